What follows belongs to an exercise in optimizing a design on an open flow for small area; a production flow would make more cautious choices.
Function was checked by simulation only, so behaviour that the tests miss may differ from the original.
Order is by start time. A run may have started before the one above it ended, and the first run may already hold edits.
Some runs may be left out. An edit can pass the tests and still lose a function that they never use.
Power figures rest on the tool's default switching activity, not on a simulated workload.

$ cat design/flow/run.sh
#!/bin/bash
# synth_recipe.tcl (not shown) runs the flow's synth.tcl, then flattens the netlist and writes it again
# the make line also repeats each setting of config.mk as NAME=value (left out here)
make -C /OpenROAD-flow-scripts/flow DESIGN_CONFIG=/design/flow/config.mk WORK_HOME=/design/flow/orfs CLKGATE_MAP_FILE= SYNTH_SCRIPT=/design/flow/synth_recipe.tcl finish
$ cat design/flow/config.mk
export PLATFORM = sky130hd
export DESIGN_NAME = top
export DESIGN_NICKNAME = top
export VERILOG_FILES = /design/flow/design.v
export SDC_FILE = /design/flow/constraint.sdc
export NUM_CORES = 4
export LEC_CHECK = 0
export CAP_MARGIN = 20
export CORE_MARGIN = 2
export CORE_UTILIZATION = 40
export SLEW_MARGIN = 20
$ cat design/flow/constraint.sdc
create_clock -name core_clock -period 40.0 [get_ports {clk}]
set_input_delay 8.0000 -clock core_clock [delete_from_list [all_inputs] [get_ports {clk}]]
set_output_delay 8.0000 -clock core_clock [all_outputs]
set_load 0.01 [all_outputs]
$ cat design/flow/design.v
`timescale 1ns / 1ps
module sync(
    input  wire clk,        
    input  wire rst,
    output reg hsync,
    output reg vsync,
    output wire video_on,
    output wire [9:0] x,
    output wire [9:0] y
);
    parameter H_TOTAL       = 800;
    parameter H_SYNC_START  = 656;
    parameter H_SYNC_END    = 752;
    parameter H_VISIBLE     = 640;
    parameter V_TOTAL       = 525;
    parameter V_SYNC_START  = 490;
    parameter V_SYNC_END    = 492;
    parameter V_VISIBLE     = 480;
    reg [9:0] h_count;
    reg [9:0] v_count;
    always @(posedge clk or posedge rst) begin
        if (rst) begin
            h_count <= 0;
            v_count <= 0;
        end else begin
            if (h_count == H_TOTAL - 1) begin
                h_count <= 0;
                if (v_count == V_TOTAL - 1)
                    v_count <= 0;
                else
                    v_count <= v_count + 1;
            end else begin
                h_count <= h_count + 1;
            end
        end
    end
    always @(posedge clk or posedge rst) begin
        if (rst) begin
            hsync <= 1;
            vsync <= 1;
        end else begin
            hsync <= ~((h_count >= H_SYNC_START) && (h_count < H_SYNC_END));
            vsync <= ~((v_count >= V_SYNC_START) && (v_count < V_SYNC_END));
        end
    end
    assign video_on = (h_count < H_VISIBLE) && (v_count < V_VISIBLE);
    assign x = h_count;
    assign y = v_count;
endmodule
`timescale 1ns / 1ps
module top(
    input wire clk,          
    input wire rst,
    input wire anim_step,    
    output wire Hsync,
    output wire Vsync,
    output wire [3:0] vgaRed,
    output wire [3:0] vgaGreen,
    output wire [3:0] vgaBlue
);
    wire video_on;
    wire [9:0] x, y;
    wire vsync_int;
    sync sync_inst(
        .clk(clk),
        .rst(rst),
        .hsync(Hsync),
        .vsync(vsync_int),
        .video_on(video_on),
        .x(x),
        .y(y)
    );
    assign Vsync = vsync_int;
    reg [9:0] sun_pos;
    reg [9:0] moon_pos;
    reg moon_active;       
    reg vsync_q;
    always @(posedge clk or posedge rst) begin
        if (rst)
            vsync_q <= 1;
        else
            vsync_q <= vsync_int;
    end
    wire frame_tick = vsync_int & ~vsync_q;
    wire anim_tick = frame_tick | anim_step;
    always @(posedge clk or posedge rst) begin
        if (rst) begin
            sun_pos <= 0;
            moon_pos <= 639;
            moon_active <= 0;
        end else if (anim_tick) begin
            if (!moon_active) begin
                if (sun_pos < 639) 
                    sun_pos <= sun_pos + 1;
               else begin
                    sun_pos <= 0;
                    moon_active <= 1;            
                    moon_pos <= 639;             
                end
                moon_pos <= 639;                  
            end else begin
                if (moon_pos > 0) 
                    moon_pos <= moon_pos - 1;
            else begin
                    moon_pos <= 0;
                    moon_active <= 0;                
                    sun_pos <= 0;
                end
                sun_pos <= 0;                         
            end
        end
    end
    localparam SUN_Y = 200;
    localparam MOON_Y = 200;
    wire ground = y > 400;
    wire sun_area = ((x - sun_pos)*(x - sun_pos) + (y - SUN_Y)*(y - SUN_Y)) < 900;  
    wire moon_outer = ((x - moon_pos)*(x - moon_pos) + (y - MOON_Y)*(y - MOON_Y)) < 625;  
    wire moon_cutout = ((x - (moon_pos + 10))*(x - (moon_pos + 10)) + (y - MOON_Y)*(y - MOON_Y)) < 400;  
    wire moon_area = moon_outer & ~moon_cutout;
    wire is_day = (moon_active == 0);
    wire is_night = (moon_active == 1);
wire cloud1 = ( ((x-100)*(x-100) + (y-150)*(y-150)) < 900 ) ||  
              ( ((x-130)*(x-130) + (y-140)*(y-140)) < 625 ) ||  
              ( ((x-160)*(x-160) + (y-150)*(y-150)) < 900 );   
wire star1 = ((x-50)*(x-50) + (y-50)*(y-50)) < 9;     
wire star2 = ((x-200)*(x-200) + (y-100)*(y-100)) < 9;
wire star3 = ((x-300)*(x-300) + (y-80)*(y-80)) < 9;
wire star4 = ((x-400)*(x-400) + (y-60)*(y-60)) < 9;
wire star5 = ((x-500)*(x-500) + (y-90)*(y-90)) < 9;
wire star6 = ((x-600)*(x-600) + (y-70)*(y-70)) < 9;
wire stars = star1 || star2 || star3 || star4 || star5 || star6;
wire tree_trunk1 = ((x >= 80) && (x <= 90) && (y >= 350) && (y <= 410));
wire tree_crown1 = ((x-85)*(x-85)+(y-340)*(y-340) < 400);
    reg [3:0] red, green, blue;
always @* begin
    if (!video_on) begin
        red = 0; green = 0; blue = 0;  
    end 
    else if (is_day && sun_area) begin
        red = 4'hF; green = 4'hF; blue = 0;   
    end 
    else if (is_night && moon_area) begin
        red = 4'hF; green = 4'hE; blue = 2;  
    end 
    else if (is_day && cloud1) begin
        red = 4'hF; green = 4'hF; blue = 4'hF;  
    end 
    else if (is_night && stars) begin
        red = 4'hF; green = 4'hF; blue = 4'hF;  
    end 
    else if (tree_trunk1) begin
        if (is_day) begin
            red = 4; green = 2; blue = 0;         
        end else begin
            red = 2; green = 1; blue = 0;         
        end
    end
    else if (tree_crown1) begin
        if (is_day) begin
            red = 1; green = 14; blue = 2;        
        end else begin
            red = 1; green = 6; blue = 2;         
        end
    end 
    else if (is_day && ground) begin
        red = 0; green = 4'hF; blue = 0;           
    end 
    else if (is_day) begin
        red = 4'hB; green = 4'hD; blue = 4'hF;     
    end 
    else if (is_night && ground) begin
        red = 4'h6; green = 3'h3; blue = 0;        
    end 
    else begin
        red = 0; green = 0; blue = 4'h4;           
    end
end
    assign vgaRed = red;
    assign vgaGreen = green;
    assign vgaBlue = blue;
endmodule
==> parameters.txt, run 1 <==
Parameter                              Value

Status
  Result of the run    finished clean

Critical path
  Largest fanout of any net on the critical path    15
  Data arrival time of the critical path    14.64 ns
  Slowest stage delay, CP    0.84 ns
  Depth of the worst register-to-register path    10
  Slack of the worst reg-to-reg path    35.82 ns
  WS Path Type    register to output pin
  Worst Path Required    32.00 ns
  Critical-path cell with the highest stage delay    sky130_fd_sc_hd__xor2_1
  Critical Path Most Common Cell    sky130_fd_sc_hd__fa_1
  Capture point of the worst reg-to-reg path    sync_inst.v_count[5]
  R2R Path Start    sync_inst.h_count[0]
  Crit end category    output pin
  Critical Path Source Type    register

Routing
  Final WL    293 mm
  DRC violation count after routing    0
  Avg WL per Cell    around 19 um
  Routed Antenna Nets    0
  Number of iterations in the first detailed-routing pass    8
  Vias per std cell    ~5
  DR vias    75.7k
  Starting DRC count in detailed routing    5,312

Synthesis
  Mapped Avg Cell Area    slightly above 9 sq um
  Post-synthesis cell type with the largest combined area    sky130_fd_sc_hd__fa_1
  Mapped Cells    approximately 12k
  Synth Cell Area    0.108 sq mm
  Distinct cells, synth    104
  Number of enable flip-flop cells after synthesis    0
  Share of Yosys cell area claimed by the top area cell type    52.0%
  Top cells by area, synth    sky130_fd_sc_hd__fa_1, sky130_fd_sc_hd__ha_1, sky130_fd_sc_hd__inv_1
  Number of storage elements in the synthesis netlist    44
  Fraction of registers with async set/reset    100%
  Primary FF master, synth    sky130_fd_sc_hd__dfrtp_1
  Sequential area share after synthesis    1.03%
  Yosys warnings    2

Global route
  Sum of overflow across all layers after global routing    0
  Wire length of the first global-routing pass    472 mm
  Largest net degree at the start of global routing    49
  Vias in the first global route    slightly above 80k
  Total Routing Usage GR    roughly 22%
  Number of antenna violations at the first check in global routing    10

Die
  Number of placement rows    about 190
  Total Die Area    roughly 0.28 sq mm
  Standard cell core area    about 0.27 sq mm
  Starting density of the core    40.1%
  Width of the die    524 um
  Die Ht    524 um
  Total I/O pin count    17

STA
  Final setup violation count    0
  Final Worst Setup Slack    17.36 ns
  Actual transition at the worst max-transition pin    1.20 ns
  RSZ-0062 raised after global routing    false
  Slew Limit Headroom    between 15 and 20%
  Setup Total Neg Slack    0 ns
  Max-slew violation count    0
  Time the final worst path needs with I/O delays and setup    22.64 ns
  Worst clock skew on the final layout    0.0193 ns
  Final Cycle Share    56.6%
  Maximum clock rate    0.0442 GHz
  Final hold viol count    0

Clock tree
  Worst-skew pair later-pin latency    0.34 ns
  Worst-case clock buffer depth    2
  Post-cts hold buffer count    0
  Number of clock buffers inserted by TritonCTS    5
  Num Clock Sinks    44
  H-tree depth reported by CTS    2
  Number of post-CTS setup repair buffers    0
  Worst-path clk slew    ~0.090 ns
  Buffer type at the clock tree root    sky130_fd_sc_hd__clkbuf_16
  Clock tree from TritonCTS    yes
  Number of gates given a new drive strength after cts    0

Placement
  Number of placed cells counting well taps    around 15k
  Number of I/O port buffers    16
  Final weighted congestion in routability-driven placement    0.953
  Pre-CTS setup slack    ~18 ns
  HPWL Detailed    258 mm

Hold path
  Hold Path Cell Cnt    0
  Hold Startpoint    sync_inst.vsync
  Path category of the worst min-delay check    register to register
  Worst hold path endpoint    vsync_q

Power and ir drop
  Static Leak    60.2 nW
  Overall power consumption    1.84 mW
  Power per unit of standard cell area    16.2 mW/mm^2
  Largest voltage drop on the vdd net    roughly 0.13 mV

Cells and area
  Net count reported at finish    15.8k
  Area grow syn2layout    4.92%
  Fraction of final layout cells sized beyond drive strength 1    2.37%
  Non-filler cells, final    15.4k
  Leading cell type in the layout, fill and taps excluded    sky130_fd_sc_hd__inv_1
  Leading cell types in the layout, fill and taps excluded    sky130_fd_sc_hd__inv_1, sky130_fd_sc_hd__fa_1, sky130_fd_sc_hd__ha_1, sky130_fd_sc_hd__nand2_1, sky130_fd_sc_hd__nor2_1

Run
  Max-capacitance violation count    0
## report_power, final
group	leakage [nW]	internal, mW	switching, mW
Sequential	0.527	0.0462	0.00176
Clock	0.0804	0.0299	0.0262
Combinational	59.6	0.740	0.999
Total	60.2	0.816	1.03
## worst max path at each step
stage / start / endpoint / slack (ns) / cells past startpoint
after floorplan: sync_inst.v_count[3] / vgaGreen[1] / 20.07 / 47
after global placement: sync_inst.v_count[3] / vgaRed[1] / 17.94 / 46
after detailed placement: sync_inst.v_count[3] / vgaRed[1] / 17.88 / 46
after CTS: sync_inst.v_count[3] / vgaRed[1] / 17.48 / 47
after global routing: sync_inst.v_count[3] / vgaRed[0] / 16.52 / 47
final: sync_inst.v_count[3] / vgaRed[1] / 17.36 / 47
## critical path, delay by kind of cell (launching register included)
kind / cells / cell delay, ns
xor+xnor: 3 / 1.20
simple gates: 11 / 2.41
buf+inv: 9 / 1.62
fa+ha+maj: 13 / 5.72
flops: 1 / 0.36
compound gates: 11 / 3.02
## layout make-up
class	count	area [sq um]
tap	3570	4470
timing repair buffer	177	1370
inverter	3731	14000
sequential	44	1150
multi-input combinational	7843	92500
clock buffer	5	125
clock inverter	3	46.3
fill	26900	156000
antenna	2	5.00
## registers in the layout, summed over array words and instances (netlist names)
| register | cells |
|---|---|
| moon_pos | 10 |
| sync_inst.h_count | 10 |
| sync_inst.v_count | 10 |
| vsync_q | 1 |
| sync_inst.vsync | 1 |
| sun_pos | 10 |
| moon_active | 1 |
| sync_inst.hsync | 1 |
## metrics by stage
stage / util, % / hold WS [ns] / cell area, sq um
2_1_floorplan: - / 0.388 / 108000
3_3_place_gp: 42.0 / 0.441 / 113000
3_5_place_dp: 42.0 / 0.442 / 113000
4_1_cts: 42.1 / 0.449 / 114000
5_1_grt: 42.1 / 0.453 / 114000
6_report: 42.1 / 0.451 / 114000
## Yosys cell counts (29+ instances only)
| master | number |
|---|---|
| sky130_fd_sc_hd__o21bai_1 | 45 |
| sky130_fd_sc_hd__o21ai_0 | 185 |
| sky130_fd_sc_hd__clkbuf_1 | 167 |
| sky130_fd_sc_hd__nand2_1 | 923 |
| sky130_fd_sc_hd__mux2i_1 | 31 |
| sky130_fd_sc_hd__nand3_1 | 60 |
| sky130_fd_sc_hd__nor3_1 | 74 |
| sky130_fd_sc_hd__nand4_1 | 29 |
| sky130_fd_sc_hd__inv_1 | 3672 |
| sky130_fd_sc_hd__dfrtp_1 | 33 |
| sky130_fd_sc_hd__nor4_1 | 29 |
| sky130_fd_sc_hd__o21a_1 | 36 |
| sky130_fd_sc_hd__and3_1 | 33 |
| sky130_fd_sc_hd__and2_1 | 51 |
| sky130_fd_sc_hd__a21o_1 | 89 |
| sky130_fd_sc_hd__clkinv_1 | 54 |
| sky130_fd_sc_hd__xnor2_1 | 370 |
| sky130_fd_sc_hd__fa_1 | 2816 |
| sky130_fd_sc_hd__o21ai_1 | 39 |
| sky130_fd_sc_hd__nor2b_1 | 44 |
| sky130_fd_sc_hd__xor2_1 | 100 |
| sky130_fd_sc_hd__buf_1 | 32 |
| sky130_fd_sc_hd__ha_1 | 1199 |
| sky130_fd_sc_hd__a21oi_1 | 324 |
| sky130_fd_sc_hd__a31oi_1 | 44 |
| sky130_fd_sc_hd__nor2_1 | 817 |
| sky130_fd_sc_hd__nand2b_1 | 105 |
| sky130_fd_sc_hd__a211oi_1 | 40 |
## routing by layer
metal | track usage, % | share of wire, % | up-vias
met5 | 0.121 | 0.047 | -
met1 | 30.5 | 43 | 38600
met3 | 3.56 | 7.1 | 408
li1 | - | - | 34600
met2 | 35.5 | 46 | 2092
met4 | 6.91 | 3.9 | 14
## cells by family (layout without fill, tap and decap cells)
group                    Yosys count  in the layout  share of synthesized area (%)
XOR/XNOR                         472            472                           3.84
other                              1              9                        0.00346
adder cells (fa/ha/maj)         4015           4015                           65.9
multiplexers                      44             44                          0.421
AND/OR/NAND/NOR                 2267           2267                           9.04
buffers and inverters           3935           3916                           13.7
AO/OA/AOI/OAI                   1038           1038                           6.14
flip-flops                        44             44                           1.03
==> run 2, diff against run 1 <==
==> design/flow/design.v (replaced) <==
module sync(
    input  wire clk,
    input  wire rst,
    output wire hsync,
    output wire vsync,
    output wire tick,
    output wire [9:0] x,
    output wire [9:0] y
);
    reg [9:0] h_count;
    reg [9:0] v_count;
    wire h_end = (h_count == 799);
    wire v_end = (v_count == 524);
    always @(posedge clk or posedge rst) begin
        if (rst) begin
            h_count <= 0;
            v_count <= 0;
        end else begin
            if (h_end) begin
                h_count <= 0;
                if (v_end)
                    v_count <= 0;
                else
                    v_count <= v_count + 1;
            end else begin
                h_count <= h_count + 1;
            end
        end
    end
    wire h0 = (h_count == 0);
    assign hsync = ~((h_count >= 657) && (h_count <= 752));
    assign vsync = ~(h0 ? ((v_count == 491) || (v_count == 492))
                        : ((v_count == 490) || (v_count == 491)));
    assign tick = (h_count == 1) && (v_count == 492);
    assign x = h_count;
    assign y = v_count;
endmodule
module top(
    input wire clk,
    input wire rst,
    input wire anim_step,
    output wire Hsync,
    output wire Vsync,
    output wire [3:0] vgaRed,
    output wire [3:0] vgaGreen,
    output wire [3:0] vgaBlue
);
    wire [9:0] x, y;
    wire tick;
    sync sync_inst(.clk(clk), .rst(rst), .hsync(Hsync), .vsync(Vsync),
                   .tick(tick), .x(x), .y(y));
    reg [9:0] pos;
    reg night;
    always @(posedge clk or posedge rst) begin
        if (rst) begin
            pos <= 0;
            night <= 0;
        end else if (anim_step | tick) begin
            if (!night) begin
                if (pos == 639) night <= 1;
                else pos <= pos + 1;
            end else begin
                if (pos == 0) night <= 0;
                else pos <= pos - 1;
            end
        end
    end
    wire video_on = (x < 640) && (y < 480);
    wire ground = y > 400;
    wire [10:0] dx = {1'b0, x} - {1'b0, pos};
    wire dx_in = (dx[10:5] == 6'b000000) || (dx[10:5] == 6'b111111);
    wire [10:0] dy = {1'b0, y} - 11'd200;
    wire dy_in = (dy[10:5] == 6'b000000) || (dy[10:5] == 6'b111111);
    function [4:0] ws;
        input [4:0] i;
        begin
            case (i)
                5'd0: ws = 5'd29;
                5'd1: ws = 5'd29;
                5'd2: ws = 5'd29;
                5'd3: ws = 5'd29;
                5'd4: ws = 5'd29;
                5'd5: ws = 5'd29;
                5'd6: ws = 5'd29;
                5'd7: ws = 5'd29;
                5'd8: ws = 5'd28;
                5'd9: ws = 5'd28;
                5'd10: ws = 5'd28;
                5'd11: ws = 5'd27;
                5'd12: ws = 5'd27;
                5'd13: ws = 5'd27;
                5'd14: ws = 5'd26;
                5'd15: ws = 5'd25;
                5'd16: ws = 5'd25;
                5'd17: ws = 5'd24;
                5'd18: ws = 5'd23;
                5'd19: ws = 5'd23;
                5'd20: ws = 5'd22;
                5'd21: ws = 5'd21;
                5'd22: ws = 5'd20;
                5'd23: ws = 5'd19;
                5'd24: ws = 5'd17;
                5'd25: ws = 5'd16;
                5'd26: ws = 5'd14;
                5'd27: ws = 5'd13;
                5'd28: ws = 5'd10;
                5'd29: ws = 5'd7;
                default: ws = 5'bx;
            endcase
        end
    endfunction
    function [4:0] wo;
        input [4:0] i;
        begin
            case (i)
                5'd0: wo = 5'd24;
                5'd1: wo = 5'd24;
                5'd2: wo = 5'd24;
                5'd3: wo = 5'd24;
                5'd4: wo = 5'd24;
                5'd5: wo = 5'd24;
                5'd6: wo = 5'd24;
                5'd7: wo = 5'd23;
                5'd8: wo = 5'd23;
                5'd9: wo = 5'd23;
                5'd10: wo = 5'd22;
                5'd11: wo = 5'd22;
                5'd12: wo = 5'd21;
                5'd13: wo = 5'd21;
                5'd14: wo = 5'd20;
                5'd15: wo = 5'd19;
                5'd16: wo = 5'd19;
                5'd17: wo = 5'd18;
                5'd18: wo = 5'd17;
                5'd19: wo = 5'd16;
                5'd20: wo = 5'd14;
                5'd21: wo = 5'd13;
                5'd22: wo = 5'd11;
                5'd23: wo = 5'd9;
                5'd24: wo = 5'd6;
                default: wo = 5'bx;
            endcase
        end
    endfunction
    function [4:0] wc;
        input [4:0] i;
        begin
            case (i)
                5'd0: wc = 5'd19;
                5'd1: wc = 5'd19;
                5'd2: wc = 5'd19;
                5'd3: wc = 5'd19;
                5'd4: wc = 5'd19;
                5'd5: wc = 5'd19;
                5'd6: wc = 5'd19;
                5'd7: wc = 5'd18;
                5'd8: wc = 5'd18;
                5'd9: wc = 5'd17;
                5'd10: wc = 5'd17;
                5'd11: wc = 5'd16;
                5'd12: wc = 5'd15;
                5'd13: wc = 5'd15;
                5'd14: wc = 5'd14;
                5'd15: wc = 5'd13;
                5'd16: wc = 5'd11;
                5'd17: wc = 5'd10;
                5'd18: wc = 5'd8;
                5'd19: wc = 5'd6;
                default: wc = 5'bx;
            endcase
        end
    endfunction
    wire sx_ = dx[5];
    wire [4:0] adx = sx_ ? (~dx[4:0] + 5'd1) : dx[4:0];
    wire sy_ = dy[5];
    wire [5:0] ady = sy_ ? ({1'b0,~dy[4:0]} + 6'd1) : {1'b0,dy[4:0]};
    wire [5:0] adx6 = sx_ ? ({1'b0,~dx[4:0]} + 6'd1) : {1'b0,dx[4:0]};
    wire sun_area = dx_in && dy_in && (ady < 30) && (adx6 <= ws(ady[4:0]));
    wire [6:0] cxs = {dx[5], dx[5:0]} - 7'd10;
    wire [5:0] acx = cxs[6] ? -cxs[5:0] : cxs[5:0];
    wire moon_area = dx_in && dy_in && (ady < 25) && (adx6 <= wo(ady[4:0])) && !((ady < 20) && (acx <= wc(ady[4:0])));
    wire cloud, stars, trunk, crown;
    static_scene sc(.x(x), .y(y), .cloud(cloud), .stars(stars), .trunk(trunk), .crown(crown));
    reg [11:0] rgb;
    always @* begin
        if (!video_on)                 rgb = 12'h000;
        else if (!night && sun_area)   rgb = 12'hFF0;
        else if (night && moon_area)   rgb = 12'hFE2;
        else if (!night && cloud)      rgb = 12'hFFF;
        else if (night && stars)       rgb = 12'hFFF;
        else if (trunk)                rgb = night ? 12'h210 : 12'h420;
        else if (crown)                rgb = night ? 12'h162 : 12'h1E2;
        else if (!night && ground)     rgb = 12'h0F0;
        else if (!night)               rgb = 12'hBDF;
        else if (ground)               rgb = 12'h630;
        else                           rgb = 12'h004;
    end
    assign {vgaRed, vgaGreen, vgaBlue} = rgb;
endmodule
module static_scene(input wire [9:0] x, input wire [9:0] y,
    output wire cloud, output wire stars, output wire trunk, output wire crown);
    assign stars = ((y >= 48) && (y <= 52) && (x >= 48) && (x <= 52)) ||
        ((y >= 98) && (y <= 102) && (x >= 198) && (x <= 202)) ||
        ((y >= 78) && (y <= 82) && (x >= 298) && (x <= 302)) ||
        ((y >= 58) && (y <= 62) && (x >= 398) && (x <= 402)) ||
        ((y >= 88) && (y <= 92) && (x >= 498) && (x <= 502)) ||
        ((y >= 68) && (y <= 72) && (x >= 598) && (x <= 602));
    assign trunk = (x >= 80) && (x <= 90) && (y >= 350) && (y <= 410);
    function [4:0] wcr;
        input [5:0] i;
        begin
            case (i)
                6'd1: wcr = 5'd6;
                6'd2: wcr = 5'd8;
                6'd3: wcr = 5'd10;
                6'd4: wcr = 5'd11;
                6'd5: wcr = 5'd13;
                6'd6: wcr = 5'd14;
                6'd7: wcr = 5'd15;
                6'd8: wcr = 5'd15;
                6'd9: wcr = 5'd16;
                6'd10: wcr = 5'd17;
                6'd11: wcr = 5'd17;
                6'd12: wcr = 5'd18;
                6'd13: wcr = 5'd18;
                6'd14: wcr = 5'd19;
                6'd15: wcr = 5'd19;
                6'd16: wcr = 5'd19;
                6'd17: wcr = 5'd19;
                6'd18: wcr = 5'd19;
                6'd19: wcr = 5'd19;
                6'd20: wcr = 5'd19;
                6'd21: wcr = 5'd19;
                6'd22: wcr = 5'd19;
                6'd23: wcr = 5'd19;
                6'd24: wcr = 5'd19;
                6'd25: wcr = 5'd19;
                6'd26: wcr = 5'd19;
                6'd27: wcr = 5'd18;
                6'd28: wcr = 5'd18;
                6'd29: wcr = 5'd17;
                6'd30: wcr = 5'd17;
                6'd31: wcr = 5'd16;
                6'd32: wcr = 5'd15;
                6'd33: wcr = 5'd15;
                6'd34: wcr = 5'd14;
                6'd35: wcr = 5'd13;
                6'd36: wcr = 5'd11;
                6'd37: wcr = 5'd10;
                6'd38: wcr = 5'd8;
                6'd39: wcr = 5'd6;
                default: wcr = 5'bx;
            endcase
        end
    endfunction
    wire [10:0] ex = {1'b0,x} - 11'd85;
    wire [10:0] ey = {1'b0,y} - 11'd320;
    wire [4:0] aex = ex[10] ? -ex[4:0] : ex[4:0];
    assign crown = (x >= 66) && (x <= 104) && (y >= 321) && (y <= 359) && (aex <= wcr(ey[5:0]));
    function [5:0] cla;
        input [5:0] i;
        begin
            case (i)
                6'd0: cla = 6'd63;
                6'd1: cla = 6'd63;
                6'd2: cla = 6'd63;
                6'd3: cla = 6'd63;
                6'd4: cla = 6'd63;
                6'd5: cla = 6'd17;
                6'd6: cla = 6'd18;
                6'd7: cla = 6'd63;
                6'd8: cla = 6'd63;
                6'd9: cla = 6'd63;
                6'd10: cla = 6'd63;
                6'd11: cla = 6'd63;
                6'd12: cla = 6'd63;
                6'd13: cla = 6'd63;
                6'd14: cla = 6'd63;
                6'd15: cla = 6'd63;
                6'd16: cla = 6'd63;
                6'd17: cla = 6'd63;
                6'd18: cla = 6'd63;
                6'd19: cla = 6'd63;
                6'd20: cla = 6'd63;
                6'd21: cla = 6'd63;
                6'd22: cla = 6'd63;
                6'd23: cla = 6'd63;
                6'd24: cla = 6'd63;
                6'd25: cla = 6'd63;
                6'd26: cla = 6'd63;
                6'd27: cla = 6'd63;
                6'd28: cla = 6'd63;
                6'd29: cla = 6'd63;
                6'd30: cla = 6'd63;
                6'd31: cla = 6'd63;
                6'd32: cla = 6'd63;
                6'd33: cla = 6'd63;
                6'd34: cla = 6'd63;
                6'd35: cla = 6'd63;
                6'd36: cla = 6'd63;
                6'd37: cla = 6'd63;
                6'd38: cla = 6'd63;
                6'd39: cla = 6'd63;
                6'd40: cla = 6'd63;
                6'd41: cla = 6'd63;
                6'd42: cla = 6'd63;
                6'd43: cla = 6'd63;
                6'd44: cla = 6'd63;
                6'd45: cla = 6'd63;
                6'd46: cla = 6'd63;
                6'd47: cla = 6'd63;
                6'd48: cla = 6'd63;
                6'd49: cla = 6'd0;
                6'd50: cla = 6'd0;
                6'd51: cla = 6'd0;
                6'd52: cla = 6'd0;
                6'd53: cla = 6'd0;
                6'd54: cla = 6'd0;
                6'd55: cla = 6'd0;
                6'd56: cla = 6'd0;
                6'd57: cla = 6'd0;
                6'd58: cla = 6'd0;
                6'd59: cla = 6'd0;
                6'd60: cla = 6'd0;
                6'd61: cla = 6'd0;
                6'd62: cla = 6'd0;
                6'd63: cla = 6'd0;
                default: cla = 6'bx;
            endcase
        end
    endfunction
    function [5:0] clb;
        input [5:0] i;
        begin
            case (i)
                6'd0: clb = 6'd0;
                6'd1: clb = 6'd0;
                6'd2: clb = 6'd0;
                6'd3: clb = 6'd0;
                6'd4: clb = 6'd0;
                6'd5: clb = 6'd22;
                6'd6: clb = 6'd19;
                6'd7: clb = 6'd0;
                6'd8: clb = 6'd0;
                6'd9: clb = 6'd0;
                6'd10: clb = 6'd0;
                6'd11: clb = 6'd0;
                6'd12: clb = 6'd0;
                6'd13: clb = 6'd0;
                6'd14: clb = 6'd0;
                6'd15: clb = 6'd0;
                6'd16: clb = 6'd0;
                6'd17: clb = 6'd0;
                6'd18: clb = 6'd0;
                6'd19: clb = 6'd0;
                6'd20: clb = 6'd0;
                6'd21: clb = 6'd0;
                6'd22: clb = 6'd0;
                6'd23: clb = 6'd0;
                6'd24: clb = 6'd0;
                6'd25: clb = 6'd0;
                6'd26: clb = 6'd0;
                6'd27: clb = 6'd0;
                6'd28: clb = 6'd0;
                6'd29: clb = 6'd0;
                6'd30: clb = 6'd0;
                6'd31: clb = 6'd0;
                6'd32: clb = 6'd0;
                6'd33: clb = 6'd0;
                6'd34: clb = 6'd0;
                6'd35: clb = 6'd0;
                6'd36: clb = 6'd0;
                6'd37: clb = 6'd0;
                6'd38: clb = 6'd0;
                6'd39: clb = 6'd0;
                6'd40: clb = 6'd0;
                6'd41: clb = 6'd0;
                6'd42: clb = 6'd0;
                6'd43: clb = 6'd0;
                6'd44: clb = 6'd0;
                6'd45: clb = 6'd0;
                6'd46: clb = 6'd0;
                6'd47: clb = 6'd0;
                6'd48: clb = 6'd0;
                6'd49: clb = 6'd4;
                6'd50: clb = 6'd4;
                6'd51: clb = 6'd5;
                6'd52: clb = 6'd6;
                6'd53: clb = 6'd6;
                6'd54: clb = 6'd7;
                6'd55: clb = 6'd8;
                6'd56: clb = 6'd9;
                6'd57: clb = 6'd10;
                6'd58: clb = 6'd12;
                6'd59: clb = 6'd13;
                6'd60: clb = 6'd15;
                6'd61: clb = 6'd16;
                6'd62: clb = 6'd19;
                6'd63: clb = 6'd22;
                default: clb = 6'bx;
            endcase
        end
    endfunction
    function [5:0] clc;
        input [5:0] i;
        begin
            case (i)
                6'd0: clc = 6'd6;
                6'd1: clc = 6'd9;
                6'd2: clc = 6'd11;
                6'd3: clc = 6'd13;
                6'd4: clc = 6'd14;
                6'd5: clc = 6'd37;
                6'd6: clc = 6'd40;
                6'd7: clc = 6'd43;
                6'd8: clc = 6'd44;
                6'd9: clc = 6'd46;
                6'd10: clc = 6'd47;
                6'd11: clc = 6'd49;
                6'd12: clc = 6'd50;
                6'd13: clc = 6'd51;
                6'd14: clc = 6'd52;
                6'd15: clc = 6'd53;
                6'd16: clc = 6'd53;
                6'd17: clc = 6'd54;
                6'd18: clc = 6'd55;
                6'd19: clc = 6'd55;
                6'd20: clc = 6'd56;
                6'd21: clc = 6'd57;
                6'd22: clc = 6'd57;
                6'd23: clc = 6'd57;
                6'd24: clc = 6'd58;
                6'd25: clc = 6'd58;
                6'd26: clc = 6'd58;
                6'd27: clc = 6'd59;
                6'd28: clc = 6'd59;
                6'd29: clc = 6'd59;
                6'd30: clc = 6'd59;
                6'd31: clc = 6'd59;
                6'd32: clc = 6'd59;
                6'd33: clc = 6'd59;
                6'd34: clc = 6'd59;
                6'd35: clc = 6'd59;
                6'd36: clc = 6'd59;
                6'd37: clc = 6'd59;
                6'd38: clc = 6'd59;
                6'd39: clc = 6'd59;
                6'd40: clc = 6'd59;
                6'd41: clc = 6'd59;
                6'd42: clc = 6'd58;
                6'd43: clc = 6'd58;
                6'd44: clc = 6'd58;
                6'd45: clc = 6'd57;
                6'd46: clc = 6'd57;
                6'd47: clc = 6'd57;
                6'd48: clc = 6'd56;
                6'd49: clc = 6'd55;
                6'd50: clc = 6'd55;
                6'd51: clc = 6'd54;
                6'd52: clc = 6'd53;
                6'd53: clc = 6'd53;
                6'd54: clc = 6'd52;
                6'd55: clc = 6'd51;
                6'd56: clc = 6'd50;
                6'd57: clc = 6'd49;
                6'd58: clc = 6'd47;
                6'd59: clc = 6'd46;
                6'd60: clc = 6'd44;
                6'd61: clc = 6'd43;
                6'd62: clc = 6'd40;
                6'd63: clc = 6'd37;
                default: clc = 6'bx;
            endcase
        end
    endfunction
    wire [10:0] cx = {1'b0,x} - 11'd130;
    wire [5:0] ce = cx[10] ? -cx[5:0] : cx[5:0];
    wire [10:0] cy = {1'b0,y} - 11'd116;
    wire cin = (x >= 70) && (x <= 190) && (y >= 116) && (y <= 179);
    assign cloud = cin && (ce <= clc(cy[5:0])) && !((ce >= cla(cy[5:0])) && (ce <= clb(cy[5:0])));
endmodule
==> run 2 against run 1 <==
Net effect:
- largest power group unchanged
- utilization rose by 1.7 points
- area after synthesis fell by 94%
- still clean
- sequential share of layout area rose by 10 points
- flip-flop and latch count fell by 13
- non-clock buffer count fell by 153
- combinational power fell by 88%
- via count fell by 91%
- clock power fell by 25%
- sequential power fell by 9.0%
==> parameters.txt, run 2 <==
Parameter                              Value

Critical path
  Worst path depth    19
  Crit end category    output pin
  Largest fanout of any net on the critical path    21
  Crit path cell chain    clkinv_1, ha_1, inv_1, nand2_1, a21oi_1, a211oi_1, a21oi_1, nor2_1, a21oi_1, ha_1, nor2b_1, o21ai_0, a21oi_1, a2111oi_0, o21ai_0, o21ai_2, o22ai_1, a21oi_1, clkdlybuf4s50_1
  WS Path Type    register to output pin
  Critical-path cell with the highest stage delay    sky130_fd_sc_hd__ha_1
  Slack of the worst reg-to-reg path    36.81 ns
  Top Family by Delay on Critical Path    compound AO/OA/AOI/OAI gates
  Data arrival time of the critical path    6.07 ns
  Critical Path Source Type    register
  Worst Path Required    32.00 ns
  Capture point of the worst reg-to-reg path    pos[8]
  Buffers plus inverters on the worst setup path    3
  Depth of the worst register-to-register path    8
  Slowest stage delay, CP    0.88 ns
  R2R Path Start    sync_inst.v_count[0]
  Critical Path Most Common Cell    sky130_fd_sc_hd__a21oi_1

Synthesis
  Yosys warnings    3
  Number of enable flip-flop cells after synthesis    0
  Top cells by area, synth    sky130_fd_sc_hd__ha_1, sky130_fd_sc_hd__dfrtp_1, sky130_fd_sc_hd__a21oi_1
  Mapped Cells    905
  Cell with the most instances after synthesis    sky130_fd_sc_hd__ha_1
  Number of storage elements in the synthesis netlist    31
  Leading cell types by count after synthesis    sky130_fd_sc_hd__ha_1, sky130_fd_sc_hd__nand2_1, sky130_fd_sc_hd__a21oi_1
  Sequential area share after synthesis    11.8%
  Post-synthesis cell type with the largest combined area    sky130_fd_sc_hd__ha_1
  Fraction of registers with async set/reset    100%
  Mapped Avg Cell Area    7.28 sq um
  Primary FF master, synth    sky130_fd_sc_hd__dfrtp_1
  Synth Cell Area    0.00659 sq mm
  Share of Yosys cell area claimed by the top area cell type    19.4%
  Distinct cells, synth    86

Routing
  Total length of routed met3 wires    982 um
  Final WL    around 19 mm
  Vias per std cell    6.09
  DR vias    6,687
  Routed Antenna Nets    0
  Starting DRC count in detailed routing    about 760
  Number of iterations in the first detailed-routing pass    8
  Routed metal-1 wirelength    roughly 9 mm
  Routed met2 length    8.68 mm
  DRC violation count after routing    0
  Avg WL per Cell    between 15 and 20 um
  Max Used Layer    met4

Cells and area
  Fraction of final layout cells sized beyond drive strength 1    roughly 5.6%
  Leading cell types in the layout, fill and taps excluded    sky130_fd_sc_hd__ha_1, sky130_fd_sc_hd__nand2_1, sky130_fd_sc_hd__a21oi_1, sky130_fd_sc_hd__nor2_1, sky130_fd_sc_hd__o21ai_0
  Largest registers    pos (10), sync_inst.h_count (10), sync_inst.v_count (10)
  Diodes inserted    0
  # fillers    1,692
  Net count reported at finish    988
  Area grow syn2layout    6.48%
  Leading cell type in the layout, fill and taps excluded    sky130_fd_sc_hd__ha_1

STA
  Final setup violation count    0
  Max-slew violation count    0
  Final hold viol count    0
  Hold Worst Slack    0.612 ns
  Worst clock skew on the final layout    0.00471 ns
  Actual transition at the worst max-transition pin    0.922 ns
  Slew Limit Headroom    38.5%
  Setup Total Neg Slack    0 ns
  RSZ-0062 raised after global routing    false
  Final Cycle Share    35.2%
  Maximum clock rate    between 0.07 and 0.08 GHz
  Time the final worst path needs with I/O delays and setup    14.07 ns

Clock tree
  H-tree depth reported by CTS    2
  Worst-skew pair later-pin latency    0.28 ns
  Post-cts hold buffer count    0
  Number of post-CTS setup repair buffers    0
  Number of gates given a new drive strength after cts    0
  Clock tree from TritonCTS    yes
  Number of clock buffers inserted by TritonCTS    5
  Buffer type at the clock tree root    sky130_fd_sc_hd__clkbuf_16
  Num Clock Sinks    31
  Worst-case clock buffer depth    2
  Worst-path clk slew    around 0.060 ns

Placement
  Final weighted congestion in routability-driven placement    0.923
  HPWL Detailed    between 10 and 15 mm
  Number of I/O port buffers    16

Global route
  Number of antenna violations at the first check in global routing    0
  Vias in the first global route    6,009
  Largest net degree at the start of global routing    39
  Wire length of the first global-routing pass    31.5 mm
  Total Routing Usage GR    21.5%
  Sum of overflow across all layers after global routing    0

Power and ir drop
  Total internal power    around 0.16 mW
  Clk pwr share    13.9%
  Switching power summed over all nets    about 0.14 mW
  Power per unit of standard cell area    between 40 and 50 mW/mm^2
  Static Leak    2.94 nW
  Largest voltage drop on the vdd net    0.0305 mV
  Switching share of total power    47.8%
  Share of power burned in combinational logic    71.6%
  Share of power burned in registers    14.5%

Hold path
  Path category of the worst min-delay check    register to register
  Worst hold path endpoint    pos[9]
  Hold Startpoint    pos[9]
  Hold Path Cell Cnt    2

Die
  Total Die Area    around 0.018 sq mm
  Starting density of the core    a little over 40%
  Die Ht    132 um
  Width of the die    132 um
  Number of placement rows    46
  Total I/O pin count    17
  Standard cell core area    around 0.016 sq mm

Run
  Max-capacitance violation count    0

Status
  Result of the run    finished clean
run 2: changes by cell type in the layout (fill, tap and decap cells not counted), moves of 122 or more:
cell,before,now
sky130_fd_sc_hd__o21ai_0,185,63
sky130_fd_sc_hd__xnor2_1,367,32
sky130_fd_sc_hd__a21oi_1,324,83
sky130_fd_sc_hd__fa_1,2816,2
sky130_fd_sc_hd__nand2_1,923,88
sky130_fd_sc_hd__inv_1,3667,38
sky130_fd_sc_hd__buf_4,161,8
sky130_fd_sc_hd__nor2_1,814,65
sky130_fd_sc_hd__ha_1,1198,102
run 2: per-layer routing:
metal	GRT usage, %	vias to the layer above
met5	0	-
met3	1.31	21
li1	-	3297
met1	31.4	3140
met4	4.96	0
met2	34.6	229
run 2: logic make-up (layout without fill, tap and decap cells):
family                   Yosys count  in the layout  synth area share [%]
adder cells (fa/ha/maj)          104            104                  20.0
AND/OR/NAND/NOR                  318            318                  24.8
multiplexers                       6              6                 0.931
XOR/XNOR                          45             45                  6.33
AO/OA/AOI/OAI                    302            302                  30.1
buffers and inverters             99             76                  6.10
flip-flops                        31             31                  11.8
run 2: how the worst max path moves through the flow:
stage,slack [ns],from,to
3_3_place_gp,26.17,sync_inst.v_count[3],vgaGreen[3]
5_1_grt,25.53,sync_inst.v_count[3],vgaGreen[0]
3_5_place_dp,26.18,sync_inst.v_count[3],vgaGreen[2]
4_1_cts,25.90,sync_inst.v_count[3],vgaGreen[2]
6_report,25.93,sync_inst.v_count[3],vgaGreen[3]
2_1_floorplan,27.71,sync_inst.v_count[3],vgaBlue[3]
run 2: cell type report:
type,count,area [sq um],area share (%)
tap,216,270,3.85
multi-input combinational,775,5420,77.3
timing repair buffer,24,220,3.14
clock inverter,1,7.51,0.107
inverter,44,165,2.36
clock buffer,7,153,2.18
sequential,31,776,11.1
run 2: worst register-to-register path: stages, from the launching register on:
cell                       delay, ns
sky130_fd_sc_hd__dfrtp_1        0.63
sky130_fd_sc_hd__inv_1          0.28
sky130_fd_sc_hd__ha_1           0.63
sky130_fd_sc_hd__a41oi_1        0.45
sky130_fd_sc_hd__a211oi_2       0.40
sky130_fd_sc_hd__buf_4          0.27
sky130_fd_sc_hd__nand2_1        0.07
sky130_fd_sc_hd__or3_1          0.30
sky130_fd_sc_hd__o211ai_1       0.08
run 2: power groups by stage:
stage	sequential, mW	clock, mW	combinational (mW)
floorplan	0.0420	0	0.175
global placement	0.0439	0	0.213
detailed placement	0.0442	0	0.214
CTS	0.0436	0.0423	0.215
global route	0.0448	0.0436	0.248
finish	0.0436	0.0420	0.216
run 2: stage by stage:
| step | utilization, % | power [mW] | instances | cell area, sq um | setup slack, ns |
|---|---|---|---|---|---|
| CTS | 43.7 | 0.301 | 1097 | 7000 | 25.90 |
| global route | 43.8 | 0.336 | 1098 | 7010 | 25.53 |
| floorplan | - | 0.217 | 905 | 6590 | 27.71 |
| finish | 43.8 | 0.301 | 1098 | 7010 | 25.93 |
| detailed placement | 42.7 | 0.258 | 1089 | 6840 | 26.18 |
| global placement | 42.7 | 0.257 | 1089 | 6840 | 26.17 |
## Run 3: large edit since run 2, in outline
design/flow/design.v: 481 -> 3252 lines; modules unchanged: 0
  comb: new, 3217 lines, shown in part
  top: edited, 162 -> 35 lines
  removed: sync, static_scene
==> module comb as of run 3, first 115 of 3217 lines <==
module comb(h, v, pos, night, anim_step, h_next, v_next, pos_next, night_next, hsync, vsync, rgb);
  input [9:0] h;
  wire [9:0] h;
  input [9:0] v;
  wire [9:0] v;
  input [9:0] pos;
  wire [9:0] pos;
  input night;
  wire night;
  input anim_step;
  wire anim_step;
  output [9:0] h_next;
  wire [9:0] h_next;
  output [9:0] v_next;
  wire [9:0] v_next;
  output [9:0] pos_next;
  wire [9:0] pos_next;
  output night_next;
  wire night_next;
  output hsync;
  wire hsync;
  output vsync;
  wire vsync;
  output [11:0] rgb;
  wire [11:0] rgb;
  wire n0;
  wire n1;
  wire n10;
  wire n100;
  wire n1000;
  wire n1001;
  wire n1002;
  wire n1003;
  wire n1004;
  wire n1005;
  wire n1006;
  wire n1007;
  wire n1008;
  wire n1009;
  wire n101;
  wire n1010;
  wire n1011;
  wire n1012;
  wire n1013;
  wire n1014;
  wire n1015;
  wire n1016;
  wire n1017;
  wire n1018;
  wire n1019;
  wire n102;
  wire n1020;
  wire n1021;
  wire n1022;
  wire n1023;
  wire n1024;
  wire n1025;
  wire n1026;
  wire n1027;
  wire n1028;
  wire n1029;
  wire n103;
  wire n1030;
  wire n1031;
  wire n1032;
  wire n1033;
  wire n1034;
  wire n1035;
  wire n1036;
  wire n1037;
  wire n1038;
  wire n1039;
  wire n104;
  wire n1040;
  wire n1041;
  wire n1042;
  wire n1043;
  wire n1044;
  wire n1045;
  wire n1046;
  wire n1047;
  wire n1048;
  wire n1049;
  wire n105;
  wire n1050;
  wire n1051;
  wire n1052;
  wire n1053;
  wire n1054;
  wire n1055;
  wire n1056;
  wire n1057;
  wire n1058;
  wire n1059;
  wire n106;
  wire n1060;
  wire n1061;
  wire n1062;
  wire n1063;
  wire n1064;
  wire n1065;
  wire n1066;
  wire n1067;
  wire n1068;
  wire n1069;
  wire n107;
  wire n1070;
  wire n1071;
  wire n1072;
  wire n1073;
  wire n1074;
  wire n1075;
  wire n1076;
  wire n1077;
  wire n1078;
==> module top as of run 3 <==
module top(
    input wire clk,          
    input wire rst,
    input wire anim_step,    
    output wire Hsync,
    output wire Vsync,
    output wire [3:0] vgaRed,
    output wire [3:0] vgaGreen,
    output wire [3:0] vgaBlue
);
    reg [9:0] h_count;       
    reg [9:0] v_count;       
    reg [9:0] pos;           
    reg night;
    wire [9:0] h_next, v_next, pos_next;
    wire night_next;
    comb c(
        .h(h_count), .v(v_count), .pos(pos), .night(night), .anim_step(anim_step),
        .h_next(h_next), .v_next(v_next), .pos_next(pos_next), .night_next(night_next),
        .hsync(Hsync), .vsync(Vsync), .rgb({vgaRed, vgaGreen, vgaBlue})
    );
    always @(posedge clk or posedge rst) begin
        if (rst) begin
            h_count <= 0;
            v_count <= 0;
            pos <= 0;
            night <= 0;
        end else begin
            h_count <= h_next;
            v_count <= v_next;
            pos <= pos_next;
            night <= night_next;
        end
    end
endmodule
==> run 3 against run 2 <==
Net effect:
- setup slack better by 0.19 ns
- design area decreased by 22%
- synthesized cell count down 23%
- combinational power down 39%
- clock power fell by 9.0%
- routed wire length is 8.0% lower
- highest routed layer unchanged
==> parameters.txt, run 3 <==
Parameter                              Value

Routing
  DRC violation count after routing    0
  Vias per std cell    6.43
  Routed Antenna Nets    0
  Avg WL per Cell    20.8 um
  Starting DRC count in detailed routing    between 600 and 700
  Number of iterations in the first detailed-routing pass    6
  DR vias    around 5.5k
  Final WL    about 18 mm

Clock tree
  Clock tree from TritonCTS    yes
  Worst-skew pair later-pin latency    around 0.28 ns
  Post-cts hold buffer count    0
  Buffer type at the clock tree root    sky130_fd_sc_hd__clkbuf_16
  Number of gates given a new drive strength after cts    0
  H-tree depth reported by CTS    2
  Worst-case clock buffer depth    2
  Number of clock buffers inserted by TritonCTS    5
  Number of post-CTS setup repair buffers    0
  Worst-path clk slew    0.06 ns
  Num Clock Sinks    31

Power and ir drop
  Static Leak    2.25 nW
  Largest voltage drop on the vdd net    0.0263 mV
  Share of power burned in registers    21.3%
  Switching power summed over all nets    0.0977 mW
  Switching share of total power    between 40% and 50%
  Share of power burned in combinational logic    61.0%
  Total internal power    0.118 mW
  Clk pwr share    17.7%
  Power per unit of standard cell area    39.5 mW/mm^2

STA
  Maximum clock rate    0.0720 GHz
  Actual transition at the worst max-transition pin    0.887 ns
  Setup Total Neg Slack    0 ns
  Final Cycle Share    a little over a third
  Time the final worst path needs with I/O delays and setup    13.88 ns
  Worst clock skew on the final layout    a little over 0.005 ns
  RSZ-0062 raised after global routing    false
  Slew Limit Headroom    40.4%
  Final setup violation count    0
  Final Worst Setup Slack    between 20 and 30 ns
  Final hold viol count    0
  Max-slew violation count    0

Synthesis
  Primary FF master, synth    sky130_fd_sc_hd__dfrtp_1
  Number of enable flip-flop cells after synthesis    0
  Leading cell types by count after synthesis    sky130_fd_sc_hd__nor2_1, sky130_fd_sc_hd__nand2_1, sky130_fd_sc_hd__a21oi_1
  Sequential area share after synthesis    15.1%
  Synth Cell Area    0.00514 sq mm
  Mapped Avg Cell Area    7.36 sq um
  Fraction of registers with async set/reset    100%
  Top cells by area, synth    sky130_fd_sc_hd__dfrtp_1, sky130_fd_sc_hd__ha_1, sky130_fd_sc_hd__nor2_1
  Distinct cells, synth    92
  Cell with the most instances after synthesis    sky130_fd_sc_hd__nor2_1
  Yosys warnings    1
  Post-synthesis cell type with the largest combined area    sky130_fd_sc_hd__dfrtp_1
  Mapped Cells    roughly 700
  Number of storage elements in the synthesis netlist    31
  Share of Yosys cell area claimed by the top area cell type    15.1%

Critical path
  Crit path cell chain    inv_1, ha_1, a21o_1, fa_1, inv_1, fa_1, inv_1, fa_1, inv_1, ha_1, mux2_2, nor3b_2, a21o_1, nor4b_1, or4_1, or4_4, a21o_1, nor3_2, clkdlybuf4s50_1
  Data arrival time of the critical path    between 5 and 6 ns
  Slowest stage delay, CP    0.60 ns
  Slack of the worst reg-to-reg path    36.31 ns
  Crit end category    output pin
  WS Path Type    register to output pin
  Worst Path Required    around 32 ns
  Critical Path Source Type    register
  Critical-path cell with the highest stage delay    sky130_fd_sc_hd__or4_1
  R2R Path Start    h_count[2]
  Depth of the worst register-to-register path    12
  Capture point of the worst reg-to-reg path    v_count[6]
  Critical Path Most Common Cell    sky130_fd_sc_hd__inv_1
  Largest fanout of any net on the critical path    8

Cells and area
  Area grow syn2layout    6.15%
  Net count reported at finish    730
  Leading cell types in the layout, fill and taps excluded    sky130_fd_sc_hd__nor2_1, sky130_fd_sc_hd__nand2_1, sky130_fd_sc_hd__a21oi_1, sky130_fd_sc_hd__inv_1, sky130_fd_sc_hd__ha_1
  Largest registers    h_count (10), pos (10), v_count (10)
  # fillers    1,301
  Diodes inserted    0
  Fraction of final layout cells sized beyond drive strength 1    7.18%
  Leading cell type in the layout, fill and taps excluded    sky130_fd_sc_hd__nor2_1

Die
  Total Die Area    0.0138 sq mm
  Number of placement rows    41
  Width of the die    approximately 120 um
  Starting density of the core    40.9%
  Standard cell core area    0.0126 sq mm
  Die Ht    117 um
  Total I/O pin count    17

Global route
  Sum of overflow across all layers after global routing    0
  Total Routing Usage GR    between 20 and 30%
  Largest net degree at the start of global routing    54
  Wire length of the first global-routing pass    28.0 mm
  Number of antenna violations at the first check in global routing    0
  Vias in the first global route    5,044

Placement
  Number of I/O port buffers    16
  Pre-CTS setup slack    26.48 ns
  HPWL Detailed    13.1 mm
  Final weighted congestion in routability-driven placement    0.967

Status
  Result of the run    finished clean

Hold path
  Worst hold path endpoint    pos[7]
  Path category of the worst min-delay check    register to register
  Hold Startpoint    pos[7]
  Hold Path Cell Cnt    1

Run
  Max-capacitance violation count    0
run 3: layout make-up:
class / instances / area, sq um / share of cell area [%]
Timing Repair Buffer: 23 / 213 / 3.89
Sequential cell: 31 / 776 / 14.2
Clock buffer: 6 / 129 / 2.36
Clock inverter: 2 / 12.5 / 0.229
Inverter: 48 / 180 / 3.30
Multi-Input combinational cell: 572 / 3940 / 72.1
Tap cell: 172 / 215 / 3.94
run 3: critical path, delay by kind of cell (launching register included):
| kind | cells | cell delay (ns) |
|---|---|---|
| flops | 1 | 0.46 |
| mux | 1 | 0.40 |
| buf+inv | 5 | 0.96 |
| compound gates | 3 | 0.56 |
| simple gates | 5 | 1.60 |
| fa+ha+maj | 5 | 1.61 |
run 3: layer usage:
metal,vias up,share of wire (%),GRT usage [%]
met2,296,45,39.1
li1,2531,-,-
met5,-,0,0
met3,51,8.0,3.21
met4,0,4.3,12.0
met1,2614,43,34.3
run 3: through the flow:
step	hold slack [ns]	cell area [sq um]	power, mW	cells	util, %
2_1_floorplan	0.477	5140	0.142	699	-
3_3_place_gp	0.552	5320	0.172	846	42.3
3_5_place_dp	0.556	5320	0.175	846	42.3
4_1_cts	0.567	5460	0.215	854	43.5
5_1_grt	0.594	5460	0.231	854	43.5
6_report	0.567	5460	0.216	854	43.5
run 3: worst max path at each step:
stage                          start          to  slack, ns  cells past startpoint
after floorplan           h_count[1]  vgaBlue[3]      27.04                     21
after global placement    h_count[0]  vgaBlue[3]      26.60                     19
after detailed placement  h_count[1]  vgaBlue[0]      26.48                     19
after CTS                 h_count[1]  vgaBlue[0]      26.14                     19
after global routing      h_count[1]  vgaBlue[0]      25.85                     19
final                     h_count[1]  vgaBlue[0]      26.12                     19
run 3: logic make-up (layout without fill, tap and decap cells):
group | Yosys count | count (layout) | share of synthesized area (%)
buffers and inverters | 96 | 79 | 8.41
DFF | 31 | 31 | 15.1
adders and majority gates | 53 | 53 | 13.0
muxes | 6 | 6 | 1.19
xor gates and xnor gates | 29 | 29 | 4.94
AOI/OAI and AO/OA | 222 | 222 | 30.7
and+or+nand+nor | 262 | 262 | 26.7
run 3: power groups by stage:
stage	logic, mW	registers (mW)	clock network (mW)
floorplan	0.0991	0.0432	0
global placement	0.126	0.0466	0
detailed placement	0.128	0.0468	0
CTS	0.130	0.0462	0.0391
global route	0.144	0.0474	0.0399
finish	0.131	0.0459	0.0382
==> run 4, diff against run 3 <==
==> design/flow/design.v (replaced) <==
module comb(h, v, pos, night, anim_step, h_next, v_next, pos_next, night_next, hsync, vsync, rgb);
  input [9:0] h;
  wire [9:0] h;
  input [9:0] v;
  wire [9:0] v;
  input [9:0] pos;
  wire [9:0] pos;
  input night;
  wire night;
  input anim_step;
  wire anim_step;
  output [9:0] h_next;
  wire [9:0] h_next;
  output [9:0] v_next;
  wire [9:0] v_next;
  output [9:0] pos_next;
  wire [9:0] pos_next;
  output night_next;
  wire night_next;
  output hsync;
  wire hsync;
  output vsync;
  wire vsync;
  output [11:0] rgb;
  wire [11:0] rgb;
  wire n0;
  wire n1;
  wire n10;
  wire n100;
  wire n1000;
  wire n1001;
  wire n1002;
  wire n1003;
  wire n1004;
  wire n1005;
  wire n1006;
  wire n1007;
  wire n1008;
  wire n1009;
  wire n101;
  wire n1010;
  wire n1011;
  wire n1012;
  wire n1013;
  wire n1014;
  wire n1015;
  wire n1016;
  wire n1017;
  wire n1018;
  wire n1019;
  wire n102;
  wire n1020;
  wire n1021;
  wire n1022;
  wire n1023;
  wire n1024;
  wire n1025;
  wire n1026;
  wire n1027;
  wire n1028;
  wire n1029;
  wire n103;
  wire n1030;
  wire n1031;
  wire n1032;
  wire n1033;
  wire n1034;
  wire n1035;
  wire n1036;
  wire n1037;
  wire n1038;
  wire n1039;
  wire n104;
  wire n1040;
  wire n1041;
  wire n1042;
  wire n1043;
  wire n1044;
  wire n1045;
  wire n1046;
  wire n1047;
  wire n1048;
  wire n1049;
  wire n105;
  wire n1050;
  wire n1051;
  wire n1052;
  wire n1053;
  wire n1054;
  wire n1055;
  wire n1056;
  wire n1057;
  wire n1058;
  wire n1059;
  wire n106;
  wire n1060;
  wire n1061;
  wire n1062;
  wire n1063;
  wire n1064;
  wire n1065;
  wire n1066;
  wire n1067;
  wire n1068;
  wire n1069;
  wire n107;
  wire n1070;
  wire n1071;
  wire n1072;
  wire n1073;
  wire n1074;
  wire n1075;
  wire n1076;
  wire n1077;
  wire n1078;
  wire n1079;
  wire n108;
  wire n1080;
  wire n1081;
  wire n1082;
  wire n1083;
  wire n1084;
  wire n1085;
  wire n1086;
  wire n1087;
  wire n1088;
  wire n1089;
  wire n109;
  wire n1090;
  wire n1091;
  wire n1092;
  wire n1093;
  wire n1094;
  wire n1095;
  wire n1096;
  wire n1097;
  wire n1098;
  wire n1099;
  wire n11;
  wire n110;
  wire n1100;
  wire n1101;
  wire n1102;
  wire n1103;
  wire n1104;
  wire n1105;
  wire n1106;
  wire n1107;
  wire n1108;
  wire n1109;
  wire n111;
  wire n1110;
  wire n1111;
  wire n1112;
  wire n1113;
  wire n1114;
  wire n1115;
  wire n1116;
  wire n1117;
  wire n1118;
  wire n1119;
  wire n112;
  wire n1120;
  wire n1121;
  wire n1122;
  wire n1123;
  wire n1124;
  wire n1125;
  wire n1126;
  wire n1127;
  wire n1128;
  wire n1129;
  wire n113;
  wire n1130;
  wire n1131;
  wire n1132;
  wire n1133;
  wire n1134;
  wire n1135;
  wire n1136;
  wire n1137;
  wire n1138;
  wire n1139;
  wire n114;
  wire n1140;
  wire n1141;
  wire n1142;
  wire n1143;
  wire n1144;
  wire n1145;
  wire n1146;
  wire n1147;
  wire n1148;
  wire n1149;
  wire n115;
  wire n1150;
  wire n1151;
  wire n1152;
  wire n1153;
  wire n1154;
  wire n1155;
  wire n1156;
  wire n1157;
  wire n1158;
  wire n1159;
  wire n116;
  wire n1160;
  wire n1161;
  wire n1162;
  wire n1163;
  wire n1164;
  wire n1165;
  wire n1166;
  wire n1167;
  wire n1168;
  wire n1169;
  wire n117;
  wire n1170;
  wire n1171;
  wire n1172;
  wire n1173;
  wire n1174;
  wire n1175;
  wire n1176;
  wire n1177;
  wire n1178;
  wire n1179;
  wire n118;
  wire n1180;
  wire n1181;
  wire n1182;
  wire n1183;
  wire n1184;
  wire n1185;
  wire n1186;
  wire n1187;
  wire n1188;
  wire n1189;
  wire n119;
  wire n1190;
  wire n1191;
  wire n1192;
  wire n1193;
  wire n1194;
  wire n1195;
  wire n1196;
  wire n1197;
  wire n1198;
  wire n1199;
  wire n12;
  wire n120;
  wire n1200;
  wire n1201;
  wire n1202;
  wire n1203;
  wire n1204;
  wire n1205;
  wire n1206;
  wire n1207;
  wire n1208;
  wire n1209;
  wire n121;
  wire n1210;
  wire n1211;
  wire n1212;
  wire n1213;
  wire n1214;
  wire n1215;
  wire n1216;
  wire n1217;
  wire n1218;
  wire n122;
  wire n123;
  wire n124;
  wire n125;
  wire n126;
  wire n127;
  wire n128;
  wire n129;
  wire n13;
  wire n130;
  wire n131;
  wire n132;
  wire n133;
  wire n134;
  wire n135;
  wire n136;
  wire n137;
  wire n138;
  wire n139;
  wire n14;
  wire n140;
  wire n141;
  wire n142;
  wire n143;
  wire n144;
  wire n145;
  wire n146;
  wire n147;
  wire n148;
  wire n149;
  wire n15;
  wire n150;
  wire n151;
  wire n152;
  wire n153;
  wire n154;
  wire n155;
  wire n156;
  wire n157;
  wire n158;
  wire n159;
  wire n16;
  wire n160;
  wire n161;
  wire n162;
  wire n163;
  wire n164;
  wire n165;
  wire n166;
  wire n167;
  wire n168;
  wire n169;
  wire n17;
  wire n170;
  wire n171;
  wire n172;
  wire n173;
  wire n174;
  wire n175;
  wire n176;
  wire n177;
  wire n178;
  wire n179;
  wire n18;
  wire n180;
  wire n181;
  wire n182;
  wire n183;
  wire n184;
  wire n185;
  wire n186;
  wire n187;
  wire n188;
  wire n189;
  wire n19;
  wire n190;
  wire n191;
  wire n192;
  wire n193;
  wire n194;
  wire n195;
  wire n196;
  wire n197;
  wire n198;
  wire n199;
  wire n2;
  wire n20;
  wire n200;
  wire n201;
  wire n202;
  wire n203;
  wire n204;
  wire n205;
  wire n206;
  wire n207;
  wire n208;
  wire n209;
  wire n21;
  wire n210;
  wire n211;
  wire n212;
  wire n213;
  wire n214;
  wire n215;
  wire n216;
  wire n217;
  wire n218;
  wire n219;
  wire n22;
  wire n220;
  wire n221;
  wire n222;
  wire n223;
  wire n224;
  wire n225;
  wire n226;
  wire n227;
  wire n228;
  wire n229;
  wire n23;
  wire n230;
  wire n231;
  wire n232;
  wire n233;
  wire n234;
  wire n235;
  wire n236;
  wire n237;
  wire n238;
  wire n239;
  wire n24;
  wire n240;
  wire n241;
  wire n242;
  wire n243;
  wire n244;
  wire n245;
  wire n246;
  wire n247;
  wire n248;
  wire n249;
  wire n25;
  wire n250;
  wire n251;
  wire n252;
  wire n253;
  wire n254;
  wire n255;
  wire n256;
  wire n257;
  wire n258;
  wire n259;
  wire n26;
  wire n260;
  wire n261;
  wire n262;
  wire n263;
  wire n264;
  wire n265;
  wire n266;
  wire n267;
  wire n268;
  wire n269;
  wire n27;
  wire n270;
  wire n271;
  wire n272;
  wire n273;
  wire n274;
  wire n275;
  wire n276;
  wire n277;
  wire n278;
  wire n279;
  wire n28;
  wire n280;
  wire n281;
  wire n282;
  wire n283;
  wire n284;
  wire n285;
  wire n286;
  wire n287;
  wire n288;
  wire n289;
  wire n29;
  wire n290;
  wire n291;
  wire n292;
  wire n293;
  wire n294;
  wire n295;
  wire n296;
  wire n297;
  wire n298;
  wire n299;
  wire n3;
  wire n30;
  wire n300;
  wire n301;
  wire n302;
  wire n303;
  wire n304;
  wire n305;
  wire n306;
  wire n307;
  wire n308;
  wire n309;
  wire n31;
  wire n310;
  wire n311;
  wire n312;
  wire n313;
  wire n314;
  wire n315;
  wire n316;
  wire n317;
  wire n318;
  wire n319;
  wire n32;
  wire n320;
  wire n321;
  wire n322;
  wire n323;
  wire n324;
  wire n325;
  wire n326;
  wire n327;
  wire n328;
  wire n329;
  wire n33;
  wire n330;
  wire n331;
  wire n332;
  wire n333;
  wire n334;
  wire n335;
  wire n336;
  wire n337;
  wire n338;
  wire n339;
  wire n34;
  wire n340;
  wire n341;
  wire n342;
  wire n343;
  wire n344;
  wire n345;
  wire n346;
  wire n347;
  wire n348;
  wire n349;
  wire n35;
  wire n350;
  wire n351;
  wire n352;
  wire n353;
  wire n354;
  wire n355;
  wire n356;
  wire n357;
  wire n358;
  wire n359;
  wire n36;
  wire n360;
  wire n361;
  wire n362;
  wire n363;
  wire n364;
  wire n365;
  wire n366;
  wire n367;
  wire n368;
  wire n369;
  wire n37;
  wire n370;
  wire n371;
  wire n372;
  wire n373;
  wire n374;
  wire n375;
  wire n376;
  wire n377;
  wire n378;
  wire n379;
  wire n38;
  wire n380;
  wire n381;
  wire n382;
  wire n383;
  wire n384;
  wire n385;
  wire n386;
  wire n387;
  wire n388;
  wire n389;
  wire n39;
  wire n390;
  wire n391;
  wire n392;
  wire n393;
  wire n394;
  wire n395;
  wire n396;
  wire n397;
  wire n398;
  wire n399;
  wire n4;
  wire n40;
  wire n400;
  wire n401;
  wire n402;
  wire n403;
  wire n404;
  wire n405;
  wire n406;
  wire n407;
  wire n408;
  wire n409;
  wire n41;
  wire n410;
  wire n411;
  wire n412;
  wire n413;
  wire n414;
  wire n415;
  wire n416;
  wire n417;
  wire n418;
  wire n419;
  wire n42;
  wire n420;
  wire n421;
  wire n422;
  wire n423;
  wire n424;
  wire n425;
  wire n426;
  wire n427;
  wire n428;
  wire n429;
  wire n43;
  wire n430;
  wire n431;
  wire n432;
  wire n433;
  wire n434;
  wire n435;
  wire n436;
  wire n437;
  wire n438;
  wire n439;
  wire n44;
  wire n440;
  wire n441;
  wire n442;
  wire n443;
  wire n444;
  wire n445;
  wire n446;
  wire n447;
  wire n448;
  wire n449;
  wire n45;
  wire n450;
  wire n451;
  wire n452;
  wire n453;
  wire n454;
  wire n455;
  wire n456;
  wire n457;
  wire n458;
  wire n459;
  wire n46;
  wire n460;
  wire n461;
  wire n462;
  wire n463;
  wire n464;
  wire n465;
  wire n466;
  wire n467;
  wire n468;
  wire n469;
  wire n47;
  wire n470;
  wire n471;
  wire n472;
  wire n473;
  wire n474;
  wire n475;
  wire n476;
  wire n477;
  wire n478;
  wire n479;
  wire n48;
  wire n480;
  wire n481;
  wire n482;
  wire n483;
  wire n484;
  wire n485;
  wire n486;
  wire n487;
  wire n488;
  wire n489;
  wire n49;
  wire n490;
  wire n491;
  wire n492;
  wire n493;
  wire n494;
  wire n495;
  wire n496;
  wire n497;
  wire n498;
  wire n499;
  wire n5;
  wire n50;
  wire n500;
  wire n501;
  wire n502;
  wire n503;
  wire n504;
  wire n505;
  wire n506;
  wire n507;
  wire n508;
  wire n509;
  wire n51;
  wire n510;
  wire n511;
  wire n512;
  wire n513;
  wire n514;
  wire n515;
  wire n516;
  wire n517;
  wire n518;
  wire n519;
  wire n52;
  wire n520;
  wire n521;
  wire n522;
  wire n523;
  wire n524;
  wire n525;
  wire n526;
  wire n527;
  wire n528;
  wire n529;
  wire n53;
  wire n530;
  wire n531;
  wire n532;
  wire n533;
  wire n534;
  wire n535;
  wire n536;
  wire n537;
  wire n538;
  wire n539;
  wire n54;
  wire n540;
  wire n541;
  wire n542;
  wire n543;
  wire n544;
  wire n545;
  wire n546;
  wire n547;
  wire n548;
  wire n549;
  wire n55;
  wire n550;
  wire n551;
  wire n552;
  wire n553;
  wire n554;
  wire n555;
  wire n556;
  wire n557;
  wire n558;
  wire n559;
  wire n56;
  wire n560;
  wire n561;
  wire n562;
  wire n563;
  wire n564;
  wire n565;
  wire n566;
  wire n567;
  wire n568;
  wire n569;
  wire n57;
  wire n570;
  wire n571;
  wire n572;
  wire n573;
  wire n574;
  wire n575;
  wire n576;
  wire n577;
  wire n578;
  wire n579;
  wire n58;
  wire n580;
  wire n581;
  wire n582;
  wire n583;
  wire n584;
  wire n585;
  wire n586;
  wire n587;
  wire n588;
  wire n589;
  wire n59;
  wire n590;
  wire n591;
  wire n592;
  wire n593;
  wire n594;
  wire n595;
  wire n596;
  wire n597;
  wire n598;
  wire n599;
  wire n6;
  wire n60;
  wire n600;
  wire n601;
  wire n602;
  wire n603;
  wire n604;
  wire n605;
  wire n606;
  wire n607;
  wire n608;
  wire n609;
  wire n61;
  wire n610;
  wire n611;
  wire n612;
  wire n613;
  wire n614;
  wire n615;
  wire n616;
  wire n617;
  wire n618;
  wire n619;
  wire n62;
  wire n620;
  wire n621;
  wire n622;
  wire n623;
  wire n624;
  wire n625;
  wire n626;
  wire n627;
  wire n628;
  wire n629;
  wire n63;
  wire n630;
  wire n631;
  wire n632;
  wire n633;
  wire n634;
  wire n635;
  wire n636;
  wire n637;
  wire n638;
  wire n639;
  wire n64;
  wire n640;
  wire n641;
  wire n642;
  wire n643;
  wire n644;
  wire n645;
  wire n646;
  wire n647;
  wire n648;
  wire n649;
  wire n65;
  wire n650;
  wire n651;
  wire n652;
  wire n653;
  wire n654;
  wire n655;
  wire n656;
  wire n657;
  wire n658;
  wire n659;
  wire n66;
  wire n660;
  wire n661;
  wire n662;
  wire n663;
  wire n664;
  wire n665;
  wire n666;
  wire n667;
  wire n668;
  wire n669;
  wire n67;
  wire n670;
  wire n671;
  wire n672;
  wire n673;
  wire n674;
  wire n675;
  wire n676;
  wire n677;
  wire n678;
  wire n679;
  wire n68;
  wire n680;
  wire n681;
  wire n682;
  wire n683;
  wire n684;
  wire n685;
  wire n686;
  wire n687;
  wire n688;
  wire n689;
  wire n69;
  wire n690;
  wire n691;
  wire n692;
  wire n693;
  wire n694;
  wire n695;
  wire n696;
  wire n697;
  wire n698;
  wire n699;
  wire n7;
  wire n70;
  wire n700;
  wire n701;
  wire n702;
  wire n703;
  wire n704;
  wire n705;
  wire n706;
  wire n707;
  wire n708;
  wire n709;
  wire n71;
  wire n710;
  wire n711;
  wire n712;
  wire n713;
  wire n714;
  wire n715;
  wire n716;
  wire n717;
  wire n718;
  wire n719;
  wire n72;
  wire n720;
  wire n721;
  wire n722;
  wire n723;
  wire n724;
  wire n725;
  wire n726;
  wire n727;
  wire n728;
  wire n729;
  wire n73;
  wire n730;
  wire n731;
  wire n732;
  wire n733;
  wire n734;
  wire n735;
  wire n736;
  wire n737;
  wire n738;
  wire n739;
  wire n74;
  wire n740;
  wire n741;
  wire n742;
  wire n743;
  wire n744;
  wire n745;
  wire n746;
  wire n747;
  wire n748;
  wire n749;
  wire n75;
  wire n750;
  wire n751;
  wire n752;
  wire n753;
  wire n754;
  wire n755;
  wire n756;
  wire n757;
  wire n758;
  wire n759;
  wire n76;
  wire n760;
  wire n761;
  wire n762;
  wire n763;
  wire n764;
  wire n765;
  wire n766;
  wire n767;
  wire n768;
  wire n769;
  wire n77;
  wire n770;
  wire n771;
  wire n772;
  wire n773;
  wire n774;
  wire n775;
  wire n776;
  wire n777;
  wire n778;
  wire n779;
  wire n78;
  wire n780;
  wire n781;
  wire n782;
  wire n783;
  wire n784;
  wire n785;
  wire n786;
  wire n787;
  wire n788;
  wire n789;
  wire n79;
  wire n790;
  wire n791;
  wire n792;
  wire n793;
  wire n794;
  wire n795;
  wire n796;
  wire n797;
  wire n798;
  wire n799;
  wire n8;
  wire n80;
  wire n800;
  wire n801;
  wire n802;
  wire n803;
  wire n804;
  wire n805;
  wire n806;
  wire n807;
  wire n808;
  wire n809;
  wire n81;
  wire n810;
  wire n811;
  wire n812;
  wire n813;
  wire n814;
  wire n815;
  wire n816;
  wire n817;
  wire n818;
  wire n819;
  wire n82;
  wire n820;
  wire n821;
  wire n822;
  wire n823;
  wire n824;
  wire n825;
  wire n826;
  wire n827;
  wire n828;
  wire n829;
  wire n83;
  wire n830;
  wire n831;
  wire n832;
  wire n833;
  wire n834;
  wire n835;
  wire n836;
  wire n837;
  wire n838;
  wire n839;
  wire n84;
  wire n840;
  wire n841;
  wire n842;
  wire n843;
  wire n844;
  wire n845;
  wire n846;
  wire n847;
  wire n848;
  wire n849;
  wire n85;
  wire n850;
  wire n851;
  wire n852;
  wire n853;
  wire n854;
  wire n855;
  wire n856;
  wire n857;
  wire n858;
  wire n859;
  wire n86;
  wire n860;
  wire n861;
  wire n862;
  wire n863;
  wire n864;
  wire n865;
  wire n866;
  wire n867;
  wire n868;
  wire n869;
  wire n87;
  wire n870;
  wire n871;
  wire n872;
  wire n873;
  wire n874;
  wire n875;
  wire n876;
  wire n877;
  wire n878;
  wire n879;
  wire n88;
  wire n880;
  wire n881;
  wire n882;
  wire n883;
  wire n884;
  wire n885;
  wire n886;
  wire n887;
  wire n888;
  wire n889;
  wire n89;
  wire n890;
  wire n891;
  wire n892;
  wire n893;
  wire n894;
  wire n895;
  wire n896;
  wire n897;
  wire n898;
  wire n899;
  wire n9;
  wire n90;
  wire n900;
  wire n901;
  wire n902;
  wire n903;
  wire n904;
  wire n905;
  wire n906;
  wire n907;
  wire n908;
  wire n909;
  wire n91;
  wire n910;
  wire n911;
  wire n912;
  wire n913;
  wire n914;
  wire n915;
  wire n916;
  wire n917;
  wire n918;
  wire n919;
  wire n92;
  wire n920;
  wire n921;
  wire n922;
  wire n923;
  wire n924;
  wire n925;
  wire n926;
  wire n927;
  wire n928;
  wire n929;
  wire n93;
  wire n930;
  wire n931;
  wire n932;
  wire n933;
  wire n934;
  wire n935;
  wire n936;
  wire n937;
  wire n938;
  wire n939;
  wire n94;
  wire n940;
  wire n941;
  wire n942;
  wire n943;
  wire n944;
  wire n945;
  wire n946;
  wire n947;
  wire n948;
  wire n949;
  wire n95;
  wire n950;
  wire n951;
  wire n952;
  wire n953;
  wire n954;
  wire n955;
  wire n956;
  wire n957;
  wire n958;
  wire n959;
  wire n96;
  wire n960;
  wire n961;
  wire n962;
  wire n963;
  wire n964;
  wire n965;
  wire n966;
  wire n967;
  wire n968;
  wire n969;
  wire n97;
  wire n970;
  wire n971;
  wire n972;
  wire n973;
  wire n974;
  wire n975;
  wire n976;
  wire n977;
  wire n978;
  wire n979;
  wire n98;
  wire n980;
  wire n981;
  wire n982;
  wire n983;
  wire n984;
  wire n985;
  wire n986;
  wire n987;
  wire n988;
  wire n989;
  wire n99;
  wire n990;
  wire n991;
  wire n992;
  wire n993;
  wire n994;
  wire n995;
  wire n996;
  wire n997;
  wire n998;
  wire n999;
  assign n1142 = 4'h2 >> { pos[0], night };
  assign n1141 = 4'h4 >> { n1142, pos[1] };
  assign n1140 = 4'h4 >> { n1141, pos[2] };
  assign n1139 = 4'h1 >> { n1140, pos[3] };
  assign n1138 = 4'h4 >> { pos[0], night };
  assign n1137 = 4'h8 >> { n1138, pos[1] };
  assign n1136 = 4'h8 >> { n1137, pos[2] };
  assign n1135 = 4'h2 >> { n1136, pos[3] };
  assign n1134 = 4'h1 >> { n1135, n1139 };
  assign n1133 = 4'h8 >> { n1136, pos[3] };
  assign n1132 = 4'h4 >> { n1140, pos[3] };
  assign n1131 = 4'h1 >> { n1132, n1133 };
  assign n1130 = 4'h1 >> { h[7], h[8] };
  assign n1129 = 4'h4 >> { n1130, h[9] };
  assign n1128 = 4'h8 >> h[1:0];
  assign n1127 = 4'h2 >> { n1128, n1129 };
  assign n1126 = 4'h8 >> { n1127, h[0] };
  assign n1125 = 4'h1 >> h[6:5];
  assign n1124 = 4'h1 >> { h[2], h[3] };
  assign n1123 = 4'h4 >> { n1124, h[4] };
  assign n1122 = 4'h4 >> { n1123, v[0] };
  assign n1121 = 4'h8 >> { n1122, n1125 };
  assign n1120 = 4'h4 >> { n1125, v[0] };
  assign n1119 = 4'h8 >> { n1120, n1123 };
  assign n1118 = 4'h8 >> { v[7], v[8] };
  assign n1117 = 4'h8 >> v[6:5];
  assign n1116 = 4'h8 >> { n1117, n1118 };
  assign n1115 = 4'h1 >> { v[9], v[4] };
  assign n1114 = 4'h8 >> { n1115, v[3] };
  assign n1113 = 4'h8 >> { n1114, n1116 };
  assign n1112 = 4'h4 >> v[2:1];
  assign n1111 = 4'h8 >> { n1112, n1113 };
  assign n1109 = 4'h8 >> { n1111, n1110 };
  assign n1108 = 4'h8 >> { n1109, n1126 };
  assign n1107 = 4'h1 >> { n1108, anim_step };
  assign n1106 = 4'h8 >> { n1110, n1126 };
  assign n1105 = 4'h8 >> { n1106, n1111 };
  assign n1104 = 4'h1 >> { n1105, anim_step };
  assign n1103 = 4'h8 >> { n1112, n1110 };
  assign n1102 = 4'h8 >> { n1103, n1113 };
  assign n1101 = 4'h8 >> { n1102, n1126 };
  assign n1100 = 4'h1 >> { n1101, anim_step };
  assign n1099 = 4'h4 >> { pos[4], night };
  assign n1098 = 4'h8 >> { n1099, pos[5] };
  assign n1097 = 4'h8 >> { n1098, pos[6] };
  assign n1096 = 4'h8 >> { n1097, pos[9] };
  assign n1095 = 4'h2 >> { pos[4], night };
  assign n1094 = 4'h4 >> { n1095, pos[5] };
  assign n1093 = 4'h4 >> { n1094, pos[6] };
  assign n1092 = 4'h4 >> { n1093, pos[7] };
  assign n1091 = 4'h1 >> { pos[8], pos[9] };
  assign n1090 = 4'h8 >> { n1091, n1092 };
  assign n1089 = 4'h1 >> { n1090, n1096 };
  assign n1087 = 4'h1 >> { n1089, n1088 };
  assign n1085 = 4'h1 >> { n1087, n1086 };
  assign n1084 = 4'h4 >> { n1092, pos[8] };
  assign n1083 = 4'h1 >> { n1084, pos[9] };
  assign n1082 = 4'h2 >> { n1097, pos[9] };
  assign n1081 = 4'h1 >> { n1082, n1088 };
  assign n1080 = 4'h4 >> { n1081, n1083 };
  assign n1079 = 4'h1 >> { n1080, n1086 };
  assign n1077 = 4'h4 >> { n1078, n1088 };
  assign n1076 = 4'h8 >> { n1097, pos[7] };
  assign n1075 = 4'h1 >> { n1076, n1092 };
  assign n1074 = 4'h2 >> { n1075, n1077 };
  assign n1073 = 4'h4 >> { n1074, pos[8] };
  assign n1072 = 4'h2 >> { n1074, pos[8] };
  assign n1071 = 4'h1 >> { n1072, n1073 };
  assign n1070 = 4'h1 >> { n1093, n1097 };
  assign n1069 = 4'h2 >> { n1070, n1077 };
  assign n1068 = 4'h8 >> { n1069, pos[7] };
  assign n1067 = 4'h1 >> { n1069, pos[7] };
  assign n1066 = 4'h1 >> { n1067, n1068 };
  assign n1065 = 4'h4 >> { n1069, pos[7] };
  assign n1064 = 4'h2 >> { n1069, pos[7] };
  assign n1063 = 4'h1 >> { n1064, n1065 };
  assign n1062 = 4'h1 >> { n1094, n1098 };
  assign n1061 = 4'h2 >> { n1062, n1077 };
  assign n1060 = 4'h8 >> { n1061, pos[6] };
  assign n1059 = 4'h1 >> { n1061, pos[6] };
  assign n1058 = 4'h1 >> { n1059, n1060 };
  assign n1057 = 4'h4 >> { n1061, pos[6] };
  assign n1056 = 4'h2 >> { n1061, pos[6] };
  assign n1055 = 4'h1 >> { n1056, n1057 };
  assign n1054 = 4'h1 >> { n1095, n1099 };
  assign n1053 = 4'h2 >> { n1054, n1077 };
  assign n1052 = 4'h8 >> { n1053, pos[5] };
  assign n1051 = 4'h1 >> { n1053, pos[5] };
  assign n1050 = 4'h1 >> { n1051, n1052 };
  assign n1049 = 4'h4 >> { n1053, pos[5] };
  assign n1048 = 4'h2 >> { n1053, pos[5] };
  assign n1047 = 4'h1 >> { n1048, n1049 };
  assign n1046 = 4'h4 >> { n1077, pos[4] };
  assign n1045 = 4'h2 >> { n1077, pos[4] };
  assign n1044 = 4'h1 >> { n1045, n1046 };
  assign n1043 = 4'h1 >> { n1077, pos[4] };
  assign n1042 = 4'h8 >> { n1077, pos[4] };
  assign n1041 = 4'h1 >> { n1042, n1043 };
  assign n1040 = 4'h1 >> { n1136, n1140 };
  assign n1039 = 4'h2 >> { n1040, n1078 };
  assign n1038 = 4'h8 >> { n1039, pos[3] };
  assign n1037 = 4'h1 >> { n1039, pos[3] };
  assign n1036 = 4'h1 >> { n1037, n1038 };
  assign n1035 = 4'h4 >> { n1039, pos[3] };
  assign n1034 = 4'h2 >> { n1039, pos[3] };
  assign n1033 = 4'h1 >> { n1034, n1035 };
  assign n1032 = 4'h1 >> { n1137, n1141 };
  assign n1031 = 4'h2 >> { n1032, n1078 };
  assign n1030 = 4'h8 >> { n1031, pos[2] };
  assign n1029 = 4'h1 >> { n1031, pos[2] };
  assign n1028 = 4'h1 >> { n1029, n1030 };
  assign n1027 = 4'h4 >> { n1031, pos[2] };
  assign n1026 = 4'h2 >> { n1031, pos[2] };
  assign n1025 = 4'h1 >> { n1026, n1027 };
  assign n1024 = 4'h1 >> { n1138, n1142 };
  assign n1023 = 4'h2 >> { n1024, n1078 };
  assign n1022 = 4'h8 >> { n1023, pos[1] };
  assign n1021 = 4'h1 >> { n1023, pos[1] };
  assign n1020 = 4'h1 >> { n1021, n1022 };
  assign n1019 = 4'h4 >> { n1023, pos[1] };
  assign n1018 = 4'h2 >> { n1023, pos[1] };
  assign n1017 = 4'h1 >> { n1018, n1019 };
  assign n1016 = 4'h1 >> { n1078, pos[0] };
  assign n1015 = 4'h8 >> { n1078, pos[0] };
  assign n1014 = 4'h1 >> { n1015, n1016 };
  assign n1013 = 4'h2 >> { n1078, pos[0] };
  assign n1012 = 4'h4 >> { n1078, pos[0] };
  assign n1011 = 4'h1 >> { n1012, n1013 };
  assign n1010 = 4'h8 >> { v[3], v[4] };
  assign n1009 = 4'h8 >> { h[4], h[9] };
  assign n1008 = 4'h8 >> { n1128, h[2] };
  assign n1007 = 4'h8 >> h[2:1];
  assign n1006 = 4'h8 >> { n1007, h[0] };
  assign n1004 = 4'h8 >> { n1005, h[3] };
  assign n1003 = 4'h8 >> { n1007, h[3] };
  assign n1002 = 4'h8 >> { n1003, h[0] };
  assign n1000 = 4'h8 >> { n1001, h[8] };
  assign n999 = 4'h8 >> { n1000, n1009 };
  assign n998 = 4'h8 >> { n1009, h[8] };
  assign n997 = 4'h8 >> { n998, n1001 };
  assign n996 = 4'h8 >> v[2:1];
  assign n995 = 4'h8 >> { n996, v[0] };
  assign n994 = 4'h8 >> v[1:0];
  assign n993 = 4'h8 >> { n994, v[2] };
  assign n990 = 4'h8 >> { n991, n992 };
  assign n989 = 4'h8 >> { n990, n1010 };
  assign n988 = 4'h8 >> { n989, n1116 };
  assign n987 = 4'h8 >> { n989, v[5] };
  assign n986 = 4'h8 >> { n987, v[6] };
  assign n985 = 4'h8 >> { n986, v[7] };
  assign n984 = 4'h1 >> { n985, v[8] };
  assign n983 = 4'h8 >> { n992, v[0] };
  assign n982 = 4'h8 >> { n983, n996 };
  assign n981 = 4'h8 >> { n982, n1010 };
  assign n980 = 4'h8 >> { n981, n1117 };
  assign n979 = 4'h8 >> { n981, v[5] };
  assign n978 = 4'h8 >> { n979, v[6] };
  assign n976 = 4'h8 >> { n977, v[7] };
  assign n975 = 4'h1 >> { n976, v[8] };
  assign n974 = 4'h8 >> v[3:2];
  assign n973 = 4'h8 >> { n992, v[9] };
  assign n972 = 4'h8 >> { n973, n974 };
  assign n970 = 4'h1 >> { n972, n971 };
  assign n969 = 4'h4 >> { n970, n988 };
  assign n968 = 4'h8 >> { n974, v[9] };
  assign n967 = 4'h8 >> { n968, n992 };
  assign n966 = 4'h8 >> { n977, n1118 };
  assign n965 = 4'h1 >> { n966, n967 };
  assign n964 = 4'h4 >> { n965, n971 };
  assign n963 = 4'h1 >> { n986, v[7] };
  assign n962 = 4'h1 >> { n977, v[7] };
  assign n960 = 4'h1 >> { n961, n985 };
  assign n959 = 4'h4 >> { n960, n972 };
  assign n958 = 4'h1 >> { n967, n976 };
  assign n957 = 4'h4 >> { n958, n961 };
  assign n956 = 4'h1 >> { n987, v[6] };
  assign n955 = 4'h1 >> { n979, v[6] };
  assign n953 = 4'h1 >> { n954, n986 };
  assign n952 = 4'h4 >> { n953, n972 };
  assign n951 = 4'h1 >> { n967, n977 };
  assign n950 = 4'h4 >> { n951, n954 };
  assign n949 = 4'h1 >> { n989, v[5] };
  assign n948 = 4'h1 >> { n981, v[5] };
  assign n946 = 4'h1 >> { n947, n972 };
  assign n945 = 4'h4 >> { n946, n987 };
  assign n944 = 4'h1 >> { n967, n979 };
  assign n943 = 4'h4 >> { n944, n947 };
  assign n942 = 4'h2 >> { n990, v[3] };
  assign n941 = 4'h2 >> { n982, v[3] };
  assign n939 = 4'h4 >> { n940, v[4] };
  assign n938 = 4'h1 >> { v[3], v[4] };
  assign n937 = 4'h1 >> { n938, n989 };
  assign n936 = 4'h4 >> { n937, n939 };
  assign n935 = 4'h4 >> { n936, n972 };
  assign n934 = 4'h1 >> { n938, n967 };
  assign n933 = 4'h4 >> { n934, n981 };
  assign n932 = 4'h4 >> { n933, n939 };
  assign n931 = 4'h4 >> { n990, v[3] };
  assign n930 = 4'h1 >> { n931, n940 };
  assign n929 = 4'h4 >> { n982, v[3] };
  assign n928 = 4'h1 >> { n929, n940 };
  assign n926 = 4'h1 >> { n927, n972 };
  assign n925 = 4'h1 >> { n927, n967 };
  assign n924 = 4'h8 >> { n994, n992 };
  assign n923 = 4'h8 >> { n983, v[1] };
  assign n921 = 4'h1 >> { n922, v[2] };
  assign n920 = 4'h1 >> { n921, n990 };
  assign n919 = 4'h4 >> { n920, n972 };
  assign n918 = 4'h1 >> { n967, n982 };
  assign n917 = 4'h4 >> { n918, n921 };
  assign n916 = 4'h1 >> { n983, v[1] };
  assign n915 = 4'h1 >> { n916, n972 };
  assign n914 = 4'h4 >> { n915, n922 };
  assign n913 = 4'h1 >> { n922, n967 };
  assign n912 = 4'h4 >> { n913, n916 };
  assign n911 = 4'h1 >> { n992, v[0] };
  assign n910 = 4'h1 >> { n911, n983 };
  assign n909 = 4'h4 >> { n910, n972 };
  assign n908 = 4'h1 >> { n967, n983 };
  assign n907 = 4'h4 >> { n908, n911 };
  assign n906 = 4'h8 >> { n1001, h[4] };
  assign n905 = 4'h8 >> { n906, h[5] };
  assign n904 = 4'h8 >> h[5:4];
  assign n903 = 4'h8 >> { n904, n1001 };
  assign n901 = 4'h8 >> { n902, h[6] };
  assign n900 = 4'h8 >> { n904, h[6] };
  assign n899 = 4'h8 >> { n900, n1001 };
  assign n897 = 4'h8 >> { n898, h[7] };
  assign n896 = 4'h1 >> { n897, n992 };
  assign n895 = 4'h8 >> h[7:6];
  assign n894 = 4'h8 >> { n895, n902 };
  assign n893 = 4'h1 >> { n894, n992 };
  assign n891 = 4'h2 >> { n892, h[8] };
  assign n890 = 4'h1 >> { n897, h[8] };
  assign n889 = 4'h1 >> { n894, h[8] };
  assign h_next[8] = 4'h1 >> { n888, n891 };
  assign n887 = 4'h1 >> { n898, h[7] };
  assign h_next[7] = 4'h2 >> { n887, n892 };
  assign n886 = 4'h1 >> { n902, h[6] };
  assign n885 = 4'h1 >> { n886, n992 };
  assign n884 = 4'h4 >> { n885, n898 };
  assign n883 = 4'h1 >> { n898, n992 };
  assign n882 = 4'h4 >> { n883, n886 };
  assign n881 = 4'h1 >> { n906, h[5] };
  assign n880 = 4'h1 >> { n881, n992 };
  assign n879 = 4'h4 >> { n880, n902 };
  assign n878 = 4'h1 >> { n902, n992 };
  assign n877 = 4'h4 >> { n878, n881 };
  assign n876 = 4'h1 >> { n1001, h[4] };
  assign h_next[4] = 4'h1 >> { n876, n906 };
  assign n875 = 4'h1 >> { n1005, h[3] };
  assign h_next[3] = 4'h1 >> { n875, n1001 };
  assign n874 = 4'h1 >> { n1128, h[2] };
  assign h_next[2] = 4'h1 >> { n874, n1005 };
  assign n873 = 4'h1 >> h[1:0];
  assign h_next[1] = 4'h1 >> { n873, n1128 };
  assign n872 = 4'h2 >> { n1130, h[9] };
  assign n871 = 4'h1 >> { n872, v[9] };
  assign n870 = 4'h2 >> v[5:4];
  assign n869 = 4'h8 >> { n870, n994 };
  assign n868 = 4'h2 >> v[1:0];
  assign n867 = 4'h2 >> { n868, v[4] };
  assign n866 = 4'h8 >> v[5:4];
  assign n865 = 4'h4 >> v[1:0];
  assign n864 = 4'h1 >> { n865, n866 };
  assign n863 = 4'h1 >> { n864, n867 };
  assign n862 = 4'h1 >> v[3:2];
  assign n861 = 4'h1 >> { n862, n974 };
  assign n860 = 4'h8 >> { n1112, v[3] };
  assign n859 = 4'h4 >> { n974, v[1] };
  assign n857 = 4'h4 >> { n858, v[0] };
  assign n856 = 4'h1 >> v[1:0];
  assign n855 = 4'h8 >> { n856, n974 };
  assign n853 = 4'h1 >> { n854, n861 };
  assign n852 = 4'h4 >> { n853, n863 };
  assign n851 = 4'h4 >> { n852, n869 };
  assign n850 = 4'h4 >> { n853, n869 };
  assign n849 = 4'h4 >> { n850, n863 };
  assign n848 = 4'h1 >> v[2:1];
  assign n847 = 4'h1 >> { n848, n991 };
  assign n846 = 4'h2 >> { n847, n861 };
  assign n845 = 4'h1 >> v[5:4];
  assign n844 = 4'h1 >> { n845, n846 };
  assign n843 = 4'h4 >> { n844, night };
  assign n842 = 4'h1 >> { n845, night };
  assign n841 = 4'h4 >> { n842, n846 };
  assign n838 = 4'h4 >> { n839, n840 };
  assign n837 = 4'h8 >> { n996, v[5] };
  assign n836 = 4'h4 >> { n837, v[0] };
  assign n835 = 4'h2 >> { v[0], v[5] };
  assign n834 = 4'h8 >> { n835, n996 };
  assign n833 = 4'h2 >> { v[2], v[5] };
  assign n832 = 4'h8 >> { n833, v[3] };
  assign n831 = 4'h4 >> v[3:2];
  assign n830 = 4'h8 >> { n831, v[5] };
  assign n828 = 4'h4 >> { n829, n867 };
  assign n827 = 4'h2 >> { n828, night };
  assign n825 = 4'h4 >> { n827, n826 };
  assign n824 = 4'h2 >> { n826, night };
  assign n823 = 4'h4 >> { n824, n828 };
  assign n822 = 4'h2 >> { n861, v[0] };
  assign n821 = 4'h4 >> { n865, v[2] };
  assign n820 = 4'h2 >> v[2:1];
  assign n819 = 4'h4 >> { n820, v[0] };
  assign n817 = 4'h1 >> { n818, n991 };
  assign n816 = 4'h1 >> { n817, v[5] };
  assign n815 = 4'h1 >> { n816, n822 };
  assign n814 = 4'h2 >> { n815, v[4] };
  assign n812 = 4'h2 >> { n814, n813 };
  assign n811 = 4'h8 >> { n822, v[4] };
  assign n810 = 4'h2 >> { n817, n870 };
  assign n809 = 4'h2 >> { n810, n827 };
  assign n808 = 4'h4 >> { n809, n826 };
  assign n807 = 4'h4 >> { n808, n811 };
  assign n806 = 4'h2 >> { n811, n813 };
  assign n805 = 4'h4 >> { n806, n810 };
  assign n803 = 4'h1 >> { n804, n838 };
  assign n802 = 4'h2 >> { h[0], pos[0] };
  assign n801 = 4'h4 >> { h[1], pos[1] };
  assign n800 = 4'h2 >> { h[1], pos[1] };
  assign n799 = 4'h1 >> { n800, n801 };
  assign n798 = 4'h2 >> { n799, n802 };
  assign n797 = 4'h4 >> { n799, n802 };
  assign n796 = 4'h1 >> { n797, n798 };
  assign n795 = 4'h1 >> { n799, n802 };
  assign n794 = 4'h8 >> { n799, n802 };
  assign n793 = 4'h1 >> { n794, n795 };
  assign n791 = 4'h2 >> { n792, n803 };
  assign n790 = 4'h4 >> { v[3], v[1] };
  assign n789 = 4'h4 >> { n994, v[3] };
  assign n788 = 4'h1 >> { n789, n790 };
  assign n787 = 4'h4 >> { n788, n847 };
  assign n786 = 4'h4 >> { n856, v[3] };
  assign n785 = 4'h8 >> { n786, v[5] };
  assign n784 = 4'h2 >> { n785, n787 };
  assign n783 = 4'h4 >> v[5:4];
  assign n782 = 4'h8 >> { n783, n847 };
  assign n781 = 4'h1 >> { n782, night };
  assign n780 = 4'h4 >> { n848, v[0] };
  assign n779 = 4'h4 >> { n856, v[2] };
  assign n777 = 4'h4 >> { n778, v[3] };
  assign n776 = 4'h8 >> { n856, n862 };
  assign n775 = 4'h4 >> { n786, v[2] };
  assign n773 = 4'h1 >> { n774, n845 };
  assign n772 = 4'h1 >> { n773, n781 };
  assign n771 = 4'h1 >> { v[3], v[5] };
  assign n770 = 4'h1 >> { n845, n866 };
  assign n769 = 4'h2 >> { v[3], v[4] };
  assign n768 = 4'h1 >> { n769, n770 };
  assign n767 = 4'h1 >> { n768, n771 };
  assign n766 = 4'h4 >> { n767, n846 };
  assign n765 = 4'h2 >> { n856, n861 };
  assign n764 = 4'h1 >> { n765, n781 };
  assign n763 = 4'h2 >> { n764, n766 };
  assign n762 = 4'h1 >> { n763, n772 };
  assign n761 = 4'h2 >> { n766, night };
  assign n760 = 4'h2 >> { n761, n762 };
  assign n759 = 4'h8 >> { n760, n840 };
  assign n758 = 4'h8 >> { n759, n822 };
  assign n757 = 4'h4 >> { n865, v[4] };
  assign n756 = 4'h1 >> { n757, n845 };
  assign n755 = 4'h2 >> { n865, v[5] };
  assign n754 = 4'h1 >> { n755, v[4] };
  assign n752 = 4'h1 >> { n753, n758 };
  assign n751 = 4'h2 >> { n760, n847 };
  assign n750 = 4'h1 >> { n751, n759 };
  assign n749 = 4'h2 >> { n750, night };
  assign n748 = 4'h2 >> { n822, night };
  assign n747 = 4'h2 >> { n748, n750 };
  assign n746 = 4'h1 >> { n747, n749 };
  assign n745 = 4'h2 >> { n746, n752 };
  assign n744 = 4'h8 >> { n748, n750 };
  assign n743 = 4'h1 >> { n750, night };
  assign n742 = 4'h2 >> { n743, n752 };
  assign n741 = 4'h4 >> { n742, n744 };
  assign n740 = 4'h2 >> { n774, v[4] };
  assign n739 = 4'h8 >> { n740, n761 };
  assign n737 = 4'h4 >> { n739, n738 };
  assign n736 = 4'h2 >> { n739, n738 };
  assign n735 = 4'h1 >> { n736, n737 };
  assign n734 = 4'h1 >> { n739, n738 };
  assign n733 = 4'h8 >> { n739, n738 };
  assign n732 = 4'h1 >> { n733, n734 };
  assign n730 = 4'h4 >> { n731, v[0] };
  assign n729 = 4'h1 >> { n730, n784 };
  assign n728 = 4'h2 >> { n729, night };
  assign n727 = 4'h8 >> { n974, v[1] };
  assign n726 = 4'h8 >> { n996, v[3] };
  assign n724 = 4'h2 >> { n725, n817 };
  assign n723 = 4'h2 >> { n724, v[5] };
  assign n722 = 4'h4 >> { n771, n848 };
  assign n721 = 4'h1 >> { n722, n837 };
  assign n720 = 4'h4 >> { n786, n833 };
  assign n719 = 4'h8 >> { n720, n721 };
  assign n718 = 4'h2 >> { v[2], v[0] };
  assign n717 = 4'h2 >> { n868, v[2] };
  assign n716 = 4'h1 >> { n717, n718 };
  assign n715 = 4'h2 >> v[3:2];
  assign n714 = 4'h1 >> { n715, n994 };
  assign n713 = 4'h8 >> { n714, n770 };
  assign n712 = 4'h4 >> { n713, n716 };
  assign n711 = 4'h4 >> { n870, v[3] };
  assign n710 = 4'h8 >> { n711, n865 };
  assign n709 = 4'h8 >> { n865, n870 };
  assign n708 = 4'h4 >> { n709, v[3] };
  assign n706 = 4'h1 >> { n707, n712 };
  assign n705 = 4'h4 >> { n706, n719 };
  assign n704 = 4'h4 >> { n705, n723 };
  assign n703 = 4'h1 >> { n707, n719 };
  assign n702 = 4'h4 >> { n703, n723 };
  assign n701 = 4'h4 >> { n702, n712 };
  assign n700 = 4'h8 >> { n769, n865 };
  assign n699 = 4'h1 >> { n700, v[5] };
  assign n698 = 4'h8 >> { n724, v[5] };
  assign n697 = 4'h1 >> { n698, n699 };
  assign n696 = 4'h1 >> { n712, n719 };
  assign n695 = 4'h4 >> { n696, n697 };
  assign n694 = 4'h4 >> { n738, n853 };
  assign n693 = 4'h8 >> { n767, n822 };
  assign n692 = 4'h2 >> { n693, night };
  assign n691 = 4'h4 >> { n692, n694 };
  assign n690 = 4'h1 >> { n691, n838 };
  assign n689 = 4'h2 >> { n690, n731 };
  assign n688 = 4'h4 >> { n690, n731 };
  assign n687 = 4'h2 >> { n688, night };
  assign n686 = 4'h4 >> { n687, n689 };
  assign n685 = 4'h2 >> { n689, night };
  assign n684 = 4'h4 >> { n685, n688 };
  assign n681 = 4'h2 >> { n682, n683 };
  assign n680 = 4'h1 >> { n681, n728 };
  assign n679 = 4'h8 >> { n861, v[4] };
  assign n678 = 4'h4 >> { n679, n786 };
  assign n677 = 4'h2 >> { n786, v[4] };
  assign n676 = 4'h8 >> { n677, n861 };
  assign n674 = 4'h1 >> { n675, n781 };
  assign n673 = 4'h2 >> { n674, n739 };
  assign n672 = 4'h4 >> { n674, n739 };
  assign n671 = 4'h2 >> { n672, n683 };
  assign n670 = 4'h1 >> { n671, n673 };
  assign n669 = 4'h2 >> { n674, n683 };
  assign n668 = 4'h4 >> { n674, n683 };
  assign n667 = 4'h2 >> { n668, n739 };
  assign n666 = 4'h1 >> { n667, n669 };
  assign n664 = 4'h2 >> { n665, n680 };
  assign n663 = 4'h4 >> { h[0], pos[0] };
  assign n662 = 4'h1 >> { n663, n802 };
  assign n661 = 4'h1 >> { n680, n739 };
  assign n660 = 4'h1 >> { n661, n662 };
  assign n659 = 4'h4 >> { n660, n664 };
  assign n658 = 4'h8 >> { n665, n680 };
  assign n657 = 4'h2 >> { n680, n739 };
  assign n656 = 4'h1 >> { n657, n658 };
  assign n655 = 4'h1 >> { n656, n662 };
  assign n653 = 4'h1 >> { n654, n791 };
  assign n652 = 4'h2 >> { h[2], pos[2] };
  assign n651 = 4'h4 >> { h[2], pos[2] };
  assign n650 = 4'h1 >> { n651, n652 };
  assign n649 = 4'h2 >> { n801, n802 };
  assign n648 = 4'h1 >> { n649, n800 };
  assign n647 = 4'h1 >> { n800, n802 };
  assign n646 = 4'h1 >> { n647, n801 };
  assign n644 = 4'h8 >> { n645, n650 };
  assign n643 = 4'h1 >> { n645, n650 };
  assign n642 = 4'h1 >> { n643, n644 };
  assign n641 = 4'h4 >> { n642, n738 };
  assign n640 = 4'h4 >> { n792, n803 };
  assign n639 = 4'h1 >> { n640, n641 };
  assign n638 = 4'h4 >> { n639, n653 };
  assign n637 = 4'h2 >> { n642, n738 };
  assign n636 = 4'h2 >> { h[3], pos[3] };
  assign n635 = 4'h4 >> { h[3], pos[3] };
  assign n634 = 4'h1 >> { n635, n636 };
  assign n633 = 4'h1 >> { n644, n652 };
  assign n632 = 4'h2 >> { n633, n634 };
  assign n631 = 4'h4 >> { n633, n634 };
  assign n630 = 4'h1 >> { n631, n632 };
  assign n629 = 4'h1 >> { n630, n762 };
  assign n628 = 4'h1 >> { n629, n637 };
  assign n627 = 4'h4 >> { n628, n638 };
  assign n626 = 4'h2 >> { h[5], pos[5] };
  assign n625 = 4'h4 >> { h[5], pos[5] };
  assign n624 = 4'h1 >> { n625, n626 };
  assign n623 = 4'h2 >> { h[4], pos[4] };
  assign n622 = 4'h4 >> { h[4], pos[4] };
  assign n621 = 4'h1 >> { n622, n623 };
  assign n620 = 4'h1 >> { n632, n636 };
  assign n619 = 4'h2 >> { n620, n621 };
  assign n618 = 4'h1 >> { n619, n623 };
  assign n617 = 4'h8 >> { n618, n624 };
  assign n616 = 4'h1 >> { n618, n624 };
  assign n615 = 4'h1 >> { n616, n617 };
  assign n614 = 4'h4 >> { n618, n624 };
  assign n613 = 4'h2 >> { n618, n624 };
  assign n612 = 4'h1 >> { n613, n614 };
  assign n611 = 4'h4 >> { n620, n621 };
  assign n610 = 4'h1 >> { n611, n619 };
  assign n609 = 4'h2 >> { n610, n761 };
  assign n607 = 4'h1 >> { n609, n608 };
  assign n606 = 4'h8 >> { n630, n762 };
  assign n605 = 4'h8 >> { n610, n781 };
  assign n604 = 4'h1 >> { n605, n606 };
  assign n603 = 4'h4 >> { n604, n607 };
  assign n602 = 4'h1 >> { n606, n607 };
  assign n601 = 4'h4 >> { n602, n605 };
  assign n600 = 4'h4 >> { n608, n781 };
  assign n599 = 4'h2 >> { n600, n610 };
  assign n598 = 4'h1 >> { n608, n761 };
  assign n597 = 4'h1 >> { n598, n606 };
  assign n596 = 4'h4 >> { n597, n599 };
  assign n594 = 4'h4 >> { n595, n627 };
  assign n593 = 4'h8 >> { n690, n792 };
  assign n592 = 4'h1 >> { n593, n662 };
  assign n591 = 4'h4 >> { n592, n680 };
  assign n590 = 4'h1 >> { n690, n792 };
  assign n589 = 4'h1 >> { n642, n731 };
  assign n588 = 4'h1 >> { n589, n590 };
  assign n587 = 4'h4 >> { n588, n591 };
  assign n586 = 4'h4 >> { n630, n760 };
  assign n585 = 4'h8 >> { n642, n731 };
  assign n584 = 4'h1 >> { n585, n586 };
  assign n583 = 4'h4 >> { n584, n587 };
  assign n582 = 4'h8 >> { n674, n767 };
  assign n581 = 4'h1 >> { n582, n610 };
  assign n580 = 4'h2 >> { n787, n845 };
  assign n579 = 4'h1 >> { n580, n760 };
  assign n578 = 4'h1 >> { n579, n630 };
  assign n577 = 4'h1 >> { n578, n581 };
  assign n576 = 4'h4 >> { n577, n583 };
  assign n575 = 4'h4 >> { h[7], pos[7] };
  assign n574 = 4'h4 >> { h[8], pos[8] };
  assign n573 = 4'h2 >> { h[8], pos[8] };
  assign n572 = 4'h1 >> { n573, n574 };
  assign n571 = 4'h1 >> { n572, n575 };
  assign n570 = 4'h8 >> { n582, n610 };
  assign n569 = 4'h8 >> { n574, pos[9] };
  assign n568 = 4'h1 >> { h[9], pos[9] };
  assign n567 = 4'h8 >> { h[9], pos[9] };
  assign n566 = 4'h1 >> { n567, n568 };
  assign n565 = 4'h2 >> { h[9], pos[9] };
  assign n564 = 4'h4 >> { h[9], pos[9] };
  assign n563 = 4'h1 >> { n564, n565 };
  assign n562 = 4'h2 >> { h[6], pos[6] };
  assign n561 = 4'h2 >> { h[7], pos[7] };
  assign n560 = 4'h1 >> { n561, n562 };
  assign n559 = 4'h2 >> { n573, n625 };
  assign n558 = 4'h8 >> { n559, n560 };
  assign n556 = 4'h2 >> { n558, n557 };
  assign n555 = 4'h1 >> { n556, n569 };
  assign n554 = 4'h4 >> { h[6], pos[6] };
  assign n553 = 4'h1 >> { n554, n575 };
  assign n552 = 4'h8 >> { n553, n560 };
  assign n551 = 4'h1 >> { n561, n575 };
  assign n550 = 4'h1 >> { n551, n554 };
  assign n549 = 4'h2 >> { n550, n625 };
  assign n548 = 4'h1 >> { n549, n552 };
  assign n547 = 4'h1 >> { n548, n555 };
  assign n546 = 4'h4 >> { n547, n570 };
  assign n545 = 4'h4 >> { n546, n608 };
  assign n544 = 4'h4 >> { n545, n571 };
  assign n543 = 4'h1 >> { n548, n571 };
  assign n542 = 4'h4 >> { n543, n555 };
  assign n541 = 4'h4 >> { n542, n570 };
  assign n540 = 4'h4 >> { n541, n608 };
  assign n538 = 4'h4 >> { n539, n576 };
  assign n537 = 4'h1 >> { n610, n781 };
  assign n536 = 4'h4 >> { n561, n1129 };
  assign n535 = 4'h1 >> { n572, pos[9] };
  assign n534 = 4'h8 >> { n535, n536 };
  assign n533 = 4'h4 >> { n561, pos[9] };
  assign n532 = 4'h4 >> { n533, n1129 };
  assign n531 = 4'h4 >> { n532, n572 };
  assign n530 = 4'h8 >> { n553, n626 };
  assign n529 = 4'h8 >> { n557, n572 };
  assign n528 = 4'h4 >> { n529, n530 };
  assign n526 = 4'h1 >> { n528, n527 };
  assign n525 = 4'h1 >> { n551, n562 };
  assign n524 = 4'h2 >> { n525, n626 };
  assign n523 = 4'h1 >> { n524, n552 };
  assign n522 = 4'h1 >> { n523, n526 };
  assign n521 = 4'h4 >> { n522, n761 };
  assign n520 = 4'h8 >> { n521, n608 };
  assign n519 = 4'h4 >> { n520, n537 };
  assign n518 = 4'h4 >> { n521, n537 };
  assign n517 = 4'h8 >> { n518, n608 };
  assign n515 = 4'h1 >> { n516, n538 };
  assign n514 = 4'h4 >> { n938, n996 };
  assign n513 = 4'h2 >> { n514, n1117 };
  assign n512 = 4'h2 >> { n938, v[5] };
  assign n511 = 4'h1 >> { n512, n837 };
  assign n510 = 4'h2 >> { n511, v[6] };
  assign n509 = 4'h2 >> { n778, night };
  assign n508 = 4'h2 >> { n509, v[6] };
  assign n507 = 4'h1 >> { n994, v[2] };
  assign n506 = 4'h2 >> { n507, v[3] };
  assign n505 = 4'h4 >> { n506, night };
  assign n504 = 4'h2 >> { n505, n783 };
  assign n503 = 4'h4 >> { n504, n508 };
  assign n502 = 4'h1 >> { n505, v[6] };
  assign n501 = 4'h1 >> { n502, n509 };
  assign n500 = 4'h2 >> { n501, n783 };
  assign n499 = 4'h1 >> v[6:5];
  assign n498 = 4'h4 >> { v[7], v[8] };
  assign n497 = 4'h4 >> { n498, n499 };
  assign n495 = 4'h4 >> { n497, n496 };
  assign n493 = 4'h4 >> { n495, n494 };
  assign n492 = 4'h4 >> { n497, n494 };
  assign n491 = 4'h4 >> { n492, n496 };
  assign n489 = 4'h4 >> { n490, n515 };
  assign n488 = 4'h4 >> { n489, n594 };
  assign n487 = 4'h8 >> { n488, n871 };
  assign n486 = 4'h4 >> { v[6], v[7] };
  assign n485 = 4'h8 >> { n725, n870 };
  assign n484 = 4'h1 >> { n485, v[5] };
  assign n483 = 4'h2 >> { n484, n486 };
  assign n482 = 4'h2 >> { n507, n1010 };
  assign n481 = 4'h2 >> { n482, n499 };
  assign n480 = 4'h8 >> { n481, v[7] };
  assign n479 = 4'h2 >> { v[6], v[7] };
  assign n478 = 4'h4 >> { n479, v[5] };
  assign n477 = 4'h4 >> { n478, n482 };
  assign n475 = 4'h1 >> { n476, n483 };
  assign n474 = 4'h8 >> { h[6], v[8] };
  assign n473 = 4'h8 >> { n1129, h[4] };
  assign n472 = 4'h2 >> { n874, h[3] };
  assign n471 = 4'h1 >> { n472, h[5] };
  assign n470 = 4'h8 >> { n471, n473 };
  assign n469 = 4'h8 >> { n470, n474 };
  assign n468 = 4'h4 >> { n474, h[5] };
  assign n467 = 4'h4 >> { n468, n472 };
  assign n466 = 4'h8 >> { n467, n473 };
  assign n464 = 4'h4 >> { n465, n475 };
  assign n463 = 4'h1 >> { v[7], v[8] };
  assign n462 = 4'h1 >> { n1005, v[5] };
  assign n461 = 4'h2 >> { n856, v[2] };
  assign n460 = 4'h4 >> h[4:3];
  assign n459 = 4'h8 >> { n460, h[6] };
  assign n458 = 4'h8 >> { n459, n1010 };
  assign n457 = 4'h8 >> { n1010, h[6] };
  assign n456 = 4'h8 >> { n457, n460 };
  assign n454 = 4'h4 >> { n455, n461 };
  assign n453 = 4'h2 >> { n454, h[7] };
  assign n452 = 4'h1 >> h[2:1];
  assign n451 = 4'h8 >> { h[5], v[6] };
  assign n450 = 4'h4 >> { n451, n452 };
  assign n449 = 4'h4 >> { n450, n453 };
  assign n448 = 4'h8 >> { n449, n462 };
  assign n447 = 4'h4 >> v[6:5];
  assign n446 = 4'h8 >> { n447, h[5] };
  assign n445 = 4'h4 >> { n446, n452 };
  assign n444 = 4'h4 >> { n445, n1005 };
  assign n443 = 4'h4 >> { n444, n453 };
  assign n442 = 4'h1 >> { h[6], v[6] };
  assign n441 = 4'h2 >> { h[5], v[3] };
  assign n440 = 4'h8 >> { n441, n442 };
  assign n439 = 4'h8 >> { n440, n866 };
  assign n438 = 4'h2 >> { h[5], v[5] };
  assign n437 = 4'h8 >> { n438, n1010 };
  assign n436 = 4'h8 >> { n437, n442 };
  assign n435 = 4'h2 >> { n1003, h[4] };
  assign n434 = 4'h2 >> h[4:3];
  assign n433 = 4'h8 >> { n434, n1007 };
  assign n432 = 4'h4 >> { n1003, h[4] };
  assign n430 = 4'h1 >> { n431, n435 };
  assign n429 = 4'h2 >> { n430, n847 };
  assign n428 = 4'h4 >> { n874, h[3] };
  assign n427 = 4'h4 >> { n1124, n1128 };
  assign n425 = 4'h1 >> { n426, n1003 };
  assign n424 = 4'h2 >> { n425, n429 };
  assign n422 = 4'h8 >> { n424, n423 };
  assign n420 = 4'h1 >> { n422, n421 };
  assign n419 = 4'h2 >> { n425, n423 };
  assign n418 = 4'h8 >> { n419, n429 };
  assign n417 = 4'h1 >> { n418, n421 };
  assign n416 = 4'h1 >> { n938, n1010 };
  assign n415 = 4'h4 >> { n416, h[6] };
  assign n414 = 4'h4 >> { n434, n861 };
  assign n413 = 4'h8 >> { n414, n788 };
  assign n412 = 4'h8 >> { n413, n415 };
  assign n411 = 4'h4 >> { n434, h[6] };
  assign n410 = 4'h4 >> { n411, n861 };
  assign n409 = 4'h8 >> { n410, n416 };
  assign n408 = 4'h8 >> { n409, n788 };
  assign n406 = 4'h1 >> { n407, h[7] };
  assign n405 = 4'h2 >> { n406, h[8] };
  assign n403 = 4'h4 >> { n405, n404 };
  assign n402 = 4'h2 >> { n862, n1009 };
  assign n401 = 4'h1 >> { n402, v[5] };
  assign n400 = 4'h8 >> { n442, n904 };
  assign n399 = 4'h4 >> { n400, n461 };
  assign n398 = 4'h8 >> { n399, n769 };
  assign n397 = 4'h8 >> { n398, n1129 };
  assign n396 = 4'h8 >> { n769, n904 };
  assign n395 = 4'h8 >> { n396, n442 };
  assign n394 = 4'h2 >> { n461, n1129 };
  assign n393 = 4'h8 >> { n394, n395 };
  assign n392 = 4'h2 >> { n778, v[3] };
  assign n391 = 4'h1 >> { n392, v[4] };
  assign n390 = 4'h4 >> { n391, n472 };
  assign n389 = 4'h4 >> { h[7], h[8] };
  assign n388 = 4'h4 >> { n389, h[4] };
  assign n387 = 4'h8 >> { n388, n847 };
  assign n386 = 4'h2 >> { n387, v[5] };
  assign n385 = 4'h1 >> { n1007, h[3] };
  assign n384 = 4'h8 >> { h[6], v[6] };
  assign n383 = 4'h4 >> { n384, n385 };
  assign n382 = 4'h4 >> { n383, n386 };
  assign n381 = 4'h8 >> { n382, n390 };
  assign n380 = 4'h4 >> { n383, n472 };
  assign n379 = 4'h8 >> { n380, n391 };
  assign n378 = 4'h4 >> { n379, n386 };
  assign n375 = 4'h1 >> { n376, n377 };
  assign n374 = 4'h2 >> { n873, h[2] };
  assign n373 = 4'h1 >> { n374, h[3] };
  assign n372 = 4'h2 >> { n373, h[5] };
  assign n371 = 4'h1 >> h[5:4];
  assign n370 = 4'h8 >> { n371, n385 };
  assign n369 = 4'h1 >> { n370, n372 };
  assign n368 = 4'h4 >> { n369, n375 };
  assign n367 = 4'h4 >> { n368, n401 };
  assign n366 = 4'h1 >> { n367, n403 };
  assign n365 = 4'h2 >> { n366, n463 };
  assign n364 = 4'h2 >> { n365, night };
  assign n363 = 4'h4 >> { n369, n401 };
  assign n362 = 4'h4 >> { n363, n375 };
  assign n361 = 4'h1 >> { n362, n403 };
  assign n360 = 4'h2 >> { n361, n463 };
  assign n359 = 4'h2 >> { n360, night };
  assign n358 = 4'h4 >> { n871, n1116 };
  assign n356 = 4'h4 >> { n358, n357 };
  assign n355 = 4'h4 >> { n356, n464 };
  assign n354 = 4'h4 >> { n358, n464 };
  assign n353 = 4'h4 >> { n354, n357 };
  assign n351 = 4'h1 >> { n352, n487 };
  assign n350 = 4'h8 >> { n371, h[1] };
  assign n349 = 4'h2 >> { n371, n873 };
  assign n348 = 4'h4 >> { n349, n460 };
  assign n347 = 4'h1 >> { n371, n460 };
  assign n346 = 4'h8 >> { n347, n873 };
  assign n344 = 4'h1 >> { n345, n350 };
  assign n343 = 4'h2 >> { n460, n873 };
  assign n342 = 4'h1 >> { n343, n371 };
  assign n341 = 4'h4 >> { n371, h[1] };
  assign n340 = 4'h1 >> { n341, n342 };
  assign n339 = 4'h1 >> { n790, n862 };
  assign n338 = 4'h2 >> { n845, v[0] };
  assign n337 = 4'h8 >> { n338, n339 };
  assign n336 = 4'h8 >> { n865, n938 };
  assign n335 = 4'h1 >> { n336, n854 };
  assign n334 = 4'h2 >> { n339, n845 };
  assign n333 = 4'h2 >> { n334, n335 };
  assign n332 = 4'h4 >> { n333, n337 };
  assign n331 = 4'h8 >> { n339, v[0] };
  assign n330 = 4'h1 >> { n331, n845 };
  assign n329 = 4'h8 >> { n339, n845 };
  assign n328 = 4'h1 >> { n329, n330 };
  assign n327 = 4'h2 >> { n328, n335 };
  assign n325 = 4'h1 >> { n326, h[0] };
  assign n323 = 4'h8 >> { n325, n324 };
  assign n322 = 4'h4 >> { n771, n820 };
  assign n321 = 4'h8 >> { n820, v[5] };
  assign n320 = 4'h1 >> { n321, n322 };
  assign n319 = 4'h4 >> { n820, v[5] };
  assign n318 = 4'h1 >> { n771, n820 };
  assign n317 = 4'h1 >> { n318, n319 };
  assign n316 = 4'h1 >> { n507, n996 };
  assign n314 = 4'h8 >> { n316, n315 };
  assign n313 = 4'h4 >> { n845, v[2] };
  assign n312 = 4'h4 >> { n313, n822 };
  assign n311 = 4'h1 >> { n835, v[4] };
  assign n310 = 4'h2 >> { n311, n461 };
  assign n309 = 4'h1 >> { n310, n312 };
  assign n308 = 4'h4 >> { n309, n314 };
  assign n307 = 4'h1 >> { n310, n314 };
  assign n306 = 4'h4 >> { n307, n312 };
  assign n304 = 4'h4 >> { n305, n323 };
  assign n303 = 4'h1 >> { n324, n1128 };
  assign n302 = 4'h4 >> { n303, n325 };
  assign n301 = 4'h4 >> { n324, h[2] };
  assign n300 = 4'h2 >> { n324, h[2] };
  assign n299 = 4'h1 >> { n300, n301 };
  assign n298 = 4'h1 >> { n324, h[2] };
  assign n297 = 4'h8 >> { n324, h[2] };
  assign n296 = 4'h1 >> { n297, n298 };
  assign n294 = 4'h8 >> { n295, n315 };
  assign n293 = 4'h4 >> { n369, n938 };
  assign n292 = 4'h1 >> { n293, n429 };
  assign n291 = 4'h4 >> { n292, n294 };
  assign n290 = 4'h4 >> { n291, n302 };
  assign n289 = 4'h4 >> { n290, n304 };
  assign n288 = 4'h8 >> { n474, n486 };
  assign n287 = 4'h1 >> { n512, n904 };
  assign n286 = 4'h8 >> { n287, n288 };
  assign n285 = 4'h8 >> { n286, n1129 };
  assign n284 = 4'h4 >> { n486, n904 };
  assign n283 = 4'h8 >> { n284, n474 };
  assign n282 = 4'h4 >> { n474, n904 };
  assign n281 = 4'h8 >> { n282, n486 };
  assign n280 = 4'h2 >> { n512, n1129 };
  assign n278 = 4'h8 >> { n280, n279 };
  assign n277 = 4'h8 >> { n295, n847 };
  assign n276 = 4'h8 >> { n374, h[3] };
  assign n275 = 4'h2 >> { n276, h[4] };
  assign n274 = 4'h4 >> { n275, n778 };
  assign n273 = 4'h2 >> { n778, h[4] };
  assign n272 = 4'h4 >> { n273, n276 };
  assign n271 = 4'h4 >> { n461, v[5] };
  assign n270 = 4'h2 >> { n833, n938 };
  assign n269 = 4'h4 >> { n270, n431 };
  assign n268 = 4'h4 >> { n269, n271 };
  assign n266 = 4'h4 >> { n268, n267 };
  assign n265 = 4'h4 >> { n266, n277 };
  assign n264 = 4'h2 >> { n452, h[3] };
  assign n263 = 4'h4 >> { h[3], h[0] };
  assign n262 = 4'h2 >> { n263, n452 };
  assign n261 = 4'h1 >> { n262, n391 };
  assign n260 = 4'h4 >> { n261, n264 };
  assign n259 = 4'h1 >> { n262, n264 };
  assign n258 = 4'h4 >> { n259, n391 };
  assign n256 = 4'h1 >> { n257, n369 };
  assign n255 = 4'h1 >> { n256, n265 };
  assign n253 = 4'h8 >> { n255, n254 };
  assign n252 = 4'h2 >> { n256, n254 };
  assign n251 = 4'h4 >> { n252, n265 };
  assign n249 = 4'h4 >> { n250, n289 };
  assign n248 = 4'h8 >> { n249, n354 };
  assign n247 = 4'h2 >> { n248, n351 };
  assign n246 = 4'h4 >> { n499, n740 };
  assign n245 = 4'h2 >> { n246, n1118 };
  assign rgb[8] = 4'h1 >> { n245, n247 };
  assign n244 = 4'h2 >> { n249, n352 };
  assign n243 = 4'h1 >> { n245, n464 };
  assign n242 = 4'h2 >> { n243, n357 };
  assign n241 = 4'h8 >> { n242, n358 };
  assign n240 = 4'h2 >> { n243, n358 };
  assign n239 = 4'h8 >> { n240, n357 };
  assign n237 = 4'h1 >> { n238, n244 };
  assign n236 = 4'h1 >> { n245, n249 };
  assign n235 = 4'h4 >> { n354, n488 };
  assign n234 = 4'h8 >> { n235, n236 };
  assign n233 = 4'h8 >> { n236, n354 };
  assign n232 = 4'h4 >> { n233, n488 };
  assign n231 = 4'h4 >> { n488, night };
  assign rgb[1] = 4'h2 >> { n231, rgb[8] };
  assign rgb[0] = 4'h4 >> { rgb[2], n357 };
  assign n230 = 4'h4 >> { n1123, n1128 };
  assign n229 = 4'h2 >> { n230, n1129 };
  assign n228 = 4'h2 >> { n426, n1129 };
  assign n227 = 4'h1 >> { n228, n473 };
  assign n226 = 4'h8 >> { n452, n460 };
  assign n225 = 4'h2 >> { n226, h[4] };
  assign n223 = 4'h2 >> { n225, n224 };
  assign n222 = 4'h2 >> { n426, n473 };
  assign n221 = 4'h8 >> { n228, h[4] };
  assign n219 = 4'h1 >> { n220, n223 };
  assign n218 = 4'h8 >> { n783, n991 };
  assign n217 = 4'h8 >> { n218, v[3] };
  assign n216 = 4'h2 >> { n725, n866 };
  assign n215 = 4'h1 >> { n216, n217 };
  assign n214 = 4'h8 >> { n826, v[3] };
  assign n213 = 4'h8 >> { n725, n835 };
  assign n211 = 4'h2 >> { n212, n215 };
  assign n210 = 4'h2 >> { n211, n219 };
  assign n209 = 4'h4 >> { n270, n785 };
  assign n208 = 4'h2 >> { n765, n866 };
  assign n207 = 4'h4 >> { n208, n714 };
  assign n206 = 4'h2 >> { n714, n866 };
  assign n205 = 4'h4 >> { n206, n765 };
  assign n204 = 4'h8 >> { n783, n790 };
  assign n203 = 4'h1 >> { n204, n828 };
  assign n201 = 4'h4 >> { n203, n202 };
  assign n200 = 4'h4 >> { n201, n209 };
  assign n199 = 4'h4 >> { n203, n209 };
  assign n198 = 4'h4 >> { n199, n202 };
  assign n197 = 4'h1 >> { n226, n264 };
  assign n196 = 4'h2 >> { n197, h[7] };
  assign n195 = 4'h1 >> { n426, h[7] };
  assign n194 = 4'h4 >> { n195, n472 };
  assign n193 = 4'h1 >> { n194, n196 };
  assign n192 = 4'h1 >> { n426, n472 };
  assign n191 = 4'h1 >> { n192, h[7] };
  assign n190 = 4'h8 >> { n197, h[7] };
  assign n189 = 4'h2 >> { n264, h[7] };
  assign n188 = 4'h4 >> { n189, n226 };
  assign n186 = 4'h1 >> { n187, n191 };
  assign n183 = 4'h2 >> { n184, n185 };
  assign n182 = 4'h2 >> { n1129, h[1] };
  assign n181 = 4'h1 >> { n182, n1127 };
  assign n180 = 4'h8 >> { n181, h[2] };
  assign n179 = 4'h1 >> { n181, h[2] };
  assign n178 = 4'h1 >> { n179, n180 };
  assign n177 = 4'h4 >> { n178, n1123 };
  assign n176 = 4'h1 >> { n179, n1123 };
  assign n175 = 4'h4 >> { n176, n180 };
  assign n174 = 4'h8 >> { n715, v[0] };
  assign n173 = 4'h2 >> { n174, n721 };
  assign n172 = 4'h1 >> { n173, v[4] };
  assign n171 = 4'h4 >> { n788, n856 };
  assign n170 = 4'h2 >> { n171, n866 };
  assign n169 = 4'h1 >> { v[0], v[4] };
  assign n168 = 4'h2 >> { n169, v[1] };
  assign n167 = 4'h2 >> { n168, n829 };
  assign n166 = 4'h1 >> { n167, n170 };
  assign n165 = 4'h4 >> { n166, n172 };
  assign n163 = 4'h8 >> { n165, n164 };
  assign n162 = 4'h4 >> h[1:0];
  assign n161 = 4'h4 >> { n996, v[4] };
  assign n160 = 4'h1 >> { n161, n870 };
  assign n159 = 4'h4 >> { n160, n162 };
  assign n158 = 4'h1 >> { n162, n870 };
  assign n157 = 4'h4 >> { n158, n161 };
  assign n156 = 4'h4 >> { n783, n861 };
  assign n155 = 4'h2 >> { n845, v[1] };
  assign n154 = 4'h2 >> { n155, n831 };
  assign n153 = 4'h2 >> { n831, v[1] };
  assign n152 = 4'h1 >> { n153, n154 };
  assign n151 = 4'h4 >> { n152, n156 };
  assign n150 = 4'h2 >> { n715, n783 };
  assign n149 = 4'h1 >> { n831, v[1] };
  assign n148 = 4'h4 >> { n149, n150 };
  assign n147 = 4'h8 >> { n831, v[1] };
  assign n146 = 4'h4 >> { n147, n845 };
  assign n145 = 4'h8 >> { n155, n831 };
  assign n143 = 4'h1 >> { n144, n148 };
  assign n142 = 4'h2 >> { n862, n866 };
  assign n141 = 4'h4 >> { n142, n392 };
  assign n139 = 4'h1 >> { n141, n140 };
  assign n138 = 4'h2 >> { n139, v[0] };
  assign n137 = 4'h8 >> { n416, v[2] };
  assign n136 = 4'h2 >> { n416, n848 };
  assign n135 = 4'h1 >> { n136, v[0] };
  assign n134 = 4'h4 >> { n135, n137 };
  assign n133 = 4'h1 >> { n134, n138 };
  assign n131 = 4'h2 >> { n133, n132 };
  assign n130 = 4'h8 >> { n139, v[0] };
  assign n129 = 4'h2 >> { n141, v[0] };
  assign n128 = 4'h4 >> { n129, n140 };
  assign n127 = 4'h1 >> { n136, n137 };
  assign n126 = 4'h1 >> { n127, v[0] };
  assign n125 = 4'h2 >> { n126, n132 };
  assign n123 = 4'h4 >> { n125, n124 };
  assign n122 = 4'h8 >> { n181, h[0] };
  assign n120 = 4'h1 >> { n122, n121 };
  assign n119 = 4'h8 >> { n723, n831 };
  assign n118 = 4'h2 >> { n724, n829 };
  assign n117 = 4'h8 >> { n845, n868 };
  assign n116 = 4'h1 >> { n339, n770 };
  assign n115 = 4'h1 >> { n116, n117 };
  assign n114 = 4'h1 >> { n115, n718 };
  assign n113 = 4'h4 >> { n868, v[5] };
  assign n112 = 4'h2 >> { n113, n339 };
  assign n111 = 4'h1 >> { n718, n770 };
  assign n110 = 4'h4 >> { n111, n112 };
  assign n109 = 4'h8 >> { n169, n974 };
  assign n108 = 4'h1 >> { n109, n785 };
  assign n107 = 4'h1 >> { n218, n485 };
  assign n106 = 4'h8 >> { n107, n108 };
  assign n104 = 4'h4 >> { n106, n105 };
  assign n102 = 4'h4 >> { n104, n103 };
  assign n101 = 4'h1 >> { n182, n1126 };
  assign n100 = 4'h8 >> { n101, n121 };
  assign n99 = 4'h4 >> { n121, n182 };
  assign n98 = 4'h4 >> { n99, n1126 };
  assign n96 = 4'h2 >> { n97, n102 };
  assign n95 = 4'h1 >> { n103, n485 };
  assign n94 = 4'h4 >> { n95, n785 };
  assign n93 = 4'h1 >> { n109, n218 };
  assign n92 = 4'h4 >> { n93, n105 };
  assign n91 = 4'h4 >> { n92, n97 };
  assign n90 = 4'h8 >> { n91, n94 };
  assign n88 = 4'h1 >> { n89, n120 };
  assign n87 = 4'h2 >> { n102, n122 };
  assign n86 = 4'h1 >> { n87, n121 };
  assign n85 = 4'h2 >> { n101, n102 };
  assign n84 = 4'h1 >> { n85, n86 };
  assign n82 = 4'h1 >> { n83, n163 };
  assign n81 = 4'h1 >> { n165, n164 };
  assign n80 = 4'h1 >> { n81, n82 };
  assign n79 = 4'h4 >> { n80, n183 };
  assign n78 = 4'h1 >> { n81, n183 };
  assign n77 = 4'h4 >> { n78, n82 };
  assign n76 = 4'h4 >> { n184, n185 };
  assign n74 = 4'h1 >> { n76, n75 };
  assign n73 = 4'h4 >> { n74, n210 };
  assign n72 = 4'h1 >> { n76, n210 };
  assign n71 = 4'h4 >> { n72, n75 };
  assign n70 = 4'h2 >> { n224, h[5] };
  assign n69 = 4'h4 >> { n224, h[5] };
  assign n68 = 4'h1 >> { n69, n70 };
  assign n67 = 4'h1 >> { n68, n141 };
  assign n66 = 4'h4 >> { n215, n219 };
  assign n65 = 4'h1 >> { n66, n67 };
  assign n63 = 4'h4 >> { n65, n64 };
  assign n62 = 4'h1 >> { n184, n848 };
  assign n61 = 4'h2 >> { n62, v[3] };
  assign n60 = 4'h1 >> { n61, n219 };
  assign n59 = 4'h4 >> { n60, n715 };
  assign n58 = 4'h1 >> { n219, n715 };
  assign n57 = 4'h4 >> { n58, n61 };
  assign n56 = 4'h4 >> { n184, n506 };
  assign n55 = 4'h1 >> { n184, n788 };
  assign n54 = 4'h4 >> { n164, n994 };
  assign n53 = 4'h1 >> { n54, n718 };
  assign n52 = 4'h1 >> { n53, n162 };
  assign n51 = 4'h1 >> { n715, n996 };
  assign n50 = 4'h8 >> { n51, n164 };
  assign n49 = 4'h4 >> { n164, n715 };
  assign n48 = 4'h4 >> { n49, n996 };
  assign n46 = 4'h1 >> { n47, n786 };
  assign n45 = 4'h4 >> { n46, n52 };
  assign n44 = 4'h1 >> { n52, n786 };
  assign n43 = 4'h4 >> { n44, n47 };
  assign n42 = 4'h1 >> { n162, n991 };
  assign n41 = 4'h1 >> { n42, n51 };
  assign n40 = 4'h2 >> { n41, n164 };
  assign n39 = 4'h8 >> { n42, n718 };
  assign n38 = 4'h1 >> { n39, n786 };
  assign n37 = 4'h4 >> { n38, n40 };
  assign n35 = 4'h1 >> { n36, n55 };
  assign n34 = 4'h8 >> { n717, n873 };
  assign n33 = 4'h1 >> { n34, n122 };
  assign n32 = 4'h1 >> { n164, n858 };
  assign n31 = 4'h1 >> { n32, n33 };
  assign n30 = 4'h1 >> { n31, n35 };
  assign n29 = 4'h4 >> { n30, n56 };
  assign n28 = 4'h1 >> { n31, n56 };
  assign n27 = 4'h4 >> { n28, n35 };
  assign n24 = 4'h1 >> { n25, n26 };
  assign n23 = 4'h4 >> { n783, n862 };
  assign n22 = 4'h4 >> { n23, n219 };
  assign n21 = 4'h2 >> { v[1], h[0] };
  assign n20 = 4'h1 >> { n21, n873 };
  assign n19 = 4'h4 >> { n20, h[2] };
  assign n18 = 4'h1 >> { n873, h[2] };
  assign n17 = 4'h4 >> { n18, n21 };
  assign n15 = 4'h2 >> { n16, n219 };
  assign n14 = 4'h2 >> { n15, v[3] };
  assign n13 = 4'h8 >> { n833, v[4] };
  assign n12 = 4'h4 >> { n13, n14 };
  assign n11 = 4'h1 >> { n12, n22 };
  assign n10 = 4'h1 >> { n11, n68 };
  assign n9 = 4'h4 >> { n10, n24 };
  assign n8 = 4'h4 >> { n68, n392 };
  assign n7 = 4'h8 >> { n142, n486 };
  assign n6 = 4'h4 >> { n7, n8 };
  assign n5 = 4'h2 >> { n142, n479 };
  assign n4 = 4'h1 >> { n5, n6 };
  assign n3 = 4'h8 >> { n371, n1124 };
  assign n2 = 4'h2 >> { n3, h[6] };
  assign n1 = 4'h4 >> { n2, h[9] };
  assign n0 = 4'h4 >> { h[6], h[9] };
  assign n1218 = 4'h4 >> { n0, n3 };
  assign n1216 = 4'h1 >> { n1217, h[7] };
  assign n1215 = 4'h1 >> { v[8], h[8] };
  assign n1214 = 4'h4 >> { n1215, n895 };
  assign n1213 = 4'h4 >> { n1214, n1216 };
  assign n1212 = 4'h4 >> { n1213, n4 };
  assign n1211 = 4'h4 >> { n1214, n4 };
  assign n1210 = 4'h4 >> { n1211, n1216 };
  assign n1209 = 4'h2 >> { n8, n486 };
  assign n1208 = 4'h2 >> { n1209, n142 };
  assign n1207 = 4'h1 >> { n142, n479 };
  assign n1206 = 4'h2 >> { n1207, n1214 };
  assign n1205 = 4'h4 >> { n1206, n1216 };
  assign n1204 = 4'h4 >> { n1205, n1208 };
  assign n1202 = 4'h4 >> { n1203, n9 };
  assign n1201 = 4'h4 >> { n1202, n63 };
  assign n1200 = 4'h1 >> { n464, night };
  assign n1199 = 4'h4 >> { n1200, n1201 };
  assign n1198 = 4'h2 >> { n1199, n356 };
  assign n1197 = 4'h1 >> { n1198, n487 };
  assign n1196 = 4'h8 >> { n245, n354 };
  assign n1195 = 4'h8 >> { n1196, night };
  assign n1194 = 4'h8 >> { n245, night };
  assign n1193 = 4'h8 >> { n1194, n354 };
  assign n1191 = 4'h2 >> { n1192, n1197 };
  assign n1190 = 4'h2 >> { n236, n354 };
  assign n1189 = 4'h2 >> { n1190, n1197 };
  assign n1188 = 4'h4 >> { n237, n487 };
  assign n1187 = 4'h4 >> { n245, night };
  assign rgb[9] = 4'h1 >> { n1187, n1188 };
  assign rgb[11] = 4'h4 >> { n236, n351 };
  assign n1186 = 4'h4 >> { n1074, night };
  assign n1185 = 4'h1 >> { n1186, pos[9] };
  assign pos_next[9] = 4'h1 >> { n1185, n1073 };
  assign n1184 = 4'h4 >> { n1087, n1086 };
  assign n1183 = 4'h2 >> { n1184, night };
  assign n1182 = 4'h4 >> { n1080, n1086 };
  assign n1181 = 4'h2 >> { n1182, night };
  assign n1180 = 4'h4 >> { n1184, night };
  assign n1178 = 4'h1 >> { n1180, n1179 };
  assign n1177 = 4'h1 >> { n1184, night };
  assign n1176 = 4'h8 >> { n1184, night };
  assign n1175 = 4'h1 >> { n1176, n1177 };
  assign n1174 = 4'h4 >> { n1182, night };
  assign n1173 = 4'h1 >> { n1174, n1179 };
  assign n1172 = 4'h8 >> { n873, n1110 };
  assign n1171 = 4'h8 >> { n1172, n1129 };
  assign n1170 = 4'h8 >> { n873, n1129 };
  assign n1169 = 4'h8 >> { n1170, n1110 };
  assign n1167 = 4'h8 >> { n1168, n1112 };
  assign n1166 = 4'h2 >> { n1168, n820 };
  assign n1165 = 4'h1 >> { n1166, n1167 };
  assign n1164 = 4'h2 >> { n1165, n1113 };
  assign n1163 = 4'h8 >> { n873, n1124 };
  assign n1162 = 4'h2 >> { n1163, h[4] };
  assign n1161 = 4'h2 >> { n1162, n1125 };
  assign n1160 = 4'h2 >> { n1163, n900 };
  assign n1159 = 4'h8 >> { n389, h[9] };
  assign n1158 = 4'h4 >> { n1159, n1160 };
  assign n1157 = 4'h4 >> { n1158, n1161 };
  assign n1156 = 4'h1 >> { n988, v[9] };
  assign n1155 = 4'h1 >> { n966, v[9] };
  assign n1153 = 4'h1 >> { n1154, n972 };
  assign n1152 = 4'h1 >> { n1154, n967 };
  assign n1151 = 4'h1 >> { n891, h[9] };
  assign h_next[9] = 4'h1 >> { n1151, n992 };
  assign n1088 = 4'hb >> { n1134, n1131 };
  assign n1110 = 4'he >> { n1121, n1119 };
  assign n1086 = 8'hfe >> { n1107, n1104, n1100 };
  assign n1078 = 4'he >> { n1085, n1079 };
  assign n1150 = 4'hb >> { n1066, n1063 };
  assign n1149 = 4'hb >> { n1058, n1055 };
  assign n1148 = 4'hb >> { n1050, n1047 };
  assign pos_next[4] = 4'hb >> { n1044, n1041 };
  assign n1143 = 4'hb >> { n1036, n1033 };
  assign n1144 = 4'hb >> { n1028, n1025 };
  assign n1145 = 4'hb >> { n1020, n1017 };
  assign n1146 = 4'hb >> { n1014, n1011 };
  assign n1005 = 4'he >> { n1008, n1006 };
  assign n1001 = 4'he >> { n1004, n1002 };
  assign n992 = 4'he >> { n999, n997 };
  assign n991 = 4'he >> { n995, n993 };
  assign n977 = 4'he >> { n980, n978 };
  assign n971 = 4'he >> { n984, n975 };
  assign v_next[8] = 4'he >> { n969, n964 };
  assign n961 = 4'he >> { n963, n962 };
  assign v_next[7] = 4'he >> { n959, n957 };
  assign n954 = 4'he >> { n956, n955 };
  assign v_next[6] = 4'he >> { n952, n950 };
  assign n947 = 4'he >> { n949, n948 };
  assign v_next[5] = 4'he >> { n945, n943 };
  assign n940 = 4'he >> { n942, n941 };
  assign v_next[4] = 4'he >> { n935, n932 };
  assign n927 = 4'he >> { n930, n928 };
  assign v_next[3] = 4'he >> { n926, n925 };
  assign n922 = 4'he >> { n924, n923 };
  assign v_next[2] = 4'he >> { n919, n917 };
  assign v_next[1] = 4'he >> { n914, n912 };
  assign v_next[0] = 4'he >> { n909, n907 };
  assign n902 = 4'he >> { n905, n903 };
  assign n898 = 4'he >> { n901, n899 };
  assign n892 = 4'he >> { n896, n893 };
  assign n888 = 4'he >> { n890, n889 };
  assign h_next[6] = 4'he >> { n884, n882 };
  assign h_next[5] = 4'he >> { n879, n877 };
  assign n858 = 4'he >> { n860, n859 };
  assign n854 = 4'he >> { n857, n855 };
  assign n840 = 4'he >> { n851, n849 };
  assign n839 = 4'he >> { n843, n841 };
  assign n826 = 4'he >> { n836, n834 };
  assign n829 = 4'he >> { n832, n830 };
  assign n813 = 4'he >> { n825, n823 };
  assign n818 = 4'he >> { n821, n819 };
  assign n804 = 8'hfe >> { n812, n807, n805 };
  assign n792 = 4'hb >> { n796, n793 };
  assign n778 = 4'he >> { n780, n779 };
  assign n774 = 8'hfe >> { n777, n776, n775 };
  assign n753 = 4'hb >> { n756, n754 };
  assign n738 = 4'he >> { n745, n741 };
  assign n731 = 4'hb >> { n735, n732 };
  assign n725 = 4'he >> { n727, n726 };
  assign n707 = 4'he >> { n710, n708 };
  assign n683 = 8'hfe >> { n704, n701, n695 };
  assign n682 = 4'he >> { n686, n684 };
  assign n675 = 4'he >> { n678, n676 };
  assign n665 = 4'he >> { n670, n666 };
  assign n654 = 4'he >> { n659, n655 };
  assign n645 = 4'hb >> { n648, n646 };
  assign n608 = 4'hb >> { n615, n612 };
  assign n595 = 8'hfe >> { n603, n601, n596 };
  assign n557 = 4'hb >> { n566, n563 };
  assign n539 = 4'he >> { n544, n540 };
  assign n527 = 4'he >> { n534, n531 };
  assign n516 = 4'he >> { n519, n517 };
  assign n494 = 4'he >> { n513, n510 };
  assign n496 = 4'he >> { n503, n500 };
  assign n490 = 4'he >> { n493, n491 };
  assign n476 = 4'he >> { n480, n477 };
  assign n465 = 4'he >> { n469, n466 };
  assign n455 = 4'he >> { n458, n456 };
  assign n421 = 4'he >> { n448, n443 };
  assign n423 = 4'he >> { n439, n436 };
  assign n431 = 4'he >> { n433, n432 };
  assign n426 = 4'he >> { n428, n427 };
  assign n404 = 4'he >> { n420, n417 };
  assign n407 = 4'he >> { n412, n408 };
  assign n377 = 4'he >> { n397, n393 };
  assign n376 = 4'he >> { n381, n378 };
  assign n357 = 4'he >> { n364, n359 };
  assign n352 = 4'he >> { n355, n353 };
  assign n345 = 4'he >> { n348, n346 };
  assign n324 = 4'hb >> { n344, n340 };
  assign n326 = 4'he >> { n332, n327 };
  assign n315 = 4'hb >> { n320, n317 };
  assign n305 = 4'he >> { n308, n306 };
  assign n295 = 4'hb >> { n299, n296 };
  assign n279 = 4'he >> { n283, n281 };
  assign n254 = 4'he >> { n285, n278 };
  assign n267 = 4'he >> { n274, n272 };
  assign n257 = 4'he >> { n260, n258 };
  assign n250 = 4'he >> { n253, n251 };
  assign n238 = 4'he >> { n241, n239 };
  assign rgb[2] = 4'he >> { n234, n232 };
  assign n224 = 4'hb >> { n229, n227 };
  assign n220 = 4'he >> { n222, n221 };
  assign n212 = 4'he >> { n214, n213 };
  assign n202 = 4'he >> { n207, n205 };
  assign n185 = 4'he >> { n200, n198 };
  assign n187 = 4'he >> { n190, n188 };
  assign n184 = 4'hb >> { n193, n186 };
  assign n164 = 4'he >> { n177, n175 };
  assign n132 = 4'he >> { n159, n157 };
  assign n144 = 4'he >> { n146, n145 };
  assign n140 = 4'hb >> { n151, n143 };
  assign n124 = 4'he >> { n130, n128 };
  assign n121 = 4'he >> { n131, n123 };
  assign n103 = 4'he >> { n119, n118 };
  assign n105 = 4'he >> { n114, n110 };
  assign n97 = 4'he >> { n100, n98 };
  assign n89 = 4'he >> { n96, n90 };
  assign n83 = 4'he >> { n88, n84 };
  assign n75 = 4'he >> { n79, n77 };
  assign n64 = 4'he >> { n73, n71 };
  assign n26 = 4'he >> { n59, n57 };
  assign n47 = 4'he >> { n50, n48 };
  assign n36 = 8'hfe >> { n45, n43, n37 };
  assign n25 = 4'he >> { n29, n27 };
  assign n16 = 4'he >> { n19, n17 };
  assign n1217 = 4'he >> { n1, n1218 };
  assign n1203 = 8'hfe >> { n1212, n1210, n1204 };
  assign n1192 = 4'he >> { n1195, n1193 };
  assign n1179 = 4'he >> { n1183, n1181 };
  assign n1147 = 8'hfb >> { n1178, n1175, n1173 };
  assign n1168 = 4'he >> { n1171, n1169 };
  assign n1154 = 4'he >> { n1156, n1155 };
  assign v_next[9] = 4'he >> { n1153, n1152 };
  assign pos_next[8] = 2'h1 >> n1071;
  assign pos_next[7] = 2'h1 >> n1150;
  assign pos_next[6] = 2'h1 >> n1149;
  assign pos_next[5] = 2'h1 >> n1148;
  assign pos_next[3] = 2'h1 >> n1143;
  assign pos_next[2] = 2'h1 >> n1144;
  assign pos_next[1] = 2'h1 >> n1145;
  assign pos_next[0] = 2'h1 >> n1146;
  assign h_next[0] = 2'h1 >> h[0];
  assign rgb[6] = 2'h1 >> n247;
  assign rgb[4] = 2'h1 >> n237;
  assign rgb[7] = 2'h1 >> n351;
  assign rgb[10] = 2'h1 >> n1191;
  assign rgb[5] = 2'h1 >> n1189;
  assign night_next = 2'h1 >> n1147;
  assign vsync = 2'h1 >> n1164;
  assign hsync = 2'h1 >> n1157;
  assign rgb[3] = rgb[0];
endmodule
module top(
    input wire clk,          
    input wire rst,
    input wire anim_step,    
    output wire Hsync,
    output wire Vsync,
    output wire [3:0] vgaRed,
    output wire [3:0] vgaGreen,
    output wire [3:0] vgaBlue
);
    reg [9:0] h_count;       
    reg [9:0] v_count;       
    reg [9:0] pos;           
    reg night;
    wire [9:0] h_next, v_next, pos_next;
    wire night_next;
    comb c(
        .h(h_count), .v(v_count), .pos(pos), .night(night), .anim_step(anim_step),
        .h_next(h_next), .v_next(v_next), .pos_next(pos_next), .night_next(night_next),
        .hsync(Hsync), .vsync(Vsync), .rgb({vgaRed, vgaGreen, vgaBlue})
    );
    always @(posedge clk or posedge rst) begin
        if (rst) begin
            h_count <= 0;
            v_count <= 0;
            pos <= 0;
            night <= 0;
        end else begin
            h_count <= h_next;
            v_count <= v_next;
            pos <= pos_next;
            night <= night_next;
        end
    end
endmodule
--- a/design/flow/config.mk
+++ b/design/flow/config.mk
@@ -7,2 +7,3 @@
 export LEC_CHECK = 0
+export ABC_AREA = 1
 export CAP_MARGIN = 20
==> run 4 against run 3 <==
Net effect:
- setup slack better by 1.3 ns
- area after synthesis is 21% lower
- routed wire length fell by 19%
- largest cell class unchanged
- clock power down 14%
- register-to-register slack better by 0.38 ns
- count of clock-buffer cells in the layout stayed put
- non-clock buffer count is 4 lower
- design area shrank 18%
- critical path type unchanged
==> parameters.txt, run 4 <==
Parameter                              Value

Status
  Result of the run    finished clean

Die
  Starting density of the core    41.6%
  Total Die Area    0.0110 sq mm
  Number of placement rows    36
  Standard cell core area    0.00982 sq mm
  Die Ht    105 um
  Total I/O pin count    17
  Width of the die    105 um

Placement
  Final weighted congestion in routability-driven placement    1.03
  Number of I/O port buffers    16
  Pre-CTS setup slack    roughly 28 ns
  Post-detailed-placement cell area    0.00436 sq mm
  HPWL Detailed    11.3 mm

Critical path
  Largest fanout of any net on the critical path    10
  WS Path Type    register to output pin
  Buffers plus inverters on the worst setup path    3
  Critical-path cell with the highest stage delay    sky130_fd_sc_hd__clkdlybuf4s50_1
  Slowest stage delay, CP    0.53 ns
  Worst Path Required    around 32 ns
  Top Family by Delay on Critical Path    adder cells
  Slack of the worst reg-to-reg path    about 37 ns
  Crit end category    output pin
  Launching instance or port of the critical path    h_count[0]
  Critical Path Most Common Cell    sky130_fd_sc_hd__fa_1
  Depth of the worst register-to-register path    14
  Critical Path Source Type    register
  Data arrival time of the critical path    4.55 ns
  R2R Path Start    h_count[1]
  Crit path cell chain    inv_1, ha_1, fa_1, fa_1, fa_1, inv_1, fa_1, xor2_1, o211ai_1, a211oi_1, nand2_1, a21oi_4, nand3_4, nand3_2, nand2_2, nor2_2, clkdlybuf4s50_1
  Capture point of the worst reg-to-reg path    v_count[8]

Clock tree
  Post-cts hold buffer count    0
  Buffer type at the clock tree root    sky130_fd_sc_hd__clkbuf_8
  Number of clock buffers inserted by TritonCTS    5
  Worst-skew pair later-pin latency    0.29 ns
  Number of post-CTS setup repair buffers    0
  Worst-case clock buffer depth    2
  Number of gates given a new drive strength after cts    0
  Clock tree from TritonCTS    yes
  H-tree depth reported by CTS    2
  Worst-path clk slew    roughly 0.070 ns
  Num Clock Sinks    31

Synthesis
  Mapped Avg Cell Area    6.27 sq um
  Sequential area share after synthesis    19.0%
  Number of storage elements in the synthesis netlist    31
  Mapped Cells    ~650
  Cell with the most instances after synthesis    sky130_fd_sc_hd__nand2_1
  Primary FF master, synth    sky130_fd_sc_hd__dfrtp_1
  Synth Cell Area    0.00408 sq mm
  Leading cell types by count after synthesis    sky130_fd_sc_hd__nand2_1, sky130_fd_sc_hd__inv_1, sky130_fd_sc_hd__nor2_1
  Post-synthesis cell type with the largest combined area    sky130_fd_sc_hd__dfrtp_1
  Share of Yosys cell area claimed by the top area cell type    19.0%
  Top cells by area, synth    sky130_fd_sc_hd__dfrtp_1, sky130_fd_sc_hd__nand2_1, sky130_fd_sc_hd__ha_1
  Distinct cells, synth    51
  Yosys warnings    1
  Number of enable flip-flop cells after synthesis    0
  Fraction of registers with async set/reset    between 90% and 100%

STA
  Time the final worst path needs with I/O delays and setup    between 10 and 15 ns
  Slew Limit Headroom    39.9%
  Final hold viol count    0
  Max-slew violation count    0
  Hold Worst Slack    0.509 ns
  RSZ-0062 raised after global routing    false
  Final Cycle Share    31.4%
  Final Worst Setup Slack    between 20 and 30 ns
  Worst clock skew on the final layout    0.00609 ns
  Actual transition at the worst max-transition pin    0.892 ns
  Final setup violation count    0
  Maximum clock rate    0.0797 GHz
  Setup Total Neg Slack    0 ns

Global route
  Vias in the first global route    about 4.4k
  Total Routing Usage GR    25.9%
  Sum of overflow across all layers after global routing    0
  Number of antenna violations at the first check in global routing    0
  Wire length of the first global-routing pass    around 23 mm
  Largest net degree at the start of global routing    32

Cells and area
  Final non-filler cell area    0.00448 sq mm
  Leading cell type in the layout, fill and taps excluded    sky130_fd_sc_hd__nand2_1
  Sequential cell area    776 sq um
  Leading cell types in the layout, fill and taps excluded    sky130_fd_sc_hd__nand2_1, sky130_fd_sc_hd__inv_1, sky130_fd_sc_hd__nor2_1, sky130_fd_sc_hd__o21ai_0, sky130_fd_sc_hd__nand3_1
  Diodes inserted    0
  Net count reported at finish    between 700 and 800
  Area grow syn2layout    9.65%
  Area of the multi-input gates    0.00279 sq mm
  Largest registers    h_count (10), pos (10), v_count (10)
  Fraction of final layout cells sized beyond drive strength 1    7.08%
  # fillers    between 1k and 1.5k

Power and ir drop
  Largest voltage drop on the vdd net    roughly 0.015 mV
  Overall power consumption    about 0.1 mW
  Power per unit of standard cell area    22.7 mW/mm^2
  Static Leak    2.16 nW

Hold path
  Hold Path Cell Cnt    1
  Worst hold path endpoint    pos[4]
  Path category of the worst min-delay check    register to register
  Hold Startpoint    pos[4]

Run
  Max-capacitance violation count    0

Routing
  Final WL    14.3 mm
  Number of iterations in the first detailed-routing pass    6
  DR vias    4,647
  Avg WL per Cell    between 15 and 20 um
  Starting DRC count in detailed routing    422
  Vias per std cell    5.83
  DRC violation count after routing    0
  Routed Antenna Nets    0
run 4: cell count changes in the layout (fill, tap and decap cells not counted), moves of 20 or more:
cell	previous run	this run
sky130_fd_sc_hd__nand2_1	51	131
sky130_fd_sc_hd__inv_1	46	106
sky130_fd_sc_hd__o21ai_0	32	57
sky130_fd_sc_hd__nand3_1	13	37
sky130_fd_sc_hd__nor2b_1	20	0
run 4: worst max path at each step:
| stage | to | cells past startpoint |
|---|---|---|
| detailed placement | vgaBlue[1] | 17 |
| CTS | vgaBlue[1] | 17 |
| global route | vgaBlue[1] | 17 |
| floorplan | vgaBlue[3] | 28 |
| finish | vgaBlue[1] | 17 |
| global placement | vgaBlue[1] | 17 |
run 4: worst reg2reg max path: cells and delay by family, from the launching register on:
| kind | cells | cell delay, ns |
|---|---|---|
| simple gates | 8 | 1.57 |
| fa+ha+maj | 2 | 0.53 |
| flops | 1 | 0.43 |
| compound gates | 1 | 0.41 |
| buf+inv | 3 | 0.27 |
run 4: metal layers:
layer	wire, um	part of all wire, %	GRT usage [%]
met1	6240	44	36.1
met2	6240	44	40.1
met3	1270	8.9	3.62
met4	585	4.1	10.3
met5	0	0	0
run 4: through the flow:
stage	cells	utilization, %
2_1_floorplan	651	-
3_3_place_gp	789	44.4
3_5_place_dp	789	44.4
4_1_cts	797	45.6
5_1_grt	797	45.6
6_report	797	45.6
run 4: power breakdown:
part | leakage [nW] | total [mW] | internal [mW] | switching, mW
combinational | 1.70 | 0.0295 | 0.0116 | 0.0179
sequential | 0.391 | 0.0393 | 0.0347 | 0.00458
clock | 0.0612 | 0.0329 | 0.0202 | 0.0128
total | 2.16 | 0.102 | 0.0665 | 0.0352
run 4: area by class of cell:
class                      instances  share of cell area (%)
multi-input combinational        489                    62.4
sequential                        31                    17.3
inverter                         117                    9.87
timing repair buffer              19                    4.08
tap                              133                    3.72
clock buffer                       6                    1.84
clock inverter                     2                   0.783
run 4: cells by family after synthesis:
family                     after synthesis  share of synthesized area, %
DFF                                     31                          19.0
buffers and inverters                  131                          12.6
adders and majority gates               37                          12.1
and+or+nand+nor                        293                          31.8
AOI/OAI and AO/OA                      146                          21.7
xor gates and xnor gates                13                          2.79
==> run 5, diff against run 4 <==
--- a/design/flow/config.mk
+++ b/design/flow/config.mk
@@ -11,2 +11,3 @@
 export CORE_UTILIZATION = 40
+export CTS_BUF_LIST = sky130_fd_sc_hd__clkbuf_8
 export SLEW_MARGIN = 20
==> run 5 against run 4 <==
Net effect:
- count of clock-buffer cells in the layout is the same
- setup slack is the same
- critical path type unchanged
- final cell count is the same
- die area is the same
- via count is the same
- flip-flop and latch count is the same
- largest cell class unchanged
- area after synthesis is the same
- utilization is the same
- register-to-register slack is essentially flat
- sequential power is essentially flat
- critical path depth is the same
==> parameters.txt, run 5 <==
Parameter                              Value

Synthesis
  Number of storage elements in the synthesis netlist    31
  Post-synthesis cell type with the largest combined area    sky130_fd_sc_hd__dfrtp_1
  Sequential area share after synthesis    19.0%
  Primary FF master, synth    sky130_fd_sc_hd__dfrtp_1
  Yosys warnings    1
  Top cells by area, synth    sky130_fd_sc_hd__dfrtp_1, sky130_fd_sc_hd__nand2_1, sky130_fd_sc_hd__ha_1
  Distinct cells, synth    51
  Mapped Cells    651
  Mapped Avg Cell Area    6.27 sq um
  Fraction of registers with async set/reset    100%
  Cell with the most instances after synthesis    sky130_fd_sc_hd__nand2_1
  Synth Cell Area    between 0.004 and 0.005 sq mm
  Share of Yosys cell area claimed by the top area cell type    19.0%
  Leading cell types by count after synthesis    sky130_fd_sc_hd__nand2_1, sky130_fd_sc_hd__inv_1, sky130_fd_sc_hd__nor2_1
  Number of enable flip-flop cells after synthesis    0

Clock tree
  H-tree depth reported by CTS    2
  Number of gates given a new drive strength after cts    0
  Worst-case clock buffer depth    2
  Num Clock Sinks    31
  Clock tree from TritonCTS    yes
  Number of clock buffers inserted by TritonCTS    5
  Worst-path clk slew    about 0.070 ns
  Post-cts hold buffer count    0
  Worst-skew pair later-pin latency    0.29 ns
  Buffer type at the clock tree root    sky130_fd_sc_hd__clkbuf_8
  Number of post-CTS setup repair buffers    0

Global route
  Wire length of the first global-routing pass    22.9 mm
  Sum of overflow across all layers after global routing    0
  Number of antenna violations at the first check in global routing    0
  Largest net degree at the start of global routing    32
  Total Routing Usage GR    25.9%
  Vias in the first global route    4,371

Routing
  Final WL    14.3 mm
  DRC violation count after routing    0
  Starting DRC count in detailed routing    422
  Avg WL per Cell    18.0 um
  Number of iterations in the first detailed-routing pass    6
  Routed Antenna Nets    0
  Vias per std cell    5.83
  DR vias    4,647

Cells and area
  Leading cell type in the layout, fill and taps excluded    sky130_fd_sc_hd__nand2_1
  Net count reported at finish    703
  Leading cell types in the layout, fill and taps excluded    sky130_fd_sc_hd__nand2_1, sky130_fd_sc_hd__inv_1, sky130_fd_sc_hd__nor2_1, sky130_fd_sc_hd__o21ai_0, sky130_fd_sc_hd__nand3_1
  Fraction of final layout cells sized beyond drive strength 1    7.08%
  Final non-filler cell area    approximately 0.0045 sq mm
  Area grow syn2layout    9.65%
  # fillers    1,104
  Utilization after layout    45.6%
  Largest registers    h_count (10), pos (10), v_count (10)
  Diodes inserted    0
  Non-filler cells, final    between 700 and 800

Die
  Starting density of the core    41.6%
  Die Ht    105 um
  Total I/O pin count    17
  Number of placement rows    36
  Standard cell core area    ~0.0098 sq mm
  Total Die Area    0.0110 sq mm
  Width of the die    105 um

STA
  Final setup violation count    0
  Setup Total Neg Slack    0 ns
  Final hold viol count    0
  Maximum clock rate    0.0797 GHz
  RSZ-0062 raised after global routing    false
  Time the final worst path needs with I/O delays and setup    ~13 ns
  Actual transition at the worst max-transition pin    0.892 ns
  Slew Limit Headroom    39.9%
  Worst clock skew on the final layout    slightly above 0.006 ns
  Final Cycle Share    31.4%
  Max-slew violation count    0

Placement
  Number of I/O port buffers    16
  HPWL Detailed    between 10 and 15 mm
  Final weighted congestion in routability-driven placement    1.03
  Number of placed cells counting well taps    ~800
  Post-detailed-placement cell area    between 0.004 and 0.005 sq mm

Hold path
  Path category of the worst min-delay check    register to register

Run
  Max-capacitance violation count    0

Power and ir drop
  Largest voltage drop on the vdd net    0.0145 mV
  Static Leak    ~2.2 nW
  Power per unit of standard cell area    22.7 mW/mm^2
  Overall power consumption    0.102 mW

Status
  Result of the run    finished clean

Critical path
  Critical Path Source Type    register
  WS Path Type    register to output pin
  Largest fanout of any net on the critical path    10
  Crit end category    output pin
  Data arrival time of the critical path    between 4 and 5 ns
  Worst Path Required    32.00 ns
## run 5: path summary, 6_finish.rpt
path	start	to	slack, ns	cells after the start
min reg2reg	pos[4]	pos[4]	0.51	1
max in group asynchronous	rst	h_count[2]	31.59	3
min in group asynchronous	rst	v_count[1]	8.09	3
max	h_count[0]	vgaBlue[1]	27.45	17
min	pos[4]	pos[4]	0.51	1
max reg2reg	h_count[1]	v_count[8]	36.69	14
## run 5: critical path: stages (launching register included)
cell	delay [ns]
sky130_fd_sc_hd__dfrtp_1	0.38
sky130_fd_sc_hd__inv_1	0.19
sky130_fd_sc_hd__ha_1	0.26
sky130_fd_sc_hd__fa_1	0.38
sky130_fd_sc_hd__fa_1	0.38
sky130_fd_sc_hd__fa_1	0.36
sky130_fd_sc_hd__inv_1	0.07
sky130_fd_sc_hd__fa_1	0.17
sky130_fd_sc_hd__xor2_1	0.35
sky130_fd_sc_hd__o211ai_1	0.15
sky130_fd_sc_hd__a211oi_1	0.33
sky130_fd_sc_hd__nand2_1	0.19
sky130_fd_sc_hd__a21oi_4	0.19
sky130_fd_sc_hd__nand3_4	0.12
sky130_fd_sc_hd__nand3_2	0.10
sky130_fd_sc_hd__nand2_2	0.06
sky130_fd_sc_hd__nor2_2	0.07
sky130_fd_sc_hd__clkdlybuf4s50_1	0.53
## run 5: routing by layer
layer	GRT usage (%)	vias to the layer above	routed length (um)
li1	-	2180	-
met1	36.1	2169	6240
met2	40.1	246	6240
met3	3.62	52	1270
met4	10.3	0	585
met5	0	-	0
## run 5: cells by family (layout without fill, tap and decap cells)
kind of cell,after synthesis,count (layout),synth area share (%)
flip-flops,31,31,19.0
XOR/XNOR,13,13,2.79
AND/OR/NAND/NOR,293,293,31.8
AO/OA/AOI/OAI,146,146,21.7
buffers and inverters,131,144,12.6
adder cells (fa/ha/maj),37,37,12.1
## run 5: cell type report
class                      instances  area [sq um]  share of cell area, %
timing repair buffer              19           183                   4.08
multi-input combinational        489          2790                   62.4
clock inverter                     2          35.0                  0.783
clock buffer                       6          82.6                   1.84
tap                              133           166                   3.72
inverter                         117           442                   9.87
sequential                        31           776                   17.3
## run 5: where the power goes
part	internal [mW]	switching (mW)	total (mW)
Clock	0.0202	0.0128	0.0329
Combinational	0.0116	0.0179	0.0295
Sequential	0.0347	0.00458	0.0393
Total	0.0665	0.0352	0.102
## run 5: metrics by stage
| step | hold WS [ns] | setup WS, ns |
|---|---|---|
| after floorplan | 0.466 | 28.59 |
| after global placement | 0.496 | 27.73 |
| after detailed placement | 0.493 | 27.70 |
| after CTS | 0.507 | 27.38 |
| after global routing | 0.549 | 27.14 |
| final | 0.509 | 27.45 |
==> run 6, diff against run 5 <==
--- a/design/flow/config.mk
+++ b/design/flow/config.mk
@@ -12,2 +12,4 @@
 export CTS_BUF_LIST = sky130_fd_sc_hd__clkbuf_8
+export CTS_CLUSTER_DIAMETER = 500
+export CTS_CLUSTER_SIZE = 40
 export SLEW_MARGIN = 20
==> run 6 against run 5 <==
Net effect:
- first-iteration DRC count is the same
- highest routed layer unchanged
- design area did not move
- routed wire length unchanged
- utilization unchanged
- critical path depth stayed put
- sequential share of layout area is the same
- final cell count is the same
- non-clock buffer count stayed put
- critical path type unchanged
- global-route usage unchanged
- register-to-register slack about the same
- sequential power hardly changed
- count of clock-buffer cells in the layout is the same
- largest power group unchanged
==> parameters.txt, run 6 <==
Parameter                              Value

Critical path
  WS Path Type    register to output pin
  Data arrival time of the critical path    4.55 ns
  Critical Path Source Type    register
  Worst Path Required    32.00 ns
  Largest fanout of any net on the critical path    10
  Crit end category    output pin

Power and ir drop
  Largest voltage drop on the vdd net    0.0145 mV
  Power per unit of standard cell area    22.7 mW/mm^2
  Static Leak    2.16 nW

Cells and area
  Final non-filler cell area    0.00448 sq mm
  Largest registers    h_count (10), pos (10), v_count (10)
  Utilization after layout    45.6%
  Diodes inserted    0
  Fraction of final layout cells sized beyond drive strength 1    7.08%
  Leading cell types in the layout, fill and taps excluded    sky130_fd_sc_hd__nand2_1, sky130_fd_sc_hd__inv_1, sky130_fd_sc_hd__nor2_1, sky130_fd_sc_hd__o21ai_0, sky130_fd_sc_hd__nand3_1
  Net count reported at finish    703
  Area grow syn2layout    9.65%
  Leading cell type in the layout, fill and taps excluded    sky130_fd_sc_hd__nand2_1
  Non-filler cells, final    ~800

Routing
  Avg WL per Cell    18.0 um
  Vias per std cell    5.83
  DR vias    4,647
  DRC violation count after routing    0
  Number of iterations in the first detailed-routing pass    6
  Routed Antenna Nets    0
  Starting DRC count in detailed routing    422
  Final WL    14.3 mm

Hold path
  Path category of the worst min-delay check    register to register

STA
  Slew Limit Headroom    39.9%
  Maximum clock rate    approximately 0.08 GHz
  Actual transition at the worst max-transition pin    0.892 ns
  Setup Total Neg Slack    0 ns
  Final Worst Setup Slack    27.45 ns
  Worst clock skew on the final layout    between 0.006 and 0.007 ns
  RSZ-0062 raised after global routing    false
  Max-slew violation count    0
  Time the final worst path needs with I/O delays and setup    12.55 ns
  Final setup violation count    0
  Final Cycle Share    31.4%
  Final hold viol count    0

Synthesis
  Sequential area share after synthesis    19.0%
  Post-synthesis cell type with the largest combined area    sky130_fd_sc_hd__dfrtp_1
  Number of storage elements in the synthesis netlist    31
  Cell with the most instances after synthesis    sky130_fd_sc_hd__nand2_1
  Fraction of registers with async set/reset    100%
  Top cells by area, synth    sky130_fd_sc_hd__dfrtp_1, sky130_fd_sc_hd__nand2_1, sky130_fd_sc_hd__ha_1
  Share of Yosys cell area claimed by the top area cell type    19.0%
  Mapped Cells    651
  Yosys warnings    1
  Distinct cells, synth    51
  Primary FF master, synth    sky130_fd_sc_hd__dfrtp_1
  Number of enable flip-flop cells after synthesis    0
  Leading cell types by count after synthesis    sky130_fd_sc_hd__nand2_1, sky130_fd_sc_hd__inv_1, sky130_fd_sc_hd__nor2_1
  Mapped Avg Cell Area    6.27 sq um
  Synth Cell Area    between 0.004 and 0.005 sq mm

Clock tree
  Worst-skew pair later-pin latency    between 0.2 and 0.3 ns
  Worst-path clk slew    0.07 ns
  Number of gates given a new drive strength after cts    0
  Number of post-CTS setup repair buffers    0
  Number of clock buffers inserted by TritonCTS    5
  Clock tree from TritonCTS    yes
  Post-cts hold buffer count    0
  Worst-case clock buffer depth    2
  H-tree depth reported by CTS    2
  Buffer type at the clock tree root    sky130_fd_sc_hd__clkbuf_8
  Num Clock Sinks    31

Placement
  HPWL Detailed    11.3 mm
  Number of placed cells counting well taps    789
  Final weighted congestion in routability-driven placement    roughly 1.0
  Number of I/O port buffers    16
  Pre-CTS setup slack    27.70 ns
  Post-detailed-placement cell area    0.00436 sq mm

Global route
  GRT met3 Usage    3.62%
  Grt met2 use    40.1%
  Sum of overflow across all layers after global routing    0
  Vias in the first global route    4,371
  Most Used Layer, Global Route    met2
  Number of antenna violations at the first check in global routing    0
  Largest net degree at the start of global routing    32
  Wire length of the first global-routing pass    between 20 and 25 mm
  Total Routing Usage GR    between 20% and 30%
  Met1 routing resource usage after global routing    36.1%

Die
  Standard cell core area    0.00982 sq mm
  Total I/O pin count    17
  Total Die Area    around 0.011 sq mm
  Number of placement rows    36
  Die Ht    105 um
  Width of the die    105 um
  Starting density of the core    41.6%

Run
  Max-capacitance violation count    0

Status
  Result of the run    finished clean
## run 6: cell counts after synthesis
No cell type changed its count.
## run 6: cells by family (layout without fill, tap and decap cells)
kind of cell / count (synthesis) / in the layout / synth area share (%)
compound gates: 146 / 146 / 21.7
flops: 31 / 31 / 19.0
buf+inv: 131 / 144 / 12.6
xor+xnor: 13 / 13 / 2.79
simple gates: 293 / 293 / 31.8
fa+ha+maj: 37 / 37 / 12.1
## run 6: report_power, final
part / switching (mW) / internal (mW) / total (mW)
Sequential: 0.00458 / 0.0347 / 0.0393
Clock: 0.0128 / 0.0202 / 0.0329
Combinational: 0.0179 / 0.0116 / 0.0295
## run 6: worst max-delay path, cell delays in order, from the launching register on
cell and delay (ns):
sky130_fd_sc_hd__dfrtp_1 0.38, sky130_fd_sc_hd__inv_1 0.19, sky130_fd_sc_hd__ha_1 0.26, sky130_fd_sc_hd__fa_1 0.38
sky130_fd_sc_hd__fa_1 0.38, sky130_fd_sc_hd__fa_1 0.36, sky130_fd_sc_hd__inv_1 0.07, sky130_fd_sc_hd__fa_1 0.17
sky130_fd_sc_hd__xor2_1 0.35, sky130_fd_sc_hd__o211ai_1 0.15, sky130_fd_sc_hd__a211oi_1 0.33, sky130_fd_sc_hd__nand2_1 0.19
sky130_fd_sc_hd__a21oi_4 0.19, sky130_fd_sc_hd__nand3_4 0.12, sky130_fd_sc_hd__nand3_2 0.10, sky130_fd_sc_hd__nand2_2 0.06
sky130_fd_sc_hd__nor2_2 0.07, sky130_fd_sc_hd__clkdlybuf4s50_1 0.53
## run 6: final timing paths
path	startpoint	end	slack, ns	depth (start not counted)
worst min register to register	pos[4]	pos[4]	0.51	1
min in group asynchronous	rst	v_count[1]	8.09	3
max in group asynchronous	rst	h_count[2]	31.59	3
worst max register to register	h_count[1]	v_count[8]	36.69	14
worst max-delay path	h_count[0]	vgaBlue[1]	27.45	17
worst min-delay path	pos[4]	pos[4]	0.51	1
## run 6: final cells by class
cell class	count	area [sq um]
fill	1104	5340
multi-input combinational	489	2790
sequential	31	776
inverter	117	442
timing repair buffer	19	183
tap	133	166
clock buffer	6	82.6
clock inverter	2	35.0
## run 6: metal layers
metal	vias up	share of wire, %
met2	246	44
met5	-	0
li1	2180	-
met1	2169	44
met3	52	8.9
met4	0	4.1
## run 6: stage by stage
step / power, mW / hold WS, ns
after floorplan: 0.0619 / 0.466
after global placement: 0.0698 / 0.496
after detailed placement: 0.0695 / 0.493
after CTS: 0.103 / 0.507
after global routing: 0.110 / 0.549
final: 0.102 / 0.509
==> run 7, diff against run 6 <==
--- a/design/flow/config.mk
+++ b/design/flow/config.mk
@@ -11,3 +11,3 @@
 export CORE_UTILIZATION = 40
-export CTS_BUF_LIST = sky130_fd_sc_hd__clkbuf_8
+export CTS_BUF_LIST = sky130_fd_sc_hd__clkbuf_4
 export CTS_CLUSTER_DIAMETER = 500
==> run 7 against run 6 <==
Net effect:
- highest routed layer unchanged
- critical path depth is the same
- largest cell class unchanged
- still clean
- count of clock-buffer cells in the layout fell by 1
- utilization shrank 0.42 points
==> parameters.txt, run 7 <==
Parameter                              Value

Routing
  Starting DRC count in detailed routing    384
  Max Used Layer    met4
  Avg WL per Cell    roughly 18 um
  Vias per std cell    ~5.8
  Routed Antenna Nets    0
  Number of iterations in the first detailed-routing pass    6
  Total length of routed met3 wires    between 1 and 1.5 mm
  DR vias    4,602
  Routed met2 length    6.44 mm
  Routed metal-1 wirelength    6.35 mm
  DRC violation count after routing    0
  Final WL    roughly 14 mm

Die
  Total Die Area    0.0110 sq mm
  Total I/O pin count    17
  Standard cell core area    0.00982 sq mm
  Width of the die    105 um
  Starting density of the core    41.6%
  Die Ht    105 um
  Number of placement rows    36

Synthesis
  Leading cell types by count after synthesis    sky130_fd_sc_hd__nand2_1, sky130_fd_sc_hd__inv_1, sky130_fd_sc_hd__nor2_1
  Primary FF master, synth    sky130_fd_sc_hd__dfrtp_1
  Synth Cell Area    0.00408 sq mm
  Number of storage elements in the synthesis netlist    31
  Mapped Avg Cell Area    6.27 sq um
  Fraction of registers with async set/reset    100%
  Yosys warnings    1
  Number of enable flip-flop cells after synthesis    0
  Distinct cells, synth    51
  Share of Yosys cell area claimed by the top area cell type    19.0%
  Post-synthesis cell type with the largest combined area    sky130_fd_sc_hd__dfrtp_1
  Sequential area share after synthesis    19.0%
  Top cells by area, synth    sky130_fd_sc_hd__dfrtp_1, sky130_fd_sc_hd__nand2_1, sky130_fd_sc_hd__ha_1
  Mapped Cells    651
  Cell with the most instances after synthesis    sky130_fd_sc_hd__nand2_1

Cells and area
  Net count reported at finish    approximately 700
  Utilization after layout    45.2%
  Sequential cell area    776 sq um
  Area grow syn2layout    8.64%
  Diodes inserted    0
  Fraction of final layout cells sized beyond drive strength 1    under 10%
  Area of the multi-input gates    0.00279 sq mm
  Leading cell types in the layout, fill and taps excluded    sky130_fd_sc_hd__nand2_1, sky130_fd_sc_hd__inv_1, sky130_fd_sc_hd__nor2_1, sky130_fd_sc_hd__o21ai_0, sky130_fd_sc_hd__nand3_1
  Leading cell type in the layout, fill and taps excluded    sky130_fd_sc_hd__nand2_1
  # fillers    1,110
  Largest registers    h_count (10), pos (10), v_count (10)

Critical path
  Critical-path cell with the highest stage delay    sky130_fd_sc_hd__clkdlybuf4s50_1
  Slowest stage delay, CP    0.53 ns
  Critical Path Source Type    register
  Slack of the worst reg-to-reg path    36.70 ns
  Crit path cell chain    inv_1, ha_1, fa_1, fa_1, fa_1, inv_1, fa_1, xor2_1, o211ai_1, a211oi_1, nand2_1, a21oi_4, nand3_4, nand3_2, nand2_2, nor2_2, clkdlybuf4s50_1
  Critical Path Most Common Cell    sky130_fd_sc_hd__fa_1
  R2R Path Start    h_count[1]
  Depth of the worst register-to-register path    14
  Launching instance or port of the critical path    h_count[0]
  Capture point of the worst reg-to-reg path    v_count[8]
  Worst Path Required    32.00 ns
  Crit end category    output pin
  Largest fanout of any net on the critical path    10
  Data arrival time of the critical path    4.68 ns
  WS Path Type    register to output pin

Clock tree
  Number of gates given a new drive strength after cts    0
  Worst-path clk slew    0.11 ns
  Worst-case clock buffer depth    2
  Clock tree from TritonCTS    yes
  Number of post-CTS setup repair buffers    0
  Num Clock Sinks    31
  Worst-skew pair later-pin latency    ~0.34 ns
  Post-cts hold buffer count    0
  H-tree depth reported by CTS    2
  Buffer type at the clock tree root    sky130_fd_sc_hd__clkbuf_4
  Number of clock buffers inserted by TritonCTS    5

Power and ir drop
  Overall power consumption    0.0935 mW
  Power per unit of standard cell area    about 21 mW/mm^2
  Static Leak    roughly 2.1 nW
  Largest voltage drop on the vdd net    0.0150 mV

STA
  RSZ-0062 raised after global routing    false
  Setup Total Neg Slack    0 ns
  Time the final worst path needs with I/O delays and setup    12.68 ns
  Final setup violation count    0
  Hold Worst Slack    0.514 ns
  Worst clock skew on the final layout    0.0145 ns
  Maximum clock rate    0.0789 GHz
  Slew Limit Headroom    a little over a third
  Final Worst Setup Slack    about 27 ns
  Max-slew violation count    0
  Final hold viol count    0
  Actual transition at the worst max-transition pin    0.949 ns
  Final Cycle Share    31.7%

Hold path
  Path category of the worst min-delay check    register to register
  Hold Startpoint    pos[4]
  Worst hold path endpoint    pos[4]
  Hold Path Cell Cnt    1

Global route
  Total Routing Usage GR    25.8%
  Wire length of the first global-routing pass    22.8 mm
  Vias in the first global route    around 4.3k
  Sum of overflow across all layers after global routing    0
  Number of antenna violations at the first check in global routing    0
  Largest net degree at the start of global routing    32

Placement
  HPWL Detailed    roughly 11 mm
  Pre-CTS setup slack    27.70 ns
  Final weighted congestion in routability-driven placement    1.03
  Number of I/O port buffers    16

Status
  Result of the run    finished clean

Run
  Max-capacitance violation count    0
[run 7: cell types whose count changed in the layout (fill, tap and decap cells not counted)]
cell                       before  now
sky130_fd_sc_hd__clkbuf_4       0    5
sky130_fd_sc_hd__clkinv_1       0    1
sky130_fd_sc_hd__clkbuf_8       6    0
[run 7: how the worst max path moves through the flow]
stage                      end  slack (ns)  depth (start not counted)
global placement    vgaBlue[1]       27.73                         17
global route        vgaBlue[1]       27.03                         17
CTS                 vgaBlue[1]       27.30                         17
finish              vgaBlue[1]       27.32                         17
detailed placement  vgaBlue[1]       27.70                         17
floorplan           vgaBlue[3]       28.59                         28
[run 7: area by class of cell]
type / count / area share, %
Multi-Input combinational cell: 489 / 63.0
Sequential cell: 31 / 17.5
Inverter: 117 / 9.96
Timing Repair Buffer: 19 / 4.12
Tap cell: 133 / 3.75
Clock inverter: 3 / 0.874
Clock buffer: 5 / 0.846
[run 7: layer usage]
layer	vias up	track usage, %
met5	-	0
met4	0	11.0
met3	35	3.31
met2	245	39.8
met1	2136	35.9
li1	2186	-
[run 7: critical path, delay by kind of cell (launching register included)]
kind,cells,cell delay [ns]
xor+xnor,1,0.38
fa+ha+maj,5,1.55
flops,1,0.40
compound gates,3,0.69
buf+inv,3,0.80
simple gates,5,0.54
[run 7: kinds of logic (layout without fill, tap and decap cells)]
group / count (synthesis) / count (layout) / synth area share [%]
fa+ha+maj: 37 / 37 / 12.1
flops: 31 / 31 / 19.0
buf+inv: 131 / 144 / 12.6
compound gates: 146 / 146 / 21.7
xor+xnor: 13 / 13 / 2.79
simple gates: 293 / 293 / 31.8
[run 7: where the power goes]
group	switching [mW]	internal (mW)	total (mW)
logic	0.0180	0.0116	0.0296
clock network	0.0118	0.0129	0.0247
registers	0.00458	0.0347	0.0392
[run 7: stage by stage]
stage          cell area, sq um  instances
2_1_floorplan              4080        651
3_3_place_gp               4360        789
3_5_place_dp               4360        789
4_1_cts                    4440        797
5_1_grt                    4440        797
6_report                   4440        797
==> run 8, diff against run 7 <==
==> design/flow/flow/run.sh (new file) <==
#!/bin/bash
# Own flow: the standard layout (standard.sh, unchanged synthesis), with
#  - the port buffers made with the smallest buffer (buf_1) instead of the
#    default clkdlybuf4s50_1;
#  - one clock-tree cluster of clkbuf_8 buffers and no dummy loads.
# The full make output goes to standard.log in this folder.
export BUFFER_PORTS_ARGS="-buffer_cell sky130_fd_sc_hd__buf_1"
export CTS_ARGS="-sink_clustering_enable -repair_clock_nets -buf_list sky130_fd_sc_hd__clkbuf_8 -sink_clustering_size 40 -sink_clustering_max_diameter 500 -dont_use_dummy_load"
bash standard.sh > standard.log 2>&1
==> design/flow/standard.sh (new file) <==
#!/bin/bash
# synth_recipe.tcl (not shown) runs the flow's synth.tcl, then flattens the netlist and writes it again
# the make line also repeats each setting of config.mk as NAME=value (left out here)
make -C /OpenROAD-flow-scripts/flow DESIGN_CONFIG=/design/flow/config.mk WORK_HOME=/design/flow/orfs CLKGATE_MAP_FILE= SYNTH_SCRIPT=/design/flow/synth_recipe.tcl "${@:-finish}"
--- a/design/flow/config.mk
+++ b/design/flow/config.mk
@@ -11,5 +11,2 @@
 export CORE_UTILIZATION = 40
-export CTS_BUF_LIST = sky130_fd_sc_hd__clkbuf_4
-export CTS_CLUSTER_DIAMETER = 500
-export CTS_CLUSTER_SIZE = 40
 export SLEW_MARGIN = 20
removed: design/flow/run.sh
==> run 8 against run 7 <==
Net effect:
- still clean
- register-to-register slack got worse by 0.08 ns
- sequential power about the same
- area after synthesis unchanged
- setup slack improved by 0.36 ns
- critical endpoint is now vgaBlue[3]
- largest power group unchanged
==> parameters.txt, run 8 <==
Parameter                              Value

Clock tree
  H-tree depth reported by CTS    2
  Worst-skew pair later-pin latency    0.30 ns
  Num Clock Sinks    31
  Worst-path clk slew    0.07 ns
  Number of clock buffers inserted by TritonCTS    5
  Post-cts hold buffer count    0
  Clock tree from TritonCTS    yes
  Buffer type at the clock tree root    sky130_fd_sc_hd__clkbuf_8
  Number of post-CTS setup repair buffers    0
  Worst-case clock buffer depth    2
  Number of gates given a new drive strength after cts    0

Power and ir drop
  Overall power consumption    ~0.092 mW
  Static Leak    2.07 nW
  Largest voltage drop on the vdd net    0.0107 mV
  Power per unit of standard cell area    ~21 mW/mm^2

Synthesis
  Mapped Cells    651
  Top cells by area, synth    sky130_fd_sc_hd__dfrtp_1, sky130_fd_sc_hd__nand2_1, sky130_fd_sc_hd__ha_1
  Number of enable flip-flop cells after synthesis    0
  Area share of fa/ha/maj cells after synthesis    12.1%
  Mapped Avg Cell Area    6.27 sq um
  Post-synthesis xor/xnor area fraction    under 10%
  Cell with the most instances after synthesis    sky130_fd_sc_hd__nand2_1
  Sequential area share after synthesis    19.0%
  Largest family of logic cells by synthesized area    simple AND/OR/NAND/NOR gates
  Synthesized-area fraction occupied by ao, oa, aoi and oai cells    21.7%
  Post-Synth Simple-Gate Area    between 30% and 40%
  Leading cell types by count after synthesis    sky130_fd_sc_hd__nand2_1, sky130_fd_sc_hd__inv_1, sky130_fd_sc_hd__nor2_1
  Synth Cell Area    between 0.004 and 0.005 sq mm
  Yosys warnings    1
  Number of storage elements in the synthesis netlist    31
  Distinct cells, synth    slightly above 50
  Share of Yosys cell area claimed by the top area cell type    19.0%
  Fraction of registers with async set/reset    100%
  Primary FF master, synth    sky130_fd_sc_hd__dfrtp_1
  Multiplexer share of the synthesized area    0%
  Post-synthesis cell type with the largest combined area    sky130_fd_sc_hd__dfrtp_1

Critical path
  Worst Path Required    32.00 ns
  Largest fanout of any net on the critical path    19
  Slowest stage delay, CP    0.78 ns
  Top Family by Delay on Critical Path    simple AND/OR/NAND/NOR gates
  Launching instance or port of the critical path    v_count[3]
  Critical Path Source Type    register
  Critical Path Most Common Cell    sky130_fd_sc_hd__nand2_1
  WS Path Type    register to output pin
  Critical-path cell with the highest stage delay    sky130_fd_sc_hd__dfrtp_1
  Buffers plus inverters on the worst setup path    2
  Data arrival time of the critical path    4.31 ns
  R2R Path Start    h_count[1]
  Crit end category    output pin

Die
  Die Ht    105 um
  Total I/O pin count    17
  Number of placement rows    36
  Width of the die    105 um
  Standard cell core area    0.00982 sq mm
  Starting density of the core    roughly two fifths
  Total Die Area    0.0110 sq mm

Cells and area
  Net count reported at finish    701
  Fraction of final layout cells sized beyond drive strength 1    6.37%
  Diodes inserted    0
  Utilization after layout    43.9%
  Largest registers    h_count (10), pos (10), v_count (10)
  Leading cell type in the layout, fill and taps excluded    sky130_fd_sc_hd__nand2_1
  Leading cell types in the layout, fill and taps excluded    sky130_fd_sc_hd__nand2_1, sky130_fd_sc_hd__inv_1, sky130_fd_sc_hd__nor2_1, sky130_fd_sc_hd__o21ai_0, sky130_fd_sc_hd__nand3_1
  Area grow syn2layout    5.64%
  Final non-filler cell area    0.00431 sq mm

Global route
  Wire length of the first global-routing pass    22.9 mm
  Sum of overflow across all layers after global routing    0
  Vias in the first global route    4,339
  Largest net degree at the start of global routing    32
  Total Routing Usage GR    25.8%
  Number of antenna violations at the first check in global routing    0

STA
  Final Cycle Share    30.8%
  Worst clock skew on the final layout    0.0175 ns
  Final setup violation count    0
  RSZ-0062 raised after global routing    false
  Hold Worst Slack    0.512 ns
  Max-slew violation count    0
  Maximum clock rate    just over 0.08 GHz
  Time the final worst path needs with I/O delays and setup    12.31 ns
  Actual transition at the worst max-transition pin    0.857 ns
  Final hold viol count    0
  Slew Limit Headroom    42.3%
  Setup Total Neg Slack    0 ns

Placement
  Number of I/O port buffers    16
  Post-detailed-placement cell area    roughly 0.0042 sq mm
  HPWL Detailed    approximately 11 mm
  Final weighted congestion in routability-driven placement    1.01

Routing
  DR vias    approximately 4.6k
  Vias per std cell    slightly below 6
  Routed Antenna Nets    0
  DRC violation count after routing    0
  Starting DRC count in detailed routing    between 400 and 500
  Final WL    ~14 mm
  Number of iterations in the first detailed-routing pass    5
  Avg WL per Cell    17.8 um

Hold path
  Hold Startpoint    pos[4]
  Path category of the worst min-delay check    register to register

Run
  Max-capacitance violation count    0

Status
  Result of the run    finished clean
==> run 8: final timing paths <==
check | end | slack (ns) | depth (start not counted)
worst min-delay path | pos[4] | 0.51 | 1
max in group asynchronous | pos[7] | 31.92 | 3
worst min register to register | pos[4] | 0.51 | 1
worst max register to register | v_count[8] | 36.62 | 14
worst max-delay path | vgaBlue[3] | 27.69 | 25
min in group asynchronous | v_count[9] | 7.77 | 3
==> run 8: logic make-up after synthesis <==
family | count (synthesis)
AO/OA/AOI/OAI | 146
XOR/XNOR | 13
adder cells (fa/ha/maj) | 37
buffers and inverters | 131
flip-flops | 31
AND/OR/NAND/NOR | 293
==> run 8: layout make-up <==
class	instances	area [sq um]
tap	133	166
sequential	31	776
fill	1093	5510
multi-input combinational	489	2790
clock buffer	5	68.8
inverter	117	442
timing repair buffer	17	67.6
==> run 8: stage by stage <==
step                      instances  setup slack [ns]
final                           792             27.69
after detailed placement        787             28.08
after global routing            792             27.43
after floorplan                 651             28.59
after CTS                       792             27.75
after global placement          787             28.08
==> run 8: power by group <==
group / total, mW / internal [mW] / switching (mW) / leakage (nW)
sequential: 0.0393 / 0.0347 / 0.00460 / 0.391
combinational: 0.0298 / 0.0116 / 0.0181 / 1.64
clock: 0.0230 / 0.0112 / 0.0118 / 0.0359
total: 0.0921 / 0.0576 / 0.0345 / 2.07
==> run 8: metal layers <==
layer | up-vias | wire, um | track usage, %
met4 | 0 | 367 | 8.00
met2 | 228 | 6240 | 39.6
li1 | 2172 | - | -
met1 | 2160 | 6300 | 37.3
met5 | - | 0 | 0
met3 | 30 | 1210 | 3.81
==> run 9, diff against run 8 <==
==> design/flow/flow/run.sh (replaced) <==
#!/bin/bash
# Own flow: the standard layout (standard.sh, unchanged synthesis), with
#  - the port buffers made with the smallest buffer (buf_1) instead of the
#    default clkdlybuf4s50_1;
#  - a small clock tree (clkbuf_4 root, clkbuf_2 leaves) and no dummy loads.
# The full make output goes to standard.log in this folder.
export BUFFER_PORTS_ARGS="-buffer_cell sky130_fd_sc_hd__buf_1"
export CTS_ARGS="-sink_clustering_enable -repair_clock_nets -root_buf sky130_fd_sc_hd__clkbuf_4 -buf_list sky130_fd_sc_hd__clkbuf_2 -sink_clustering_size 40 -sink_clustering_max_diameter 500 -dont_use_dummy_load"
bash standard.sh > standard.log 2>&1
==> run 9 against run 8 <==
Net effect:
- combinational power about the same
- highest routed layer unchanged
- count of clock-buffer cells in the layout stayed put
- design area shrank 0.73%
- utilization decreased by 0.32 points
- sequential share of layout area increased by 0.13 points
- fmax fell by 0.22%
- first-iteration DRC count up 11%
- still clean on timing, DRC and antenna
- synthesized cell count unchanged
==> parameters.txt, run 9 <==
Parameter                              Value

Critical path
  Depth of the worst register-to-register path    14
  Worst Path Required    32.00 ns
  Crit end category    output pin
  Critical Path Source Type    register
  Data arrival time of the critical path    roughly 4.3 ns
  WS Path Type    register to output pin
  Largest fanout of any net on the critical path    19

Synthesis
  Yosys warnings    1
  Post-synthesis cell type with the largest combined area    sky130_fd_sc_hd__dfrtp_1
  Number of enable flip-flop cells after synthesis    0
  Leading cell types by count after synthesis    sky130_fd_sc_hd__nand2_1, sky130_fd_sc_hd__inv_1, sky130_fd_sc_hd__nor2_1
  Primary FF master, synth    sky130_fd_sc_hd__dfrtp_1
  Distinct cells, synth    51
  Fraction of registers with async set/reset    100%
  Mapped Avg Cell Area    6.27 sq um
  Share of Yosys cell area claimed by the top area cell type    19.0%
  Cell with the most instances after synthesis    sky130_fd_sc_hd__nand2_1
  Number of storage elements in the synthesis netlist    31
  Synth Cell Area    0.00408 sq mm
  Sequential area share after synthesis    19.0%
  Top cells by area, synth    sky130_fd_sc_hd__dfrtp_1, sky130_fd_sc_hd__nand2_1, sky130_fd_sc_hd__ha_1
  Mapped Cells    about 650

Die
  Number of placement rows    36
  Total I/O pin count    17
  Width of the die    between 100 and 150 um
  Die Ht    around 110 um
  Starting density of the core    41.6%
  Total Die Area    0.0110 sq mm
  Standard cell core area    around 0.01 sq mm

Placement
  Pre-CTS setup slack    28.08 ns
  Number of I/O port buffers    16
  Final weighted congestion in routability-driven placement    1.01
  HPWL Detailed    roughly 11 mm

STA
  Slew Limit Headroom    43.8%
  Max-slew violation count    0
  Maximum clock rate    0.0810 GHz
  Final Cycle Share    30.8%
  Setup Total Neg Slack    0 ns
  Time the final worst path needs with I/O delays and setup    12.34 ns
  RSZ-0062 raised after global routing    false
  Worst clock skew on the final layout    0.0284 ns
  Final setup violation count    0
  Final Worst Setup Slack    27.66 ns
  Actual transition at the worst max-transition pin    0.834 ns
  Final hold viol count    0

Clock tree
  H-tree depth reported by CTS    2
  Clock tree from TritonCTS    yes
  Worst-case clock buffer depth    2
  Post-cts hold buffer count    0
  Worst-skew pair later-pin latency    roughly 0.35 ns
  Number of gates given a new drive strength after cts    0
  Number of post-CTS setup repair buffers    0
  Buffer type at the clock tree root    sky130_fd_sc_hd__clkbuf_4
  Worst-path clk slew    0.11 ns
  Number of clock buffers inserted by TritonCTS    5
  Num Clock Sinks    31

Routing
  Number of iterations in the first detailed-routing pass    6
  DRC violation count after routing    0
  Final WL    14.1 mm
  Avg WL per Cell    17.8 um
  Vias per std cell    5.78
  DR vias    4,574
  Routed Antenna Nets    0
  Starting DRC count in detailed routing    487

Power and ir drop
  Static Leak    2.06 nW
  Overall power consumption    0.0854 mW
  Largest voltage drop on the vdd net    0.0131 mV
  Power per unit of standard cell area    19.9 mW/mm^2

Global route
  Total Routing Usage GR    25.7%
  Wire length of the first global-routing pass    22.8 mm
  Sum of overflow across all layers after global routing    0
  Number of antenna violations at the first check in global routing    0
  Vias in the first global route    4,350
  Largest net degree at the start of global routing    32

Cells and area
  Area grow syn2layout    4.87%
  Leading cell type in the layout, fill and taps excluded    sky130_fd_sc_hd__nand2_1
  Diodes inserted    0
  # fillers    1,098
  Leading cell types in the layout, fill and taps excluded    sky130_fd_sc_hd__nand2_1, sky130_fd_sc_hd__inv_1, sky130_fd_sc_hd__nor2_1, sky130_fd_sc_hd__o21ai_0, sky130_fd_sc_hd__nand3_1
  Fraction of final layout cells sized beyond drive strength 1    6.37%
  Largest registers    h_count (10), pos (10), v_count (10)
  Net count reported at finish    between 700 and 800

Status
  Result of the run    finished clean

Hold path
  Path category of the worst min-delay check    register to register
  Hold Path Cell Cnt    1

Run
  Max-capacitance violation count    0
==> run 9: per-stage QoR <==
| stage | util (%) | hold slack (ns) | instances | instance area (sq um) |
|---|---|---|---|---|
| floorplan | - | 0.466 | 651 | 4080 |
| global placement | 43.2 | 0.490 | 787 | 4240 |
| detailed placement | 43.2 | 0.492 | 787 | 4240 |
| CTS | 43.6 | 0.514 | 792 | 4280 |
| global route | 43.6 | 0.552 | 792 | 4280 |
| finish | 43.6 | 0.514 | 792 | 4280 |
==> run 9: worst paths after layout <==
kind	start	to	slack, ns
hold / removal	pos[4]	pos[4]	0.51
max in group asynchronous	rst	h_count[7]	31.97
setup / recovery	v_count[3]	vgaBlue[3]	27.66
hold reg to reg	pos[4]	pos[4]	0.51
min in group asynchronous	rst	h_count[2]	7.71
setup reg to reg	h_count[1]	v_count[8]	36.60
==> run 9: kinds of logic (layout without fill, tap and decap cells) <==
logic type | Yosys count | count (layout) | synth area share (%)
AND/OR/NAND/NOR | 293 | 293 | 31.8
buffers and inverters | 131 | 139 | 12.6
flip-flops | 31 | 31 | 19.0
AO/OA/AOI/OAI | 146 | 146 | 21.7
adder cells (fa/ha/maj) | 37 | 37 | 12.1
XOR/XNOR | 13 | 13 | 2.79
==> run 9: layer usage <==
metal	track usage, %	up-vias	wire (um)
met2	39.5	219	6320
met5	0	-	0
li1	-	2172	-
met4	7.43	0	331
met3	3.99	28	1120
met1	37.2	2155	6290
==> run 9: worst max-delay path: stages (launching register included) <==
cell and delay, ns:
sky130_fd_sc_hd__dfrtp_1 0.80, sky130_fd_sc_hd__inv_2 0.26, sky130_fd_sc_hd__ha_1 0.60, sky130_fd_sc_hd__nand2_1 0.15, sky130_fd_sc_hd__nand2_1 0.11, sky130_fd_sc_hd__nand2_2 0.09, sky130_fd_sc_hd__nand4_1 0.11, sky130_fd_sc_hd__nor2_1 0.06
sky130_fd_sc_hd__nor2_2 0.17, sky130_fd_sc_hd__nand3_1 0.10, sky130_fd_sc_hd__nand2_1 0.09, sky130_fd_sc_hd__nand2_1 0.08, sky130_fd_sc_hd__nand2_1 0.07, sky130_fd_sc_hd__nand3_1 0.07, sky130_fd_sc_hd__nand2_1 0.11, sky130_fd_sc_hd__nand2_1 0.08
sky130_fd_sc_hd__nand2_1 0.06, sky130_fd_sc_hd__nand3_1 0.06, sky130_fd_sc_hd__nand2_1 0.06, sky130_fd_sc_hd__nand2_1 0.05, sky130_fd_sc_hd__nand2_1 0.06, sky130_fd_sc_hd__nand2_1 0.14, sky130_fd_sc_hd__nand2_1 0.14, sky130_fd_sc_hd__nand2_1 0.08
sky130_fd_sc_hd__nor3_1 0.21, sky130_fd_sc_hd__buf_1 0.18
==> run 9: cell type report <==
class	instances	area, sq um	area share [%]
sequential	31	776	18.1
timing repair buffer	17	67.6	1.58
clock buffer	5	37.5	0.877
inverter	117	442	10.3
multi-input combinational	489	2790	65.2
tap	133	166	3.89
==> run 9: power by group <==
| part | internal (mW) | switching [mW] | total, mW |
|---|---|---|---|
| combinational | 0.0116 | 0.0181 | 0.0298 |
| clock | 0.00587 | 0.0105 | 0.0163 |
| sequential | 0.0347 | 0.00465 | 0.0393 |
==> run 10, diff against run 9 <==
==> design/flow/flow/run.sh (replaced) <==
#!/bin/bash
# Own flow: the standard layout (standard.sh with synth_recipe.tcl, the
# standard synthesis script), with three changes:
#  - synthesis and the later steps also treat the half/full adder cells
#    (ha_*, fa_*) as don't-use (flow/dont_use.txt is the platform's list plus
#    those), so Yosys leaves adders to ABC instead of extracting them;
#  - the port buffers are made with buf_1 instead of clkdlybuf4s50_1;
#  - a small clock tree (clkbuf_8 buffers) and no dummy loads.
# The full make output goes to standard.log in this folder.
set -euo pipefail
DONT_USE="$(cat flow/dont_use.txt)"
sed -e "s|\"\${@:-finish}\"|\"DONT_USE_CELLS=$DONT_USE\" \"\${@:-finish}\"|" standard.sh > standard_dont_use.sh
export BUFFER_PORTS_ARGS="-buffer_cell sky130_fd_sc_hd__buf_1"
export CTS_ARGS="-sink_clustering_enable -repair_clock_nets -buf_list sky130_fd_sc_hd__clkbuf_8 -sink_clustering_size 40 -sink_clustering_max_diameter 500 -dont_use_dummy_load"
bash standard_dont_use.sh > standard.log 2>&1
==> design/flow/flow/dont_use.txt (new file) <==
sky130_fd_sc_hd__probe_p_8 sky130_fd_sc_hd__probec_p_8 sky130_fd_sc_hd__lpflow_bleeder_1 sky130_fd_sc_hd__lpflow_clkbufkapwr_1 sky130_fd_sc_hd__lpflow_clkbufkapwr_16 sky130_fd_sc_hd__lpflow_clkbufkapwr_2 sky130_fd_sc_hd__lpflow_clkbufkapwr_4 sky130_fd_sc_hd__lpflow_clkbufkapwr_8 sky130_fd_sc_hd__lpflow_clkinvkapwr_1 sky130_fd_sc_hd__lpflow_clkinvkapwr_16 sky130_fd_sc_hd__lpflow_clkinvkapwr_2 sky130_fd_sc_hd__lpflow_clkinvkapwr_4 sky130_fd_sc_hd__lpflow_clkinvkapwr_8 sky130_fd_sc_hd__lpflow_decapkapwr_12 sky130_fd_sc_hd__lpflow_decapkapwr_3 sky130_fd_sc_hd__lpflow_decapkapwr_4 sky130_fd_sc_hd__lpflow_decapkapwr_6 sky130_fd_sc_hd__lpflow_decapkapwr_8 sky130_fd_sc_hd__lpflow_inputiso0n_1 sky130_fd_sc_hd__lpflow_inputiso0p_1 sky130_fd_sc_hd__lpflow_inputiso1n_1 sky130_fd_sc_hd__lpflow_inputiso1p_1 sky130_fd_sc_hd__lpflow_inputisolatch_1 sky130_fd_sc_hd__lpflow_isobufsrc_1 sky130_fd_sc_hd__lpflow_isobufsrc_16 sky130_fd_sc_hd__lpflow_isobufsrc_2 sky130_fd_sc_hd__lpflow_isobufsrc_4 sky130_fd_sc_hd__lpflow_isobufsrc_8 sky130_fd_sc_hd__lpflow_isobufsrckapwr_16 sky130_fd_sc_hd__lpflow_lsbuf_lh_hl_isowell_tap_1 sky130_fd_sc_hd__lpflow_lsbuf_lh_hl_isowell_tap_2 sky130_fd_sc_hd__lpflow_lsbuf_lh_hl_isowell_tap_4 sky130_fd_sc_hd__lpflow_lsbuf_lh_isowell_4 sky130_fd_sc_hd__lpflow_lsbuf_lh_isowell_tap_1 sky130_fd_sc_hd__lpflow_lsbuf_lh_isowell_tap_2 sky130_fd_sc_hd__lpflow_lsbuf_lh_isowell_tap_4 sky130_fd_sc_hd__ha_1 sky130_fd_sc_hd__ha_2 sky130_fd_sc_hd__ha_4 sky130_fd_sc_hd__fa_1 sky130_fd_sc_hd__fa_2 sky130_fd_sc_hd__fa_4
==> run 10 against run 9 <==
Net effect:
- still clean on timing, DRC and antenna
- die area shrank 6.8%
- worst hold slack lost 0.013 ns
- synthesized cell count grew 1.2%
- design area shrank 6.6%
- routed wire length grew 5.6%
- total power grew 78%
- clock skew shrank 0.0091 ns
- register-to-register slack gained 0.12 ns
- setup slack gained 0.24 ns
- final cell count shrank 0.13%
- first-iteration DRC count grew 38%
==> parameters.txt, run 10 <==
Parameter                              Value

Status
  Result of the run    finished clean

Placement
  Pre-CTS setup slack    approximately 28 ns
  Number of I/O port buffers    16
  Final weighted congestion in routability-driven placement    1.11
  HPWL Detailed    about 12 mm

Synthesis
  Synth Cell Area    0.00379 sq mm
  Sequential area share after synthesis    20.4%
  Cell with the most instances after synthesis    sky130_fd_sc_hd__nand2_1
  Leading cell types by count after synthesis    sky130_fd_sc_hd__nand2_1, sky130_fd_sc_hd__inv_1, sky130_fd_sc_hd__nor2_1
  Number of storage elements in the synthesis netlist    31
  Primary FF master, synth    sky130_fd_sc_hd__dfrtp_1
  Mapped Cells    659
  Post-synthesis cell type with the largest combined area    sky130_fd_sc_hd__dfrtp_1
  Number of enable flip-flop cells after synthesis    0
  Fraction of registers with async set/reset    100%
  Yosys warnings    1
  Mapped Avg Cell Area    around 5.8 sq um
  Distinct cells, synth    43
  Top cells by area, synth    sky130_fd_sc_hd__dfrtp_1, sky130_fd_sc_hd__nand2_1, sky130_fd_sc_hd__inv_1
  Share of Yosys cell area claimed by the top area cell type    20.4%

Die
  Width of the die    101 um
  Die Ht    a little over 100 um
  Total I/O pin count    17
  Starting density of the core    41.1%
  Number of placement rows    35
  Total Die Area    0.0103 sq mm
  Standard cell core area    0.00924 sq mm

Cells and area
  Leading cell type in the layout, fill and taps excluded    sky130_fd_sc_hd__nand2_1
  Area grow syn2layout    5.44%
  Net count reported at finish    667
  # fillers    between 1k and 1.5k
  Utilization after layout    between 40% and 50%
  Fraction of final layout cells sized beyond drive strength 1    6.04%
  Largest registers    h_count (10), pos (10), v_count (10)
  Leading cell types in the layout, fill and taps excluded    sky130_fd_sc_hd__nand2_1, sky130_fd_sc_hd__inv_1, sky130_fd_sc_hd__nor2_1, sky130_fd_sc_hd__o21ai_0, sky130_fd_sc_hd__nand3_1
  Diodes inserted    0

Routing
  Vias per std cell    5.91
  DR vias    4,678
  Final WL    14.8 mm
  Starting DRC count in detailed routing    672
  DRC violation count after routing    0
  Avg WL per Cell    18.8 um
  Number of iterations in the first detailed-routing pass    7
  Routed Antenna Nets    0

Critical path
  Critical-path cell with the highest stage delay    sky130_fd_sc_hd__dfrtp_1
  Crit end category    output pin
  Critical Path Source Type    register
  Critical Path Most Common Cell    sky130_fd_sc_hd__nand2_1
  WS Path Type    register to output pin
  Worst Path Required    around 32 ns
  Data arrival time of the critical path    4.09 ns
  Top Family by Delay on Critical Path    simple AND/OR/NAND/NOR gates
  Buffers plus inverters on the worst setup path    2
  Slowest stage delay, CP    about 0.68 ns
  Largest fanout of any net on the critical path    18

Clock tree
  Buffer type at the clock tree root    sky130_fd_sc_hd__clkbuf_8
  Number of gates given a new drive strength after cts    0
  Num Clock Sinks    31
  Number of clock buffers inserted by TritonCTS    5
  Number of post-CTS setup repair buffers    0
  Worst-skew pair later-pin latency    approximately 0.3 ns
  H-tree depth reported by CTS    2
  Worst-path clk slew    0.08 ns
  Worst-case clock buffer depth    2
  Clock tree from TritonCTS    yes
  Post-cts hold buffer count    0

Hold path
  Path category of the worst min-delay check    register to register

STA
  Time the final worst path needs with I/O delays and setup    12.09 ns
  Final setup violation count    0
  Maximum clock rate    slightly above 0.08 GHz
  Setup Total Neg Slack    0 ns
  Final Worst Setup Slack    roughly 28 ns
  Worst clock skew on the final layout    ~0.019 ns
  Max-slew violation count    0
  Final Cycle Share    a little under a third
  Final hold viol count    0
  Hold Worst Slack    0.502 ns
  Slew Limit Headroom    41.6%
  Actual transition at the worst max-transition pin    0.866 ns
  RSZ-0062 raised after global routing    false

Global route
  Total Routing Usage GR    29.7%
  Sum of overflow across all layers after global routing    0
  Number of antenna violations at the first check in global routing    0
  Wire length of the first global-routing pass    about 24 mm
  Vias in the first global route    4,311
  Largest net degree at the start of global routing    32

Power and ir drop
  Static Leak    2.01 nW
  Switching power summed over all nets    approximately 0.075 mW
  Share of power burned in registers    29.9%
  Clk pwr share    roughly 17%
  Total internal power    0.0763 mW
  Share of power burned in combinational logic    between 50% and 60%
  Switching share of total power    about half
  Largest voltage drop on the vdd net    about 0.023 mV
  Power per unit of standard cell area    37.9 mW/mm^2

Run
  Max-capacitance violation count    0
[run 10: worst register-to-register path: stages (launching register included)]
cell	delay, ns
sky130_fd_sc_hd__dfrtp_1	0.61
sky130_fd_sc_hd__inv_1	0.23
sky130_fd_sc_hd__nor2_1	0.24
sky130_fd_sc_hd__inv_1	0.11
sky130_fd_sc_hd__nor3_1	0.51
sky130_fd_sc_hd__inv_1	0.32
sky130_fd_sc_hd__nor2_1	0.20
sky130_fd_sc_hd__inv_1	0.09
sky130_fd_sc_hd__nor2_1	0.14
sky130_fd_sc_hd__inv_1	0.07
sky130_fd_sc_hd__nor2_1	0.08
sky130_fd_sc_hd__inv_1	0.07
sky130_fd_sc_hd__nor2_1	0.12
sky130_fd_sc_hd__inv_1	0.08
sky130_fd_sc_hd__nor2_1	0.13
sky130_fd_sc_hd__nor2_1	0.05
sky130_fd_sc_hd__nor3_1	0.14
[run 10: final timing paths]
check	slack, ns	end	depth (start not counted)	start
max	27.91	vgaBlue[1]	27	v_count[5]
min	0.50	v_count[9]	2	v_count[9]
max reg2reg	36.72	v_count[8]	16	h_count[0]
min reg2reg	0.50	v_count[9]	2	v_count[9]
max in group asynchronous	31.94	v_count[0]	3	rst
min in group asynchronous	7.74	pos[7]	3	rst
[run 10: cell families after synthesis]
logic type | count (synthesis) | share of synthesized area, %
AO/OA/AOI/OAI | 149 | 23.1
XOR/XNOR | 20 | 4.62
adder cells (fa/ha/maj) | 1 | 0.264
buffers and inverters | 133 | 13.7
flip-flops | 31 | 20.4
AND/OR/NAND/NOR | 325 | 37.9
[run 10: metal layers]
metal  global-route usage, %  wire [um]  up-vias
li1                        -          -     2191
met1                    42.4       6570     2123
met2                    46.0       6230      311
met3                    4.76       1430       53
met4                    9.36        614        0
met5                       0          0        -
[run 10: power groups by stage]
stage | Combinational [mW] | Sequential (mW) | Clock [mW]
6_report | 0.0809 | 0.0454 | 0.0253
5_1_grt | 0.0919 | 0.0464 | 0.0266
4_1_cts | 0.0809 | 0.0452 | 0.0249
3_5_place_dp | 0.0804 | 0.0458 | 0
3_3_place_gp | 0.0788 | 0.0457 | 0
2_1_floorplan | 0.0670 | 0.0415 | 0
[run 10: area by class of cell]
class / count / area [sq um] / area share (%)
multi-input cells: 495 / 2500 / 62.5
well taps: 129 / 161 / 4.04
inverters: 114 / 428 / 10.7
repair buffers: 17 / 67.6 / 1.69
clock buffers: 5 / 68.8 / 1.72
flip-flops and latches: 31 / 776 / 19.4
[run 10: per-stage QoR]
step                std cells  area [sq um]  total power, mW
finish                    791          4000            0.152
global route              791          4000            0.165
CTS                       791          4000            0.151
detailed placement        786          3930            0.126
global placement          786          3930            0.124
floorplan                 659          3790            0.109
==> run 11, diff against run 10 <==
--- a/design/flow/flow/run.sh
+++ b/design/flow/flow/run.sh
@@ -7,3 +7,3 @@
 #  - the port buffers are made with buf_1 instead of clkdlybuf4s50_1;
-#  - a small clock tree (clkbuf_8 buffers) and no dummy loads.
+#  - a small clock tree (clkbuf_4 buffers) and no dummy loads.
 # The full make output goes to standard.log in this folder.
@@ -13,3 +13,3 @@
 export BUFFER_PORTS_ARGS="-buffer_cell sky130_fd_sc_hd__buf_1"
-export CTS_ARGS="-sink_clustering_enable -repair_clock_nets -buf_list sky130_fd_sc_hd__clkbuf_8 -sink_clustering_size 40 -sink_clustering_max_diameter 500 -dont_use_dummy_load"
+export CTS_ARGS="-sink_clustering_enable -repair_clock_nets -buf_list sky130_fd_sc_hd__clkbuf_4 -sink_clustering_size 40 -sink_clustering_max_diameter 500 -dont_use_dummy_load"
 bash standard_dont_use.sh > standard.log 2>&1
--- a/design/flow/config.mk
+++ b/design/flow/config.mk
@@ -10,3 +10,3 @@
 export CORE_MARGIN = 2
-export CORE_UTILIZATION = 40
+export CORE_UTILIZATION = 65
 export SLEW_MARGIN = 20
==> run 11 against run 10 <==
Net effect:
- die area decreased by 37%
- critical path type unchanged
- non-clock buffer count is the same
- register-to-register slack improved by 0.06 ns
- design area decreased by 2.6%
- highest routed layer unchanged
==> parameters.txt, run 11 <==
Parameter                              Value

Status
  Result of the run    finished clean

Synthesis
  Distinct cells, synth    43
  Synth Cell Area    0.00379 sq mm
  Yosys warnings    1
  Share of Yosys cell area claimed by the top area cell type    20.4%
  Synthesized-area fraction occupied by ao, oa, aoi and oai cells    23.1%
  Post-synthesis cell type with the largest combined area    sky130_fd_sc_hd__dfrtp_1
  Sequential area share after synthesis    20.4%
  Number of storage elements in the synthesis netlist    31
  Post-Synth Simple-Gate Area    37.9%
  Leading cell types by count after synthesis    sky130_fd_sc_hd__nand2_1, sky130_fd_sc_hd__inv_1, sky130_fd_sc_hd__nor2_1
  Mapped Cells    around 660
  Area share of fa/ha/maj cells after synthesis    less than 1%
  Fraction of registers with async set/reset    between 90% and 100%
  Post-synthesis xor/xnor area fraction    4.62%
  Largest family of logic cells by synthesized area    simple AND/OR/NAND/NOR gates
  Multiplexer share of the synthesized area    0%
  Primary FF master, synth    sky130_fd_sc_hd__dfrtp_1
  Mapped Avg Cell Area    5.76 sq um
  Top cells by area, synth    sky130_fd_sc_hd__dfrtp_1, sky130_fd_sc_hd__nand2_1, sky130_fd_sc_hd__inv_1
  Number of enable flip-flop cells after synthesis    0
  Cell with the most instances after synthesis    sky130_fd_sc_hd__nand2_1

Clock tree
  Number of post-CTS setup repair buffers    0
  Worst-path clk slew    around 0.10 ns
  Post-cts hold buffer count    0
  Num Clock Sinks    31
  Number of gates given a new drive strength after cts    0
  Number of clock buffers inserted by TritonCTS    5
  Worst-case clock buffer depth    2
  Clock tree from TritonCTS    yes
  H-tree depth reported by CTS    2
  Buffer type at the clock tree root    sky130_fd_sc_hd__clkbuf_4
  Worst-skew pair later-pin latency    0.34 ns

Cells and area
  Final non-filler cell area    0.00390 sq mm
  Utilization after layout    69.9%
  Fraction of final layout cells sized beyond drive strength 1    6.04%
  Net count reported at finish    667
  Leading cell type in the layout, fill and taps excluded    sky130_fd_sc_hd__nand2_1
  Largest registers    h_count (10), pos (10), v_count (10)
  Non-filler cells, final    734
  # fillers    between 500 and 600
  Leading cell types in the layout, fill and taps excluded    sky130_fd_sc_hd__nand2_1, sky130_fd_sc_hd__inv_1, sky130_fd_sc_hd__nor2_1, sky130_fd_sc_hd__o21ai_0, sky130_fd_sc_hd__nand3_1
  Area grow syn2layout    2.74%
  Diodes inserted    0

Global route
  Sum of overflow across all layers after global routing    0
  Total Routing Usage GR    between 40% and 50%
  Number of antenna violations at the first check in global routing    0
  Largest net degree at the start of global routing    32
  Wire length of the first global-routing pass    roughly 21 mm
  Vias in the first global route    between 4k and 5k

Routing
  Vias per std cell    6.46
  DR vias    4,743
  DRC violation count after routing    0
  Routed Antenna Nets    0
  Number of iterations in the first detailed-routing pass    7
  Final WL    13.3 mm
  Starting DRC count in detailed routing    977
  Avg WL per Cell    about 18 um

Critical path
  Critical-path cell with the highest stage delay    sky130_fd_sc_hd__dfrtp_1
  Crit end category    output pin
  Worst Path Required    around 32 ns
  Top Family by Delay on Critical Path    simple AND/OR/NAND/NOR gates
  Buffers plus inverters on the worst setup path    2
  Data arrival time of the critical path    between 3 and 4 ns
  Slowest stage delay, CP    0.66 ns
  Critical Path Source Type    register
  WS Path Type    register to output pin
  Largest fanout of any net on the critical path    18
  Critical Path Most Common Cell    sky130_fd_sc_hd__nand2_1

Die
  Total Die Area    about 0.0065 sq mm
  Total I/O pin count    17
  Die Ht    ~80 um
  Number of placement rows    27
  Starting density of the core    68.1%
  Standard cell core area    about 0.0056 sq mm
  Width of the die    80.4 um

STA
  Setup Total Neg Slack    0 ns
  Final setup violation count    0
  Worst clock skew on the final layout    between 0.015 and 0.02 ns
  Final hold viol count    0
  Actual transition at the worst max-transition pin    0.719 ns
  Time the final worst path needs with I/O delays and setup    between 10 and 15 ns
  Hold Worst Slack    0.517 ns
  Max-slew violation count    0
  RSZ-0062 raised after global routing    false
  Slew Limit Headroom    51.7%
  Final Cycle Share    approximately 30%
  Final Worst Setup Slack    28.15 ns
  Maximum clock rate    0.0844 GHz

Power and ir drop
  Power per unit of standard cell area    37.5 mW/mm^2
  Switching power summed over all nets    around 0.075 mW
  Share of power burned in combinational logic    57.2%
  Share of power burned in registers    30.9%
  Switching share of total power    51.4%
  Largest voltage drop on the vdd net    0.0404 mV
  Overall power consumption    0.146 mW
  Static Leak    1.99 nW
  Total internal power    0.0709 mW
  Clk pwr share    11.9%

Placement
  Final weighted congestion in routability-driven placement    roughly 1.2
  Number of I/O port buffers    16
  Post-detailed-placement cell area    between 0.003 and 0.004 sq mm
  Number of placed cells counting well taps    729
  HPWL Detailed    10.2 mm
  Pre-CTS setup slack    28.62 ns

Run
  Max-capacitance violation count    0

Hold path
  Path category of the worst min-delay check    register to register
-- run 11: cell counts after synthesis --
No cell type changed its count.
-- run 11: cells by family (layout without fill, tap and decap cells) --
group | count (synthesis) | after routing
adders and majority gates | 1 | 1
DFF | 31 | 31
AOI/OAI and AO/OA | 149 | 149
xor gates and xnor gates | 20 | 20
and+or+nand+nor | 325 | 325
buffers and inverters | 133 | 136
-- run 11: cell type report --
class / instances / area [sq um] / share of cell area (%)
inverter: 114 / 428 / 11.0
clock buffer: 5 / 37.5 / 0.963
tap: 72 / 90.1 / 2.31
multi-input combinational: 495 / 2500 / 64.1
timing repair buffer: 17 / 67.6 / 1.73
sequential: 31 / 776 / 19.9
-- run 11: worst register-to-register path, stage by stage (launching register included) --
cell                      delay [ns]
sky130_fd_sc_hd__dfrtp_1        0.59
sky130_fd_sc_hd__nand2_1        0.23
sky130_fd_sc_hd__nor2_1         0.21
sky130_fd_sc_hd__inv_1          0.11
sky130_fd_sc_hd__nor3_1         0.46
sky130_fd_sc_hd__inv_1          0.32
sky130_fd_sc_hd__nor2_1         0.21
sky130_fd_sc_hd__inv_1          0.09
sky130_fd_sc_hd__nor2_1         0.13
sky130_fd_sc_hd__inv_1          0.08
sky130_fd_sc_hd__nor2_1         0.09
sky130_fd_sc_hd__inv_1          0.08
sky130_fd_sc_hd__nor2_1         0.13
sky130_fd_sc_hd__inv_1          0.09
sky130_fd_sc_hd__nor2_1         0.12
sky130_fd_sc_hd__nor2_1         0.05
sky130_fd_sc_hd__nor3_1         0.14
-- run 11: power groups by stage --
stage | clock network (mW) | logic [mW] | registers, mW
after floorplan | 0 | 0.0670 | 0.0415
final | 0.0174 | 0.0836 | 0.0451
after global placement | 0 | 0.0781 | 0.0453
after detailed placement | 0 | 0.0812 | 0.0453
after global routing | 0.0182 | 0.0935 | 0.0460
after CTS | 0.0173 | 0.0818 | 0.0448
-- run 11: worst paths after layout --
kind / from / slack, ns / endpoint / depth (start not counted)
max: v_count[5] / 28.15 / vgaBlue[1] / 27
min: pos[7] / 0.52 / pos[7] / 1
max reg2reg: h_count[3] / 36.78 / v_count[8] / 16
min reg2reg: pos[7] / 0.52 / pos[7] / 1
max in group asynchronous: rst / 31.98 / h_count[1] / 3
min in group asynchronous: rst / 7.70 / pos[5] / 3
-- run 11: metal layers --
metal	vias up	GRT usage, %	part of all wire (%)
met5	-	0	0
met4	0	22.4	6.5
met3	103	9.55	13
met2	419	65.8	43
met1	2035	55.4	38
li1	2186	-	-
==> run 12, diff against run 11 <==
==> design/flow/design.v (replaced) <==
module comb(h, v, pos, night, anim_step, h_next, v_next, pos_next, night_next, hsync, vsync, rgb);
  input [9:0] h;
  wire [9:0] h;
  input [9:0] v;
  wire [9:0] v;
  input [9:0] pos;
  wire [9:0] pos;
  input night;
  wire night;
  input anim_step;
  wire anim_step;
  output [9:0] h_next;
  wire [9:0] h_next;
  output [9:0] v_next;
  wire [9:0] v_next;
  output [9:0] pos_next;
  wire [9:0] pos_next;
  output night_next;
  wire night_next;
  output hsync;
  wire hsync;
  output vsync;
  wire vsync;
  output [11:0] rgb;
  wire [11:0] rgb;
  wire \h_next[0] ;
  wire \h_next[1] ;
  wire \h_next[2] ;
  wire \h_next[3] ;
  wire \h_next[4] ;
  wire \h_next[5] ;
  wire \h_next[6] ;
  wire \h_next[7] ;
  wire \h_next[8] ;
  wire \h_next[9] ;
  wire new_n100;
  wire new_n102;
  wire new_n103;
  wire new_n104;
  wire new_n106;
  wire new_n107;
  wire new_n108;
  wire new_n110;
  wire new_n112;
  wire new_n113;
  wire new_n114;
  wire new_n115;
  wire new_n116;
  wire new_n117;
  wire new_n119;
  wire new_n120;
  wire new_n121;
  wire new_n122;
  wire new_n124;
  wire new_n125;
  wire new_n126;
  wire new_n128;
  wire new_n129;
  wire new_n131;
  wire new_n132;
  wire new_n133;
  wire new_n134;
  wire new_n135;
  wire new_n136;
  wire new_n138;
  wire new_n139;
  wire new_n140;
  wire new_n141;
  wire new_n142;
  wire new_n143;
  wire new_n145;
  wire new_n146;
  wire new_n147;
  wire new_n148;
  wire new_n150;
  wire new_n151;
  wire new_n152;
  wire new_n154;
  wire new_n155;
  wire new_n156;
  wire new_n157;
  wire new_n158;
  wire new_n160;
  wire new_n162;
  wire new_n163;
  wire new_n164;
  wire new_n165;
  wire new_n166;
  wire new_n167;
  wire new_n168;
  wire new_n169;
  wire new_n170;
  wire new_n171;
  wire new_n172;
  wire new_n173;
  wire new_n174;
  wire new_n175;
  wire new_n176;
  wire new_n177;
  wire new_n178;
  wire new_n179;
  wire new_n180;
  wire new_n181;
  wire new_n182;
  wire new_n183;
  wire new_n184;
  wire new_n185;
  wire new_n186;
  wire new_n187;
  wire new_n188;
  wire new_n189;
  wire new_n190;
  wire new_n191;
  wire new_n192;
  wire new_n193;
  wire new_n194;
  wire new_n195;
  wire new_n196;
  wire new_n197;
  wire new_n198;
  wire new_n199;
  wire new_n200;
  wire new_n201;
  wire new_n202;
  wire new_n204;
  wire new_n205;
  wire new_n206;
  wire new_n207;
  wire new_n209;
  wire new_n210;
  wire new_n211;
  wire new_n212;
  wire new_n214;
  wire new_n215;
  wire new_n216;
  wire new_n217;
  wire new_n219;
  wire new_n220;
  wire new_n221;
  wire new_n223;
  wire new_n224;
  wire new_n225;
  wire new_n226;
  wire new_n227;
  wire new_n229;
  wire new_n230;
  wire new_n231;
  wire new_n232;
  wire new_n233;
  wire new_n235;
  wire new_n236;
  wire new_n237;
  wire new_n238;
  wire new_n240;
  wire new_n241;
  wire new_n242;
  wire new_n243;
  wire new_n244;
  wire new_n246;
  wire new_n247;
  wire new_n249;
  wire new_n250;
  wire new_n251;
  wire new_n253;
  wire new_n254;
  wire new_n255;
  wire new_n256;
  wire new_n257;
  wire new_n258;
  wire new_n259;
  wire new_n260;
  wire new_n261;
  wire new_n262;
  wire new_n264;
  wire new_n265;
  wire new_n266;
  wire new_n267;
  wire new_n268;
  wire new_n270;
  wire new_n271;
  wire new_n272;
  wire new_n273;
  wire new_n274;
  wire new_n275;
  wire new_n276;
  wire new_n277;
  wire new_n278;
  wire new_n279;
  wire new_n280;
  wire new_n281;
  wire new_n282;
  wire new_n283;
  wire new_n284;
  wire new_n285;
  wire new_n286;
  wire new_n287;
  wire new_n288;
  wire new_n289;
  wire new_n290;
  wire new_n291;
  wire new_n292;
  wire new_n293;
  wire new_n294;
  wire new_n295;
  wire new_n296;
  wire new_n297;
  wire new_n298;
  wire new_n299;
  wire new_n300;
  wire new_n301;
  wire new_n302;
  wire new_n303;
  wire new_n304;
  wire new_n305;
  wire new_n306;
  wire new_n307;
  wire new_n308;
  wire new_n309;
  wire new_n310;
  wire new_n311;
  wire new_n312;
  wire new_n313;
  wire new_n314;
  wire new_n315;
  wire new_n316;
  wire new_n317;
  wire new_n318;
  wire new_n319;
  wire new_n320;
  wire new_n321;
  wire new_n322;
  wire new_n323;
  wire new_n324;
  wire new_n325;
  wire new_n326;
  wire new_n327;
  wire new_n328;
  wire new_n329;
  wire new_n330;
  wire new_n331;
  wire new_n332;
  wire new_n333;
  wire new_n334;
  wire new_n335;
  wire new_n336;
  wire new_n337;
  wire new_n338;
  wire new_n339;
  wire new_n340;
  wire new_n341;
  wire new_n342;
  wire new_n343;
  wire new_n344;
  wire new_n345;
  wire new_n346;
  wire new_n347;
  wire new_n348;
  wire new_n349;
  wire new_n350;
  wire new_n351;
  wire new_n352;
  wire new_n353;
  wire new_n354;
  wire new_n355;
  wire new_n356;
  wire new_n357;
  wire new_n358;
  wire new_n359;
  wire new_n360;
  wire new_n361;
  wire new_n362;
  wire new_n363;
  wire new_n364;
  wire new_n365;
  wire new_n366;
  wire new_n367;
  wire new_n368;
  wire new_n369;
  wire new_n370;
  wire new_n371;
  wire new_n372;
  wire new_n373;
  wire new_n374;
  wire new_n375;
  wire new_n376;
  wire new_n377;
  wire new_n378;
  wire new_n379;
  wire new_n380;
  wire new_n381;
  wire new_n382;
  wire new_n383;
  wire new_n384;
  wire new_n385;
  wire new_n386;
  wire new_n387;
  wire new_n388;
  wire new_n389;
  wire new_n390;
  wire new_n391;
  wire new_n392;
  wire new_n393;
  wire new_n394;
  wire new_n395;
  wire new_n396;
  wire new_n397;
  wire new_n398;
  wire new_n399;
  wire new_n400;
  wire new_n401;
  wire new_n402;
  wire new_n403;
  wire new_n404;
  wire new_n405;
  wire new_n406;
  wire new_n407;
  wire new_n408;
  wire new_n409;
  wire new_n410;
  wire new_n411;
  wire new_n412;
  wire new_n413;
  wire new_n414;
  wire new_n415;
  wire new_n416;
  wire new_n417;
  wire new_n418;
  wire new_n419;
  wire new_n420;
  wire new_n421;
  wire new_n422;
  wire new_n423;
  wire new_n424;
  wire new_n425;
  wire new_n426;
  wire new_n427;
  wire new_n428;
  wire new_n429;
  wire new_n430;
  wire new_n431;
  wire new_n432;
  wire new_n433;
  wire new_n434;
  wire new_n435;
  wire new_n436;
  wire new_n437;
  wire new_n438;
  wire new_n439;
  wire new_n440;
  wire new_n441;
  wire new_n442;
  wire new_n443;
  wire new_n444;
  wire new_n445;
  wire new_n446;
  wire new_n447;
  wire new_n448;
  wire new_n449;
  wire new_n450;
  wire new_n451;
  wire new_n452;
  wire new_n453;
  wire new_n454;
  wire new_n455;
  wire new_n456;
  wire new_n457;
  wire new_n458;
  wire new_n459;
  wire new_n460;
  wire new_n461;
  wire new_n462;
  wire new_n463;
  wire new_n464;
  wire new_n465;
  wire new_n466;
  wire new_n467;
  wire new_n468;
  wire new_n469;
  wire new_n470;
  wire new_n471;
  wire new_n472;
  wire new_n473;
  wire new_n474;
  wire new_n475;
  wire new_n476;
  wire new_n477;
  wire new_n478;
  wire new_n479;
  wire new_n480;
  wire new_n481;
  wire new_n482;
  wire new_n483;
  wire new_n484;
  wire new_n485;
  wire new_n486;
  wire new_n487;
  wire new_n488;
  wire new_n489;
  wire new_n490;
  wire new_n491;
  wire new_n492;
  wire new_n493;
  wire new_n494;
  wire new_n495;
  wire new_n496;
  wire new_n497;
  wire new_n498;
  wire new_n499;
  wire new_n500;
  wire new_n501;
  wire new_n502;
  wire new_n503;
  wire new_n504;
  wire new_n505;
  wire new_n506;
  wire new_n507;
  wire new_n508;
  wire new_n509;
  wire new_n510;
  wire new_n511;
  wire new_n512;
  wire new_n513;
  wire new_n514;
  wire new_n515;
  wire new_n516;
  wire new_n517;
  wire new_n518;
  wire new_n519;
  wire new_n520;
  wire new_n521;
  wire new_n522;
  wire new_n523;
  wire new_n524;
  wire new_n525;
  wire new_n526;
  wire new_n527;
  wire new_n528;
  wire new_n529;
  wire new_n530;
  wire new_n531;
  wire new_n532;
  wire new_n533;
  wire new_n534;
  wire new_n535;
  wire new_n536;
  wire new_n537;
  wire new_n538;
  wire new_n539;
  wire new_n540;
  wire new_n541;
  wire new_n542;
  wire new_n543;
  wire new_n544;
  wire new_n545;
  wire new_n546;
  wire new_n547;
  wire new_n548;
  wire new_n549;
  wire new_n550;
  wire new_n551;
  wire new_n552;
  wire new_n553;
  wire new_n554;
  wire new_n555;
  wire new_n556;
  wire new_n557;
  wire new_n558;
  wire new_n559;
  wire new_n560;
  wire new_n561;
  wire new_n562;
  wire new_n563;
  wire new_n564;
  wire new_n565;
  wire new_n566;
  wire new_n567;
  wire new_n568;
  wire new_n569;
  wire new_n570;
  wire new_n571;
  wire new_n572;
  wire new_n573;
  wire new_n574;
  wire new_n575;
  wire new_n576;
  wire new_n577;
  wire new_n578;
  wire new_n579;
  wire new_n580;
  wire new_n581;
  wire new_n582;
  wire new_n583;
  wire new_n584;
  wire new_n585;
  wire new_n586;
  wire new_n587;
  wire new_n588;
  wire new_n589;
  wire new_n590;
  wire new_n591;
  wire new_n592;
  wire new_n593;
  wire new_n594;
  wire new_n595;
  wire new_n596;
  wire new_n597;
  wire new_n598;
  wire new_n599;
  wire new_n600;
  wire new_n601;
  wire new_n602;
  wire new_n603;
  wire new_n604;
  wire new_n605;
  wire new_n606;
  wire new_n607;
  wire new_n608;
  wire new_n609;
  wire new_n610;
  wire new_n611;
  wire new_n612;
  wire new_n613;
  wire new_n614;
  wire new_n615;
  wire new_n616;
  wire new_n617;
  wire new_n618;
  wire new_n619;
  wire new_n620;
  wire new_n621;
  wire new_n622;
  wire new_n623;
  wire new_n624;
  wire new_n625;
  wire new_n626;
  wire new_n627;
  wire new_n628;
  wire new_n629;
  wire new_n630;
  wire new_n631;
  wire new_n632;
  wire new_n633;
  wire new_n634;
  wire new_n635;
  wire new_n636;
  wire new_n637;
  wire new_n638;
  wire new_n639;
  wire new_n640;
  wire new_n641;
  wire new_n642;
  wire new_n643;
  wire new_n644;
  wire new_n645;
  wire new_n646;
  wire new_n647;
  wire new_n648;
  wire new_n649;
  wire new_n650;
  wire new_n651;
  wire new_n652;
  wire new_n653;
  wire new_n654;
  wire new_n655;
  wire new_n656;
  wire new_n657;
  wire new_n658;
  wire new_n659;
  wire new_n660;
  wire new_n661;
  wire new_n662;
  wire new_n663;
  wire new_n664;
  wire new_n665;
  wire new_n666;
  wire new_n667;
  wire new_n668;
  wire new_n669;
  wire new_n672;
  wire new_n673;
  wire new_n674;
  wire new_n676;
  wire new_n679;
  wire new_n681;
  wire new_n682;
  wire new_n683;
  wire new_n684;
  wire new_n686;
  wire new_n687;
  wire new_n688;
  wire new_n689;
  wire new_n690;
  wire new_n691;
  wire new_n692;
  wire new_n693;
  wire new_n694;
  wire new_n695;
  wire new_n696;
  wire new_n697;
  wire new_n698;
  wire new_n699;
  wire new_n700;
  wire new_n701;
  wire new_n702;
  wire new_n703;
  wire new_n704;
  wire new_n705;
  wire new_n706;
  wire new_n707;
  wire new_n708;
  wire new_n709;
  wire new_n710;
  wire new_n711;
  wire new_n712;
  wire new_n713;
  wire new_n714;
  wire new_n715;
  wire new_n716;
  wire new_n717;
  wire new_n718;
  wire new_n719;
  wire new_n720;
  wire new_n721;
  wire new_n722;
  wire new_n723;
  wire new_n724;
  wire new_n725;
  wire new_n726;
  wire new_n727;
  wire new_n728;
  wire new_n729;
  wire new_n730;
  wire new_n731;
  wire new_n732;
  wire new_n733;
  wire new_n734;
  wire new_n735;
  wire new_n736;
  wire new_n737;
  wire new_n738;
  wire new_n739;
  wire new_n740;
  wire new_n741;
  wire new_n742;
  wire new_n743;
  wire new_n744;
  wire new_n745;
  wire new_n746;
  wire new_n747;
  wire new_n748;
  wire new_n749;
  wire new_n750;
  wire new_n751;
  wire new_n752;
  wire new_n753;
  wire new_n754;
  wire new_n755;
  wire new_n756;
  wire new_n757;
  wire new_n758;
  wire new_n759;
  wire new_n760;
  wire new_n761;
  wire new_n762;
  wire new_n763;
  wire new_n764;
  wire new_n765;
  wire new_n766;
  wire new_n767;
  wire new_n768;
  wire new_n769;
  wire new_n770;
  wire new_n771;
  wire new_n772;
  wire new_n773;
  wire new_n774;
  wire new_n775;
  wire new_n776;
  wire new_n777;
  wire new_n778;
  wire new_n779;
  wire new_n78;
  wire new_n780;
  wire new_n781;
  wire new_n782;
  wire new_n783;
  wire new_n784;
  wire new_n785;
  wire new_n786;
  wire new_n787;
  wire new_n788;
  wire new_n789;
  wire new_n79;
  wire new_n790;
  wire new_n791;
  wire new_n792;
  wire new_n793;
  wire new_n794;
  wire new_n795;
  wire new_n796;
  wire new_n797;
  wire new_n798;
  wire new_n799;
  wire new_n800;
  wire new_n801;
  wire new_n802;
  wire new_n803;
  wire new_n804;
  wire new_n805;
  wire new_n806;
  wire new_n807;
  wire new_n808;
  wire new_n809;
  wire new_n81;
  wire new_n810;
  wire new_n811;
  wire new_n812;
  wire new_n813;
  wire new_n814;
  wire new_n815;
  wire new_n816;
  wire new_n817;
  wire new_n818;
  wire new_n819;
  wire new_n82;
  wire new_n820;
  wire new_n821;
  wire new_n822;
  wire new_n823;
  wire new_n824;
  wire new_n825;
  wire new_n826;
  wire new_n827;
  wire new_n828;
  wire new_n829;
  wire new_n83;
  wire new_n830;
  wire new_n831;
  wire new_n832;
  wire new_n834;
  wire new_n835;
  wire new_n837;
  wire new_n838;
  wire new_n85;
  wire new_n86;
  wire new_n88;
  wire new_n89;
  wire new_n91;
  wire new_n92;
  wire new_n93;
  wire new_n94;
  wire new_n95;
  wire new_n96;
  wire new_n98;
  wire new_n99;
  wire \pos_next[0] ;
  wire \pos_next[1] ;
  wire \pos_next[2] ;
  wire \pos_next[3] ;
  wire \pos_next[4] ;
  wire \pos_next[5] ;
  wire \pos_next[6] ;
  wire \pos_next[7] ;
  wire \pos_next[8] ;
  wire \pos_next[9] ;
  wire \rgb[0] ;
  wire \rgb[10] ;
  wire \rgb[11] ;
  wire \rgb[1] ;
  wire \rgb[2] ;
  wire \rgb[4] ;
  wire \rgb[5] ;
  wire \rgb[6] ;
  wire \rgb[7] ;
  wire \rgb[8] ;
  wire \rgb[9] ;
  wire \v_next[0] ;
  wire \v_next[1] ;
  wire \v_next[2] ;
  wire \v_next[3] ;
  wire \v_next[4] ;
  wire \v_next[5] ;
  wire \v_next[6] ;
  wire \v_next[7] ;
  wire \v_next[8] ;
  wire \v_next[9] ;
  assign \h_next[0]  = 2'h1 >> h[0];
  assign \rgb[11]  = 4'h8 >> { \rgb[7] , new_n654 };
  assign new_n831 = 4'h2 >> { new_n830, new_n673 };
  assign new_n741 = 4'h4 >> { new_n740, new_n698 };
  assign new_n740 = 4'h4 >> { new_n401, new_n293 };
  assign new_n739 = 4'h4 >> { new_n738, new_n737 };
  assign new_n738 = 4'h4 >> { new_n325, v[2] };
  assign new_n737 = 4'h2 >> { new_n736, v[3] };
  assign new_n736 = 4'h2 >> { new_n735, new_n698 };
  assign new_n735 = 4'h4 >> { new_n734, new_n733 };
  assign new_n734 = 4'h1 >> { new_n78, h[2] };
  assign new_n733 = 4'h2 >> { v[1], h[0] };
  assign new_n732 = 4'h1 >> { new_n731, new_n730 };
  assign new_n830 = 4'h4 >> { new_n829, new_n828 };
  assign new_n731 = 4'h4 >> { new_n694, h[5] };
  assign new_n730 = 4'h2 >> { new_n694, h[5] };
  assign new_n729 = 4'h1 >> { new_n728, new_n701 };
  assign new_n728 = 4'h4 >> { new_n727, new_n718 };
  assign new_n727 = 4'h1 >> { new_n726, new_n719 };
  assign new_n726 = 4'h1 >> { new_n725, new_n721 };
  assign new_n725 = 4'h1 >> { new_n724, new_n722 };
  assign new_n724 = 4'h4 >> { new_n723, new_n360 };
  assign new_n723 = 4'h8 >> { new_n78, v[2] };
  assign new_n722 = 4'h2 >> { new_n706, h[0] };
  assign new_n829 = 4'h1 >> { new_n667, night };
  assign new_n721 = 4'h1 >> { new_n720, new_n710 };
  assign new_n720 = 4'h4 >> { new_n113, v[1] };
  assign new_n719 = 4'h1 >> { new_n691, new_n572 };
  assign new_n718 = 4'h1 >> { new_n717, new_n702 };
  assign new_n717 = 4'h4 >> { new_n716, new_n713 };
  assign new_n716 = 4'h1 >> { new_n715, new_n390 };
  assign new_n715 = 4'h2 >> { new_n714, new_n710 };
  assign new_n714 = 4'h2 >> { new_n331, v[2] };
  assign new_n713 = 4'h1 >> { new_n712, new_n703 };
  assign new_n712 = 4'h1 >> { new_n711, new_n372 };
  assign new_n828 = 4'h4 >> { new_n827, new_n744 };
  assign new_n711 = 4'h4 >> { new_n710, new_n120 };
  assign new_n710 = 4'h1 >> { new_n709, new_n184 };
  assign new_n709 = 4'h1 >> { new_n708, new_n707 };
  assign new_n708 = 4'h1 >> { new_n706, h[2] };
  assign new_n707 = 4'h8 >> { new_n706, h[2] };
  assign new_n706 = 4'h1 >> { new_n705, new_n704 };
  assign new_n705 = 4'h1 >> { new_n187, h[1] };
  assign new_n704 = 4'h8 >> { new_n187, new_n79 };
  assign new_n703 = 4'h4 >> h[1:0];
  assign new_n702 = 4'h4 >> { new_n691, new_n333 };
  assign new_n827 = 4'h4 >> { new_n826, new_n813 };
  assign new_n701 = 4'h4 >> { new_n700, new_n692 };
  assign new_n700 = 4'h1 >> { new_n699, new_n698 };
  assign new_n699 = 4'h4 >> { new_n334, new_n266 };
  assign new_n698 = 4'h1 >> { new_n697, new_n696 };
  assign new_n697 = 4'h8 >> { new_n693, h[4] };
  assign new_n696 = 4'h2 >> { new_n695, new_n694 };
  assign new_n695 = 4'h2 >> { new_n638, h[4] };
  assign new_n694 = 4'h1 >> { new_n693, new_n296 };
  assign new_n693 = 4'h2 >> { new_n323, new_n187 };
  assign new_n692 = 4'h2 >> { new_n691, v[3] };
  assign new_n826 = 4'h4 >> { new_n825, new_n814 };
  assign new_n691 = 4'h1 >> { new_n690, new_n688 };
  assign new_n690 = 4'h4 >> { new_n689, new_n323 };
  assign new_n689 = 4'h1 >> { new_n280, h[7] };
  assign new_n688 = 4'h4 >> { new_n687, new_n640 };
  assign new_n687 = 4'h2 >> { new_n184, h[7] };
  assign new_n686 = 4'h4 >> { new_n668, new_n654 };
  assign \rgb[4]  = 4'he >> { new_n684, new_n681 };
  assign new_n684 = 4'h8 >> { new_n683, new_n347 };
  assign new_n683 = 4'h2 >> { new_n682, new_n657 };
  assign new_n682 = 4'h1 >> { new_n667, new_n588 };
  assign new_n825 = 4'h4 >> { new_n824, new_n819 };
  assign new_n681 = 4'h4 >> { new_n674, new_n653 };
  assign \rgb[1]  = 4'h2 >> { new_n679, \rgb[8]  };
  assign new_n679 = 4'h4 >> { new_n586, night };
  assign \rgb[8]  = 4'h4 >> { \rgb[6] , new_n588 };
  assign \rgb[6]  = 4'he >> { new_n676, \rgb[7]  };
  assign new_n676 = 4'h8 >> { new_n668, new_n653 };
  assign \rgb[7]  = 4'he >> { new_n674, new_n672 };
  assign new_n674 = 4'h4 >> { new_n673, new_n667 };
  assign new_n673 = 4'h4 >> { new_n657, new_n347 };
  assign new_n672 = 4'h8 >> { new_n656, new_n586 };
  assign new_n824 = 4'h4 >> { new_n823, new_n820 };
  assign \rgb[0]  = 4'h4 >> { \rgb[2] , new_n347 };
  assign \rgb[2]  = 4'h4 >> { new_n669, new_n586 };
  assign new_n669 = 4'h8 >> { new_n668, new_n654 };
  assign new_n668 = 4'h2 >> { new_n667, new_n657 };
  assign new_n667 = 4'h4 >> { new_n666, new_n664 };
  assign new_n666 = 4'h8 >> { new_n665, new_n296 };
  assign new_n665 = 4'h4 >> { new_n647, new_n280 };
  assign new_n664 = 4'h1 >> { new_n663, new_n659 };
  assign new_n663 = 4'h4 >> { new_n662, new_n660 };
  assign new_n662 = 4'h4 >> { new_n661, v[5] };
  assign new_n823 = 4'h4 >> { new_n822, new_n821 };
  assign new_n661 = 4'h4 >> v[7:6];
  assign new_n660 = 4'h2 >> { new_n571, new_n132 };
  assign new_n659 = 4'h2 >> { new_n658, new_n644 };
  assign new_n658 = 4'h1 >> { new_n139, v[5] };
  assign new_n657 = 4'h4 >> { new_n656, new_n156 };
  assign new_n656 = 4'h1 >> { new_n655, v[9] };
  assign new_n655 = 4'h2 >> { new_n186, h[9] };
  assign new_n654 = 4'h1 >> { new_n653, new_n588 };
  assign new_n653 = 4'h4 >> { new_n652, new_n625 };
  assign new_n652 = 4'h4 >> { new_n651, new_n636 };
  assign new_n822 = 4'h1 >> { v[8], h[8] };
  assign new_n651 = 4'h4 >> { new_n650, new_n643 };
  assign new_n650 = 4'h8 >> { new_n649, new_n645 };
  assign new_n649 = 4'h2 >> { new_n648, new_n647 };
  assign new_n648 = 4'h2 >> { new_n133, v[5] };
  assign new_n647 = 4'h4 >> { new_n646, new_n257 };
  assign new_n646 = 4'h8 >> { v[8], h[6] };
  assign new_n645 = 4'h8 >> { new_n644, new_n187 };
  assign new_n644 = 4'h2 >> v[7:6];
  assign new_n643 = 4'h1 >> { new_n642, new_n292 };
  assign new_n642 = 4'h4 >> { new_n641, new_n279 };
  assign \rgb[10]  = 4'hd >> { new_n838, new_n832 };
  assign new_n821 = 4'h4 >> { new_n749, new_n644 };
  assign new_n641 = 4'h4 >> { new_n640, new_n637 };
  assign new_n640 = 4'h1 >> { new_n639, new_n638 };
  assign new_n639 = 4'h2 >> { new_n312, h[3] };
  assign new_n638 = 4'h4 >> { new_n312, h[3] };
  assign new_n637 = 4'h8 >> { h[3], h[0] };
  assign new_n636 = 4'h4 >> { new_n635, new_n626 };
  assign new_n635 = 4'h4 >> { new_n634, new_n630 };
  assign new_n634 = 4'h1 >> { new_n633, new_n320 };
  assign new_n633 = 4'h4 >> { new_n632, new_n631 };
  assign new_n632 = 4'h2 >> { new_n277, h[4] };
  assign new_n820 = 4'h1 >> { new_n749, new_n661 };
  assign new_n631 = 4'h8 >> { new_n287, h[3] };
  assign new_n630 = 4'h1 >> { new_n629, new_n627 };
  assign new_n629 = 4'h4 >> { new_n628, new_n297 };
  assign new_n628 = 4'h2 >> { new_n603, new_n133 };
  assign new_n627 = 4'h8 >> { new_n401, v[2] };
  assign new_n626 = 4'h1 >> { new_n617, new_n272 };
  assign new_n625 = 4'h4 >> { new_n624, new_n614 };
  assign new_n624 = 4'h4 >> { new_n623, new_n618 };
  assign new_n623 = 4'h4 >> { new_n622, new_n620 };
  assign new_n622 = 4'h1 >> { new_n621, new_n322 };
  assign new_n819 = 4'h1 >> { new_n818, new_n815 };
  assign new_n621 = 4'h4 >> { new_n292, new_n133 };
  assign new_n620 = 4'h4 >> { new_n619, new_n601 };
  assign new_n619 = 4'h4 >> { new_n592, new_n79 };
  assign new_n618 = 4'h1 >> { new_n617, new_n610 };
  assign new_n617 = 4'h1 >> { new_n616, new_n615 };
  assign new_n616 = 4'h8 >> { new_n592, h[2] };
  assign new_n615 = 4'h1 >> { new_n592, h[2] };
  assign new_n614 = 4'h4 >> { new_n613, new_n602 };
  assign new_n613 = 4'h1 >> { new_n612, new_n607 };
  assign new_n612 = 4'h4 >> { new_n611, new_n610 };
  assign new_n818 = 4'h4 >> { new_n817, new_n185 };
  assign new_n611 = 4'h1 >> { new_n435, new_n138 };
  assign new_n610 = 4'h1 >> { new_n609, new_n608 };
  assign new_n609 = 4'h4 >> { new_n393, new_n266 };
  assign new_n608 = 4'h8 >> { new_n266, v[5] };
  assign new_n607 = 4'h4 >> { new_n606, new_n603 };
  assign new_n606 = 4'h1 >> { new_n605, new_n604 };
  assign new_n605 = 4'h8 >> { new_n366, v[2] };
  assign new_n604 = 4'h2 >> { v[3], v[0] };
  assign new_n603 = 4'h1 >> { new_n366, new_n297 };
  assign new_n602 = 4'h4 >> { new_n601, new_n592 };
  assign new_n817 = 4'h4 >> { new_n816, h[9] };
  assign new_n601 = 4'h1 >> { new_n600, h[0] };
  assign new_n600 = 4'h8 >> { new_n599, new_n594 };
  assign new_n599 = 4'h1 >> { new_n598, new_n596 };
  assign new_n598 = 4'h8 >> { new_n597, new_n595 };
  assign new_n597 = 4'h2 >> { new_n366, v[0] };
  assign new_n596 = 4'h2 >> { new_n595, new_n366 };
  assign new_n595 = 4'h1 >> { new_n331, new_n293 };
  assign new_n594 = 4'h1 >> { new_n593, new_n355 };
  assign new_n593 = 4'h4 >> { new_n359, v[3] };
  assign new_n592 = 4'h1 >> { new_n591, new_n589 };
  assign new_n816 = 4'h2 >> h[7:6];
  assign new_n591 = 4'h4 >> { new_n590, new_n307 };
  assign new_n590 = 4'h2 >> { new_n290, new_n78 };
  assign new_n589 = 4'h8 >> { new_n290, h[1] };
  assign new_n588 = 4'h2 >> { new_n587, new_n155 };
  assign new_n587 = 4'h4 >> { new_n579, new_n392 };
  assign new_n586 = 4'h4 >> { new_n585, new_n507 };
  assign new_n585 = 4'h4 >> { new_n584, new_n554 };
  assign new_n584 = 4'h4 >> { new_n583, new_n570 };
  assign new_n583 = 4'h4 >> { new_n582, new_n576 };
  assign new_n582 = 4'h4 >> { new_n581, new_n578 };
  assign new_n815 = 4'h4 >> h[7:6];
  assign new_n581 = 4'h4 >> { new_n580, new_n579 };
  assign new_n580 = 4'h2 >> v[8:7];
  assign new_n579 = 4'h1 >> v[6:5];
  assign new_n578 = 4'h2 >> { new_n577, new_n146 };
  assign new_n577 = 4'h2 >> { new_n138, new_n133 };
  assign new_n576 = 4'h2 >> { new_n575, new_n401 };
  assign new_n575 = 4'h1 >> { new_n574, new_n573 };
  assign new_n574 = 4'h2 >> { new_n277, night };
  assign new_n573 = 4'h1 >> { new_n572, v[6] };
  assign new_n572 = 4'h2 >> { new_n571, v[3] };
  assign new_n814 = 4'h8 >> { new_n750, new_n732 };
  assign new_n571 = 4'h1 >> { new_n120, v[2] };
  assign new_n570 = 4'h1 >> { new_n569, new_n500 };
  assign new_n569 = 4'h4 >> { new_n568, new_n555 };
  assign new_n568 = 4'h4 >> { new_n567, new_n397 };
  assign new_n567 = 4'h4 >> { new_n566, new_n563 };
  assign new_n566 = 4'h1 >> { new_n565, new_n564 };
  assign new_n565 = 4'h1 >> { new_n537, new_n495 };
  assign new_n564 = 4'h1 >> { new_n536, new_n534 };
  assign new_n563 = 4'h1 >> { new_n562, new_n559 };
  assign new_n562 = 4'h4 >> { new_n561, new_n530 };
  assign new_n813 = 4'h4 >> { new_n812, new_n809 };
  assign new_n561 = 4'h4 >> { new_n560, new_n187 };
  assign new_n560 = 4'h4 >> { new_n533, pos[9] };
  assign new_n559 = 4'h4 >> { new_n558, new_n557 };
  assign new_n558 = 4'h8 >> { new_n548, new_n530 };
  assign new_n557 = 4'h4 >> { new_n556, new_n527 };
  assign new_n556 = 4'h2 >> { new_n532, new_n495 };
  assign new_n555 = 4'h1 >> { new_n493, new_n403 };
  assign new_n554 = 4'h2 >> { new_n553, new_n500 };
  assign new_n553 = 4'h4 >> { new_n552, new_n525 };
  assign new_n552 = 4'h4 >> { new_n551, new_n526 };
  assign new_n812 = 4'h1 >> { new_n811, new_n810 };
  assign new_n551 = 4'h8 >> { new_n550, new_n540 };
  assign new_n550 = 4'h1 >> { new_n549, new_n545 };
  assign new_n549 = 4'h1 >> { new_n548, new_n543 };
  assign new_n548 = 4'h1 >> { new_n547, new_n546 };
  assign new_n547 = 4'h4 >> { pos[9], h[9] };
  assign new_n546 = 4'h2 >> { pos[9], h[9] };
  assign new_n545 = 4'h2 >> { new_n544, new_n543 };
  assign new_n544 = 4'h2 >> { new_n530, pos[9] };
  assign new_n543 = 4'h8 >> { new_n542, new_n541 };
  assign new_n542 = 4'h1 >> { new_n536, new_n528 };
  assign new_n838 = 4'h8 >> { new_n837, new_n668 };
  assign new_n811 = 4'h4 >> { new_n804, new_n698 };
  assign new_n541 = 4'h2 >> { new_n533, new_n494 };
  assign new_n540 = 4'h4 >> { new_n539, new_n531 };
  assign new_n539 = 4'h1 >> { new_n538, new_n535 };
  assign new_n538 = 4'h1 >> { new_n537, new_n494 };
  assign new_n537 = 4'h1 >> { new_n536, new_n532 };
  assign new_n536 = 4'h4 >> { pos[6], h[6] };
  assign new_n535 = 4'h1 >> { new_n534, new_n532 };
  assign new_n534 = 4'h1 >> { new_n533, new_n527 };
  assign new_n533 = 4'h4 >> { pos[7], h[7] };
  assign new_n532 = 4'h2 >> { pos[6], h[6] };
  assign new_n810 = 4'h1 >> { new_n750, new_n732 };
  assign new_n531 = 4'h1 >> { new_n530, new_n527 };
  assign new_n530 = 4'h1 >> { new_n529, new_n528 };
  assign new_n529 = 4'h2 >> { pos[8], h[8] };
  assign new_n528 = 4'h4 >> { pos[8], h[8] };
  assign new_n527 = 4'h2 >> { pos[7], h[7] };
  assign new_n526 = 4'h8 >> { new_n519, new_n493 };
  assign new_n525 = 4'h4 >> { new_n524, new_n518 };
  assign new_n524 = 4'h1 >> { new_n523, new_n520 };
  assign new_n523 = 4'h1 >> { new_n522, new_n483 };
  assign new_n522 = 4'h1 >> { new_n521, new_n410 };
  assign new_n809 = 4'h4 >> { new_n808, new_n800 };
  assign new_n521 = 4'h2 >> { new_n399, new_n366 };
  assign new_n520 = 4'h1 >> { new_n519, new_n493 };
  assign new_n519 = 4'h8 >> { new_n456, new_n395 };
  assign new_n518 = 4'h4 >> { new_n517, new_n514 };
  assign new_n517 = 4'h1 >> { new_n516, new_n515 };
  assign new_n516 = 4'h4 >> { new_n471, new_n424 };
  assign new_n515 = 4'h4 >> { new_n483, new_n410 };
  assign new_n514 = 4'h4 >> { new_n513, new_n510 };
  assign new_n513 = 4'h1 >> { new_n512, new_n511 };
  assign new_n512 = 4'h2 >> { new_n471, new_n424 };
  assign new_n808 = 4'h1 >> { new_n807, new_n801 };
  assign new_n511 = 4'h1 >> { new_n446, new_n354 };
  assign new_n510 = 4'h4 >> { new_n509, new_n452 };
  assign new_n509 = 4'h1 >> { new_n508, new_n389 };
  assign new_n508 = 4'h8 >> { new_n446, new_n354 };
  assign new_n507 = 4'h4 >> { new_n506, new_n486 };
  assign new_n506 = 4'h4 >> { new_n505, new_n502 };
  assign new_n505 = 4'h1 >> { new_n504, new_n503 };
  assign new_n504 = 4'h4 >> { new_n500, new_n397 };
  assign new_n503 = 4'h8 >> { new_n483, new_n409 };
  assign new_n502 = 4'h2 >> { new_n501, new_n493 };
  assign new_n807 = 4'h2 >> { new_n806, new_n698 };
  assign new_n501 = 4'h1 >> { new_n500, new_n403 };
  assign new_n500 = 4'h1 >> { new_n499, new_n498 };
  assign new_n499 = 4'h1 >> { new_n497, new_n496 };
  assign new_n498 = 4'h8 >> { new_n497, new_n496 };
  assign new_n497 = 4'h1 >> { new_n491, new_n487 };
  assign new_n496 = 4'h1 >> { new_n495, new_n494 };
  assign new_n495 = 4'h4 >> { pos[5], h[5] };
  assign new_n494 = 4'h2 >> { pos[5], h[5] };
  assign new_n493 = 4'h1 >> { new_n492, new_n491 };
  assign new_n492 = 4'h4 >> { new_n490, new_n489 };
  assign new_n806 = 4'h2 >> { new_n805, new_n804 };
  assign new_n491 = 4'h2 >> { new_n490, new_n489 };
  assign new_n490 = 4'h1 >> { new_n481, new_n478 };
  assign new_n489 = 4'h1 >> { new_n488, new_n487 };
  assign new_n488 = 4'h2 >> { pos[4], h[4] };
  assign new_n487 = 4'h4 >> { pos[4], h[4] };
  assign new_n486 = 4'h4 >> { new_n485, new_n475 };
  assign new_n485 = 4'h1 >> { new_n484, new_n476 };
  assign new_n484 = 4'h1 >> { new_n483, new_n409 };
  assign new_n483 = 4'h1 >> { new_n482, new_n481 };
  assign new_n482 = 4'h2 >> { new_n480, new_n477 };
  assign new_n805 = 4'h8 >> { new_n382, v[3] };
  assign new_n481 = 4'h4 >> { new_n480, new_n477 };
  assign new_n480 = 4'h1 >> { new_n479, new_n478 };
  assign new_n479 = 4'h2 >> { pos[3], h[3] };
  assign new_n478 = 4'h4 >> { pos[3], h[3] };
  assign new_n477 = 4'h1 >> { new_n469, new_n465 };
  assign new_n476 = 4'h2 >> { new_n471, new_n421 };
  assign new_n475 = 4'h4 >> { new_n474, new_n464 };
  assign new_n474 = 4'h1 >> { new_n473, new_n472 };
  assign new_n473 = 4'h2 >> { new_n386, new_n354 };
  assign new_n472 = 4'h4 >> { new_n471, new_n421 };
  assign new_n804 = 4'h1 >> { new_n803, new_n802 };
  assign new_n471 = 4'h1 >> { new_n470, new_n469 };
  assign new_n470 = 4'h4 >> { new_n468, new_n467 };
  assign new_n469 = 4'h2 >> { new_n468, new_n467 };
  assign new_n468 = 4'h1 >> { new_n352, new_n349 };
  assign new_n467 = 4'h1 >> { new_n466, new_n465 };
  assign new_n466 = 4'h2 >> { pos[2], h[2] };
  assign new_n465 = 4'h4 >> { pos[2], h[2] };
  assign new_n464 = 4'h1 >> { new_n463, new_n387 };
  assign new_n463 = 4'h1 >> { new_n462, new_n389 };
  assign new_n462 = 4'h1 >> { new_n461, new_n453 };
  assign new_n803 = 4'h8 >> { new_n766, v[3] };
  assign new_n461 = 4'h2 >> { new_n460, new_n452 };
  assign new_n460 = 4'h1 >> { new_n459, new_n458 };
  assign new_n459 = 4'h4 >> { new_n456, new_n443 };
  assign new_n458 = 4'h1 >> { new_n457, new_n398 };
  assign new_n457 = 4'h2 >> { new_n456, new_n443 };
  assign new_n456 = 4'h1 >> { new_n455, new_n403 };
  assign new_n455 = 4'h4 >> { new_n454, new_n390 };
  assign new_n454 = 4'h8 >> { new_n334, v[4] };
  assign new_n453 = 4'h2 >> { new_n452, new_n398 };
  assign new_n452 = 4'h1 >> { new_n451, new_n427 };
  assign new_n802 = 4'h4 >> { new_n325, new_n139 };
  assign new_n451 = 4'h2 >> { new_n450, new_n443 };
  assign new_n450 = 4'h4 >> { new_n449, new_n447 };
  assign new_n449 = 4'h2 >> { new_n448, night };
  assign new_n448 = 4'h1 >> { new_n446, new_n424 };
  assign new_n447 = 4'h8 >> { new_n446, new_n424 };
  assign new_n446 = 4'h1 >> { new_n445, new_n369 };
  assign new_n445 = 4'h1 >> { new_n444, new_n416 };
  assign new_n444 = 4'h4 >> { new_n421, new_n356 };
  assign new_n443 = 4'h4 >> { new_n442, new_n433 };
  assign new_n442 = 4'h1 >> { new_n441, new_n437 };
  assign new_n837 = 4'h8 >> { new_n588, night };
  assign new_n801 = 4'h1 >> { new_n796, new_n691 };
  assign new_n441 = 4'h4 >> { new_n440, new_n439 };
  assign new_n440 = 4'h4 >> { new_n393, new_n194 };
  assign new_n439 = 4'h1 >> { new_n438, new_n277 };
  assign new_n438 = 4'h4 >> { new_n134, v[0] };
  assign new_n437 = 4'h8 >> { new_n436, new_n434 };
  assign new_n436 = 4'h4 >> { new_n435, new_n373 };
  assign new_n435 = 4'h1 >> { new_n430, new_n120 };
  assign new_n434 = 4'h1 >> { new_n366, new_n325 };
  assign new_n433 = 4'h2 >> { new_n432, v[5] };
  assign new_n432 = 4'h1 >> { new_n431, new_n429 };
  assign new_n800 = 4'h4 >> { new_n799, new_n790 };
  assign new_n431 = 4'h8 >> { new_n430, new_n276 };
  assign new_n430 = 4'h2 >> v[3:2];
  assign new_n429 = 4'h2 >> { new_n428, v[1] };
  assign new_n428 = 4'h1 >> { new_n373, new_n113 };
  assign new_n427 = 4'h2 >> { new_n426, night };
  assign new_n426 = 4'h1 >> { new_n425, new_n400 };
  assign new_n425 = 4'h1 >> { new_n424, v[0] };
  assign new_n424 = 4'h1 >> { new_n423, new_n422 };
  assign new_n423 = 4'h4 >> { new_n421, new_n398 };
  assign new_n422 = 4'h2 >> { new_n421, new_n398 };
  assign new_n799 = 4'h1 >> { new_n798, new_n797 };
  assign new_n421 = 4'h4 >> { new_n420, new_n417 };
  assign new_n420 = 4'h4 >> { new_n419, new_n418 };
  assign new_n419 = 4'h1 >> { new_n366, new_n359 };
  assign new_n418 = 4'h4 >> { new_n414, new_n413 };
  assign new_n417 = 4'h8 >> { new_n416, new_n413 };
  assign new_n416 = 4'h1 >> { new_n415, new_n414 };
  assign new_n415 = 4'h2 >> { new_n395, night };
  assign new_n414 = 4'h2 >> { new_n370, night };
  assign new_n413 = 4'h1 >> { new_n412, new_n411 };
  assign new_n412 = 4'h2 >> { new_n410, new_n272 };
  assign new_n798 = 4'h1 >> { new_n785, new_n710 };
  assign new_n411 = 4'h4 >> { new_n410, new_n364 };
  assign new_n410 = 4'h4 >> { new_n409, new_n397 };
  assign new_n409 = 4'h1 >> { new_n408, new_n405 };
  assign new_n408 = 4'h2 >> { new_n407, new_n396 };
  assign new_n407 = 4'h1 >> { new_n406, new_n403 };
  assign new_n406 = 4'h4 >> { new_n334, new_n276 };
  assign new_n405 = 4'h1 >> { new_n404, new_n403 };
  assign new_n404 = 4'h1 >> { new_n391, new_n366 };
  assign new_n403 = 4'h1 >> { new_n402, night };
  assign new_n402 = 4'h4 >> { new_n401, new_n272 };
  assign new_n797 = 4'h8 >> { new_n796, new_n691 };
  assign new_n401 = 4'h4 >> v[5:4];
  assign new_n400 = 4'h4 >> { new_n399, new_n381 };
  assign new_n399 = 4'h8 >> { new_n333, new_n272 };
  assign new_n398 = 4'h8 >> { new_n397, new_n392 };
  assign new_n397 = 4'h2 >> { new_n396, night };
  assign new_n396 = 4'h4 >> { new_n395, new_n365 };
  assign new_n395 = 4'h4 >> { new_n394, new_n326 };
  assign new_n394 = 4'h1 >> { new_n393, new_n366 };
  assign new_n393 = 4'h1 >> { v[5], v[3] };
  assign new_n392 = 4'h2 >> { new_n391, v[4] };
  assign new_n796 = 4'h4 >> { new_n795, new_n792 };
  assign new_n391 = 4'h4 >> { new_n390, v[2] };
  assign new_n390 = 4'h4 >> { new_n276, v[3] };
  assign new_n389 = 4'h1 >> { new_n388, new_n348 };
  assign new_n388 = 4'h2 >> { pos[0], h[0] };
  assign new_n387 = 4'h4 >> { new_n386, new_n354 };
  assign new_n386 = 4'h1 >> { new_n385, new_n369 };
  assign new_n385 = 4'h4 >> { new_n384, new_n376 };
  assign new_n384 = 4'h4 >> { new_n383, new_n380 };
  assign new_n383 = 4'h2 >> { new_n382, night };
  assign new_n382 = 4'h8 >> { new_n381, new_n138 };
  assign new_n795 = 4'h4 >> { new_n794, new_n628 };
  assign new_n381 = 4'h4 >> { v[5], v[0] };
  assign new_n380 = 4'h2 >> { new_n379, new_n378 };
  assign new_n379 = 4'h2 >> { new_n360, v[4] };
  assign new_n378 = 4'h8 >> { new_n377, v[5] };
  assign new_n377 = 4'h4 >> v[3:2];
  assign new_n376 = 4'h2 >> { new_n375, v[4] };
  assign new_n375 = 4'h1 >> { new_n374, new_n370 };
  assign new_n374 = 4'h8 >> { new_n373, new_n371 };
  assign new_n373 = 4'h1 >> { new_n372, new_n270 };
  assign new_n372 = 4'h2 >> { v[2], v[0] };
  assign new_n794 = 4'h1 >> { new_n793, new_n380 };
  assign new_n371 = 4'h2 >> { v[5], v[1] };
  assign new_n370 = 4'h2 >> { new_n334, v[0] };
  assign new_n369 = 4'h4 >> { new_n368, new_n364 };
  assign new_n368 = 4'h4 >> { new_n367, new_n365 };
  assign new_n367 = 4'h1 >> { new_n366, night };
  assign new_n366 = 4'h1 >> v[5:4];
  assign new_n365 = 4'h8 >> { new_n334, new_n272 };
  assign new_n364 = 4'h8 >> { new_n363, new_n356 };
  assign new_n363 = 4'h4 >> { new_n362, new_n357 };
  assign new_n362 = 4'h1 >> { new_n361, new_n359 };
  assign new_n793 = 4'h8 >> { new_n401, new_n331 };
  assign new_n361 = 4'h8 >> { new_n360, new_n325 };
  assign new_n360 = 4'h2 >> v[1:0];
  assign new_n359 = 4'h8 >> { new_n358, v[1] };
  assign new_n358 = 4'h1 >> { v[4], v[0] };
  assign new_n357 = 4'h4 >> { new_n120, v[5] };
  assign new_n356 = 4'h1 >> { new_n355, new_n334 };
  assign new_n355 = 4'h8 >> { new_n276, new_n113 };
  assign new_n354 = 4'h1 >> { new_n353, new_n352 };
  assign new_n353 = 4'h1 >> { new_n351, new_n348 };
  assign new_n352 = 4'h8 >> { new_n351, new_n348 };
  assign new_n792 = 4'h4 >> { new_n791, new_n406 };
  assign new_n351 = 4'h1 >> { new_n350, new_n349 };
  assign new_n350 = 4'h2 >> { pos[1], h[1] };
  assign new_n349 = 4'h4 >> { pos[1], h[1] };
  assign new_n348 = 4'h4 >> { pos[0], h[0] };
  assign new_n347 = 4'h2 >> { new_n346, night };
  assign new_n346 = 4'h4 >> { new_n345, new_n344 };
  assign new_n345 = 4'h1 >> v[8:7];
  assign new_n344 = 4'h1 >> { new_n343, new_n306 };
  assign new_n343 = 4'h4 >> { new_n342, new_n317 };
  assign new_n342 = 4'h4 >> { new_n341, new_n330 };
  assign \rgb[9]  = 4'h1 >> { new_n835, new_n834 };
  assign new_n791 = 4'h2 >> { new_n435, new_n325 };
  assign new_n341 = 4'h2 >> { new_n340, h[8] };
  assign new_n340 = 4'h1 >> { new_n339, h[7] };
  assign new_n339 = 4'h8 >> { new_n338, new_n333 };
  assign new_n338 = 4'h4 >> { new_n337, new_n334 };
  assign new_n337 = 4'h8 >> { new_n336, new_n134 };
  assign new_n336 = 4'h4 >> { new_n335, h[6] };
  assign new_n335 = 4'h2 >> h[4:3];
  assign new_n334 = 4'h1 >> { new_n293, new_n113 };
  assign new_n333 = 4'h1 >> { new_n332, new_n331 };
  assign new_n332 = 4'h4 >> { new_n120, v[3] };
  assign new_n790 = 4'h4 >> { new_n789, new_n773 };
  assign new_n331 = 4'h4 >> { v[3], v[1] };
  assign new_n330 = 4'h1 >> { new_n329, v[6] };
  assign new_n329 = 4'h8 >> { new_n328, new_n322 };
  assign new_n328 = 4'h4 >> { new_n327, new_n324 };
  assign new_n327 = 4'h8 >> { new_n326, new_n255 };
  assign new_n326 = 4'h8 >> { new_n325, v[3] };
  assign new_n325 = 4'h8 >> v[5:4];
  assign new_n324 = 4'h1 >> { new_n323, new_n318 };
  assign new_n323 = 4'h4 >> { new_n81, h[3] };
  assign new_n322 = 4'h1 >> { new_n321, new_n272 };
  assign new_n789 = 4'h1 >> { new_n788, new_n786 };
  assign new_n321 = 4'h1 >> { new_n320, new_n319 };
  assign new_n320 = 4'h4 >> { new_n318, h[4] };
  assign new_n319 = 4'h2 >> { new_n318, h[4] };
  assign new_n318 = 4'h8 >> { new_n82, h[3] };
  assign new_n317 = 4'h2 >> { new_n316, v[6] };
  assign new_n316 = 4'h4 >> { new_n315, new_n311 };
  assign new_n315 = 4'h4 >> { new_n314, new_n83 };
  assign new_n314 = 4'h4 >> { new_n313, new_n312 };
  assign new_n313 = 4'h2 >> { v[5], h[5] };
  assign new_n312 = 4'h1 >> h[2:1];
  assign new_n788 = 4'h2 >> { new_n787, new_n758 };
  assign new_n311 = 4'h2 >> { new_n310, h[7] };
  assign new_n310 = 4'h4 >> { new_n309, new_n297 };
  assign new_n309 = 4'h8 >> { new_n308, new_n307 };
  assign new_n308 = 4'h8 >> { new_n132, h[6] };
  assign new_n307 = 4'h4 >> h[4:3];
  assign new_n306 = 4'h4 >> { new_n305, new_n286 };
  assign new_n305 = 4'h8 >> { new_n304, new_n292 };
  assign new_n304 = 4'h1 >> { new_n303, new_n295 };
  assign new_n303 = 4'h1 >> { new_n302, h[6] };
  assign new_n302 = 4'h8 >> { new_n301, new_n296 };
  assign new_n787 = 4'h4 >> { new_n706, new_n78 };
  assign new_n301 = 4'h4 >> { new_n300, new_n297 };
  assign new_n300 = 4'h8 >> { new_n299, new_n298 };
  assign new_n299 = 4'h2 >> { v[6], v[4] };
  assign new_n298 = 4'h2 >> { v[3], h[5] };
  assign new_n297 = 4'h2 >> { new_n276, v[2] };
  assign new_n296 = 4'h8 >> { new_n187, h[4] };
  assign new_n295 = 4'h1 >> { new_n294, v[5] };
  assign new_n294 = 4'h2 >> { new_n293, new_n92 };
  assign new_n293 = 4'h1 >> v[3:2];
  assign new_n292 = 4'h1 >> { new_n291, new_n289 };
  assign new_n786 = 4'h8 >> { new_n785, new_n710 };
  assign new_n291 = 4'h8 >> { new_n290, new_n281 };
  assign new_n290 = 4'h1 >> h[5:4];
  assign new_n289 = 4'h2 >> { new_n288, h[5] };
  assign new_n288 = 4'h1 >> { new_n287, h[3] };
  assign new_n287 = 4'h2 >> { new_n78, h[2] };
  assign new_n286 = 4'h2 >> { new_n285, h[6] };
  assign new_n285 = 4'h4 >> { new_n284, new_n275 };
  assign new_n284 = 4'h8 >> { new_n283, new_n279 };
  assign new_n283 = 4'h4 >> { new_n282, new_n280 };
  assign new_n282 = 4'h2 >> { new_n281, v[6] };
  assign new_n785 = 4'h4 >> { new_n784, new_n779 };
  assign new_n281 = 4'h1 >> { new_n82, h[3] };
  assign new_n280 = 4'h2 >> { new_n81, h[3] };
  assign new_n279 = 4'h1 >> { new_n278, v[4] };
  assign new_n278 = 4'h2 >> { new_n277, v[3] };
  assign new_n277 = 4'h4 >> { new_n276, v[2] };
  assign new_n276 = 4'h1 >> v[1:0];
  assign new_n275 = 4'h2 >> { new_n274, v[5] };
  assign new_n274 = 4'h4 >> { new_n273, new_n272 };
  assign new_n273 = 4'h4 >> { new_n260, h[4] };
  assign new_n272 = 4'h4 >> { new_n271, new_n270 };
  assign new_n784 = 4'h1 >> { new_n783, new_n781 };
  assign new_n271 = 4'h1 >> { new_n266, new_n194 };
  assign new_n270 = 4'h4 >> { v[2], v[0] };
  assign vsync = 4'hd >> { new_n268, new_n193 };
  assign new_n268 = 4'h1 >> { new_n267, new_n265 };
  assign new_n267 = 4'h4 >> { new_n266, new_n264 };
  assign new_n266 = 4'h2 >> v[2:1];
  assign new_n265 = 4'h8 >> { new_n264, new_n194 };
  assign new_n264 = 4'h8 >> { new_n190, new_n78 };
  assign hsync = 4'hb >> { new_n262, new_n256 };
  assign new_n262 = 4'h4 >> { new_n261, new_n259 };
  assign new_n783 = 4'h2 >> { new_n782, new_n378 };
  assign new_n261 = 4'h8 >> { new_n260, h[9] };
  assign new_n260 = 4'h2 >> h[8:7];
  assign new_n259 = 4'h4 >> { new_n258, new_n253 };
  assign new_n258 = 4'h8 >> { new_n257, h[6] };
  assign new_n257 = 4'h8 >> h[5:4];
  assign new_n256 = 4'h4 >> { new_n255, new_n254 };
  assign new_n255 = 4'h1 >> h[6:5];
  assign new_n254 = 4'h2 >> { new_n253, h[4] };
  assign new_n253 = 4'h8 >> { new_n183, new_n78 };
  assign night_next = 4'he >> { new_n251, new_n250 };
  assign new_n782 = 4'h2 >> { new_n358, v[1] };
  assign new_n251 = 4'h2 >> { new_n249, night };
  assign new_n250 = 4'h4 >> { new_n249, night };
  assign new_n249 = 4'h2 >> { new_n199, new_n182 };
  assign \pos_next[9]  = 4'h1 >> { new_n247, new_n243 };
  assign new_n247 = 4'h1 >> { new_n246, pos[9] };
  assign new_n246 = 4'h4 >> { new_n242, night };
  assign \pos_next[8]  = 4'he >> { new_n244, new_n243 };
  assign new_n244 = 4'h2 >> { new_n242, pos[8] };
  assign new_n243 = 4'h4 >> { new_n242, pos[8] };
  assign new_n242 = 4'h2 >> { new_n241, new_n219 };
  assign new_n835 = 4'h4 >> { new_n588, night };
  assign new_n781 = 4'h2 >> { new_n780, new_n325 };
  assign new_n241 = 4'h1 >> { new_n240, new_n178 };
  assign new_n240 = 4'h8 >> { new_n173, pos[7] };
  assign \pos_next[7]  = 4'he >> { new_n238, new_n237 };
  assign new_n238 = 4'h2 >> { new_n236, pos[7] };
  assign new_n237 = 4'h4 >> { new_n236, pos[7] };
  assign new_n236 = 4'h2 >> { new_n235, new_n219 };
  assign new_n235 = 4'h1 >> { new_n177, new_n173 };
  assign \pos_next[6]  = 4'he >> { new_n233, new_n232 };
  assign new_n233 = 4'h4 >> { new_n231, pos[6] };
  assign new_n232 = 4'h2 >> { new_n231, pos[6] };
  assign new_n780 = 4'h4 >> { new_n333, new_n276 };
  assign new_n231 = 4'h2 >> { new_n230, new_n225 };
  assign new_n230 = 4'h1 >> { new_n229, new_n175 };
  assign new_n229 = 4'h2 >> { night, pos[5] };
  assign \pos_next[5]  = 4'he >> { new_n227, new_n226 };
  assign new_n227 = 4'h4 >> { new_n225, pos[5] };
  assign new_n226 = 4'h2 >> { new_n225, pos[5] };
  assign new_n225 = 4'h2 >> { new_n224, new_n219 };
  assign new_n224 = 4'h1 >> { new_n223, new_n171 };
  assign new_n223 = 4'h4 >> { night, pos[4] };
  assign \pos_next[4]  = 4'he >> { new_n221, new_n220 };
  assign new_n779 = 4'h1 >> { new_n778, v[4] };
  assign new_n221 = 4'h2 >> { new_n219, pos[4] };
  assign new_n220 = 4'h4 >> { new_n219, pos[4] };
  assign new_n219 = 4'h4 >> { new_n200, new_n170 };
  assign \pos_next[3]  = 4'he >> { new_n217, new_n216 };
  assign new_n217 = 4'h2 >> { new_n215, pos[3] };
  assign new_n216 = 4'h4 >> { new_n215, pos[3] };
  assign new_n215 = 4'h2 >> { new_n214, new_n200 };
  assign new_n214 = 4'h1 >> { new_n168, new_n164 };
  assign \pos_next[2]  = 4'he >> { new_n212, new_n211 };
  assign new_n212 = 4'h2 >> { new_n210, pos[2] };
  assign new_n778 = 4'h4 >> { new_n777, new_n774 };
  assign new_n211 = 4'h4 >> { new_n210, pos[2] };
  assign new_n210 = 4'h2 >> { new_n209, new_n200 };
  assign new_n209 = 4'h1 >> { new_n167, new_n163 };
  assign \pos_next[1]  = 4'he >> { new_n207, new_n206 };
  assign new_n207 = 4'h2 >> { new_n205, pos[1] };
  assign new_n206 = 4'h4 >> { new_n205, pos[1] };
  assign new_n205 = 4'h2 >> { new_n204, new_n200 };
  assign new_n204 = 4'h1 >> { new_n166, new_n162 };
  assign \pos_next[0]  = 4'he >> { new_n202, new_n201 };
  assign new_n202 = 4'h2 >> { new_n200, pos[0] };
  assign new_n777 = 4'h1 >> { new_n776, new_n775 };
  assign new_n201 = 4'h4 >> { new_n200, pos[0] };
  assign new_n200 = 4'h1 >> { new_n199, new_n182 };
  assign new_n199 = 4'h1 >> { new_n198, anim_step };
  assign new_n198 = 4'h8 >> { new_n197, new_n190 };
  assign new_n197 = 4'h8 >> { new_n196, new_n193 };
  assign new_n196 = 4'h8 >> { new_n195, new_n194 };
  assign new_n195 = 4'h2 >> h[1:0];
  assign new_n194 = 4'h4 >> v[2:1];
  assign new_n193 = 4'h8 >> { new_n192, new_n156 };
  assign new_n192 = 4'h4 >> { new_n191, v[9] };
  assign new_n776 = 4'h8 >> { new_n138, v[5] };
  assign new_n191 = 4'h2 >> v[4:3];
  assign new_n190 = 4'h8 >> { new_n189, new_n185 };
  assign new_n189 = 4'h8 >> { new_n188, new_n187 };
  assign new_n188 = 4'h1 >> { v[0], h[6] };
  assign new_n187 = 4'h4 >> { new_n186, h[9] };
  assign new_n186 = 4'h1 >> h[8:7];
  assign new_n185 = 4'h4 >> { new_n184, h[5] };
  assign new_n184 = 4'h4 >> { new_n183, h[4] };
  assign new_n183 = 4'h1 >> h[3:2];
  assign new_n182 = 4'h4 >> { new_n181, new_n170 };
  assign new_n775 = 4'h4 >> { new_n371, v[3] };
  assign new_n181 = 4'h1 >> { new_n180, new_n174 };
  assign new_n180 = 4'h1 >> { new_n179, pos[9] };
  assign new_n179 = 4'h4 >> { new_n178, pos[8] };
  assign new_n178 = 4'h4 >> { new_n177, pos[7] };
  assign new_n177 = 4'h8 >> { new_n176, new_n175 };
  assign new_n176 = 4'h1 >> { pos[6], pos[4] };
  assign new_n175 = 4'h4 >> { night, pos[5] };
  assign new_n174 = 4'h2 >> { new_n173, pos[9] };
  assign new_n173 = 4'h8 >> { new_n172, new_n171 };
  assign new_n172 = 4'h8 >> pos[6:5];
  assign new_n774 = 4'h4 >> { new_n430, new_n381 };
  assign new_n171 = 4'h2 >> { night, pos[4] };
  assign new_n170 = 4'h1 >> { new_n169, new_n165 };
  assign new_n169 = 4'h8 >> { new_n168, pos[3] };
  assign new_n168 = 4'h8 >> { new_n167, pos[2] };
  assign new_n167 = 4'h8 >> { new_n166, pos[1] };
  assign new_n166 = 4'h2 >> { night, pos[0] };
  assign new_n165 = 4'h4 >> { new_n164, pos[3] };
  assign new_n164 = 4'h4 >> { new_n163, pos[2] };
  assign new_n163 = 4'h4 >> { new_n162, pos[1] };
  assign new_n162 = 4'h4 >> { night, pos[0] };
  assign new_n773 = 4'h4 >> { new_n772, new_n759 };
  assign \v_next[9]  = 4'h1 >> { new_n160, new_n115 };
  assign new_n160 = 4'h1 >> { new_n157, v[9] };
  assign \v_next[8]  = 4'h4 >> { new_n158, new_n154 };
  assign new_n158 = 4'h1 >> { new_n157, new_n115 };
  assign new_n157 = 4'h8 >> { new_n156, new_n140 };
  assign new_n156 = 4'h8 >> { new_n155, new_n146 };
  assign new_n155 = 4'h8 >> v[8:7];
  assign new_n154 = 4'h1 >> { new_n150, v[8] };
  assign \v_next[7]  = 4'h4 >> { new_n152, new_n150 };
  assign new_n152 = 4'h1 >> { new_n151, new_n115 };
  assign new_n772 = 4'h2 >> { new_n771, h[0] };
  assign new_n151 = 4'h1 >> { new_n147, v[7] };
  assign new_n150 = 4'h8 >> { new_n147, v[7] };
  assign \v_next[6]  = 4'h4 >> { new_n148, new_n145 };
  assign new_n148 = 4'h1 >> { new_n147, new_n115 };
  assign new_n147 = 4'h8 >> { new_n146, new_n140 };
  assign new_n146 = 4'h8 >> v[6:5];
  assign new_n145 = 4'h1 >> { new_n141, v[6] };
  assign \v_next[5]  = 4'h4 >> { new_n143, new_n141 };
  assign new_n143 = 4'h1 >> { new_n142, new_n115 };
  assign new_n142 = 4'h1 >> { new_n140, v[5] };
  assign new_n834 = 4'h1 >> { \rgb[4] , new_n672 };
  assign new_n771 = 4'h4 >> { new_n770, new_n760 };
  assign new_n141 = 4'h8 >> { new_n140, v[5] };
  assign new_n140 = 4'h8 >> { new_n139, new_n112 };
  assign new_n139 = 4'h8 >> { new_n138, new_n132 };
  assign new_n138 = 4'h8 >> v[2:1];
  assign \v_next[4]  = 4'h4 >> { new_n136, new_n131 };
  assign new_n136 = 4'h1 >> { new_n135, new_n115 };
  assign new_n135 = 4'h2 >> { new_n134, new_n125 };
  assign new_n134 = 4'h1 >> { new_n133, new_n132 };
  assign new_n133 = 4'h1 >> v[4:3];
  assign new_n132 = 4'h8 >> v[4:3];
  assign new_n770 = 4'h4 >> { new_n769, new_n763 };
  assign new_n131 = 4'h1 >> { new_n125, v[4] };
  assign \v_next[3]  = 4'he >> { new_n129, new_n128 };
  assign new_n129 = 4'h4 >> { new_n125, v[3] };
  assign new_n128 = 4'h8 >> { new_n126, v[3] };
  assign \v_next[2]  = 4'h4 >> { new_n126, new_n124 };
  assign new_n126 = 4'h1 >> { new_n125, new_n115 };
  assign new_n125 = 4'h8 >> { new_n121, v[2] };
  assign new_n124 = 4'h1 >> { new_n121, v[2] };
  assign \v_next[1]  = 4'h4 >> { new_n122, new_n119 };
  assign new_n122 = 4'h1 >> { new_n121, new_n115 };
  assign new_n769 = 4'h4 >> { new_n768, new_n765 };
  assign new_n121 = 4'h8 >> { new_n120, new_n94 };
  assign new_n120 = 4'h8 >> v[1:0];
  assign new_n119 = 4'h1 >> { new_n112, v[1] };
  assign \v_next[0]  = 4'h4 >> { new_n117, new_n112 };
  assign new_n117 = 4'h1 >> { new_n116, new_n115 };
  assign new_n116 = 4'h1 >> { new_n94, v[0] };
  assign new_n115 = 4'h8 >> { new_n114, new_n94 };
  assign new_n114 = 4'h8 >> { new_n113, v[9] };
  assign new_n113 = 4'h8 >> v[3:2];
  assign new_n112 = 4'h8 >> { new_n94, v[0] };
  assign new_n768 = 4'h1 >> { new_n767, new_n766 };
  assign \h_next[9]  = 4'h1 >> { new_n110, new_n94 };
  assign new_n110 = 4'h1 >> { new_n107, h[9] };
  assign \h_next[8]  = 4'h4 >> { new_n108, new_n106 };
  assign new_n108 = 4'h1 >> { new_n107, new_n94 };
  assign new_n107 = 4'h8 >> { new_n103, h[8] };
  assign new_n106 = 4'h1 >> { new_n103, h[8] };
  assign \h_next[7]  = 4'h4 >> { new_n104, new_n102 };
  assign new_n104 = 4'h1 >> { new_n103, new_n94 };
  assign new_n103 = 4'h8 >> { new_n99, h[7] };
  assign new_n102 = 4'h1 >> { new_n99, h[7] };
  assign new_n767 = 4'h8 >> { new_n358, new_n113 };
  assign \h_next[6]  = 4'h4 >> { new_n100, new_n98 };
  assign new_n100 = 4'h1 >> { new_n99, new_n94 };
  assign new_n99 = 4'h8 >> { new_n95, h[6] };
  assign new_n98 = 4'h1 >> { new_n95, h[6] };
  assign \h_next[5]  = 4'h4 >> { new_n96, new_n91 };
  assign new_n96 = 4'h1 >> { new_n95, new_n94 };
  assign new_n95 = 4'h8 >> { new_n88, h[5] };
  assign new_n94 = 4'h8 >> { new_n93, new_n86 };
  assign new_n93 = 4'h8 >> { new_n92, h[8] };
  assign new_n92 = 4'h8 >> { h[9], h[4] };
  assign new_n766 = 4'h8 >> { new_n627, new_n120 };
  assign new_n91 = 4'h1 >> { new_n88, h[5] };
  assign \h_next[4]  = 4'h1 >> { new_n89, new_n88 };
  assign new_n89 = 4'h1 >> { new_n86, h[4] };
  assign new_n88 = 4'h8 >> { new_n86, h[4] };
  assign \h_next[3]  = 4'h1 >> { new_n86, new_n85 };
  assign new_n86 = 4'h8 >> { new_n83, h[3] };
  assign new_n85 = 4'h1 >> { new_n83, h[3] };
  assign \h_next[2]  = 4'h1 >> { new_n83, new_n81 };
  assign new_n83 = 4'h8 >> { new_n82, h[0] };
  assign new_n82 = 4'h8 >> h[2:1];
  assign new_n765 = 4'h1 >> { new_n764, new_n658 };
  assign new_n81 = 4'h1 >> { new_n79, h[2] };
  assign \h_next[1]  = 4'h1 >> { new_n79, new_n78 };
  assign new_n79 = 4'h8 >> h[1:0];
  assign new_n78 = 4'h1 >> h[1:0];
  assign new_n764 = 4'h2 >> { new_n390, v[5] };
  assign new_n763 = 4'h4 >> { new_n762, new_n761 };
  assign new_n762 = 4'h1 >> { new_n434, new_n428 };
  assign \rgb[5]  = 4'hb >> { new_n832, new_n686 };
  assign new_n761 = 4'h2 >> { new_n612, new_n595 };
  assign new_n760 = 4'h8 >> { new_n433, new_n377 };
  assign new_n759 = 4'h2 >> { new_n758, new_n706 };
  assign new_n758 = 4'h4 >> { new_n757, new_n746 };
  assign new_n757 = 4'h1 >> { new_n756, new_n748 };
  assign new_n756 = 4'h1 >> { new_n755, new_n750 };
  assign new_n755 = 4'h1 >> { new_n754, new_n751 };
  assign new_n754 = 4'h4 >> { new_n753, new_n752 };
  assign new_n753 = 4'h2 >> { new_n377, new_n360 };
  assign new_n752 = 4'h2 >> { new_n430, new_n401 };
  assign new_n832 = 4'h1 >> { new_n831, new_n672 };
  assign new_n751 = 4'h8 >> { new_n378, new_n120 };
  assign new_n750 = 4'h4 >> { new_n749, new_n278 };
  assign new_n749 = 4'h4 >> { new_n325, new_n293 };
  assign new_n748 = 4'h1 >> { new_n747, new_n325 };
  assign new_n747 = 4'h1 >> { new_n138, v[4] };
  assign new_n746 = 4'h1 >> { new_n745, new_n439 };
  assign new_n745 = 4'h4 >> { new_n134, v[2] };
  assign new_n744 = 4'h4 >> { new_n743, new_n729 };
  assign new_n743 = 4'h1 >> { new_n742, new_n732 };
  assign new_n742 = 4'h1 >> { new_n741, new_n739 };
  assign rgb = { \rgb[11] , \rgb[10] , \rgb[9] , \rgb[8] , \rgb[7] , \rgb[6] , \rgb[5] , \rgb[4] , \rgb[0] , \rgb[2] , \rgb[1] , \rgb[0]  };
  assign pos_next = { \pos_next[9] , \pos_next[8] , \pos_next[7] , \pos_next[6] , \pos_next[5] , \pos_next[4] , \pos_next[3] , \pos_next[2] , \pos_next[1] , \pos_next[0]  };
  assign v_next = { \v_next[9] , \v_next[8] , \v_next[7] , \v_next[6] , \v_next[5] , \v_next[4] , \v_next[3] , \v_next[2] , \v_next[1] , \v_next[0]  };
  assign h_next = { \h_next[9] , \h_next[8] , \h_next[7] , \h_next[6] , \h_next[5] , \h_next[4] , \h_next[3] , \h_next[2] , \h_next[1] , \h_next[0]  };
endmodule
module top(
    input wire clk,          
    input wire rst,
    input wire anim_step,    
    output wire Hsync,
    output wire Vsync,
    output wire [3:0] vgaRed,
    output wire [3:0] vgaGreen,
    output wire [3:0] vgaBlue
);
    reg [9:0] h_count;       
    reg [9:0] v_count;       
    reg [9:0] pos;           
    reg night;
    wire [9:0] h_next, v_next, pos_next;
    wire night_next;
    comb c(
        .h(h_count), .v(v_count), .pos(pos), .night(night), .anim_step(anim_step),
        .h_next(h_next), .v_next(v_next), .pos_next(pos_next), .night_next(night_next),
        .hsync(Hsync), .vsync(Vsync), .rgb({vgaRed, vgaGreen, vgaBlue})
    );
    always @(posedge clk or posedge rst) begin
        if (rst) begin
            h_count <= 0;
            v_count <= 0;
            pos <= 0;
            night <= 0;
        end else begin
            h_count <= h_next;
            v_count <= v_next;
            pos <= pos_next;
            night <= night_next;
        end
    end
endmodule
==> run 12 against run 11 <==
Net effect:
- clock skew grew 0.0049 ns
- register-to-register slack lost 0.05 ns
- sequential share of layout area grew 0.62 points
- flip-flop and latch count is the same
- design area shrank 3.0%
- still clean on timing, DRC and antenna
- highest routed layer unchanged
- first-iteration DRC count shrank 28%
==> parameters.txt, run 12 <==
Parameter                              Value

Power and ir drop
  Power per unit of standard cell area    about 33 mW/mm^2
  Static Leak    1.80 nW
  Overall power consumption    between 0.1 and 0.15 mW
  Largest voltage drop on the vdd net    0.0277 mV

Synthesis
  Post-synthesis cell type with the largest combined area    sky130_fd_sc_hd__dfrtp_1
  Yosys warnings    1
  Fraction of registers with async set/reset    100%
  Sequential area share after synthesis    21.1%
  Distinct cells, synth    47
  Mapped Cells    625
  Synth Cell Area    0.00367 sq mm
  Cell with the most instances after synthesis    sky130_fd_sc_hd__nand2_1
  Top cells by area, synth    sky130_fd_sc_hd__dfrtp_1, sky130_fd_sc_hd__nand2_1, sky130_fd_sc_hd__nor2_1
  Primary FF master, synth    sky130_fd_sc_hd__dfrtp_1
  Mapped Avg Cell Area    roughly 5.9 sq um
  Number of storage elements in the synthesis netlist    31
  Number of enable flip-flop cells after synthesis    0
  Share of Yosys cell area claimed by the top area cell type    21.1%
  Leading cell types by count after synthesis    sky130_fd_sc_hd__nand2_1, sky130_fd_sc_hd__nor2_1, sky130_fd_sc_hd__inv_1

Cells and area
  Leading cell types in the layout, fill and taps excluded    sky130_fd_sc_hd__nand2_1, sky130_fd_sc_hd__nor2_1, sky130_fd_sc_hd__inv_1, sky130_fd_sc_hd__o21ai_0, sky130_fd_sc_hd__nand3_1
  Non-filler cells, final    ~700
  Fraction of final layout cells sized beyond drive strength 1    6.22%
  Net count reported at finish    ~630
  Leading cell type in the layout, fill and taps excluded    sky130_fd_sc_hd__nand2_1
  Diodes inserted    0
  Largest registers    h_count (10), pos (10), v_count (10)
  Utilization after layout    69.1%
  Area grow syn2layout    2.90%
  Final non-filler cell area    0.00378 sq mm

Critical path
  Worst path depth    27
  Worst Path Required    32.00 ns
  Crit end category    output pin
  Slowest stage delay, CP    0.63 ns
  Critical Path Most Common Cell    sky130_fd_sc_hd__nand2_1
  Buffers plus inverters on the worst setup path    2
  WS Path Type    register to output pin
  Top Family by Delay on Critical Path    simple AND/OR/NAND/NOR gates
  Depth of the worst register-to-register path    13
  Critical-path cell with the highest stage delay    sky130_fd_sc_hd__dfrtp_1
  Critical Path Source Type    register
  Data arrival time of the critical path    around 4.2 ns
  Largest fanout of any net on the critical path    14

Routing
  Number of iterations in the first detailed-routing pass    7
  DR vias    4,587
  Vias per std cell    6.56
  Avg WL per Cell    17.7 um
  Final WL    between 10 and 15 mm
  Starting DRC count in detailed routing    703
  Routed Antenna Nets    0
  DRC violation count after routing    0

STA
  Setup Total Neg Slack    0 ns
  Actual transition at the worst max-transition pin    0.699 ns
  Worst clock skew on the final layout    roughly 0.024 ns
  Maximum clock rate    0.0822 GHz
  Hold Worst Slack    0.534 ns
  RSZ-0062 raised after global routing    false
  Final setup violation count    0
  Final Cycle Share    between 30% and 40%
  Max-slew violation count    0
  Time the final worst path needs with I/O delays and setup    ~12 ns
  Final hold viol count    0
  Final Worst Setup Slack    about 28 ns
  Slew Limit Headroom    53.0%

Clock tree
  Number of post-CTS setup repair buffers    0
  Number of clock buffers inserted by TritonCTS    5
  Worst-path clk slew    0.11 ns
  Num Clock Sinks    31
  Worst-case clock buffer depth    2
  H-tree depth reported by CTS    2
  Number of gates given a new drive strength after cts    0
  Post-cts hold buffer count    0
  Buffer type at the clock tree root    sky130_fd_sc_hd__clkbuf_4
  Clock tree from TritonCTS    yes
  Worst-skew pair later-pin latency    0.34 ns

Hold path
  Hold Path Cell Cnt    1
  Path category of the worst min-delay check    register to register

Placement
  Number of I/O port buffers    16
  Final weighted congestion in routability-driven placement    1.24
  Number of placed cells counting well taps    between 600 and 700
  Post-detailed-placement cell area    0.00374 sq mm
  Pre-CTS setup slack    28.36 ns
  HPWL Detailed    roughly 9.5 mm

Die
  Number of placement rows    27
  Total I/O pin count    17
  Total Die Area    approximately 0.0063 sq mm
  Die Ht    79.2 um
  Starting density of the core    67.1%
  Standard cell core area    0.00547 sq mm
  Width of the die    roughly 80 um

Run
  Max-capacitance violation count    0

Global route
  Wire length of the first global-routing pass    roughly 20 mm
  Sum of overflow across all layers after global routing    0
  Number of antenna violations at the first check in global routing    0
  Largest net degree at the start of global routing    32
  Vias in the first global route    4,147
  Total Routing Usage GR    40.1%

Status
  Result of the run    finished clean
==> run 12: cell types whose count changed after synthesis, moves of 5 or more <==
cell / previous run / this run
sky130_fd_sc_hd__buf_2: 7 / 2
sky130_fd_sc_hd__nand2_1: 130 / 123
sky130_fd_sc_hd__nand3_1: 47 / 37
sky130_fd_sc_hd__nor3_1: 18 / 13
sky130_fd_sc_hd__o21ai_1: 0 / 8
sky130_fd_sc_hd__o21ai_0: 62 / 56
sky130_fd_sc_hd__a21oi_1: 45 / 34
sky130_fd_sc_hd__inv_1: 106 / 88
==> run 12: final cells by class <==
type	instances	area, sq um
multi-input cells	474	2430
fillers	538	1690
flip-flops and latches	31	776
inverters	100	375
well taps	72	90.1
repair buffers	17	67.6
clock buffers	5	37.5
==> run 12: routing by layer <==
metal	GRT usage [%]	vias to the layer above	wire, um
met3	11.0	88	1650
met2	59.4	373	5320
li1	-	2088	-
met5	0	-	0
met4	21.6	0	706
met1	52.9	2038	4700
==> run 12: cells by family after synthesis <==
group	count (synthesis)	synth area share, %
compound gates	146	23.8
flops	31	21.1
xor+xnor	25	5.96
simple gates	302	36.2
fa+ha+maj	1	0.272
buf+inv	120	12.6
==> run 12: path summary, 6_finish.rpt <==
path / startpoint / to / slack [ns]
setup / recovery: v_count[2] / vgaBlue[0] / 27.84
hold / removal: pos[8] / pos[8] / 0.53
setup reg to reg: v_count[5] / pos[6] / 36.73
hold reg to reg: pos[8] / pos[8] / 0.53
max in group asynchronous: rst / v_count[8] / 32.00
min in group asynchronous: rst / h_count[8] / 7.69
==> run 12: power by group <==
| part | leakage [nW] | internal, mW | total [mW] | switching (mW) |
|---|---|---|---|---|
| Clock | 0.0230 | 0.00587 | 0.0168 | 0.0109 |
| Combinational | 1.38 | 0.0224 | 0.0656 | 0.0432 |
| Sequential | 0.394 | 0.0363 | 0.0425 | 0.00622 |

-- separate check: timing with driven ports --
The results above use ideal ports. As a check the final layouts listed here were re-extracted and re-timed, cells and wires unchanged.
Step 1 (the two cells are an assumption about what drives the block):
set clk [get_ports {clk}]
set_driving_cell -lib_cell sky130_fd_sc_hd__clkbuf_16 $clk
set_driving_cell -lib_cell sky130_fd_sc_hd__buf_2 [delete_from_list [all_inputs] $clk]
Step 2 adds t to the input delays and takes it off the output delays; t is the mean of the earliest and latest rising clock arrival at the registers after step 1. Input paths then give back, and output paths get back, about the clock's delay inside the block.
a / b / c = no drivers / after step 1 / after step 2; a / b = the first two.
run | t (ns) | setup slack, ns | hold WS [ns] | pins driven straight from the clock port
run 1 | 0.400 | 17.360 / 17.291 / 17.692 | 0.451 / 0.451 / 0.451 | 1
run 2 | 0.307 | 25.930 / 25.896 / 26.204 | 0.612 / 0.612 / 0.612 | 1
run 3 | 0.317 | 26.119 / 26.083 / 26.399 | 0.567 / 0.567 / 0.567 | 1
run 4 | 0.318 | 27.450 / 27.416 / 27.734 | 0.509 / 0.509 / 0.509 | 1
run 5 | 0.318 | 27.450 / 27.416 / 27.734 | 0.509 / 0.509 / 0.509 | 1
run 6 | 0.318 | 27.450 / 27.416 / 27.734 | 0.509 / 0.509 / 0.509 | 1
run 7 | 0.360 | 27.324 / 27.295 / 27.655 | 0.514 / 0.514 / 0.514 | 1
run 8 | 0.321 | 27.688 / 27.654 / 27.975 | 0.512 / 0.512 / 0.512 | 1
run 9 | 0.362 | 27.661 / 27.631 / 27.993 | 0.514 / 0.514 / 0.514 | 1
run 10 | 0.324 | 27.906 / 27.873 / 28.197 | 0.502 / 0.502 / 0.502 | 1
run 11 | 0.367 | 28.146 / 28.114 / 28.481 | 0.517 / 0.517 / 0.517 | 1
run 12 | 0.362 | 27.841 / 27.812 / 28.174 | 0.534 / 0.534 / 0.534 | 1
After both steps setup and hold are still met in every run listed.
